Context: an optimization exercise on an open-source flow, tuned for small area, a short achievable clock period and few clock cycles. The choices shown serve that exercise and are no tape-out recipe.
RTL that was checked went through simulation tests only; none was proved equivalent to the original.
The runs stand in the order in which they began. Some may have run side by side, so a run need not build on the results above it, and the first need not be the original design.
Some runs may be left out. An edit can pass the tests and still lose a function that they never use.
Only the layout flow was run in runs 3 to 7, 9 to 14, 16 to 25 and 33; the RTL was not checked for function there.
No activity file was given, so power comes from the tool's default toggle rates.

==> design.v <==
module adder
#(
  parameter integer AWIDTH=5,
  parameter integer DWIDTH=32
 )
 (
  input  wire [DWIDTH-1:0] pc_out ,
  output  wire [DWIDTH-1:0] pc_out_new  
 );
  assign pc_out_new = pc_out + 4 ;
endmodule
module alu(in_a, in_b, ALU_Sel, alu_out);
    parameter DWIDTH = 32;
    input [DWIDTH-1:0] in_a, in_b;
    input [3:0]ALU_Sel;
    output reg [DWIDTH-1:0] alu_out;
    wire [4:0] shamt = in_b[4:0];
always @*
begin
case(ALU_Sel)
    4'b0000: alu_out = in_a + in_b ;                       
    4'b0001: alu_out = in_a - in_b;                        
    4'b0010: alu_out = in_a << shamt;                       
    4'b0011: alu_out = $signed(in_a) < $signed(in_b);      
    4'b0100: alu_out = in_a < in_b;                        
    4'b0101: alu_out = in_a ^ in_b;                        
    4'b0110: alu_out = in_a >> shamt;                       
    4'b0111: alu_out = $signed($signed(in_a) >>> shamt);                      
    4'b1000: alu_out = in_a | in_b;                        
    4'b1001: alu_out = in_a & in_b;                        
    4'b1010: alu_out = in_a + in_b;                        
    4'b1011: alu_out = in_a - in_b;                        
    4'b1100: alu_out = in_a << shamt;                       
    4'b1101: alu_out = in_a << shamt;                       
    4'b1110: alu_out = in_a >>> shamt;                      
    default: alu_out = 'h0;
endcase
end
endmodule
module branch_comp
#(
  parameter integer AWIDTH=32,
  parameter integer DWIDTH=32
 )
 (
  input                 BrUN ,
  input  [DWIDTH-1:0]   DataA , 
  input  [DWIDTH-1:0]   DataB  ,
  output wire           BrEQ, 
  output wire           BrLT  
 );
  assign BrEQ = (DataA == DataB);
  assign BrLT = BrUN ? (DataA <  DataB) : ($signed(DataA) <  $signed(DataB));
endmodule
module controller
#(
  parameter integer AWIDTH=32,
  parameter integer DWIDTH=32
 )
 (
  input                 BrEQ,
  input                 BrLT,
  input  [DWIDTH-1:0]   instr  ,
  output     reg           PCSel,
  output     reg [3:0]      ImmSel,
  output      reg          RegWEn,
  output      reg          BrUN,
  output    reg            ASel,
  output     reg           BSel,
  output  reg [3:0]        ALUSel,
  output   reg             MemRW,
  output    reg   [1:0]     WBSel,
  output reg [2:0]          Size
 );
 localparam  rtype1 = 7'b0110011, rtype2 = 7'b01110011, itype1 = 7'b0000011 , itype2 = 7'b0001111, itype3 = 7'b0010011,
                  itype4 = 7'b0011011 ,itype5 = 7'b1100111 , itype6 = 7'b1110011, stype = 7'b0100011, sbtype = 7'b1100011, utype1 = 7'b0010111,
                  utype2 = 7'b0110111, ujtype = 7'b1101111 ;
  localparam  add=4'b0000 , sub=4'b0001 , sll=4'b0010 , slt=4'b0011 , sltu=4'b0100 ,
                   xorr=4'b0101 , srl=4'b0110 , sra=4'b0111 , orr=4'b1000 , andd=4'b1001 ,
                   addw=4'b1010 ,subw=4'b1011 ,sllw=4'b1100 ,srlw=4'b1101 ,sraw=4'b1110 ;
  reg [6:0] opcode;
  reg [2:0] func3;
  reg [6:0] func7;
always @ (*) begin
  opcode <= instr [6:0];
  func3 <= instr [14:12];
  func7 <= instr [31:25];
  case (opcode)
    rtype1: begin
      case (func3)
        3'b000: begin
          case (func7[5])
            1'b0:  ALUSel <= add;
            1'b1:  ALUSel <= sub;
          endcase
        end
        3'b001: begin
          ALUSel <= sll;
        end
        3'b010: begin
          ALUSel <= slt;
        end
        3'b011: begin
          ALUSel <= sltu;
        end 
        3'b100: begin
          ALUSel <= xorr;
        end
        3'b101: begin
          case (func7[5])
            1'b0:  ALUSel <= srl;
            1'b1:  ALUSel <= sra;
          endcase
        end
        3'b110: begin
          ALUSel <= orr;
        end
        3'b111: begin
          ALUSel <= andd;
        end
      endcase
      {PCSel,ImmSel,RegWEn,BrUN,ASel,BSel,MemRW,WBSel,Size} <= { 1'b0,{4'b0000},1'b1,1'b0,1'b0,1'b0,1'b0,{2'b01},{3'b000} };
    end
    rtype2: begin
      case (func3)
        3'b000: begin
          case (func7[5])
            1'b0:  ALUSel <= addw;
            1'b1:  ALUSel <= subw;
          endcase
        end
        3'b001: begin
          ALUSel <= sllw;
        end
        3'b101: begin
          case (func7[5])
            1'b0:  ALUSel <= srlw;
            1'b1:  ALUSel <= sraw;
          endcase
        end
        default: begin
            ALUSel <= add;
        end
      endcase
    {PCSel,ImmSel,RegWEn,BrUN,ASel,BSel,MemRW,WBSel,Size} <= { 1'b0,{4'b0000},1'b1,1'b0,1'b0,1'b0,1'b0,{2'b01} ,{3'b000}};
    end
    itype1: begin
      case (func3)
        3'b000: begin
          ImmSel <= 4'b1000;
          Size   <= 3'b100;
        end
        3'b001: begin
          ImmSel <= 4'b1000;
          Size   <= 3'b101;
        end
        3'b010: begin
          ImmSel <= 4'b1000;
          Size   <= 3'b110;
        end
        3'b011: begin
          ImmSel <= 4'b1000;
          Size   <= 3'b111;
        end 
        3'b100: begin
          ImmSel <= 4'b0000;
          Size   <= 3'b000;
        end
        3'b101: begin
          ImmSel <= 4'b0000;
          Size   <= 3'b001;
        end
        3'b110: begin
          ImmSel <= 4'b0000;
          Size   <= 3'b010;
        end
        default: begin
          ImmSel <= 4'b0000;
          Size   <= 3'b000; 
        end
      endcase
      {PCSel,RegWEn,BrUN,ASel,BSel,MemRW,WBSel,ALUSel} <= { 1'b0,1'b1  ,1'b0,1'b0,1'b1,1'b0,2'b00, 4'b0000 };
    end
    itype3: begin
      case (func3)
        3'b000: begin
          ImmSel <= 4'b1000;
          ALUSel <= 4'b0000;
        end
        3'b001: begin
          ImmSel <= 4'b1000;
          ALUSel <= 4'b0010;
        end
        3'b010: begin
          ImmSel <= 4'b1000;
          ALUSel <= 4'b0011;
        end
        3'b011: begin
          ImmSel <= 4'b1000;
          ALUSel <= 4'b0100;
        end 
        3'b100: begin
          ImmSel <= 4'b1000;
          ALUSel <= 4'b0101;
        end
        3'b101: begin
          ImmSel <= 4'b1000;
          case (func7[5]) 
            1'b0: ALUSel <= 4'b0110;
            1'b1: ALUSel <= 4'b0111;
          endcase
        end
        3'b110: begin
          ImmSel <= 4'b1000;
          ALUSel <= 4'b1000;
        end
        3'b111: begin
          ImmSel <= 4'b1000;
          ALUSel <= 4'b1001;
        end
        default: begin
            ImmSel <= 4'b0000;
            ALUSel <= 4'b0000;
        end
      endcase
      {PCSel,RegWEn,BrUN,ASel,BSel,MemRW,WBSel , Size} <=  { 1'b0,1'b1,  1'b0,1'b0,1'b1,1'b0, {2'b01}, {3'b000}};
    end
    itype5: begin
      PCSel <= 1'b1;
      RegWEn<= 1'b1;
      BrUN  <= 'b0;
      ASel  <= 1'b0;
      BSel  <= 1'b1;
      MemRW <= 1'b0;
      WBSel <= 2'b10;
      Size  <= 'b0;
      ALUSel<= 4'b0000;
      ImmSel<= 4'b1000;
    end
    stype: begin
      case (func3)
        3'b000: begin
          Size <= 3'b000;
        end
        3'b001: begin
          Size <= 3'b001;
        end
        3'b010: begin
          Size <= 3'b010;
        end
        3'b011: begin
          Size <= 3'b000;    
        end 
        default: begin
            Size = 3'b000;
        end
      endcase
      MemRW <= 1'b1;
      ALUSel<= 4'b0000;
      PCSel <= 1'b0;
      ImmSel<= 4'b0001;
      BSel  <= 1'b1;
      ASel  <= 1'b0;
      WBSel <= 2'b00;
      RegWEn<= 1'b0;
      BrUN  <= 1'b0;
    end
    sbtype: begin
      RegWEn<= 1'b0;
      MemRW <= 1'b0;
      ALUSel<= 4'b0000;
      BSel  <= 1'b1;
      ASel  <= 1'b1;
      WBSel <= 2'b00;
      Size  <= 3'b000;
      case (func3)
        3'b000:begin
          ImmSel <= 4'b0010;
          BrUN   <= 1'b0;
          if(BrEQ) begin
            PCSel <= 1'b1;
          end
          else begin
            PCSel <= 1'b0;
          end
        end
        3'b001:begin
          ImmSel <= 4'b0010;
          BrUN   <= 1'b0;
          if(BrEQ) begin
            PCSel <= 1'b0;
          end
          else begin
            PCSel <= 1'b1;  
          end
        end
        3'b100:begin
          ImmSel <= 4'b0010;
          BrUN   <= 1'b0;
          if(BrLT) begin
            PCSel <= 1'b1;
          end
          else begin
            PCSel <= 1'b0;
          end
        end
        3'b101:begin
          ImmSel <= 4'b0010;
          BrUN   <= 1'b0;
          if(BrLT) begin
            PCSel <= 1'b0;
          end
          else begin
            PCSel <= 1'b1;
          end
        end
        3'b110:begin
          ImmSel <= 4'b0010;
          BrUN   <= 1'b1;
          if(BrLT) begin
            PCSel <= 1'b1;
          end
          else begin
            PCSel <= 1'b0;
          end
        end
        3'b111:begin
          ImmSel <= 4'b0010;
          BrUN   <= 1'b1;
          if(BrLT) begin
            PCSel <= 1'b0;
          end
          else begin
            PCSel <= 1'b1;
          end
        end
        default: begin
            ImmSel <= 4'b0000;
            BrUN   <= 1'b0;
            PCSel  <= 1'b0;
        end
      endcase
    end
    utype1: begin
      PCSel  <= 1'b0;
      ImmSel <= 4'b0011;
      BrUN   <= 1'b0;
      ASel   <= 1'b1;
      BSel   <= 1'b1;
      ALUSel <= 4'b0000;
      MemRW  <= 1'b0;
      RegWEn <= 1'b1;
      WBSel  <= 2'b01;
      Size   <= 3'b000;
    end
    utype2: begin
      PCSel  <= 1'b0;
      ImmSel <= 4'b0011;
      BrUN   <= 1'b0;
      ASel   <= 1'b1;
      BSel   <= 1'b1;
      ALUSel <= 4'b0000;
      MemRW  <= 1'b0;
      RegWEn <= 1'b1;
      WBSel  <= 2'b11;
      Size   <= 3'b000;
    end
    ujtype: begin
      WBSel <= 2'b10;
      RegWEn<= 1'b1;
      MemRW <= 1'b0;
      ALUSel<= 4'b0000;
      Size  <= 3'b000;
      ImmSel<= 4'b0100;
      ASel  <= 1'b1;
      BSel  <= 1'b1;
      BrUN  <= 1'b0;
      PCSel <= 1'b1;
    end
    default: begin
      {PCSel,ImmSel,RegWEn,BrUN,ASel,BSel,ALUSel,MemRW,WBSel,Size} <= { 1'b0,{4'b0000},1'b0,1'b0,1'b0,1'b0,{4'b0000},1'b0,{2'b00} ,{4'b000}};
    end
  endcase
end
endmodule
module dmem#
(
  parameter AWIDTH=5,
  parameter DWIDTH=32
 )
 (
  input  clk, MemRW,
  input  [AWIDTH-1:0]   Addr,
  input  [DWIDTH-1:0]   DataW,
  input  [2:0] Size,
  output reg [DWIDTH-1:0] DataR
 );
  localparam load_word = 3'b010, load_half_word = 3'b001, load_byte = 3'b000,
             load_word_signed = 3'b110, load_half_word_signed = 3'b101,
             load_byte_signed = 3'b100, load_double_word = 3'b111;
  localparam store_word = 2'b10, store_half_word = 2'b01, store_byte = 2'b00, store_double_word = 2'b11;
  reg [7:0] dmemory [0:31];
  wire [AWIDTH-1:0] Addr1 = Addr + 1'b1;
  wire [AWIDTH-1:0] Addr2 = Addr + 2'd2;
  wire [AWIDTH-1:0] Addr3 = Addr + 2'd3;
always @(posedge clk)
begin
    if ( MemRW )
    begin
      case(Size[1:0])
          store_word:
          begin
                dmemory[Addr] = DataW[7:0];
                dmemory[Addr1] = DataW[15:8];
                dmemory[Addr2] = DataW[23:16];
                dmemory[Addr3] = DataW[31:24];
          end
          store_half_word:
          begin
                dmemory[Addr] = DataW[7:0];
                dmemory[Addr1] = DataW[15:8];
          end
          store_byte:
          begin
                dmemory[Addr] = DataW[7:0];
          end
			 default: begin
			 dmemory[Addr] = dmemory[Addr];
			 end
      endcase
    end
end
always @*
begin
  case(Size)
      load_word:
      begin
                DataR[7:0] = dmemory[Addr];
                DataR[15:8] = dmemory[Addr1];
                DataR[23:16] = dmemory[Addr2];
                DataR[31:24] = dmemory[Addr3];
      end
      load_half_word:
      begin
                DataR[7:0] = dmemory[Addr];
                DataR[15:8] = dmemory[Addr1];
                DataR[23:16] = 8'h0;
                DataR[31:24] = 8'h0;
      end
      load_byte:
      begin
                DataR[7:0] = dmemory[Addr];
                DataR[15:8] = 8'h0;
                DataR[23:16] = 8'h0;
                DataR[31:24] = 8'h0;
      end
      load_word_signed:
      begin
                DataR[7:0] = dmemory[Addr];
                DataR[15:8] = dmemory[Addr1];
                DataR[23:16] = dmemory[Addr2];
                DataR[31:24] = dmemory[Addr3];
      end
      load_half_word_signed:
      begin
                DataR[7:0] = dmemory[Addr];
                DataR[15:8] = dmemory[Addr1];
                DataR[23:16] = {8{DataR[15]}};
                DataR[31:24] = {8{DataR[15]}};
      end
      load_byte_signed:
      begin
                DataR[7:0] = dmemory[Addr];
                DataR[15:8] = {8{DataR[7]}};  
                DataR[23:16] = {8{DataR[7]}};
                DataR[31:24] = {8{DataR[7]}};
      end
		default: begin
		DataR = 'b0;
		end
  endcase
end
endmodule
module imm_gen(in, ImmSel, out);
    parameter IMMWIDTH = 25;
    parameter DWIDTH   = 32;
    input [IMMWIDTH-1:0] in;
    input [3:0]          ImmSel;
    output reg [DWIDTH-1:0] out;
always @*
begin
case(ImmSel[2:0])
    3'b000: out = ImmSel[3]? { {{DWIDTH-12}{in[24]}} , {in[24 : 13]}  } :                            
                    { {{DWIDTH-12}{1'b0}} , {in[24 : 13]}  } ; 
    3'b001: out = { {{DWIDTH-12}{in[24]}} , {in[24 : 18]} , {in[4 : 0]} } ;                         
    3'b010: out = { {{DWIDTH-13}{in[24]}} , {in[24]} , {in[0]} , {in[23:18]} , {in[4:1]} ,1'b0} ;
    3'b011: out = { {in[24:5]} , {{DWIDTH-20}{1'b0}} } ;
    3'b100: out = { {{DWIDTH-21}{in[24]}} , {in[24]} , {in[12 : 5]} , {in[13]} , {in[23:14]} ,1'b0} ;    
    default: out = 'h0;
endcase
end
endmodule
module mux2x1 (sel, in0, in1, mux_out);
parameter WIDTH=32;
input sel;
input   [WIDTH-1:0] in0, in1;
output reg [WIDTH-1:0] mux_out;
always @ ( sel , in0 , in1 )
begin
    mux_out = sel ? in1 : in0 ;
end
endmodule
module mux4x1 (sel, mem, alu, pc,lui, mux_out);
parameter WIDTH=32;
input   [1:0]       sel;
input   [WIDTH-1:0] mem, alu, pc,lui ;
output reg [WIDTH-1:0] mux_out;
always @ ( sel , mem , alu , pc , lui )
begin
    case (sel)
        2'b00: mux_out = mem;
        2'b01: mux_out = alu;
        2'b10: mux_out = pc;
        2'b11: mux_out = lui;
    endcase
end
endmodule
module program_counter (pc_in , pc_out , clk , rst);
    parameter AWIDTH = 32;
    input clk , rst;
    input [AWIDTH-1:0]pc_in;
    output reg [AWIDTH-1:0]pc_out;
always @ ( posedge clk ) 
begin
    if (rst)
            pc_out <= 'b0;
    else
            pc_out <= pc_in;
end
endmodule
module reg_file
#(
  parameter integer RAWIDTH=5,
  parameter integer DWIDTH=32
 )
 (
  input                 clk  ,
  input                 RegWEn,
  input  [RAWIDTH-1:0]          AddrA,
  input  [RAWIDTH-1:0]          AddrB,
  input  [RAWIDTH-1:0]          AddrD,
  input  [DWIDTH-1:0]   DataD ,
  output  reg [DWIDTH-1:0]   DataA , 
  output  reg [DWIDTH-1:0]   DataB   
 );
  reg [DWIDTH-1:0] register [2**RAWIDTH-1:0];
  always @ (posedge clk) begin
          register[0] = 'b0;
          if (RegWEn)
            register[AddrD] = |AddrD ? DataD : 0;
  end
always @(*) begin
   DataA = register[AddrA];
   DataB = register[AddrB];
end
endmodule
module single_cycle_risc (
  input         clk,
  input         rst,
  output [31:0] imem_addr,
  input  [31:0] imem_data,
  output        wb_valid,
  output [4:0]  wb_rd,
  output [31:0] wb_data
);
wire [31:0] pc_out_new;
wire [31:0] pc;
wire [31:0] pc_in;
program_counter pc_reg(pc_in , pc , clk , rst);
wire [31:0] instr = imem_data;
assign imem_addr = pc;
adder add4(.pc_out(pc) , .pc_out_new(pc_out_new));
wire PCSel, RegWEn, BrUN, BrEQ, BrLT, ASel, BSel, MemRW;
wire [3:0] ImmSel;
wire [3:0] ALU_Sel;
wire [1:0] WBSel;
wire [2:0] Size;
controller controlLogic ( .BrEQ(BrEQ), .BrLT(BrLT), .instr(instr), .PCSel(PCSel), .ImmSel(ImmSel),
                          .RegWEn(RegWEn), .BrUN(BrUN), .ASel(ASel), .BSel(BSel), .ALUSel(ALU_Sel),
                          .MemRW(MemRW), .WBSel(WBSel), .Size(Size) );
wire [31:0] wb;
wire [31:0] DataA, DataB;
reg_file rfile(.clk (clk) , .RegWEn(RegWEn), .AddrA(instr[19:15]), .AddrB(instr[24:20]),
                .AddrD(instr[11:7]), .DataD(wb) ,.DataA (DataA), .DataB (DataB)   );
branch_comp br_cmp(  .BrUN(BrUN) , .DataA(DataA) ,  .DataB(DataB)  ,
                    .BrEQ(BrEQ),  .BrLT (BrLT)  );
wire [31:0] imm;
imm_gen imgen(.in(instr[31:7]), .ImmSel(ImmSel), .out(imm));
wire [31:0] DA, DB, alu_out;
mux2x1 m_a(.sel(ASel), .in0(DataA), .in1(pc), .mux_out(DA));
mux2x1 m_b(.sel(BSel), .in0(DataB), .in1(imm), .mux_out(DB));
alu arlu(.in_a(DA), .in_b(DB), .ALU_Sel(ALU_Sel), .alu_out(alu_out));
wire [31:0] DataR;
dmem dmemo( .clk(clk) ,.Size(Size) , .MemRW (MemRW), .Addr (alu_out[4:0]) ,  .DataW(DataB)  ,  .DataR(DataR)  );
mux4x1 m_wb(.sel(WBSel), .mem(DataR), .alu(alu_out), .pc(pc_out_new), .lui(imm), .mux_out(wb));
mux2x1 m_pc(.sel(PCSel), .in0(pc_out_new), .in1(alu_out), .mux_out(pc_in));
assign wb_valid = RegWEn & (|instr[11:7]);
assign wb_rd    = instr[11:7];
assign wb_data  = wb;
endmodule
==> run.sh <==
#!/bin/bash
# synth_recipe.tcl (not shown) runs the flow's synth.tcl, then flattens the netlist and writes it again
# the make line also repeats each setting of config.mk as NAME=value (left out here)
make -C /OpenROAD-flow-scripts/flow DESIGN_CONFIG=/design/flow/config.mk WORK_HOME=/design/flow/orfs CLKGATE_MAP_FILE= SYNTH_SCRIPT=/design/flow/synth_recipe.tcl finish
==> config.mk <==
export PLATFORM = sky130hd
export DESIGN_NAME = single_cycle_risc
export DESIGN_NICKNAME = single_cycle_risc
export VERILOG_FILES = /design/flow/design.v
export SDC_FILE = /design/flow/constraint.sdc
export NUM_CORES = 8
export LEC_CHECK = 0
export CAP_MARGIN = 30
export CELL_PAD_IN_SITES_DETAIL_PLACEMENT = 1
export CELL_PAD_IN_SITES_GLOBAL_PLACEMENT = 2
export CORE_MARGIN = 2
export CORE_UTILIZATION = 30
export PLACE_DENSITY = 0.35
export SLEW_MARGIN = 30
==> constraint.sdc <==
create_clock -name core_clock -period 25.0 [get_ports {clk}]
set_input_delay 5.0000 -clock core_clock [delete_from_list [all_inputs] [get_ports {clk}]]
set_output_delay 5.0000 -clock core_clock [all_outputs]
set_load 0.01 [all_outputs]
==> results of run 1 <==
[cell usage after synthesis, types with 24 or more instances]
master | n | area [um2]
edfxtp_1 | 1248 | 37500
mux2i_1 | 936 | 9370
a21oi_1 | 809 | 4050
nand2_1 | 738 | 2770
nor2_1 | 541 | 2030
clkbuf_1 | 488 | 1830
a22oi_1 | 476 | 3570
o21ai_0 | 406 | 2030
mux4_2 | 284 | 6400
nand3_1 | 180 | 901
nor3_1 | 164 | 821
a221oi_1 | 162 | 1420
buf_2 | 147 | 736
o211ai_1 | 146 | 1100
inv_1 | 145 | 544
ha_1 | 139 | 1740
a31oi_1 | 137 | 857
a211oi_1 | 126 | 946
mux2_2 | 99 | 1110
buf_1 | 93 | 349
o22ai_1 | 85 | 532
and2_1 | 79 | 494
nand4_1 | 76 | 475
a22o_1 | 71 | 622
and3_1 | 65 | 407
dfxtp_1 | 64 | 1280
nor4_1 | 63 | 394
a32oi_1 | 53 | 464
buf_6 | 50 | 563
nand2b_1 | 49 | 307
buf_4 | 48 | 360
o2111ai_1 | 46 | 403
a21o_1 | 41 | 308
o221ai_1 | 41 | 359
xnor2_1 | 40 | 350
a222oi_1 | 38 | 380
nor2b_1 | 35 | 219
o31ai_1 | 34 | 255
a2111oi_0 | 28 | 245
a221o_1 | 27 | 270
o21a_1 | 24 | 180
xor2_1 | 24 | 210
[final cells by class]
cell class | count | area (um2) | share of cell area (%)
inverters | 158 | 607 | 0.559
flip-flops and latches | 1312 | 38800 | 35.7
well taps | 4120 | 5150 | 4.75
clock inverters | 84 | 935 | 0.862
multi-input cells | 6667 | 51500 | 47.5
diodes | 116 | 290 | 0.268
repair buffers | 820 | 6800 | 6.27
clock buffers | 217 | 4450 | 4.10
[worst paths after layout]
check                        start                endpoint  slack, ns  cells past startpoint
max                  imem_data[17]             wb_data[13]       1.21                     32
min              pc_reg.pc_out[27]       pc_reg.pc_out[27]       0.79                      2
max reg2reg  rfile.register[31][0]  rfile.register[10][13]      12.08                     32
min reg2reg      pc_reg.pc_out[27]       pc_reg.pc_out[27]       0.79                      2
[state kept, by name, summed over array words and instances, names as in the netlist]
signal and flops:
rfile.register 1024, dmemo.dmemory 256, pc_reg.pc_out 32
[metal layers]
layer | vias up | global-route usage (%) | part of all wire [%] | wire length, um
li1 | 35900 | - | - | -
met1 | 51900 | 63.0 | 42 | 314000
met2 | 8323 | 60.4 | 38 | 290000
met3 | 1737 | 20.3 | 14 | 106000
met4 | 72 | 24.1 | 5.8 | 43600
met5 | - | 0.838 | 0.065 | 492
[critical path, delay by kind of cell]
| family | cells | cell delay (ns) |
|---|---|---|
| AOI/OAI and AO/OA | 15 | 5.52 |
| adders and majority gates | 2 | 0.92 |
| and+or+nand+nor | 8 | 4.40 |
| muxes | 1 | 0.17 |
| buffers and inverters | 6 | 2.55 |
[cell families after synthesis]
kind of cell / Yosys count / share of synthesized area, %
and+or+nand+nor: 2134 / 10.8
adders and majority gates: 141 / 1.92
xor gates and xnor gates: 65 / 0.622
other: 1 / 0.00404
muxes: 1320 / 18.2
DFF: 1312 / 41.8
AOI/OAI and AO/OA: 2975 / 21.7
buffers and inverters: 989 / 4.86
[power by group through the flow]
stage | Clock [mW] | Combinational, mW | Sequential (mW)
floorplan | 0 | 2.11 | 2.67
global placement | 0 | 4.79 | 2.68
detailed placement | 0 | 4.85 | 2.67
CTS | 2.49 | 4.86 | 2.63
global route | 2.56 | 5.11 | 2.63
finish | 2.49 | 5.24 | 2.63
[stage by stage]
step           total power [mW]  std cells  instance area [um2]  setup WS [ns]
2_1_floorplan              4.77       8968                92800           5.74
3_3_place_gp               7.47      13000               102000           2.10
3_5_place_dp               7.52      13100               103000           2.17
4_1_cts                    9.98      13400               108000           2.16
5_1_grt                    10.3      13400               108000           1.66
6_report                   10.4      13500               108000           1.21
==> flow_summary.toml, run 1 <==
[layout]
final_nets = 9300
nFillCells = 33900
final_common_cell = "edfxtp_1"
layout_common_cells = "edfxtp_1, mux2i_1, a21oi_1, nand2_1, buf_4"
fin_util_pct = 35.2
syn2layout_area_growth_pct = 17.0
drive_gt1_share_pct = 19.0

[detailed_routing]
final_antenna_net_count = 0
drc = 0
first_iter_violations = 17800
drt_wl_total_mm = 754
detail_route.first_pass.iterations = 7
dr_total_vias = 98000
wl_per_cell_um = 55.9
drt-vias-per-instance = 7.26

[clock_tree]
cts_buffers = 166
clkSlewWorstSetupHoldPaths_ns = 0.04
cts_sinks = 1312
cts_resized = 0
clk_latency_ns = 0.93
cts_tree = "yes"
ctsHoldBuffers = 0
htree_num_levels = 4
cts_buffer_depth = 4
cts-root-buf = "clkbuf_16"
cts_setup_buffers = 0

[floorplan]
initial_core_util_pct = 30.1
die_x_um = 560
ios = 104
row_count = 204
core_mm2 = 0.308
die_h_um = 560
die_area_mm2 = 0.314

[synth]
synth_area_mm2 = 0.0927
synth_edf_count = 1248
synth_flop_cell = "edfxtp_1"
async_flop_share_pct = 0
synthCells = 8937
seq_area_frac_synth_pct = 41.8
syn_avg_cell_area_um2 = 10.4
yosysUniqueCellTypes = 120
ys_ff_latch = 1312
yosysWarningCount = 9

[status]
outcome = "finished clean"

[worst_setup_path]
cp-start-kind = "input pin"
critical_path.endpoint_type = "output pin"
cp.required_ns = 20.00
worst-path-max-fanout = 41
cpPeakStageDelay_ns = 1.01
worstSetupPathType = "input pin to output pin"
crit_path_top_delay_cell = "nor2_2"
arrival_ns = 18.79

[timing]
period_minus_slack_ns = 23.79
fmax_ghz = 0.0420
grt_setup_unrepaired = "no"
hold_violations = 0
min_period_over_period_pct = 95.2
fin_setup_tns_ns = 0
worstMarginPinSlew_ns = 1.21
finalMaxSlewViolations = 0
slew_headroom_pct = 19.1
setup_viol = 0
fin_skew_ns = 0.132
timing.hold.ws_ns = 0.794

[power]
p_comb_share_pct = 50.6
powerDensity_mw_per_mm2 = 95.4
p_leak_nw = 37.7
power.switching_mw = 5.10
p_seq_share_pct = 25.4
power.share.clock_pct = 24.0
internal_power_mw = 5.26
netSwitchingFraction_pct = 49.2
ir_drop_mv = 0.115

[placed_design]
gp_congestion = 1.10
numPortBuffers = 103
post-dp-hpwl_mm = 545

[global_route]
antenna_found_initial = 200
grt_pass1_vias = 90500
grt_util_all_layers_pct = 46.2
grt_max_degree = 113
grt_pass1_wl_mm = 956
grt_overflow = 0

[job]
cap_violations = 0

[hold_path]
worstHoldPathType = "register to register"
Testbench counts, summed over its fixed seeds: cycles 30,116.
==> inputs of run 2 (changes only) <==
==> design.v (replaced) <==
module single_cycle_risc (
  input         clk,
  input         rst,
  output [31:0] imem_addr,
  input  [31:0] imem_data,
  output        wb_valid,
  output [4:0]  wb_rd,
  output [31:0] wb_data
);
reg [31:0] pc_f;
reg [31:0] ir;
reg        v_x;
reg        wb_valid_r;
reg [4:0]  wb_rd_r;
reg [31:0] wb_data_r;
assign imem_addr = pc_f;
assign wb_valid  = wb_valid_r;
assign wb_rd     = wb_rd_r;
assign wb_data   = wb_data_r;
wire [4:0] op  = ir[6:2];
wire [2:0] f3  = ir[14:12];
wire [4:0] rd  = ir[11:7];
wire [4:0] rs1 = ir[19:15];
wire [4:0] rs2 = ir[24:20];
wire is_load   = (op == 5'b00000);
wire is_store  = (op == 5'b01000);
wire is_branch = (op == 5'b11000);
wire is_jalr   = (op == 5'b11001);
wire is_jal    = (op == 5'b11011);
wire is_opimm  = (op == 5'b00100);
wire is_op     = (op == 5'b01100);
wire is_auipc  = (op == 5'b00101);
wire is_lui    = (op == 5'b01101);
wire writes_rd = is_load | is_jalr | is_jal | is_opimm | is_op | is_auipc | is_lui;
wire rf_we     = v_x & writes_rd & (rd != 5'd0);
wire [31:0] imm_i = {{20{ir[31]}}, ir[31:20]};
wire [31:0] imm_s = {{20{ir[31]}}, ir[31:25], ir[11:7]};
wire [31:0] imm_b = {{19{ir[31]}}, ir[31], ir[7], ir[30:25], ir[11:8], 1'b0};
wire [31:0] imm_u = {ir[31:12], 12'b0};
wire [31:0] imm_j = {{11{ir[31]}}, ir[31], ir[19:12], ir[20], ir[30:21], 1'b0};
reg [1023:32] rf;
reg [31:0] rv1, rv2;
integer k;
always @* begin
  rv1 = 32'b0;
  rv2 = 32'b0;
  for (k = 1; k < 32; k = k + 1) begin
    rv1 = rv1 | ({32{rs1 == k}} & rf[32*k +: 32]);
    rv2 = rv2 | ({32{rs2 == k}} & rf[32*k +: 32]);
  end
end
wire [31:0] opb = (is_op | is_branch) ? rv2 : imm_i;
wire        sub = is_branch | (is_op & ir[30] & (f3 == 3'b000)) | (f3[2:1] == 2'b01);
wire [32:0] sum = {1'b0, rv1} + {1'b0, opb ^ {32{sub}}} + {32'b0, sub};
wire        ltu = ~sum[32];
wire        lts = (rv1[31] ^ opb[31]) ? rv1[31] : sum[31];
wire        eq  = (rv1 == rv2);
wire        sh_left = ~f3[2];
wire [31:0] sh_in;
wire [31:0] sh_out;
genvar g;
generate
  for (g = 0; g < 32; g = g + 1) begin : g_rev
    assign sh_in[g] = sh_left ? rv1[31-g] : rv1[g];
  end
endgenerate
wire        sh_fill = ir[30] & rv1[31] & ~sh_left;
wire [31:0] sh_r = $signed({sh_fill, sh_in}) >>> opb[4:0];
generate
  for (g = 0; g < 32; g = g + 1) begin : g_rev2
    assign sh_out[g] = sh_left ? sh_r[31-g] : sh_r[g];
  end
endgenerate
reg [31:0] alu;
always @* begin
  case (f3)
    3'b000: alu = sum[31:0];
    3'b001: alu = sh_out;
    3'b010: alu = {31'b0, lts};
    3'b011: alu = {31'b0, ltu};
    3'b100: alu = rv1 ^ opb;
    3'b101: alu = sh_out;
    3'b110: alu = rv1 | opb;
    default: alu = rv1 & opb;
  endcase
end
reg  [255:0] dm;    
wire [31:0] imm_ls = is_store ? imm_s : imm_i;
wire [4:0]  addr = rv1[4:0] + imm_ls[4:0];
wire [2:0]  aw   = addr[4:2];
wire [1:0]  ao   = addr[1:0];
wire [2:0]  aw1  = aw + 3'd1;
wire [2:0] lw1 = (ao <= 2'd1) ? aw : aw1;
wire [2:0] lw2 = (ao <= 2'd2) ? aw : aw1;
wire [2:0] lw3 = aw;
wire [2:0] lane_w [0:3];
assign lane_w[0] = (ao == 2'd0) ? aw : aw1;
assign lane_w[1] = lw1;
assign lane_w[2] = lw2;
assign lane_w[3] = lw3;
reg [7:0] lane_r [0:3];
integer w, j;
always @* begin
  for (j = 0; j < 4; j = j + 1) begin
    lane_r[j] = 8'b0;
    for (w = 0; w < 8; w = w + 1)
      lane_r[j] = lane_r[j] | ({8{lane_w[j] == w}} & dm[8*(w*4+j) +: 8]);
  end
end
wire [31:0] lanes = {lane_r[3], lane_r[2], lane_r[1], lane_r[0]};
reg  [31:0] mrd;    
always @* begin
  case (ao)
    2'd0: mrd = lanes;
    2'd1: mrd = {lanes[7:0],  lanes[31:8]};
    2'd2: mrd = {lanes[15:0], lanes[31:16]};
    default: mrd = {lanes[23:0], lanes[31:24]};
  endcase
end
wire        ld_sign = ~f3[2] & (f3[0] ? mrd[15] : mrd[7]);
wire [31:0] ld_val = {f3[1] ? mrd[31:16] : {16{ld_sign}},
                      (f3[1] | f3[0]) ? mrd[15:8] : {8{ld_sign}},
                      mrd[7:0]};
reg [31:0] st_data;
always @* begin
  case (ao)
    2'd0: st_data = rv2;
    2'd1: st_data = {rv2[23:0], rv2[31:24]};
    2'd2: st_data = {rv2[15:0], rv2[31:16]};
    default: st_data = {rv2[7:0], rv2[31:8]};
  endcase
end
wire [3:0] nb_mask = f3[1] ? 4'b1111 : (f3[0] ? 4'b0011 : 4'b0001);
wire [7:0] en_rot  = {nb_mask, nb_mask} << ao;
wire [3:0] lane_en = en_rot[7:4];
wire       st_en = v_x & is_store;
integer sw, sj;
always @(posedge clk) begin
  for (sw = 0; sw < 8; sw = sw + 1)
    for (sj = 0; sj < 4; sj = sj + 1)
      if (st_en & lane_en[sj] & (lane_w[sj] == sw))
        dm[8*(sw*4+sj) +: 8] <= st_data[sj*8 +: 8];
end
wire [31:0] pc_x   = pc_f - 32'd4;
wire [31:0] tgt_imm = is_jal ? imm_j : (is_auipc ? imm_u : imm_b);
wire [31:0] tgt    = pc_x + tgt_imm;
wire        taken  = f3[2] ? (f3[1] ? ltu : lts) ^ f3[0] : eq ^ f3[0];
wire        redirect = v_x & (is_jal | is_jalr | (is_branch & taken));
wire [31:0] npc    = is_jalr ? {sum[31:1], 1'b0} : tgt;
reg [31:0] result;
always @* begin
  if (is_load)               result = ld_val;
  else if (is_jal | is_jalr) result = pc_f;
  else if (is_lui)           result = imm_u;
  else if (is_auipc)         result = tgt;
  else                       result = alu;
end
always @(posedge clk) begin
  if (rst) begin
    pc_f       <= 32'b0;
    v_x        <= 1'b0;
    wb_valid_r <= 1'b0;
  end else begin
    pc_f       <= redirect ? npc : pc_f + 32'd4;
    v_x        <= ~redirect;
    wb_valid_r <= rf_we;
  end
  ir        <= imem_data;
  wb_rd_r   <= rd;
  wb_data_r <= result;
end
integer wk;
always @(posedge clk) begin
  for (wk = 1; wk < 32; wk = wk + 1)
    if (rf_we & (rd == wk))
      rf[32*wk +: 32] <= result;
end
endmodule
==> run 2 against run 1 <==
Core utilization rose by 0.24 points. Global-route usage fell by 7.5 points. Count of clock-buffer cells in the layout fell by 4. Non-clock buffer count fell by 365. Die area fell by 22%. Power fell by 31%. Critical path type is now register to register. Critical endpoint is now rf[790]. Largest power group is now registers.
==> flow_summary.toml, run 2 <==
[global_route]
grt_pass1_wl_mm = 636
grt_util_all_layers_pct = 38.6
grt_pass1_vias = 64600
antenna_found_initial = 63
grt_max_degree = 90
grt_overflow = 0

[clock_tree]
htree_num_levels = 4
clk_latency_ns = 0.86
cts-root-buf = "clkbuf_16"
clkSlewWorstSetupHoldPaths_ns = 0.06
cts_resized = 0
cts_tree = "yes"
cts_buffer_depth = 3
cts_setup_buffers = 0
ctsHoldBuffers = 0
cts_sinks = 1348
cts_buffers = 165

[worst_setup_path]
critical_path.most_common_cell = "buf_4"
worstSetupPathType = "register to register"
crit_path_top_delay_cell = "dfxtp_2"
cp.required_ns = 25.51
arrival_ns = 11.45
crit_end = "rf[790]"
crit_family = "buffers and inverters"
reg2reg_to = "rf[790]"
path_buf_inv = 8
worst-path-max-fanout = 45
path_depth = 27
r2r-start = "ir[15]"
reg2reg_depth = 27
r2r_slack_ns = 14.06
critical_path.endpoint_type = "register"
startpoint = "ir[15]"
cp-start-kind = "register"
cpPeakStageDelay_ns = 0.87

[detailed_routing]
drt-vias-per-instance = 6.77
drt_wl_total_mm = 487
drc = 0
wl_per_cell_um = 49.5
first_iter_violations = 9921
dr_total_vias = 66600
detail_route.first_pass.iterations = 9
final_antenna_net_count = 0

[synth]
synth_flop_cell = "edfxtp_1"
synthCells = 6346
seq_area_frac_synth_pct = 54.4
yosysTopAreaCell = "edfxtp_1"
ys_ff_latch = 1348
synthTopCellsByArea = "edfxtp_1, and3_1, a22oi_1, ha_1, dfxtp_1"
syn_avg_cell_area_um2 = 11.4
yosysUniqueCellTypes = 114
ys_top_cells_by_count = "edfxtp_1, and3_1, a22oi_1"
synth_area_mm2 = 0.0726
async_flop_share_pct = 0
yosysMostFrequentCell = "edfxtp_1"
yosysWarningCount = 2
synth_edf_count = 1248
synth_top_area_share_pct = 51.7

[timing]
slew_headroom_pct = 25.1
period_minus_slack_ns = 10.94
min_period_over_period_pct = 43.7
timing.hold.ws_ns = 0.437
grt_setup_unrepaired = "no"
fmax_ghz = 0.0914
finalMaxSlewViolations = 0
fin_skew_ns = 0.0757
setup_viol = 0
hold_violations = 0
fin_setup_tns_ns = 0
fin_ws_ns = 14.06
worstMarginPinSlew_ns = 1.12

[floorplan]
ios = 104
die_x_um = 496
initial_core_util_pct = 30.2
core_mm2 = 0.241
row_count = 180
die_h_um = 496
die_area_mm2 = 0.246

[power]
power_mw = 7.17
ir_drop_mv = 0.0551
powerDensity_mw_per_mm2 = 84.0
p_leak_nw = 31.3

[placed_design]
numPortBuffers = 100
place_area_mm2 = 0.0793
gp_congestion = 0.942
dp_slack_ns = 14.37
post-dp-hpwl_mm = 321
dp_cells = 9483

[status]
outcome = "finished clean"

[layout]
finalInstanceArea_mm2 = 0.0853
layout.cells.non_filler = 9843
largest_register_ffs = 992
final_nets = 6666
fin_util_pct = 35.5
layout_common_cells = "edfxtp_1, and3_1, a22oi_1, buf_4, nand2_1"
drive_gt1_share_pct = 14.8
final_common_cell = "edfxtp_1"
syn2layout_area_growth_pct = 17.5

[job]
cap_violations = 0

[hold_path]
worstHoldPathType = "register to register"
## run 2: changes by cell type in the layout (fill, tap and decap cells not counted), moves of 119 or more
cell	change
mux2i_1	-822
and3_1	+620
a21oi_1	-588
nand2_1	-438
buf_4	-346
nor2_1	-267
mux4_2	-241
o21ai_0	-233
a2111oi_0	+172
o211ai_1	-119
## run 2: cell type report
cell class / instances / area, um2
Sequential cell: 1348 / 39500
Multi-Input combinational cell: 4286 / 31200
Inverter: 210 / 788
Tap cell: 3185 / 3990
Clock buffer: 213 / 4500
Clock inverter: 95 / 1270
Antenna cell: 51 / 128
Timing Repair Buffer: 455 / 3950
Fill cell: 25700 / 155000
## run 2: kinds of logic after synthesis
group           share of synthesized area, %
compound gates                          17.5
xor+xnor                                1.80
fa+ha+maj                               2.89
buf+inv                                 3.97
flops                                   54.4
mux                                     3.37
other cells                          0.00517
simple gates                            16.0
## run 2: how the worst min path moves through the flow
stage,startpoint,end,slack (ns),cells after the start
2_1_floorplan,ir[7],wb_rd_r[0],0.33,0
3_3_place_gp,ir[11],wb_rd_r[4],0.44,0
3_5_place_dp,ir[11],wb_rd_r[4],0.45,0
4_1_cts,ir[11],wb_rd_r[4],0.45,0
5_1_grt,ir[11],wb_rd_r[4],0.45,0
6_report,ir[11],wb_rd_r[4],0.44,0
## run 2: report_power, final
| part | internal [mW] | total (mW) | leakage (nW) | switching (mW) |
|---|---|---|---|---|
| logic | 0.526 | 1.92 | 16.3 | 1.40 |
| clock network | 1.50 | 2.59 | 2.80 | 1.09 |
| registers | 2.63 | 2.65 | 12.1 | 0.0264 |
## run 2: routing by layer
layer	share of wire [%]	track usage, %
met1	39	49.2
met2	45	60.8
met3	8.5	7.06
met4	7.3	23.9
met5	0.017	0
Testbench counts for the RTL of run 2, summed over its fixed seeds: cycles 36,730.
==> inputs of run 3 (changes only) <==
--- a/design.v
+++ b/design.v
@@ -11,4 +11,7 @@
 reg [31:0] ir;
 reg        v_x;
+reg [31:0] pc_x;    
+reg        p_x;     
+reg [1:0]  w_x;     
 reg        wb_valid_r;
 reg [4:0]  wb_rd_r;
@@ -40,14 +43,18 @@
 wire [31:0] imm_j = {{11{ir[31]}}, ir[31], ir[19:12], ir[20], ir[30:21], 1'b0};
 reg [1023:32] rf;
-reg [31:0] rv1, rv2;
+reg [31:0] rf1, rf2;
 integer k;
 always @* begin
-  rv1 = 32'b0;
-  rv2 = 32'b0;
+  rf1 = 32'b0;
+  rf2 = 32'b0;
   for (k = 1; k < 32; k = k + 1) begin
-    rv1 = rv1 | ({32{rs1 == k}} & rf[32*k +: 32]);
-    rv2 = rv2 | ({32{rs2 == k}} & rf[32*k +: 32]);
-  end
-end
+    rf1 = rf1 | ({32{rs1 == k}} & rf[32*k +: 32]);
+    rf2 = rf2 | ({32{rs2 == k}} & rf[32*k +: 32]);
+  end
+end
+wire byp1 = wb_valid_r & (wb_rd_r == rs1);
+wire byp2 = wb_valid_r & (wb_rd_r == rs2);
+wire [31:0] rv1 = byp1 ? wb_data_r : rf1;
+wire [31:0] rv2 = byp2 ? wb_data_r : rf2;
 wire [31:0] opb = (is_op | is_branch) ? rv2 : imm_i;
 wire        sub = is_branch | (is_op & ir[30] & (f3 == 3'b000)) | (f3[2:1] == 2'b01);
@@ -142,14 +149,38 @@
         dm[8*(sw*4+sj) +: 8] <= st_data[sj*8 +: 8];
 end
-wire [31:0] pc_x   = pc_f - 32'd4;
+localparam NB = 3, TB = 6, GB = 8;
+reg  [NB-1:0]   bv;
+reg  [TB*NB-1:0] btag;
+reg  [GB*NB-1:0] btgt;
+reg  [1:0]      bptr;
+reg  [NB-1:0]   bhit;
+reg  [GB-1:0]   bsel;
+reg  [1:0]      bway;
+integer b;
+always @* begin
+  bsel = {GB{1'b0}};
+  bway = 2'd0;
+  for (b = 0; b < NB; b = b + 1) begin
+    bhit[b] = bv[b] & (btag[TB*b +: TB] == pc_f[TB+1:2]);
+    bsel = bsel | ({GB{bhit[b]}} & btgt[GB*b +: GB]);
+    if (bhit[b]) bway = b;
+  end
+end
+wire        bhit_any = |bhit;
+wire [31:0] pc_seq   = pc_f + 32'd4;
+wire [31:0] pc_pred  = bhit_any ? {pc_f[31:GB+2], bsel, 2'b00} : pc_seq;
 wire [31:0] tgt_imm = is_jal ? imm_j : (is_auipc ? imm_u : imm_b);
 wire [31:0] tgt    = pc_x + tgt_imm;
+wire [31:0] link   = pc_x + 32'd4;
 wire        taken  = f3[2] ? (f3[1] ? ltu : lts) ^ f3[0] : eq ^ f3[0];
-wire        redirect = v_x & (is_jal | is_jalr | (is_branch & taken));
-wire [31:0] npc    = is_jalr ? {sum[31:1], 1'b0} : tgt;
+wire        jump   = is_jal | (is_branch & taken);
+wire        tgt_ne = (tgt != pc_f);
+wire        redirect = v_x & (is_jalr | (jump ? tgt_ne : p_x));
+wire [31:0] npc    = is_jalr ? {sum[31:1], 1'b0} : (jump ? tgt : link);
+wire        bupd   = v_x & jump & tgt_ne;
 reg [31:0] result;
 always @* begin
   if (is_load)               result = ld_val;
-  else if (is_jal | is_jalr) result = pc_f;
+  else if (is_jal | is_jalr) result = link;
   else if (is_lui)           result = imm_u;
   else if (is_auipc)         result = tgt;
@@ -161,10 +192,23 @@
     v_x        <= 1'b0;
     wb_valid_r <= 1'b0;
+    bv         <= {NB{1'b0}};
+    bptr       <= 2'd0;
   end else begin
-    pc_f       <= redirect ? npc : pc_f + 32'd4;
+    pc_f       <= redirect ? npc : pc_pred;
     v_x        <= ~redirect;
     wb_valid_r <= rf_we;
+    if (bupd & ~p_x) begin
+      bv[bptr] <= 1'b1;
+      bptr     <= (bptr == NB - 1) ? 2'd0 : bptr + 2'd1;
+    end
+  end
+  if (bupd) begin
+    btag[TB*(p_x ? w_x : bptr) +: TB] <= pc_x[TB+1:2];
+    btgt[GB*(p_x ? w_x : bptr) +: GB] <= tgt[GB+1:2];
   end
   ir        <= imem_data;
+  pc_x      <= pc_f;
+  p_x       <= bhit_any;
+  w_x       <= bway;
   wb_rd_r   <= rd;
   wb_data_r <= result;
@@ -173,6 +217,6 @@
 always @(posedge clk) begin
   for (wk = 1; wk < 32; wk = wk + 1)
-    if (rf_we & (rd == wk))
-      rf[32*wk +: 32] <= result;
+    if (wb_valid_r & (wb_rd_r == wk))
+      rf[32*wk +: 32] <= wb_data_r;
 end
 endmodule
==> flow/run.sh (new file) <==
#!/bin/bash
set -euo pipefail
bash standard.sh SETUP_SLACK_MARGIN=18.5 TNS_END_PERCENT=0 finish > standard_flow.log 2>&1
==> standard.sh (new file) <==
#!/bin/bash
# synth_recipe.tcl (not shown) runs the flow's synth.tcl, then flattens the netlist and writes it again
# the make line also repeats each setting of config.mk as NAME=value (left out here)
make -C /OpenROAD-flow-scripts/flow DESIGN_CONFIG=/design/flow/config.mk WORK_HOME=/design/flow/orfs CLKGATE_MAP_FILE= SYNTH_SCRIPT=/design/flow/synth_recipe.tcl "${@:-finish}"
removed: run.sh
==> run 3 against run 2 <==
Global-route usage rose by 0.72 points. Still clean on timing, DRC and antenna. Sequential share of layout area shrank 3.0 points. Synthesized cell count grew 8.9%. Design area grew 13%. Routed wire length increased by 7.6%. Via count up 8.1%. Largest power group unchanged. Count of clock-buffer cells in the layout increased by 19. Clock skew rose by 0.013 ns. Core utilization grew 2.4 points. Fmax grew 51%. Worst setup slack better by 3.7 ns.
==> flow_summary.toml, run 3 <==
[layout]
layout_common_cells = "edfxtp_1, nand3_1, buf_4, a22oi_1, nand2_1"
final_common_cell = "edfxtp_1"
finalInstanceArea_mm2 = 0.0962
layout.cells.non_filler = 10900
final_nets = 7550
largest_register_ffs = 992
nFillCells = 27000
drive_gt1_share_pct = 20.9
syn2layout_area_growth_pct = 25.5

[floorplan]
die_area_mm2 = 0.259
row_count = 185
core_mm2 = 0.254
initial_core_util_pct = 30.2
die_x_um = 509
die_h_um = 509
ios = 104

[power]
powerDensity_mw_per_mm2 = 80.3
power.share.clock_pct = 33.2
power.switching_mw = 2.79
netSwitchingFraction_pct = 36.1
power_mw = 7.73
internal_power_mw = 4.94
p_seq_share_pct = 36.2
p_leak_nw = 33.8
ir_drop_mv = 0.0706
p_comb_share_pct = 30.6

[placed_design]
post-dp-hpwl_mm = 330
place_area_mm2 = 0.0836
numPortBuffers = 101
gp_congestion = 0.930
dp_cells = 10200

[worst_setup_path]
r2r_slack_ns = 17.76
cp-start-kind = "register"
critical_path.most_common_cell = "buf_16"
worstSetupPathType = "register to register"
path_buf_inv = 5
crit_path_top_delay_cell = "a2111oi_0"
worst-path-max-fanout = 48
critical_path.endpoint_type = "register"
cp.required_ns = 25.77
arrival_ns = 8.00
crit_family = "compound AO/OA/AOI/OAI gates"
cpPeakStageDelay_ns = 0.46

[clock_tree]
cts-root-buf = "clkbuf_16"
cts_buffers = 175
clk_latency_ns = 0.90
clkSlewWorstSetupHoldPaths_ns = 0.06
cts_tree = "yes"
htree_num_levels = 4
cts_buffer_depth = 3
cts_sinks = 1431
ctsHoldBuffers = 0

[timing]
slew_headroom_pct = 21.8
min_period_over_period_pct = 28.9
fin_skew_ns = 0.0884
period_minus_slack_ns = 7.24
setup_viol = 0
fin_setup_tns_ns = 0
timing.hold.ws_ns = 0.463
grt_setup_unrepaired = "yes"
hold_violations = 0
finalMaxSlewViolations = 0
worstMarginPinSlew_ns = 1.17
fmax_ghz = 0.138

[synth]
async_flop_share_pct = 0
ys_ff_latch = 1431
synthCells = 6909
yosysUniqueCellTypes = 109
syn_avg_cell_area_um2 = 11.1
yosysWarningCount = 2
yosysTopAreaCell = "edfxtp_1"
synth_flop_cell = "edfxtp_1"
seq_area_frac_synth_pct = 54.2
synth_top_area_share_pct = 50.6
synth_edf_count = 1290
synthTopCellsByArea = "edfxtp_1, nand3_1, dfxtp_1, a22oi_1, mux2i_1"
yosysMostFrequentCell = "edfxtp_1"
ys_top_cells_by_count = "edfxtp_1, nand3_1, a22oi_1"
synth_area_mm2 = 0.0766

[detailed_routing]
first_iter_violations = 10100
final_antenna_net_count = 0
drt-vias-per-instance = 6.60
detail_route.first_pass.iterations = 6
drt_wl_total_mm = 524
drc = 0
wl_per_cell_um = 48.1
dr_total_vias = 72000

[global_route]
grt_overflow = 0
antenna_found_initial = 52
grt_max_degree = 82
grt_pass1_vias = 69800
grt_pass1_wl_mm = 685
grt_util_all_layers_pct = 39.4

[hold_path]
worstHoldPathType = "register to register"

[status]
outcome = "finished clean"

[job]
cap_violations = 0
## run 3: cell types whose count changed after synthesis, moves of 107 or more
cell | previous run | this run
a21oi_1 | 203 | 310
nand4_1 | 126 | 291
mux2i_1 | 98 | 237
a2111oi_0 | 190 | 31
and3_1 | 684 | 144
nand3_1 | 253 | 867
## run 3: repair_timing
action / in CTS / in global routing
pin swaps: 91 / 43
gates cloned: 41 / 2
endpoints found under the setup margin: 528 / 242
resized for setup: 687 / 88
buffers inserted: 266 / 35
## run 3: layout make-up
type	count	area [um2]	area share (%)
Antenna cell	23	57.6	0.0598
Multi-Input combinational cell	4782	34700	36.1
Tap cell	3366	4210	4.38
Timing Repair Buffer	830	9400	9.77
Inverter	155	588	0.611
Clock buffer	232	4700	4.89
Clock inverter	89	892	0.927
Sequential cell	1431	41600	43.3
## run 3: per-layer routing
metal	up-vias	GRT usage (%)	routed length, um
li1	28100	-	-
met1	38100	49.9	206000
met2	4450	61.8	235000
met3	1319	7.62	44000
met4	8	24.5	39100
met5	-	0	66
## run 3: power groups by stage
stage	Combinational [mW]	Clock [mW]	Sequential (mW)
final	2.36	2.56	2.80
after global routing	2.44	2.67	2.80
after CTS	2.27	2.59	2.80
after detailed placement	2.02	0	2.85
after global placement	2.00	0	2.85
after floorplan	0.992	0	2.89
## run 3: cells by family (layout without fill, tap and decap cells)
kind of cell | Yosys count | in the layout | share of synthesized area, %
multiplexers | 358 | 358 | 5.56
buffers and inverters | 707 | 1306 | 3.89
AND/OR/NAND/NOR | 2446 | 2450 | 16.4
adder cells (fa/ha/maj) | 141 | 141 | 2.33
other | 0 | 23 | 0
XOR/XNOR | 247 | 247 | 3.03
AO/OA/AOI/OAI | 1579 | 1586 | 14.5
flip-flops | 1431 | 1431 | 54.2
## run 3: worst paths after layout
check	depth (start not counted)	endpoint	startpoint
max	26	pc_f[0]	ir[17]
min	0	pc_x[15]	pc_f[15]
max reg2reg	26	pc_f[0]	ir[17]
min reg2reg	0	pc_x[15]	pc_f[15]
## run 3: through the flow
stage	setup slack [ns]	utilization (%)
final	17.76	37.9
after CTS	17.91	37.6
after global placement	13.86	32.8
after floorplan	18.49	-
after global routing	17.84	37.9
after detailed placement	13.91	32.9
==> inputs of run 4 (changes only) <==
--- a/design.v
+++ b/design.v
@@ -11,4 +11,6 @@
 reg [31:0] ir;
 reg        v_x;
+reg [31:0] a_r, b_r;  
+reg        fx1, fx2;  
 reg [31:0] pc_x;    
 reg        p_x;     
@@ -43,4 +45,6 @@
 wire [31:0] imm_j = {{11{ir[31]}}, ir[31], ir[19:12], ir[20], ir[30:21], 1'b0};
 reg [1023:32] rf;
+wire [4:0] f_rs1 = imem_data[19:15];
+wire [4:0] f_rs2 = imem_data[24:20];
 reg [31:0] rf1, rf2;
 integer k;
@@ -49,12 +53,14 @@
   rf2 = 32'b0;
   for (k = 1; k < 32; k = k + 1) begin
-    rf1 = rf1 | ({32{rs1 == k}} & rf[32*k +: 32]);
-    rf2 = rf2 | ({32{rs2 == k}} & rf[32*k +: 32]);
-  end
-end
-wire byp1 = wb_valid_r & (wb_rd_r == rs1);
-wire byp2 = wb_valid_r & (wb_rd_r == rs2);
-wire [31:0] rv1 = byp1 ? wb_data_r : rf1;
-wire [31:0] rv2 = byp2 ? wb_data_r : rf2;
+    rf1 = rf1 | ({32{f_rs1 == k}} & rf[32*k +: 32]);
+    rf2 = rf2 | ({32{f_rs2 == k}} & rf[32*k +: 32]);
+  end
+end
+wire        byp1 = wb_valid_r & (wb_rd_r == f_rs1);
+wire        byp2 = wb_valid_r & (wb_rd_r == f_rs2);
+wire [31:0] f_rv1 = byp1 ? wb_data_r : rf1;
+wire [31:0] f_rv2 = byp2 ? wb_data_r : rf2;
+wire [31:0] rv1 = fx1 ? wb_data_r : a_r;
+wire [31:0] rv2 = fx2 ? wb_data_r : b_r;
 wire [31:0] opb = (is_op | is_branch) ? rv2 : imm_i;
 wire        sub = is_branch | (is_op & ir[30] & (f3 == 3'b000)) | (f3[2:1] == 2'b01);
@@ -208,4 +214,8 @@
   end
   ir        <= imem_data;
+  a_r       <= f_rv1;
+  b_r       <= f_rv2;
+  fx1       <= rf_we & (rd == f_rs1);
+  fx2       <= rf_we & (rd == f_rs2);
   pc_x      <= pc_f;
   p_x       <= bhit_any;
==> run 4 against run 3 <==
Clock power grew 8.2%. Combinational power is essentially flat. Worst setup slack gained 0.46 ns. Highest routed layer unchanged.
==> flow_summary.toml, run 4 <==
[layout]
nFillCells = 27300
final_common_cell = "edfxtp_1"
finalInstanceArea_mm2 = 0.0954
largest_register_ffs = 992
drive_gt1_share_pct = 19.6
layout_common_cells = "edfxtp_1, nand2_1, a22oi_1, buf_4, a21oi_1"
final_nets = 7169
syn2layout_area_growth_pct = 22.5

[worst_setup_path]
cp.required_ns = 25.69
worstSetupPathType = "input pin to register"
critical_path.endpoint_type = "register"
arrival_ns = 7.46
worst-path-max-fanout = 21
cp-start-kind = "input pin"

[detailed_routing]
detail_route.first_pass.iterations = 8
final_antenna_net_count = 0
wl_per_cell_um = 46.3
drt-vias-per-instance = 6.54
drt_wl_total_mm = 489
dr_total_vias = 69100
drc = 0
first_iter_violations = 9823

[global_route]
grt_max_degree = 67
grt_util_all_layers_pct = 35.8
grt_pass1_wl_mm = 642
grt_pass1_vias = 67700
antenna_found_initial = 28
grt_overflow = 0

[timing]
fin_skew_ns = 0.126
hold_violations = 0
min_period_over_period_pct = 27.1
finalMaxSlewViolations = 0
setup_viol = 0
grt_setup_unrepaired = "yes"
period_minus_slack_ns = 6.78
slew_headroom_pct = 24.9
fmax_ghz = 0.148
fin_setup_tns_ns = 0
worstMarginPinSlew_ns = 1.12

[power]
p_leak_nw = 32.4
power.share.clock_pct = 34.1
power.switching_mw = 2.89
p_seq_share_pct = 36.6
p_comb_share_pct = 29.4
ir_drop_mv = 0.0776
powerDensity_mw_per_mm2 = 85.1
internal_power_mw = 5.23
netSwitchingFraction_pct = 35.6

[synth]
syn_avg_cell_area_um2 = 11.6
synth_top_area_share_pct = 49.7
async_flop_share_pct = 0
synthTopCellsByArea = "edfxtp_1, dfxtp_1, a22oi_1, a221oi_1, a22o_1"
ys_ff_latch = 1497
synth_flop_cell = "edfxtp_1"
yosysUniqueCellTypes = 101
seq_area_frac_synth_pct = 55.1
synth_area_mm2 = 0.0779
yosysTopAreaCell = "edfxtp_1"
ys_top_cells_by_count = "edfxtp_1, nand2_1, a22oi_1"
yosysMostFrequentCell = "edfxtp_1"
synth_edf_count = 1290
synthCells = 6705
yosysWarningCount = 2

[clock_tree]
clk_latency_ns = 0.91
cts_sinks = 1497
ctsHoldBuffers = 0
cts_buffer_depth = 3
cts_buffers = 182
htree_num_levels = 4
cts-root-buf = "clkbuf_16"
cts_tree = "yes"
clkSlewWorstSetupHoldPaths_ns = 0.05

[job]
cap_violations = 0

[placed_design]
gp_congestion = 0.940
numPortBuffers = 101
place_area_mm2 = 0.0848
post-dp-hpwl_mm = 309

[floorplan]
die_area_mm2 = 0.264
initial_core_util_pct = 30.1
ios = 104
core_mm2 = 0.259
die_x_um = 514
row_count = 187
die_h_um = 514

[hold_path]
worstHoldPathType = "register to register"

[status]
outcome = "finished clean"
run 4: cell types whose count changed after synthesis, moves of 92 or more:
cell      change
nand4_1     -113
and3_1      -107
a221oi_1    +219
nand3_1     -665
nand2_1      +92
buf_2       -103
a22o_1      +199
run 4: worst max-delay path, cell delays in order:
cell and delay [ns]:
clkbuf_4 0.20, or3b_4 0.50, nor2_4 0.11, buf_6 0.54, buf_6 0.36, a221oi_1 0.15, nand4_1 0.14, nor3_1 0.07
a21oi_1 0.33
run 4: power by group through the flow:
| stage | clock (mW) | sequential, mW | combinational [mW] |
|---|---|---|---|
| floorplan | 0 | 3.03 | 1.09 |
| global placement | 0 | 3.03 | 2.09 |
| detailed placement | 0 | 3.03 | 2.09 |
| CTS | 2.80 | 2.97 | 2.30 |
| global route | 2.88 | 2.97 | 2.49 |
| finish | 2.77 | 2.97 | 2.38 |
run 4: cell type report:
class                   count  area, um2  area share [%]
flip-flops and latches   1497      43100            45.2
multi-input cells        4528      34300            36.0
repair buffers            620       6880            7.22
clock buffers             229       4870            5.11
well taps                3402       4260            4.46
clock inverters           112       1310            1.37
inverters                 163        628           0.658
diodes                      5       12.5          0.0131
run 4: cells by family after synthesis:
group	synth area share [%]
AO/OA/AOI/OAI	20.4
AND/OR/NAND/NOR	10.0
flip-flops	55.1
buffers and inverters	3.37
multiplexers	5.52
XOR/XNOR	3.31
adder cells (fa/ha/maj)	2.33
run 4: metal layers:
metal  routed length, um  track usage, %  vias up
li1                    -               -    27500
met1              198000            47.1    36400
met2              223000            57.7     4019
met3               39600            5.87     1120
met4               28000            16.3       18
met5                 139               0        -
run 4: final timing paths:
| kind | slack (ns) | depth (start not counted) | start | to |
|---|---|---|---|---|
| max | 18.22 | 9 | imem_data[23] | b_r[27] |
| min | 0.41 | 0 | pc_f[0] | pc_x[0] |
| max reg2reg | 18.37 | 23 | ir[2] | wb_data_r[16] |
| min reg2reg | 0.41 | 0 | pc_f[0] | pc_x[0] |
run 4: stage by stage:
stage	util (%)	worst slack, ns	power (mW)	std cells	hold WS (ns)
CTS	36.2	18.24	8.07	10500	0.418
global placement	32.7	15.65	5.12	10000	0.457
finish	36.8	18.22	8.12	10600	0.413
detailed placement	32.7	15.77	5.12	10000	0.455
floorplan	-	18.34	4.12	6705	0.390
global route	36.8	18.31	8.34	10600	0.423
run 4: timing repair:
item | 4_1_cts | 5_1_grt
pin swaps | 31 | 40
gates cloned | 23 | 13
buffers inserted | 78 | 58
setup endpoints to repair | 393 | 241
resized for setup | 549 | 231
==> inputs of run 5 (changes only) <==
==> flow/run.sh (replaced) <==
#!/bin/bash
set -euo pipefail
bash standard.sh SETUP_SLACK_MARGIN=19 TNS_END_PERCENT=100 finish > standard_flow.log 2>&1
==> run 5 against run 4 <==
Still clean on timing, DRC and antenna. Power grew 6.8%. Count of clock-buffer cells in the layout grew 8. Sequential power is essentially flat. First-iteration DRC count grew 23%.
==> flow_summary.toml, run 5 <==
[floorplan]
ios = 104
die_x_um = 514
initial_core_util_pct = 30.1
die_area_mm2 = 0.264
core_mm2 = 0.259
die_h_um = 514
row_count = 187

[detailed_routing]
final_antenna_net_count = 0
drc = 0
drt-vias-per-instance = 6.64
first_iter_violations = 12100
dr_total_vias = 75500
detail_route.first_pass.iterations = 7
wl_per_cell_um = 48.9
drt_wl_total_mm = 556

[placed_design]
numPortBuffers = 101
place_area_mm2 = 0.0853
dp_cells = 10000
post-dp-hpwl_mm = 312
gp_congestion = 0.954

[synth]
synth_flop_cell = "edfxtp_1"
yosysWarningCount = 2
synthTopCellsByArea = "edfxtp_1, dfxtp_1, a22oi_1, a221oi_1, a22o_1"
yosysMostFrequentCell = "edfxtp_1"
seq_area_frac_synth_pct = 55.1
synth_edf_count = 1290
yosysUniqueCellTypes = 101
synthCells = 6705
synth_top_area_share_pct = 49.7
syn_avg_cell_area_um2 = 11.6
async_flop_share_pct = 0
synth_area_mm2 = 0.0779
ys_ff_latch = 1497
ys_top_cells_by_count = "edfxtp_1, nand2_1, a22oi_1"
yosysTopAreaCell = "edfxtp_1"

[global_route]
grt_max_degree = 53
grt_pass1_wl_mm = 716
grt_pass1_vias = 72600
antenna_found_initial = 60
grt_util_all_layers_pct = 40.5
grt_overflow = 0

[clock_tree]
cts_buffer_depth = 4
cts_sinks = 1497
htree_num_levels = 4
ctsHoldBuffers = 0
cts-root-buf = "clkbuf_16"
clkSlewWorstSetupHoldPaths_ns = 0.06
cts_tree = "yes"
clk_latency_ns = 0.89
cts_buffers = 189

[layout]
largest_register_ffs = 992
fin_util_pct = 42.6
layout.cells.non_filler = 11400
final_nets = 7975
layout_common_cells = "edfxtp_1, buf_4, nand2_1, a22oi_1, nor2_1"
syn2layout_area_growth_pct = 41.6
drive_gt1_share_pct = 33.5
finalInstanceArea_mm2 = 0.110
final_common_cell = "edfxtp_1"

[hold_path]
hp-start = "pc_f[0]"
worstHoldPathType = "register to register"
whs_path_depth = 1
holdPathEnd = "pc_x[0]"

[power]
p_leak_nw = 39.1
ir_drop_mv = 0.0693
powerDensity_mw_per_mm2 = 78.7

[worst_setup_path]
worstSetupPathType = "input pin to register"
reg2reg_depth = 28
cp.required_ns = 25.72
arrival_ns = 7.29
r2r-start = "fx1"
path_buf_inv = 5
r2r_slack_ns = 18.88
cp-start-kind = "input pin"
crit_family = "simple AND/OR/NAND/NOR gates"
critical_path.endpoint_type = "register"
cpPeakStageDelay_ns = 0.45
critical_path.most_common_cell = "buf_12"
crit_chain = "buf_12 > nand2b_4 > buf_12 > buf_12 > nor2_4 > buf_4 > buf_12 > a22o_1 > a221oi_2 > nand4_1 > nor3_2 > a21oi_2"
worst-path-max-fanout = 10
reg2reg_to = "wb_data_r[8]"
crit_path_top_delay_cell = "nor2_4"

[timing]
min_period_over_period_pct = 26.3
fin_skew_ns = 0.0943
fin_setup_tns_ns = 0
worstMarginPinSlew_ns = 1.17
fmax_ghz = 0.152
setup_viol = 0
slew_headroom_pct = 22.0
grt_setup_unrepaired = "yes"
period_minus_slack_ns = 6.57
finalMaxSlewViolations = 0
hold_violations = 0

[status]
outcome = "finished clean"

[job]
cap_violations = 0
-- run 5: changes by cell type in the layout (fill, tap and decap cells not counted), moves of 31 or more --
cell | before | now
buf_4 | 332 | 697
buf_12 | 56 | 263
a221oi_1 | 253 | 74
a221oi_2 | 18 | 185
buf_6 | 64 | 214
buf_16 | 8 | 105
a21oi_1 | 326 | 273
a22oi_1 | 435 | 390
a22oi_2 | 0 | 45
dlygate4sd2_1 | 40 | 0
a21oi_2 | 19 | 52
bufbuf_16 | 23 | 54
-- run 5: per-layer routing --
metal | routed length [um] | vias up | global-route usage (%)
met5 | 134 | - | 0
met1 | 211000 | 39300 | 50.4
met2 | 245000 | 5312 | 62.8
met3 | 55100 | 1688 | 9.69
met4 | 45700 | 22 | 26.5
li1 | - | 29200 | -
-- run 5: repair_timing --
item,CTS,global route
gates resized for setup,1722,339
buffers inserted,685,182
cloned,97,11
endpoints found under the setup margin,475,244
pin swaps,367,279
-- run 5: where the power goes --
| part | switching (mW) | internal (mW) |
|---|---|---|
| clock | 1.18 | 1.60 |
| combinational | 1.83 | 1.10 |
| sequential | 0.0766 | 2.89 |
| total | 3.09 | 5.59 |
-- run 5: area by class of cell --
class / count / area, um2
fill: 26600 / 149000
sequential: 1497 / 43100
clock buffer: 237 / 5000
multi-input combinational: 4530 / 37300
timing repair buffer: 1417 / 18800
tap: 3402 / 4260
antenna: 21 / 52.6
inverter: 163 / 641
clock inverter: 102 / 1050
-- run 5: kinds of logic after synthesis --
group	synth area share, %
AOI/OAI and AO/OA	20.4
and+or+nand+nor	10.0
DFF	55.1
buffers and inverters	3.37
muxes	5.52
xor gates and xnor gates	3.31
adders and majority gates	2.33
-- run 5: worst max path at each step --
| stage | startpoint | end | depth (start not counted) |
|---|---|---|---|
| final | imem_data[21] | b_r[12] | 12 |
| after global routing | wb_data_r[20] | wb_data[20] | 1 |
| after CTS | wb_data_r[2] | wb_data[2] | 2 |
| after detailed placement | ir[5] | wb_data_r[8] | 25 |
| after global placement | ir[5] | wb_data_r[8] | 25 |
| after floorplan | imem_data[17] | a_r[16] | 9 |
-- run 5: metrics by stage --
stage          hold WS, ns  setup WS (ns)  total power, mW
6_report             0.496          18.43             8.68
2_1_floorplan        0.390          18.51             4.13
4_1_cts              0.488          18.46             8.49
5_1_grt              0.494          18.48             8.87
3_5_place_dp         0.458          15.54             5.13
3_3_place_gp         0.462          15.62             5.13
==> inputs of run 6 (changes only) <==
==> design.v (replaced) <==
module aoi222 (
  input  a0, b0, a1, b1, a2, b2,
  output y
);
  assign y = ~((a0 & b0) | (a1 & b1) | (a2 & b2));
endmodule
module nand4x (
  input  a, b, c, d,
  output y
);
  assign y = ~(a & b & c & d);
endmodule
module nand3x (
  input  a, b, c,
  output y
);
  assign y = ~(a & b & c);
endmodule
module sel33 (
  input  [32:0] s,
  input  [32:0] d,
  output        y
);
  wire [10:0] n;
  genvar g;
  generate
    for (g = 0; g < 11; g = g + 1) begin : grp
      aoi222 u (.a0(s[3*g]), .b0(d[3*g]), .a1(s[3*g+1]), .b1(d[3*g+1]),
                .a2(s[3*g+2]), .b2(d[3*g+2]), .y(n[g]));
    end
  endgenerate
  wire o0, o1, o2;
  nand4x q0 (.a(n[0]), .b(n[1]), .c(n[2]),  .d(n[3]), .y(o0));
  nand4x q1 (.a(n[4]), .b(n[5]), .c(n[6]),  .d(n[7]), .y(o1));
  nand3x q2 (.a(n[8]), .b(n[9]), .c(n[10]), .y(o2));
  assign y = o0 | o1 | o2;
endmodule
module sel8 (
  input  [7:0] s,
  input  [7:0] d,
  output       y
);
  wire [2:0] n;
  aoi222 u0 (.a0(s[0]), .b0(d[0]), .a1(s[1]), .b1(d[1]), .a2(s[2]), .b2(d[2]), .y(n[0]));
  aoi222 u1 (.a0(s[3]), .b0(d[3]), .a1(s[4]), .b1(d[4]), .a2(s[5]), .b2(d[5]), .y(n[1]));
  aoi222 u2 (.a0(s[6]), .b0(d[6]), .a1(s[7]), .b1(d[7]), .a2(1'b0), .b2(1'b0), .y(n[2]));
  nand3x q (.a(n[0]), .b(n[1]), .c(n[2]), .y(y));
endmodule
module single_cycle_risc (
  input         clk,
  input         rst,
  output [31:0] imem_addr,
  input  [31:0] imem_data,
  output        wb_valid,
  output [4:0]  wb_rd,
  output [31:0] wb_data
);
reg [31:0] pc_f;
reg        v_x;          
reg [31:0] a_r, b_r;     
reg        fx1, fx2;     
reg [31:0] imm_r;        
reg [31:0] alt_r;        
reg [4:0]  rd_x;
reg [2:0]  f3_x;         
reg [2:0]  op_x;         
reg        x_load, x_store, x_branch, x_jalr, x_link, x_wr, x_use2, x_sub, x_sra, x_pt;
reg        wb_valid_r;
reg [4:0]  wb_rd_r;
reg [31:0] wb_data_r;
assign imem_addr = pc_f;
assign wb_valid  = wb_valid_r;
assign wb_rd     = wb_rd_r;
assign wb_data   = wb_data_r;
wire [31:0] ins = imem_data;
wire [4:0]  f_op  = ins[6:2];
wire [2:0]  f_f3  = ins[14:12];
wire [4:0]  f_rd  = ins[11:7];
wire [4:0]  f_rs1 = ins[19:15];
wire [4:0]  f_rs2 = ins[24:20];
wire f_load   = (f_op == 5'b00000);
wire f_store  = (f_op == 5'b01000);
wire f_branch = (f_op == 5'b11000);
wire f_jalr   = (f_op == 5'b11001);
wire f_jal    = (f_op == 5'b11011);
wire f_opimm  = (f_op == 5'b00100);
wire f_opr    = (f_op == 5'b01100);
wire f_auipc  = (f_op == 5'b00101);
wire f_lui    = (f_op == 5'b01101);
wire f_arith  = f_opimm | f_opr;
reg [1023:32] rf;
wire        byp1 = wb_valid_r & (wb_rd_r == f_rs1);
wire        byp2 = wb_valid_r & (wb_rd_r == f_rs2);
wire        blk1 = byp1 | f_lui | f_auipc;
wire [32:0] s1, s2;
genvar r;
generate
  for (r = 1; r < 32; r = r + 1) begin : g_sel
    assign s1[r] = (f_rs1 == r) & ~blk1;
    assign s2[r] = (f_rs2 == r) & ~byp2;
  end
endgenerate
assign s1[0]  = byp1 & ~f_lui & ~f_auipc;
assign s1[32] = f_auipc;
assign s2[0]  = byp2;
assign s2[32] = 1'b0;
wire [31:0] f_a, f_b;
generate
  for (r = 0; r < 32; r = r + 1) begin : g_rd
    wire [32:0] d1 = {pc_f[r], rf[32*31+r], rf[32*30+r], rf[32*29+r], rf[32*28+r],
                      rf[32*27+r], rf[32*26+r], rf[32*25+r], rf[32*24+r], rf[32*23+r],
                      rf[32*22+r], rf[32*21+r], rf[32*20+r], rf[32*19+r], rf[32*18+r],
                      rf[32*17+r], rf[32*16+r], rf[32*15+r], rf[32*14+r], rf[32*13+r],
                      rf[32*12+r], rf[32*11+r], rf[32*10+r], rf[32*9+r],  rf[32*8+r],
                      rf[32*7+r],  rf[32*6+r],  rf[32*5+r],  rf[32*4+r],  rf[32*3+r],
                      rf[32*2+r],  rf[32*1+r],  wb_data_r[r]};
    wire [32:0] d2 = {1'b0, d1[31:0]};
    sel33 u1 (.s(s1), .d(d1), .y(f_a[r]));
    sel33 u2 (.s(s2), .d(d2), .y(f_b[r]));
  end
endgenerate
wire        f_immu = ins[4] & ins[2];                
wire        f_imms = ~ins[6] & ins[5] & ~ins[4];     
wire [31:0] f_imm  = {f_immu ? ins[31:12] : {20{ins[31]}},
                      f_immu ? 7'b0 : ins[31:25],
                      f_immu ? 5'b0 : (f_imms ? ins[11:7] : ins[24:20])};
wire [31:0] f_immb = {{19{ins[31]}}, ins[31], ins[7], ins[30:25], ins[11:8], 1'b0};
wire [31:0] f_immj = {{11{ins[31]}}, ins[31], ins[19:12], ins[20], ins[30:21], 1'b0};
wire [31:0] pc_seq = pc_f + 32'd4;
wire [31:0] f_tgtb = pc_f + f_immb;
wire [31:0] f_tgtj = pc_f + f_immj;
wire [31:0] f_tgt  = f_jal ? f_tgtj : f_tgtb;
wire        f_pt   = f_jal | (f_branch & ins[31]);
wire [31:0] rv1 = fx1 ? wb_data_r : a_r;
wire [31:0] rv2 = fx2 ? wb_data_r : b_r;
wire [31:0] opb = x_use2 ? rv2 : imm_r;
wire [32:0] sum = {1'b0, rv1} + {1'b0, opb ^ {32{x_sub}}} + {32'b0, x_sub};
wire        ltu = ~sum[32];
wire        lts = (rv1[31] ^ opb[31]) ? rv1[31] : sum[31];
wire        eq  = (rv1 == rv2);
wire        sh_left = ~op_x[2];
wire [31:0] sh_in;
wire [31:0] sh_out;
genvar g;
generate
  for (g = 0; g < 32; g = g + 1) begin : g_rev
    assign sh_in[g] = sh_left ? rv1[31-g] : rv1[g];
  end
endgenerate
wire [31:0] sh_r = $signed({x_sra & rv1[31], sh_in}) >>> opb[4:0];
generate
  for (g = 0; g < 32; g = g + 1) begin : g_rev2
    assign sh_out[g] = sh_left ? sh_r[31-g] : sh_r[g];
  end
endgenerate
reg [31:0] alu;
always @* begin
  case (op_x)
    3'b000: alu = sum[31:0];
    3'b001: alu = sh_out;
    3'b010: alu = {31'b0, lts};
    3'b011: alu = {31'b0, ltu};
    3'b100: alu = rv1 ^ opb;
    3'b101: alu = sh_out;
    3'b110: alu = rv1 | opb;
    default: alu = rv1 & opb;
  endcase
end
reg  [255:0] dm;
wire [4:0]  addr = rv1[4:0] + imm_r[4:0];
wire [2:0]  aw   = addr[4:2];
wire [1:0]  ao   = addr[1:0];
wire [2:0]  aw1  = aw + 3'd1;
wire [2:0] lane_w [0:3];
assign lane_w[0] = (ao == 2'd0) ? aw : aw1;
assign lane_w[1] = (ao <= 2'd1) ? aw : aw1;
assign lane_w[2] = (ao <= 2'd2) ? aw : aw1;
assign lane_w[3] = aw;
wire [7:0] lane_r [0:3];
generate
  for (r = 0; r < 32; r = r + 1) begin : g_dm
    wire [7:0] ws = 8'b1 << lane_w[r/8];
    wire [7:0] wd = {dm[8*(28+r/8)+r%8], dm[8*(24+r/8)+r%8], dm[8*(20+r/8)+r%8], dm[8*(16+r/8)+r%8],
                     dm[8*(12+r/8)+r%8], dm[8*(8+r/8)+r%8],  dm[8*(4+r/8)+r%8],  dm[8*(r/8)+r%8]};
    sel8 u (.s(ws), .d(wd), .y(lane_r[r/8][r%8]));
  end
endgenerate
wire [31:0] lanes = {lane_r[3], lane_r[2], lane_r[1], lane_r[0]};
reg  [31:0] mrd;    
always @* begin
  case (ao)
    2'd0: mrd = lanes;
    2'd1: mrd = {lanes[7:0],  lanes[31:8]};
    2'd2: mrd = {lanes[15:0], lanes[31:16]};
    default: mrd = {lanes[23:0], lanes[31:24]};
  endcase
end
wire        ld_sign = ~f3_x[2] & (f3_x[0] ? mrd[15] : mrd[7]);
wire [31:0] ld_val = {f3_x[1] ? mrd[31:16] : {16{ld_sign}},
                      (f3_x[1] | f3_x[0]) ? mrd[15:8] : {8{ld_sign}},
                      mrd[7:0]};
reg [31:0] st_data;
always @* begin
  case (ao)
    2'd0: st_data = rv2;
    2'd1: st_data = {rv2[23:0], rv2[31:24]};
    2'd2: st_data = {rv2[15:0], rv2[31:16]};
    default: st_data = {rv2[7:0], rv2[31:8]};
  endcase
end
wire [3:0] nb_mask = f3_x[1] ? 4'b1111 : (f3_x[0] ? 4'b0011 : 4'b0001);
wire [7:0] en_rot  = {nb_mask, nb_mask} << ao;
wire [3:0] lane_en = en_rot[7:4];
wire       st_en   = v_x & x_store;
integer sw, sj;
always @(posedge clk) begin
  for (sw = 0; sw < 8; sw = sw + 1)
    for (sj = 0; sj < 4; sj = sj + 1)
      if (st_en & lane_en[sj] & (lane_w[sj] == sw))
        dm[8*(sw*4+sj) +: 8] <= st_data[sj*8 +: 8];
end
wire        taken    = f3_x[2] ? ((f3_x[1] ? ltu : lts) ^ f3_x[0]) : (eq ^ f3_x[0]);
wire        redirect = v_x & (x_jalr | (x_branch & (taken ^ x_pt)));
wire [31:0] npc      = x_jalr ? {sum[31:1], 1'b0} : alt_r;
wire        rf_we    = v_x & x_wr;
wire [31:0] result = x_load ? ld_val : (x_link ? alt_r : alu);
always @(posedge clk) begin
  if (rst) begin
    pc_f       <= 32'b0;
    v_x        <= 1'b0;
    wb_valid_r <= 1'b0;
  end else begin
    pc_f       <= redirect ? npc : (f_pt ? f_tgt : pc_seq);
    v_x        <= ~redirect;
    wb_valid_r <= rf_we;
  end
  a_r      <= f_a;
  b_r      <= f_b;
  fx1      <= rf_we & (rd_x == f_rs1) & ~f_lui & ~f_auipc;
  fx2      <= rf_we & (rd_x == f_rs2);
  imm_r    <= f_imm;
  alt_r    <= (f_branch & ~ins[31]) ? f_tgtb : pc_seq;
  rd_x     <= f_rd;
  f3_x     <= f_f3;
  op_x     <= f_arith ? f_f3 : 3'b000;
  x_load   <= f_load;
  x_store  <= f_store;
  x_branch <= f_branch;
  x_jalr   <= f_jalr;
  x_link   <= f_jal | f_jalr;
  x_wr     <= (f_load | f_jalr | f_jal | f_arith | f_auipc | f_lui) & (f_rd != 5'd0);
  x_use2   <= f_opr | f_branch;
  x_sub    <= f_branch | (f_opr & ins[30] & (f_f3 == 3'b000)) | (f_arith & (f_f3[2:1] == 2'b01));
  x_sra    <= f_arith & ins[30] & (f_f3 == 3'b101);
  x_pt     <= f_branch & ins[31];
  wb_rd_r   <= rd_x;
  wb_data_r <= result;
end
integer wk;
always @(posedge clk) begin
  for (wk = 1; wk < 32; wk = wk + 1)
    if (wb_valid_r & (wb_rd_r == wk))
      rf[32*wk +: 32] <= wb_data_r;
end
endmodule
==> flow/run.sh (replaced) <==
#!/bin/bash
# Layout: the standard ORFS flow (standard.sh), with
#  - timing repair aimed well below the design's clock period (a setup-slack
#    margin), so that the period the layout achieves gets optimised;
set -euo pipefail
CTS="-sink_clustering_enable -repair_clock_nets -sink_clustering_size 20 -sink_clustering_max_diameter 100 -dont_use_dummy_load -buf_list {sky130_fd_sc_hd__clkbuf_8 sky130_fd_sc_hd__clkbuf_16}"
bash standard.sh SETUP_SLACK_MARGIN=18.5 TNS_END_PERCENT=0 "CTS_ARGS=$CTS" finish > standard_flow.log 2>&1
--- a/config.mk
+++ b/config.mk
@@ -13,2 +13,3 @@
 export PLACE_DENSITY = 0.35
 export SLEW_MARGIN = 30
+export SYNTH_HIERARCHICAL = 1
==> run 6 against run 5 <==
Final cell count shrank 21%. Worst setup slack lost 0.96 ns. Routed wire length shrank 32%. Combinational power shrank 26%. Die area shrank 9.2%. Hold slack lost 0.13 ns. Core utilization shrank 7.5 points. Non-clock buffer count shrank 964. Synthesized area shrank 9.3%. Critical endpoint is now b_r[31]. Via count shrank 26%. Power shrank 22%. Flip-flop and latch count shrank 27.
==> flow_summary.toml, run 6 <==
[synth]
synth_flop_cell = "edfxtp_1"
ys_ff_latch = 1470
synthSimpleGateAreaFrac_pct = 8.13
synthTopCellsByArea = "edfxtp_1, a222oi_1, dfxtp_1, ha_1, mux2i_1"
ys_top_cells_by_count = "edfxtp_1, a222oi_1, nor2_1"
seq_area_frac_synth_pct = 59.3
async_flop_share_pct = 0
muxShareOfSynthArea_pct = 5.61
synth_top_area_share_pct = 53.1
yosysTopAreaCell = "edfxtp_1"
synth-xor-area-share_pct = 2.44
yosysWarningCount = 7
synthAdderAreaFrac_pct = 2.75
synth_area_mm2 = 0.0706
synth_top_family_by_area = "compound AO/OA/AOI/OAI gates"
yosysUniqueCellTypes = 92
yosysMostFrequentCell = "edfxtp_1"
synthCells = 5374
synth_edf_count = 1248
syn_avg_cell_area_um2 = 13.1
synth_compound_area_share_pct = 18.9

[timing]
timing.hold.ws_ns = 0.367
fmax_ghz = 0.133
grt_setup_unrepaired = "yes"
period_minus_slack_ns = 7.53
finalMaxSlewViolations = 0
slew_headroom_pct = 25.8
hold_violations = 0
fin_ws_ns = 17.47
setup_viol = 0
fin_setup_tns_ns = 0
min_period_over_period_pct = 30.1
worstMarginPinSlew_ns = 1.11
fin_skew_ns = 0.146

[placed_design]
dp_slack_ns = 15.04
dp_cells = 8711
place_area_mm2 = 0.0774
gp_congestion = 0.877
post-dp-hpwl_mm = 249
numPortBuffers = 101

[clock_tree]
htree_num_levels = 3
cts_tree = "yes"
ctsHoldBuffers = 0
cts_sinks = 1470
clk_latency_ns = 0.80
clkSlewWorstSetupHoldPaths_ns = 0.09
cts-root-buf = "clkbuf_16"
cts_buffers = 93
cts_buffer_depth = 3

[hold_path]
hp-start = "rd_x[3]"
whs_path_depth = 0
worstHoldPathType = "register to register"

[global_route]
antenna_found_initial = 35
grt_pass1_wl_mm = 499
grt_overflow = 0
grt_util_all_layers_pct = 30.6
grt_pass1_vias = 55000
grt_max_degree = 80

[worst_setup_path]
critical_path.endpoint_type = "register"
r2r-start = "fx1"
startpoint = "imem_data[22]"
crit_family = "simple AND/OR/NAND/NOR gates"
path_buf_inv = 5
arrival_ns = 8.16
cp.required_ns = 25.63
crit_path_top_delay_cell = "or3_1"
crit_chain = "buf_6 > buf_12 > xor2_1 > nor4_1 > and3_4 > buf_12 > nand3b_1 > buf_4 > nor2_4 > bufbuf_16 > a222oi_1 > nand3_2 > or3_1"
cpPeakStageDelay_ns = 0.46
critical_path.most_common_cell = "buf_12"
path_depth = 13
worst-path-max-fanout = 16
worstSetupPathType = "input pin to register"
reg2reg_depth = 22
cp-start-kind = "input pin"

[status]
outcome = "finished clean"

[detailed_routing]
wl_met1_mm = 159
dr_total_vias = 55900
drc = 0
final_antenna_net_count = 0
first_iter_violations = 8485
drt_wl_total_mm = 376
route.met2.wl_mm = 178
dr_wl_met3_mm = 21.3
top_layer_used = "met5"
drt-vias-per-instance = 6.26
wl_per_cell_um = 42.1
detail_route.first_pass.iterations = 7

[layout]
largest_register_ffs = 992
drive_gt1_share_pct = 16.5
syn2layout_area_growth_pct = 16.6
layout_common_cells = "edfxtp_1, a222oi_1, a21oi_1, nor2_1, buf_4"
final_nets = 5929
fin_util_pct = 35.1
final_common_cell = "edfxtp_1"
layout.cells.non_filler = 8930
finalInstanceArea_mm2 = 0.0824

[floorplan]
die_area_mm2 = 0.239
initial_core_util_pct = 30.1
ios = 104
die_h_um = 489
row_count = 178
die_x_um = 489
core_mm2 = 0.235

[power]
ir_drop_mv = 0.0595
powerDensity_mw_per_mm2 = 82.4
p_leak_nw = 27.3
power_mw = 6.79

[job]
cap_violations = 0
run 6: timing repair:
action                                  CTS  global route
hold endpoints to repair                  0             0
setup buffers                            69             1
endpoints found under the setup margin  228           229
gates resized for setup                 395            11
cloned                                   15             0
pin swaps                                92             3
run 6: worst paths after layout:
check,slack (ns),to
hold reg to reg,0.37,wb_rd_r[3]
hold / removal,0.37,wb_rd_r[3]
setup reg to reg,17.79,wb_data_r[29]
setup / recovery,17.47,b_r[31]
run 6: cells by family (layout without fill, tap and decap cells):
| logic type | count (synthesis) | after routing |
|---|---|---|
| AOI/OAI and AO/OA | 1631 | 1631 |
| xor gates and xnor gates | 197 | 197 |
| adders and majority gates | 153 | 153 |
| buffers and inverters | 400 | 671 |
| DFF | 1470 | 1470 |
| muxes | 295 | 295 |
| other | 33 | 168 |
| and+or+nand+nor | 1195 | 1195 |
run 6: power breakdown:
group	internal, mW	switching (mW)
Clock	0.657	0.847
Combinational	0.610	1.57
Sequential	3.01	0.0998
run 6: routing by layer:
metal / track usage (%) / vias to the layer above
li1: - / 23400
met1: 41.1 / 29800
met2: 50.5 / 2269
met3: 2.93 / 380
met4: 12.7 / 4
met5: 0 / -
run 6: modules after synthesis, one instance, submodules excluded:
| module | copies in the design | cells | flip-flops and latches |
|---|---|---|---|
| aoi222 | 800 | 1 | 0 |
| nand3x | 96 | 1 | 0 |
| nand4x | 128 | 1 | 0 |
| sel33 | 64 | 1 | 0 |
| sel8 | 32 | 1 | 0 |
| single_cycle_risc | 1 | 4254 | 1470 |
run 6: final cells by class:
cell class,instances,area (um2)
Timing Repair Buffer,453,4750
Tap cell,3150,3940
Fill cell,24800,152000
Antenna cell,40,100
Inverter,125,485
Sequential cell,1470,42000
Multi-Input combinational cell,3599,28800
Clock buffer,93,2330
==> inputs of run 7 (changes only) <==
--- a/design.v
+++ b/design.v
@@ -1,50 +1,2 @@
-module aoi222 (
-  input  a0, b0, a1, b1, a2, b2,
-  output y
-);
-  assign y = ~((a0 & b0) | (a1 & b1) | (a2 & b2));
-endmodule
-module nand4x (
-  input  a, b, c, d,
-  output y
-);
-  assign y = ~(a & b & c & d);
-endmodule
-module nand3x (
-  input  a, b, c,
-  output y
-);
-  assign y = ~(a & b & c);
-endmodule
-module sel33 (
-  input  [32:0] s,
-  input  [32:0] d,
-  output        y
-);
-  wire [10:0] n;
-  genvar g;
-  generate
-    for (g = 0; g < 11; g = g + 1) begin : grp
-      aoi222 u (.a0(s[3*g]), .b0(d[3*g]), .a1(s[3*g+1]), .b1(d[3*g+1]),
-                .a2(s[3*g+2]), .b2(d[3*g+2]), .y(n[g]));
-    end
-  endgenerate
-  wire o0, o1, o2;
-  nand4x q0 (.a(n[0]), .b(n[1]), .c(n[2]),  .d(n[3]), .y(o0));
-  nand4x q1 (.a(n[4]), .b(n[5]), .c(n[6]),  .d(n[7]), .y(o1));
-  nand3x q2 (.a(n[8]), .b(n[9]), .c(n[10]), .y(o2));
-  assign y = o0 | o1 | o2;
-endmodule
-module sel8 (
-  input  [7:0] s,
-  input  [7:0] d,
-  output       y
-);
-  wire [2:0] n;
-  aoi222 u0 (.a0(s[0]), .b0(d[0]), .a1(s[1]), .b1(d[1]), .a2(s[2]), .b2(d[2]), .y(n[0]));
-  aoi222 u1 (.a0(s[3]), .b0(d[3]), .a1(s[4]), .b1(d[4]), .a2(s[5]), .b2(d[5]), .y(n[1]));
-  aoi222 u2 (.a0(s[6]), .b0(d[6]), .a1(s[7]), .b1(d[7]), .a2(1'b0), .b2(1'b0), .y(n[2]));
-  nand3x q (.a(n[0]), .b(n[1]), .c(n[2]), .y(y));
-endmodule
 module single_cycle_risc (
   input         clk,
@@ -90,34 +42,18 @@
 wire f_arith  = f_opimm | f_opr;
 reg [1023:32] rf;
+reg [31:0] rf1, rf2;
+integer k;
+always @* begin
+  rf1 = 32'b0;
+  rf2 = 32'b0;
+  for (k = 1; k < 32; k = k + 1) begin
+    rf1 = rf1 | ({32{f_rs1 == k}} & rf[32*k +: 32]);
+    rf2 = rf2 | ({32{f_rs2 == k}} & rf[32*k +: 32]);
+  end
+end
 wire        byp1 = wb_valid_r & (wb_rd_r == f_rs1);
 wire        byp2 = wb_valid_r & (wb_rd_r == f_rs2);
-wire        blk1 = byp1 | f_lui | f_auipc;
-wire [32:0] s1, s2;
-genvar r;
-generate
-  for (r = 1; r < 32; r = r + 1) begin : g_sel
-    assign s1[r] = (f_rs1 == r) & ~blk1;
-    assign s2[r] = (f_rs2 == r) & ~byp2;
-  end
-endgenerate
-assign s1[0]  = byp1 & ~f_lui & ~f_auipc;
-assign s1[32] = f_auipc;
-assign s2[0]  = byp2;
-assign s2[32] = 1'b0;
-wire [31:0] f_a, f_b;
-generate
-  for (r = 0; r < 32; r = r + 1) begin : g_rd
-    wire [32:0] d1 = {pc_f[r], rf[32*31+r], rf[32*30+r], rf[32*29+r], rf[32*28+r],
-                      rf[32*27+r], rf[32*26+r], rf[32*25+r], rf[32*24+r], rf[32*23+r],
-                      rf[32*22+r], rf[32*21+r], rf[32*20+r], rf[32*19+r], rf[32*18+r],
-                      rf[32*17+r], rf[32*16+r], rf[32*15+r], rf[32*14+r], rf[32*13+r],
-                      rf[32*12+r], rf[32*11+r], rf[32*10+r], rf[32*9+r],  rf[32*8+r],
-                      rf[32*7+r],  rf[32*6+r],  rf[32*5+r],  rf[32*4+r],  rf[32*3+r],
-                      rf[32*2+r],  rf[32*1+r],  wb_data_r[r]};
-    wire [32:0] d2 = {1'b0, d1[31:0]};
-    sel33 u1 (.s(s1), .d(d1), .y(f_a[r]));
-    sel33 u2 (.s(s2), .d(d2), .y(f_b[r]));
-  end
-endgenerate
+wire [31:0] f_a  = f_lui ? 32'b0 : (f_auipc ? pc_f : (byp1 ? wb_data_r : rf1));
+wire [31:0] f_b  = byp2 ? wb_data_r : rf2;
 wire        f_immu = ins[4] & ins[2];                
 wire        f_imms = ~ins[6] & ins[5] & ~ins[4];     
@@ -177,13 +113,13 @@
 assign lane_w[2] = (ao <= 2'd2) ? aw : aw1;
 assign lane_w[3] = aw;
-wire [7:0] lane_r [0:3];
-generate
-  for (r = 0; r < 32; r = r + 1) begin : g_dm
-    wire [7:0] ws = 8'b1 << lane_w[r/8];
-    wire [7:0] wd = {dm[8*(28+r/8)+r%8], dm[8*(24+r/8)+r%8], dm[8*(20+r/8)+r%8], dm[8*(16+r/8)+r%8],
-                     dm[8*(12+r/8)+r%8], dm[8*(8+r/8)+r%8],  dm[8*(4+r/8)+r%8],  dm[8*(r/8)+r%8]};
-    sel8 u (.s(ws), .d(wd), .y(lane_r[r/8][r%8]));
-  end
-endgenerate
+reg [7:0] lane_r [0:3];
+integer w, j;
+always @* begin
+  for (j = 0; j < 4; j = j + 1) begin
+    lane_r[j] = 8'b0;
+    for (w = 0; w < 8; w = w + 1)
+      lane_r[j] = lane_r[j] | ({8{lane_w[j] == w}} & dm[8*(w*4+j) +: 8]);
+  end
+end
 wire [31:0] lanes = {lane_r[3], lane_r[2], lane_r[1], lane_r[0]};
 reg  [31:0] mrd;    
--- a/config.mk
+++ b/config.mk
@@ -13,3 +13,2 @@
 export PLACE_DENSITY = 0.35
 export SLEW_MARGIN = 30
-export SYNTH_HIERARCHICAL = 1
==> run 7 against run 6 <==
Routed wire length rose by 18%. Sequential power hardly changed. Highest routed layer unchanged. Critical endpoint is now b_r[18]. First-iteration DRC count down 0.93%. Still clean. Sequential share of layout area fell by 2.1 points. Hold slack gained 0.037 ns. Count of clock-buffer cells in the layout unchanged. Design area up 4.2%. Flip-flop and latch count stayed put.
==> flow_summary.toml, run 7 <==
[placed_design]
post-dp-hpwl_mm = 284
dp_cells = 9235
numPortBuffers = 101
gp_congestion = 0.921
place_area_mm2 = 0.0800
dp_slack_ns = 15.36

[timing]
fmax_ghz = 0.135
setup_viol = 0
grt_setup_unrepaired = "yes"
fin_setup_tns_ns = 0
slew_headroom_pct = 27.0
min_period_over_period_pct = 29.7
finalMaxSlewViolations = 0
period_minus_slack_ns = 7.43
hold_violations = 0
timing.hold.ws_ns = 0.404
fin_ws_ns = 17.57
worstMarginPinSlew_ns = 1.09
fin_skew_ns = 0.124

[clock_tree]
clkSlewWorstSetupHoldPaths_ns = 0.08
cts-root-buf = "clkbuf_16"
ctsHoldBuffers = 0
cts_buffer_depth = 3
cts_tree = "yes"
htree_num_levels = 3
cts_buffers = 93
cts_sinks = 1470
clk_latency_ns = 0.79

[status]
outcome = "finished clean"

[layout]
layout.cells.non_filler = 9468
final_common_cell = "edfxtp_1"
final_nets = 6444
syn2layout_area_growth_pct = 17.7
layout_common_cells = "edfxtp_1, a22oi_1, nand2_1, buf_4, nor2_1"
fin_util_pct = 35.4
largest_register_ffs = 992
drive_gt1_share_pct = 17.5
finalInstanceArea_mm2 = 0.0859

[synth]
synth_top_area_share_pct = 51.4
ys_ff_latch = 1470
yosysTopAreaCell = "edfxtp_1"
synth_flop_cell = "edfxtp_1"
yosysUniqueCellTypes = 92
async_flop_share_pct = 0
synth_area_mm2 = 0.0730
ys_top_cells_by_count = "edfxtp_1, a22oi_1, nand2_1"
yosysMostFrequentCell = "edfxtp_1"
yosysWarningCount = 2
seq_area_frac_synth_pct = 57.4
synthTopCellsByArea = "edfxtp_1, dfxtp_1, a22oi_1, a221oi_1, a22o_1"
syn_avg_cell_area_um2 = 12.1
synthCells = 6050
synth_edf_count = 1248

[floorplan]
die_area_mm2 = 0.247
die_x_um = 497
core_mm2 = 0.243
initial_core_util_pct = 30.1
row_count = 181
ios = 104
die_h_um = 497

[worst_setup_path]
cp-start-kind = "input pin"
crit_path_top_delay_cell = "or3b_2"
critical_path.endpoint_type = "register"
arrival_ns = 8.06
crit_chain = "dlygate4sd2_1 > buf_12 > or3b_2 > nor2_4 > buf_8 > buf_6 > a221oi_2 > nand3_1 > nor3_4 > a21oi_1"
worstSetupPathType = "input pin to register"
cp.required_ns = 25.63
worst-path-max-fanout = 15
cpPeakStageDelay_ns = 0.57

[global_route]
grt_pass1_wl_mm = 581
grt_util_all_layers_pct = 34.6
grt_max_degree = 69
grt_overflow = 0
grt_pass1_vias = 60600
antenna_found_initial = 36

[power]
ir_drop_mv = 0.0935
power_mw = 6.98
powerDensity_mw_per_mm2 = 81.3
p_leak_nw = 28.5

[detailed_routing]
drc = 0
final_antenna_net_count = 0
drt_wl_total_mm = 443
detail_route.first_pass.iterations = 6
drt-vias-per-instance = 6.53
first_iter_violations = 8406
wl_per_cell_um = 46.8
dr_total_vias = 61800

[job]
cap_violations = 0

[hold_path]
worstHoldPathType = "register to register"
==> run 7: cell types whose count changed in the layout (fill, tap and decap cells not counted), moves of 41 or more <==
| cell | previous run | this run |
|---|---|---|
| a222oi_1 | 801 | 71 |
| a22oi_1 | 8 | 483 |
| a22o_1 | 2 | 230 |
| a221oi_1 | 24 | 238 |
| nand2_1 | 232 | 409 |
| conb_1 | 128 | 0 |
| buf_4 | 238 | 299 |
| o22ai_1 | 13 | 70 |
| nand3_2 | 46 | 4 |
| nand3_1 | 102 | 143 |
| nand3b_1 | 1 | 42 |
==> run 7: worst paths after layout <==
| kind | slack (ns) | end | from | depth (start not counted) |
|---|---|---|---|---|
| hold reg to reg | 0.40 | wb_rd_r[2] | rd_x[2] | 0 |
| setup / recovery | 17.57 | b_r[18] | imem_data[20] | 10 |
| hold / removal | 0.40 | wb_rd_r[2] | rd_x[2] | 0 |
| setup reg to reg | 17.96 | wb_data_r[27] | fx1 | 20 |
==> run 7: routing by layer <==
layer,global-route usage (%),up-vias,part of all wire [%]
met5,0,-,0.065
met4,15.2,10,5.3
met3,5.52,902,7.6
met2,56.1,3492,46
met1,45.5,32800,41
li1,-,24700,-
==> run 7: timing repair <==
action,in CTS,in global routing
buffers inserted,92,26
pin swaps,73,57
endpoints found under the hold margin,0,0
endpoints found under the setup margin,228,219
resized for setup,471,122
gates cloned,6,2
==> run 7: power by group <==
part	total (mW)	leakage (nW)	switching, mW	internal, mW
clock network	1.53	1.15	0.867	0.658
registers	3.14	13.1	0.128	3.01
logic	2.32	14.2	1.67	0.647
total	6.98	28.5	2.67	4.31
==> run 7: final cells by class <==
type	instances	area, um2
Inverter	130	494
Sequential cell	1470	42000
Clock buffer	93	2330
Tap cell	3202	4010
Fill cell	25400	157000
Antenna cell	11	27.5
Multi-Input combinational cell	4019	31500
Timing Repair Buffer	543	5580
==> run 7: critical path, delay by kind of cell <==
| kind | cells | cell delay (ns) |
|---|---|---|
| compound gates | 2 | 0.58 |
| buf+inv | 4 | 1.17 |
| simple gates | 4 | 1.24 |
==> run 7: cell families (layout without fill, tap and decap cells) <==
kind of cell	Yosys count	after routing	share of synthesized area, %
compound gates	1946	1946	19.8
xor+xnor	188	188	2.28
fa+ha+maj	153	153	2.66
buf+inv	561	766	2.96
flops	1470	1470	57.4
mux	311	311	5.66
other cells	0	11	0
simple gates	1421	1421	9.15
==> inputs of run 8 (changes only) <==
--- a/design.v
+++ b/design.v
@@ -1,2 +1,50 @@
+module aoi222 (
+  input  a0, b0, a1, b1, a2, b2,
+  output y
+);
+  assign y = ~((a0 & b0) | (a1 & b1) | (a2 & b2));
+endmodule
+module nand4x (
+  input  a, b, c, d,
+  output y
+);
+  assign y = ~(a & b & c & d);
+endmodule
+module nand3x (
+  input  a, b, c,
+  output y
+);
+  assign y = ~(a & b & c);
+endmodule
+module sel33 (
+  input  [32:0] s,
+  input  [32:0] d,
+  output        y
+);
+  wire [10:0] n;
+  genvar g;
+  generate
+    for (g = 0; g < 11; g = g + 1) begin : grp
+      aoi222 u (.a0(s[3*g]), .b0(d[3*g]), .a1(s[3*g+1]), .b1(d[3*g+1]),
+                .a2(s[3*g+2]), .b2(d[3*g+2]), .y(n[g]));
+    end
+  endgenerate
+  wire o0, o1, o2;
+  nand4x q0 (.a(n[0]), .b(n[1]), .c(n[2]),  .d(n[3]), .y(o0));
+  nand4x q1 (.a(n[4]), .b(n[5]), .c(n[6]),  .d(n[7]), .y(o1));
+  nand3x q2 (.a(n[8]), .b(n[9]), .c(n[10]), .y(o2));
+  assign y = o0 | o1 | o2;
+endmodule
+module sel8 (
+  input  [7:0] s,
+  input  [7:0] d,
+  output       y
+);
+  wire [2:0] n;
+  aoi222 u0 (.a0(s[0]), .b0(d[0]), .a1(s[1]), .b1(d[1]), .a2(s[2]), .b2(d[2]), .y(n[0]));
+  aoi222 u1 (.a0(s[3]), .b0(d[3]), .a1(s[4]), .b1(d[4]), .a2(s[5]), .b2(d[5]), .y(n[1]));
+  aoi222 u2 (.a0(s[6]), .b0(d[6]), .a1(s[7]), .b1(d[7]), .a2(1'b0), .b2(1'b0), .y(n[2]));
+  nand3x q (.a(n[0]), .b(n[1]), .c(n[2]), .y(y));
+endmodule
 module single_cycle_risc (
   input         clk,
@@ -42,18 +90,34 @@
 wire f_arith  = f_opimm | f_opr;
 reg [1023:32] rf;
-reg [31:0] rf1, rf2;
-integer k;
-always @* begin
-  rf1 = 32'b0;
-  rf2 = 32'b0;
-  for (k = 1; k < 32; k = k + 1) begin
-    rf1 = rf1 | ({32{f_rs1 == k}} & rf[32*k +: 32]);
-    rf2 = rf2 | ({32{f_rs2 == k}} & rf[32*k +: 32]);
-  end
-end
+wire [31:0] wdec = {31'b0, wb_valid_r} << wb_rd_r;
 wire        byp1 = wb_valid_r & (wb_rd_r == f_rs1);
 wire        byp2 = wb_valid_r & (wb_rd_r == f_rs2);
-wire [31:0] f_a  = f_lui ? 32'b0 : (f_auipc ? pc_f : (byp1 ? wb_data_r : rf1));
-wire [31:0] f_b  = byp2 ? wb_data_r : rf2;
+wire [32:0] s1, s2;
+genvar r;
+generate
+  for (r = 1; r < 32; r = r + 1) begin : g_sel
+    assign s1[r] = (f_rs1 == r) & ~wdec[r] & ~f_lui & ~f_auipc;
+    assign s2[r] = (f_rs2 == r) & ~wdec[r];
+  end
+endgenerate
+assign s1[0]  = byp1 & ~f_lui & ~f_auipc;
+assign s1[32] = f_auipc;
+assign s2[0]  = byp2;
+assign s2[32] = 1'b0;
+wire [31:0] f_a, f_b;
+generate
+  for (r = 0; r < 32; r = r + 1) begin : g_rd
+    wire [32:0] d1 = {pc_f[r], rf[32*31+r], rf[32*30+r], rf[32*29+r], rf[32*28+r],
+                      rf[32*27+r], rf[32*26+r], rf[32*25+r], rf[32*24+r], rf[32*23+r],
+                      rf[32*22+r], rf[32*21+r], rf[32*20+r], rf[32*19+r], rf[32*18+r],
+                      rf[32*17+r], rf[32*16+r], rf[32*15+r], rf[32*14+r], rf[32*13+r],
+                      rf[32*12+r], rf[32*11+r], rf[32*10+r], rf[32*9+r],  rf[32*8+r],
+                      rf[32*7+r],  rf[32*6+r],  rf[32*5+r],  rf[32*4+r],  rf[32*3+r],
+                      rf[32*2+r],  rf[32*1+r],  wb_data_r[r]};
+    wire [32:0] d2 = {1'b0, d1[31:0]};
+    sel33 u1 (.s(s1), .d(d1), .y(f_a[r]));
+    sel33 u2 (.s(s2), .d(d2), .y(f_b[r]));
+  end
+endgenerate
 wire        f_immu = ins[4] & ins[2];                
 wire        f_imms = ~ins[6] & ins[5] & ~ins[4];     
@@ -104,22 +168,24 @@
 end
 reg  [255:0] dm;
-wire [4:0]  addr = rv1[4:0] + imm_r[4:0];
+wire [4:0]  addr_a = a_r[4:0] + imm_r[4:0];
+wire [4:0]  addr_w = wb_data_r[4:0] + imm_r[4:0];
+wire [4:0]  addr = fx1 ? addr_w : addr_a;
 wire [2:0]  aw   = addr[4:2];
 wire [1:0]  ao   = addr[1:0];
-wire [2:0]  aw1  = aw + 3'd1;
-wire [2:0] lane_w [0:3];
-assign lane_w[0] = (ao == 2'd0) ? aw : aw1;
-assign lane_w[1] = (ao <= 2'd1) ? aw : aw1;
-assign lane_w[2] = (ao <= 2'd2) ? aw : aw1;
-assign lane_w[3] = aw;
-reg [7:0] lane_r [0:3];
-integer w, j;
-always @* begin
-  for (j = 0; j < 4; j = j + 1) begin
-    lane_r[j] = 8'b0;
-    for (w = 0; w < 8; w = w + 1)
-      lane_r[j] = lane_r[j] | ({8{lane_w[j] == w}} & dm[8*(w*4+j) +: 8]);
-  end
-end
+wire [7:0] ws0 = 8'b1 << aw;
+wire [7:0] ws1 = {ws0[6:0], ws0[7]};
+wire [7:0] lane_s [0:3];
+assign lane_s[0] = (ao == 2'd0) ? ws0 : ws1;
+assign lane_s[1] = (ao <= 2'd1) ? ws0 : ws1;
+assign lane_s[2] = (ao <= 2'd2) ? ws0 : ws1;
+assign lane_s[3] = ws0;
+wire [7:0] lane_r [0:3];
+generate
+  for (r = 0; r < 32; r = r + 1) begin : g_dm
+    wire [7:0] wd = {dm[8*(28+r/8)+r%8], dm[8*(24+r/8)+r%8], dm[8*(20+r/8)+r%8], dm[8*(16+r/8)+r%8],
+                     dm[8*(12+r/8)+r%8], dm[8*(8+r/8)+r%8],  dm[8*(4+r/8)+r%8],  dm[8*(r/8)+r%8]};
+    sel8 u (.s(lane_s[r/8]), .d(wd), .y(lane_r[r/8][r%8]));
+  end
+endgenerate
 wire [31:0] lanes = {lane_r[3], lane_r[2], lane_r[1], lane_r[0]};
 reg  [31:0] mrd;    
@@ -153,5 +219,5 @@
   for (sw = 0; sw < 8; sw = sw + 1)
     for (sj = 0; sj < 4; sj = sj + 1)
-      if (st_en & lane_en[sj] & (lane_w[sj] == sw))
+      if (st_en & lane_en[sj] & lane_s[sj][sw])
         dm[8*(sw*4+sj) +: 8] <= st_data[sj*8 +: 8];
 end
==> flow/run.sh (replaced) <==
#!/bin/bash
# Layout: the standard ORFS flow (standard.sh), with
#  - timing repair aimed well below the design's clock period (a setup-slack
#    margin), so that the period the layout achieves gets optimised;
#  - port buffers of a stronger cell than the default delay buffer;
set -euo pipefail
CTS="-sink_clustering_enable -repair_clock_nets -sink_clustering_size 20 -sink_clustering_max_diameter 100 -dont_use_dummy_load -buf_list {sky130_fd_sc_hd__clkbuf_8 sky130_fd_sc_hd__clkbuf_16}"
bash standard.sh SETUP_SLACK_MARGIN=${MARGIN:-18.6} TNS_END_PERCENT=${TNS:-100} \
  "BUFFER_PORTS_ARGS=-buffer_cell sky130_fd_sc_hd__buf_4" "CTS_ARGS=$CTS" finish > standard_flow.log 2>&1
--- a/config.mk
+++ b/config.mk
@@ -13,2 +13,3 @@
 export PLACE_DENSITY = 0.35
 export SLEW_MARGIN = 30
+export SYNTH_HIERARCHICAL = 1
==> run 8 against run 7 <==
Still clean. Critical path depth is 3 higher. Non-clock buffer count is 160 higher. Flip-flop and latch count stayed put. Clock skew is 0.013 ns higher. First-iteration DRC count is 17% higher. Combinational power is 12% higher. Synthesized cell count is 13% lower. Hold slack worse by 0.00058 ns. Synthesized area is 4.4% lower. Clock power hardly changed. Critical path type unchanged. Highest routed layer unchanged.
==> flow_summary.toml, run 8 <==
[timing]
worstMarginPinSlew_ns = 1.06
hold_violations = 0
period_minus_slack_ns = 7.08
finalMaxSlewViolations = 0
setup_viol = 0
fin_setup_tns_ns = 0
slew_headroom_pct = 27.1
fin_skew_ns = 0.137
grt_setup_unrepaired = "yes"
fmax_ghz = 0.141
min_period_over_period_pct = 28.3

[worst_setup_path]
r2r-start = "fx2"
path_buf_inv = 2
critical_path.endpoint_type = "register"
crit_path_top_delay_cell = "o311ai_4"
crit_chain = "buf_12 > ha_4 > a211oi_4 > o211ai_1 > a32o_2 > o311ai_4 > buf_6 > nand3_2 > nand2_2 > o21ai_2 > xor2_2 > nor2_2 > a21oi_4"
cpPeakStageDelay_ns = 0.38
r2r_slack_ns = 18.56
arrival_ns = 7.64
cp.required_ns = 25.56
startpoint = "imem_data[27]"
crit_family = "compound AO/OA/AOI/OAI gates"
cp-start-kind = "input pin"
worst-path-max-fanout = 3
worstSetupPathType = "input pin to register"

[hold_path]
worstHoldPathType = "register to register"
hp-start = "rd_x[2]"

[synth]
synth_edf_count = 1248
synth_top_area_share_pct = 53.7
synthTopCellsByArea = "edfxtp_1, a222oi_1, dfxtp_1, ha_1, mux2i_1"
async_flop_share_pct = 0
ys_ff_latch = 1470
yosysUniqueCellTypes = 90
seq_area_frac_synth_pct = 60.1
ys_top_cells_by_count = "edfxtp_1, a222oi_1, nor2_1"
yosysWarningCount = 7
syn_avg_cell_area_um2 = 13.2
synth_flop_cell = "edfxtp_1"
yosysTopAreaCell = "edfxtp_1"
synth_area_mm2 = 0.0698
synthCells = 5286
yosysMostFrequentCell = "edfxtp_1"

[detailed_routing]
drt-vias-per-instance = 6.41
drt_wl_total_mm = 405
final_antenna_net_count = 0
wl_per_cell_um = 45.0
drc = 0
detail_route.first_pass.iterations = 10
dr_total_vias = 57700
first_iter_violations = 9822

[layout]
nFillCells = 23900
syn2layout_area_growth_pct = 23.9
final_common_cell = "edfxtp_1"
drive_gt1_share_pct = 24.7
largest_register_ffs = 992
final_nets = 6098
layout_common_cells = "edfxtp_1, a222oi_1, buf_4, nand2_1, nor2_1"

[global_route]
antenna_found_initial = 49
grt_util_all_layers_pct = 33.2
grt_max_degree = 76
grt_pass1_vias = 55700
grt_overflow = 0
grtUsageMet2_pct = 52.9
grtUsageMet3_pct = 3.79
use_met1_pct = 45.4
grt_pass1_wl_mm = 531
grt-busiest-layer = "met2"

[clock_tree]
ctsHoldBuffers = 0
clk_latency_ns = 0.79
cts_buffer_depth = 3
htree_num_levels = 3
cts_sinks = 1470
cts_tree = "yes"
cts_buffers = 94
cts-root-buf = "clkbuf_16"
clkSlewWorstSetupHoldPaths_ns = 0.08

[power]
powerDensity_mw_per_mm2 = 83.4
ir_drop_mv = 0.0711
power_mw = 7.21
p_leak_nw = 29.3

[placed_design]
post-dp-hpwl_mm = 251
numPortBuffers = 101
gp_congestion = 0.907

[job]
cap_violations = 0

[floorplan]
die_x_um = 486
die_area_mm2 = 0.236
die_h_um = 486
core_mm2 = 0.232
row_count = 177
initial_core_util_pct = 30.1
ios = 104

[status]
outcome = "finished clean"
## run 8: report_power, final
group	total (mW)	switching, mW	internal [mW]
clock network	1.52	0.855	0.664
registers	3.10	0.0875	3.02
logic	2.59	1.75	0.840
## run 8: metrics by stage
step                      setup slack [ns]  std cells  hold slack (ns)  util (%)  cell area (um2)
after floorplan                      16.38       5381            0.364         -            70700
after global placement               16.10       8518            0.401      33.0            76500
after detailed placement             16.20       8518            0.391      33.0            76600
after CTS                            17.97       8906            0.407      36.8            85300
after global routing                 17.89       8979            0.419      37.3            86400
final                                17.92       8992            0.404      37.3            86500
## run 8: cell type report
class                           instances  area (um2)  share of cell area (%)
Multi-Input combinational cell       3527       29400                    34.0
Timing Repair Buffer                  703        8200                    9.48
Antenna cell                           34        85.1                  0.0984
Sequential cell                      1470       42100                    48.7
Tap cell                             3043        3810                    4.40
Inverter                              121         522                   0.603
Clock buffer                           94        2350                    2.72
## run 8: path summary, 6_finish.rpt
check	endpoint	depth (start not counted)
worst max-delay path	alt_r[30]	13
worst min-delay path	wb_rd_r[2]	0
worst max register to register	pc_f[30]	17
worst min register to register	wb_rd_r[2]	0
## run 8: cell families after synthesis
logic type	share of synthesized area [%]
XOR/XNOR	2.47
AND/OR/NAND/NOR	8.22
adder cells (fa/ha/maj)	2.68
flip-flops	60.1
other	0.178
AO/OA/AOI/OAI	18.8
buffers and inverters	2.50
multiplexers	5.03
## run 8: Yosys stat by module, one instance, submodules excluded
| module | times used | flops+latches | cell area [um2] |
|---|---|---|---|
| aoi222 | 800 | 0 | 10.0 |
| nand3x | 96 | 0 | 5.00 |
| nand4x | 128 | 0 | 6.26 |
| sel33 | 64 | 0 | 6.26 |
| sel8 | 32 | 0 | 3.75 |
| single_cycle_risc | 1 | 1470 | 60000 |
## run 8: repair_timing
item / in CTS / in global routing
setup buffers: 250 / 49
gates cloned: 44 / 1
pin swaps: 302 / 184
gates resized for setup: 699 / 122
setup endpoints to repair: 211 / 140
## run 8: worst reg2reg max path: stages, from the launching register on
cell       delay [ns]
dfxtp_2          0.33
buf_6            0.39
mux2i_2          0.60
nor2_1           0.17
a21oi_2          0.48
xnor2_1          0.14
ha_1             0.43
nand2_1          0.17
nor3_1           0.47
nand3_1          0.29
o211ai_4         0.41
a31oi_1          0.21
xnor2_2          0.29
a2111oi_2        0.45
a211o_2          0.40
buf_6            0.43
o311ai_2         0.47
o21ai_1          0.21
## run 8: metal layers
metal,share of wire [%],vias to the layer above
li1,-,23600
met1,42,30900
met2,46,2606
met3,6.4,475
met4,5.5,8
met5,0.012,-
Testbench counts for the RTL of run 8, summed over its fixed seeds: cycles 32,822.
==> inputs of run 9 (changes only) <==
--- a/design.v
+++ b/design.v
@@ -1,2 +1,23 @@
+module add13 (
+  input  [12:0] a,
+  input  [12:0] b,
+  output [13:0] s
+);
+  assign s = {1'b0, a} + {1'b0, b};
+endmodule
+module add21 (
+  input  [20:0] a,
+  input  [20:0] b,
+  output [21:0] s
+);
+  assign s = {1'b0, a} + {1'b0, b};
+endmodule
+module add5 (
+  input  [4:0] a,
+  input  [4:0] b,
+  output [4:0] s
+);
+  assign s = a + b;
+endmodule
 module aoi222 (
   input  a0, b0, a1, b1, a2, b2,
@@ -5,4 +26,10 @@
   assign y = ~((a0 & b0) | (a1 & b1) | (a2 & b2));
 endmodule
+module aoi22 (
+  input  a0, b0, a1, b1,
+  output y
+);
+  assign y = ~((a0 & b0) | (a1 & b1));
+endmodule
 module nand4x (
   input  a, b, c, d,
@@ -36,4 +63,50 @@
   assign y = o0 | o1 | o2;
 endmodule
+module nand2x (
+  input  a, b,
+  output y
+);
+  assign y = ~(a & b);
+endmodule
+module sel34 (
+  input  [33:0] s,
+  input  [33:0] d,
+  output        y
+);
+  wire [11:0] n;
+  genvar g;
+  generate
+    for (g = 0; g < 11; g = g + 1) begin : grp
+      aoi222 u (.a0(s[3*g]), .b0(d[3*g]), .a1(s[3*g+1]), .b1(d[3*g+1]),
+                .a2(s[3*g+2]), .b2(d[3*g+2]), .y(n[g]));
+    end
+  endgenerate
+  nand2x u11 (.a(s[33]), .b(d[33]), .y(n[11]));
+  wire o0, o1, o2;
+  nand4x q0 (.a(n[0]), .b(n[1]), .c(n[2]),  .d(n[3]),  .y(o0));
+  nand4x q1 (.a(n[4]), .b(n[5]), .c(n[6]),  .d(n[7]),  .y(o1));
+  nand4x q2 (.a(n[8]), .b(n[9]), .c(n[10]), .d(n[11]), .y(o2));
+  assign y = o0 | o1 | o2;
+endmodule
+module sel32 (
+  input  [31:0] s,
+  input  [31:0] d,
+  output        y
+);
+  wire [10:0] n;
+  genvar g;
+  generate
+    for (g = 0; g < 10; g = g + 1) begin : grp
+      aoi222 u (.a0(s[3*g]), .b0(d[3*g]), .a1(s[3*g+1]), .b1(d[3*g+1]),
+                .a2(s[3*g+2]), .b2(d[3*g+2]), .y(n[g]));
+    end
+  endgenerate
+  aoi22 u10 (.a0(s[30]), .b0(d[30]), .a1(s[31]), .b1(d[31]), .y(n[10]));
+  wire o0, o1, o2;
+  nand4x q0 (.a(n[0]), .b(n[1]), .c(n[2]),  .d(n[3]), .y(o0));
+  nand4x q1 (.a(n[4]), .b(n[5]), .c(n[6]),  .d(n[7]), .y(o1));
+  nand3x q2 (.a(n[8]), .b(n[9]), .c(n[10]), .y(o2));
+  assign y = o0 | o1 | o2;
+endmodule
 module sel8 (
   input  [7:0] s,
@@ -44,5 +117,5 @@
   aoi222 u0 (.a0(s[0]), .b0(d[0]), .a1(s[1]), .b1(d[1]), .a2(s[2]), .b2(d[2]), .y(n[0]));
   aoi222 u1 (.a0(s[3]), .b0(d[3]), .a1(s[4]), .b1(d[4]), .a2(s[5]), .b2(d[5]), .y(n[1]));
-  aoi222 u2 (.a0(s[6]), .b0(d[6]), .a1(s[7]), .b1(d[7]), .a2(1'b0), .b2(1'b0), .y(n[2]));
+  aoi22  u2 (.a0(s[6]), .b0(d[6]), .a1(s[7]), .b1(d[7]), .y(n[2]));
   nand3x q (.a(n[0]), .b(n[1]), .c(n[2]), .y(y));
 endmodule
@@ -66,7 +139,10 @@
 reg [2:0]  op_x;         
 reg        x_load, x_store, x_branch, x_jalr, x_link, x_wr, x_use2, x_sub, x_sra, x_pt;
-reg        wb_valid_r;
+reg        wb_valid_r;   
 reg [4:0]  wb_rd_r;
 reg [31:0] wb_data_r;
+reg        w2_valid;     
+reg [4:0]  w2_rd;
+reg [31:0] w2_data;
 assign imem_addr = pc_f;
 assign wb_valid  = wb_valid_r;
@@ -90,32 +166,37 @@
 wire f_arith  = f_opimm | f_opr;
 reg [1023:32] rf;
-wire [31:0] wdec = {31'b0, wb_valid_r} << wb_rd_r;
-wire        byp1 = wb_valid_r & (wb_rd_r == f_rs1);
-wire        byp2 = wb_valid_r & (wb_rd_r == f_rs2);
-wire [32:0] s1, s2;
+wire        w2_eff = w2_valid & ~(wb_valid_r & (wb_rd_r == w2_rd));
+wire [31:0] wdec  = {31'b0, wb_valid_r} << wb_rd_r;
+wire [31:0] w2dec = {31'b0, w2_valid} << w2_rd;
+wire        byp1  = wb_valid_r & (wb_rd_r == f_rs1);
+wire        byp2  = wb_valid_r & (wb_rd_r == f_rs2);
+wire        byq1  = w2_eff & (w2_rd == f_rs1);
+wire        byq2  = w2_eff & (w2_rd == f_rs2);
+wire [33:0] s1;
+wire [32:0] s2;
 genvar r;
 generate
   for (r = 1; r < 32; r = r + 1) begin : g_sel
-    assign s1[r] = (f_rs1 == r) & ~wdec[r] & ~f_lui & ~f_auipc;
-    assign s2[r] = (f_rs2 == r) & ~wdec[r];
+    assign s1[r] = (f_rs1 == r) & ~wdec[r] & ~w2dec[r] & ~f_lui & ~f_auipc;
+    assign s2[r] = (f_rs2 == r) & ~wdec[r] & ~w2dec[r];
   end
 endgenerate
 assign s1[0]  = byp1 & ~f_lui & ~f_auipc;
-assign s1[32] = f_auipc;
+assign s1[32] = byq1 & ~f_lui & ~f_auipc;
+assign s1[33] = f_auipc;
 assign s2[0]  = byp2;
-assign s2[32] = 1'b0;
+assign s2[32] = byq2;
 wire [31:0] f_a, f_b;
 generate
   for (r = 0; r < 32; r = r + 1) begin : g_rd
-    wire [32:0] d1 = {pc_f[r], rf[32*31+r], rf[32*30+r], rf[32*29+r], rf[32*28+r],
-                      rf[32*27+r], rf[32*26+r], rf[32*25+r], rf[32*24+r], rf[32*23+r],
-                      rf[32*22+r], rf[32*21+r], rf[32*20+r], rf[32*19+r], rf[32*18+r],
-                      rf[32*17+r], rf[32*16+r], rf[32*15+r], rf[32*14+r], rf[32*13+r],
-                      rf[32*12+r], rf[32*11+r], rf[32*10+r], rf[32*9+r],  rf[32*8+r],
-                      rf[32*7+r],  rf[32*6+r],  rf[32*5+r],  rf[32*4+r],  rf[32*3+r],
-                      rf[32*2+r],  rf[32*1+r],  wb_data_r[r]};
-    wire [32:0] d2 = {1'b0, d1[31:0]};
-    sel33 u1 (.s(s1), .d(d1), .y(f_a[r]));
-    sel33 u2 (.s(s2), .d(d2), .y(f_b[r]));
+    wire [32:0] d = {w2_data[r], rf[32*31+r], rf[32*30+r], rf[32*29+r], rf[32*28+r],
+                     rf[32*27+r], rf[32*26+r], rf[32*25+r], rf[32*24+r], rf[32*23+r],
+                     rf[32*22+r], rf[32*21+r], rf[32*20+r], rf[32*19+r], rf[32*18+r],
+                     rf[32*17+r], rf[32*16+r], rf[32*15+r], rf[32*14+r], rf[32*13+r],
+                     rf[32*12+r], rf[32*11+r], rf[32*10+r], rf[32*9+r],  rf[32*8+r],
+                     rf[32*7+r],  rf[32*6+r],  rf[32*5+r],  rf[32*4+r],  rf[32*3+r],
+                     rf[32*2+r],  rf[32*1+r],  wb_data_r[r]};
+    sel34 u1 (.s(s1), .d({pc_f[r], d}), .y(f_a[r]));
+    sel33 u2 (.s(s2), .d(d),            .y(f_b[r]));
   end
 endgenerate
@@ -128,6 +209,16 @@
 wire [31:0] f_immj = {{11{ins[31]}}, ins[31], ins[19:12], ins[20], ins[30:21], 1'b0};
 wire [31:0] pc_seq = pc_f + 32'd4;
-wire [31:0] f_tgtb = pc_f + f_immb;
-wire [31:0] f_tgtj = pc_f + f_immj;
+wire [13:0] tb_lo;
+wire [21:0] tj_lo;
+add13 u_tb (.a(pc_f[12:0]), .b(f_immb[12:0]), .s(tb_lo));
+add21 u_tj (.a(pc_f[20:0]), .b(f_immj[20:0]), .s(tj_lo));
+wire [18:0] pb    = pc_f[31:13];
+wire [18:0] pb_p1 = pb + 19'd1;
+wire [18:0] pb_m1 = pb - 19'd1;
+wire [10:0] pj    = pc_f[31:21];
+wire [10:0] pj_p1 = pj + 11'd1;
+wire [10:0] pj_m1 = pj - 11'd1;
+wire [31:0] f_tgtb = {ins[31] ? (tb_lo[13] ? pb : pb_m1) : (tb_lo[13] ? pb_p1 : pb), tb_lo[12:0]};
+wire [31:0] f_tgtj = {ins[31] ? (tj_lo[21] ? pj : pj_m1) : (tj_lo[21] ? pj_p1 : pj), tj_lo[20:0]};
 wire [31:0] f_tgt  = f_jal ? f_tgtj : f_tgtb;
 wire        f_pt   = f_jal | (f_branch & ins[31]);
@@ -168,6 +259,7 @@
 end
 reg  [255:0] dm;
-wire [4:0]  addr_a = a_r[4:0] + imm_r[4:0];
-wire [4:0]  addr_w = wb_data_r[4:0] + imm_r[4:0];
+wire [4:0]  addr_a, addr_w;
+add5 u_aa (.a(a_r[4:0]),       .b(imm_r[4:0]), .s(addr_a));
+add5 u_aw (.a(wb_data_r[4:0]), .b(imm_r[4:0]), .s(addr_w));
 wire [4:0]  addr = fx1 ? addr_w : addr_a;
 wire [2:0]  aw   = addr[4:2];
@@ -232,5 +324,7 @@
     v_x        <= 1'b0;
     wb_valid_r <= 1'b0;
+    w2_valid   <= 1'b0;
   end else begin
+    w2_valid   <= wb_valid_r;
     pc_f       <= redirect ? npc : (f_pt ? f_tgt : pc_seq);
     v_x        <= ~redirect;
@@ -258,10 +352,12 @@
   wb_rd_r   <= rd_x;
   wb_data_r <= result;
+  w2_rd     <= wb_rd_r;
+  w2_data   <= wb_data_r;
 end
 integer wk;
 always @(posedge clk) begin
   for (wk = 1; wk < 32; wk = wk + 1)
-    if (wb_valid_r & (wb_rd_r == wk))
-      rf[32*wk +: 32] <= wb_data_r;
+    if (w2_valid & (w2_rd == wk))
+      rf[32*wk +: 32] <= w2_data;
 end
 endmodule
--- a/flow/run.sh
+++ b/flow/run.sh
@@ -6,4 +6,4 @@
 set -euo pipefail
 CTS="-sink_clustering_enable -repair_clock_nets -sink_clustering_size 20 -sink_clustering_max_diameter 100 -dont_use_dummy_load -buf_list {sky130_fd_sc_hd__clkbuf_8 sky130_fd_sc_hd__clkbuf_16}"
-bash standard.sh SETUP_SLACK_MARGIN=${MARGIN:-18.6} TNS_END_PERCENT=${TNS:-100} \
+bash standard.sh SETUP_SLACK_MARGIN=${MARGIN:-18.5} TNS_END_PERCENT=${TNS:-0} \
   "BUFFER_PORTS_ARGS=-buffer_cell sky130_fd_sc_hd__buf_4" "CTS_ARGS=$CTS" finish > standard_flow.log 2>&1
==> run 9 against run 8 <==
Critical endpoint is now a_r[22]. Still clean. Sequential share of layout area up 3.5 points. Worst setup slack worse by 0.71 ns. Power down 5.3%.
==> flow_summary.toml, run 9 <==
[power]
powerDensity_mw_per_mm2 = 83.4
p_leak_nw = 26.6
ir_drop_mv = 0.0597

[synth]
yosysWarningCount = 7
synthSimpleGateAreaFrac_pct = 9.72
ys_ff_latch = 1508
yosysTopAreaCell = "edfxtp_1"
synthTopCellsByArea = "edfxtp_1, a222oi_1, dfxtp_1, ha_1, mux2i_1"
ys_top_cells_by_count = "edfxtp_1, a222oi_1, nand2_1"
async_flop_share_pct = 0
synthCells = 5584
seq_area_frac_synth_pct = 59.2
synth_compound_area_share_pct = 19.0
yosysMostFrequentCell = "edfxtp_1"
yosysUniqueCellTypes = 116
synth-xor-area-share_pct = 2.49
synth_top_family_by_area = "compound AO/OA/AOI/OAI gates"
synthAdderAreaFrac_pct = 2.75
synth_area_mm2 = 0.0721
synth_edf_count = 1248
synth_flop_cell = "edfxtp_1"
syn_avg_cell_area_um2 = 12.9
muxShareOfSynthArea_pct = 4.32
synth_top_area_share_pct = 51.9

[clock_tree]
cts-root-buf = "clkbuf_16"
cts_buffers = 96
clkSlewWorstSetupHoldPaths_ns = 0.08
cts_tree = "yes"
cts_sinks = 1508
clk_latency_ns = 0.83
cts_buffer_depth = 3
htree_num_levels = 3

[timing]
worstMarginPinSlew_ns = 0.986
fmax_ghz = 0.128
fin_skew_ns = 0.161
setup_viol = 0
min_period_over_period_pct = 31.2
period_minus_slack_ns = 7.79
finalMaxSlewViolations = 0
slew_headroom_pct = 33.6
grt_setup_unrepaired = "yes"
hold_violations = 0
fin_setup_tns_ns = 0

[floorplan]
initial_core_util_pct = 30.1
die_h_um = 494
die_area_mm2 = 0.244
die_x_um = 494
core_mm2 = 0.240
row_count = 180
ios = 104

[layout]
drive_gt1_share_pct = 14.9
final_common_cell = "edfxtp_1"
nFillCells = 25400
final_nets = 6020
syn2layout_area_growth_pct = 13.5
layout_common_cells = "edfxtp_1, a222oi_1, buf_4, nand2_1, dfxtp_1"
largest_register_ffs = 992
layout.cells.non_filler = 9128

[placed_design]
gp_congestion = 0.907
post-dp-hpwl_mm = 257
dp_cells = 8896
numPortBuffers = 101

[global_route]
grt_util_all_layers_pct = 30.1
grt_pass1_vias = 56500
antenna_found_initial = 50
grt_overflow = 0
grt_max_degree = 67
grt_pass1_wl_mm = 507

[worst_setup_path]
worstSetupPathType = "input pin to register"
crit_path_top_delay_cell = "nand4_1"
cp.required_ns = 25.63
arrival_ns = 8.42
worst-path-max-fanout = 13
critical_path.endpoint_type = "register"
path_buf_inv = 4
cp-start-kind = "input pin"
crit_family = "simple AND/OR/NAND/NOR gates"
cpPeakStageDelay_ns = 0.82
crit_chain = "buf_4 > nand2b_2 > nand2b_4 > nor4_4 > buf_12 > buf_4 > buf_4 > a222oi_1 > nand4_1 > or3_1"
critical_path.most_common_cell = "buf_4"

[detailed_routing]
final_antenna_net_count = 0
detail_route.first_pass.iterations = 10
first_iter_violations = 8380
wl_per_cell_um = 41.5
dr_total_vias = 57300
drt-vias-per-instance = 6.28
drc = 0
drt_wl_total_mm = 379

[hold_path]
worstHoldPathType = "register to register"

[status]
outcome = "finished clean"

[job]
cap_violations = 0
[run 9: what timing repair did]
action | 4_1_cts | 5_1_grt
setup buffers | 14 | 5
hold buffers | 0 | 0
pin swaps | 19 | 5
gates cloned | 3 | 0
gates resized for setup | 43 | 14
endpoints found under the setup margin | 185 | 191
[run 9: cell families after synthesis]
logic type      after synthesis
compound gates             1653
xor+xnor                    205
fa+ha+maj                   155
buf+inv                     396
flops                      1508
mux                         252
other cells                   1
simple gates               1414
[run 9: area by class of cell]
cell class	count	area [um2]	share of cell area, %
sequential	1508	42700	52.2
multi-input combinational	3681	28700	35.1
tap	3185	3990	4.87
timing repair buffer	410	3230	3.94
clock buffer	96	2400	2.94
inverter	134	507	0.619
antenna	114	285	0.349
[run 9: where the power goes]
part	switching (mW)	internal (mW)	total [mW]
logic	1.51	0.544	2.06
clock network	0.863	0.678	1.54
registers	0.145	3.09	3.23
total	2.52	4.31	6.83
[run 9: path summary, 6_finish.rpt]
check	from	endpoint	slack, ns	cells after the start
min reg2reg	rd_x[3]	wb_rd_r[3]	0.42	0
min	rd_x[3]	wb_rd_r[3]	0.42	0
max	imem_data[17]	a_r[22]	17.21	10
max reg2reg	fx1	wb_data_r[16]	18.21	17
[run 9: modules after synthesis, one instance, submodules excluded, a selection]
module,times used,flip-flops and latches
sel33,32,0
nand3x,64,0
nand2x,32,0
add5,2,0
single_cycle_risc,1,1508
sel34,32,0
add13,1,0
aoi22,32,0
add21,1,0
aoi222,768,0
nand4x,160,0
[run 9: routing by layer]
metal | wire [um] | global-route usage (%)
met3 | 21900 | 3.58
met2 | 182000 | 50.1
met5 | 66 | 0.0196
met4 | 17000 | 12.5
met1 | 158000 | 39.6
[run 9: through the flow]
step	hold WS [ns]	power [mW]	setup WS, ns	utilization, %	instance area [um2]
6_report	0.416	6.83	17.21	34.1	81800
5_1_grt	0.419	7.05	17.17	34.1	81800
4_1_cts	0.405	6.88	17.37	34.0	81500
3_5_place_dp	0.386	5.34	15.64	32.8	78700
3_3_place_gp	0.389	5.32	15.58	32.8	78600
2_1_floorplan	0.375	4.19	17.02	-	72400
==> inputs of run 10 (changes only) <==
--- a/flow/run.sh
+++ b/flow/run.sh
@@ -6,4 +6,4 @@
 set -euo pipefail
 CTS="-sink_clustering_enable -repair_clock_nets -sink_clustering_size 20 -sink_clustering_max_diameter 100 -dont_use_dummy_load -buf_list {sky130_fd_sc_hd__clkbuf_8 sky130_fd_sc_hd__clkbuf_16}"
-bash standard.sh SETUP_SLACK_MARGIN=${MARGIN:-18.5} TNS_END_PERCENT=${TNS:-0} \
+bash standard.sh SETUP_SLACK_MARGIN=${MARGIN:-18.6} TNS_END_PERCENT=${TNS:-100} \
   "BUFFER_PORTS_ARGS=-buffer_cell sky130_fd_sc_hd__buf_4" "CTS_ARGS=$CTS" finish > standard_flow.log 2>&1
==> run 10 against run 9 <==
Still clean. Power is 0.56% higher. Routed wire length is 6.2% higher. Combinational power hardly changed. Count of clock-buffer cells in the layout is 2 lower. Die area stayed put. First-iteration DRC count is 7.5% higher. Critical endpoint is now pc_f[22]. Largest cell class unchanged.
==> flow_summary.toml, run 10 <==
[status]
outcome = "finished clean"

[floorplan]
row_count = 180
initial_core_util_pct = 30.1
core_mm2 = 0.240
die_x_um = 494
die_area_mm2 = 0.244
die_h_um = 494
ios = 104

[synth]
synthTopCellsByArea = "edfxtp_1, a222oi_1, dfxtp_1, ha_1, mux2i_1"
yosysUniqueCellTypes = 116
syn_avg_cell_area_um2 = 12.9
yosysWarningCount = 7
synth_area_mm2 = 0.0721
synthCells = 5584
async_flop_share_pct = 0
ys_ff_latch = 1508
ys_top_cells_by_count = "edfxtp_1, a222oi_1, nand2_1"
synth_flop_cell = "edfxtp_1"
yosysMostFrequentCell = "edfxtp_1"
synth_edf_count = 1248
seq_area_frac_synth_pct = 59.2
yosysTopAreaCell = "edfxtp_1"
synth_top_area_share_pct = 51.9

[detailed_routing]
wl_per_cell_um = 43.4
detail_route.first_pass.iterations = 13
drt-vias-per-instance = 6.40
drc = 0
final_antenna_net_count = 0
first_iter_violations = 9005
drt_wl_total_mm = 402
dr_total_vias = 59400

[layout]
layout_common_cells = "edfxtp_1, a222oi_1, buf_4, nand2_1, nor2_1"
syn2layout_area_growth_pct = 21.2
final_common_cell = "edfxtp_1"
finalInstanceArea_mm2 = 0.0875
final_nets = 6269
drive_gt1_share_pct = 22.5
largest_register_ffs = 992

[job]
cap_violations = 0

[timing]
slew_headroom_pct = 29.3
worstMarginPinSlew_ns = 1.03
min_period_over_period_pct = 30.5
finalMaxSlewViolations = 0
hold_violations = 0
timing.hold.ws_ns = 0.294
fmax_ghz = 0.131
fin_skew_ns = 0.165
setup_viol = 0
grt_setup_unrepaired = "yes"
period_minus_slack_ns = 7.63
fin_setup_tns_ns = 0

[placed_design]
numPortBuffers = 101
post-dp-hpwl_mm = 251
place_area_mm2 = 0.0793
gp_congestion = 0.893

[worst_setup_path]
critical_path.endpoint_type = "register"
cp.required_ns = 25.57
worst-path-max-fanout = 5
cp-start-kind = "input pin"
r2r-start = "fx2"
startpoint = "imem_data[8]"
arrival_ns = 8.20
worstSetupPathType = "input pin to register"

[power]
p_leak_nw = 28.9
powerDensity_mw_per_mm2 = 78.5
ir_drop_mv = 0.0668

[global_route]
grt_pass1_wl_mm = 528
grt_overflow = 0
antenna_found_initial = 38
grt_pass1_vias = 58900
grt_util_all_layers_pct = 31.6
grt_max_degree = 65

[clock_tree]
cts-root-buf = "clkbuf_16"
clk_latency_ns = 0.81
cts_buffers = 94
cts_sinks = 1508
ctsHoldBuffers = 0
cts_buffer_depth = 3
clkSlewWorstSetupHoldPaths_ns = 0.08
cts_tree = "yes"
htree_num_levels = 3

[hold_path]
worstHoldPathType = "register to register"
hp-start = "rd_x[3]"
[run 10: routing by layer]
metal,track usage (%),share of wire [%]
met4,14.7,5.7
met1,40.5,40
met5,0,0.012
met2,52.7,48
met3,4.27,6.5
[run 10: cell families after synthesis]
kind of cell	count (synthesis)	synth area share [%]
xor+xnor	205	2.49
other cells	1	0.00520
fa+ha+maj	155	2.75
flops	1508	59.2
buf+inv	396	2.51
mux	252	4.32
simple gates	1414	9.72
compound gates	1653	19.0
[run 10: area by class of cell]
class	count	area (um2)
Inverter	134	536
Multi-Input combinational cell	3683	30500
Antenna cell	13	32.5
Timing Repair Buffer	659	7200
Sequential cell	1508	42800
Fill cell	25000	152000
Clock buffer	94	2350
Tap cell	3185	3990
[run 10: worst paths after layout]
kind	endpoint	slack, ns	cells past startpoint
hold / removal	wb_rd_r[3]	0.29	0
setup reg to reg	pc_f[21]	18.76	16
hold reg to reg	wb_rd_r[3]	0.29	0
setup / recovery	pc_f[22]	17.37	16
[run 10: per-module statistics from Yosys, one instance, submodules excluded, a selection]
module | flip-flops and latches | copies in the design
single_cycle_risc | 1508 | 1
add21 | 0 | 1
add13 | 0 | 1
add5 | 0 | 2
aoi22 | 0 | 32
aoi222 | 0 | 768
nand4x | 0 | 160
sel33 | 0 | 32
sel34 | 0 | 32
nand3x | 0 | 64
nand2x | 0 | 32
[run 10: worst max-delay path: stages]
cell and delay (ns):
buf_12 0.13, ha_4 0.16, a21oi_4 0.12, nand4b_1 0.17
nand3b_1 0.18, a21oi_4 0.26, o21ai_4 0.11, or4b_4 0.52
or3_4 0.43, o22a_4 0.25, a22oi_2 0.19, a21oi_2 0.08
o22ai_2 0.15, nor2_1 0.06, and4_1 0.18, a31o_2 0.20
[run 10: what timing repair did]
| action | CTS | global route |
|---|---|---|
| endpoints found under the setup margin | 204 | 133 |
| pin swaps | 282 | 181 |
| resized for setup | 558 | 102 |
| cloned | 29 | 10 |
| buffers inserted | 161 | 74 |
[run 10: where the power goes]
part | switching, mW | total [mW] | internal, mW
clock network | 0.861 | 1.53 | 0.664
logic | 1.46 | 2.08 | 0.622
registers | 0.156 | 3.26 | 3.10
total | 2.48 | 6.87 | 4.39
[run 10: stage by stage]
| stage | setup slack [ns] | power (mW) | utilization [%] | instances |
|---|---|---|---|---|
| global placement | 16.09 | 5.22 | 33.0 | 8895 |
| detailed placement | 16.08 | 5.24 | 33.1 | 8895 |
| floorplan | 17.03 | 4.20 | - | 5585 |
| finish | 17.37 | 6.87 | 36.5 | 9276 |
| CTS | 17.41 | 6.88 | 35.9 | 9179 |
| global route | 17.29 | 7.10 | 36.5 | 9266 |
==> inputs of run 11 (changes only) <==
--- a/design.v
+++ b/design.v
@@ -72,5 +72,5 @@
   input  [33:0] s,
   input  [33:0] d,
-  output        y
+  output        yn
 );
   wire [11:0] n;
@@ -87,5 +87,5 @@
   nand4x q1 (.a(n[4]), .b(n[5]), .c(n[6]),  .d(n[7]),  .y(o1));
   nand4x q2 (.a(n[8]), .b(n[9]), .c(n[10]), .d(n[11]), .y(o2));
-  assign y = o0 | o1 | o2;
+  assign yn = ~(o0 | o1 | o2);
 endmodule
 module sel32 (
@@ -131,12 +131,12 @@
 reg [31:0] pc_f;
 reg        v_x;          
-reg [31:0] a_r, b_r;     
+reg [31:0] a_rn, b_rn;
 reg        fx1, fx2;     
-reg [31:0] imm_r;        
+reg [4:0]  imm_r;        
 reg [31:0] alt_r;        
 reg [4:0]  rd_x;
 reg [2:0]  f3_x;         
 reg [2:0]  op_x;         
-reg        x_load, x_store, x_branch, x_jalr, x_link, x_wr, x_use2, x_sub, x_sra, x_pt;
+reg        x_load, x_store, x_branch, x_jalr, x_link, x_wr, x_sub, x_sra, x_pt;
 reg        wb_valid_r;   
 reg [4:0]  wb_rd_r;
@@ -165,4 +165,9 @@
 wire f_lui    = (f_op == 5'b01101);
 wire f_arith  = f_opimm | f_opr;
+wire        f_immu = ins[4] & ins[2];                
+wire        f_imms = ~ins[6] & ins[5] & ~ins[4];     
+wire [31:0] f_imm  = {f_immu ? ins[31:12] : {20{ins[31]}},
+                      f_immu ? 7'b0 : ins[31:25],
+                      f_immu ? 5'b0 : (f_imms ? ins[11:7] : ins[24:20])};
 reg [1023:32] rf;
 wire        w2_eff = w2_valid & ~(wb_valid_r & (wb_rd_r == w2_rd));
@@ -173,11 +178,11 @@
 wire        byq1  = w2_eff & (w2_rd == f_rs1);
 wire        byq2  = w2_eff & (w2_rd == f_rs2);
-wire [33:0] s1;
-wire [32:0] s2;
+wire        f_use2 = f_opr | f_branch | f_store;    
+wire [33:0] s1, s2;
 genvar r;
 generate
   for (r = 1; r < 32; r = r + 1) begin : g_sel
     assign s1[r] = (f_rs1 == r) & ~wdec[r] & ~w2dec[r] & ~f_lui & ~f_auipc;
-    assign s2[r] = (f_rs2 == r) & ~wdec[r] & ~w2dec[r];
+    assign s2[r] = (f_rs2 == r) & ~wdec[r] & ~w2dec[r] & f_use2;
   end
 endgenerate
@@ -185,7 +190,8 @@
 assign s1[32] = byq1 & ~f_lui & ~f_auipc;
 assign s1[33] = f_auipc;
-assign s2[0]  = byp2;
-assign s2[32] = byq2;
-wire [31:0] f_a, f_b;
+assign s2[0]  = byp2 & f_use2;
+assign s2[32] = byq2 & f_use2;
+assign s2[33] = ~f_use2;
+wire [31:0] f_an, f_bn;    
 generate
   for (r = 0; r < 32; r = r + 1) begin : g_rd
@@ -197,13 +203,8 @@
                      rf[32*7+r],  rf[32*6+r],  rf[32*5+r],  rf[32*4+r],  rf[32*3+r],
                      rf[32*2+r],  rf[32*1+r],  wb_data_r[r]};
-    sel34 u1 (.s(s1), .d({pc_f[r], d}), .y(f_a[r]));
-    sel33 u2 (.s(s2), .d(d),            .y(f_b[r]));
+    sel34 u1 (.s(s1), .d({pc_f[r], d}),     .yn(f_an[r]));
+    sel34 u2 (.s(s2), .d({f_imm[r], d}),    .yn(f_bn[r]));
   end
 endgenerate
-wire        f_immu = ins[4] & ins[2];                
-wire        f_imms = ~ins[6] & ins[5] & ~ins[4];     
-wire [31:0] f_imm  = {f_immu ? ins[31:12] : {20{ins[31]}},
-                      f_immu ? 7'b0 : ins[31:25],
-                      f_immu ? 5'b0 : (f_imms ? ins[11:7] : ins[24:20])};
 wire [31:0] f_immb = {{19{ins[31]}}, ins[31], ins[7], ins[30:25], ins[11:8], 1'b0};
 wire [31:0] f_immj = {{11{ins[31]}}, ins[31], ins[19:12], ins[20], ins[30:21], 1'b0};
@@ -223,7 +224,7 @@
 wire [31:0] f_tgt  = f_jal ? f_tgtj : f_tgtb;
 wire        f_pt   = f_jal | (f_branch & ins[31]);
-wire [31:0] rv1 = fx1 ? wb_data_r : a_r;
-wire [31:0] rv2 = fx2 ? wb_data_r : b_r;
-wire [31:0] opb = x_use2 ? rv2 : imm_r;
+wire [31:0] rv1 = fx1 ? wb_data_r : ~a_rn;
+wire [31:0] rv2 = fx2 ? wb_data_r : ~b_rn;
+wire [31:0] opb = rv2;
 wire [32:0] sum = {1'b0, rv1} + {1'b0, opb ^ {32{x_sub}}} + {32'b0, x_sub};
 wire        ltu = ~sum[32];
@@ -260,5 +261,5 @@
 reg  [255:0] dm;
 wire [4:0]  addr_a, addr_w;
-add5 u_aa (.a(a_r[4:0]),       .b(imm_r[4:0]), .s(addr_a));
+add5 u_aa (.a(~a_rn[4:0]),     .b(imm_r[4:0]), .s(addr_a));
 add5 u_aw (.a(wb_data_r[4:0]), .b(imm_r[4:0]), .s(addr_w));
 wire [4:0]  addr = fx1 ? addr_w : addr_a;
@@ -331,9 +332,9 @@
     wb_valid_r <= rf_we;
   end
-  a_r      <= f_a;
-  b_r      <= f_b;
+  a_rn     <= f_an;
+  b_rn     <= f_bn;
   fx1      <= rf_we & (rd_x == f_rs1) & ~f_lui & ~f_auipc;
-  fx2      <= rf_we & (rd_x == f_rs2);
-  imm_r    <= f_imm;
+  fx2      <= rf_we & (rd_x == f_rs2) & f_use2;
+  imm_r    <= f_imms ? ins[11:7] : ins[24:20];
   alt_r    <= (f_branch & ~ins[31]) ? f_tgtb : pc_seq;
   rd_x     <= f_rd;
@@ -346,5 +347,4 @@
   x_link   <= f_jal | f_jalr;
   x_wr     <= (f_load | f_jalr | f_jal | f_arith | f_auipc | f_lui) & (f_rd != 5'd0);
-  x_use2   <= f_opr | f_branch;
   x_sub    <= f_branch | (f_opr & ins[30] & (f_f3 == 3'b000)) | (f_arith & (f_f3[2:1] == 2'b01));
   x_sra    <= f_arith & ins[30] & (f_f3 == 3'b101);
--- a/flow/run.sh
+++ b/flow/run.sh
@@ -6,4 +6,4 @@
 set -euo pipefail
 CTS="-sink_clustering_enable -repair_clock_nets -sink_clustering_size 20 -sink_clustering_max_diameter 100 -dont_use_dummy_load -buf_list {sky130_fd_sc_hd__clkbuf_8 sky130_fd_sc_hd__clkbuf_16}"
-bash standard.sh SETUP_SLACK_MARGIN=${MARGIN:-18.6} TNS_END_PERCENT=${TNS:-100} \
+bash standard.sh SETUP_SLACK_MARGIN=${MARGIN:-18.0} TNS_END_PERCENT=${TNS:-100} \
   "BUFFER_PORTS_ARGS=-buffer_cell sky130_fd_sc_hd__buf_4" "CTS_ARGS=$CTS" finish > standard_flow.log 2>&1
==> run 11 against run 10 <==
Core utilization fell by 0.54 points. Via count fell by 3.0%. Combinational power rose by 3%. Routed wire length fell by 3.7%. Critical endpoint is now b_rn[7]. Largest cell class unchanged. Highest routed layer unchanged.
==> flow_summary.toml, run 11 <==
[status]
outcome = "finished clean"

[clock_tree]
htree_num_levels = 3
clk_latency_ns = 0.82
cts-root-buf = "clkbuf_16"
cts_buffers = 98
cts_sinks = 1480
cts_buffer_depth = 3
clkSlewWorstSetupHoldPaths_ns = 0.08
cts_tree = "yes"

[detailed_routing]
detail_route.first_pass.iterations = 10
drc = 0
drt_wl_total_mm = 387
final_antenna_net_count = 0
first_iter_violations = 8925
drt-vias-per-instance = 6.36
wl_per_cell_um = 42.8
dr_total_vias = 57600

[floorplan]
initial_core_util_pct = 30.2
die_x_um = 491
die_area_mm2 = 0.241
row_count = 178
core_mm2 = 0.236
die_h_um = 491
ios = 104

[hold_path]
worstHoldPathType = "register to register"

[timing]
min_period_over_period_pct = 29.3
fin_skew_ns = 0.170
fin_ws_ns = 17.69
hold_violations = 0
setup_viol = 0
worstMarginPinSlew_ns = 1.10
timing.hold.ws_ns = 0.402
period_minus_slack_ns = 7.31
fin_setup_tns_ns = 0
grt_setup_unrepaired = "yes"
slew_headroom_pct = 24.7
fmax_ghz = 0.137
finalMaxSlewViolations = 0

[power]
powerDensity_mw_per_mm2 = 81.5
power_mw = 6.90
p_leak_nw = 27.8
ir_drop_mv = 0.0564

[layout]
nFillCells = 24700
fin_util_pct = 35.9
final_nets = 6085
syn2layout_area_growth_pct = 18.8
final_common_cell = "edfxtp_1"
layout_common_cells = "edfxtp_1, a222oi_1, buf_4, nand2_1, nor2_1"
largest_register_ffs = 992
drive_gt1_share_pct = 20.0

[worst_setup_path]
worstSetupPathType = "input pin to register"
r2r_slack_ns = 18.28
cp-start-kind = "input pin"
worst-path-max-fanout = 6
path_buf_inv = 7
crit_family = "simple AND/OR/NAND/NOR gates"
cpPeakStageDelay_ns = 0.67
critical_path.endpoint_type = "register"
arrival_ns = 7.92
crit_path_top_delay_cell = "nand4_1"
crit_chain = "buf_12 > nor2_4 > and3_4 > buf_12 > nand4b_1 > buf_4 > nor3_4 > buf_12 > buf_12 > buf_8 > buf_6 > a222oi_1 > nand4_1 > nor3_4"
cp.required_ns = 25.61
critical_path.most_common_cell = "buf_12"

[synth]
yosysMostFrequentCell = "edfxtp_1"
synth_flop_cell = "edfxtp_1"
ys_ff_latch = 1480
yosysUniqueCellTypes = 102
seq_area_frac_synth_pct = 59.1
synthTopCellsByArea = "edfxtp_1, a222oi_1, dfxtp_1, ha_1, mux2i_1"
synth_area_mm2 = 0.0712
yosysWarningCount = 7
syn_avg_cell_area_um2 = 13.0
async_flop_share_pct = 0
synth_top_area_share_pct = 52.6
synth_edf_count = 1248
ys_top_cells_by_count = "edfxtp_1, a222oi_1, nand2_1"
synthCells = 5490
yosysTopAreaCell = "edfxtp_1"

[global_route]
grtUsageMet3_pct = 3.25
grt_util_all_layers_pct = 30.9
use_met1_pct = 41.7
grt_overflow = 0
grt_max_degree = 64
grt_pass1_vias = 56400
grtUsageMet2_pct = 50.3
grt_pass1_wl_mm = 513
grt-busiest-layer = "met2"
antenna_found_initial = 26

[placed_design]
gp_congestion = 0.892
post-dp-hpwl_mm = 256
dp_slack_ns = 15.73
numPortBuffers = 101

[job]
cap_violations = 0
run 11: cell count changes after synthesis, moves of 35 or more:
cell / before / now
nor3_2: 1 / 67
or3_1: 85 / 12
a21oi_1: 190 / 234
o21ai_0: 208 / 168
inv_1: 126 / 161
nand3_1: 152 / 104
a211oi_1: 27 / 79
run 11: timing repair:
action                     4_1_cts  5_1_grt
setup endpoints to repair      106       87
pin swaps                      115      164
gates resized for setup        253      190
setup buffers                  108       70
hold buffers                     0        0
cloned                          13        4
run 11: report_power, final:
group          internal [mW]  total, mW  switching, mW
Clock                  0.691       1.55          0.862
Combinational          0.599       2.15           1.55
Sequential              3.04       3.20          0.156
run 11: cell type report:
class                   instances  area, um2  area share (%)
diodes                         11       27.5          0.0325
flip-flops and latches       1480      42100            49.8
multi-input cells            3591      29700            35.1
repair buffers                557       5700            6.74
inverters                     171        677           0.800
well taps                    3150       3940            4.66
clock buffers                  98       2450            2.90
run 11: worst register-to-register path, delay by kind of cell, from the launching register on:
kind | cells | cell delay [ns]
AOI/OAI and AO/OA | 6 | 1.68
buffers and inverters | 4 | 1.62
muxes | 2 | 1.52
and+or+nand+nor | 3 | 0.97
adders and majority gates | 1 | 0.46
DFF | 1 | 0.30
run 11: per-layer routing:
layer / vias up / routed length (um) / part of all wire, %
li1: 24000 / - / -
met2: 2435 / 182000 / 47
met3: 432 / 24500 / 6.3
met5: - / 23 / 0.0059
met1: 30700 / 162000 / 42
met4: 4 / 19900 / 5.1
run 11: kinds of logic (layout without fill, tap and decap cells):
| kind of cell | count (synthesis) | in the layout | share of synthesized area, % |
|---|---|---|---|
| AO/OA/AOI/OAI | 1642 | 1642 | 19.0 |
| XOR/XNOR | 180 | 180 | 2.21 |
| adder cells (fa/ha/maj) | 152 | 152 | 2.72 |
| buffers and inverters | 420 | 826 | 2.63 |
| flip-flops | 1480 | 1480 | 59.1 |
| multiplexers | 262 | 262 | 4.60 |
| other | 1 | 13 | 0.00526 |
| AND/OR/NAND/NOR | 1353 | 1353 | 9.71 |
run 11: stage by stage:
| stage | std cells | cell area (um2) |
|---|---|---|
| after floorplan | 5491 | 72200 |
| after global placement | 8753 | 78000 |
| after detailed placement | 8753 | 78100 |
| after CTS | 8972 | 83100 |
| after global routing | 9050 | 84600 |
| final | 9058 | 84600 |
run 11: worst paths after layout:
check / start / end / cells past startpoint
max: imem_data[3] / b_rn[7] / 14
min: rd_x[0] / wb_rd_r[0] / 0
max reg2reg: fx1 / pc_f[15] / 16
min reg2reg: rd_x[0] / wb_rd_r[0] / 0
run 11: modules after synthesis, one instance, submodules excluded, excerpt:
module / times used / cells
add5: 2 / 19
sel34: 64 / 1
nand2x: 64 / 1
nand3x: 32 / 1
add13: 1 / 91
single_cycle_risc: 1 / 4058
add21: 1 / 151
aoi222: 768 / 1
==> inputs of run 12 (changes only) <==
--- a/flow/run.sh
+++ b/flow/run.sh
@@ -6,4 +6,4 @@
 set -euo pipefail
 CTS="-sink_clustering_enable -repair_clock_nets -sink_clustering_size 20 -sink_clustering_max_diameter 100 -dont_use_dummy_load -buf_list {sky130_fd_sc_hd__clkbuf_8 sky130_fd_sc_hd__clkbuf_16}"
-bash standard.sh SETUP_SLACK_MARGIN=${MARGIN:-18.0} TNS_END_PERCENT=${TNS:-100} \
+bash standard.sh SETUP_SLACK_MARGIN=${MARGIN:-18.5} TNS_END_PERCENT=${TNS:-0} \
   "BUFFER_PORTS_ARGS=-buffer_cell sky130_fd_sc_hd__buf_4" "CTS_ARGS=$CTS" finish > standard_flow.log 2>&1
--- a/config.mk
+++ b/config.mk
@@ -11,5 +11,5 @@
 export CORE_MARGIN = 2
 export CORE_UTILIZATION = 30
-export PLACE_DENSITY = 0.35
+export PLACE_DENSITY = 0.55
 export SLEW_MARGIN = 30
 export SYNTH_HIERARCHICAL = 1
==> run 12 against run 11 <==
Sequential power barely moved. Global-route usage fell by 2.7 points. Flip-flop and latch count did not move. Still clean on timing, DRC and antenna. Hold slack improved by 0.0015 ns. Highest routed layer is now met4. Register-to-register slack got worse by 0.45 ns. Count of clock-buffer cells in the layout fell by 2. First-iteration DRC count rose by 5.0%.
==> flow_summary.toml, run 12 <==
[clock_tree]
ctsHoldBuffers = 0
cts_buffers = 96
htree_num_levels = 3
clkSlewWorstSetupHoldPaths_ns = 0.08
cts_tree = "yes"
cts_sinks = 1480
cts-root-buf = "clkbuf_16"
cts_buffer_depth = 3
clk_latency_ns = 0.77

[worst_setup_path]
cpPeakStageDelay_ns = 0.84
worstSetupPathType = "input pin to register"
crit_chain = "buf_4 > nand2b_1 > nor3_4 > buf_12 > a222oi_1 > nand4_1 > nor3_4"
critical_path.most_common_cell = "nor3_4"
worst-path-max-fanout = 16
critical_path.endpoint_type = "register"
arrival_ns = 8.25
crit_path_top_delay_cell = "nand4_1"
cp-start-kind = "input pin"
cp.required_ns = 25.60

[power]
power_mw = 6.73
ir_drop_mv = 0.0569
power.share.clock_pct = 22.6
powerDensity_mw_per_mm2 = 82.6
power.switching_mw = 2.46
p_leak_nw = 26.6
p_comb_share_pct = 29.9
internal_power_mw = 4.27
p_seq_share_pct = 47.5
netSwitchingFraction_pct = 36.5

[job]
cap_violations = 0

[hold_path]
worstHoldPathType = "register to register"

[status]
outcome = "finished clean"

[timing]
fin_setup_tns_ns = 0
fin_skew_ns = 0.107
timing.hold.ws_ns = 0.404
slew_headroom_pct = 24.7
grt_setup_unrepaired = "yes"
period_minus_slack_ns = 7.65
setup_viol = 0
min_period_over_period_pct = 30.6
finalMaxSlewViolations = 0
hold_violations = 0
fmax_ghz = 0.131
worstMarginPinSlew_ns = 1.10

[synth]
ys_ff_latch = 1480
yosysMostFrequentCell = "edfxtp_1"
synth_compound_area_share_pct = 19.0
synthTopCellsByArea = "edfxtp_1, a222oi_1, dfxtp_1, ha_1, mux2i_1"
synthSimpleGateAreaFrac_pct = 9.71
synth-xor-area-share_pct = 2.21
ys_top_cells_by_count = "edfxtp_1, a222oi_1, nand2_1"
synth_top_area_share_pct = 52.6
synth_edf_count = 1248
yosysUniqueCellTypes = 102
muxShareOfSynthArea_pct = 4.60
yosysWarningCount = 7
synth_area_mm2 = 0.0712
syn_avg_cell_area_um2 = 13.0
synthAdderAreaFrac_pct = 2.72
seq_area_frac_synth_pct = 59.1
yosysTopAreaCell = "edfxtp_1"
synth_top_family_by_area = "compound AO/OA/AOI/OAI gates"
async_flop_share_pct = 0
synth_flop_cell = "edfxtp_1"
synthCells = 5490

[placed_design]
numPortBuffers = 101
post-dp-hpwl_mm = 235
gp_congestion = 0.918

[layout]
nFillCells = 25000
seq_area_mm2 = 0.0421
largest_register_ffs = 992
syn2layout_area_growth_pct = 14.3
layout_common_cells = "edfxtp_1, a222oi_1, nand2_1, buf_4, nor2_1"
final_nets = 5925
multi_input_area_mm2 = 0.0289
drive_gt1_share_pct = 16.0
final_common_cell = "edfxtp_1"

[floorplan]
die_h_um = 491
die_area_mm2 = 0.241
row_count = 178
die_x_um = 491
ios = 104
core_mm2 = 0.236
initial_core_util_pct = 30.2

[global_route]
grt_pass1_wl_mm = 476
grt_util_all_layers_pct = 28.2
grt-busiest-layer = "met2"
grt_max_degree = 64
grtUsageMet2_pct = 44.7
grt_overflow = 0
grtUsageMet3_pct = 4.65
antenna_found_initial = 22
use_met1_pct = 37.9
grt_pass1_vias = 56000

[detailed_routing]
first_iter_violations = 9369
dr_total_vias = 56700
drt_wl_total_mm = 352
wl_per_cell_um = 39.6
detail_route.first_pass.iterations = 13
drt-vias-per-instance = 6.38
final_antenna_net_count = 0
drc = 0
-- run 12: cell types whose count changed in the layout (fill, tap and decap cells not counted), moves of 11 or more --
cell     delta
nor3_4     -23
nor3_2     +22
o21ai_0    +12
buf_6      -22
buf_4      -56
mux2i_2    -12
mux2i_1    +12
a21oi_1    +12
buf_12     -46
nand2_1    +11
buf_8      -19
-- run 12: layout make-up --
cell class	count	share of cell area, %
antenna	5	0.0154
inverter	171	0.800
tap	3150	4.84
timing repair buffer	399	4.14
multi-input combinational	3591	35.5
sequential	1480	51.7
clock buffer	96	2.95
-- run 12: critical path, delay by kind of cell --
family                 cells  cell delay (ns)
AOI/OAI and AO/OA          1             0.35
buffers and inverters      2             0.64
and+or+nand+nor            4             2.18
-- run 12: modules after synthesis (local to each module, per instance), excerpt --
module | flops+latches | times used
add21 | 0 | 1
aoi222 | 0 | 768
nand4x | 0 | 192
add5 | 0 | 2
single_cycle_risc | 1480 | 1
nand3x | 0 | 32
aoi22 | 0 | 32
sel34 | 0 | 64
nand2x | 0 | 64
-- run 12: layer usage --
metal	vias to the layer above	part of all wire, %
met5	-	0
met4	0	5.0
met3	437	8.2
met2	2710	46
met1	29900	41
li1	23700	-
-- run 12: power by group through the flow --
stage	registers [mW]	logic [mW]	clock network, mW
finish	3.20	2.01	1.52
global route	3.20	2.11	1.62
CTS	3.20	1.99	1.55
detailed placement	3.25	1.96	0
global placement	3.25	1.94	0
floorplan	3.27	0.901	0
-- run 12: path summary, 6_finish.rpt --
path	slack (ns)	cells past startpoint	to	start
min	0.40	0	wb_rd_r[3]	rd_x[3]
max	17.35	7	a_rn[12]	imem_data[15]
max reg2reg	17.83	17	pc_f[26]	fx1
min reg2reg	0.40	0	wb_rd_r[3]	rd_x[3]
-- run 12: metrics by stage --
| stage | utilization, % | setup WS (ns) | area (um2) | cells |
|---|---|---|---|---|
| 2_1_floorplan | - | 17.27 | 71900 | 5491 |
| 4_1_cts | 34.4 | 17.71 | 81100 | 8867 |
| 3_3_place_gp | 33.0 | 15.64 | 77700 | 8733 |
| 5_1_grt | 34.6 | 17.48 | 81400 | 8888 |
| 3_5_place_dp | 33.0 | 15.62 | 77800 | 8735 |
| 6_report | 34.6 | 17.35 | 81400 | 8892 |
-- run 12: cell families after synthesis --
kind of cell               after synthesis
AOI/OAI and AO/OA                     1642
other                                    1
adders and majority gates              152
DFF                                   1480
xor gates and xnor gates               180
muxes                                  262
and+or+nand+nor                       1353
buffers and inverters                  420
-- run 12: what timing repair did --
action | 4_1_cts | 5_1_grt
cloned | 2 | 1
pin swaps | 39 | 34
buffers inserted | 34 | 17
gates resized for setup | 136 | 27
setup endpoints to repair | 187 | 192
==> inputs of run 13 (changes only) <==
--- a/design.v
+++ b/design.v
@@ -20,4 +20,10 @@
   assign s = a + b;
 endmodule
+module mux2c (
+  input  s, a1, a0,
+  output y
+);
+  assign y = s ? a1 : a0;
+endmodule
 module aoi222 (
   input  a0, b0, a1, b1, a2, b2,
@@ -132,5 +138,4 @@
 reg        v_x;          
 reg [31:0] a_rn, b_rn;
-reg        fx1, fx2;     
 reg [4:0]  imm_r;        
 reg [31:0] alt_r;        
@@ -220,10 +225,22 @@
 wire [10:0] pj_p1 = pj + 11'd1;
 wire [10:0] pj_m1 = pj - 11'd1;
-wire [31:0] f_tgtb = {ins[31] ? (tb_lo[13] ? pb : pb_m1) : (tb_lo[13] ? pb_p1 : pb), tb_lo[12:0]};
-wire [31:0] f_tgtj = {ins[31] ? (tj_lo[21] ? pj : pj_m1) : (tj_lo[21] ? pj_p1 : pj), tj_lo[20:0]};
-wire [31:0] f_tgt  = f_jal ? f_tgtj : f_tgtb;
-wire        f_pt   = f_jal | (f_branch & ins[31]);
-wire [31:0] rv1 = fx1 ? wb_data_r : ~a_rn;
-wire [31:0] rv2 = fx2 ? wb_data_r : ~b_rn;
+wire [18:0] hb1 = ins[31] ? pb : pb_p1;
+wire [18:0] hb0 = ins[31] ? pb_m1 : pb;
+wire [10:0] hj1 = ins[31] ? pj : pj_p1;
+wire [10:0] hj0 = ins[31] ? pj_m1 : pj;
+wire [31:0] f_tgtb, f_tgtj;
+assign f_tgtb[12:0] = tb_lo[12:0];
+assign f_tgtj[20:0] = tj_lo[20:0];
+genvar t;
+generate
+  for (t = 13; t < 32; t = t + 1) begin : g_tb
+    mux2c u (.s(tb_lo[13]), .a1(hb1[t-13]), .a0(hb0[t-13]), .y(f_tgtb[t]));
+  end
+  for (t = 21; t < 32; t = t + 1) begin : g_tj
+    mux2c u (.s(tj_lo[21]), .a1(hj1[t-21]), .a0(hj0[t-21]), .y(f_tgtj[t]));
+  end
+endgenerate
+wire [31:0] rv1 = ~a_rn;
+wire [31:0] rv2 = ~b_rn;
 wire [31:0] opb = rv2;
 wire [32:0] sum = {1'b0, rv1} + {1'b0, opb ^ {32{x_sub}}} + {32'b0, x_sub};
@@ -260,8 +277,6 @@
 end
 reg  [255:0] dm;
-wire [4:0]  addr_a, addr_w;
-add5 u_aa (.a(~a_rn[4:0]),     .b(imm_r[4:0]), .s(addr_a));
-add5 u_aw (.a(wb_data_r[4:0]), .b(imm_r[4:0]), .s(addr_w));
-wire [4:0]  addr = fx1 ? addr_w : addr_a;
+wire [4:0]  addr;
+add5 u_aa (.a(rv1[4:0]), .b(imm_r[4:0]), .s(addr));
 wire [2:0]  aw   = addr[4:2];
 wire [1:0]  ao   = addr[1:0];
@@ -319,4 +334,10 @@
 wire [31:0] npc      = x_jalr ? {sum[31:1], 1'b0} : alt_r;
 wire        rf_we    = v_x & x_wr;
+wire        sel_npc = redirect;
+wire        sel_tj  = ~redirect & f_jal;
+wire        sel_tb  = ~redirect & f_branch & ins[31];
+wire        sel_seq = ~redirect & ~f_jal & ~(f_branch & ins[31]);
+wire [31:0] pc_next = ({32{sel_npc}} & npc) | ({32{sel_tj}} & f_tgtj) |
+                      ({32{sel_tb}} & f_tgtb) | ({32{sel_seq}} & pc_seq);
 wire [31:0] result = x_load ? ld_val : (x_link ? alt_r : alu);
 always @(posedge clk) begin
@@ -328,14 +349,12 @@
   end else begin
     w2_valid   <= wb_valid_r;
-    pc_f       <= redirect ? npc : (f_pt ? f_tgt : pc_seq);
+    pc_f       <= pc_next;
     v_x        <= ~redirect;
     wb_valid_r <= rf_we;
   end
-  a_rn     <= f_an;
-  b_rn     <= f_bn;
-  fx1      <= rf_we & (rd_x == f_rs1) & ~f_lui & ~f_auipc;
-  fx2      <= rf_we & (rd_x == f_rs2) & f_use2;
+  a_rn     <= (rf_we & (rd_x == f_rs1) & ~f_lui & ~f_auipc) ? ~result : f_an;
+  b_rn     <= (rf_we & (rd_x == f_rs2) & f_use2) ? ~result : f_bn;
   imm_r    <= f_imms ? ins[11:7] : ins[24:20];
-  alt_r    <= (f_branch & ~ins[31]) ? f_tgtb : pc_seq;
+  alt_r    <= ({32{f_branch & ~ins[31]}} & f_tgtb) | ({32{~(f_branch & ~ins[31])}} & pc_seq);
   rd_x     <= f_rd;
   f3_x     <= f_f3;
--- a/config.mk
+++ b/config.mk
@@ -11,5 +11,5 @@
 export CORE_MARGIN = 2
 export CORE_UTILIZATION = 30
-export PLACE_DENSITY = 0.55
+export PLACE_DENSITY = 0.35
 export SLEW_MARGIN = 30
 export SYNTH_HIERARCHICAL = 1
==> run 13 against run 12 <==
Via count is 1.6% lower. Count of clock-buffer cells in the layout down 3. Fmax grew 2.0%. Critical endpoint is now a_rn[21]. Largest cell class unchanged.
==> flow_summary.toml, run 13 <==
[worst_setup_path]
worstSetupPathType = "input pin to register"
arrival_ns = 8.17
critical_path.endpoint_type = "register"
cp-start-kind = "input pin"
worst-path-max-fanout = 32
startpoint = "imem_data[3]"
cp.required_ns = 25.68
r2r-start = "a_rn[0]"

[synth]
synth_edf_count = 1248
ys_top_cells_by_count = "edfxtp_1, a222oi_1, nand2_1"
syn_avg_cell_area_um2 = 13.5
async_flop_share_pct = 0
yosysUniqueCellTypes = 110
synth_flop_cell = "edfxtp_1"
synth_top_area_share_pct = 52.7
yosysTopAreaCell = "edfxtp_1"
ys_ff_latch = 1478
yosysWarningCount = 7
synthTopCellsByArea = "edfxtp_1, a222oi_1, dfxtp_1, mux4_2, ha_1"
yosysMostFrequentCell = "edfxtp_1"
synth_area_mm2 = 0.0712
seq_area_frac_synth_pct = 59.1
synthCells = 5275

[placed_design]
dp_cells = 8529
numPortBuffers = 101
dp_slack_ns = 15.35
post-dp-hpwl_mm = 252
gp_congestion = 0.885

[global_route]
grt_util_all_layers_pct = 30.4
antenna_found_initial = 24
grt_pass1_wl_mm = 504
grt_max_degree = 62
grt_pass1_vias = 55900
grt_overflow = 0

[detailed_routing]
wl_per_cell_um = 43.5
drt-vias-per-instance = 6.42
top_layer_used = "met5"
first_iter_violations = 8605
dr_wl_met3_mm = 23.5
detail_route.first_pass.iterations = 10
drc = 0
final_antenna_net_count = 0
wl_met1_mm = 157
route.met2.wl_mm = 183
dr_total_vias = 55800
drt_wl_total_mm = 378

[timing]
fin_skew_ns = 0.126
worstMarginPinSlew_ns = 1.04
finalMaxSlewViolations = 0
slew_headroom_pct = 29.9
setup_viol = 0
period_minus_slack_ns = 7.50
fmax_ghz = 0.133
hold_violations = 0
fin_setup_tns_ns = 0
min_period_over_period_pct = 30.0
grt_setup_unrepaired = "yes"
fin_ws_ns = 17.50

[layout]
multi_input_area_mm2 = 0.0287
final_common_cell = "edfxtp_1"
layout_common_cells = "edfxtp_1, a222oi_1, buf_4, nand2_1, dfxtp_1"
final_nets = 5720
seq_area_mm2 = 0.0421
largest_register_ffs = 992
layout.cells.non_filler = 8700
drive_gt1_share_pct = 18.7
syn2layout_area_growth_pct = 14.9
nFillCells = 24600

[clock_tree]
clkSlewWorstSetupHoldPaths_ns = 0.09
cts-root-buf = "clkbuf_16"
cts_sinks = 1478
cts_tree = "yes"
htree_num_levels = 3
ctsHoldBuffers = 0
clk_latency_ns = 0.80
cts_buffers = 93
cts_buffer_depth = 3

[job]
cap_violations = 0

[power]
p_leak_nw = 26.8
netSwitchingFraction_pct = 35.8
p_comb_share_pct = 29.0
internal_power_mw = 4.27
p_seq_share_pct = 48.4
power_mw = 6.64
power.share.clock_pct = 22.6
power.switching_mw = 2.38
powerDensity_mw_per_mm2 = 81.2
ir_drop_mv = 0.0616

[floorplan]
die_area_mm2 = 0.241
core_mm2 = 0.236
row_count = 178
die_x_um = 491
die_h_um = 491
initial_core_util_pct = 30.2
ios = 104

[status]
outcome = "finished clean"

[hold_path]
hp-start = "rd_x[0]"
worstHoldPathType = "register to register"
==> run 13: worst paths after layout <==
| path | endpoint | slack, ns | depth (start not counted) |
|---|---|---|---|
| worst max-delay path | a_rn[21] | 17.50 | 14 |
| worst min-delay path | wb_rd_r[0] | 0.37 | 0 |
| worst max register to register | a_rn[9] | 17.88 | 20 |
| worst min register to register | wb_rd_r[0] | 0.37 | 0 |
==> run 13: what timing repair did <==
action | in CTS | in global routing
pin swaps | 62 | 7
gates cloned | 10 | 0
buffers inserted | 58 | 2
resized for setup | 196 | 10
setup endpoints to repair | 174 | 173
==> run 13: layout make-up <==
cell class	count	share of cell area (%)
timing repair buffer	419	4.87
clock buffer	93	2.85
inverter	169	0.814
sequential	1478	51.5
timing repair inverter	1	0.0199
tap	3150	4.82
multi-input combinational	3382	35.1
antenna	8	0.0245
==> run 13: modules after synthesis (local to each module, per instance), a selection <==
| module | flops+latches | cells inside | copies in the design | area [um2] |
|---|---|---|---|---|
| aoi22 | 0 | 1 | 32 | 12.5 |
| sel34 | 0 | 1 | 64 | 10.0 |
| nand4x | 0 | 1 | 192 | 6.26 |
| add13 | 0 | 91 | 1 | 687 |
| aoi222 | 0 | 1 | 768 | 10.0 |
| add21 | 0 | 151 | 1 | 1200 |
| single_cycle_risc | 1478 | 3832 | 1 | 58300 |
==> run 13: critical path, stage by stage <==
cell      delay (ns)
buf_12          0.12
nor2_4          0.21
nand2_4         0.13
nor2_4          0.16
buf_12          0.12
nor2_1          0.05
nand2_4         0.18
buf_4           0.16
nor3_4          0.04
buf_12          0.19
a222oi_1        0.38
nand4_1         0.57
nor3_2          0.50
mux2_2          0.24
==> run 13: cells by family after synthesis <==
kind of cell	share of synthesized area [%]
xor gates and xnor gates	2.42
AOI/OAI and AO/OA	17.8
DFF	59.1
other	0.00527
adders and majority gates	2.54
muxes	6.20
buffers and inverters	2.57
and+or+nand+nor	9.36
==> run 13: power by group through the flow <==
stage                     clock network (mW)  logic (mW)  registers (mW)
after global routing                    1.61        2.03            3.22
after detailed placement                   0        1.91            3.27
after floorplan                            0       0.907            3.24
final                                   1.50        1.93            3.21
after CTS                               1.54        1.94            3.22
after global placement                     0        1.89            3.27
==> run 13: per-stage QoR <==
stage,instance area [um2],util (%),hold WS [ns]
3_5_place_dp,77700,33.0,0.390
3_3_place_gp,77700,33.0,0.398
4_1_cts,81700,34.7,0.361
5_1_grt,81800,34.7,0.367
2_1_floorplan,72000,-,0.363
6_report,81800,34.7,0.371
==> run 13: per-layer routing <==
metal / up-vias / track usage (%)
met4: 6 / 10.7
met5: - / 0
li1: 23000 / -
met2: 2287 / 51.3
met1: 30100 / 39.7
met3: 460 / 4.10
==> inputs of run 14 (changes only) <==
--- a/flow/run.sh
+++ b/flow/run.sh
@@ -6,4 +6,4 @@
 set -euo pipefail
 CTS="-sink_clustering_enable -repair_clock_nets -sink_clustering_size 20 -sink_clustering_max_diameter 100 -dont_use_dummy_load -buf_list {sky130_fd_sc_hd__clkbuf_8 sky130_fd_sc_hd__clkbuf_16}"
-bash standard.sh SETUP_SLACK_MARGIN=${MARGIN:-18.5} TNS_END_PERCENT=${TNS:-0} \
+bash standard.sh SETUP_SLACK_MARGIN=${MARGIN:-18.0} TNS_END_PERCENT=${TNS:-100} \
   "BUFFER_PORTS_ARGS=-buffer_cell sky130_fd_sc_hd__buf_4" "CTS_ARGS=$CTS" finish > standard_flow.log 2>&1
==> run 14 against run 13 <==
Still clean. Via count increased by 0.70%. Clock skew rose by 0.022 ns. Die area stayed put. Final cell count is 1.1% higher. Clock power about the same. Hold slack better by 0.026 ns. Flip-flop and latch count unchanged. Routed wire length increased by 2.8%. Non-clock buffer count increased by 98. Sequential share of layout area decreased by 1.7 points.
==> flow_summary.toml, run 14 <==
[floorplan]
die_x_um = 491
die_h_um = 491
core_mm2 = 0.236
die_area_mm2 = 0.241
ios = 104
initial_core_util_pct = 30.2
row_count = 178

[clock_tree]
cts-root-buf = "clkbuf_16"
htree_num_levels = 3
clkSlewWorstSetupHoldPaths_ns = 0.09
clk_latency_ns = 0.81
cts_buffers = 94
cts_sinks = 1478
ctsHoldBuffers = 0
cts_tree = "yes"
cts_buffer_depth = 3

[power]
p_seq_share_pct = 48.2
power.share.clock_pct = 22.7
p_comb_share_pct = 29.1
power.switching_mw = 2.39
netSwitchingFraction_pct = 35.7
ir_drop_mv = 0.0487
internal_power_mw = 4.29
power_mw = 6.68
powerDensity_mw_per_mm2 = 79.0
p_leak_nw = 27.9

[detailed_routing]
drt_wl_total_mm = 389
final_antenna_net_count = 0
drc = 0
first_iter_violations = 8686
wl_per_cell_um = 44.2
drt-vias-per-instance = 6.39
dr_total_vias = 56200
detail_route.first_pass.iterations = 10

[worst_setup_path]
cpPeakStageDelay_ns = 0.44
arrival_ns = 7.97
critical_path.endpoint_type = "register"
worstSetupPathType = "input pin to register"
r2r-start = "a_rn[0]"
cp-start-kind = "input pin"
worst-path-max-fanout = 28
crit_path_top_delay_cell = "nand4_1"
cp.required_ns = 25.67
startpoint = "imem_data[3]"
crit_chain = "buf_12 > nor2_4 > nand2_4 > nor2_4 > nor2_4 > nand2_8 > buf_4 > nor3_4 > buf_12 > buf_12 > a222oi_1 > nand4_1 > nor3_4 > mux2_2"
r2r_slack_ns = 18.18

[layout]
largest_register_ffs = 992
fin_util_pct = 35.9
multi_input_area_mm2 = 0.0296
final_nets = 5821
nFillCells = 24500
layout_common_cells = "edfxtp_1, a222oi_1, buf_4, nand2_1, nand4_1"
syn2layout_area_growth_pct = 18.8
seq_area_mm2 = 0.0421
final_common_cell = "edfxtp_1"
drive_gt1_share_pct = 21.9

[timing]
period_minus_slack_ns = 7.29
worstMarginPinSlew_ns = 1.26
grt_setup_unrepaired = "yes"
fin_skew_ns = 0.147
fmax_ghz = 0.137
finalMaxSlewViolations = 0
fin_setup_tns_ns = 0
hold_violations = 0
slew_headroom_pct = 15.7
setup_viol = 0
min_period_over_period_pct = 29.2

[synth]
synth_area_mm2 = 0.0712
syn_avg_cell_area_um2 = 13.5
ys_top_cells_by_count = "edfxtp_1, a222oi_1, nand2_1"
synthTopCellsByArea = "edfxtp_1, a222oi_1, dfxtp_1, mux4_2, ha_1"
synth_flop_cell = "edfxtp_1"
synth_top_area_share_pct = 52.7
yosysWarningCount = 7
yosysUniqueCellTypes = 110
synth_edf_count = 1248
yosysTopAreaCell = "edfxtp_1"
synthCells = 5275
async_flop_share_pct = 0
yosysMostFrequentCell = "edfxtp_1"
ys_ff_latch = 1478
seq_area_frac_synth_pct = 59.1

[global_route]
grt_util_all_layers_pct = 30.1
grt_pass1_vias = 55800
grt_max_degree = 62
antenna_found_initial = 22
grt_pass1_wl_mm = 501
grt_overflow = 0

[status]
outcome = "finished clean"

[hold_path]
worstHoldPathType = "register to register"
hp-start = "wb_data_r[4]"

[placed_design]
numPortBuffers = 101
post-dp-hpwl_mm = 250
gp_congestion = 0.873

[job]
cap_violations = 0
[run 14: changes by cell type in the layout (fill, tap and decap cells not counted), sizes merged]
cell and delta:
buf +82, bufbuf -4, clkbuf +21, clkinv +2, diode -5, inv -1
or2 +1
[run 14: logic make-up after synthesis]
group                      after synthesis  share of synthesized area (%)
AOI/OAI and AO/OA                     1487                           17.8
adders and majority gates              142                           2.54
and+or+nand+nor                       1281                           9.36
muxes                                  272                           6.20
DFF                                   1478                           59.1
other                                    1                        0.00527
buffers and inverters                  417                           2.57
xor gates and xnor gates               197                           2.42
[run 14: per-stage QoR]
stage                     worst slack [ns]  hold slack (ns)  instance area [um2]  std cells
after global routing                 17.78            0.405                84600       8794
after global placement               15.65            0.403                77800       8515
final                                17.71            0.398                84600       8796
after detailed placement             15.65            0.392                77900       8519
after CTS                            17.95            0.397                82500       8686
after floorplan                      17.32            0.363                72300       5276
[run 14: path summary, 6_finish.rpt]
kind                end  cells past startpoint
max            a_rn[17]                     14
min          w2_data[4]                      0
max reg2reg    a_rn[20]                     24
min reg2reg  w2_data[4]                      0
[run 14: final cells by class]
type | instances | share of cell area, %
Antenna cell | 3 | 0.00888
Tap cell | 3150 | 4.66
Timing Repair inverter | 2 | 0.0385
Multi-Input combinational cell | 3383 | 35.0
Timing Repair Buffer | 517 | 6.92
Sequential cell | 1478 | 49.8
Clock buffer | 94 | 2.78
Inverter | 169 | 0.784
[run 14: what timing repair did]
| action | 4_1_cts | 5_1_grt |
|---|---|---|
| endpoints found under the setup margin | 97 | 80 |
| setup buffers | 63 | 82 |
| gates resized for setup | 317 | 171 |
| cloned | 10 | 24 |
| pin swaps | 143 | 190 |
[run 14: per-layer routing]
| metal | vias to the layer above | track usage (%) | share of wire, % |
|---|---|---|---|
| li1 | 23200 | - | - |
| met2 | 2317 | 50.4 | 48 |
| met1 | 30200 | 40.3 | 41 |
| met4 | 6 | 10.4 | 4.5 |
| met5 | - | 0 | 0.018 |
| met3 | 511 | 3.68 | 6.1 |
[run 14: critical path: cells and delay by family]
family / cells / cell delay [ns]
AO/OA/AOI/OAI: 1 / 0.37
AND/OR/NAND/NOR: 8 / 1.68
multiplexers: 1 / 0.21
buffers and inverters: 4 / 0.62
[run 14: modules after synthesis (local to each module, per instance), excerpt]
module,area [um2],cells
single_cycle_risc,58300,3832
nand4x,6.26,1
add5,159,19
mux2c,15.0,1
sel34,10.0,1
aoi22,12.5,1
add21,1200,151
nand2x,3.75,1
add13,687,91
aoi222,10.0,1
nand3x,5.00,1
[run 14: power by group through the flow]
stage | Combinational, mW | Sequential (mW) | Clock, mW
2_1_floorplan | 0.912 | 3.24 | 0
3_3_place_gp | 1.87 | 3.27 | 0
3_5_place_dp | 1.88 | 3.27 | 0
4_1_cts | 1.92 | 3.22 | 1.55
5_1_grt | 2.04 | 3.23 | 1.62
6_report | 1.95 | 3.22 | 1.51
==> inputs of run 15 (changes only) <==
==> design.v: back to that of run 8 <==
--- a/flow/run.sh
+++ b/flow/run.sh
@@ -6,4 +6,4 @@
 set -euo pipefail
 CTS="-sink_clustering_enable -repair_clock_nets -sink_clustering_size 20 -sink_clustering_max_diameter 100 -dont_use_dummy_load -buf_list {sky130_fd_sc_hd__clkbuf_8 sky130_fd_sc_hd__clkbuf_16}"
-bash standard.sh SETUP_SLACK_MARGIN=${MARGIN:-18.0} TNS_END_PERCENT=${TNS:-100} \
+bash standard.sh SETUP_SLACK_MARGIN=${MARGIN:-18.5} TNS_END_PERCENT=${TNS:-0} \
   "BUFFER_PORTS_ARGS=-buffer_cell sky130_fd_sc_hd__buf_4" "CTS_ARGS=$CTS" finish > standard_flow.log 2>&1
==> run 15 against run 14 <==
Hold slack gained 0.021 ns. Synthesized cell count up 0.21%. Power down 0.74%. Routed wire length is 4.8% lower. Core utilization decreased by 1.2 points. Worst setup slack better by 0.070 ns. Sequential share of layout area up 2.5 points. Global-route usage rose by 0.19 points. Clock skew increased by 0.0013 ns. Sequential power fell by 2%. Non-clock buffer count down 119. Critical path type unchanged.
==> flow_summary.toml, run 15 <==
[status]
outcome = "finished clean"

[power]
ir_drop_mv = 0.0696
powerDensity_mw_per_mm2 = 82.5
p_seq_share_pct = 47.6
power.switching_mw = 2.43
p_leak_nw = 26.5
p_comb_share_pct = 29.8
internal_power_mw = 4.20
netSwitchingFraction_pct = 36.7
power.share.clock_pct = 22.5

[timing]
timing.hold.ws_ns = 0.419
setup_viol = 0
fmax_ghz = 0.138
finalMaxSlewViolations = 0
worstMarginPinSlew_ns = 1.10
slew_headroom_pct = 26.2
fin_skew_ns = 0.148
period_minus_slack_ns = 7.22
grt_setup_unrepaired = "yes"
min_period_over_period_pct = 28.9
hold_violations = 0
fin_setup_tns_ns = 0

[layout]
final_nets = 5791
nFillCells = 24300
final_common_cell = "edfxtp_1"
drive_gt1_share_pct = 17.2
layout_common_cells = "edfxtp_1, a222oi_1, buf_4, nand2_1, nor2_1"
syn2layout_area_growth_pct = 15.2
largest_register_ffs = 992
layout.cells.non_filler = 8732

[worst_setup_path]
crit_end = "b_r[9]"
crit_chain = "buf_16 > clkinvlp_4 > buf_4 > buf_4 > nand3_1 > nor3_2 > buf_4 > a222oi_1 > nand4_1 > or3_1"
cpPeakStageDelay_ns = 0.63
cp-start-kind = "input pin"
critical_path.endpoint_type = "register"
cp.required_ns = 25.54
reg2reg_depth = 24
r2r_slack_ns = 18.14
worst-path-max-fanout = 32
worstSetupPathType = "input pin to register"
crit_path_top_delay_cell = "or3_1"
arrival_ns = 7.76
reg2reg_to = "wb_data_r[30]"
startpoint = "imem_data[22]"
r2r-start = "fx1"
critical_path.most_common_cell = "buf_4"

[global_route]
grt_pass1_wl_mm = 492
grt_pass1_vias = 53600
grt_overflow = 0
grt_util_all_layers_pct = 30.3
grt_max_degree = 81
antenna_found_initial = 55

[job]
cap_violations = 0

[synth]
synthCells = 5286
syn_avg_cell_area_um2 = 13.2
synth_flop_cell = "edfxtp_1"
yosysTopAreaCell = "edfxtp_1"
yosysUniqueCellTypes = 90
muxShareOfSynthArea_pct = 5.03
ys_top_cells_by_count = "edfxtp_1, a222oi_1, nor2_1"
synth-xor-area-share_pct = 2.47
synth_edf_count = 1248
synth_compound_area_share_pct = 18.8
synth_area_mm2 = 0.0698
synthTopCellsByArea = "edfxtp_1, a222oi_1, dfxtp_1, ha_1, mux2i_1"
synthSimpleGateAreaFrac_pct = 8.22
yosysMostFrequentCell = "edfxtp_1"
ys_ff_latch = 1470
synthAdderAreaFrac_pct = 2.68
async_flop_share_pct = 0
yosysWarningCount = 7
seq_area_frac_synth_pct = 60.1
synth_top_family_by_area = "compound AO/OA/AOI/OAI gates"
synth_top_area_share_pct = 53.7

[clock_tree]
clk_latency_ns = 0.80
cts_tree = "yes"
cts_buffer_depth = 3
cts-root-buf = "clkbuf_16"
cts_buffers = 92
htree_num_levels = 3
cts_sinks = 1470
clkSlewWorstSetupHoldPaths_ns = 0.09
ctsHoldBuffers = 0

[detailed_routing]
drt-vias-per-instance = 6.31
dr_total_vias = 55100
first_iter_violations = 8347
drc = 0
drt_wl_total_mm = 370
wl_per_cell_um = 42.4
detail_route.first_pass.iterations = 11
final_antenna_net_count = 0

[floorplan]
ios = 104
die_h_um = 486
core_mm2 = 0.232
row_count = 177
die_x_um = 486
initial_core_util_pct = 30.1
die_area_mm2 = 0.236

[placed_design]
numPortBuffers = 101
post-dp-hpwl_mm = 249
gp_congestion = 0.895
dp_cells = 8519

[hold_path]
worstHoldPathType = "register to register"
run 15: cell count changes after synthesis, sizes merged, moves of 37 or more:
| cell | change |
|---|---|
| nand4 | -65 |
| mux2i | +118 |
| a21oi | +97 |
| a22oi | -61 |
| or3 | +69 |
| nand2 | -73 |
| nor2 | +37 |
| nand3 | +51 |
| mux4 | -72 |
| inv | -48 |
| nor3 | -98 |
run 15: layout make-up:
| type | count | area [um2] | area share [%] |
|---|---|---|---|
| diodes | 81 | 203 | 0.252 |
| well taps | 3043 | 3810 | 4.74 |
| repair buffers | 398 | 3300 | 4.11 |
| clock buffers | 92 | 2300 | 2.87 |
| multi-input cells | 3527 | 28300 | 35.2 |
| flip-flops and latches | 1470 | 42000 | 52.3 |
| inverters | 121 | 464 | 0.578 |
run 15: Yosys stat by module, one instance, submodules excluded:
module             flops+latches  area, um2
sel33                          0       6.26
single_cycle_risc           1470      60000
sel8                           0       3.75
nand4x                         0       6.26
aoi222                         0       10.0
nand3x                         0       5.00
run 15: per-stage QoR:
step	power, mW	instance area (um2)	util, %	worst slack, ns
3_3_place_gp	5.11	76100	32.8	15.95
2_1_floorplan	4.04	70100	-	16.38
3_5_place_dp	5.13	76100	32.8	15.89
6_report	6.63	80300	34.7	17.78
5_1_grt	6.83	80300	34.6	17.81
4_1_cts	6.65	79800	34.4	17.97
run 15: how the worst min path moves through the flow:
stage                     cells after the start    endpoint  startpoint
after floorplan                               0    alt_r[0]     pc_f[0]
after global routing                          0  wb_rd_r[1]     rd_x[1]
after global placement                        0  wb_rd_r[4]     rd_x[4]
final                                         0  wb_rd_r[1]     rd_x[1]
after CTS                                     0  wb_rd_r[1]     rd_x[1]
after detailed placement                      0  wb_rd_r[4]     rd_x[4]
run 15: repair_timing:
item                                    in CTS  in global routing
endpoints found under the setup margin     205                200
buffers inserted                            26                  9
gates cloned                                 2                  0
pin swaps                                   64                 21
gates resized for setup                    242                 48
run 15: cell families (layout without fill, tap and decap cells):
group | count (synthesis) | after routing
compound gates | 1595 | 1595
xor+xnor | 197 | 197
fa+ha+maj | 147 | 147
buf+inv | 385 | 611
flops | 1470 | 1470
mux | 288 | 288
other cells | 33 | 209
simple gates | 1171 | 1172
run 15: worst max-delay path: cells and delay by family:
family | cells | cell delay (ns)
AND/OR/NAND/NOR | 4 | 1.23
buffers and inverters | 5 | 1.00
AO/OA/AOI/OAI | 1 | 0.44
run 15: routing by layer:
metal	vias to the layer above	track usage, %	share of wire, %
li1	23100	-	-
met1	29400	41.1	42
met2	2326	50.1	48
met3	360	3.62	6.7
met4	16	10.2	3.5
met5	-	0	0.028
run 15: power groups by stage:
| stage | Sequential [mW] | Clock, mW | Combinational [mW] |
|---|---|---|---|
| 2_1_floorplan | 3.21 | 0 | 0.829 |
| 3_3_place_gp | 3.21 | 0 | 1.90 |
| 3_5_place_dp | 3.21 | 0 | 1.92 |
| 4_1_cts | 3.16 | 1.54 | 1.96 |
| 5_1_grt | 3.16 | 1.60 | 2.07 |
| 6_report | 3.16 | 1.49 | 1.98 |
Testbench counts for the RTL of run 15, summed over its fixed seeds: cycles 32,822.
==> inputs of run 16 (changes only) <==
==> design.v: back to that of run 13 <==
--- a/config.mk
+++ b/config.mk
@@ -10,6 +10,6 @@
 export CELL_PAD_IN_SITES_GLOBAL_PLACEMENT = 2
 export CORE_MARGIN = 2
-export CORE_UTILIZATION = 30
-export PLACE_DENSITY = 0.35
+export CORE_UTILIZATION = 40
+export PLACE_DENSITY = 0.5
 export SLEW_MARGIN = 30
 export SYNTH_HIERARCHICAL = 1
==> run 16 against run 15 <==
Combinational power shrank 6%. Core utilization grew 11 points. Sequential share of layout area shrank 0.21 points. Clock power shrank 3%. Fmax shrank 1.7%. Design area grew 0.65%. Critical path depth grew 3. Final cell count shrank 9.8%. Sequential power is essentially flat. Synthesized area grew 2.0%. Global-route usage grew 6.1 points. Via count grew 2.6%. Critical path type unchanged. Largest power group unchanged.
==> flow_summary.toml, run 16 <==
[clock_tree]
cts-root-buf = "clkbuf_16"
cts_buffers = 88
htree_num_levels = 3
clkSlewWorstSetupHoldPaths_ns = 0.09
cts_tree = "yes"
cts_sinks = 1478
clk_latency_ns = 0.78
cts_buffer_depth = 3
ctsHoldBuffers = 0

[placed_design]
dp_cells = 7699
gp_congestion = 0.976
post-dp-hpwl_mm = 220
numPortBuffers = 101

[synth]
seq_area_frac_synth_pct = 59.1
yosysMostFrequentCell = "edfxtp_1"
synth_top_area_share_pct = 52.7
yosysUniqueCellTypes = 110
async_flop_share_pct = 0
syn_avg_cell_area_um2 = 13.5
synthTopCellsByArea = "edfxtp_1, a222oi_1, dfxtp_1, mux4_2, ha_1"
synth_area_mm2 = 0.0712
yosysTopAreaCell = "edfxtp_1"
synth_flop_cell = "edfxtp_1"
ys_top_cells_by_count = "edfxtp_1, a222oi_1, nand2_1"
ys_ff_latch = 1478
synth_edf_count = 1248
synthCells = 5275
yosysWarningCount = 7

[detailed_routing]
drt_wl_total_mm = 340
first_iter_violations = 9625
top_layer_used = "met5"
dr_wl_met3_mm = 31.9
dr_total_vias = 56600
wl_met1_mm = 128
drc = 0
route.met2.wl_mm = 159
drt-vias-per-instance = 7.18
wl_per_cell_um = 43.1
final_antenna_net_count = 0
detail_route.first_pass.iterations = 10

[global_route]
grt_overflow = 0
grt_max_degree = 65
grt_pass1_wl_mm = 459
grt_pass1_vias = 55900
grt_util_all_layers_pct = 36.4
antenna_found_initial = 13

[power]
power.share.clock_pct = 22.2
p_leak_nw = 26.8
internal_power_mw = 4.23
ir_drop_mv = 0.0651
netSwitchingFraction_pct = 34.9
p_seq_share_pct = 49.0
power.switching_mw = 2.26
powerDensity_mw_per_mm2 = 80.3
p_comb_share_pct = 28.8

[layout]
final_common_cell = "edfxtp_1"
multi_input_area_mm2 = 0.0289
largest_register_ffs = 992
final_nets = 5708
layout_common_cells = "edfxtp_1, a222oi_1, buf_4, nand2_1, dfxtp_1"
drive_gt1_share_pct = 19.0
layout.cells.non_filler = 7876
seq_area_mm2 = 0.0421
nFillCells = 17800
syn2layout_area_growth_pct = 13.6

[worst_setup_path]
cp-start-kind = "input pin"
crit_path_top_delay_cell = "nand4_1"
critical_path.endpoint_type = "register"
arrival_ns = 8.06
worstSetupPathType = "input pin to register"
cpPeakStageDelay_ns = 0.53
crit_chain = "buf_12 > nor2_4 > nand2_8 > nor2_4 > nor2_2 > nand2_4 > buf_4 > nor3_4 > buf_12 > a222oi_1 > nand4_1 > nor3_4 > mux2_2"
cp.required_ns = 25.71
worst-path-max-fanout = 32

[timing]
finalMaxSlewViolations = 0
worstMarginPinSlew_ns = 0.996
fmax_ghz = 0.136
slew_headroom_pct = 33.5
grt_setup_unrepaired = "yes"
fin_setup_tns_ns = 0
hold_violations = 0
min_period_over_period_pct = 29.4
period_minus_slack_ns = 7.35
fin_skew_ns = 0.0896
setup_viol = 0

[hold_path]
worstHoldPathType = "register to register"

[job]
cap_violations = 0

[floorplan]
die_x_um = 426
core_mm2 = 0.176
ios = 104
die_h_um = 426
row_count = 154
die_area_mm2 = 0.181
initial_core_util_pct = 40.3

[status]
outcome = "finished clean"
-- run 16: repair_timing --
action	in CTS	in global routing
endpoints found under the setup margin	167	166
gates resized for setup	233	36
pin swaps	91	37
gates cloned	9	2
setup buffers	49	22
-- run 16: logic make-up after synthesis --
| logic type | count (synthesis) | share of synthesized area [%] |
|---|---|---|
| AOI/OAI and AO/OA | 1487 | 17.8 |
| DFF | 1478 | 59.1 |
| and+or+nand+nor | 1281 | 9.36 |
| buffers and inverters | 417 | 2.57 |
| muxes | 272 | 6.20 |
| xor gates and xnor gates | 197 | 2.42 |
| adders and majority gates | 142 | 2.54 |
| other | 1 | 0.00527 |
-- run 16: final timing paths --
path,end,depth (start not counted),startpoint,slack [ns]
max reg2reg,a_rn[22],24,a_rn[0],18.00
min,wb_rd_r[0],0,rd_x[0],0.42
min reg2reg,wb_rd_r[0],0,rd_x[0],0.42
max,a_rn[21],13,imem_data[3],17.65
-- run 16: final cells by class --
class | instances | share of cell area, %
sequential | 1478 | 52.1
multi-input combinational | 3382 | 35.8
timing repair buffer | 412 | 4.99
tap | 2340 | 3.62
clock buffer | 88 | 2.72
inverter | 169 | 0.820
timing repair inverter | 1 | 0.0201
antenna | 6 | 0.0186
-- run 16: layer usage --
metal	track usage [%]	vias up
met4	18.6	2
li1	-	23000
met1	47.1	29600
met2	58.9	3370
met5	0	-
met3	6.33	701
-- run 16: worst max-delay path, delay by kind of cell --
family / cells / cell delay (ns)
buf+inv: 3 / 0.46
mux: 1 / 0.22
compound gates: 1 / 0.46
simple gates: 8 / 1.84
-- run 16: metrics by stage --
step	util, %	setup WS, ns	total power [mW]	area [um2]	hold slack, ns
floorplan	-	17.32	4.14	72000	0.363
finish	45.8	17.65	6.49	80900	0.422
global placement	43.3	15.90	5.01	76500	0.408
detailed placement	43.4	15.93	5.04	76500	0.409
global route	45.8	17.77	6.66	80900	0.440
CTS	45.6	17.97	6.47	80400	0.429
-- run 16: modules after synthesis (local to each module, per instance), a selection --
module,cells inside,copies in the design
aoi222,1,768
single_cycle_risc,3832,1
add21,151,1
sel34,1,64
add13,91,1
aoi22,1,32
mux2c,1,30
add5,19,1
nand4x,1,192
-- run 16: power groups by stage --
stage	Sequential, mW	Combinational [mW]	Clock (mW)
after global routing	3.19	1.95	1.53
final	3.18	1.87	1.44
after CTS	3.18	1.83	1.46
after floorplan	3.24	0.907	0
after detailed placement	3.23	1.81	0
after global placement	3.23	1.78	0
==> inputs of run 17 (changes only) <==
--- a/design.v
+++ b/design.v
@@ -126,4 +126,10 @@
   nand3x q (.a(n[0]), .b(n[1]), .c(n[2]), .y(y));
 endmodule
+module nor3x (
+  input  a, b, c,
+  output y
+);
+  assign y = ~(a | b | c);
+endmodule
 module single_cycle_risc (
   input         clk,
@@ -160,14 +166,15 @@
 wire [4:0]  f_rs1 = ins[19:15];
 wire [4:0]  f_rs2 = ins[24:20];
-wire f_load   = (f_op == 5'b00000);
-wire f_store  = (f_op == 5'b01000);
-wire f_branch = (f_op == 5'b11000);
-wire f_jalr   = (f_op == 5'b11001);
-wire f_jal    = (f_op == 5'b11011);
-wire f_opimm  = (f_op == 5'b00100);
-wire f_opr    = (f_op == 5'b01100);
-wire f_auipc  = (f_op == 5'b00101);
-wire f_lui    = (f_op == 5'b01101);
-wire f_arith  = f_opimm | f_opr;
+wire f_load   = ~ins[5] & ~ins[4];
+wire f_store  = ~ins[6] & ins[5] & ~ins[4];
+wire f_branch = ins[6] & ~ins[2];
+wire f_jalr   = ins[6] & ~ins[3] & ins[2];
+wire f_jal    = ins[6] & ins[3];
+wire f_opr    = ~ins[6] & ins[5] & ins[4] & ~ins[2];
+wire f_auipc  = ~ins[5] & ins[4] & ins[2];
+wire f_lui    = ~ins[6] & ins[5] & ins[4] & ins[2];
+wire f_arith  = ~ins[6] & ins[4] & ~ins[2];        
+wire f_uimm   = ~ins[6] & ins[4] & ins[2];         
+wire f_use2   = ins[5] & ~ins[2];                  
 wire        f_immu = ins[4] & ins[2];                
 wire        f_imms = ~ins[6] & ins[5] & ~ins[4];     
@@ -183,15 +190,26 @@
 wire        byq1  = w2_eff & (w2_rd == f_rs1);
 wire        byq2  = w2_eff & (w2_rd == f_rs2);
-wire        f_use2 = f_opr | f_branch | f_store;    
 wire [33:0] s1, s2;
+wire [31:0] blk = wdec | w2dec;
+wire [7:0]  lo1n, lo2n;
+wire [3:0]  hi1n, hi2n;
+wire        uimm_n = ~f_uimm;
 genvar r;
 generate
+  for (r = 0; r < 8; r = r + 1) begin : g_lo
+    nand3x u1 (.a(f_rs1[0] == r[0]), .b(f_rs1[1] == r[1]), .c(f_rs1[2] == r[2]), .y(lo1n[r]));
+    nand3x u2 (.a(f_rs2[0] == r[0]), .b(f_rs2[1] == r[1]), .c(f_rs2[2] == r[2]), .y(lo2n[r]));
+  end
+  for (r = 0; r < 4; r = r + 1) begin : g_hi
+    nand3x u1 (.a(f_rs1[3] == r[0]), .b(f_rs1[4] == r[1]), .c(uimm_n), .y(hi1n[r]));
+    nand4x u2 (.a(f_rs2[3] == r[0]), .b(f_rs2[4] == r[1]), .c(ins[5]), .d(~ins[2]), .y(hi2n[r]));
+  end
   for (r = 1; r < 32; r = r + 1) begin : g_sel
-    assign s1[r] = (f_rs1 == r) & ~wdec[r] & ~w2dec[r] & ~f_lui & ~f_auipc;
-    assign s2[r] = (f_rs2 == r) & ~wdec[r] & ~w2dec[r] & f_use2;
+    nor3x u1 (.a(lo1n[r%8]), .b(hi1n[r/8]), .c(blk[r]), .y(s1[r]));
+    nor3x u2 (.a(lo2n[r%8]), .b(hi2n[r/8]), .c(blk[r]), .y(s2[r]));
   end
 endgenerate
-assign s1[0]  = byp1 & ~f_lui & ~f_auipc;
-assign s1[32] = byq1 & ~f_lui & ~f_auipc;
+assign s1[0]  = byp1 & ~f_uimm;
+assign s1[32] = byq1 & ~f_uimm;
 assign s1[33] = f_auipc;
 assign s2[0]  = byp2 & f_use2;
@@ -284,7 +302,10 @@
 wire [7:0] ws1 = {ws0[6:0], ws0[7]};
 wire [7:0] lane_s [0:3];
-assign lane_s[0] = (ao == 2'd0) ? ws0 : ws1;
-assign lane_s[1] = (ao <= 2'd1) ? ws0 : ws1;
-assign lane_s[2] = (ao <= 2'd2) ? ws0 : ws1;
+wire [2:0] ao_le = {ao <= 2'd2, ao <= 2'd1, ao == 2'd0};
+generate
+  for (r = 0; r < 24; r = r + 1) begin : g_ls
+    mux2c u (.s(ao_le[r/8]), .a1(ws0[r%8]), .a0(ws1[r%8]), .y(lane_s[r/8][r%8]));
+  end
+endgenerate
 assign lane_s[3] = ws0;
 wire [7:0] lane_r [0:3];
@@ -353,5 +374,5 @@
     wb_valid_r <= rf_we;
   end
-  a_rn     <= (rf_we & (rd_x == f_rs1) & ~f_lui & ~f_auipc) ? ~result : f_an;
+  a_rn     <= (rf_we & (rd_x == f_rs1) & ~f_uimm) ? ~result : f_an;
   b_rn     <= (rf_we & (rd_x == f_rs2) & f_use2) ? ~result : f_bn;
   imm_r    <= f_imms ? ins[11:7] : ins[24:20];
@@ -365,5 +386,5 @@
   x_jalr   <= f_jalr;
   x_link   <= f_jal | f_jalr;
-  x_wr     <= (f_load | f_jalr | f_jal | f_arith | f_auipc | f_lui) & (f_rd != 5'd0);
+  x_wr     <= ~f_store & ~f_branch & (f_rd != 5'd0);
   x_sub    <= f_branch | (f_opr & ins[30] & (f_f3 == 3'b000)) | (f_arith & (f_f3[2:1] == 2'b01));
   x_sra    <= f_arith & ins[30] & (f_f3 == 3'b101);
==> run 17 against run 16 <==
Still clean on timing, DRC and antenna. Non-clock buffer count down 65. Count of clock-buffer cells in the layout shrank 1. Die area increased by 0.57%. First-iteration DRC count is 0.84% lower. Sequential power rose by 2%. Sequential share of layout area grew 0.71 points.
==> flow_summary.toml, run 17 <==
[synth]
yosysWarningCount = 7
yosysUniqueCellTypes = 105
yosysTopAreaCell = "edfxtp_1"
seq_area_frac_synth_pct = 58.8
synth_edf_count = 1248
synth_compound_area_share_pct = 17.8
async_flop_share_pct = 0
muxShareOfSynthArea_pct = 6.13
ys_ff_latch = 1478
synth_top_area_share_pct = 52.4
synthTopCellsByArea = "edfxtp_1, a222oi_1, dfxtp_1, mux4_2, ha_1"
synthAdderAreaFrac_pct = 2.52
synth_top_family_by_area = "compound AO/OA/AOI/OAI gates"
synth_area_mm2 = 0.0716
synthCells = 5307
synth_flop_cell = "edfxtp_1"
yosysMostFrequentCell = "edfxtp_1"
ys_top_cells_by_count = "edfxtp_1, a222oi_1, nand2_1"
synthSimpleGateAreaFrac_pct = 9.85
syn_avg_cell_area_um2 = 13.5
synth-xor-area-share_pct = 2.51

[detailed_routing]
first_iter_violations = 9544
wl_per_cell_um = 41.8
drt-vias-per-instance = 7.09
final_antenna_net_count = 0
dr_total_vias = 55800
detail_route.first_pass.iterations = 10
drt_wl_total_mm = 329
drc = 0

[floorplan]
ios = 104
die_x_um = 427
row_count = 155
initial_core_util_pct = 40.2
core_mm2 = 0.178
die_h_um = 427
die_area_mm2 = 0.182

[global_route]
grt_pass1_vias = 54100
grt_overflow = 0
grt_max_degree = 62
grt_util_all_layers_pct = 35.2
antenna_found_initial = 8
grt_pass1_wl_mm = 447

[clock_tree]
cts_buffers = 87
cts-root-buf = "clkbuf_16"
htree_num_levels = 3
clkSlewWorstSetupHoldPaths_ns = 0.09
cts_sinks = 1478
cts_tree = "yes"
clk_latency_ns = 0.79
cts_buffer_depth = 3

[worst_setup_path]
crit_chain = "buf_4 > and2_4 > buf_12 > nand2b_4 > buf_12 > nand3_4 > nor3_4 > buf_4 > a222oi_1 > nand4_1 > nor3_2 > nand2_1 > o21ai_0"
cp.required_ns = 25.62
cpPeakStageDelay_ns = 0.50
crit_path_top_delay_cell = "nor3_2"
arrival_ns = 8.03
worst-path-max-fanout = 32
worstSetupPathType = "input pin to register"
r2r_slack_ns = 18.02
critical_path.endpoint_type = "register"
cp-start-kind = "input pin"

[timing]
fin_ws_ns = 17.59
slew_headroom_pct = 25.9
fmax_ghz = 0.135
period_minus_slack_ns = 7.41
grt_setup_unrepaired = "yes"
worstMarginPinSlew_ns = 1.10
fin_setup_tns_ns = 0
setup_viol = 0
min_period_over_period_pct = 29.6
hold_violations = 0
finalMaxSlewViolations = 0
fin_skew_ns = 0.136

[placed_design]
numPortBuffers = 101
dp_cells = 7749
place_area_mm2 = 0.0767
post-dp-hpwl_mm = 218
dp_slack_ns = 15.85
gp_congestion = 0.949

[layout]
drive_gt1_share_pct = 17.8
syn2layout_area_growth_pct = 11.5
finalInstanceArea_mm2 = 0.0798
layout_common_cells = "edfxtp_1, a222oi_1, nand2_1, buf_4, dfxtp_1"
largest_register_ffs = 992
nFillCells = 17900
final_nets = 5693
final_common_cell = "edfxtp_1"
layout.cells.non_filler = 7872

[hold_path]
worstHoldPathType = "register to register"

[power]
power_mw = 6.87
p_leak_nw = 26.7
ir_drop_mv = 0.0604
powerDensity_mw_per_mm2 = 86.1

[job]
cap_violations = 0

[status]
outcome = "finished clean"
==> run 17: layer usage <==
metal	vias to the layer above	share of wire (%)	global-route usage, %
met2	2992	47	56.9
met3	571	8.3	4.67
li1	23000	-	-
met4	10	5.4	15.6
met5	-	0.020	0
met1	29300	40	47.2
==> run 17: Yosys stat by module, one instance, submodules excluded, excerpt <==
module  cell area [um2]  times used  cells inside
nand3x             5.00          52             1
aoi22              12.5          32             1
mux2c              15.0          54             1
add21              1130           1           159
nand2x             3.75          64             1
add5                159           1            19
nor3x              10.0          62             1
nand4x             6.26         196             1
sel34              10.0          64             1
==> run 17: logic make-up after synthesis <==
| logic type | Yosys count |
|---|---|
| compound gates | 1498 |
| xor+xnor | 205 |
| fa+ha+maj | 142 |
| buf+inv | 408 |
| flops | 1478 |
| mux | 290 |
| other cells | 1 |
| simple gates | 1285 |
==> run 17: worst paths after layout <==
path | from | end | cells past startpoint
min reg2reg | rd_x[1] | wb_rd_r[1] | 0
max reg2reg | a_rn[0] | a_rn[22] | 20
max | imem_data[2] | a_rn[16] | 13
min | rd_x[1] | wb_rd_r[1] | 0
==> run 17: timing repair <==
| action | CTS | global route |
|---|---|---|
| endpoints found under the setup margin | 169 | 182 |
| hold buffers | 0 | 0 |
| gates resized for setup | 90 | 33 |
| pin swaps | 38 | 17 |
| gates cloned | 0 | 3 |
| setup buffers | 22 | 8 |
==> run 17: per-stage QoR <==
stage               utilization (%)  hold WS (ns)
floorplan                         -         0.363
CTS                            44.6         0.347
global placement               43.0         0.390
finish                         44.8         0.362
detailed placement             43.1         0.384
global route                   44.8         0.372
==> run 17: cell type report <==
| cell class | instances | area (um2) | share of cell area, % |
|---|---|---|---|
| Clock buffer | 87 | 2180 | 2.73 |
| Timing Repair Buffer | 347 | 2920 | 3.66 |
| Multi-Input combinational cell | 3422 | 29000 | 36.3 |
| Tap cell | 2355 | 2950 | 3.69 |
| Inverter | 181 | 684 | 0.858 |
| Sequential cell | 1478 | 42100 | 52.8 |
| Antenna cell | 2 | 5.00 | 0.00627 |
==> run 17: critical path: cells and delay by family <==
kind | cells | cell delay (ns)
and+or+nand+nor | 7 | 1.58
buffers and inverters | 4 | 0.78
AOI/OAI and AO/OA | 2 | 0.59
==> run 17: where the power goes <==
group / leakage (nW) / internal (mW) / switching [mW] / total [mW]
combinational: 12.4 / 0.722 / 1.50 / 2.22
sequential: 13.2 / 3.03 / 0.200 / 3.23
clock: 1.07 / 0.617 / 0.801 / 1.42
total: 26.7 / 4.37 / 2.50 / 6.87
==> inputs of run 18 (changes only) <==
--- a/flow/run.sh
+++ b/flow/run.sh
@@ -6,4 +6,4 @@
 set -euo pipefail
 CTS="-sink_clustering_enable -repair_clock_nets -sink_clustering_size 20 -sink_clustering_max_diameter 100 -dont_use_dummy_load -buf_list {sky130_fd_sc_hd__clkbuf_8 sky130_fd_sc_hd__clkbuf_16}"
-bash standard.sh SETUP_SLACK_MARGIN=${MARGIN:-18.5} TNS_END_PERCENT=${TNS:-0} \
+bash standard.sh SETUP_SLACK_MARGIN=${MARGIN:-18.2} TNS_END_PERCENT=${TNS:-100} \
   "BUFFER_PORTS_ARGS=-buffer_cell sky130_fd_sc_hd__buf_4" "CTS_ARGS=$CTS" finish > standard_flow.log 2>&1
==> run 18 against run 17 <==
Routed wire length is 5.9% higher. Power is 2.2% higher. Clock power hardly changed. Critical path type unchanged.
==> flow_summary.toml, run 18 <==
[status]
outcome = "finished clean"

[timing]
setup_viol = 0
hold_violations = 0
fmax_ghz = 0.136
period_minus_slack_ns = 7.35
finalMaxSlewViolations = 0
worstMarginPinSlew_ns = 1.19
fin_setup_tns_ns = 0
fin_ws_ns = 17.65
fin_skew_ns = 0.0870
grt_setup_unrepaired = "yes"
slew_headroom_pct = 20.6
min_period_over_period_pct = 29.4

[synth]
synth_flop_cell = "edfxtp_1"
yosysTopAreaCell = "edfxtp_1"
yosysMostFrequentCell = "edfxtp_1"
ys_ff_latch = 1478
ys_top_cells_by_count = "edfxtp_1, a222oi_1, nand2_1"
synth_area_mm2 = 0.0716
syn_avg_cell_area_um2 = 13.5
synth_top_area_share_pct = 52.4
synthTopCellsByArea = "edfxtp_1, a222oi_1, dfxtp_1, mux4_2, ha_1"
seq_area_frac_synth_pct = 58.8
yosysUniqueCellTypes = 105
synth_edf_count = 1248
async_flop_share_pct = 0
synthCells = 5307
yosysWarningCount = 7

[worst_setup_path]
cp-start-kind = "input pin"
crit_path_top_delay_cell = "nand4_1"
cpPeakStageDelay_ns = 0.65
crit_family = "simple AND/OR/NAND/NOR gates"
worst-path-max-fanout = 6
path_depth = 13
crit_chain = "buf_16 > buf_4 > clkinvlp_4 > nand3_4 > nor3_4 > buf_6 > buf_12 > buf_8 > buf_12 > a222oi_1 > nand4_1 > nor3_4 > mux2_4"
worstSetupPathType = "input pin to register"
critical_path.endpoint_type = "register"
arrival_ns = 8.04
cp.required_ns = 25.69
reg2reg_depth = 20
path_buf_inv = 7

[global_route]
grt_util_all_layers_pct = 36.6
antenna_found_initial = 14
grt_pass1_wl_mm = 462
grt_max_degree = 56
grt_pass1_vias = 55600
grt_overflow = 0

[floorplan]
die_h_um = 427
core_mm2 = 0.178
die_area_mm2 = 0.182
initial_core_util_pct = 40.2
die_x_um = 427
row_count = 155
ios = 104

[clock_tree]
cts_sinks = 1478
cts_tree = "yes"
cts_buffer_depth = 3
cts_buffers = 87
cts-root-buf = "clkbuf_16"
clk_latency_ns = 0.76
ctsHoldBuffers = 0
clkSlewWorstSetupHoldPaths_ns = 0.10
htree_num_levels = 3

[power]
internal_power_mw = 4.42
power.share.clock_pct = 20.4
p_comb_share_pct = 33.7
powerDensity_mw_per_mm2 = 83.1
p_leak_nw = 28.7
netSwitchingFraction_pct = 37.0
p_seq_share_pct = 45.9
power.switching_mw = 2.60
ir_drop_mv = 0.0596

[placed_design]
post-dp-hpwl_mm = 224
gp_congestion = 0.969
dp_slack_ns = 16.03
numPortBuffers = 101

[layout]
fin_util_pct = 47.4
final_common_cell = "edfxtp_1"
layout_common_cells = "edfxtp_1, a222oi_1, buf_4, nand2_1, dfxtp_1"
syn2layout_area_growth_pct = 17.9
drive_gt1_share_pct = 22.9
largest_register_ffs = 992
final_nets = 5953

[hold_path]
worstHoldPathType = "register to register"
whs_path_depth = 0

[detailed_routing]
drc = 0
wl_per_cell_um = 42.8
drt-vias-per-instance = 7.09
first_iter_violations = 10100
final_antenna_net_count = 0
drt_wl_total_mm = 348
dr_total_vias = 57600
detail_route.first_pass.iterations = 11

[job]
cap_violations = 0
-- run 18: cell types whose count changed in the layout (fill, tap and decap cells not counted), moves of 12 or more --
cell / previous run / this run
buf_4: 309 / 375
nand3_4: 7 / 19
buf_6: 14 / 98
buf_16: 1 / 15
mux2_2: 75 / 45
o21ai_1: 6 / 32
o21ai_0: 150 / 109
mux2_4: 56 / 86
o21ai_2: 6 / 20
buf_12: 9 / 80
clkbuf_16: 90 / 105
nor3_2: 73 / 58
nor3_4: 72 / 92
-- run 18: per-module statistics from Yosys, one instance, submodules excluded, a selection --
| module | times used | cells | area (um2) |
|---|---|---|---|
| single_cycle_risc | 1 | 3746 | 57700 |
| add21 | 1 | 159 | 1130 |
| add13 | 1 | 91 | 687 |
| add5 | 1 | 19 | 159 |
| mux2c | 54 | 1 | 15.0 |
| aoi22 | 32 | 1 | 12.5 |
| aoi222 | 768 | 1 | 10.0 |
| nand4x | 196 | 1 | 6.26 |
| nand3x | 52 | 1 | 5.00 |
| nand2x | 64 | 1 | 3.75 |
-- run 18: worst paths after layout --
check | slack, ns | endpoint | from
worst min register to register | 0.42 | wb_rd_r[0] | rd_x[0]
worst min-delay path | 0.42 | wb_rd_r[0] | rd_x[0]
worst max register to register | 18.31 | b_rn[18] | a_rn[0]
worst max-delay path | 17.65 | b_rn[11] | imem_data[22]
-- run 18: per-layer routing --
metal,share of wire (%),up-vias,GRT usage (%)
li1,-,23500,-
met1,38,30200,47.6
met2,46,3310,57.7
met3,9.3,656,6.60
met4,6.9,0,20.5
met5,0,-,0
-- run 18: cell type report --
| cell class | count | area, um2 |
|---|---|---|
| flip-flops and latches | 1478 | 42100 |
| diodes | 3 | 7.51 |
| clock buffers | 87 | 2180 |
| multi-input cells | 3424 | 29800 |
| fillers | 17600 | 93600 |
| inverters | 181 | 707 |
| repair buffers | 605 | 6720 |
| well taps | 2355 | 2950 |
-- run 18: logic make-up (layout without fill, tap and decap cells) --
family	after synthesis	after routing	synth area share (%)
AND/OR/NAND/NOR	1285	1287	9.85
XOR/XNOR	205	205	2.51
flip-flops	1478	1478	58.8
AO/OA/AOI/OAI	1498	1498	17.8
other	1	5	0.00524
adder cells (fa/ha/maj)	142	142	2.52
buffers and inverters	408	873	2.40
multiplexers	290	290	6.13
-- run 18: timing repair --
item                       CTS  global route
pin swaps                  272           218
resized for setup          353           138
setup endpoints to repair  100            90
buffers inserted           161            85
gates cloned                19            17
-- run 18: per-stage QoR --
stage | cell area [um2] | instances | hold slack, ns | total power [mW]
2_1_floorplan | 72300 | 5308 | 0.363 | 4.43
3_3_place_gp | 77000 | 7759 | 0.393 | 5.48
3_5_place_dp | 77000 | 7761 | 0.387 | 5.51
4_1_cts | 82600 | 8028 | 0.413 | 6.96
5_1_grt | 84400 | 8130 | 0.423 | 7.22
6_report | 84400 | 8133 | 0.416 | 7.02
-- run 18: power groups by stage --
stage	Sequential (mW)	Clock (mW)	Combinational (mW)
floorplan	3.26	0	1.17
global placement	3.27	0	2.21
detailed placement	3.27	0	2.24
CTS	3.21	1.45	2.30
global route	3.22	1.52	2.48
finish	3.22	1.43	2.36
==> inputs of run 19 (changes only) <==
--- a/design.v
+++ b/design.v
@@ -132,4 +132,24 @@
   assign y = ~(a | b | c);
 endmodule
+module sel32n (
+  input  [31:0] s,
+  input  [31:0] d,
+  output        yn
+);
+  wire [10:0] n;
+  genvar g;
+  generate
+    for (g = 0; g < 10; g = g + 1) begin : grp
+      aoi222 u (.a0(s[3*g]), .b0(d[3*g]), .a1(s[3*g+1]), .b1(d[3*g+1]),
+                .a2(s[3*g+2]), .b2(d[3*g+2]), .y(n[g]));
+    end
+  endgenerate
+  aoi22 u10 (.a0(s[30]), .b0(d[30]), .a1(s[31]), .b1(d[31]), .y(n[10]));
+  wire o0, o1, o2;
+  nand4x q0 (.a(n[0]), .b(n[1]), .c(n[2]),  .d(n[3]), .y(o0));
+  nand4x q1 (.a(n[4]), .b(n[5]), .c(n[6]),  .d(n[7]), .y(o1));
+  nand3x q2 (.a(n[8]), .b(n[9]), .c(n[10]), .y(o2));
+  nor3x  q3 (.a(o0), .b(o1), .c(o2), .y(yn));
+endmodule
 module single_cycle_risc (
   input         clk,
@@ -143,6 +163,6 @@
 reg [31:0] pc_f;
 reg        v_x;          
-reg [31:0] a_rn, b_rn;
-reg [4:0]  imm_r;        
+reg [31:0] a_rn, b_rn;   
+reg [31:0] imm_r;        
 reg [31:0] alt_r;        
 reg [4:0]  rd_x;
@@ -150,10 +170,8 @@
 reg [2:0]  op_x;         
 reg        x_load, x_store, x_branch, x_jalr, x_link, x_wr, x_sub, x_sra, x_pt;
+reg        x_use2, x_lui, x_auipc;
 reg        wb_valid_r;   
 reg [4:0]  wb_rd_r;
 reg [31:0] wb_data_r;
-reg        w2_valid;     
-reg [4:0]  w2_rd;
-reg [31:0] w2_data;
 assign imem_addr = pc_f;
 assign wb_valid  = wb_valid_r;
@@ -179,20 +197,15 @@
 wire        f_immu = ins[4] & ins[2];                
 wire        f_imms = ~ins[6] & ins[5] & ~ins[4];     
-wire [31:0] f_imm  = {f_immu ? ins[31:12] : {20{ins[31]}},
-                      f_immu ? 7'b0 : ins[31:25],
-                      f_immu ? 5'b0 : (f_imms ? ins[11:7] : ins[24:20])};
+wire [19:0] f_uhi  = ins[31:12] - {19'b0, ~ins[5]};  
+wire [31:0] f_imm  = {f_immu ? f_uhi : {20{ins[31]}},
+                      f_immu ? {7{~ins[5]}} : ins[31:25],
+                      f_immu ? {{3{~ins[5]}}, 2'b0} : (f_imms ? ins[11:7] : ins[24:20])};
 reg [1023:32] rf;
-wire        w2_eff = w2_valid & ~(wb_valid_r & (wb_rd_r == w2_rd));
-wire [31:0] wdec  = {31'b0, wb_valid_r} << wb_rd_r;
-wire [31:0] w2dec = {31'b0, w2_valid} << w2_rd;
-wire        byp1  = wb_valid_r & (wb_rd_r == f_rs1);
-wire        byp2  = wb_valid_r & (wb_rd_r == f_rs2);
-wire        byq1  = w2_eff & (w2_rd == f_rs1);
-wire        byq2  = w2_eff & (w2_rd == f_rs2);
-wire [33:0] s1, s2;
-wire [31:0] blk = wdec | w2dec;
+wire [31:0] wdec = {31'b0, wb_valid_r} << wb_rd_r;    
+wire        byp1 = wb_valid_r & (wb_rd_r == f_rs1);
+wire        byp2 = wb_valid_r & (wb_rd_r == f_rs2);
+wire [31:0] s1, s2;
 wire [7:0]  lo1n, lo2n;
 wire [3:0]  hi1n, hi2n;
-wire        uimm_n = ~f_uimm;
 genvar r;
 generate
@@ -202,22 +215,18 @@
   end
   for (r = 0; r < 4; r = r + 1) begin : g_hi
-    nand3x u1 (.a(f_rs1[3] == r[0]), .b(f_rs1[4] == r[1]), .c(uimm_n), .y(hi1n[r]));
-    nand4x u2 (.a(f_rs2[3] == r[0]), .b(f_rs2[4] == r[1]), .c(ins[5]), .d(~ins[2]), .y(hi2n[r]));
+    nand2x u1 (.a(f_rs1[3] == r[0]), .b(f_rs1[4] == r[1]), .y(hi1n[r]));
+    nand2x u2 (.a(f_rs2[3] == r[0]), .b(f_rs2[4] == r[1]), .y(hi2n[r]));
   end
   for (r = 1; r < 32; r = r + 1) begin : g_sel
-    nor3x u1 (.a(lo1n[r%8]), .b(hi1n[r/8]), .c(blk[r]), .y(s1[r]));
-    nor3x u2 (.a(lo2n[r%8]), .b(hi2n[r/8]), .c(blk[r]), .y(s2[r]));
+    nor3x u1 (.a(lo1n[r%8]), .b(hi1n[r/8]), .c(wdec[r]), .y(s1[r]));
+    nor3x u2 (.a(lo2n[r%8]), .b(hi2n[r/8]), .c(wdec[r]), .y(s2[r]));
   end
 endgenerate
-assign s1[0]  = byp1 & ~f_uimm;
-assign s1[32] = byq1 & ~f_uimm;
-assign s1[33] = f_auipc;
-assign s2[0]  = byp2 & f_use2;
-assign s2[32] = byq2 & f_use2;
-assign s2[33] = ~f_use2;
+assign s1[0] = byp1;
+assign s2[0] = byp2;
 wire [31:0] f_an, f_bn;    
 generate
   for (r = 0; r < 32; r = r + 1) begin : g_rd
-    wire [32:0] d = {w2_data[r], rf[32*31+r], rf[32*30+r], rf[32*29+r], rf[32*28+r],
+    wire [31:0] d = {rf[32*31+r], rf[32*30+r], rf[32*29+r], rf[32*28+r],
                      rf[32*27+r], rf[32*26+r], rf[32*25+r], rf[32*24+r], rf[32*23+r],
                      rf[32*22+r], rf[32*21+r], rf[32*20+r], rf[32*19+r], rf[32*18+r],
@@ -226,6 +235,6 @@
                      rf[32*7+r],  rf[32*6+r],  rf[32*5+r],  rf[32*4+r],  rf[32*3+r],
                      rf[32*2+r],  rf[32*1+r],  wb_data_r[r]};
-    sel34 u1 (.s(s1), .d({pc_f[r], d}),     .yn(f_an[r]));
-    sel34 u2 (.s(s2), .d({f_imm[r], d}),    .yn(f_bn[r]));
+    sel32n u1 (.s(s1), .d(d), .yn(f_an[r]));
+    sel32n u2 (.s(s2), .d(d), .yn(f_bn[r]));
   end
 endgenerate
@@ -261,8 +270,9 @@
 wire [31:0] rv1 = ~a_rn;
 wire [31:0] rv2 = ~b_rn;
-wire [31:0] opb = rv2;
-wire [32:0] sum = {1'b0, rv1} + {1'b0, opb ^ {32{x_sub}}} + {32'b0, x_sub};
+wire [31:0] opa = x_lui ? 32'b0 : (x_auipc ? alt_r : rv1);
+wire [31:0] opb = x_use2 ? rv2 : imm_r;
+wire [32:0] sum = {1'b0, opa} + {1'b0, opb ^ {32{x_sub}}} + {32'b0, x_sub};
 wire        ltu = ~sum[32];
-wire        lts = (rv1[31] ^ opb[31]) ? rv1[31] : sum[31];
+wire        lts = (opa[31] ^ opb[31]) ? opa[31] : sum[31];
 wire        eq  = (rv1 == rv2);
 wire        sh_left = ~op_x[2];
@@ -367,14 +377,12 @@
     v_x        <= 1'b0;
     wb_valid_r <= 1'b0;
-    w2_valid   <= 1'b0;
   end else begin
-    w2_valid   <= wb_valid_r;
     pc_f       <= pc_next;
     v_x        <= ~redirect;
     wb_valid_r <= rf_we;
   end
-  a_rn     <= (rf_we & (rd_x == f_rs1) & ~f_uimm) ? ~result : f_an;
-  b_rn     <= (rf_we & (rd_x == f_rs2) & f_use2) ? ~result : f_bn;
-  imm_r    <= f_imms ? ins[11:7] : ins[24:20];
+  a_rn     <= (rf_we & (rd_x == f_rs1)) ? ~result : f_an;
+  b_rn     <= (rf_we & (rd_x == f_rs2)) ? ~result : f_bn;
+  imm_r    <= f_imm;
   alt_r    <= ({32{f_branch & ~ins[31]}} & f_tgtb) | ({32{~(f_branch & ~ins[31])}} & pc_seq);
   rd_x     <= f_rd;
@@ -390,14 +398,15 @@
   x_sra    <= f_arith & ins[30] & (f_f3 == 3'b101);
   x_pt     <= f_branch & ins[31];
+  x_use2   <= f_use2;
+  x_lui    <= f_lui;
+  x_auipc  <= f_auipc;
   wb_rd_r   <= rd_x;
   wb_data_r <= result;
-  w2_rd     <= wb_rd_r;
-  w2_data   <= wb_data_r;
 end
 integer wk;
 always @(posedge clk) begin
   for (wk = 1; wk < 32; wk = wk + 1)
-    if (w2_valid & (w2_rd == wk))
-      rf[32*wk +: 32] <= w2_data;
+    if (wb_valid_r & (wb_rd_r == wk))
+      rf[32*wk +: 32] <= wb_data_r;
 end
 endmodule
--- a/flow/run.sh
+++ b/flow/run.sh
@@ -6,4 +6,4 @@
 set -euo pipefail
 CTS="-sink_clustering_enable -repair_clock_nets -sink_clustering_size 20 -sink_clustering_max_diameter 100 -dont_use_dummy_load -buf_list {sky130_fd_sc_hd__clkbuf_8 sky130_fd_sc_hd__clkbuf_16}"
-bash standard.sh SETUP_SLACK_MARGIN=${MARGIN:-18.2} TNS_END_PERCENT=${TNS:-100} \
+bash standard.sh SETUP_SLACK_MARGIN=${MARGIN:-18.5} TNS_END_PERCENT=${TNS:-0} \
   "BUFFER_PORTS_ARGS=-buffer_cell sky130_fd_sc_hd__buf_4" "CTS_ARGS=$CTS" finish > standard_flow.log 2>&1
==> run 19 against run 18 <==
Die area grew 1.7%. Critical endpoint unchanged. Worst setup slack gained 0.44 ns. Clock power about the same. Sequential share of layout area grew 0.92 points. Sequential power down 3%. Count of clock-buffer cells in the layout unchanged. Still clean on timing, DRC and antenna. Combinational power about the same.
==> flow_summary.toml, run 19 <==
[synth]
synth_top_area_share_pct = 51.5
synthTopCellsByArea = "edfxtp_1, a222oi_1, dfxtp_1, ha_1, mux4_2"
synth_top_family_by_area = "compound AO/OA/AOI/OAI gates"
synthSimpleGateAreaFrac_pct = 9.56
synthAdderAreaFrac_pct = 2.52
ys_ff_latch = 1470
yosysTopAreaCell = "edfxtp_1"
synthCells = 5565
muxShareOfSynthArea_pct = 5.95
synth_flop_cell = "edfxtp_1"
seq_area_frac_synth_pct = 57.6
synth-xor-area-share_pct = 2.86
yosysWarningCount = 7
synth_edf_count = 1248
synth_compound_area_share_pct = 18.7
yosysUniqueCellTypes = 101
yosysMostFrequentCell = "edfxtp_1"
ys_top_cells_by_count = "edfxtp_1, a222oi_1, nor2_1"
syn_avg_cell_area_um2 = 13.1
async_flop_share_pct = 0
synth_area_mm2 = 0.0728

[worst_setup_path]
cp.required_ns = 25.64
critical_path.endpoint_type = "register"
cp-start-kind = "input pin"
worst-path-max-fanout = 32
reg2reg_depth = 17
arrival_ns = 7.54
worstSetupPathType = "input pin to register"

[global_route]
grt_util_all_layers_pct = 33.4
grt_pass1_wl_mm = 441
grt_pass1_vias = 55900
grt_max_degree = 55
grt_overflow = 0
antenna_found_initial = 16

[layout]
layout_common_cells = "edfxtp_1, a222oi_1, buf_4, nor2_1, a21oi_1"
syn2layout_area_growth_pct = 13.4
final_nets = 5995
final_common_cell = "edfxtp_1"
largest_register_ffs = 992
drive_gt1_share_pct = 19.7

[detailed_routing]
dr_wl_met3_mm = 19.9
dr_total_vias = 56200
drt-vias-per-instance = 6.86
drc = 0
wl_met1_mm = 130
first_iter_violations = 8675
wl_per_cell_um = 38.8
detail_route.first_pass.iterations = 10
route.met2.wl_mm = 155
final_antenna_net_count = 0
drt_wl_total_mm = 318
top_layer_used = "met5"

[clock_tree]
cts_buffer_depth = 3
cts_tree = "yes"
cts-root-buf = "clkbuf_16"
ctsHoldBuffers = 0
htree_num_levels = 3
cts_sinks = 1470
clkSlewWorstSetupHoldPaths_ns = 0.09
cts_buffers = 87
clk_latency_ns = 0.78

[power]
power_mw = 6.88
netSwitchingFraction_pct = 36.3
p_seq_share_pct = 45.5
power.share.clock_pct = 20.5
internal_power_mw = 4.38
powerDensity_mw_per_mm2 = 83.3
p_comb_share_pct = 34.0
power.switching_mw = 2.50
ir_drop_mv = 0.0653
p_leak_nw = 27.6

[placed_design]
post-dp-hpwl_mm = 211
gp_congestion = 0.950
numPortBuffers = 101

[timing]
period_minus_slack_ns = 6.90
hold_violations = 0
fin_skew_ns = 0.0866
grt_setup_unrepaired = "yes"
min_period_over_period_pct = 27.6
finalMaxSlewViolations = 0
fin_setup_tns_ns = 0
setup_viol = 0
fmax_ghz = 0.145
slew_headroom_pct = 26.1
worstMarginPinSlew_ns = 1.08

[hold_path]
worstHoldPathType = "register to register"
whs_path_depth = 0

[status]
outcome = "finished clean"

[floorplan]
die_h_um = 431
ios = 104
die_area_mm2 = 0.185
core_mm2 = 0.181
initial_core_util_pct = 40.3
row_count = 156
die_x_um = 431

[job]
cap_violations = 0
[run 19: kinds of logic after synthesis]
family | Yosys count
DFF | 1470
other | 1
and+or+nand+nor | 1303
xor gates and xnor gates | 237
AOI/OAI and AO/OA | 1626
buffers and inverters | 480
muxes | 304
adders and majority gates | 144
[run 19: path summary, 6_finish.rpt]
kind	to	slack (ns)	from
worst max-delay path	b_rn[11]	18.10	imem_data[21]
worst min-delay path	wb_rd_r[3]	0.39	rd_x[3]
worst max register to register	b_rn[8]	18.33	a_rn[0]
worst min register to register	wb_rd_r[3]	0.39	rd_x[3]
[run 19: critical path, stage by stage]
cell        delay, ns
buf_8            0.16
clkinvlp_4       0.25
nand3_4          0.26
nor3_4           0.08
buf_12           0.18
a222oi_1         0.48
nand4_1          0.35
nor3_2           0.46
mux2_2           0.23
[run 19: area by class of cell]
| type | instances | area (um2) |
|---|---|---|
| clock buffer | 87 | 2180 |
| tap | 2370 | 2970 |
| multi-input combinational | 3617 | 30600 |
| timing repair buffer | 424 | 4050 |
| inverter | 217 | 858 |
| fill | 18100 | 98200 |
| antenna | 11 | 27.5 |
| sequential | 1470 | 41900 |
[run 19: what timing repair did]
item                                    4_1_cts  5_1_grt
endpoints found under the hold margin         0        0
gates cloned                                  7        0
pin swaps                                   125       12
buffers inserted                             97        4
resized for setup                           297        9
endpoints found under the setup margin      201      192
[run 19: stage by stage]
step                area, um2  setup slack (ns)  std cells  hold WS, ns  util, %
detailed placement      77800             16.65       7990        0.396     43.0
global placement        77700             16.65       7988        0.388     43.0
global route            82600             18.04       8191        0.404     45.7
CTS                     82500             18.27       8181        0.391     45.6
floorplan               72900             17.49       5566        0.374        -
finish                  82600             18.10       8196        0.389     45.7
[run 19: power groups by stage]
stage          combinational [mW]  clock (mW)  sequential [mW]
2_1_floorplan                1.20           0             3.22
3_3_place_gp                 2.20           0             3.18
3_5_place_dp                 2.23           0             3.18
4_1_cts                      2.31        1.44             3.13
5_1_grt                      2.47        1.51             3.13
6_report                     2.34        1.41             3.13
[run 19: per-module statistics from Yosys (local to each module, per instance), a selection]
module / cells inside / cell area [um2] / flops+latches
nand4x: 1 / 6.26 / 0
add21: 151 / 1200 / 0
single_cycle_risc: 4076 / 59100 / 1470
add13: 91 / 687 / 0
add5: 19 / 159 / 0
nor3x: 1 / 10.0 / 0
nand3x: 1 / 5.00 / 0
aoi222: 1 / 10.0 / 0
aoi22: 1 / 12.5 / 0
nand2x: 1 / 3.75 / 0
mux2c: 1 / 15.0 / 0
[run 19: layer usage]
layer / vias to the layer above / track usage (%)
met4: 8 / 11.9
met5: - / 0
met1: 29500 / 43.8
met3: 505 / 3.64
li1: 23800 / -
met2: 2482 / 57.2
==> inputs of run 20 (changes only) <==
--- a/design.v
+++ b/design.v
@@ -135,4 +135,6 @@
   input  [31:0] s,
   input  [31:0] d,
+  input         fx,
+  input         fd,
   output        yn
 );
@@ -150,5 +152,11 @@
   nand4x q1 (.a(n[4]), .b(n[5]), .c(n[6]),  .d(n[7]), .y(o1));
   nand3x q2 (.a(n[8]), .b(n[9]), .c(n[10]), .y(o2));
-  nor3x  q3 (.a(o0), .b(o1), .c(o2), .y(yn));
+  aoi2111 q3 (.a0(fx), .a1(fd), .b(o0), .c(o1), .d(o2), .y(yn));
+endmodule
+module aoi2111 (
+  input  a0, a1, b, c, d,
+  output y
+);
+  assign y = ~((a0 & a1) | b | c | d);
 endmodule
 module single_cycle_risc (
@@ -202,7 +210,13 @@
                       f_immu ? {{3{~ins[5]}}, 2'b0} : (f_imms ? ins[11:7] : ins[24:20])};
 reg [1023:32] rf;
+wire        rf_we;
 wire [31:0] wdec = {31'b0, wb_valid_r} << wb_rd_r;    
-wire        byp1 = wb_valid_r & (wb_rd_r == f_rs1);
-wire        byp2 = wb_valid_r & (wb_rd_r == f_rs2);
+wire [31:0] xdec = {31'b0, rf_we} << rd_x;            
+wire        w_eff = wb_valid_r & ~(rf_we & (rd_x == wb_rd_r));
+wire        byp1 = w_eff & (wb_rd_r == f_rs1);
+wire        byp2 = w_eff & (wb_rd_r == f_rs2);
+wire        fx1  = rf_we & (rd_x == f_rs1);
+wire        fx2  = rf_we & (rd_x == f_rs2);
+wire [31:0] blk  = wdec | xdec;
 wire [31:0] s1, s2;
 wire [7:0]  lo1n, lo2n;
@@ -219,6 +233,6 @@
   end
   for (r = 1; r < 32; r = r + 1) begin : g_sel
-    nor3x u1 (.a(lo1n[r%8]), .b(hi1n[r/8]), .c(wdec[r]), .y(s1[r]));
-    nor3x u2 (.a(lo2n[r%8]), .b(hi2n[r/8]), .c(wdec[r]), .y(s2[r]));
+    nor3x u1 (.a(lo1n[r%8]), .b(hi1n[r/8]), .c(blk[r]), .y(s1[r]));
+    nor3x u2 (.a(lo2n[r%8]), .b(hi2n[r/8]), .c(blk[r]), .y(s2[r]));
   end
 endgenerate
@@ -235,6 +249,6 @@
                      rf[32*7+r],  rf[32*6+r],  rf[32*5+r],  rf[32*4+r],  rf[32*3+r],
                      rf[32*2+r],  rf[32*1+r],  wb_data_r[r]};
-    sel32n u1 (.s(s1), .d(d), .yn(f_an[r]));
-    sel32n u2 (.s(s2), .d(d), .yn(f_bn[r]));
+    sel32n u1 (.s(s1), .d(d), .fx(fx1), .fd(result[r]), .yn(f_an[r]));
+    sel32n u2 (.s(s2), .d(d), .fx(fx2), .fd(result[r]), .yn(f_bn[r]));
   end
 endgenerate
@@ -364,5 +378,5 @@
 wire        redirect = v_x & (x_jalr | (x_branch & (taken ^ x_pt)));
 wire [31:0] npc      = x_jalr ? {sum[31:1], 1'b0} : alt_r;
-wire        rf_we    = v_x & x_wr;
+assign      rf_we    = v_x & x_wr;
 wire        sel_npc = redirect;
 wire        sel_tj  = ~redirect & f_jal;
@@ -382,6 +396,6 @@
     wb_valid_r <= rf_we;
   end
-  a_rn     <= (rf_we & (rd_x == f_rs1)) ? ~result : f_an;
-  b_rn     <= (rf_we & (rd_x == f_rs2)) ? ~result : f_bn;
+  a_rn     <= f_an;
+  b_rn     <= f_bn;
   imm_r    <= f_imm;
   alt_r    <= ({32{f_branch & ~ins[31]}} & f_tgtb) | ({32{~(f_branch & ~ins[31])}} & pc_seq);
==> run 20 against run 19 <==
Sequential share of layout area grew 0.35 points. Worst setup slack lost 0.30 ns. Global-route usage grew 1.7 points. Clock skew grew 0.0099 ns. Clock power is essentially flat. Synthesized area shrank 1.6%. Die area shrank 1.6%. Design area shrank 0.67%. Non-clock buffer count grew 26. Critical path type unchanged. Critical endpoint is now a_rn[22]. Still clean. Count of clock-buffer cells in the layout is the same.
==> flow_summary.toml, run 20 <==
[status]
outcome = "finished clean"

[worst_setup_path]
cpPeakStageDelay_ns = 0.82
reg2reg_depth = 22
cp.required_ns = 25.53
worst-path-max-fanout = 32
critical_path.endpoint_type = "register"
crit_chain = "buf_16 > clkinvlp_4 > nand2_8 > buf_12 > nor3_4 > buf_12 > a222oi_1 > nand4_1 > a2111oi_4"
path_buf_inv = 4
critical_path.most_common_cell = "buf_12"
crit_family = "compound AO/OA/AOI/OAI gates"
cp-start-kind = "input pin"
r2r_slack_ns = 18.17
reg2reg_to = "b_rn[20]"
worstSetupPathType = "input pin to register"
r2r-start = "a_rn[2]"
crit_path_top_delay_cell = "a2111oi_4"
arrival_ns = 7.73

[power]
p_leak_nw = 27.3
p_comb_share_pct = 34.0
power.share.clock_pct = 20.5
p_seq_share_pct = 45.5
ir_drop_mv = 0.0739
internal_power_mw = 4.39
power_mw = 6.93
netSwitchingFraction_pct = 36.7
power.switching_mw = 2.54
powerDensity_mw_per_mm2 = 84.5

[detailed_routing]
first_iter_violations = 8980
detail_route.first_pass.iterations = 10
wl_per_cell_um = 41.0
dr_total_vias = 55800
drt_wl_total_mm = 327
drc = 0
final_antenna_net_count = 0
drt-vias-per-instance = 6.99

[layout]
nFillCells = 17800
multi_input_area_mm2 = 0.0299
finalInstanceArea_mm2 = 0.0820
largest_register_ffs = 992
seq_area_mm2 = 0.0419
fin_util_pct = 46.0
final_nets = 5801
drive_gt1_share_pct = 19.8
layout_common_cells = "edfxtp_1, a222oi_1, buf_4, nor2_1, a21oi_1"
syn2layout_area_growth_pct = 14.4
layout.cells.non_filler = 7981
final_common_cell = "edfxtp_1"

[placed_design]
dp_cells = 7774
gp_congestion = 0.943
dp_slack_ns = 16.18
post-dp-hpwl_mm = 213
place_area_mm2 = 0.0770
numPortBuffers = 101

[global_route]
grt_max_degree = 63
grt_util_all_layers_pct = 35.1
grt_overflow = 0
antenna_found_initial = 22
grt_pass1_vias = 55500
grt_pass1_wl_mm = 447

[hold_path]
whs_path_depth = 0
worstHoldPathType = "register to register"
holdPathEnd = "wb_rd_r[0]"
hp-start = "rd_x[0]"

[clock_tree]
clk_latency_ns = 0.78
cts_sinks = 1470
clkSlewWorstSetupHoldPaths_ns = 0.08
cts-root-buf = "clkbuf_16"
cts_buffer_depth = 3
cts_buffers = 87
ctsHoldBuffers = 0
cts_tree = "yes"
htree_num_levels = 3

[synth]
ys_top_cells_by_count = "edfxtp_1, a222oi_1, nor2_1"
synth_top_area_share_pct = 52.3
synth_flop_cell = "edfxtp_1"
seq_area_frac_synth_pct = 58.5
syn_avg_cell_area_um2 = 13.5
yosysTopAreaCell = "edfxtp_1"
synthCells = 5322
yosysWarningCount = 7
synth_area_mm2 = 0.0717
synth_edf_count = 1248
ys_ff_latch = 1470
async_flop_share_pct = 0
synthTopCellsByArea = "edfxtp_1, a222oi_1, dfxtp_1, ha_1, mux4_2"
yosysMostFrequentCell = "edfxtp_1"
yosysUniqueCellTypes = 101

[timing]
fin_ws_ns = 17.79
hold_violations = 0
finalMaxSlewViolations = 0
period_minus_slack_ns = 7.21
fin_skew_ns = 0.0965
min_period_over_period_pct = 28.8
grt_setup_unrepaired = "yes"
slew_headroom_pct = 21.7
setup_viol = 0
worstMarginPinSlew_ns = 1.17
fin_setup_tns_ns = 0
fmax_ghz = 0.139
timing.hold.ws_ns = 0.428

[floorplan]
die_area_mm2 = 0.183
core_mm2 = 0.178
row_count = 155
die_x_um = 427
ios = 104
die_h_um = 427
initial_core_util_pct = 40.2

[job]
cap_violations = 0
run 20: changes by cell type after synthesis, moves of 22 or more:
cell,before,now
a2111oi_2,0,64
nor2_1,348,296
inv_1,210,188
o22ai_1,10,44
mux2_2,75,23
mux2i_1,101,140
nor3_2,127,63
a21oi_1,267,239
and2_1,63,37
a211oi_1,72,26
o21ai_0,135,102
run 20: power groups by stage:
| stage | clock, mW | sequential, mW | combinational (mW) |
|---|---|---|---|
| 6_report | 1.42 | 3.15 | 2.36 |
| 5_1_grt | 1.52 | 3.16 | 2.48 |
| 3_3_place_gp | 0 | 3.20 | 2.21 |
| 4_1_cts | 1.44 | 3.15 | 2.32 |
| 3_5_place_dp | 0 | 3.20 | 2.24 |
| 2_1_floorplan | 0 | 3.24 | 1.18 |
run 20: final cells by class:
type | count | area share, %
repair buffers | 450 | 5.18
well taps | 2355 | 3.59
multi-input cells | 3422 | 36.5
clock buffers | 87 | 2.65
diodes | 5 | 0.0153
inverters | 192 | 0.931
flip-flops and latches | 1470 | 51.1
run 20: worst max-delay path by stage:
stage,start,endpoint,slack (ns),depth (start not counted)
floorplan,imem_data[27],pc_f[26],17.49,12
global placement,imem_data[21],b_rn[8],16.19,9
detailed placement,imem_data[21],b_rn[8],16.18,9
CTS,imem_data[15],a_rn[25],18.09,9
global route,imem_data[18],a_rn[25],17.93,9
finish,imem_data[18],a_rn[22],17.79,9
run 20: repair_timing:
item,CTS,global route
cloned,3,0
gates resized for setup,274,18
endpoints found under the setup margin,197,185
setup buffers,91,20
pin swaps,92,25
run 20: cell families (layout without fill, tap and decap cells):
group / after synthesis / count (layout) / synth area share (%)
AOI/OAI and AO/OA: 1588 / 1588 / 19.4
xor gates and xnor gates: 241 / 241 / 2.95
adders and majority gates: 144 / 144 / 2.56
buffers and inverters: 431 / 729 / 2.56
DFF: 1470 / 1470 / 58.5
muxes: 291 / 291 / 5.76
other: 1 / 7 / 0.00523
and+or+nand+nor: 1156 / 1156 / 8.26
run 20: metal layers:
metal  share of wire [%]  vias to the layer above  track usage (%)
met5               0.012                        -                0
met4                 6.9                        6             20.7
met3                 7.9                      696             5.08
met2                  46                     2918             55.6
met1                  39                    29100             45.9
li1                    -                    23100                -
run 20: worst register-to-register path: cells and delay by family, from the launching register on:
family                   cells  cell delay [ns]
multiplexers                 2             0.48
adder cells (fa/ha/maj)      1             0.40
AO/OA/AOI/OAI                8             2.09
flip-flops                   1             0.65
buffers and inverters        4             1.04
AND/OR/NAND/NOR              6             1.27
XOR/XNOR                     1             0.68
run 20: per-module statistics from Yosys (local to each module, per instance), excerpt:
module             cells inside  copies in the design  flip-flops and latches  area [um2]
nor3x                         1                    62                       0        10.0
add21                       151                     1                       0        1200
single_cycle_risc          3833                     1                    1470       57600
aoi2111                       1                    64                       0        15.0
nand4x                        1                   128                       0        6.26
aoi222                        1                   704                       0        10.0
nand2x                        1                     8                       0        3.75
==> inputs of run 21 (changes only) <==
==> flow/run.sh (replaced) <==
#!/bin/bash
# Layout: the standard ORFS flow (standard.sh), with
#  - timing repair aimed well below the design's clock period (a setup-slack
#    margin), so that the period the layout achieves gets optimised;
#  - port buffers of a stronger cell than the default delay buffer;
set -euo pipefail
CTS="-sink_clustering_enable -repair_clock_nets -sink_clustering_size 26 -sink_clustering_max_diameter 100 -dont_use_dummy_load -buf_list {sky130_fd_sc_hd__clkbuf_8 sky130_fd_sc_hd__clkbuf_16}"
bash standard.sh SETUP_SLACK_MARGIN=${MARGIN:-18.5} TNS_END_PERCENT=${TNS:-0} \
  "BUFFER_PORTS_ARGS=-buffer_cell sky130_fd_sc_hd__buf_4" "CTS_ARGS=$CTS" finish > standard_flow.log 2>&1
==> run 21 against run 20 <==
Via count grew 0.15%. Largest cell class unchanged. Synthesized area unchanged. Fmax is 0.27% higher. Routed wire length rose by 0.57%. Combinational power hardly changed. Sequential power about the same. Flip-flop and latch count stayed put. First-iteration DRC count is 2.2% lower. Still clean. Global-route usage fell by 0.074 points. Worst setup slack gained 0.019 ns. Synthesized cell count did not move. Largest power group unchanged.
==> flow_summary.toml, run 21 <==
[synth]
yosysUniqueCellTypes = 101
synthTopCellsByArea = "edfxtp_1, a222oi_1, dfxtp_1, ha_1, mux4_2"
synthSimpleGateAreaFrac_pct = 8.26
synthAdderAreaFrac_pct = 2.56
synth_edf_count = 1248
yosysWarningCount = 7
muxShareOfSynthArea_pct = 5.76
synthCells = 5322
async_flop_share_pct = 0
yosysTopAreaCell = "edfxtp_1"
synth_top_area_share_pct = 52.3
synth-xor-area-share_pct = 2.95
syn_avg_cell_area_um2 = 13.5
synth_compound_area_share_pct = 19.4
ys_ff_latch = 1470
seq_area_frac_synth_pct = 58.5
yosysMostFrequentCell = "edfxtp_1"
synth_area_mm2 = 0.0717
synth_flop_cell = "edfxtp_1"
synth_top_family_by_area = "compound AO/OA/AOI/OAI gates"
ys_top_cells_by_count = "edfxtp_1, a222oi_1, nor2_1"

[hold_path]
hp-start = "rd_x[0]"
whs_path_depth = 0
worstHoldPathType = "register to register"
holdPathEnd = "wb_rd_r[0]"

[job]
cap_violations = 0

[layout]
fin_util_pct = 45.9
layout_common_cells = "edfxtp_1, a222oi_1, buf_4, nor2_1, a21oi_1"
syn2layout_area_growth_pct = 14.2
layout.cells.non_filler = 7971
drive_gt1_share_pct = 19.7
largest_register_ffs = 992
final_common_cell = "edfxtp_1"
finalInstanceArea_mm2 = 0.0818
final_nets = 5795
nFillCells = 17800

[power]
p_leak_nw = 27.2
ir_drop_mv = 0.0774
powerDensity_mw_per_mm2 = 83.2

[global_route]
grt_overflow = 0
grt_util_all_layers_pct = 35.1
grt_pass1_vias = 55100
antenna_found_initial = 19
grt_pass1_wl_mm = 446
grt_max_degree = 63

[timing]
min_period_over_period_pct = 28.7
fin_setup_tns_ns = 0
finalMaxSlewViolations = 0
fin_skew_ns = 0.105
fin_ws_ns = 17.81
slew_headroom_pct = 22.7
worstMarginPinSlew_ns = 1.16
period_minus_slack_ns = 7.19
setup_viol = 0
hold_violations = 0
grt_setup_unrepaired = "yes"
fmax_ghz = 0.139

[status]
outcome = "finished clean"

[clock_tree]
cts_buffers = 72
cts_sinks = 1470
htree_num_levels = 3
clkSlewWorstSetupHoldPaths_ns = 0.07
clk_latency_ns = 0.76
cts-root-buf = "clkbuf_16"
cts_buffer_depth = 3
cts_tree = "yes"

[floorplan]
initial_core_util_pct = 40.2
die_area_mm2 = 0.183
die_h_um = 427
ios = 104
die_x_um = 427
core_mm2 = 0.178
row_count = 155

[placed_design]
place_area_mm2 = 0.0770
dp_slack_ns = 16.18
numPortBuffers = 101
gp_congestion = 0.943
dp_cells = 7774
post-dp-hpwl_mm = 213

[worst_setup_path]
crit_path_top_delay_cell = "a2111oi_4"
critical_path.endpoint_type = "register"
r2r_slack_ns = 18.22
arrival_ns = 7.68
worst-path-max-fanout = 32
cp.required_ns = 25.50
cp-start-kind = "input pin"
reg2reg_to = "a_rn[22]"
cpPeakStageDelay_ns = 0.84
r2r-start = "a_rn[2]"
worstSetupPathType = "input pin to register"
crit_chain = "buf_12 > clkinvlp_4 > buf_4 > nand3_4 > buf_4 > nor3_4 > buf_8 > a222oi_1 > nand4_1 > a2111oi_4"
reg2reg_depth = 20
critical_path.most_common_cell = "buf_4"

[detailed_routing]
dr_total_vias = 55900
drc = 0
final_antenna_net_count = 0
drt_wl_total_mm = 329
first_iter_violations = 8786
detail_route.first_pass.iterations = 8
drt-vias-per-instance = 7.01
wl_per_cell_um = 41.3
run 21: stage by stage:
stage / hold slack, ns / total power, mW
detailed placement: 0.494 / 5.45
CTS: 0.456 / 6.78
finish: 0.481 / 6.81
global route: 0.482 / 7.02
floorplan: 0.329 / 4.42
global placement: 0.495 / 5.41
run 21: cell families (layout without fill, tap and decap cells):
family | after synthesis | count (layout)
muxes | 291 | 291
AOI/OAI and AO/OA | 1588 | 1588
DFF | 1470 | 1470
buffers and inverters | 431 | 723
adders and majority gates | 144 | 144
and+or+nand+nor | 1156 | 1156
xor gates and xnor gates | 241 | 241
other | 1 | 3
run 21: final cells by class:
| class | instances | area (um2) | area share, % |
|---|---|---|---|
| repair buffers | 459 | 4430 | 5.42 |
| diodes | 1 | 2.50 | 0.00306 |
| well taps | 2355 | 2950 | 3.60 |
| inverters | 192 | 768 | 0.939 |
| flip-flops and latches | 1470 | 41900 | 51.3 |
| multi-input cells | 3422 | 29900 | 36.6 |
| clock buffers | 72 | 1800 | 2.20 |
run 21: worst max path at each step:
stage,slack [ns],endpoint,cells past startpoint,start
detailed placement,16.18,b_rn[8],9,imem_data[21]
global placement,16.19,b_rn[8],9,imem_data[21]
floorplan,17.49,pc_f[26],12,imem_data[27]
global route,17.90,a_rn[25],10,imem_data[16]
finish,17.81,b_rn[25],10,imem_data[22]
CTS,18.08,b_rn[25],10,imem_data[23]
run 21: per-module statistics from Yosys, one instance, submodules excluded, excerpt:
module,times used,flip-flops and latches,cells inside
aoi2111,64,0,1
nand4x,128,0,1
nor3x,62,0,1
mux2c,54,0,1
nand2x,8,0,1
add13,1,0,91
single_cycle_risc,1,1470,3833
aoi22,96,0,1
add21,1,0,151
nand3x,112,0,1
add5,1,0,19
aoi222,704,0,1
run 21: power breakdown:
| group | total (mW) | switching [mW] | internal, mW |
|---|---|---|---|
| sequential | 3.15 | 0.145 | 3.01 |
| combinational | 2.36 | 1.59 | 0.767 |
| clock | 1.29 | 0.777 | 0.517 |
run 21: repair_timing:
item,in CTS,in global routing
pin swaps,101,31
endpoints found under the hold margin,0,0
resized for setup,256,61
cloned,2,5
endpoints found under the setup margin,195,184
setup buffers,90,25
hold buffers,0,0
run 21: worst max-delay path, delay by kind of cell:
kind	cells	cell delay (ns)
compound gates	2	1.18
buf+inv	5	0.91
simple gates	3	0.54
run 21: routing by layer:
| metal | GRT usage (%) | wire length, um | vias up | share of wire [%] |
|---|---|---|---|---|
| met1 | 45.6 | 129000 | 29200 | 39 |
| met4 | 19.6 | 22700 | 4 | 6.9 |
| li1 | - | - | 23100 | - |
| met3 | 5.29 | 25700 | 678 | 7.8 |
| met2 | 56.1 | 152000 | 2910 | 46 |
| met5 | 0 | 26 | - | 0.0079 |
==> inputs of run 22 (changes only) <==
==> design.v: back to that of run 19 <==
==> flow/run.sh (replaced) <==
#!/bin/bash
# Layout: the standard ORFS flow (standard.sh), with
#  - timing repair aimed well below the design's clock period (a setup-slack
#    margin), so that the period the layout achieves gets optimised;
#  - port buffers of a stronger cell than the default delay buffer;
set -euo pipefail
CTS="-sink_clustering_enable -repair_clock_nets -sink_clustering_size 20 -sink_clustering_max_diameter 100 -dont_use_dummy_load -buf_list {sky130_fd_sc_hd__clkbuf_8 sky130_fd_sc_hd__clkbuf_16}"
bash standard.sh SETUP_SLACK_MARGIN=${MARGIN:-18.5} TNS_END_PERCENT=${TNS:-0} \
  "BUFFER_PORTS_ARGS=-buffer_cell sky130_fd_sc_hd__buf_4" "CTS_ARGS=$CTS" finish > standard_flow.log 2>&1
--- a/config.mk
+++ b/config.mk
@@ -10,6 +10,6 @@
 export CELL_PAD_IN_SITES_GLOBAL_PLACEMENT = 2
 export CORE_MARGIN = 2
-export CORE_UTILIZATION = 40
-export PLACE_DENSITY = 0.5
+export CORE_UTILIZATION = 45
+export PLACE_DENSITY = 0.62
 export SLEW_MARGIN = 30
 export SYNTH_HIERARCHICAL = 1
==> run 22 against run 21 <==
Still clean. Global-route usage is 0.56 points higher. Combinational power decreased by 3%. Core utilization is 5.2 points higher. Clock power up 9%. Critical path depth rose by 2. Die area is 9.6% lower. Final cell count is 0.15% higher. Register-to-register slack got worse by 0.07 ns. Highest routed layer unchanged.
==> flow_summary.toml, run 22 <==
[status]
outcome = "finished clean"

[timing]
fin_setup_tns_ns = 0
worstMarginPinSlew_ns = 1.13
fmax_ghz = 0.142
slew_headroom_pct = 22.8
period_minus_slack_ns = 7.05
hold_violations = 0
fin_skew_ns = 0.130
grt_setup_unrepaired = "yes"
setup_viol = 0
min_period_over_period_pct = 28.2
finalMaxSlewViolations = 0

[clock_tree]
clkSlewWorstSetupHoldPaths_ns = 0.08
cts_sinks = 1470
cts_buffers = 88
cts_buffer_depth = 3
clk_latency_ns = 0.76
htree_num_levels = 3
ctsHoldBuffers = 0
cts-root-buf = "clkbuf_16"
cts_tree = "yes"

[synth]
synth_top_area_share_pct = 51.5
synth_area_mm2 = 0.0728
yosysMostFrequentCell = "edfxtp_1"
yosysTopAreaCell = "edfxtp_1"
async_flop_share_pct = 0
synthCells = 5565
syn_avg_cell_area_um2 = 13.1
ys_ff_latch = 1470
synth_flop_cell = "edfxtp_1"
synthTopCellsByArea = "edfxtp_1, a222oi_1, dfxtp_1, ha_1, mux4_2"
synth_edf_count = 1248
seq_area_frac_synth_pct = 57.6
ys_top_cells_by_count = "edfxtp_1, a222oi_1, nor2_1"
yosysUniqueCellTypes = 101
yosysWarningCount = 7

[placed_design]
place_area_mm2 = 0.0774
dp_cells = 7771
gp_congestion = 0.994
numPortBuffers = 101
post-dp-hpwl_mm = 202

[layout]
final_common_cell = "edfxtp_1"
fin_util_pct = 51.1
largest_register_ffs = 992
finalInstanceArea_mm2 = 0.0821
layout_common_cells = "edfxtp_1, a222oi_1, buf_4, nor2_1, a21oi_1"
syn2layout_area_growth_pct = 12.8
layout.cells.non_filler = 7983
drive_gt1_share_pct = 19.8
final_nets = 6001

[worst_setup_path]
startpoint = "imem_data[18]"
r2r-start = "a_rn[0]"
arrival_ns = 7.63
worst-path-max-fanout = 9
worstSetupPathType = "input pin to register"
reg2reg_to = "a_rn[12]"
cp-start-kind = "input pin"
critical_path.endpoint_type = "register"
r2r_slack_ns = 18.15
crit_end = "a_rn[5]"
cp.required_ns = 25.58
reg2reg_depth = 17

[floorplan]
initial_core_util_pct = 45.3
core_mm2 = 0.161
ios = 104
die_h_um = 406
die_area_mm2 = 0.165
row_count = 147
die_x_um = 406

[global_route]
antenna_found_initial = 9
grt_max_degree = 65
grt_pass1_vias = 55700
grt_util_all_layers_pct = 35.6
grt_pass1_wl_mm = 420
grt_overflow = 0

[detailed_routing]
final_antenna_net_count = 0
dr_total_vias = 56600
drt_wl_total_mm = 302
detail_route.first_pass.iterations = 9
drt-vias-per-instance = 7.09
first_iter_violations = 8972
wl_per_cell_um = 37.8
drc = 0

[power]
powerDensity_mw_per_mm2 = 83.4
ir_drop_mv = 0.0639
p_leak_nw = 27.6

[job]
cap_violations = 0

[hold_path]
worstHoldPathType = "register to register"
[run 22: changes by cell type in the layout (fill, tap and decap cells not counted), sizes merged, moves of 34 or more]
cell     before  now
a2111oi      67    5
nor3        111  185
mux2         77  129
nor2        297  349
a211oi       27   73
o22ai        44   10
mux2i       141  102
[run 22: worst max-delay path, stage by stage]
cell and delay, ns:
buf_8 0.19, clkinvlp_4 0.22, nand2_8 0.19, buf_12 0.12, nor3_4 0.07, buf_12 0.19
buf_8 0.17, a222oi_1 0.43, nand4_1 0.44, nor3_4 0.39, nand2_1 0.09, o21ai_0 0.09
[run 22: metal layers]
layer  share of wire, %  vias to the layer above  GRT usage [%]
li1                   -                    23800              -
met1                 39                    29300           46.8
met2                 48                     3022           60.1
met3                8.6                      546           5.10
met4                4.4                        2           12.6
met5             0.0040                        -              0
[run 22: cell families after synthesis]
family | after synthesis | synth area share (%)
mux | 304 | 5.95
other cells | 1 | 0.00515
buf+inv | 480 | 2.83
compound gates | 1626 | 18.7
flops | 1470 | 57.6
xor+xnor | 237 | 2.86
fa+ha+maj | 144 | 2.52
simple gates | 1303 | 9.56
[run 22: report_power, final]
part	switching [mW]	internal, mW
Clock	0.780	0.624
Sequential	0.145	3.00
Combinational	1.53	0.767
[run 22: worst min path at each step]
stage / startpoint / endpoint / slack, ns / cells past startpoint
after floorplan: rd_x[2] / wb_rd_r[2] / 0.37 / 0
after global routing: rd_x[3] / wb_rd_r[3] / 0.38 / 0
final: rd_x[2] / wb_rd_r[2] / 0.38 / 0
after detailed placement: rd_x[0] / wb_rd_r[0] / 0.39 / 0
after global placement: rd_x[0] / wb_rd_r[0] / 0.39 / 0
after CTS: rd_x[3] / wb_rd_r[3] / 0.36 / 0
[run 22: Yosys stat by module, one instance, submodules excluded, a selection]
module             copies in the design  cells inside  area, um2  flops+latches
single_cycle_risc                     1          4076      59100           1470
add21                                 1           151       1200              0
add13                                 1            91        687              0
add5                                  1            19        159              0
aoi22                                96             1       12.5              0
aoi222                              704             1       10.0              0
nand4x                              128             1       6.26              0
nand3x                              112             1       5.00              0
nand2x                                8             1       3.75              0
[run 22: timing repair]
| item | in CTS | in global routing |
|---|---|---|
| setup buffers | 92 | 24 |
| resized for setup | 223 | 40 |
| pin swaps | 94 | 46 |
| gates cloned | 3 | 2 |
| endpoints found under the setup margin | 178 | 184 |
[run 22: per-stage QoR]
stage / hold WS, ns / power (mW) / worst slack (ns)
after floorplan: 0.374 / 4.41 / 17.49
after global placement: 0.394 / 5.32 / 16.67
after detailed placement: 0.394 / 5.36 / 16.62
after CTS: 0.361 / 6.80 / 18.18
after global routing: 0.382 / 7.06 / 18.02
final: 0.383 / 6.84 / 17.95
[run 22: area by class of cell]
type	count	area (um2)
Timing Repair Buffer	429	3840
Clock buffer	88	2200
Tap cell	2160	2700
Multi-Input combinational cell	3617	30600
Sequential cell	1470	41900
Antenna cell	2	5.00
Fill cell	15800	78500
Inverter	217	853
==> inputs of run 23 (changes only) <==
--- a/design.v
+++ b/design.v
@@ -135,4 +135,6 @@
   input  [31:0] s,
   input  [31:0] d,
+  input         fx,
+  input         fd,
   output        yn
 );
@@ -150,5 +152,11 @@
   nand4x q1 (.a(n[4]), .b(n[5]), .c(n[6]),  .d(n[7]), .y(o1));
   nand3x q2 (.a(n[8]), .b(n[9]), .c(n[10]), .y(o2));
-  nor3x  q3 (.a(o0), .b(o1), .c(o2), .y(yn));
+  aoi2111 q3 (.a0(fx), .a1(fd), .b(o0), .c(o1), .d(o2), .y(yn));
+endmodule
+module aoi2111 (
+  input  a0, a1, b, c, d,
+  output y
+);
+  assign y = ~((a0 & a1) | b | c | d);
 endmodule
 module single_cycle_risc (
@@ -202,7 +210,13 @@
                       f_immu ? {{3{~ins[5]}}, 2'b0} : (f_imms ? ins[11:7] : ins[24:20])};
 reg [1023:32] rf;
+wire        rf_we;
 wire [31:0] wdec = {31'b0, wb_valid_r} << wb_rd_r;    
-wire        byp1 = wb_valid_r & (wb_rd_r == f_rs1);
-wire        byp2 = wb_valid_r & (wb_rd_r == f_rs2);
+wire [31:0] xdec = {31'b0, rf_we} << rd_x;            
+wire        w_eff = wb_valid_r & ~(rf_we & (rd_x == wb_rd_r));
+wire        byp1 = w_eff & (wb_rd_r == f_rs1);
+wire        byp2 = w_eff & (wb_rd_r == f_rs2);
+wire        fx1  = rf_we & (rd_x == f_rs1);
+wire        fx2  = rf_we & (rd_x == f_rs2);
+wire [31:0] blk  = wdec | xdec;
 wire [31:0] s1, s2;
 wire [7:0]  lo1n, lo2n;
@@ -219,6 +233,6 @@
   end
   for (r = 1; r < 32; r = r + 1) begin : g_sel
-    nor3x u1 (.a(lo1n[r%8]), .b(hi1n[r/8]), .c(wdec[r]), .y(s1[r]));
-    nor3x u2 (.a(lo2n[r%8]), .b(hi2n[r/8]), .c(wdec[r]), .y(s2[r]));
+    nor3x u1 (.a(lo1n[r%8]), .b(hi1n[r/8]), .c(blk[r]), .y(s1[r]));
+    nor3x u2 (.a(lo2n[r%8]), .b(hi2n[r/8]), .c(blk[r]), .y(s2[r]));
   end
 endgenerate
@@ -235,6 +249,6 @@
                      rf[32*7+r],  rf[32*6+r],  rf[32*5+r],  rf[32*4+r],  rf[32*3+r],
                      rf[32*2+r],  rf[32*1+r],  wb_data_r[r]};
-    sel32n u1 (.s(s1), .d(d), .yn(f_an[r]));
-    sel32n u2 (.s(s2), .d(d), .yn(f_bn[r]));
+    sel32n u1 (.s(s1), .d(d), .fx(fx1), .fd(result[r]), .yn(f_an[r]));
+    sel32n u2 (.s(s2), .d(d), .fx(fx2), .fd(result[r]), .yn(f_bn[r]));
   end
 endgenerate
@@ -305,18 +319,19 @@
 end
 reg  [255:0] dm;
-wire [4:0]  addr;
-add5 u_aa (.a(rv1[4:0]), .b(imm_r[4:0]), .s(addr));
-wire [2:0]  aw   = addr[4:2];
-wire [1:0]  ao   = addr[1:0];
-wire [7:0] ws0 = 8'b1 << aw;
-wire [7:0] ws1 = {ws0[6:0], ws0[7]};
+wire [4:0] la [0:3];
+generate
+  for (r = 0; r < 4; r = r + 1) begin : g_la
+    wire [4:0] off = imm_r[4:0] + (5'd3 - r);
+    add5 u (.a(rv1[4:0]), .b(off), .s(la[r]));
+  end
+endgenerate
+wire [4:0] addr = la[3];
+wire [1:0] ao   = addr[1:0];
 wire [7:0] lane_s [0:3];
-wire [2:0] ao_le = {ao <= 2'd2, ao <= 2'd1, ao == 2'd0};
 generate
-  for (r = 0; r < 24; r = r + 1) begin : g_ls
-    mux2c u (.s(ao_le[r/8]), .a1(ws0[r%8]), .a0(ws1[r%8]), .y(lane_s[r/8][r%8]));
+  for (r = 0; r < 4; r = r + 1) begin : g_ls
+    assign lane_s[r] = 8'b1 << la[r][4:2];
   end
 endgenerate
-assign lane_s[3] = ws0;
 wire [7:0] lane_r [0:3];
 generate
@@ -327,18 +342,19 @@
   end
 endgenerate
-wire [31:0] lanes = {lane_r[3], lane_r[2], lane_r[1], lane_r[0]};
-reg  [31:0] mrd;    
-always @* begin
-  case (ao)
-    2'd0: mrd = lanes;
-    2'd1: mrd = {lanes[7:0],  lanes[31:8]};
-    2'd2: mrd = {lanes[15:0], lanes[31:16]};
-    default: mrd = {lanes[23:0], lanes[31:24]};
-  endcase
-end
-wire        ld_sign = ~f3_x[2] & (f3_x[0] ? mrd[15] : mrd[7]);
-wire [31:0] ld_val = {f3_x[1] ? mrd[31:16] : {16{ld_sign}},
-                      (f3_x[1] | f3_x[0]) ? mrd[15:8] : {8{ld_sign}},
-                      mrd[7:0]};
+wire [3:0] aoh = 4'b1 << ao;
+wire [3:0] keep = {f3_x[1], f3_x[1], f3_x[1] | f3_x[0], 1'b1};
+wire [3:0] ssel;    
+wire [3:0] bsel [0:3];
+generate
+  for (r = 0; r < 4; r = r + 1) begin : g_bs
+    assign ssel[r] = x_load & ~f3_x[2] & ~f3_x[1] & (f3_x[0] ? aoh[(r+3)%4] : aoh[r]);
+    genvar q;
+    for (q = 0; q < 4; q = q + 1) begin : g_q
+      assign bsel[r][q] = x_load & keep[r] & aoh[(q+4-r)%4];    
+    end
+  end
+endgenerate
+wire ld_sign = |(ssel & {lane_r[3][7], lane_r[2][7], lane_r[1][7], lane_r[0][7]});
+wire x_other = ~x_load & ~x_link;
 reg [31:0] st_data;
 always @* begin
@@ -364,5 +380,5 @@
 wire        redirect = v_x & (x_jalr | (x_branch & (taken ^ x_pt)));
 wire [31:0] npc      = x_jalr ? {sum[31:1], 1'b0} : alt_r;
-wire        rf_we    = v_x & x_wr;
+assign      rf_we    = v_x & x_wr;
 wire        sel_npc = redirect;
 wire        sel_tj  = ~redirect & f_jal;
@@ -371,5 +387,14 @@
 wire [31:0] pc_next = ({32{sel_npc}} & npc) | ({32{sel_tj}} & f_tgtj) |
                       ({32{sel_tb}} & f_tgtb) | ({32{sel_seq}} & pc_seq);
-wire [31:0] result = x_load ? ld_val : (x_link ? alt_r : alu);
+reg [31:0] result;
+integer rb, rq;
+always @* begin
+  for (rb = 0; rb < 32; rb = rb + 1) begin
+    result[rb] = (x_link & alt_r[rb]) | (x_other & alu[rb]) |
+                 (x_load & ~keep[rb/8] & ld_sign);
+    for (rq = 0; rq < 4; rq = rq + 1)
+      result[rb] = result[rb] | (bsel[rb/8][rq] & lane_r[rq][rb%8]);
+  end
+end
 always @(posedge clk) begin
   if (rst) begin
@@ -382,6 +407,6 @@
     wb_valid_r <= rf_we;
   end
-  a_rn     <= (rf_we & (rd_x == f_rs1)) ? ~result : f_an;
-  b_rn     <= (rf_we & (rd_x == f_rs2)) ? ~result : f_bn;
+  a_rn     <= f_an;
+  b_rn     <= f_bn;
   imm_r    <= f_imm;
   alt_r    <= ({32{f_branch & ~ins[31]}} & f_tgtb) | ({32{~(f_branch & ~ins[31])}} & pc_seq);
--- a/config.mk
+++ b/config.mk
@@ -10,6 +10,6 @@
 export CELL_PAD_IN_SITES_GLOBAL_PLACEMENT = 2
 export CORE_MARGIN = 2
-export CORE_UTILIZATION = 45
-export PLACE_DENSITY = 0.62
+export CORE_UTILIZATION = 40
+export PLACE_DENSITY = 0.5
 export SLEW_MARGIN = 30
 export SYNTH_HIERARCHICAL = 1
==> run 23 against run 22 <==
Sequential power hardly changed. Flip-flop and latch count is the same. Routed wire length increased by 11%. Synthesized cell count is 2.8% lower. Hold slack better by 0.11 ns. Clock power hardly changed. Worst setup slack got worse by 0.16 ns. Synthesized area shrank 0.89%. Via count is 0.34% higher. Register-to-register slack worse by 0.29 ns. Fmax is 2.2% lower. First-iteration DRC count rose by 3.7%. Critical endpoint is now a_rn[12]. Largest cell class unchanged. Largest power group unchanged. Highest routed layer unchanged.
==> flow_summary.toml, run 23 <==
[placed_design]
numPortBuffers = 101
post-dp-hpwl_mm = 218
gp_congestion = 0.974
dp_cells = 7865
place_area_mm2 = 0.0774

[clock_tree]
ctsHoldBuffers = 0
cts_tree = "yes"
htree_num_levels = 3
cts_sinks = 1470
cts_buffers = 87
cts_buffer_depth = 3
clkSlewWorstSetupHoldPaths_ns = 0.09
clk_latency_ns = 0.79
cts-root-buf = "clkbuf_16"

[detailed_routing]
wl_per_cell_um = 41.5
first_iter_violations = 9308
drc = 0
dr_total_vias = 56800
drt-vias-per-instance = 7.05
detail_route.first_pass.iterations = 11
drt_wl_total_mm = 335
final_antenna_net_count = 0

[global_route]
grt_pass1_wl_mm = 457
antenna_found_initial = 16
grt_overflow = 0
grt_max_degree = 65
grt_util_all_layers_pct = 35.4
grt_pass1_vias = 56500

[timing]
worstMarginPinSlew_ns = 1.13
min_period_over_period_pct = 28.8
setup_viol = 0
slew_headroom_pct = 23.8
fmax_ghz = 0.139
fin_skew_ns = 0.144
hold_violations = 0
period_minus_slack_ns = 7.21
timing.hold.ws_ns = 0.494
grt_setup_unrepaired = "yes"
finalMaxSlewViolations = 0
fin_setup_tns_ns = 0

[power]
power.switching_mw = 2.63
p_leak_nw = 27.5
internal_power_mw = 4.34
p_comb_share_pct = 34.5
power.share.clock_pct = 20.2
p_seq_share_pct = 45.3
powerDensity_mw_per_mm2 = 84.6
ir_drop_mv = 0.0622
power_mw = 6.98
netSwitchingFraction_pct = 37.7

[hold_path]
whs_path_depth = 0
worstHoldPathType = "register to register"
hp-start = "rd_x[0]"
holdPathEnd = "wb_rd_r[0]"

[layout]
final_common_cell = "edfxtp_1"
largest_register_ffs = 992
layout.cells.non_filler = 8063
finalInstanceArea_mm2 = 0.0825
final_nets = 5902
drive_gt1_share_pct = 19.0
layout_common_cells = "edfxtp_1, a222oi_1, nor2_1, buf_4, dfxtp_1"
syn2layout_area_growth_pct = 14.3

[synth]
syn_avg_cell_area_um2 = 13.3
yosysWarningCount = 7
synthCells = 5407
synth_area_mm2 = 0.0722

[worst_setup_path]
r2r-start = "a_rn[0]"
worstSetupPathType = "input pin to register"
arrival_ns = 7.78
r2r_slack_ns = 17.86
cp.required_ns = 25.57
reg2reg_to = "b_rn[22]"
reg2reg_depth = 17
cp-start-kind = "input pin"
critical_path.endpoint_type = "register"
worst-path-max-fanout = 19

[floorplan]
row_count = 155
die_h_um = 429
core_mm2 = 0.179
die_area_mm2 = 0.184
ios = 104
die_x_um = 429
initial_core_util_pct = 40.4

[job]
cap_violations = 0

[status]
outcome = "finished clean"
-- run 23: cell count changes in the layout (fill, tap and decap cells not counted), sizes merged, moves of 38 or more --
cell	delta
and2	-52
nor2	+52
a22oi	+38
a2111oi	+60
a211oi	-51
mux2	-70
xnor2	+39
a21oi	-54
nor3	-48
-- run 23: power by group through the flow --
stage	Combinational, mW	Sequential [mW]	Clock [mW]
after global routing	2.52	3.16	1.50
final	2.41	3.16	1.41
after detailed placement	2.28	3.21	0
after global placement	2.25	3.21	0
after CTS	2.36	3.15	1.43
after floorplan	1.14	3.24	0
-- run 23: worst max path at each step --
stage                              from       end  slack [ns]  cells after the start
final                     imem_data[16]  a_rn[12]       17.79                     10
after detailed placement  imem_data[19]   a_rn[7]       16.37                      8
after global placement    imem_data[18]  a_rn[27]       16.43                      9
after floorplan           imem_data[22]  pc_f[30]       17.45                     12
after global routing      imem_data[16]   a_rn[0]       17.89                     10
after CTS                 imem_data[20]  pc_f[30]       18.09                     14
-- run 23: cell type report --
cell class	count	area [um2]
Sequential cell	1470	41900
Multi-Input combinational cell	3500	30400
Tap cell	2355	2950
Fill cell	17900	96300
Antenna cell	5	12.5
Clock buffer	87	2180
Inverter	204	803
Timing Repair Buffer	442	4240
-- run 23: timing repair --
item,in CTS,in global routing
resized for setup,283,27
pin swaps,98,44
buffers inserted,74,22
endpoints found under the setup margin,183,189
gates cloned,10,0
-- run 23: routing by layer --
metal  GRT usage, %  part of all wire [%]
met1           43.7                    37
met3           8.22                   9.4
met4           21.4                   7.1
met5              0                 0.017
met2           56.5                    46
-- run 23: through the flow --
stage	util, %	setup slack [ns]
after detailed placement	43.3	16.37
after global placement	43.2	16.43
after global routing	46.1	17.89
after floorplan	-	17.45
final	46.1	17.79
after CTS	46.0	18.09
-- run 23: critical path: stages --
cell	delay [ns]
buf_12	0.15
clkinvlp_4	0.23
buf_4	0.23
nand3_4	0.15
nor3_4	0.06
buf_8	0.18
buf_8	0.20
a222oi_1	0.31
nand4_1	0.62
a2111oi_4	0.60
==> inputs of run 24 (changes only) <==
==> design.v: back to that of run 19 <==
--- a/flow/run.sh
+++ b/flow/run.sh
@@ -6,4 +6,4 @@
 set -euo pipefail
 CTS="-sink_clustering_enable -repair_clock_nets -sink_clustering_size 20 -sink_clustering_max_diameter 100 -dont_use_dummy_load -buf_list {sky130_fd_sc_hd__clkbuf_8 sky130_fd_sc_hd__clkbuf_16}"
-bash standard.sh SETUP_SLACK_MARGIN=${MARGIN:-18.5} TNS_END_PERCENT=${TNS:-0} \
+bash standard.sh SETUP_SLACK_MARGIN=${MARGIN:-18.0} TNS_END_PERCENT=${TNS:-0} \
   "BUFFER_PORTS_ARGS=-buffer_cell sky130_fd_sc_hd__buf_4" "CTS_ARGS=$CTS" finish > standard_flow.log 2>&1
==> run 24 against run 23 <==
Critical path depth stayed put. Synthesized area is 0.89% higher. Final cell count is 0.58% higher. Synthesized cell count is 2.9% higher. Worst setup slack better by 0.022 ns. Non-clock buffer count is 96 lower. Register-to-register slack better by 0.26 ns. Combinational power is 5% lower.
==> flow_summary.toml, run 24 <==
[status]
outcome = "finished clean"

[clock_tree]
htree_num_levels = 3
clkSlewWorstSetupHoldPaths_ns = 0.09
ctsHoldBuffers = 0
cts_sinks = 1470
cts_buffer_depth = 3
cts_tree = "yes"
cts_buffers = 87
cts-root-buf = "clkbuf_16"
clk_latency_ns = 0.77

[synth]
synth_area_mm2 = 0.0728
yosysUniqueCellTypes = 101
synth_edf_count = 1248
seq_area_frac_synth_pct = 57.6
ys_ff_latch = 1470
yosysMostFrequentCell = "edfxtp_1"
async_flop_share_pct = 0
yosysTopAreaCell = "edfxtp_1"
ys_top_cells_by_count = "edfxtp_1, a222oi_1, nor2_1"
synth_flop_cell = "edfxtp_1"
synthCells = 5565
syn_avg_cell_area_um2 = 13.1
synthTopCellsByArea = "edfxtp_1, a222oi_1, dfxtp_1, ha_1, mux4_2"
synth_top_area_share_pct = 51.5
yosysWarningCount = 7

[worst_setup_path]
arrival_ns = 7.83
cp.required_ns = 25.64
reg2reg_depth = 20
startpoint = "imem_data[23]"
reg2reg_to = "a_rn[19]"
crit_end = "b_rn[12]"
worstSetupPathType = "input pin to register"
critical_path.endpoint_type = "register"
worst-path-max-fanout = 32
r2r_slack_ns = 18.12
r2r-start = "a_rn[0]"
cp-start-kind = "input pin"

[detailed_routing]
drt-vias-per-instance = 6.86
drt_wl_total_mm = 311
drc = 0
detail_route.first_pass.iterations = 10
first_iter_violations = 8497
wl_per_cell_um = 38.3
dr_total_vias = 55600
final_antenna_net_count = 0

[floorplan]
die_h_um = 431
ios = 104
die_area_mm2 = 0.185
die_x_um = 431
row_count = 156
initial_core_util_pct = 40.3
core_mm2 = 0.181

[power]
p_leak_nw = 26.9
powerDensity_mw_per_mm2 = 84.4
ir_drop_mv = 0.0647
power_mw = 6.82

[global_route]
grt_pass1_vias = 55100
grt_util_all_layers_pct = 32.5
antenna_found_initial = 15
grt_overflow = 0
grt_max_degree = 55
grt_pass1_wl_mm = 431

[layout]
syn2layout_area_growth_pct = 11.1
seq_area_mm2 = 0.0419
drive_gt1_share_pct = 18.0
layout_common_cells = "edfxtp_1, a222oi_1, buf_4, nor2_1, a21oi_1"
multi_input_area_mm2 = 0.0302
final_common_cell = "edfxtp_1"
largest_register_ffs = 992
final_nets = 5916
finalInstanceArea_mm2 = 0.0809
nFillCells = 18200

[placed_design]
post-dp-hpwl_mm = 211
dp_slack_ns = 16.65
gp_congestion = 0.950
place_area_mm2 = 0.0778
numPortBuffers = 101

[timing]
fin_setup_tns_ns = 0
grt_setup_unrepaired = "yes"
finalMaxSlewViolations = 0
hold_violations = 0
fin_ws_ns = 17.81
worstMarginPinSlew_ns = 1.17
fin_skew_ns = 0.0902
period_minus_slack_ns = 7.19
slew_headroom_pct = 19.8
min_period_over_period_pct = 28.8
fmax_ghz = 0.139
setup_viol = 0

[job]
cap_violations = 0

[hold_path]
worstHoldPathType = "register to register"
## run 24: worst min path at each step
| stage | slack [ns] | startpoint | endpoint | cells after the start |
|---|---|---|---|---|
| 3_5_place_dp | 0.40 | rd_x[4] | wb_rd_r[4] | 0 |
| 3_3_place_gp | 0.39 | rd_x[1] | wb_rd_r[1] | 0 |
| 5_1_grt | 0.41 | rd_x[3] | wb_rd_r[3] | 0 |
| 2_1_floorplan | 0.37 | rd_x[2] | wb_rd_r[2] | 0 |
| 6_report | 0.39 | rd_x[3] | wb_rd_r[3] | 0 |
| 4_1_cts | 0.39 | rd_x[3] | wb_rd_r[3] | 0 |
## run 24: area by class of cell
class                      count  area share [%]
antenna                        4          0.0124
clock buffer                  87            2.69
inverter                     217            1.05
multi-input combinational   3616            37.4
sequential                  1470            51.8
tap                         2370            3.67
timing repair buffer         346            3.38
## run 24: kinds of logic (layout without fill, tap and decap cells)
logic type      after synthesis  in the layout  share of synthesized area [%]
other cells                   1              6                        0.00515
compound gates             1626           1626                           18.7
xor+xnor                    237            237                           2.86
fa+ha+maj                   144            144                           2.52
mux                         304            304                           5.95
buf+inv                     480            650                           2.83
flops                      1470           1470                           57.6
simple gates               1303           1303                           9.56
## run 24: repair_timing
| item | in CTS | in global routing |
|---|---|---|
| setup buffers | 5 | 24 |
| resized for setup | 84 | 57 |
| cloned | 0 | 0 |
| setup endpoints to repair | 109 | 97 |
| pin swaps | 32 | 33 |
## run 24: power by group
group          internal, mW  leakage (nW)  switching (mW)
clock                 0.617          1.07           0.794
combinational         0.731          12.7            1.55
sequential             3.00          13.2           0.131
total                  4.34          26.9            2.48
## run 24: critical path: stages
cell and delay, ns:
buf_4 0.25, clkinvlp_4 0.27, nand2_4 0.29, nor3_4 0.08
buf_4 0.31, a222oi_1 0.72, nand4_1 0.20, nor3_2 0.42
nand2_1 0.10, o21ai_0 0.09
## run 24: layer usage
layer	GRT usage (%)	part of all wire (%)	vias to the layer above
met4	10.6	3.7	12
met2	55.5	49	2406
met3	3.63	6.4	462
met5	0	0.026	-
met1	43.2	41	29100
li1	-	-	23600
## run 24: through the flow
stage | cells | hold WS, ns | utilization [%]
floorplan | 5566 | 0.374 | -
global placement | 7988 | 0.388 | 43.0
detailed placement | 7990 | 0.396 | 43.0
CTS | 8082 | 0.391 | 44.5
global route | 8107 | 0.405 | 44.7
finish | 8110 | 0.394 | 44.8
## run 24: per-module statistics from Yosys, one instance, submodules excluded, a selection
module	flops+latches	copies in the design
add13	0	1
add21	0	1
add5	0	1
aoi22	0	96
aoi222	0	704
mux2c	0	54
nand2x	0	8
nand3x	0	112
nand4x	0	128
nor3x	0	126
single_cycle_risc	1470	1
==> inputs of run 25 (changes only) <==
--- a/flow/run.sh
+++ b/flow/run.sh
@@ -6,4 +6,4 @@
 set -euo pipefail
 CTS="-sink_clustering_enable -repair_clock_nets -sink_clustering_size 20 -sink_clustering_max_diameter 100 -dont_use_dummy_load -buf_list {sky130_fd_sc_hd__clkbuf_8 sky130_fd_sc_hd__clkbuf_16}"
-bash standard.sh SETUP_SLACK_MARGIN=${MARGIN:-18.0} TNS_END_PERCENT=${TNS:-0} \
+bash standard.sh SETUP_SLACK_MARGIN=${MARGIN:-18.8} TNS_END_PERCENT=${TNS:-0} \
   "BUFFER_PORTS_ARGS=-buffer_cell sky130_fd_sc_hd__buf_4" "CTS_ARGS=$CTS" finish > standard_flow.log 2>&1
==> run 25 against run 24 <==
Global-route usage grew 0.88 points. Core utilization increased by 0.93 points. First-iteration DRC count is 2.1% higher. Clock power about the same. Synthesized cell count stayed put. Still clean. Die area did not move. Via count grew 1.1%. Fmax increased by 4.1%. Final cell count rose by 1.1%. Power up 0.84%. Largest power group unchanged. Worst setup slack improved by 0.29 ns. Hold slack got worse by 0.0052 ns.
==> flow_summary.toml, run 25 <==
[synth]
async_flop_share_pct = 0
ys_top_cells_by_count = "edfxtp_1, a222oi_1, nor2_1"
synth_area_mm2 = 0.0728
yosysTopAreaCell = "edfxtp_1"
synth_top_area_share_pct = 51.5
yosysUniqueCellTypes = 101
synthTopCellsByArea = "edfxtp_1, a222oi_1, dfxtp_1, ha_1, mux4_2"
synthCells = 5565
syn_avg_cell_area_um2 = 13.1
seq_area_frac_synth_pct = 57.6
yosysWarningCount = 7
synth_edf_count = 1248
synth_flop_cell = "edfxtp_1"
ys_ff_latch = 1470
yosysMostFrequentCell = "edfxtp_1"

[worst_setup_path]
crit_path_top_delay_cell = "a222oi_1"
reg2reg_depth = 17
worst-path-max-fanout = 32
cp-start-kind = "input pin"
cpPeakStageDelay_ns = 0.48
crit_family = "simple AND/OR/NAND/NOR gates"
cp.required_ns = 25.64
r2r_slack_ns = 18.33
reg2reg_to = "b_rn[8]"
arrival_ns = 7.54
critical_path.endpoint_type = "register"
path_buf_inv = 3
r2r-start = "a_rn[0]"
crit_chain = "buf_8 > clkinvlp_4 > nand3_4 > nor3_4 > buf_12 > a222oi_1 > nand4_1 > nor3_2 > mux2_2"
worstSetupPathType = "input pin to register"

[timing]
timing.hold.ws_ns = 0.389
finalMaxSlewViolations = 0
min_period_over_period_pct = 27.6
setup_viol = 0
grt_setup_unrepaired = "yes"
hold_violations = 0
worstMarginPinSlew_ns = 1.08
fmax_ghz = 0.145
fin_setup_tns_ns = 0
period_minus_slack_ns = 6.90
fin_ws_ns = 18.10
fin_skew_ns = 0.0866
slew_headroom_pct = 26.1

[clock_tree]
cts_buffers = 87
clk_latency_ns = 0.78
htree_num_levels = 3
clkSlewWorstSetupHoldPaths_ns = 0.09
cts_sinks = 1470
cts_tree = "yes"
cts_buffer_depth = 3
cts-root-buf = "clkbuf_16"

[layout]
largest_register_ffs = 992
finalInstanceArea_mm2 = 0.0826
fin_util_pct = 45.7
layout_common_cells = "edfxtp_1, a222oi_1, buf_4, nor2_1, a21oi_1"
final_nets = 5995
drive_gt1_share_pct = 19.7
syn2layout_area_growth_pct = 13.4
final_common_cell = "edfxtp_1"

[power]
p_leak_nw = 27.6
ir_drop_mv = 0.0653
powerDensity_mw_per_mm2 = 83.3

[floorplan]
initial_core_util_pct = 40.3
core_mm2 = 0.181
row_count = 156
die_h_um = 431
ios = 104
die_area_mm2 = 0.185
die_x_um = 431

[global_route]
grt_max_degree = 55
antenna_found_initial = 16
grt_pass1_wl_mm = 441
grt_overflow = 0
grt_util_all_layers_pct = 33.4
grt_pass1_vias = 55900

[placed_design]
numPortBuffers = 101
place_area_mm2 = 0.0778
dp_slack_ns = 16.65
post-dp-hpwl_mm = 211
gp_congestion = 0.950

[detailed_routing]
wl_per_cell_um = 38.8
first_iter_violations = 8675
dr_total_vias = 56200
final_antenna_net_count = 0
drc = 0
drt_wl_total_mm = 318
detail_route.first_pass.iterations = 10
drt-vias-per-instance = 6.86

[status]
outcome = "finished clean"

[hold_path]
whs_path_depth = 0
worstHoldPathType = "register to register"
holdPathEnd = "wb_rd_r[3]"
hp-start = "rd_x[3]"

[job]
cap_violations = 0
[run 25: cells by family (layout without fill, tap and decap cells)]
group	Yosys count	in the layout	share of synthesized area (%)
AOI/OAI and AO/OA	1626	1626	18.7
muxes	304	304	5.95
adders and majority gates	144	144	2.52
xor gates and xnor gates	237	237	2.86
other	1	13	0.00515
DFF	1470	1470	57.6
buffers and inverters	480	728	2.83
and+or+nand+nor	1303	1304	9.56
[run 25: layout make-up]
class                           instances  area (um2)
Clock buffer                           87        2180
Multi-Input combinational cell       3617       30600
Antenna cell                           11        27.5
Inverter                              217         858
Sequential cell                      1470       41900
Fill cell                           18100       98200
Timing Repair Buffer                  424        4050
Tap cell                             2370        2970
[run 25: Yosys stat by module, one instance, submodules excluded, a selection]
module             copies in the design  flip-flops and latches  cells
nand3x                              112                       0      1
add21                                 1                       0    151
nand4x                              128                       0      1
aoi222                              704                       0      1
add5                                  1                       0     19
nand2x                                8                       0      1
aoi22                                96                       0      1
mux2c                                54                       0      1
single_cycle_risc                     1                    1470   4076
add13                                 1                       0     91
nor3x                               126                       0      1
[run 25: timing repair]
action / CTS / global route
pin swaps: 125 / 12
resized for setup: 297 / 9
setup endpoints to repair: 230 / 225
hold buffers: 0 / 0
gates cloned: 7 / 0
setup buffers: 97 / 4
[run 25: how the worst max path moves through the flow]
stage | startpoint | to | slack [ns] | cells after the start
floorplan | imem_data[22] | pc_f[22] | 17.49 | 12
global placement | imem_data[18] | a_rn[24] | 16.65 | 10
detailed placement | imem_data[18] | a_rn[24] | 16.65 | 10
CTS | imem_data[18] | a_rn[14] | 18.27 | 10
global route | imem_data[21] | b_rn[24] | 18.04 | 10
finish | imem_data[21] | b_rn[11] | 18.10 | 9
[run 25: where the power goes]
| part | leakage, nW | total, mW | internal (mW) | switching, mW |
|---|---|---|---|---|
| logic | 13.4 | 2.34 | 0.767 | 1.57 |
| clock network | 1.07 | 1.41 | 0.617 | 0.796 |
| registers | 13.2 | 3.13 | 3.00 | 0.132 |
[run 25: through the flow]
step           std cells  power, mW
4_1_cts             8181       6.88
5_1_grt             8191       7.12
2_1_floorplan       5566       4.41
3_3_place_gp        7988       5.38
3_5_place_dp        7990       5.41
6_report            8196       6.88
[run 25: metal layers]
metal | global-route usage, % | up-vias | share of wire (%)
li1 | - | 23800 | -
met1 | 43.8 | 29500 | 41
met2 | 57.2 | 2482 | 49
met3 | 3.64 | 505 | 6.3
met4 | 11.9 | 8 | 4.2
met5 | 0 | - | 0.017
==> inputs of run 26 (changes only) <==
--- a/design.v
+++ b/design.v
@@ -242,30 +242,21 @@
 wire [31:0] f_immj = {{11{ins[31]}}, ins[31], ins[19:12], ins[20], ins[30:21], 1'b0};
 wire [31:0] pc_seq = pc_f + 32'd4;
-wire [13:0] tb_lo;
-wire [21:0] tj_lo;
-add13 u_tb (.a(pc_f[12:0]), .b(f_immb[12:0]), .s(tb_lo));
-add21 u_tj (.a(pc_f[20:0]), .b(f_immj[20:0]), .s(tj_lo));
-wire [18:0] pb    = pc_f[31:13];
-wire [18:0] pb_p1 = pb + 19'd1;
-wire [18:0] pb_m1 = pb - 19'd1;
+wire [20:0] f_off = f_jal ? f_immj[20:0] : f_immb[20:0];
+wire [21:0] t_lo;
+add21 u_t (.a(pc_f[20:0]), .b(f_off), .s(t_lo));
 wire [10:0] pj    = pc_f[31:21];
 wire [10:0] pj_p1 = pj + 11'd1;
 wire [10:0] pj_m1 = pj - 11'd1;
-wire [18:0] hb1 = ins[31] ? pb : pb_p1;
-wire [18:0] hb0 = ins[31] ? pb_m1 : pb;
 wire [10:0] hj1 = ins[31] ? pj : pj_p1;
 wire [10:0] hj0 = ins[31] ? pj_m1 : pj;
-wire [31:0] f_tgtb, f_tgtj;
-assign f_tgtb[12:0] = tb_lo[12:0];
-assign f_tgtj[20:0] = tj_lo[20:0];
+wire [31:0] f_tgt;
+assign f_tgt[20:0] = t_lo[20:0];
 genvar t;
 generate
-  for (t = 13; t < 32; t = t + 1) begin : g_tb
-    mux2c u (.s(tb_lo[13]), .a1(hb1[t-13]), .a0(hb0[t-13]), .y(f_tgtb[t]));
-  end
-  for (t = 21; t < 32; t = t + 1) begin : g_tj
-    mux2c u (.s(tj_lo[21]), .a1(hj1[t-21]), .a0(hj0[t-21]), .y(f_tgtj[t]));
+  for (t = 21; t < 32; t = t + 1) begin : g_t
+    mux2c u (.s(t_lo[21]), .a1(hj1[t-21]), .a0(hj0[t-21]), .y(f_tgt[t]));
   end
 endgenerate
+wire        f_pt = f_jal | (f_branch & ins[31]);    
 wire [31:0] rv1 = ~a_rn;
 wire [31:0] rv2 = ~b_rn;
@@ -366,9 +357,8 @@
 wire        rf_we    = v_x & x_wr;
 wire        sel_npc = redirect;
-wire        sel_tj  = ~redirect & f_jal;
-wire        sel_tb  = ~redirect & f_branch & ins[31];
-wire        sel_seq = ~redirect & ~f_jal & ~(f_branch & ins[31]);
-wire [31:0] pc_next = ({32{sel_npc}} & npc) | ({32{sel_tj}} & f_tgtj) |
-                      ({32{sel_tb}} & f_tgtb) | ({32{sel_seq}} & pc_seq);
+wire        sel_t   = ~redirect & f_pt;
+wire        sel_seq = ~redirect & ~f_pt;
+wire [31:0] pc_next = ({32{sel_npc}} & npc) | ({32{sel_t}} & f_tgt) |
+                      ({32{sel_seq}} & pc_seq);
 wire [31:0] result = x_load ? ld_val : (x_link ? alt_r : alu);
 always @(posedge clk) begin
@@ -385,5 +375,5 @@
   b_rn     <= (rf_we & (rd_x == f_rs2)) ? ~result : f_bn;
   imm_r    <= f_imm;
-  alt_r    <= ({32{f_branch & ~ins[31]}} & f_tgtb) | ({32{~(f_branch & ~ins[31])}} & pc_seq);
+  alt_r    <= ({32{f_branch & ~ins[31]}} & f_tgt) | ({32{~(f_branch & ~ins[31])}} & pc_seq);
   rd_x     <= f_rd;
   f3_x     <= f_f3;
--- a/flow/run.sh
+++ b/flow/run.sh
@@ -6,4 +6,4 @@
 set -euo pipefail
 CTS="-sink_clustering_enable -repair_clock_nets -sink_clustering_size 20 -sink_clustering_max_diameter 100 -dont_use_dummy_load -buf_list {sky130_fd_sc_hd__clkbuf_8 sky130_fd_sc_hd__clkbuf_16}"
-bash standard.sh SETUP_SLACK_MARGIN=${MARGIN:-18.8} TNS_END_PERCENT=${TNS:-0} \
+bash standard.sh SETUP_SLACK_MARGIN=${MARGIN:-18.5} TNS_END_PERCENT=${TNS:-0} \
   "BUFFER_PORTS_ARGS=-buffer_cell sky130_fd_sc_hd__buf_4" "CTS_ARGS=$CTS" finish > standard_flow.log 2>&1
==> run 26 against run 25 <==
Power is 2.5% lower. Critical path type unchanged. Critical path depth is 1 higher. Synthesized area is 2.9% lower. Clock power hardly changed. Via count is 3.7% lower. Register-to-register slack worse by 0.11 ns. Routed wire length is 1.8% lower. Core utilization is 0.81 points lower. Sequential share of layout area is 2.3 points higher.
==> flow_summary.toml, run 26 <==
[timing]
finalMaxSlewViolations = 0
fin_setup_tns_ns = 0
hold_violations = 0
period_minus_slack_ns = 7.17
fin_ws_ns = 17.83
grt_setup_unrepaired = "yes"
setup_viol = 0
fmax_ghz = 0.139
slew_headroom_pct = 27.8
fin_skew_ns = 0.133
worstMarginPinSlew_ns = 1.05
min_period_over_period_pct = 28.7
timing.hold.ws_ns = 0.419

[job]
cap_violations = 0

[synth]
ys_top_cells_by_count = "edfxtp_1, a222oi_1, nor2_1"
synth-xor-area-share_pct = 2.38
yosysTopAreaCell = "edfxtp_1"
yosysWarningCount = 7
seq_area_frac_synth_pct = 59.3
ys_ff_latch = 1470
yosysUniqueCellTypes = 96
async_flop_share_pct = 0
synth_edf_count = 1248
synth_top_family_by_area = "compound AO/OA/AOI/OAI gates"
synthSimpleGateAreaFrac_pct = 9.41
muxShareOfSynthArea_pct = 5.50
synth_area_mm2 = 0.0707
synthTopCellsByArea = "edfxtp_1, a222oi_1, dfxtp_1, mux4_2, ha_1"
synthCells = 5300
synth_flop_cell = "edfxtp_1"
yosysMostFrequentCell = "edfxtp_1"
synthAdderAreaFrac_pct = 2.30
syn_avg_cell_area_um2 = 13.3
synth_compound_area_share_pct = 18.5
synth_top_area_share_pct = 53.0

[global_route]
grt_max_degree = 78
antenna_found_initial = 9
grt_overflow = 0
grt_pass1_wl_mm = 428
grt_pass1_vias = 53800
grt_util_all_layers_pct = 33.7

[clock_tree]
cts_buffers = 87
cts_sinks = 1470
clkSlewWorstSetupHoldPaths_ns = 0.08
cts_buffer_depth = 3
cts-root-buf = "clkbuf_16"
htree_num_levels = 3
clk_latency_ns = 0.78
ctsHoldBuffers = 0
cts_tree = "yes"

[floorplan]
die_x_um = 424
core_mm2 = 0.176
initial_core_util_pct = 40.2
die_h_um = 424
ios = 104
row_count = 154
die_area_mm2 = 0.180

[worst_setup_path]
arrival_ns = 7.81
cp.required_ns = 25.64
cp-start-kind = "input pin"
crit_chain = "buf_8 > clkinvlp_4 > nand3_2 > nor3_4 > buf_4 > a222oi_1 > nand4_1 > nor3_4 > nand2_1 > o31ai_1"
cpPeakStageDelay_ns = 0.57
worst-path-max-fanout = 32
crit_family = "simple AND/OR/NAND/NOR gates"
worstSetupPathType = "input pin to register"
path_buf_inv = 3
critical_path.most_common_cell = "nor3_4"
critical_path.endpoint_type = "register"
crit_path_top_delay_cell = "a222oi_1"

[hold_path]
worstHoldPathType = "register to register"

[layout]
syn2layout_area_growth_pct = 11.7
fin_util_pct = 44.9
nFillCells = 17700
multi_input_area_mm2 = 0.0283
finalInstanceArea_mm2 = 0.0789
seq_area_mm2 = 0.0419
drive_gt1_share_pct = 18.4
final_nets = 5673
final_common_cell = "edfxtp_1"
layout.cells.non_filler = 7852
layout_common_cells = "edfxtp_1, a222oi_1, buf_4, nor2_1, a21oi_1"
largest_register_ffs = 992

[detailed_routing]
first_iter_violations = 8616
final_antenna_net_count = 0
wl_per_cell_um = 39.7
drc = 0
detail_route.first_pass.iterations = 13
drt_wl_total_mm = 312
drt-vias-per-instance = 6.90
dr_total_vias = 54200

[placed_design]
numPortBuffers = 101
gp_congestion = 0.937
post-dp-hpwl_mm = 206
dp_slack_ns = 15.93
place_area_mm2 = 0.0755
dp_cells = 7709

[status]
outcome = "finished clean"

[power]
ir_drop_mv = 0.0656
powerDensity_mw_per_mm2 = 84.9
p_leak_nw = 26.3
power_mw = 6.71
==> run 26: cell types whose count changed after synthesis, sizes merged, moves of 16 or more <==
| cell | before | now |
|---|---|---|
| a211oi | 73 | 57 |
| o21ai | 138 | 158 |
| xor2 | 99 | 80 |
| clkbuf | 169 | 144 |
| mux2 | 129 | 106 |
| xnor2 | 138 | 112 |
==> run 26: area by class of cell <==
class,instances,area share (%)
well taps,2340,3.71
flip-flops and latches,1470,53.1
clock buffers,87,2.76
diodes,3,0.00951
repair buffers,352,3.53
inverters,207,1.01
multi-input cells,3393,35.9
==> run 26: final timing paths <==
path                  from          to  slack (ns)  depth (start not counted)
max          imem_data[20]    b_rn[19]       17.83                         10
min                rd_x[3]  wb_rd_r[3]        0.42                          0
min reg2reg        rd_x[3]  wb_rd_r[3]        0.42                          0
max reg2reg       imm_r[0]    a_rn[25]       18.22                         17
==> run 26: power by group <==
part           internal [mW]  switching, mW  leakage (nW)  total (mW)
sequential              3.00          0.130          13.2        3.13
combinational          0.677           1.49          12.0        2.16
clock                  0.617          0.794          1.07        1.41
==> run 26: timing repair <==
item                                    4_1_cts  5_1_grt
gates cloned                                  1        0
resized for setup                           132       28
endpoints found under the setup margin      185      177
pin swaps                                    54       30
setup buffers                                43        9
==> run 26: per-module statistics from Yosys, one instance, submodules excluded, a selection <==
module,cells inside,times used,cell area (um2),flip-flops and latches
single_cycle_risc,3921,1,57900,1470
add21,151,1,1200,0
add5,19,1,155,0
mux2c,1,35,15.0,0
aoi22,1,96,12.5,0
aoi222,1,704,10.0,0
nor3x,1,126,10.0,0
nand4x,1,128,6.26,0
nand3x,1,112,5.00,0
nand2x,1,8,3.75,0
==> run 26: cell families after synthesis <==
| logic type | count (synthesis) |
|---|---|
| DFF | 1470 |
| buffers and inverters | 438 |
| muxes | 273 |
| xor gates and xnor gates | 192 |
| and+or+nand+nor | 1244 |
| other | 1 |
| AOI/OAI and AO/OA | 1554 |
| adders and majority gates | 128 |
==> run 26: per-layer routing <==
| metal | vias up | track usage [%] | wire length (um) |
|---|---|---|---|
| met5 | - | 0 | 46 |
| met4 | 6 | 12.5 | 13400 |
| met3 | 536 | 5.78 | 25500 |
| met2 | 2679 | 55.7 | 148000 |
| met1 | 28300 | 44.3 | 125000 |
| li1 | 22700 | - | - |
Testbench counts for the RTL of run 26, summed over its fixed seeds: cycles 32,822.
==> inputs of run 27 (changes only) <==
==> flow/run.sh (replaced) <==
#!/bin/bash
# Layout: the standard ORFS flow (standard.sh), with
#  - timing repair aimed well below the design's clock period (a setup-slack
#    margin), so that the period the layout achieves gets optimised;
#  - port buffers of a stronger cell than the default delay buffer;
set -euo pipefail
CTS="-sink_clustering_enable -repair_clock_nets -sink_clustering_size 26 -sink_clustering_max_diameter 100 -dont_use_dummy_load -buf_list {sky130_fd_sc_hd__clkbuf_8 sky130_fd_sc_hd__clkbuf_16}"
bash standard.sh SETUP_SLACK_MARGIN=${MARGIN:-18.5} TNS_END_PERCENT=${TNS:-0} \
  "BUFFER_PORTS_ARGS=-buffer_cell sky130_fd_sc_hd__buf_4" "CTS_ARGS=$CTS" finish > standard_flow.log 2>&1
==> run 27 against run 26 <==
Still clean. Critical path depth is the same. Sequential power is essentially flat. Register-to-register slack lost 0.17 ns. Worst setup slack lost 0.016 ns. Power shrank 2.0%. Hold slack lost 0.020 ns. Fmax shrank 0.23%. Non-clock buffer count grew 1. Die area is the same. Synthesized cell count is the same. First-iteration DRC count grew 3.0%. Largest power group unchanged. Highest routed layer unchanged.
==> flow_summary.toml, run 27 <==
[detailed_routing]
first_iter_violations = 8876
top_layer_used = "met5"
drt-vias-per-instance = 6.92
drt_wl_total_mm = 312
detail_route.first_pass.iterations = 14
route.met2.wl_mm = 149
final_antenna_net_count = 0
wl_met1_mm = 123
dr_total_vias = 54200
dr_wl_met3_mm = 26.8
drc = 0
wl_per_cell_um = 39.8

[clock_tree]
cts_sinks = 1470
cts-root-buf = "clkbuf_16"
clkSlewWorstSetupHoldPaths_ns = 0.10
cts_buffer_depth = 3
cts_tree = "yes"
ctsHoldBuffers = 0
htree_num_levels = 3
cts_buffers = 70
clk_latency_ns = 0.75

[synth]
syn_avg_cell_area_um2 = 13.3
synthSimpleGateAreaFrac_pct = 9.41
seq_area_frac_synth_pct = 59.3
synthCells = 5300
synthTopCellsByArea = "edfxtp_1, a222oi_1, dfxtp_1, mux4_2, ha_1"
yosysMostFrequentCell = "edfxtp_1"
synth-xor-area-share_pct = 2.38
synth_top_area_share_pct = 53.0
ys_ff_latch = 1470
synth_area_mm2 = 0.0707
synth_top_family_by_area = "compound AO/OA/AOI/OAI gates"
ys_top_cells_by_count = "edfxtp_1, a222oi_1, nor2_1"
synthAdderAreaFrac_pct = 2.30
muxShareOfSynthArea_pct = 5.50
synth_compound_area_share_pct = 18.5
synth_flop_cell = "edfxtp_1"
yosysWarningCount = 7
yosysUniqueCellTypes = 96
async_flop_share_pct = 0
synth_edf_count = 1248
yosysTopAreaCell = "edfxtp_1"

[layout]
multi_input_area_mm2 = 0.0283
final_common_cell = "edfxtp_1"
seq_area_mm2 = 0.0419
final_nets = 5657
fin_util_pct = 44.6
largest_register_ffs = 992
drive_gt1_share_pct = 18.2
nFillCells = 17800
layout_common_cells = "edfxtp_1, a222oi_1, buf_4, nor2_1, a21oi_1"
layout.cells.non_filler = 7839
syn2layout_area_growth_pct = 11.1
finalInstanceArea_mm2 = 0.0785

[floorplan]
die_x_um = 424
initial_core_util_pct = 40.2
die_area_mm2 = 0.180
row_count = 154
ios = 104
core_mm2 = 0.176
die_h_um = 424

[worst_setup_path]
critical_path.endpoint_type = "register"
r2r-start = "imm_r[0]"
worst-path-max-fanout = 32
startpoint = "imem_data[16]"
arrival_ns = 7.79
cp.required_ns = 25.60
cp-start-kind = "input pin"
worstSetupPathType = "input pin to register"

[timing]
finalMaxSlewViolations = 0
fmax_ghz = 0.139
setup_viol = 0
hold_violations = 0
fin_setup_tns_ns = 0
fin_skew_ns = 0.131
period_minus_slack_ns = 7.19
slew_headroom_pct = 26.3
worstMarginPinSlew_ns = 1.07
min_period_over_period_pct = 28.7
grt_setup_unrepaired = "yes"

[power]
power_mw = 6.57
p_comb_share_pct = 32.9
power.share.clock_pct = 19.5
powerDensity_mw_per_mm2 = 83.6
p_seq_share_pct = 47.6
power.switching_mw = 2.39
netSwitchingFraction_pct = 36.4
internal_power_mw = 4.18
p_leak_nw = 26.1
ir_drop_mv = 0.0552

[hold_path]
hp-start = "rd_x[0]"
worstHoldPathType = "register to register"

[job]
cap_violations = 0

[placed_design]
dp_cells = 7709
place_area_mm2 = 0.0755
gp_congestion = 0.937
numPortBuffers = 101
post-dp-hpwl_mm = 206

[status]
outcome = "finished clean"

[global_route]
grt_util_all_layers_pct = 33.6
grt_pass1_wl_mm = 427
grt_pass1_vias = 53700
antenna_found_initial = 12
grt_max_degree = 78
grt_overflow = 0
run 27: cell counts after synthesis:
Identical to the previous run, type by type.
run 27: layout make-up:
cell class	instances	share of cell area [%]
diodes	6	0.0191
clock buffers	70	2.23
inverters	207	1.02
multi-input cells	3393	36.1
flip-flops and latches	1470	53.4
well taps	2340	3.73
repair buffers	353	3.56
run 27: what timing repair did:
action | CTS | global route
buffers inserted | 49 | 4
pin swaps | 52 | 21
gates resized for setup | 139 | 23
cloned | 1 | 0
endpoints found under the setup margin | 189 | 181
run 27: modules after synthesis, one instance, submodules excluded, a selection:
module | cell area, um2 | flops+latches | times used
nor3x | 10.0 | 0 | 126
nand3x | 5.00 | 0 | 112
single_cycle_risc | 57900 | 1470 | 1
mux2c | 15.0 | 0 | 35
add21 | 1200 | 0 | 1
nand2x | 3.75 | 0 | 8
run 27: layer usage:
metal	GRT usage, %	up-vias
met4	12.1	8
met5	0	-
met3	5.70	508
met1	44.2	28300
met2	55.8	2775
li1	-	22600
run 27: logic make-up (layout without fill, tap and decap cells):
| kind of cell | count (synthesis) | in the layout |
|---|---|---|
| AO/OA/AOI/OAI | 1554 | 1554 |
| flip-flops | 1470 | 1470 |
| AND/OR/NAND/NOR | 1244 | 1245 |
| buffers and inverters | 438 | 630 |
| multiplexers | 273 | 273 |
| XOR/XNOR | 192 | 192 |
| adder cells (fa/ha/maj) | 128 | 128 |
| other | 1 | 7 |
run 27: worst paths after layout:
check | end | slack, ns | cells past startpoint
max | a_rn[22] | 17.81 | 10
min | wb_rd_r[0] | 0.40 | 0
max reg2reg | a_rn[9] | 18.05 | 17
min reg2reg | wb_rd_r[0] | 0.40 | 0
run 27: stage by stage:
stage | hold WS, ns | setup WS (ns)
global placement | 0.397 | 15.93
finish | 0.399 | 17.81
floorplan | 0.373 | 17.09
CTS | 0.394 | 17.98
detailed placement | 0.389 | 15.93
global route | 0.408 | 17.81
run 27: critical path, stage by stage:
cell	delay (ns)
buf_4	0.22
inv_1	0.23
nand3_2	0.30
nor3_4	0.07
buf_4	0.33
a222oi_1	0.46
nand4_1	0.29
nor3_2	0.64
nand2_1	0.11
o21ai_0	0.10
run 27: power by group through the flow:
stage / combinational (mW) / clock, mW / sequential (mW)
finish: 2.16 / 1.28 / 3.13
global route: 2.29 / 1.37 / 3.13
CTS: 2.13 / 1.30 / 3.13
detailed placement: 2.09 / 0 / 3.18
global placement: 2.06 / 0 / 3.18
floorplan: 1.09 / 0 / 3.22
==> inputs of run 28 (changes only) <==
==> flow/run.sh (replaced) <==
#!/bin/bash
# Layout: the standard ORFS flow (standard.sh), with
#  - timing repair aimed well below the design's clock period (a setup-slack
#    margin), so that the period the layout achieves gets optimised;
#  - port buffers of a stronger cell than the default delay buffer;
set -euo pipefail
CTS="-sink_clustering_enable -repair_clock_nets -sink_clustering_size 20 -sink_clustering_max_diameter 100 -dont_use_dummy_load -buf_list {sky130_fd_sc_hd__clkbuf_8 sky130_fd_sc_hd__clkbuf_16}"
bash standard.sh SETUP_SLACK_MARGIN=${MARGIN:-18.5} TNS_END_PERCENT=${TNS:-0} \
  "BUFFER_PORTS_ARGS=-buffer_cell sky130_fd_sc_hd__buf_4" "CTS_ARGS=$CTS" finish > standard_flow.log 2>&1
--- a/config.mk
+++ b/config.mk
@@ -7,6 +7,6 @@
 export LEC_CHECK = 0
 export CAP_MARGIN = 30
-export CELL_PAD_IN_SITES_DETAIL_PLACEMENT = 1
-export CELL_PAD_IN_SITES_GLOBAL_PLACEMENT = 2
+export CELL_PAD_IN_SITES_DETAIL_PLACEMENT = 0
+export CELL_PAD_IN_SITES_GLOBAL_PLACEMENT = 0
 export CORE_MARGIN = 2
 export CORE_UTILIZATION = 40
==> run 28 against run 27 <==
Still clean. Sequential share of layout area down 0.23 points. Flip-flop and latch count unchanged. Final cell count up 0.17%. Register-to-register slack better by 0.29 ns. Global-route usage down 1.5 points. Synthesized area unchanged. Core utilization up 0.19 points. Clock skew down 0.018 ns. Synthesized cell count unchanged. Power up 2.0%. Count of clock-buffer cells in the layout up 17. Design area up 0.43%. Critical endpoint is now b_rn[8].
==> flow_summary.toml, run 28 <==
[status]
outcome = "finished clean"

[synth]
synth_area_mm2 = 0.0707
ys_top_cells_by_count = "edfxtp_1, a222oi_1, nor2_1"
seq_area_frac_synth_pct = 59.3
syn_avg_cell_area_um2 = 13.3
async_flop_share_pct = 0
synth_edf_count = 1248
synthTopCellsByArea = "edfxtp_1, a222oi_1, dfxtp_1, mux4_2, ha_1"
synth_top_area_share_pct = 53.0
yosysUniqueCellTypes = 96
synth_flop_cell = "edfxtp_1"
yosysMostFrequentCell = "edfxtp_1"
yosysWarningCount = 7
ys_ff_latch = 1470
yosysTopAreaCell = "edfxtp_1"
synthCells = 5300

[clock_tree]
cts_buffers = 87
clk_latency_ns = 0.73
cts-root-buf = "clkbuf_16"
cts_tree = "yes"
cts_buffer_depth = 3
htree_num_levels = 3
ctsHoldBuffers = 0
cts_sinks = 1470
clkSlewWorstSetupHoldPaths_ns = 0.08

[worst_setup_path]
reg2reg_depth = 18
cpPeakStageDelay_ns = 0.60
crit_chain = "buf_12 > clkinvlp_4 > buf_4 > buf_4 > nand3_4 > nor3_4 > buf_8 > a222oi_1 > nand4_1 > nor3_4 > nand2_1 > o21ai_0"
reg2reg_to = "wb_data_r[21]"
cp.required_ns = 25.60
cp-start-kind = "input pin"
crit_family = "simple AND/OR/NAND/NOR gates"
critical_path.endpoint_type = "register"
r2r_slack_ns = 18.34
worst-path-max-fanout = 32
worstSetupPathType = "input pin to register"
arrival_ns = 7.94
r2r-start = "a_rn[1]"
path_buf_inv = 5
path_depth = 12
crit_path_top_delay_cell = "nor3_4"

[timing]
grt_setup_unrepaired = "yes"
fmax_ghz = 0.136
setup_viol = 0
fin_skew_ns = 0.113
fin_setup_tns_ns = 0
min_period_over_period_pct = 29.4
slew_headroom_pct = 27.9
worstMarginPinSlew_ns = 1.08
hold_violations = 0
period_minus_slack_ns = 7.35
fin_ws_ns = 17.65
finalMaxSlewViolations = 0

[layout]
final_common_cell = "edfxtp_1"
final_nets = 5671
fin_util_pct = 44.8
drive_gt1_share_pct = 18.1
layout_common_cells = "edfxtp_1, a222oi_1, buf_4, nor2_1, a21oi_1"
syn2layout_area_growth_pct = 11.6
nFillCells = 16000
largest_register_ffs = 992

[job]
cap_violations = 0

[power]
p_seq_share_pct = 46.9
power.share.clock_pct = 21.0
internal_power_mw = 4.29
powerDensity_mw_per_mm2 = 84.9
ir_drop_mv = 0.0621
netSwitchingFraction_pct = 35.9
p_comb_share_pct = 32.2
power.switching_mw = 2.40
p_leak_nw = 26.2

[detailed_routing]
final_antenna_net_count = 0
drc = 0
drt_wl_total_mm = 298
first_iter_violations = 10000
wl_per_cell_um = 37.9
drt-vias-per-instance = 6.92
dr_total_vias = 54300
detail_route.first_pass.iterations = 10

[placed_design]
numPortBuffers = 101
gp_congestion = 0.990
dp_slack_ns = 16.10
post-dp-hpwl_mm = 191

[hold_path]
worstHoldPathType = "register to register"
holdPathEnd = "wb_rd_r[3]"
hp-start = "rd_x[3]"
whs_path_depth = 0

[floorplan]
die_x_um = 424
die_h_um = 424
core_mm2 = 0.176
die_area_mm2 = 0.180
initial_core_util_pct = 40.2
row_count = 154
ios = 104

[global_route]
antenna_found_initial = 10
grt_max_degree = 82
grt_pass1_vias = 51500
grt_util_all_layers_pct = 32.1
grt_overflow = 0
grt_pass1_wl_mm = 407
==> run 28: timing repair <==
item / in CTS / in global routing
buffers inserted: 42 / 6
gates resized for setup: 131 / 7
cloned: 1 / 0
setup endpoints to repair: 162 / 170
pin swaps: 42 / 11
==> run 28: area by class of cell <==
type | instances | area, um2 | share of cell area (%)
diodes | 5 | 12.5 | 0.0159
flip-flops and latches | 1470 | 41900 | 53.2
clock buffers | 87 | 2180 | 2.76
repair buffers | 351 | 2810 | 3.56
inverters | 207 | 797 | 1.01
multi-input cells | 3392 | 28200 | 35.8
well taps | 2340 | 2930 | 3.71
==> run 28: power by group through the flow <==
| stage | clock network (mW) | registers [mW] | logic [mW] |
|---|---|---|---|
| after floorplan | 0 | 3.22 | 1.09 |
| after global placement | 0 | 3.19 | 2.06 |
| after detailed placement | 0 | 3.19 | 2.07 |
| after CTS | 1.43 | 3.14 | 2.11 |
| after global routing | 1.51 | 3.14 | 2.26 |
| final | 1.40 | 3.14 | 2.15 |
==> run 28: modules after synthesis (local to each module, per instance), excerpt <==
module,copies in the design,cells inside
aoi22,96,1
add5,1,19
nor3x,126,1
add21,1,151
aoi222,704,1
nand4x,128,1
mux2c,35,1
single_cycle_risc,1,3921
nand3x,112,1
nand2x,8,1
==> run 28: worst register-to-register path: cells and delay by family (launching register included) <==
kind,cells,cell delay [ns]
flops,1,0.30
buf+inv,5,1.20
mux,3,1.23
compound gates,5,1.79
simple gates,4,1.33
fa+ha+maj,1,0.57
==> run 28: logic make-up after synthesis <==
kind of cell	share of synthesized area, %
compound gates	18.5
xor+xnor	2.38
fa+ha+maj	2.30
buf+inv	2.66
flops	59.3
mux	5.50
other cells	0.00530
simple gates	9.41
==> run 28: worst max path at each step <==
stage	from	end	slack, ns
finish	imem_data[21]	b_rn[8]	17.65
global route	imem_data[21]	b_rn[22]	17.74
CTS	imem_data[6]	pc_f[22]	17.89
detailed placement	imem_data[6]	pc_f[28]	16.10
global placement	imem_data[6]	pc_f[28]	16.16
floorplan	imem_data[31]	pc_f[26]	17.09
==> run 28: metal layers <==
layer	up-vias	routed length [um]	track usage, %
li1	22700	-	-
met1	27700	113000	41.7
met2	3302	134000	50.1
met3	655	30700	6.65
met4	2	20000	17.9
met5	-	14	0
==> run 28: through the flow <==
step           total power [mW]  hold WS, ns  cell area, um2  cells
5_1_grt                    6.91        0.414           78900   7849
3_5_place_dp               5.26        0.382           75500   7709
2_1_floorplan              4.31        0.373           70800   5300
6_report                   6.70        0.408           78900   7852
3_3_place_gp               5.25        0.392           75500   7708
4_1_cts                    6.67        0.407           78800   7839
==> inputs of run 29 (changes only) <==
==> flow/run.sh (replaced) <==
#!/bin/bash
# Layout: the standard ORFS flow (standard.sh), with
#  - timing repair aimed well below the design's clock period (a setup-slack
#    margin), so that the period the layout achieves gets optimised;
#  - port buffers of a stronger cell than the default delay buffer;
set -euo pipefail
CTS="-sink_clustering_enable -repair_clock_nets -sink_clustering_size 26 -sink_clustering_max_diameter 100 -dont_use_dummy_load -buf_list {sky130_fd_sc_hd__clkbuf_8 sky130_fd_sc_hd__clkbuf_16}"
bash standard.sh SETUP_SLACK_MARGIN=${MARGIN:-18.5} TNS_END_PERCENT=${TNS:-0} \
  "BUFFER_PORTS_ARGS=-buffer_cell sky130_fd_sc_hd__buf_4" "CTS_ARGS=$CTS" finish > standard_flow.log 2>&1
--- a/config.mk
+++ b/config.mk
@@ -7,8 +7,9 @@
 export LEC_CHECK = 0
 export CAP_MARGIN = 30
-export CELL_PAD_IN_SITES_DETAIL_PLACEMENT = 0
-export CELL_PAD_IN_SITES_GLOBAL_PLACEMENT = 0
+export CELL_PAD_IN_SITES_DETAIL_PLACEMENT = 1
+export CELL_PAD_IN_SITES_GLOBAL_PLACEMENT = 2
 export CORE_MARGIN = 2
 export CORE_UTILIZATION = 40
+export GPL_ROUTABILITY_DRIVEN = 0
 export PLACE_DENSITY = 0.5
 export SLEW_MARGIN = 30
==> run 29 against run 28 <==
Critical path type unchanged. Fmax fell by 0.13%. Non-clock buffer count grew 21. Largest power group unchanged. Die area did not move. Power down 2.3%. Register-to-register slack worse by 0.32 ns. Synthesized cell count stayed put. Global-route usage is 1.4 points higher. Final cell count about the same. Count of clock-buffer cells in the layout down 18. Combinational power about the same. Core utilization shrank 0.20 points. Flip-flop and latch count unchanged.
==> flow_summary.toml, run 29 <==
[synth]
synth_flop_cell = "edfxtp_1"
synthTopCellsByArea = "edfxtp_1, a222oi_1, dfxtp_1, mux4_2, ha_1"
ys_top_cells_by_count = "edfxtp_1, a222oi_1, nor2_1"
yosysTopAreaCell = "edfxtp_1"
synthCells = 5300
synth_area_mm2 = 0.0707
yosysMostFrequentCell = "edfxtp_1"
synth_edf_count = 1248
syn_avg_cell_area_um2 = 13.3
seq_area_frac_synth_pct = 59.3
yosysUniqueCellTypes = 96
synth_top_area_share_pct = 53.0
ys_ff_latch = 1470
async_flop_share_pct = 0
yosysWarningCount = 7

[timing]
finalMaxSlewViolations = 0
worstMarginPinSlew_ns = 1.15
hold_violations = 0
fin_skew_ns = 0.116
fin_setup_tns_ns = 0
fmax_ghz = 0.136
setup_viol = 0
min_period_over_period_pct = 29.4
period_minus_slack_ns = 7.36
slew_headroom_pct = 22.9
grt_setup_unrepaired = "yes"

[worst_setup_path]
critical_path.most_common_cell = "buf_4"
cp-start-kind = "input pin"
cpPeakStageDelay_ns = 0.65
critical_path.endpoint_type = "register"
cp.required_ns = 25.53
worstSetupPathType = "input pin to register"
crit_path_top_delay_cell = "nor3_4"
worst-path-max-fanout = 24
crit_chain = "buf_4 > inv_1 > nand3_1 > nor3_4 > buf_4 > a222oi_1 > nand4_1 > nor3_2 > mux2_2"
arrival_ns = 7.88

[floorplan]
core_mm2 = 0.176
ios = 104
row_count = 154
die_area_mm2 = 0.180
die_x_um = 424
initial_core_util_pct = 40.2
die_h_um = 424

[power]
power_mw = 6.54
p_comb_share_pct = 33.0
p_seq_share_pct = 47.8
p_leak_nw = 26.1
powerDensity_mw_per_mm2 = 83.3
power.switching_mw = 2.37
netSwitchingFraction_pct = 36.2
power.share.clock_pct = 19.2
ir_drop_mv = 0.0655
internal_power_mw = 4.17

[global_route]
grt_pass1_wl_mm = 426
antenna_found_initial = 16
grt_overflow = 0
grt_util_all_layers_pct = 33.5
grt_max_degree = 66
grt_pass1_vias = 53600

[clock_tree]
cts_tree = "yes"
cts-root-buf = "clkbuf_16"
clkSlewWorstSetupHoldPaths_ns = 0.07
clk_latency_ns = 0.75
cts_sinks = 1470
cts_buffer_depth = 3
cts_buffers = 69
ctsHoldBuffers = 0
htree_num_levels = 3

[layout]
largest_register_ffs = 992
layout_common_cells = "edfxtp_1, a222oi_1, buf_4, nor2_1, a21oi_1"
finalInstanceArea_mm2 = 0.0785
drive_gt1_share_pct = 18.2
multi_input_area_mm2 = 0.0282
syn2layout_area_growth_pct = 11.1
final_common_cell = "edfxtp_1"
seq_area_mm2 = 0.0419
final_nets = 5675
nFillCells = 17700
layout.cells.non_filler = 7857

[status]
outcome = "finished clean"

[placed_design]
dp_cells = 7706
post-dp-hpwl_mm = 207
numPortBuffers = 101
place_area_mm2 = 0.0755

[detailed_routing]
detail_route.first_pass.iterations = 9
first_iter_violations = 8584
wl_per_cell_um = 39.5
dr_total_vias = 54300
drt-vias-per-instance = 6.91
final_antenna_net_count = 0
drc = 0
drt_wl_total_mm = 311

[hold_path]
worstHoldPathType = "register to register"

[job]
cap_violations = 0
-- run 29: changes by cell type in the layout (fill, tap and decap cells not counted), sizes merged --
cell    previous run  this run
inv              197       196
nand2            219       220
buf              351       372
diode              5         6
clkbuf            87        69
clkinv             5         6
-- run 29: worst paths after layout --
kind                  from          to  slack, ns  cells after the start
min                rd_x[0]  wb_rd_r[0]       0.40                      0
min reg2reg        rd_x[0]  wb_rd_r[0]       0.40                      0
max          imem_data[17]     a_rn[5]      17.64                      9
max reg2reg       imm_r[0]    a_rn[26]      18.02                     17
-- run 29: final cells by class --
| cell class | count | share of cell area, % |
|---|---|---|
| inverters | 207 | 1.02 |
| repair buffers | 372 | 3.76 |
| well taps | 2340 | 3.73 |
| clock buffers | 69 | 2.20 |
| multi-input cells | 3393 | 35.9 |
| diodes | 6 | 0.0191 |
| flip-flops and latches | 1470 | 53.4 |
-- run 29: timing repair --
| item | CTS | global route |
|---|---|---|
| pin swaps | 38 | 32 |
| resized for setup | 92 | 36 |
| gates cloned | 2 | 0 |
| buffers inserted | 54 | 20 |
| endpoints found under the hold margin | 0 | 0 |
| endpoints found under the setup margin | 184 | 183 |
-- run 29: logic make-up after synthesis --
family                     after synthesis  share of synthesized area (%)
AOI/OAI and AO/OA                     1554                           18.5
xor gates and xnor gates               192                           2.38
adders and majority gates              128                           2.30
buffers and inverters                  438                           2.66
DFF                                   1470                           59.3
muxes                                  273                           5.50
other                                    1                        0.00530
and+or+nand+nor                       1244                           9.41
-- run 29: stage by stage --
step / util [%] / setup WS (ns) / hold WS, ns
3_3_place_gp: 42.9 / 15.94 / 0.381
3_5_place_dp: 42.9 / 15.91 / 0.390
4_1_cts: 44.4 / 17.83 / 0.402
6_report: 44.6 / 17.64 / 0.401
5_1_grt: 44.6 / 17.70 / 0.414
2_1_floorplan: - / 17.09 / 0.373
-- run 29: modules after synthesis, one instance, submodules excluded, a selection --
module	cell area [um2]	flops+latches	times used
aoi222	10.0	0	704
add21	1200	0	1
nand2x	3.75	0	8
nor3x	10.0	0	126
aoi22	12.5	0	96
nand4x	6.26	0	128
nand3x	5.00	0	112
mux2c	15.0	0	35
add5	155	0	1
-- run 29: layer usage --
layer	part of all wire [%]	routed length (um)	track usage, %
met1	40	123000	44.4
met2	47	147000	55.0
met3	8.4	26000	5.50
met4	4.5	14100	13.2
met5	0.032	99	0
-- run 29: power groups by stage --
stage / logic, mW / registers, mW / clock network [mW]
6_report: 2.16 / 3.13 / 1.26
5_1_grt: 2.28 / 3.13 / 1.35
4_1_cts: 2.13 / 3.13 / 1.28
3_5_place_dp: 2.09 / 3.18 / 0
3_3_place_gp: 2.07 / 3.18 / 0
2_1_floorplan: 1.09 / 3.22 / 0
-- run 29: critical path: cells and delay by family --
| family | cells | cell delay, ns |
|---|---|---|
| and+or+nand+nor | 4 | 1.42 |
| muxes | 1 | 0.28 |
| buffers and inverters | 3 | 0.95 |
| AOI/OAI and AO/OA | 1 | 0.20 |
==> inputs of run 30 (changes only) <==
--- a/config.mk
+++ b/config.mk
@@ -11,5 +11,5 @@
 export CORE_MARGIN = 2
 export CORE_UTILIZATION = 40
-export GPL_ROUTABILITY_DRIVEN = 0
+export GPL_TIMING_DRIVEN = 0
 export PLACE_DENSITY = 0.5
 export SLEW_MARGIN = 30
==> run 30 against run 29 <==
Die area stayed put. Still clean on timing, DRC and antenna. Critical endpoint is now a_rn[3]. Flip-flop and latch count unchanged. Largest power group unchanged. Fmax decreased by 2.2%. Synthesized cell count stayed put. Non-clock buffer count is 261 higher. Combinational power decreased by 6%. Design area increased by 4.8%. Clock skew up 0.045 ns.
==> flow_summary.toml, run 30 <==
[status]
outcome = "finished clean"

[timing]
grt_setup_unrepaired = "yes"
hold_violations = 0
worstMarginPinSlew_ns = 1.21
finalMaxSlewViolations = 0
fin_skew_ns = 0.161
fin_setup_tns_ns = 0
min_period_over_period_pct = 30.1
setup_viol = 0
period_minus_slack_ns = 7.52
fmax_ghz = 0.133
slew_headroom_pct = 19.5

[synth]
synthAdderAreaFrac_pct = 2.30
async_flop_share_pct = 0
synth-xor-area-share_pct = 2.38
muxShareOfSynthArea_pct = 5.50
ys_ff_latch = 1470
syn_avg_cell_area_um2 = 13.3
synth_top_family_by_area = "compound AO/OA/AOI/OAI gates"
yosysTopAreaCell = "edfxtp_1"
seq_area_frac_synth_pct = 59.3
synthSimpleGateAreaFrac_pct = 9.41
synth_flop_cell = "edfxtp_1"
yosysWarningCount = 7
synth_top_area_share_pct = 53.0
synthCells = 5300
yosysMostFrequentCell = "edfxtp_1"
synth_compound_area_share_pct = 18.5
synth_edf_count = 1248
synth_area_mm2 = 0.0707
synthTopCellsByArea = "edfxtp_1, a222oi_1, dfxtp_1, mux4_2, ha_1"
yosysUniqueCellTypes = 96
ys_top_cells_by_count = "edfxtp_1, a222oi_1, nor2_1"

[worst_setup_path]
reg2reg_to = "a_rn[22]"
r2r_slack_ns = 17.62
cp-start-kind = "input pin"
worstSetupPathType = "input pin to register"
reg2reg_depth = 17
r2r-start = "b_rn[0]"
startpoint = "imem_data[17]"
cp.required_ns = 25.61
critical_path.endpoint_type = "register"
arrival_ns = 8.13
worst-path-max-fanout = 10
crit_end = "a_rn[3]"

[job]
cap_violations = 0

[floorplan]
row_count = 154
die_x_um = 424
die_h_um = 424
initial_core_util_pct = 40.2
die_area_mm2 = 0.180
ios = 104
core_mm2 = 0.176

[detailed_routing]
wl_per_cell_um = 41.3
drt-vias-per-instance = 6.99
detail_route.first_pass.iterations = 12
drt_wl_total_mm = 335
drc = 0
dr_total_vias = 56800
final_antenna_net_count = 0
first_iter_violations = 9498

[power]
ir_drop_mv = 0.0748
p_leak_nw = 27.6
powerDensity_mw_per_mm2 = 82.0

[clock_tree]
cts_buffer_depth = 3
htree_num_levels = 3
ctsHoldBuffers = 0
cts_tree = "yes"
cts-root-buf = "clkbuf_16"
cts_buffers = 72
clk_latency_ns = 0.75
clkSlewWorstSetupHoldPaths_ns = 0.10
cts_sinks = 1470

[placed_design]
numPortBuffers = 101
post-dp-hpwl_mm = 259
dp_cells = 8019
gp_congestion = 1.01

[global_route]
grt_pass1_wl_mm = 457
grt_max_degree = 35
antenna_found_initial = 15
grt_util_all_layers_pct = 36.3
grt_pass1_vias = 56000
grt_overflow = 0

[layout]
layout_common_cells = "edfxtp_1, a222oi_1, nor2_1, a21oi_1, nand2_1"
drive_gt1_share_pct = 19.6
syn2layout_area_growth_pct = 16.4
final_nets = 5938
layout.cells.non_filler = 8120
nFillCells = 17700
final_common_cell = "edfxtp_1"
largest_register_ffs = 992

[hold_path]
worstHoldPathType = "register to register"
## run 30: cell counts after synthesis
Identical to the previous run, type by type.
## run 30: final cells by class
class / count / area (um2) / area share [%]
repair buffers: 402 / 5460 / 6.63
inverters: 207 / 787 / 0.957
well taps: 2340 / 2930 / 3.56
flip-flops and latches: 1470 / 42000 / 51.0
clock buffers: 72 / 1800 / 2.19
diodes: 6 / 15.0 / 0.0183
multi-input cells: 3392 / 28100 / 34.2
plain buffers: 231 / 1180 / 1.44
## run 30: critical path: stages
cell      delay (ns)
buf_4           0.22
inv_1           0.22
nand3_4         0.23
nor3_4          0.14
buf_8           0.20
buf_6           0.15
buf_6           0.15
a222oi_1        0.38
nand4_1         0.55
nor3_4          0.61
inv_1           0.09
mux2i_1         0.16
## run 30: report_power, final
part	internal, mW	switching [mW]
clock network	0.517	0.767
logic	0.696	1.34
registers	3.01	0.412
total	4.22	2.52
## run 30: worst min-delay path by stage
stage	start	endpoint	slack [ns]	cells after the start
2_1_floorplan	rd_x[1]	wb_rd_r[1]	0.37	0
3_3_place_gp	rd_x[2]	wb_rd_r[2]	0.38	0
3_5_place_dp	rd_x[2]	wb_rd_r[2]	0.38	0
4_1_cts	rd_x[4]	wb_rd_r[4]	0.39	0
5_1_grt	rd_x[4]	wb_rd_r[4]	0.41	0
6_report	rd_x[4]	wb_rd_r[4]	0.39	0
## run 30: routing by layer
layer / up-vias / GRT usage, % / part of all wire [%]
li1: 23200 / - / -
met1: 29500 / 46.8 / 38
met2: 3308 / 57.0 / 45
met3: 759 / 6.78 / 9.1
met4: 8 / 21.5 / 7.1
met5: - / 0 / 0.018
## run 30: Yosys stat by module (local to each module, per instance), a selection
module	cells inside	flops+latches	times used
nor3x	1	0	126
nand2x	1	0	8
single_cycle_risc	3921	1470	1
add5	19	0	1
aoi222	1	0	704
add21	151	0	1
nand4x	1	0	128
## run 30: logic make-up (layout without fill, tap and decap cells)
logic type      after synthesis  after routing
mux                         273            273
fa+ha+maj                   128            128
simple gates               1244           1244
other cells                   1              7
buf+inv                     438            912
flops                      1470           1470
xor+xnor                    192            192
compound gates             1554           1554
## run 30: metrics by stage
| stage | cell area, um2 | hold WS (ns) | util, % | power [mW] | worst slack, ns |
|---|---|---|---|---|---|
| after floorplan | 70800 | 0.373 | - | 4.31 | 17.09 |
| after global placement | 74500 | 0.380 | 42.3 | 5.35 | 14.03 |
| after detailed placement | 79700 | 0.384 | 45.3 | 5.41 | 15.81 |
| after CTS | 81900 | 0.391 | 46.6 | 6.70 | 17.59 |
| after global routing | 82300 | 0.407 | 46.8 | 6.92 | 17.44 |
| final | 82300 | 0.391 | 46.8 | 6.74 | 17.48 |
## run 30: what timing repair did
| item | 4_1_cts | 5_1_grt |
|---|---|---|
| pin swaps | 23 | 26 |
| endpoints found under the setup margin | 200 | 195 |
| buffers inserted | 11 | 9 |
| gates resized for setup | 88 | 52 |
| endpoints found under the hold margin | 0 | 0 |
| gates cloned | 1 | 0 |
==> inputs of run 31 (changes only) <==
--- a/config.mk
+++ b/config.mk
@@ -11,6 +11,5 @@
 export CORE_MARGIN = 2
 export CORE_UTILIZATION = 40
-export GPL_TIMING_DRIVEN = 0
-export PLACE_DENSITY = 0.5
+export PLACE_DENSITY = 0.55
 export SLEW_MARGIN = 30
 export SYNTH_HIERARCHICAL = 1
==> run 31 against run 30 <==
Clock skew shrank 0.030 ns. Critical path depth shrank 2. Power shrank 2.6%. Non-clock buffer count shrank 280. Routed wire length shrank 7.0%. Critical endpoint is now a_rn[22]. Final cell count shrank 3.5%. Highest routed layer unchanged. Worst setup slack gained 0.34 ns. Sequential power shrank 8.5%. Count of clock-buffer cells in the layout shrank 2. Global-route usage shrank 2.7 points. Via count shrank 4.5%. Die area is the same.
==> flow_summary.toml, run 31 <==
[status]
outcome = "finished clean"

[global_route]
grt_util_all_layers_pct = 33.6
grt_overflow = 0
grtUsageMet3_pct = 5.70
grt_max_degree = 78
grt-busiest-layer = "met2"
use_met1_pct = 44.2
grt_pass1_wl_mm = 427
grt_pass1_vias = 53700
antenna_found_initial = 12
grtUsageMet2_pct = 55.8

[placed_design]
numPortBuffers = 101
gp_congestion = 0.937
place_area_mm2 = 0.0755
post-dp-hpwl_mm = 206

[synth]
synth_edf_count = 1248
yosysTopAreaCell = "edfxtp_1"
synthTopCellsByArea = "edfxtp_1, a222oi_1, dfxtp_1, mux4_2, ha_1"
yosysMostFrequentCell = "edfxtp_1"
yosysUniqueCellTypes = 96
synth_area_mm2 = 0.0707
synthCells = 5300
ys_top_cells_by_count = "edfxtp_1, a222oi_1, nor2_1"
ys_ff_latch = 1470
yosysWarningCount = 7
async_flop_share_pct = 0
synth_top_area_share_pct = 53.0
synth_flop_cell = "edfxtp_1"
seq_area_frac_synth_pct = 59.3
syn_avg_cell_area_um2 = 13.3

[layout]
finalInstanceArea_mm2 = 0.0785
layout_common_cells = "edfxtp_1, a222oi_1, buf_4, nor2_1, a21oi_1"
seq_area_mm2 = 0.0419
final_common_cell = "edfxtp_1"
syn2layout_area_growth_pct = 11.1
drive_gt1_share_pct = 18.2
largest_register_ffs = 992
nFillCells = 17800
final_nets = 5657
multi_input_area_mm2 = 0.0283

[timing]
fmax_ghz = 0.139
slew_headroom_pct = 26.3
fin_skew_ns = 0.131
fin_setup_tns_ns = 0
finalMaxSlewViolations = 0
min_period_over_period_pct = 28.7
hold_violations = 0
grt_setup_unrepaired = "yes"
worstMarginPinSlew_ns = 1.07
period_minus_slack_ns = 7.19
setup_viol = 0

[detailed_routing]
dr_total_vias = 54200
wl_per_cell_um = 39.8
final_antenna_net_count = 0
drc = 0
drt_wl_total_mm = 312
drt-vias-per-instance = 6.92
detail_route.first_pass.iterations = 14
first_iter_violations = 8876

[power]
p_leak_nw = 26.1
ir_drop_mv = 0.0552
powerDensity_mw_per_mm2 = 83.6

[floorplan]
die_x_um = 424
initial_core_util_pct = 40.2
core_mm2 = 0.176
ios = 104
die_area_mm2 = 0.180
die_h_um = 424
row_count = 154

[worst_setup_path]
cpPeakStageDelay_ns = 0.64
crit_path_top_delay_cell = "nor3_2"
worstSetupPathType = "input pin to register"
worst-path-max-fanout = 32
crit_chain = "buf_4 > inv_1 > nand3_2 > nor3_4 > buf_4 > a222oi_1 > nand4_1 > nor3_2 > nand2_1 > o21ai_0"
r2r_slack_ns = 18.05
crit_family = "simple AND/OR/NAND/NOR gates"
critical_path.endpoint_type = "register"
arrival_ns = 7.79
path_buf_inv = 3
cp.required_ns = 25.60
cp-start-kind = "input pin"
critical_path.most_common_cell = "buf_4"

[job]
cap_violations = 0

[clock_tree]
clk_latency_ns = 0.75
clkSlewWorstSetupHoldPaths_ns = 0.10
cts_buffer_depth = 3
cts_buffers = 70
cts_tree = "yes"
cts-root-buf = "clkbuf_16"
ctsHoldBuffers = 0
cts_sinks = 1470
htree_num_levels = 3

[hold_path]
worstHoldPathType = "register to register"
==> run 31: cell types whose count changed in the layout (fill, tap and decap cells not counted), sizes merged <==
cell / change
clkbuf: -147
inv: -3
clkinv: +1
nand2: +1
clkinvlp: +2
buf: -133
bufbuf: -2
==> run 31: per-module statistics from Yosys (local to each module, per instance), a selection <==
module | cells | area [um2]
single_cycle_risc | 3921 | 57900
add21 | 151 | 1200
add5 | 19 | 155
aoi222 | 1 | 10.0
nor3x | 1 | 10.0
nand4x | 1 | 6.26
nand2x | 1 | 3.75
==> run 31: layout make-up <==
type / instances / share of cell area, %
Inverter: 207 / 1.02
Tap cell: 2340 / 3.73
Antenna cell: 6 / 0.0191
Timing Repair Buffer: 353 / 3.56
Clock buffer: 70 / 2.23
Sequential cell: 1470 / 53.4
Multi-Input combinational cell: 3393 / 36.1
==> run 31: layer usage <==
| layer | routed length, um | part of all wire [%] |
|---|---|---|
| met5 | 79 | 0.025 |
| met4 | 12200 | 3.9 |
| met3 | 26800 | 8.6 |
| met2 | 149000 | 48 |
| met1 | 123000 | 40 |
==> run 31: repair_timing <==
action,CTS,global route
cloned,1,0
pin swaps,52,21
buffers inserted,49,4
setup endpoints to repair,189,181
resized for setup,139,23
==> run 31: final timing paths <==
kind | startpoint | endpoint | cells past startpoint
setup / recovery | imem_data[16] | a_rn[22] | 10
hold / removal | rd_x[0] | wb_rd_r[0] | 0
setup reg to reg | imm_r[0] | a_rn[9] | 17
hold reg to reg | rd_x[0] | wb_rd_r[0] | 0
==> run 31: cell families after synthesis <==
group / count (synthesis) / synth area share, %
buf+inv: 438 / 2.66
mux: 273 / 5.50
simple gates: 1244 / 9.41
flops: 1470 / 59.3
compound gates: 1554 / 18.5
other cells: 1 / 0.00530
xor+xnor: 192 / 2.38
fa+ha+maj: 128 / 2.30
==> run 31: through the flow <==
step                      instances  utilization, %  setup slack, ns  hold slack [ns]  power, mW
final                          7839            44.6            17.81            0.399       6.57
after global routing           7834            44.6            17.81            0.408       6.79
after CTS                      7829            44.5            17.98            0.394       6.56
after detailed placement       7709            42.9            15.93            0.389       5.27
after global placement         7708            42.9            15.93            0.397       5.24
after floorplan                5300               -            17.09            0.373       4.31
==> run 31: where the power goes <==
part | switching (mW) | internal, mW | total [mW] | leakage [nW]
sequential | 0.129 | 3.00 | 3.13 | 13.2
combinational | 1.48 | 0.676 | 2.16 | 12.0
clock | 0.776 | 0.504 | 1.28 | 0.863
==> inputs of run 32 (changes only) <==
--- a/config.mk
+++ b/config.mk
@@ -11,5 +11,5 @@
 export CORE_MARGIN = 2
 export CORE_UTILIZATION = 40
-export PLACE_DENSITY = 0.55
+export PLACE_DENSITY = 0.45
 export SLEW_MARGIN = 30
 export SYNTH_HIERARCHICAL = 1
==> run 32 against run 31 <==
Highest routed layer unchanged. Global-route usage unchanged. Final cell count unchanged. Sequential power about the same. Power stayed put. Via count unchanged. Clock power barely moved. Clock skew unchanged. Routed wire length is the same. Die area is the same. Sequential share of layout area did not move. Critical path type unchanged.
==> flow_summary.toml, run 32 <==
[synth]
ys_top_cells_by_count = "edfxtp_1, a222oi_1, nor2_1"
syn_avg_cell_area_um2 = 13.3
synth_top_area_share_pct = 53.0
yosysWarningCount = 7
yosysMostFrequentCell = "edfxtp_1"
synth_edf_count = 1248
async_flop_share_pct = 0
synth_flop_cell = "edfxtp_1"
synthCells = 5300
synthTopCellsByArea = "edfxtp_1, a222oi_1, dfxtp_1, mux4_2, ha_1"
yosysTopAreaCell = "edfxtp_1"
synth_area_mm2 = 0.0707
seq_area_frac_synth_pct = 59.3
yosysUniqueCellTypes = 96
ys_ff_latch = 1470

[detailed_routing]
dr_total_vias = 54200
drt-vias-per-instance = 6.92
first_iter_violations = 8876
route.met2.wl_mm = 149
drc = 0
drt_wl_total_mm = 312
final_antenna_net_count = 0
wl_per_cell_um = 39.8
dr_wl_met3_mm = 26.8
top_layer_used = "met5"
wl_met1_mm = 123
detail_route.first_pass.iterations = 14

[worst_setup_path]
cpPeakStageDelay_ns = 0.64
cp.required_ns = 25.60
worstSetupPathType = "input pin to register"
arrival_ns = 7.79
crit_path_top_delay_cell = "nor3_2"
reg2reg_depth = 17
critical_path.most_common_cell = "buf_4"
crit_chain = "buf_4 > inv_1 > nand3_2 > nor3_4 > buf_4 > a222oi_1 > nand4_1 > nor3_2 > nand2_1 > o21ai_0"
critical_path.endpoint_type = "register"
worst-path-max-fanout = 32
cp-start-kind = "input pin"

[floorplan]
die_area_mm2 = 0.180
core_mm2 = 0.176
initial_core_util_pct = 40.2
die_x_um = 424
row_count = 154
die_h_um = 424
ios = 104

[power]
powerDensity_mw_per_mm2 = 83.6
p_leak_nw = 26.1
ir_drop_mv = 0.0552

[layout]
largest_register_ffs = 992
syn2layout_area_growth_pct = 11.1
final_common_cell = "edfxtp_1"
finalInstanceArea_mm2 = 0.0785
layout_common_cells = "edfxtp_1, a222oi_1, buf_4, nor2_1, a21oi_1"
final_nets = 5657
nFillCells = 17800
drive_gt1_share_pct = 18.2
seq_area_mm2 = 0.0419
multi_input_area_mm2 = 0.0283

[hold_path]
whs_path_depth = 0
worstHoldPathType = "register to register"

[clock_tree]
clk_latency_ns = 0.75
cts-root-buf = "clkbuf_16"
cts_buffer_depth = 3
ctsHoldBuffers = 0
clkSlewWorstSetupHoldPaths_ns = 0.10
cts_buffers = 70
cts_sinks = 1470
cts_tree = "yes"
htree_num_levels = 3

[timing]
setup_viol = 0
worstMarginPinSlew_ns = 1.07
fin_setup_tns_ns = 0
fin_skew_ns = 0.131
grt_setup_unrepaired = "yes"
hold_violations = 0
fmax_ghz = 0.139
min_period_over_period_pct = 28.7
period_minus_slack_ns = 7.19
finalMaxSlewViolations = 0
slew_headroom_pct = 26.3

[global_route]
antenna_found_initial = 12
grt_pass1_wl_mm = 427
grt_pass1_vias = 53700
grt_max_degree = 78
grt_util_all_layers_pct = 33.6
grt_overflow = 0

[placed_design]
place_area_mm2 = 0.0755
numPortBuffers = 101
post-dp-hpwl_mm = 206
gp_congestion = 0.937

[job]
cap_violations = 0

[status]
outcome = "finished clean"
[run 32: cell counts after synthesis]
No cell type changed its count.
[run 32: per-stage QoR]
step	setup slack, ns	power [mW]	hold slack [ns]	instances	utilization [%]
after floorplan	17.09	4.31	0.373	5300	-
after CTS	17.98	6.56	0.394	7829	44.5
after global placement	15.93	5.24	0.397	7708	42.9
final	17.81	6.57	0.399	7839	44.6
after detailed placement	15.93	5.27	0.389	7709	42.9
after global routing	17.81	6.79	0.408	7834	44.6
[run 32: metal layers]
layer / up-vias / global-route usage [%]
met5: - / 0
met2: 2775 / 55.8
met1: 28300 / 44.2
met4: 8 / 12.1
met3: 508 / 5.70
li1: 22600 / -
[run 32: cell type report]
cell class | instances | share of cell area (%)
flip-flops and latches | 1470 | 53.4
multi-input cells | 3393 | 36.1
well taps | 2340 | 3.73
repair buffers | 353 | 3.56
clock buffers | 70 | 2.23
inverters | 207 | 1.02
diodes | 6 | 0.0191
[run 32: path summary, 6_finish.rpt]
path / slack [ns] / endpoint / startpoint
max: 17.81 / a_rn[22] / imem_data[16]
min: 0.40 / wb_rd_r[0] / rd_x[0]
max reg2reg: 18.05 / a_rn[9] / imm_r[0]
min reg2reg: 0.40 / wb_rd_r[0] / rd_x[0]
[run 32: where the power goes]
part | leakage [nW] | switching, mW | internal [mW]
combinational | 12.0 | 1.48 | 0.676
clock | 0.863 | 0.776 | 0.504
sequential | 13.2 | 0.129 | 3.00
[run 32: kinds of logic after synthesis]
kind of cell / after synthesis / share of synthesized area, %
AND/OR/NAND/NOR: 1244 / 9.41
XOR/XNOR: 192 / 2.38
other: 1 / 0.00530
multiplexers: 273 / 5.50
adder cells (fa/ha/maj): 128 / 2.30
AO/OA/AOI/OAI: 1554 / 18.5
buffers and inverters: 438 / 2.66
flip-flops: 1470 / 59.3
[run 32: modules after synthesis (local to each module, per instance), excerpt]
module / cell area (um2) / flip-flops and latches / cells inside
nand2x: 3.75 / 0 / 1
aoi222: 10.0 / 0 / 1
nor3x: 10.0 / 0 / 1
single_cycle_risc: 57900 / 1470 / 3921
aoi22: 12.5 / 0 / 1
mux2c: 15.0 / 0 / 1
add21: 1200 / 0 / 151
nand4x: 6.26 / 0 / 1
add5: 155 / 0 / 19
nand3x: 5.00 / 0 / 1
[run 32: worst max-delay path: cells and delay by family]
kind	cells	cell delay [ns]
AND/OR/NAND/NOR	5	1.41
buffers and inverters	3	0.78
AO/OA/AOI/OAI	2	0.56
[run 32: what timing repair did]
item,in CTS,in global routing
gates resized for setup,139,23
endpoints found under the setup margin,189,181
setup buffers,49,4
gates cloned,1,0
pin swaps,52,21
==> inputs of run 33 (changes only) <==
--- a/design.v
+++ b/design.v
@@ -205,5 +205,5 @@
 wire        byp1 = wb_valid_r & (wb_rd_r == f_rs1);
 wire        byp2 = wb_valid_r & (wb_rd_r == f_rs2);
-wire [31:0] s1, s2;
+wire [31:0] s1, s2, s1h, s2h;
 wire [7:0]  lo1n, lo2n;
 wire [3:0]  hi1n, hi2n;
@@ -221,8 +221,12 @@
     nor3x u1 (.a(lo1n[r%8]), .b(hi1n[r/8]), .c(wdec[r]), .y(s1[r]));
     nor3x u2 (.a(lo2n[r%8]), .b(hi2n[r/8]), .c(wdec[r]), .y(s2[r]));
+    nor3x u3 (.a(lo1n[r%8]), .b(hi1n[r/8]), .c(wdec[r]), .y(s1h[r]));
+    nor3x u4 (.a(lo2n[r%8]), .b(hi2n[r/8]), .c(wdec[r]), .y(s2h[r]));
   end
 endgenerate
 assign s1[0] = byp1;
 assign s2[0] = byp2;
+assign s1h[0] = byp1;
+assign s2h[0] = byp2;
 wire [31:0] f_an, f_bn;    
 generate
@@ -235,6 +239,6 @@
                      rf[32*7+r],  rf[32*6+r],  rf[32*5+r],  rf[32*4+r],  rf[32*3+r],
                      rf[32*2+r],  rf[32*1+r],  wb_data_r[r]};
-    sel32n u1 (.s(s1), .d(d), .yn(f_an[r]));
-    sel32n u2 (.s(s2), .d(d), .yn(f_bn[r]));
+    sel32n u1 (.s(r < 16 ? s1 : s1h), .d(d), .yn(f_an[r]));
+    sel32n u2 (.s(r < 16 ? s2 : s2h), .d(d), .yn(f_bn[r]));
   end
 endgenerate
--- a/config.mk
+++ b/config.mk
@@ -11,5 +11,5 @@
 export CORE_MARGIN = 2
 export CORE_UTILIZATION = 40
-export PLACE_DENSITY = 0.45
+export PLACE_DENSITY = 0.5
 export SLEW_MARGIN = 30
 export SYNTH_HIERARCHICAL = 1
==> run 33 against run 32 <==
Critical endpoint is now a_rn[29]. First-iteration DRC count decreased by 11%. Clock skew decreased by 0.015 ns. Fmax shrank 0.63%. Sequential power is essentially flat. Worst setup slack got worse by 0.046 ns. Core utilization increased by 0.16 points.
==> flow_summary.toml, run 33 <==
[layout]
multi_input_area_mm2 = 0.0285
layout.cells.non_filler = 7948
final_nets = 5771
seq_area_mm2 = 0.0419
largest_register_ffs = 992
layout_common_cells = "edfxtp_1, a222oi_1, buf_4, nor2_1, a21oi_1"
final_common_cell = "edfxtp_1"
drive_gt1_share_pct = 19.5
nFillCells = 17900
syn2layout_area_growth_pct = 11.0
finalInstanceArea_mm2 = 0.0792

[synth]
syn_avg_cell_area_um2 = 13.3
seq_area_frac_synth_pct = 58.8
synth-xor-area-share_pct = 2.36
muxShareOfSynthArea_pct = 5.45
synth_flop_cell = "edfxtp_1"
synth_area_mm2 = 0.0713
synth_compound_area_share_pct = 18.3
ys_ff_latch = 1470
synth_top_family_by_area = "compound AO/OA/AOI/OAI gates"
yosysWarningCount = 7
synthAdderAreaFrac_pct = 2.28
yosysMostFrequentCell = "edfxtp_1"
yosysUniqueCellTypes = 96
ys_top_cells_by_count = "edfxtp_1, a222oi_1, nor2_1"
async_flop_share_pct = 0
synthTopCellsByArea = "edfxtp_1, a222oi_1, dfxtp_1, nor3_2, mux4_2"
synthCells = 5362
synth_top_area_share_pct = 52.5
synthSimpleGateAreaFrac_pct = 10.2
yosysTopAreaCell = "edfxtp_1"
synth_edf_count = 1248

[floorplan]
initial_core_util_pct = 40.4
die_area_mm2 = 0.182
row_count = 154
die_x_um = 426
ios = 104
core_mm2 = 0.177
die_h_um = 426

[placed_design]
place_area_mm2 = 0.0764
numPortBuffers = 101
post-dp-hpwl_mm = 209
dp_cells = 7834
gp_congestion = 0.950

[clock_tree]
clkSlewWorstSetupHoldPaths_ns = 0.11
cts-root-buf = "clkbuf_16"
htree_num_levels = 3
cts_buffers = 71
ctsHoldBuffers = 0
cts_buffer_depth = 3
clk_latency_ns = 0.72
cts_tree = "yes"
cts_sinks = 1470

[worst_setup_path]
startpoint = "imem_data[15]"
cpPeakStageDelay_ns = 0.46
cp.required_ns = 25.64
worstSetupPathType = "input pin to register"
cp-start-kind = "input pin"
reg2reg_depth = 19
reg2reg_to = "a_rn[26]"
r2r-start = "a_rn[0]"
worst-path-max-fanout = 16
critical_path.most_common_cell = "buf_4"
critical_path.endpoint_type = "register"
crit_chain = "buf_4 > inv_1 > nand3_2 > nor3_2 > buf_4 > a222oi_1 > nand4_1 > nor3_4 > nand2_1 > o31ai_1"
crit_path_top_delay_cell = "nand4_1"
r2r_slack_ns = 18.15
arrival_ns = 7.87

[detailed_routing]
first_iter_violations = 7929
dr_total_vias = 53900
wl_per_cell_um = 36.9
drt_wl_total_mm = 293
detail_route.first_pass.iterations = 8
drt-vias-per-instance = 6.78
final_antenna_net_count = 0
drc = 0

[timing]
period_minus_slack_ns = 7.23
fin_setup_tns_ns = 0
finalMaxSlewViolations = 0
min_period_over_period_pct = 28.9
slew_headroom_pct = 29.2
grt_setup_unrepaired = "yes"
fin_skew_ns = 0.116
worstMarginPinSlew_ns = 1.06
fmax_ghz = 0.138
hold_violations = 0
setup_viol = 0

[power]
powerDensity_mw_per_mm2 = 82.5
ir_drop_mv = 0.0519
power_mw = 6.54
p_leak_nw = 26.3

[global_route]
grt_util_all_layers_pct = 31.5
grt_max_degree = 65
grt_pass1_wl_mm = 410
grt_overflow = 0
grt_pass1_vias = 53700
antenna_found_initial = 4

[hold_path]
whs_path_depth = 0
worstHoldPathType = "register to register"
holdPathEnd = "wb_rd_r[1]"
hp-start = "rd_x[1]"

[status]
outcome = "finished clean"

[job]
cap_violations = 0
run 33: changes by cell type after synthesis, sizes merged:
cell,change
nor3,+62
run 33: layout make-up:
class	count	area share, %
sequential	1470	53.0
multi-input combinational	3455	36.0
timing repair buffer	404	4.14
tap	2340	3.70
clock buffer	71	2.24
inverter	207	1.01
antenna	1	0.00316
run 33: cells by family (layout without fill, tap and decap cells):
kind of cell	after synthesis	in the layout
simple gates	1306	1307
mux	273	273
buf+inv	438	682
fa+ha+maj	128	128
compound gates	1554	1554
xor+xnor	192	192
other cells	1	2
flops	1470	1470
run 33: stage by stage:
step                      utilization (%)  hold slack [ns]  setup slack (ns)
after floorplan                         -            0.373             17.09
after global placement               43.2            0.390             16.16
after detailed placement             43.2            0.392             16.11
after CTS                            44.8            0.411             17.87
after global routing                 44.8            0.423             17.70
final                                44.8            0.413             17.77
run 33: worst max path at each step:
stage                to  cells past startpoint
6_report       a_rn[29]                     10
5_1_grt        pc_f[23]                     14
4_1_cts        pc_f[24]                     17
3_5_place_dp   pc_f[28]                     14
3_3_place_gp   pc_f[23]                     14
2_1_floorplan  pc_f[26]                     16
run 33: critical path, delay by kind of cell:
kind	cells	cell delay, ns
AO/OA/AOI/OAI	2	0.53
AND/OR/NAND/NOR	5	1.52
buffers and inverters	3	0.76
run 33: report_power, final:
group	internal (mW)	switching (mW)
clock	0.510	0.764
combinational	0.680	1.46
sequential	3.00	0.117
run 33: what timing repair did:
item / CTS / global route
pin swaps: 26 / 9
endpoints found under the setup margin: 173 / 193
gates resized for setup: 91 / 16
setup buffers: 38 / 2
gates cloned: 2 / 0
run 33: modules after synthesis, one instance, submodules excluded, a selection:
module / cells / area (um2) / times used / flops+latches
add5: 19 / 155 / 1 / 0
nor3x: 1 / 10.0 / 188 / 0
aoi222: 1 / 10.0 / 704 / 0
mux2c: 1 / 15.0 / 35 / 0
aoi22: 1 / 12.5 / 96 / 0
nand2x: 1 / 3.75 / 8 / 0
single_cycle_risc: 3921 / 57900 / 1 / 1470
nand4x: 1 / 6.26 / 128 / 0
nand3x: 1 / 5.00 / 112 / 0
add21: 151 / 1200 / 1 / 0
run 33: routing by layer:
layer,GRT usage [%],part of all wire (%)
met5,0,0
met2,54.0,49
met1,41.4,41
met3,4.18,6.3
met4,10.0,3.5
==> inputs of run 34 (changes only) <==
--- a/design.v
+++ b/design.v
@@ -205,5 +205,5 @@
 wire        byp1 = wb_valid_r & (wb_rd_r == f_rs1);
 wire        byp2 = wb_valid_r & (wb_rd_r == f_rs2);
-wire [31:0] s1, s2, s1h, s2h;
+wire [31:0] s1, s2;
 wire [7:0]  lo1n, lo2n;
 wire [3:0]  hi1n, hi2n;
@@ -221,12 +221,8 @@
     nor3x u1 (.a(lo1n[r%8]), .b(hi1n[r/8]), .c(wdec[r]), .y(s1[r]));
     nor3x u2 (.a(lo2n[r%8]), .b(hi2n[r/8]), .c(wdec[r]), .y(s2[r]));
-    nor3x u3 (.a(lo1n[r%8]), .b(hi1n[r/8]), .c(wdec[r]), .y(s1h[r]));
-    nor3x u4 (.a(lo2n[r%8]), .b(hi2n[r/8]), .c(wdec[r]), .y(s2h[r]));
   end
 endgenerate
 assign s1[0] = byp1;
 assign s2[0] = byp2;
-assign s1h[0] = byp1;
-assign s2h[0] = byp2;
 wire [31:0] f_an, f_bn;    
 generate
@@ -239,6 +235,6 @@
                      rf[32*7+r],  rf[32*6+r],  rf[32*5+r],  rf[32*4+r],  rf[32*3+r],
                      rf[32*2+r],  rf[32*1+r],  wb_data_r[r]};
-    sel32n u1 (.s(r < 16 ? s1 : s1h), .d(d), .yn(f_an[r]));
-    sel32n u2 (.s(r < 16 ? s2 : s2h), .d(d), .yn(f_bn[r]));
+    sel32n u1 (.s(s1), .d(d), .yn(f_an[r]));
+    sel32n u2 (.s(s2), .d(d), .yn(f_bn[r]));
   end
 endgenerate
--- a/flow/run.sh
+++ b/flow/run.sh
@@ -6,4 +6,4 @@
 set -euo pipefail
 CTS="-sink_clustering_enable -repair_clock_nets -sink_clustering_size 26 -sink_clustering_max_diameter 100 -dont_use_dummy_load -buf_list {sky130_fd_sc_hd__clkbuf_8 sky130_fd_sc_hd__clkbuf_16}"
-bash standard.sh SETUP_SLACK_MARGIN=${MARGIN:-18.5} TNS_END_PERCENT=${TNS:-0} \
+bash standard.sh SETUP_SLACK_MARGIN=${MARGIN:-18.5} TNS_END_PERCENT=${TNS:-5} \
   "BUFFER_PORTS_ARGS=-buffer_cell sky130_fd_sc_hd__buf_4" "CTS_ARGS=$CTS" finish > standard_flow.log 2>&1
==> run 34 against run 33 <==
Combinational power is essentially flat. Clock skew is 0.0039 ns higher. Core utilization is 0.14 points lower. Critical path type unchanged. Still clean. Final cell count decreased by 1.3%. Power increased by 0.66%. Hold slack got worse by 0.011 ns. Register-to-register slack gained 0.23 ns. Sequential share of layout area grew 0.39 points.
==> flow_summary.toml, run 34 <==
[status]
outcome = "finished clean"

[layout]
syn2layout_area_growth_pct = 11.2
largest_register_ffs = 992
final_nets = 5666
seq_area_mm2 = 0.0419
final_common_cell = "edfxtp_1"
layout_common_cells = "edfxtp_1, a222oi_1, buf_4, nor2_1, a21oi_1"
nFillCells = 17700
multi_input_area_mm2 = 0.0283
drive_gt1_share_pct = 18.1

[power]
ir_drop_mv = 0.0597
p_leak_nw = 26.1
powerDensity_mw_per_mm2 = 83.7

[detailed_routing]
dr_total_vias = 54500
wl_per_cell_um = 39.9
final_antenna_net_count = 0
detail_route.first_pass.iterations = 10
drt_wl_total_mm = 313
drt-vias-per-instance = 6.94
drc = 0
first_iter_violations = 8552

[synth]
synth_flop_cell = "edfxtp_1"
async_flop_share_pct = 0
synth_top_area_share_pct = 53.0
yosysMostFrequentCell = "edfxtp_1"
ys_top_cells_by_count = "edfxtp_1, a222oi_1, nor2_1"
synth_edf_count = 1248
synthTopCellsByArea = "edfxtp_1, a222oi_1, dfxtp_1, mux4_2, ha_1"
yosysWarningCount = 7
seq_area_frac_synth_pct = 59.3
ys_ff_latch = 1470
syn_avg_cell_area_um2 = 13.3
synthCells = 5300
synth_area_mm2 = 0.0707
yosysUniqueCellTypes = 96
yosysTopAreaCell = "edfxtp_1"

[timing]
slew_headroom_pct = 28.5
min_period_over_period_pct = 28.6
setup_viol = 0
grt_setup_unrepaired = "yes"
fmax_ghz = 0.140
fin_skew_ns = 0.120
fin_ws_ns = 17.85
period_minus_slack_ns = 7.15
hold_violations = 0
fin_setup_tns_ns = 0
finalMaxSlewViolations = 0
worstMarginPinSlew_ns = 1.07

[worst_setup_path]
reg2reg_depth = 19
arrival_ns = 7.78
reg2reg_to = "pc_f[23]"
cp.required_ns = 25.63
critical_path.endpoint_type = "register"
crit_end = "a_rn[16]"
r2r-start = "x_use2"
worstSetupPathType = "input pin to register"
critical_path.most_common_cell = "nor3_4"
cp-start-kind = "input pin"
crit_chain = "buf_4 > inv_1 > nand3_4 > nor3_4 > buf_6 > a222oi_1 > nand4_1 > nor3_4 > nand2_1 > o21ai_0"
crit_path_top_delay_cell = "a222oi_1"
startpoint = "imem_data[15]"
worst-path-max-fanout = 32
r2r_slack_ns = 18.38
cpPeakStageDelay_ns = 0.57

[global_route]
antenna_found_initial = 11
grt_pass1_vias = 53900
grt_overflow = 0
grt_util_all_layers_pct = 33.8
grt_max_degree = 73
grt_pass1_wl_mm = 429

[placed_design]
gp_congestion = 0.933
numPortBuffers = 101
post-dp-hpwl_mm = 206
dp_slack_ns = 16.11

[floorplan]
core_mm2 = 0.176
die_h_um = 424
die_x_um = 424
ios = 104
initial_core_util_pct = 40.2
die_area_mm2 = 0.180
row_count = 154

[clock_tree]
cts_tree = "yes"
clkSlewWorstSetupHoldPaths_ns = 0.11
cts_buffers = 71
cts_sinks = 1470
clk_latency_ns = 0.76
ctsHoldBuffers = 0
cts-root-buf = "clkbuf_16"
cts_buffer_depth = 3
htree_num_levels = 3

[job]
cap_violations = 0

[hold_path]
worstHoldPathType = "register to register"
-- run 34: layout make-up --
cell class              instances  area share [%]
multi-input cells            3393            36.0
well taps                    2340            3.73
flip-flops and latches       1470            53.4
clock buffers                  71            2.26
repair buffers                361            3.67
diodes                          3         0.00955
inverters                     207            1.01
-- run 34: report_power, final --
group          internal [mW]  switching, mW  total [mW]
sequential              3.00          0.126        3.13
clock                  0.510          0.771        1.28
combinational          0.677           1.49        2.17
total                   4.19           2.39        6.58
-- run 34: kinds of logic after synthesis --
family / after synthesis / synth area share [%]
AO/OA/AOI/OAI: 1554 / 18.5
AND/OR/NAND/NOR: 1244 / 9.41
XOR/XNOR: 192 / 2.38
adder cells (fa/ha/maj): 128 / 2.30
flip-flops: 1470 / 59.3
multiplexers: 273 / 5.50
other: 1 / 0.00530
buffers and inverters: 438 / 2.66
-- run 34: timing repair --
action | in CTS | in global routing
setup endpoints to repair | 176 | 177
gates cloned | 2 | 0
buffers inserted | 48 | 11
pin swaps | 68 | 17
gates resized for setup | 137 | 22
-- run 34: how the worst min path moves through the flow --
stage | start | endpoint | slack, ns | cells past startpoint
2_1_floorplan | rd_x[1] | wb_rd_r[1] | 0.37 | 0
5_1_grt | rd_x[4] | wb_rd_r[4] | 0.41 | 0
3_3_place_gp | rd_x[1] | wb_rd_r[1] | 0.39 | 0
4_1_cts | rd_x[4] | wb_rd_r[4] | 0.40 | 0
3_5_place_dp | rd_x[0] | wb_rd_r[0] | 0.39 | 0
6_report | rd_x[4] | wb_rd_r[4] | 0.40 | 0
-- run 34: modules after synthesis (local to each module, per instance), a selection --
module             flip-flops and latches  area, um2  times used
nor3x                                   0       10.0         126
add5                                    0        155           1
aoi222                                  0       10.0         704
mux2c                                   0       15.0          35
nand4x                                  0       6.26         128
aoi22                                   0       12.5          96
nand3x                                  0       5.00         112
single_cycle_risc                    1470      57900           1
nand2x                                  0       3.75           8
add21                                   0       1200           1
-- run 34: layer usage --
layer  GRT usage (%)  vias up  routed length (um)
li1                -    22600                   -
met5               0        -                  36
met2            56.4     2886              150000
met4            14.1        6               14500
met1            44.4    28400              123000
met3            4.47      573               25100
-- run 34: worst max-delay path, delay by kind of cell --
family	cells	cell delay, ns
simple gates	5	1.33
compound gates	2	0.68
buf+inv	3	0.66
-- run 34: metrics by stage --
step	instance area [um2]	std cells	power, mW	hold slack, ns	util, %
floorplan	70800	5300	4.31	0.373	-
global placement	75500	7709	5.25	0.394	42.9
detailed placement	75500	7709	5.28	0.387	42.9
CTS	78400	7830	6.57	0.404	44.6
global route	78600	7842	6.80	0.414	44.7
finish	78600	7845	6.58	0.402	44.7
Testbench counts for the RTL of run 34, summed over its fixed seeds: cycles 32,822.
==> inputs of run 35 (changes only) <==
--- a/flow/run.sh
+++ b/flow/run.sh
@@ -6,4 +6,4 @@
 set -euo pipefail
 CTS="-sink_clustering_enable -repair_clock_nets -sink_clustering_size 26 -sink_clustering_max_diameter 100 -dont_use_dummy_load -buf_list {sky130_fd_sc_hd__clkbuf_8 sky130_fd_sc_hd__clkbuf_16}"
-bash standard.sh SETUP_SLACK_MARGIN=${MARGIN:-18.5} TNS_END_PERCENT=${TNS:-5} \
+bash standard.sh SETUP_SLACK_MARGIN=${MARGIN:-18.5} TNS_END_PERCENT=${TNS:-20} \
   "BUFFER_PORTS_ARGS=-buffer_cell sky130_fd_sc_hd__buf_4" "CTS_ARGS=$CTS" finish > standard_flow.log 2>&1
==> run 35 against run 34 <==
Clock skew down 0.0032 ns. Die area unchanged. Synthesized cell count unchanged. Sequential power about the same. Fmax down 0.35%. Hold slack worse by 0.0014 ns. Core utilization up 0.56 points. Global-route usage up 0.40 points. Critical path type unchanged. Largest cell class unchanged.
==> flow_summary.toml, run 35 <==
[worst_setup_path]
r2r_slack_ns = 18.27
cpPeakStageDelay_ns = 0.53
critical_path.endpoint_type = "register"
cp.required_ns = 25.64
crit_path_top_delay_cell = "a222oi_1"
cp-start-kind = "input pin"
worstSetupPathType = "input pin to register"
crit_chain = "buf_12 > clkinvlp_4 > buf_4 > buf_4 > nand3_4 > nor3_4 > buf_6 > a222oi_1 > nand4_1 > nor3_4 > nand2_1 > o21ai_0"
worst-path-max-fanout = 32
arrival_ns = 7.82

[timing]
fmax_ghz = 0.139
timing.hold.ws_ns = 0.400
hold_violations = 0
fin_setup_tns_ns = 0
period_minus_slack_ns = 7.18
setup_viol = 0
min_period_over_period_pct = 28.7
slew_headroom_pct = 29.4
fin_skew_ns = 0.117
finalMaxSlewViolations = 0
grt_setup_unrepaired = "yes"
worstMarginPinSlew_ns = 1.06

[synth]
synth_area_mm2 = 0.0707
synth_edf_count = 1248
synth_top_area_share_pct = 53.0
ys_top_cells_by_count = "edfxtp_1, a222oi_1, nor2_1"
syn_avg_cell_area_um2 = 13.3
synthCells = 5300
yosysWarningCount = 7
synthTopCellsByArea = "edfxtp_1, a222oi_1, dfxtp_1, mux4_2, ha_1"
async_flop_share_pct = 0
yosysMostFrequentCell = "edfxtp_1"
ys_ff_latch = 1470
seq_area_frac_synth_pct = 59.3
yosysUniqueCellTypes = 96
synth_flop_cell = "edfxtp_1"
yosysTopAreaCell = "edfxtp_1"

[detailed_routing]
drt_wl_total_mm = 317
drt-vias-per-instance = 6.98
wl_per_cell_um = 40.2
dr_wl_met3_mm = 28.0
route.met2.wl_mm = 149
first_iter_violations = 8890
top_layer_used = "met5"
final_antenna_net_count = 0
drc = 0
wl_met1_mm = 125
detail_route.first_pass.iterations = 9
dr_total_vias = 55000

[layout]
final_common_cell = "edfxtp_1"
nFillCells = 17600
largest_register_ffs = 992
fin_util_pct = 45.2
syn2layout_area_growth_pct = 12.5
final_nets = 5707
layout_common_cells = "edfxtp_1, a222oi_1, buf_4, nor2_1, a21oi_1"
drive_gt1_share_pct = 19.4

[clock_tree]
htree_num_levels = 3
clk_latency_ns = 0.76
clkSlewWorstSetupHoldPaths_ns = 0.11
cts_tree = "yes"
cts_buffers = 72
ctsHoldBuffers = 0
cts_buffer_depth = 3
cts_sinks = 1470
cts-root-buf = "clkbuf_16"

[global_route]
grt_overflow = 0
grt_pass1_wl_mm = 435
grt_pass1_vias = 54100
grt_max_degree = 70
grt_util_all_layers_pct = 34.2
antenna_found_initial = 16

[floorplan]
core_mm2 = 0.176
ios = 104
die_h_um = 424
initial_core_util_pct = 40.2
die_x_um = 424
row_count = 154
die_area_mm2 = 0.180

[status]
outcome = "finished clean"

[power]
power_mw = 6.63
powerDensity_mw_per_mm2 = 83.3
p_leak_nw = 26.5
ir_drop_mv = 0.0505

[placed_design]
gp_congestion = 0.949
numPortBuffers = 101
post-dp-hpwl_mm = 208

[job]
cap_violations = 0

[hold_path]
worstHoldPathType = "register to register"
==> run 35: cell type report <==
type                    count  area [um2]  area share [%]
diodes                      2        5.00         0.00629
clock buffers              72        1800            2.26
inverters                 207         813            1.02
multi-input cells        3393       28500            35.8
flip-flops and latches   1470       41900            52.7
well taps                2340        2930            3.68
repair buffers            401        3640            4.58
==> run 35: kinds of logic (layout without fill, tap and decap cells) <==
logic type	after synthesis	after routing	synth area share (%)
DFF	1470	1470	59.3
other	1	3	0.00530
and+or+nand+nor	1244	1245	9.41
buffers and inverters	438	680	2.66
xor gates and xnor gates	192	192	2.38
adders and majority gates	128	128	2.30
muxes	273	273	5.50
AOI/OAI and AO/OA	1554	1554	18.5
==> run 35: path summary, 6_finish.rpt <==
path	from	to	cells past startpoint
hold / removal	rd_x[0]	wb_rd_r[0]	0
setup / recovery	imem_data[22]	b_rn[1]	12
hold reg to reg	rd_x[0]	wb_rd_r[0]	0
setup reg to reg	x_use2	pc_f[22]	19
==> run 35: power breakdown <==
part           internal (mW)  switching (mW)
clock                  0.517           0.774
combinational          0.692            1.52
sequential              3.00           0.122
==> run 35: worst max-delay path: cells and delay by family <==
kind	cells	cell delay, ns
simple gates	5	1.26
buf+inv	5	0.86
compound gates	2	0.66
==> run 35: metrics by stage <==
| stage | worst slack [ns] | instance area, um2 | std cells |
|---|---|---|---|
| after floorplan | 17.09 | 71000 | 5300 |
| after global placement | 15.94 | 75600 | 7723 |
| after detailed placement | 15.90 | 75700 | 7723 |
| after CTS | 17.93 | 79100 | 7868 |
| after global routing | 17.78 | 79600 | 7883 |
| final | 17.82 | 79600 | 7885 |
==> run 35: Yosys stat by module (local to each module, per instance), a selection <==
module,cells inside,times used,flops+latches
add21,151,1,0
aoi22,1,96,0
aoi222,1,704,0
mux2c,1,35,0
nand2x,1,8,0
single_cycle_risc,3921,1,1470
==> run 35: routing by layer <==
| layer | vias to the layer above | global-route usage, % |
|---|---|---|
| li1 | 22700 | - |
| met1 | 28800 | 45.7 |
| met2 | 2893 | 55.9 |
| met3 | 560 | 5.19 |
| met4 | 10 | 13.6 |
| met5 | - | 0 |
==> run 35: timing repair <==
action                                  CTS  global route
buffers inserted                         66            14
resized for setup                       197            80
cloned                                    7             1
pin swaps                                79            64
endpoints found under the setup margin  182           192

-- separate check: timing with driven ports --
How much do the figures lean on ideal ports? The routed layouts below were timed once more, with nothing changed but the port constraints. Step 1, drivers: a clkbuf_16 drives clk and a buf_2 each remaining input, both assumed. Step 2 adds t to the input delays and takes it off the output delays; t is the mean of the earliest and latest rising clock arrival at the registers after step 1. Input paths then give back, and output paths get back, about the clock's delay inside the block. a / b / c = ideal / step 1 / step 2; a / b = the first two.
run	t, ns	setup slack, ns	worst setup path at the end	cell pins on the clock port's net
run 1	0.975	1.206 / 1.184 / 1.184	input to output	1
run 2	0.921	14.064 / 14.064 / 14.064	register to register	1
run 3	0.949	17.763 / 17.763 / 17.763	register to register	1
run 4	0.940	18.224 / 18.217 / 17.354	input to register	1
run 5	0.950	18.434 / 18.272 / 17.322	input to register	1
run 6	0.831	17.473 / 17.538 / 16.707	input to register	1
run 7	0.834	17.574 / 17.651 / 16.818	input to register	1
run 8	0.824	17.920 / 17.965 / 17.141	input to register	1
run 9	0.843	17.210 / 17.283 / 16.440	input to register	1
run 10	0.823	17.371 / 17.405 / 16.583	input to register	1
run 11	0.832	17.687 / 17.602 / 16.771	input to register	1
run 12	0.826	17.354 / 17.423 / 16.598	input to register	1
run 13	0.823	17.503 / 17.464 / 16.641	input to register	1
run 14	0.831	17.706 / 17.748 / 16.918	input to register	1
run 15	0.818	17.776 / 17.785 / 16.967	input to register	1
run 16	0.822	17.648 / 17.680 / 16.859	input to register	1
run 17	0.817	17.589 / 17.650 / 16.833	input to register	1
run 18	0.814	17.653 / 17.651 / 16.838	input to register	1
run 19	0.814	18.097 / 18.099 / 17.285	input to register	1
run 20	0.825	17.794 / 17.787 / 16.963	input to register	1
run 21	0.798	17.813 / 17.836 / 17.038	input to register	1
run 22	0.780	17.949 / 17.989 / 17.209	input to register	1
run 23	0.813	17.790 / 17.810 / 16.997	input to register	1
run 24	0.806	17.812 / 17.872 / 17.066	input to register	1
run 25	0.814	18.097 / 18.099 / 17.285	input to register	1
run 26	0.801	17.830 / 17.867 / 17.066	input to register	1
run 27	0.780	17.814 / 17.881 / 17.101	input to register	1
run 28	0.783	17.654 / 17.689 / 16.906	input to register	1
run 29	0.781	17.645 / 17.713 / 16.932	input to register	1
run 30	0.766	17.478 / 17.545 / 16.779	input to register	1
run 31	0.780	17.814 / 17.881 / 17.101	input to register	1
run 32	0.780	17.814 / 17.881 / 17.101	input to register	1
run 33	0.775	17.768 / 17.814 / 17.039	input to register	1
run 34	0.793	17.846 / 17.911 / 17.118	input to register	1
run 35	0.789	17.821 / 17.846 / 17.056	input to register	1
After both steps every run listed still meets setup and hold. The setup slack of run 5, which loses most, moves by -0.162 ns with the drivers and by -1.112 ns with both steps.
